Background: an optimization exercise with open tools, aiming at small area. Do not read the settings as production practice. Where RTL was checked, it was by simulation tests only, not by an equivalence proof against the original. Order is by start time. A run may have started before the one above it ended, and the first run may already hold edits. The series may have gaps, and a smaller design here may also do less where the tests do not look. No functional check of the RTL was part of runs 2, 3, 9 to 12, 14 to 16, 21, 23 to 27, 30, 32, 35 and 36.

==> design/flow/constraint.sdc <==
create_clock -name core_clock -period 10.0 [get_ports {aclk}]
set_input_delay 2.0000 -clock core_clock [delete_from_list [all_inputs] [get_ports {aclk}]]
set_output_delay 2.0000 -clock core_clock [all_outputs]
set_load 0.01 [all_outputs]
==> design/flow/config.mk <==
export PLATFORM = sky130hd
export DESIGN_NAME = magnitude_wrapper
export DESIGN_NICKNAME = magnitude_wrapper
export VERILOG_FILES = /design/flow/design.v
export SDC_FILE = /design/flow/constraint.sdc
export NUM_CORES = 4
export LEC_CHECK = 0
export CAP_MARGIN = 20
export CORE_MARGIN = 2
export CORE_UTILIZATION = 40
export SLEW_MARGIN = 20
==> design/flow/run.sh <==
#!/bin/bash
# synth_recipe.tcl (not shown) runs the flow's synth.tcl, then flattens the netlist and writes it again
# the make line also repeats each setting of config.mk as NAME=value (left out here)
make -C /OpenROAD-flow-scripts/flow DESIGN_CONFIG=/design/flow/config.mk WORK_HOME=/design/flow/orfs CLKGATE_MAP_FILE= SYNTH_SCRIPT=/design/flow/synth_recipe.tcl finish
==> design/flow/design.v <==
`timescale 1ns / 1ps
module magnitude_wrapper(
	input aclk,
	input aresetn,
	input s_i_data_valid,
	output reg s_o_data_ready,
	input [31:0] s_i_data,
	output reg m_o_data_valid,
	input m_i_data_ready,
	output reg [31:0] m_o_data
    );
	reg [31:0] o_data_temp;
	reg [15:0] data_real;
	reg [15:0] data_imag;
	reg start_calc;
	reg ack_calc;
	wire [15:0] in_real = s_i_data[15:0];
	wire [15:0] in_imag = s_i_data[31:16];
	always @ (posedge aclk)
		begin
			if (aresetn == 0) begin
				s_o_data_ready <= 1'b0;
				start_calc <= 1'b0;
			end
			if (ack_calc == 1'b1) begin
				start_calc <= 0;
			end
			if ( (s_i_data_valid == 1'b1) && (ack_calc == 0)) begin
				if (in_real[15] == 1'b1)
					data_real <= ~in_real + 16'd1;
				else
					data_real <= in_real;
				if (in_imag[15] == 1'b1)
					data_imag <= ~in_imag + 16'd1;
				else
					data_imag <= in_imag;
				s_o_data_ready <= 1;
				start_calc <= 1'b1;
			end
		end
	always @ (posedge aclk)
		begin
			if (aresetn == 0) begin
				ack_calc <= 0;
			end
			if (start_calc == 1'b1) begin
				ack_calc <= 1;
				o_data_temp <= data_real*data_real + data_imag*data_imag;
			end
			else begin
				ack_calc <= 0;
			end
		end
	always @ (posedge aclk)
		begin
			if (aresetn == 0) begin
				m_o_data_valid <= 1'b0;
			end
			if (m_i_data_ready == 1'b1) begin
				if (ack_calc == 0) begin
					m_o_data_valid <= 1'b0;
				end
				else begin
					m_o_data_valid <= 1'b1;
					m_o_data <= o_data_temp;
				end
			end
		end
endmodule
==> results.json, run 1 <==
{
  "async_reset_ff_share_pct": 0,
  "grt_use_total_pct": 17.47,
  "ios": 70,
  "cts_tree": "built",
  "crit_chain": "inv_1 > nor2_1 > fa_1 > inv_1 > fa_1 > fa_1 > fa_1 > inv_1 > fa_1 > fa_1 > fa_1 > inv_1 > fa_1 > inv_1 > ha_1 > a211oi_1 > o21ai_0 > a221oi_1 > a2bb2oi_1 > a31oi_1 > o21ai_0 > a211oi_1",
  "grt_pass1_wl_um": 65210,
  "synth.distinct_cells": 59,
  "grt_overflow": 0,
  "critPathLaunchType": "flip-flop",
  "dieArea_sq_um": 48090,
  "worstSetupEndpointType": "flip-flop",
  "slew_headroom_pct": 26.68,
  "fin_nets": 2442,
  "hold_viol_final": 0,
  "cts.reportedPaths.clkPinSlew_ps": 70,
  "wl_per_cell_um": 15.73,
  "status": "timing/DRC/antenna clean",
  "drt_iter0_drc": 492,
  "numCtsBuffers": 9,
  "antennaDiodeCount": 0,
  "synth_top_cell_area_share_pct": 41.46,
  "drc": 0,
  "grt_pass1_vias": 13260,
  "synth_area_sq_um": 18540,
  "rsz0062_at_grt": "no",
  "ys_ff_latch": 100,
  "crit_arrival_ps": 8160,
  "crit_required_ps": 10120,
  "max_stage_delay_ps": 760,
  "ctsResizeCount": 0,
  "slew_violations": 0,
  "drive_gt1_share_pct": 1.965,
  "clk_latency_ps": 380,
  "portBuffers": 69,
  "wirelength_um": 38260,
  "fin_tns_setup_ps": 0,
  "core_area_sq_um": 45580,
  "netlist_instances": 1791,
  "cts_root_buf": "clkbuf_16",
  "cts_sinks": 100,
  "max_freq_ghz": 0.1245,
  "path_class": "reg2reg",
  "fin_crit_ps": 8034,
  "synth_ff_type": "edfxtp_1",
  "synth.area.top_cells": "fa_1, edfxtp_1, ha_1",
  "cts-htree-levels": 3,
  "synth.yosys.seq_area_share_pct": 16.03,
  "cts_setup_buffers": 0,
  "initial_core_util_pct": 40.68,
  "max_cap_violations": 0,
  "min_period_over_period_pct": 80.34,
  "setup_viol": 0,
  "r2r_slack_ps": 1970,
  "synth_edf_count": 97,
  "vias_per_cell": 4.813,
  "crit_family": "adder cells",
  "r2r_start": "data_real[11]",
  "avgSynthCellArea_sq_um": 10.35,
  "grt_antenna_before_repair": 0,
  "clock_path_buffers": 2,
  "worstHoldPathType": "reg2reg",
  "fp.dieH_um": 219.3,
  "yosysWarnings": 1,
  "drt_first_pass_iters": 5,
  "syn2layout_area_growth_pct": 8.509,
  "gp_congestion": 0.8606,
  "crit_slowest_cell": "edfxtp_1",
  "path_buf_inv": 5,
  "cp_common_cell": "fa_1",
  "grt_max_degree": 34,
  "path_max_fanout": 15,
  "die_x_um": 219.3,
  "tightest_slew_ps": 1086,
  "post-dp-hpwl_um": 33300,
  "via_count": 11705,
  "yosysTopAreaCell": "fa_1",
  "holdBufCountCts": 0,
  "worstSetupStartpoint": "data_real[11]",
  "num_rows": 78,
  "ant_nets": 0,
  "fin_skew_ps": 10.96,
  "holdCritStartpoint": "o_data_temp[3]"
}
-- through the flow --
| step | hold WS (ps) | instance area, sq um | instances | util (%) | setup slack, ps |
|---|---|---|---|---|---|
| floorplan | 400.3 | 18540 | 1791 | - | 2962 |
| global placement | 401.0 | 19810 | 2416 | 43.46 | 2125 |
| detailed placement | 405.2 | 19810 | 2416 | 43.46 | 2075 |
| CTS | 422.4 | 20120 | 2432 | 44.14 | 2035 |
| global route | 430.5 | 20120 | 2432 | 44.14 | 1513 |
| finish | 421.0 | 20120 | 2432 | 44.14 | 1966 |
-- registers in the layout, summed over array words and instances, names as in the netlist --
name and flops:
m_o_data_valid 1, data_imag 16, s_o_data_ready 1, ack_calc 1, m_o_data 32, data_real 16
o_data_temp 32, start_calc 1
-- per-layer routing --
| layer | routed length, um | GRT usage [%] |
|---|---|---|
| met1 | 14890 | 20.56 |
| met2 | 21440 | 33.17 |
| met3 | 1049 | 2.245 |
| met4 | 883 | 4.707 |
| met5 | 0 | 0 |
-- placed cells by master (no fill, tap or decap), types with 6 or more instances in the layout --
| master | n |
|---|---|
| inv_1 | 515 |
| fa_1 | 384 |
| ha_1 | 195 |
| nand2_1 | 133 |
| and2_1 | 127 |
| edfxtp_1 | 97 |
| clkdlybuf4s50_1 | 69 |
| xnor2_1 | 47 |
| nor2_1 | 36 |
| o21ai_0 | 25 |
| a21oi_1 | 20 |
| xor2_1 | 18 |
| a21o_1 | 18 |
| nor3_1 | 10 |
| nor2b_1 | 9 |
| clkbuf_16 | 9 |
| o31ai_1 | 8 |
| nand2b_1 | 7 |
| nand3_1 | 7 |
| a211oi_1 | 7 |
| or3_1 | 6 |
-- worst register-to-register path, stage by stage, from the launching register on --
cell       delay [ps]
edfxtp_1          760
inv_1             300
nor2_1            320
fa_1              470
inv_1              90
fa_1              430
fa_1              520
fa_1              520
inv_1              60
fa_1              550
fa_1              430
fa_1              490
inv_1              50
fa_1              530
inv_1              60
ha_1              400
a211oi_1          260
o21ai_0           150
a221oi_1          480
a2bb2oi_1         340
a31oi_1           170
o21ai_0           290
a211oi_1          110
-- cell usage after synthesis (all sizes together), types with 18 or more instances --
| cell type | instances |
|---|---|
| xnor2 | 47 |
| edfxtp | 97 |
| o21ai | 26 |
| a21o | 19 |
| inv | 515 |
| clkbuf | 45 |
| xor2 | 18 |
| nor2 | 36 |
| and2 | 128 |
| ha | 195 |
| fa | 384 |
| a21oi | 21 |
| nand2 | 133 |
-- kinds of logic after synthesis --
group / synth area share (%)
buffers and inverters: 11.54
AO/OA/AOI/OAI: 4.596
AND/OR/NAND/NOR: 9.967
flip-flops: 16.03
multiplexers: 0.1754
adder cells (fa/ha/maj): 54.62
XOR/XNOR: 3.070
-- worst paths after layout --
check	to	cells past startpoint
hold reg to reg	m_o_data[3]	0
setup reg to reg	o_data_temp[31]	22
hold / removal	m_o_data[3]	0
setup / recovery	o_data_temp[31]	22
-- final cells by class --
class / count / area, sq um
Clock buffer: 9 / 225.2
Clock inverter: 7 / 87.58
Fill cell: 4331 / 25460
Inverter: 515 / 1933
Multi-Input combinational cell: 1129 / 13440
Sequential cell: 100 / 2973
Tap cell: 600 / 750.7
Timing Repair Buffer: 72 / 713.2
Power of run 1 is not shown: default switching activity piles up to over one toggle a cycle in this logic, so the estimate is an artifact.
==> inputs of run 2 (changes only) <==
==> design/flow/design.v (replaced) <==
module magnitude_wrapper(
	input aclk,
	input aresetn,
	input s_i_data_valid,
	output reg s_o_data_ready,
	input [31:0] s_i_data,
	output reg m_o_data_valid,
	input m_i_data_ready,
	output reg [31:0] m_o_data
    );
	reg start, ack, f1, f2, f3;
	reg [15:0] a_re, a_im;
	reg [31:0] p;
	wire acc = s_i_data_valid & ~ack;
	wire [15:0] x = f2 ? a_re : (f1 | f3) ? a_im : ack ? 16'd0 : s_i_data[15:0];
	wire pm = f1 | (ack & ~f2);
	wire signed [31:0] xs = $signed(x);
	wire [31:0] t = (pm ? p : 32'd0) + xs * xs;
	always @(posedge aclk) begin
		start <= acc | (start & ~ack & aresetn);
		s_o_data_ready <= acc | (s_o_data_ready & aresetn);
		ack <= start;
		f1 <= acc & ~start;
		f2 <= acc & start;
		f3 <= f2;
		a_re <= s_i_data[15:0];
		if (acc) a_im <= s_i_data[31:16];
		p <= t;
		if (m_i_data_ready) m_o_data_valid <= ack;
		else if (!aresetn) m_o_data_valid <= 1'b0;
		if (m_i_data_ready & ack) m_o_data <= f3 ? t : p;
	end
endmodule
==> results.json, run 2 <==
{
  "async_reset_ff_share_pct": 0,
  "netlist_instances": 1356,
  "gp_congestion": 0.8814,
  "wl_met2_um": 15500,
  "synth.top_cells.by_count": "inv_1, fa_1, ha_1, nand2_1, nor2_1",
  "worstHoldPathType": "reg2reg",
  "cp_common_cell": "fa_1",
  "grt_max_degree": 41,
  "syn2layout_area_growth_pct": 11.87,
  "initial_core_util_pct": 40.56,
  "cts_root_buf": "clkbuf_16",
  "cts_setup_buffers": 0,
  "fin_tns_setup_ps": 0,
  "ant_nets": 0,
  "synth_area_sq_um": 13600,
  "path_max_fanout": 6,
  "grt_antenna_before_repair": 0,
  "drt_first_pass_iters": 5,
  "synth.area.top_cells": "fa_1, edfxtp_1, ha_1",
  "synth.distinct_cells": 57,
  "crit_required_ps": 10140,
  "mostFrequentLayoutCells": "inv_1, fa_1, nand2_1, ha_1, nor2_1",
  "crit_slowest_cell": "o21ai_0",
  "via_count": 9117,
  "synth_top_cell_area_share_pct": 38.57,
  "path_class": "in2reg",
  "hold_viol_final": 0,
  "hold_depth": 0,
  "wl_met3_um": 1483,
  "cts_tree": "built",
  "ys_ff_latch": 103,
  "fp.dieH_um": 188.4,
  "crit_family": "adder cells",
  "post-dp-hpwl_um": 26830,
  "grt_pass1_vias": 10008,
  "clk_latency_ps": 380,
  "core_area_sq_um": 33530,
  "slew_violations": 0,
  "slew_headroom_pct": 34.29,
  "synth.yosys.seq_area_share_pct": 18.77,
  "hold_end": "ack",
  "numCtsBuffers": 9,
  "fin_crit_ps": 9390,
  "max_cap_violations": 0,
  "grt_overflow": 0,
  "dieArea_sq_um": 35490,
  "r2r_start": "f1",
  "path_buf_inv": 6,
  "portBuffers": 69,
  "ctsResizeCount": 0,
  "max_stage_delay_ps": 580,
  "r2r_slack_ps": 1700,
  "yosysWarnings": 1,
  "setup_viol": 0,
  "final_common_cell": "inv_1",
  "synth_edf_count": 49,
  "crit_arrival_ps": 9530,
  "cts-htree-levels": 3,
  "die_x_um": 188.4,
  "wl_per_cell_um": 17.18,
  "top_layer": "met4",
  "fin_nets": 1830,
  "grt_pass1_wl_um": 53070,
  "antennaDiodeCount": 0,
  "vias_per_cell": 4.860,
  "fin_skew_ps": 15.04,
  "top_regs": "m_o_data (32), p (32)",
  "rsz0062_at_grt": "no",
  "reg2reg_to": "m_o_data[25]",
  "holdCritStartpoint": "start",
  "min_period_over_period_pct": 93.90,
  "synth_ff_type": "dfxtp_1",
  "reg2reg_depth": 25,
  "max_freq_ghz": 0.1065,
  "num_rows": 67,
  "drc": 0,
  "critPathLaunchType": "input port",
  "avgSynthCellArea_sq_um": 10.03,
  "tightest_slew_ps": 985.6,
  "cts.reportedPaths.clkPinSlew_ps": 90,
  "yosysMostFrequentCell": "inv_1",
  "holdBufCountCts": 0,
  "grt_use_total_pct": 19.55,
  "drt_iter0_drc": 387,
  "yosysTopAreaCell": "fa_1",
  "wirelength_um": 32220,
  "cts_sinks": 103,
  "drive_gt1_share_pct": 5.742,
  "clock_path_buffers": 2,
  "ios": 70,
  "worstSetupEndpointType": "flip-flop",
  "wirelength_met1_um": 14260,
  "status": "timing/DRC/antenna clean"
}
run 2: cell types whose count changed after synthesis, sizes merged, moves of 25 or more:
cell,before,now
nor2,36,87
inv,515,350
mux2,2,27
edfxtp,97,49
fa,384,262
nor2b,10,37
dfxtp,3,54
ha,195,109
and2,128,5
run 2: layout make-up:
cell class / count / area, sq um
timing repair buffer: 90 / 848.3
inverter: 357 / 1340
clock inverter: 7 / 96.34
sequential: 103 / 2554
clock buffer: 9 / 225.2
tap: 448 / 560.5
fill: 3221 / 18320
multi-input combinational: 862 / 9589
run 2: cell families (layout without fill, tap and decap cells):
family | Yosys count | in the layout | share of synthesized area [%]
fa+ha+maj | 371 | 371 | 48.60
xor+xnor | 44 | 44 | 2.935
buf+inv | 391 | 463 | 10.81
flops | 103 | 103 | 18.77
mux | 27 | 27 | 2.263
compound gates | 127 | 127 | 6.486
simple gates | 293 | 293 | 10.14
run 2: how the worst max path moves through the flow:
| stage | from | endpoint | slack, ps | cells past startpoint |
|---|---|---|---|---|
| global route | s_i_data[4] | m_o_data[25] | 290 | 25 |
| detailed placement | s_i_data[4] | m_o_data[25] | 310 | 25 |
| floorplan | s_i_data[15] | m_o_data[29] | 1390 | 25 |
| finish | s_i_data[4] | m_o_data[25] | 610 | 25 |
| CTS | s_i_data[4] | m_o_data[25] | 720 | 25 |
| global placement | s_i_data[4] | m_o_data[25] | 430 | 25 |
run 2: metal layers:
layer	track usage, %	vias up
met2	33.04	235
met1	26.07	4586
li1	-	4256
met5	0	-
met3	3.055	40
met4	5.709	0
run 2: through the flow:
step / setup slack [ps] / area (sq um) / std cells / hold slack, ps / utilization, %
2_1_floorplan: 1389 / 13600 / 1356 / 360.0 / -
3_3_place_gp: 435.0 / 14890 / 1860 / 369.7 / 44.41
3_5_place_dp: 314.3 / 14890 / 1860 / 373.8 / 44.41
4_1_cts: 724.9 / 15210 / 1876 / 386.8 / 45.37
5_1_grt: 291.3 / 15210 / 1876 / 395.3 / 45.37
6_report: 609.6 / 15210 / 1876 / 387.2 / 45.37
Power of run 2 is left out for the same reason.
==> inputs of run 3 (changes only) <==
==> design/flow/design.v (replaced) <==
module p_fa(input a, input b, input c, output s, output co);
  assign s = a ^ b ^ c;
  assign co = (a & b) | (c & (a ^ b));
endmodule
module p_fac(input a, input b, output s, output co);
  assign s = ~(a ^ b);
  assign co = a | b;
endmodule
module p_ha(input a, input b, output s, output co);
  assign s = a ^ b;
  assign co = a & b;
endmodule
module p_nor2(input a, input b, output y);
  assign y = ~(a | b);
endmodule
module p_or2(input a, input b, output y);
  assign y = a | b;
endmodule
module p_and2(input a, input b, output y);
  assign y = a & b;
endmodule
module p_inv(input a, output y);
  assign y = ~a;
endmodule
module p_xor2(input a, input b, output y);
  assign y = a ^ b;
endmodule
module p_xnor2(input a, input b, output y);
  assign y = ~(a ^ b);
endmodule
module p_xor3(input a, input b, input c, output y);
  assign y = a ^ b ^ c;
endmodule
module p_a222oi(input a1, input a2, input b1, input b2, input c1, input c2, output y);
  assign y = ~((a1 & a2) | (b1 & b2) | (c1 & c2));
endmodule
module magnitude_wrapper(
	input aclk,
	input aresetn,
	input s_i_data_valid,
	output reg s_o_data_ready,
	input [31:0] s_i_data,
	output reg m_o_data_valid,
	input m_i_data_ready,
	output [31:0] m_o_data
    );
	reg start, ack;
	reg f1, f2, f3;
	reg [15:0] a_re, a_im;
	reg [31:0] p;         
	reg [31:0] cn;        
	reg pc_9, cnc_9;
	wire tc_9, cvc_9, cdc_9;
	reg pc_16, cnc_16;
	wire tc_16, cvc_16, cdc_16;
	reg pc_22, cnc_22;
	wire tc_22, cvc_22, cdc_22;
	reg pc_27, cnc_27;
	wire tc_27, cvc_27, cdc_27;
	wire acc = s_i_data_valid & ~ack;
	wire [15:0] xn;       
	wire [31:0] t;        
	wire [31:0] cv;       
	wire [31:0] mo;
	wire [31:0] cd;
	wire sel_re = f2;
	wire sel_im = f1 | f3;
	wire sel_pin = ~ack & ~f1;
	wire pm = f1 | (ack & ~f2);
	wire ld_t = m_i_data_ready & f3;
	wire ld_p = m_i_data_ready & ~f3;
	wire hold = ~m_i_data_ready;
	p_a222oi um0 (.a1(sel_re), .a2(a_re[0]), .b1(sel_im), .b2(a_im[0]), .c1(sel_pin), .c2(s_i_data[0]), .y(xn[0]));
	p_a222oi um1 (.a1(sel_re), .a2(a_re[1]), .b1(sel_im), .b2(a_im[1]), .c1(sel_pin), .c2(s_i_data[1]), .y(xn[1]));
	p_a222oi um2 (.a1(sel_re), .a2(a_re[2]), .b1(sel_im), .b2(a_im[2]), .c1(sel_pin), .c2(s_i_data[2]), .y(xn[2]));
	p_a222oi um3 (.a1(sel_re), .a2(a_re[3]), .b1(sel_im), .b2(a_im[3]), .c1(sel_pin), .c2(s_i_data[3]), .y(xn[3]));
	p_a222oi um4 (.a1(sel_re), .a2(a_re[4]), .b1(sel_im), .b2(a_im[4]), .c1(sel_pin), .c2(s_i_data[4]), .y(xn[4]));
	p_a222oi um5 (.a1(sel_re), .a2(a_re[5]), .b1(sel_im), .b2(a_im[5]), .c1(sel_pin), .c2(s_i_data[5]), .y(xn[5]));
	p_a222oi um6 (.a1(sel_re), .a2(a_re[6]), .b1(sel_im), .b2(a_im[6]), .c1(sel_pin), .c2(s_i_data[6]), .y(xn[6]));
	p_a222oi um7 (.a1(sel_re), .a2(a_re[7]), .b1(sel_im), .b2(a_im[7]), .c1(sel_pin), .c2(s_i_data[7]), .y(xn[7]));
	p_a222oi um8 (.a1(sel_re), .a2(a_re[8]), .b1(sel_im), .b2(a_im[8]), .c1(sel_pin), .c2(s_i_data[8]), .y(xn[8]));
	p_a222oi um9 (.a1(sel_re), .a2(a_re[9]), .b1(sel_im), .b2(a_im[9]), .c1(sel_pin), .c2(s_i_data[9]), .y(xn[9]));
	p_a222oi um10 (.a1(sel_re), .a2(a_re[10]), .b1(sel_im), .b2(a_im[10]), .c1(sel_pin), .c2(s_i_data[10]), .y(xn[10]));
	p_a222oi um11 (.a1(sel_re), .a2(a_re[11]), .b1(sel_im), .b2(a_im[11]), .c1(sel_pin), .c2(s_i_data[11]), .y(xn[11]));
	p_a222oi um12 (.a1(sel_re), .a2(a_re[12]), .b1(sel_im), .b2(a_im[12]), .c1(sel_pin), .c2(s_i_data[12]), .y(xn[12]));
	p_a222oi um13 (.a1(sel_re), .a2(a_re[13]), .b1(sel_im), .b2(a_im[13]), .c1(sel_pin), .c2(s_i_data[13]), .y(xn[13]));
	p_a222oi um14 (.a1(sel_re), .a2(a_re[14]), .b1(sel_im), .b2(a_im[14]), .c1(sel_pin), .c2(s_i_data[14]), .y(xn[14]));
	p_a222oi um15 (.a1(sel_re), .a2(a_re[15]), .b1(sel_im), .b2(a_im[15]), .c1(sel_pin), .c2(s_i_data[15]), .y(xn[15]));
	assign t[0] = s_755;
	assign t[1] = s_758;
	assign t[2] = s_761;
	assign t[3] = s_764;
	assign t[4] = s_767;
	assign t[5] = s_770;
	assign t[6] = s_773;
	assign t[7] = s_776;
	assign t[8] = s_779;
	assign t[9] = s_782;
	assign t[10] = s_785;
	assign t[11] = s_788;
	assign t[12] = s_791;
	assign t[13] = s_794;
	assign t[14] = s_797;
	assign t[15] = s_800;
	assign t[16] = s_803;
	assign t[17] = s_806;
	assign t[18] = s_809;
	assign t[19] = s_812;
	assign t[20] = s_815;
	assign t[21] = s_818;
	assign t[22] = s_821;
	assign t[23] = s_824;
	assign t[24] = s_827;
	assign t[25] = s_830;
	assign t[26] = s_833;
	assign t[27] = s_836;
	assign t[28] = s_839;
	assign t[29] = s_842;
	assign t[30] = s_845;
	assign t[31] = s_848;
	assign tc_9 = c_780;
	assign tc_16 = c_801;
	assign tc_22 = c_819;
	assign tc_27 = c_834;
	p_a222oi uc0 (.a1(ld_t), .a2(t[0]), .b1(ld_p), .b2(p[0]), .c1(hold), .c2(cv[0]), .y(cd[0]));
	p_inv ui0 (.a(cn[0]), .y(cv[0]));
	p_a222oi uc1 (.a1(ld_t), .a2(t[1]), .b1(ld_p), .b2(p[1]), .c1(hold), .c2(cv[1]), .y(cd[1]));
	p_inv ui1 (.a(cn[1]), .y(cv[1]));
	p_a222oi uc2 (.a1(ld_t), .a2(t[2]), .b1(ld_p), .b2(p[2]), .c1(hold), .c2(cv[2]), .y(cd[2]));
	p_inv ui2 (.a(cn[2]), .y(cv[2]));
	p_a222oi uc3 (.a1(ld_t), .a2(t[3]), .b1(ld_p), .b2(p[3]), .c1(hold), .c2(cv[3]), .y(cd[3]));
	p_inv ui3 (.a(cn[3]), .y(cv[3]));
	p_a222oi uc4 (.a1(ld_t), .a2(t[4]), .b1(ld_p), .b2(p[4]), .c1(hold), .c2(cv[4]), .y(cd[4]));
	p_inv ui4 (.a(cn[4]), .y(cv[4]));
	p_a222oi uc5 (.a1(ld_t), .a2(t[5]), .b1(ld_p), .b2(p[5]), .c1(hold), .c2(cv[5]), .y(cd[5]));
	p_inv ui5 (.a(cn[5]), .y(cv[5]));
	p_a222oi uc6 (.a1(ld_t), .a2(t[6]), .b1(ld_p), .b2(p[6]), .c1(hold), .c2(cv[6]), .y(cd[6]));
	p_inv ui6 (.a(cn[6]), .y(cv[6]));
	p_a222oi uc7 (.a1(ld_t), .a2(t[7]), .b1(ld_p), .b2(p[7]), .c1(hold), .c2(cv[7]), .y(cd[7]));
	p_inv ui7 (.a(cn[7]), .y(cv[7]));
	p_a222oi uc8 (.a1(ld_t), .a2(t[8]), .b1(ld_p), .b2(p[8]), .c1(hold), .c2(cv[8]), .y(cd[8]));
	p_inv ui8 (.a(cn[8]), .y(cv[8]));
	p_a222oi uc9 (.a1(ld_t), .a2(t[9]), .b1(ld_p), .b2(p[9]), .c1(hold), .c2(cv[9]), .y(cd[9]));
	p_inv ui9 (.a(cn[9]), .y(cv[9]));
	p_a222oi uc10 (.a1(ld_t), .a2(t[10]), .b1(ld_p), .b2(p[10]), .c1(hold), .c2(cv[10]), .y(cd[10]));
	p_inv ui10 (.a(cn[10]), .y(cv[10]));
	p_a222oi uc11 (.a1(ld_t), .a2(t[11]), .b1(ld_p), .b2(p[11]), .c1(hold), .c2(cv[11]), .y(cd[11]));
	p_inv ui11 (.a(cn[11]), .y(cv[11]));
	p_a222oi uc12 (.a1(ld_t), .a2(t[12]), .b1(ld_p), .b2(p[12]), .c1(hold), .c2(cv[12]), .y(cd[12]));
	p_inv ui12 (.a(cn[12]), .y(cv[12]));
	p_a222oi uc13 (.a1(ld_t), .a2(t[13]), .b1(ld_p), .b2(p[13]), .c1(hold), .c2(cv[13]), .y(cd[13]));
	p_inv ui13 (.a(cn[13]), .y(cv[13]));
	p_a222oi uc14 (.a1(ld_t), .a2(t[14]), .b1(ld_p), .b2(p[14]), .c1(hold), .c2(cv[14]), .y(cd[14]));
	p_inv ui14 (.a(cn[14]), .y(cv[14]));
	p_a222oi uc15 (.a1(ld_t), .a2(t[15]), .b1(ld_p), .b2(p[15]), .c1(hold), .c2(cv[15]), .y(cd[15]));
	p_inv ui15 (.a(cn[15]), .y(cv[15]));
	p_a222oi uc16 (.a1(ld_t), .a2(t[16]), .b1(ld_p), .b2(p[16]), .c1(hold), .c2(cv[16]), .y(cd[16]));
	p_inv ui16 (.a(cn[16]), .y(cv[16]));
	p_a222oi uc17 (.a1(ld_t), .a2(t[17]), .b1(ld_p), .b2(p[17]), .c1(hold), .c2(cv[17]), .y(cd[17]));
	p_inv ui17 (.a(cn[17]), .y(cv[17]));
	p_a222oi uc18 (.a1(ld_t), .a2(t[18]), .b1(ld_p), .b2(p[18]), .c1(hold), .c2(cv[18]), .y(cd[18]));
	p_inv ui18 (.a(cn[18]), .y(cv[18]));
	p_a222oi uc19 (.a1(ld_t), .a2(t[19]), .b1(ld_p), .b2(p[19]), .c1(hold), .c2(cv[19]), .y(cd[19]));
	p_inv ui19 (.a(cn[19]), .y(cv[19]));
	p_a222oi uc20 (.a1(ld_t), .a2(t[20]), .b1(ld_p), .b2(p[20]), .c1(hold), .c2(cv[20]), .y(cd[20]));
	p_inv ui20 (.a(cn[20]), .y(cv[20]));
	p_a222oi uc21 (.a1(ld_t), .a2(t[21]), .b1(ld_p), .b2(p[21]), .c1(hold), .c2(cv[21]), .y(cd[21]));
	p_inv ui21 (.a(cn[21]), .y(cv[21]));
	p_a222oi uc22 (.a1(ld_t), .a2(t[22]), .b1(ld_p), .b2(p[22]), .c1(hold), .c2(cv[22]), .y(cd[22]));
	p_inv ui22 (.a(cn[22]), .y(cv[22]));
	p_a222oi uc23 (.a1(ld_t), .a2(t[23]), .b1(ld_p), .b2(p[23]), .c1(hold), .c2(cv[23]), .y(cd[23]));
	p_inv ui23 (.a(cn[23]), .y(cv[23]));
	p_a222oi uc24 (.a1(ld_t), .a2(t[24]), .b1(ld_p), .b2(p[24]), .c1(hold), .c2(cv[24]), .y(cd[24]));
	p_inv ui24 (.a(cn[24]), .y(cv[24]));
	p_a222oi uc25 (.a1(ld_t), .a2(t[25]), .b1(ld_p), .b2(p[25]), .c1(hold), .c2(cv[25]), .y(cd[25]));
	p_inv ui25 (.a(cn[25]), .y(cv[25]));
	p_a222oi uc26 (.a1(ld_t), .a2(t[26]), .b1(ld_p), .b2(p[26]), .c1(hold), .c2(cv[26]), .y(cd[26]));
	p_inv ui26 (.a(cn[26]), .y(cv[26]));
	p_a222oi uc27 (.a1(ld_t), .a2(t[27]), .b1(ld_p), .b2(p[27]), .c1(hold), .c2(cv[27]), .y(cd[27]));
	p_inv ui27 (.a(cn[27]), .y(cv[27]));
	p_a222oi uc28 (.a1(ld_t), .a2(t[28]), .b1(ld_p), .b2(p[28]), .c1(hold), .c2(cv[28]), .y(cd[28]));
	p_inv ui28 (.a(cn[28]), .y(cv[28]));
	p_a222oi uc29 (.a1(ld_t), .a2(t[29]), .b1(ld_p), .b2(p[29]), .c1(hold), .c2(cv[29]), .y(cd[29]));
	p_inv ui29 (.a(cn[29]), .y(cv[29]));
	p_a222oi uc30 (.a1(ld_t), .a2(t[30]), .b1(ld_p), .b2(p[30]), .c1(hold), .c2(cv[30]), .y(cd[30]));
	p_inv ui30 (.a(cn[30]), .y(cv[30]));
	p_a222oi uc31 (.a1(ld_t), .a2(t[31]), .b1(ld_p), .b2(p[31]), .c1(hold), .c2(cv[31]), .y(cd[31]));
	p_inv ui31 (.a(cn[31]), .y(cv[31]));
	p_a222oi ucc9 (.a1(ld_t), .a2(tc_9), .b1(ld_p), .b2(pc_9), .c1(hold), .c2(cvc_9), .y(cdc_9));
	p_inv uic9 (.a(cnc_9), .y(cvc_9));
	p_a222oi ucc16 (.a1(ld_t), .a2(tc_16), .b1(ld_p), .b2(pc_16), .c1(hold), .c2(cvc_16), .y(cdc_16));
	p_inv uic16 (.a(cnc_16), .y(cvc_16));
	p_a222oi ucc22 (.a1(ld_t), .a2(tc_22), .b1(ld_p), .b2(pc_22), .c1(hold), .c2(cvc_22), .y(cdc_22));
	p_inv uic22 (.a(cnc_22), .y(cvc_22));
	p_a222oi ucc27 (.a1(ld_t), .a2(tc_27), .b1(ld_p), .b2(pc_27), .c1(hold), .c2(cvc_27), .y(cdc_27));
	p_inv uic27 (.a(cnc_27), .y(cvc_27));
	assign mo[0] = cv[0];
	assign mo[1] = cv[1];
	assign mo[2] = cv[2];
	assign mo[3] = cv[3];
	assign mo[4] = cv[4];
	assign mo[5] = cv[5];
	assign mo[6] = cv[6];
	assign mo[7] = cv[7];
	assign mo[8] = cv[8];
	assign m_o_data = mo;
	wire dg_1;
	wire pp_3;
	wire pp_5;
	wire pp_7;
	wire pp_9;
	wire pp_11;
	wire pp_13;
	wire pp_15;
	wire pp_17;
	wire pp_19;
	wire pp_21;
	wire pp_23;
	wire pp_25;
	wire pp_27;
	wire pp_29;
	wire pp_31;
	wire dg_33;
	wire pp_35;
	wire pp_37;
	wire pp_39;
	wire pp_41;
	wire pp_43;
	wire pp_45;
	wire pp_47;
	wire pp_49;
	wire pp_51;
	wire pp_53;
	wire pp_55;
	wire pp_57;
	wire pp_59;
	wire pp_61;
	wire dg_63;
	wire pp_65;
	wire pp_67;
	wire pp_69;
	wire pp_71;
	wire pp_73;
	wire pp_75;
	wire pp_77;
	wire pp_79;
	wire pp_81;
	wire pp_83;
	wire pp_85;
	wire pp_87;
	wire pp_89;
	wire dg_91;
	wire pp_93;
	wire pp_95;
	wire pp_97;
	wire pp_99;
	wire pp_101;
	wire pp_103;
	wire pp_105;
	wire pp_107;
	wire pp_109;
	wire pp_111;
	wire pp_113;
	wire pp_115;
	wire dg_117;
	wire pp_119;
	wire pp_121;
	wire pp_123;
	wire pp_125;
	wire pp_127;
	wire pp_129;
	wire pp_131;
	wire pp_133;
	wire pp_135;
	wire pp_137;
	wire pp_139;
	wire dg_141;
	wire pp_143;
	wire pp_145;
	wire pp_147;
	wire pp_149;
	wire pp_151;
	wire pp_153;
	wire pp_155;
	wire pp_157;
	wire pp_159;
	wire pp_161;
	wire dg_163;
	wire pp_165;
	wire pp_167;
	wire pp_169;
	wire pp_171;
	wire pp_173;
	wire pp_175;
	wire pp_177;
	wire pp_179;
	wire pp_181;
	wire dg_183;
	wire pp_185;
	wire pp_187;
	wire pp_189;
	wire pp_191;
	wire pp_193;
	wire pp_195;
	wire pp_197;
	wire pp_199;
	wire dg_201;
	wire pp_203;
	wire pp_205;
	wire pp_207;
	wire pp_209;
	wire pp_211;
	wire pp_213;
	wire pp_215;
	wire dg_217;
	wire pp_219;
	wire pp_221;
	wire pp_223;
	wire pp_225;
	wire pp_227;
	wire pp_229;
	wire dg_231;
	wire pp_233;
	wire pp_235;
	wire pp_237;
	wire pp_239;
	wire pp_241;
	wire dg_243;
	wire pp_245;
	wire pp_247;
	wire pp_249;
	wire pp_251;
	wire dg_253;
	wire pp_255;
	wire pp_257;
	wire pp_259;
	wire dg_261;
	wire pp_263;
	wire pp_265;
	wire dg_267;
	wire pp_269;
	wire dg_271;
	wire pm_273;
	wire pm_275;
	wire pm_277;
	wire pm_279;
	wire pm_281;
	wire pm_283;
	wire pm_285;
	wire pm_287;
	wire pm_289;
	wire pm_291;
	wire pm_293;
	wire pm_295;
	wire pm_297;
	wire pm_299;
	wire pm_301;
	wire pm_303;
	wire pm_305;
	wire pm_307;
	wire pm_309;
	wire pm_311;
	wire pm_313;
	wire pm_315;
	wire pm_317;
	wire pm_319;
	wire pm_321;
	wire pm_323;
	wire pm_325;
	wire pm_327;
	wire pm_329;
	wire pm_331;
	wire pm_333;
	wire pm_335;
	wire pmc_337;
	wire pmc_339;
	wire pmc_341;
	wire pmc_343;
	wire s_345;
	wire c_346;
	wire s_348;
	wire c_349;
	wire s_351;
	wire c_352;
	wire s_354;
	wire c_355;
	wire s_357;
	wire c_358;
	wire s_360;
	wire c_361;
	wire s_363;
	wire c_364;
	wire s_366;
	wire c_367;
	wire s_369;
	wire c_370;
	wire s_372;
	wire c_373;
	wire s_375;
	wire c_376;
	wire s_378;
	wire c_379;
	wire s_381;
	wire c_382;
	wire s_384;
	wire c_385;
	wire s_387;
	wire c_388;
	wire s_390;
	wire c_391;
	wire s_393;
	wire c_394;
	wire s_396;
	wire c_397;
	wire s_399;
	wire c_400;
	wire s_402;
	wire c_403;
	wire s_405;
	wire c_406;
	wire s_408;
	wire c_409;
	wire s_411;
	wire c_412;
	wire s_414;
	wire c_415;
	wire s_417;
	wire c_418;
	wire s_420;
	wire c_421;
	wire s_423;
	wire c_424;
	wire s_426;
	wire c_427;
	wire s_429;
	wire c_430;
	wire s_432;
	wire c_433;
	wire s_435;
	wire c_436;
	wire s_438;
	wire c_439;
	wire s_441;
	wire c_442;
	wire s_444;
	wire c_445;
	wire s_447;
	wire c_448;
	wire s_450;
	wire c_451;
	wire s_453;
	wire c_454;
	wire s_456;
	wire c_457;
	wire s_459;
	wire c_460;
	wire s_462;
	wire c_463;
	wire s_465;
	wire c_466;
	wire s_468;
	wire c_469;
	wire s_471;
	wire c_472;
	wire s_474;
	wire c_475;
	wire s_477;
	wire c_478;
	wire s_480;
	wire c_481;
	wire s_483;
	wire c_484;
	wire s_486;
	wire c_487;
	wire s_489;
	wire c_490;
	wire s_492;
	wire c_493;
	wire s_495;
	wire c_496;
	wire s_498;
	wire c_499;
	wire s_501;
	wire c_502;
	wire s_504;
	wire c_505;
	wire s_507;
	wire c_508;
	wire s_510;
	wire c_511;
	wire s_513;
	wire c_514;
	wire s_516;
	wire c_517;
	wire s_519;
	wire c_520;
	wire s_522;
	wire c_523;
	wire s_525;
	wire c_526;
	wire s_528;
	wire c_529;
	wire s_531;
	wire c_532;
	wire s_534;
	wire c_535;
	wire s_537;
	wire c_538;
	wire s_540;
	wire c_541;
	wire s_543;
	wire c_544;
	wire s_546;
	wire c_547;
	wire s_549;
	wire c_550;
	wire s_552;
	wire c_553;
	wire s_555;
	wire c_556;
	wire s_558;
	wire c_559;
	wire s_561;
	wire c_562;
	wire s_564;
	wire c_565;
	wire s_567;
	wire c_568;
	wire s_570;
	wire c_571;
	wire s_573;
	wire c_574;
	wire s_576;
	wire c_577;
	wire s_579;
	wire c_580;
	wire s_582;
	wire c_583;
	wire s_585;
	wire c_586;
	wire s_588;
	wire c_589;
	wire s_591;
	wire c_592;
	wire s_594;
	wire c_595;
	wire s_597;
	wire c_598;
	wire s_600;
	wire c_601;
	wire s_603;
	wire c_604;
	wire s_606;
	wire c_607;
	wire s_609;
	wire c_610;
	wire s_612;
	wire c_613;
	wire s_615;
	wire c_616;
	wire s_618;
	wire c_619;
	wire s_621;
	wire c_622;
	wire s_624;
	wire c_625;
	wire s_627;
	wire c_628;
	wire s_630;
	wire c_631;
	wire s_633;
	wire c_634;
	wire s_636;
	wire c_637;
	wire s_639;
	wire c_640;
	wire s_642;
	wire c_643;
	wire s_645;
	wire c_646;
	wire s_648;
	wire c_649;
	wire s_651;
	wire c_652;
	wire s_654;
	wire c_655;
	wire s_657;
	wire c_658;
	wire s_660;
	wire c_661;
	wire s_663;
	wire c_664;
	wire s_666;
	wire c_667;
	wire s_669;
	wire c_670;
	wire s_672;
	wire c_673;
	wire s_675;
	wire c_676;
	wire s_678;
	wire c_679;
	wire s_681;
	wire c_682;
	wire s_684;
	wire c_685;
	wire s_687;
	wire c_688;
	wire s_690;
	wire c_691;
	wire s_693;
	wire c_694;
	wire s_696;
	wire c_697;
	wire s_699;
	wire c_700;
	wire s_702;
	wire c_703;
	wire s_705;
	wire c_706;
	wire s_708;
	wire c_709;
	wire s_711;
	wire c_712;
	wire s_714;
	wire c_715;
	wire s_717;
	wire c_718;
	wire s_720;
	wire c_721;
	wire s_723;
	wire c_724;
	wire s_726;
	wire c_727;
	wire s_729;
	wire c_730;
	wire s_732;
	wire c_733;
	wire s_735;
	wire c_736;
	wire s_738;
	wire c_739;
	wire s_741;
	wire c_742;
	wire s_744;
	wire c_745;
	wire s_747;
	wire c_748;
	wire s_750;
	wire c_751;
	wire s_753;
	wire s_755;
	wire c_756;
	wire s_758;
	wire c_759;
	wire s_761;
	wire c_762;
	wire s_764;
	wire c_765;
	wire s_767;
	wire c_768;
	wire s_770;
	wire c_771;
	wire s_773;
	wire c_774;
	wire s_776;
	wire c_777;
	wire s_779;
	wire c_780;
	wire s_782;
	wire c_783;
	wire s_785;
	wire c_786;
	wire s_788;
	wire c_789;
	wire s_791;
	wire c_792;
	wire s_794;
	wire c_795;
	wire s_797;
	wire c_798;
	wire s_800;
	wire c_801;
	wire s_803;
	wire c_804;
	wire s_806;
	wire c_807;
	wire s_809;
	wire c_810;
	wire s_812;
	wire c_813;
	wire s_815;
	wire c_816;
	wire s_818;
	wire c_819;
	wire s_821;
	wire c_822;
	wire s_824;
	wire c_825;
	wire s_827;
	wire c_828;
	wire s_830;
	wire c_831;
	wire s_833;
	wire c_834;
	wire s_836;
	wire c_837;
	wire s_839;
	wire c_840;
	wire s_842;
	wire c_843;
	wire s_845;
	wire c_846;
	wire s_848;
	wire e_850;
	wire e_852;
	wire e_854;
	wire e_856;
	wire e_858;
	wire e_860;
	wire e_862;
	wire e_864;
	wire e_866;
	wire e_868;
	wire e_870;
	wire e_872;
	wire e_874;
	wire e_876;
	wire e_878;
	wire e_880;
	wire e_882;
	wire e_884;
	wire e_886;
	wire e_888;
	wire e_890;
	wire e_892;
  p_inv u2 (.a(xn[0]), .y(dg_1));
  p_nor2 u4 (.a(xn[0]), .b(xn[1]), .y(pp_3));
  p_nor2 u6 (.a(xn[0]), .b(xn[2]), .y(pp_5));
  p_nor2 u8 (.a(xn[0]), .b(xn[3]), .y(pp_7));
  p_nor2 u10 (.a(xn[0]), .b(xn[4]), .y(pp_9));
  p_nor2 u12 (.a(xn[0]), .b(xn[5]), .y(pp_11));
  p_nor2 u14 (.a(xn[0]), .b(xn[6]), .y(pp_13));
  p_nor2 u16 (.a(xn[0]), .b(xn[7]), .y(pp_15));
  p_nor2 u18 (.a(xn[0]), .b(xn[8]), .y(pp_17));
  p_nor2 u20 (.a(xn[0]), .b(xn[9]), .y(pp_19));
  p_nor2 u22 (.a(xn[0]), .b(xn[10]), .y(pp_21));
  p_nor2 u24 (.a(xn[0]), .b(xn[11]), .y(pp_23));
  p_nor2 u26 (.a(xn[0]), .b(xn[12]), .y(pp_25));
  p_nor2 u28 (.a(xn[0]), .b(xn[13]), .y(pp_27));
  p_nor2 u30 (.a(xn[0]), .b(xn[14]), .y(pp_29));
  p_or2 u32 (.a(xn[0]), .b(xn[15]), .y(pp_31));
  p_inv u34 (.a(xn[1]), .y(dg_33));
  p_nor2 u36 (.a(xn[1]), .b(xn[2]), .y(pp_35));
  p_nor2 u38 (.a(xn[1]), .b(xn[3]), .y(pp_37));
  p_nor2 u40 (.a(xn[1]), .b(xn[4]), .y(pp_39));
  p_nor2 u42 (.a(xn[1]), .b(xn[5]), .y(pp_41));
  p_nor2 u44 (.a(xn[1]), .b(xn[6]), .y(pp_43));
  p_nor2 u46 (.a(xn[1]), .b(xn[7]), .y(pp_45));
  p_nor2 u48 (.a(xn[1]), .b(xn[8]), .y(pp_47));
  p_nor2 u50 (.a(xn[1]), .b(xn[9]), .y(pp_49));
  p_nor2 u52 (.a(xn[1]), .b(xn[10]), .y(pp_51));
  p_nor2 u54 (.a(xn[1]), .b(xn[11]), .y(pp_53));
  p_nor2 u56 (.a(xn[1]), .b(xn[12]), .y(pp_55));
  p_nor2 u58 (.a(xn[1]), .b(xn[13]), .y(pp_57));
  p_nor2 u60 (.a(xn[1]), .b(xn[14]), .y(pp_59));
  p_or2 u62 (.a(xn[1]), .b(xn[15]), .y(pp_61));
  p_inv u64 (.a(xn[2]), .y(dg_63));
  p_nor2 u66 (.a(xn[2]), .b(xn[3]), .y(pp_65));
  p_nor2 u68 (.a(xn[2]), .b(xn[4]), .y(pp_67));
  p_nor2 u70 (.a(xn[2]), .b(xn[5]), .y(pp_69));
  p_nor2 u72 (.a(xn[2]), .b(xn[6]), .y(pp_71));
  p_nor2 u74 (.a(xn[2]), .b(xn[7]), .y(pp_73));
  p_nor2 u76 (.a(xn[2]), .b(xn[8]), .y(pp_75));
  p_nor2 u78 (.a(xn[2]), .b(xn[9]), .y(pp_77));
  p_nor2 u80 (.a(xn[2]), .b(xn[10]), .y(pp_79));
  p_nor2 u82 (.a(xn[2]), .b(xn[11]), .y(pp_81));
  p_nor2 u84 (.a(xn[2]), .b(xn[12]), .y(pp_83));
  p_nor2 u86 (.a(xn[2]), .b(xn[13]), .y(pp_85));
  p_nor2 u88 (.a(xn[2]), .b(xn[14]), .y(pp_87));
  p_or2 u90 (.a(xn[2]), .b(xn[15]), .y(pp_89));
  p_inv u92 (.a(xn[3]), .y(dg_91));
  p_nor2 u94 (.a(xn[3]), .b(xn[4]), .y(pp_93));
  p_nor2 u96 (.a(xn[3]), .b(xn[5]), .y(pp_95));
  p_nor2 u98 (.a(xn[3]), .b(xn[6]), .y(pp_97));
  p_nor2 u100 (.a(xn[3]), .b(xn[7]), .y(pp_99));
  p_nor2 u102 (.a(xn[3]), .b(xn[8]), .y(pp_101));
  p_nor2 u104 (.a(xn[3]), .b(xn[9]), .y(pp_103));
  p_nor2 u106 (.a(xn[3]), .b(xn[10]), .y(pp_105));
  p_nor2 u108 (.a(xn[3]), .b(xn[11]), .y(pp_107));
  p_nor2 u110 (.a(xn[3]), .b(xn[12]), .y(pp_109));
  p_nor2 u112 (.a(xn[3]), .b(xn[13]), .y(pp_111));
  p_nor2 u114 (.a(xn[3]), .b(xn[14]), .y(pp_113));
  p_or2 u116 (.a(xn[3]), .b(xn[15]), .y(pp_115));
  p_inv u118 (.a(xn[4]), .y(dg_117));
  p_nor2 u120 (.a(xn[4]), .b(xn[5]), .y(pp_119));
  p_nor2 u122 (.a(xn[4]), .b(xn[6]), .y(pp_121));
  p_nor2 u124 (.a(xn[4]), .b(xn[7]), .y(pp_123));
  p_nor2 u126 (.a(xn[4]), .b(xn[8]), .y(pp_125));
  p_nor2 u128 (.a(xn[4]), .b(xn[9]), .y(pp_127));
  p_nor2 u130 (.a(xn[4]), .b(xn[10]), .y(pp_129));
  p_nor2 u132 (.a(xn[4]), .b(xn[11]), .y(pp_131));
  p_nor2 u134 (.a(xn[4]), .b(xn[12]), .y(pp_133));
  p_nor2 u136 (.a(xn[4]), .b(xn[13]), .y(pp_135));
  p_nor2 u138 (.a(xn[4]), .b(xn[14]), .y(pp_137));
  p_or2 u140 (.a(xn[4]), .b(xn[15]), .y(pp_139));
  p_inv u142 (.a(xn[5]), .y(dg_141));
  p_nor2 u144 (.a(xn[5]), .b(xn[6]), .y(pp_143));
  p_nor2 u146 (.a(xn[5]), .b(xn[7]), .y(pp_145));
  p_nor2 u148 (.a(xn[5]), .b(xn[8]), .y(pp_147));
  p_nor2 u150 (.a(xn[5]), .b(xn[9]), .y(pp_149));
  p_nor2 u152 (.a(xn[5]), .b(xn[10]), .y(pp_151));
  p_nor2 u154 (.a(xn[5]), .b(xn[11]), .y(pp_153));
  p_nor2 u156 (.a(xn[5]), .b(xn[12]), .y(pp_155));
  p_nor2 u158 (.a(xn[5]), .b(xn[13]), .y(pp_157));
  p_nor2 u160 (.a(xn[5]), .b(xn[14]), .y(pp_159));
  p_or2 u162 (.a(xn[5]), .b(xn[15]), .y(pp_161));
  p_inv u164 (.a(xn[6]), .y(dg_163));
  p_nor2 u166 (.a(xn[6]), .b(xn[7]), .y(pp_165));
  p_nor2 u168 (.a(xn[6]), .b(xn[8]), .y(pp_167));
  p_nor2 u170 (.a(xn[6]), .b(xn[9]), .y(pp_169));
  p_nor2 u172 (.a(xn[6]), .b(xn[10]), .y(pp_171));
  p_nor2 u174 (.a(xn[6]), .b(xn[11]), .y(pp_173));
  p_nor2 u176 (.a(xn[6]), .b(xn[12]), .y(pp_175));
  p_nor2 u178 (.a(xn[6]), .b(xn[13]), .y(pp_177));
  p_nor2 u180 (.a(xn[6]), .b(xn[14]), .y(pp_179));
  p_or2 u182 (.a(xn[6]), .b(xn[15]), .y(pp_181));
  p_inv u184 (.a(xn[7]), .y(dg_183));
  p_nor2 u186 (.a(xn[7]), .b(xn[8]), .y(pp_185));
  p_nor2 u188 (.a(xn[7]), .b(xn[9]), .y(pp_187));
  p_nor2 u190 (.a(xn[7]), .b(xn[10]), .y(pp_189));
  p_nor2 u192 (.a(xn[7]), .b(xn[11]), .y(pp_191));
  p_nor2 u194 (.a(xn[7]), .b(xn[12]), .y(pp_193));
  p_nor2 u196 (.a(xn[7]), .b(xn[13]), .y(pp_195));
  p_nor2 u198 (.a(xn[7]), .b(xn[14]), .y(pp_197));
  p_or2 u200 (.a(xn[7]), .b(xn[15]), .y(pp_199));
  p_inv u202 (.a(xn[8]), .y(dg_201));
  p_nor2 u204 (.a(xn[8]), .b(xn[9]), .y(pp_203));
  p_nor2 u206 (.a(xn[8]), .b(xn[10]), .y(pp_205));
  p_nor2 u208 (.a(xn[8]), .b(xn[11]), .y(pp_207));
  p_nor2 u210 (.a(xn[8]), .b(xn[12]), .y(pp_209));
  p_nor2 u212 (.a(xn[8]), .b(xn[13]), .y(pp_211));
  p_nor2 u214 (.a(xn[8]), .b(xn[14]), .y(pp_213));
  p_or2 u216 (.a(xn[8]), .b(xn[15]), .y(pp_215));
  p_inv u218 (.a(xn[9]), .y(dg_217));
  p_nor2 u220 (.a(xn[9]), .b(xn[10]), .y(pp_219));
  p_nor2 u222 (.a(xn[9]), .b(xn[11]), .y(pp_221));
  p_nor2 u224 (.a(xn[9]), .b(xn[12]), .y(pp_223));
  p_nor2 u226 (.a(xn[9]), .b(xn[13]), .y(pp_225));
  p_nor2 u228 (.a(xn[9]), .b(xn[14]), .y(pp_227));
  p_or2 u230 (.a(xn[9]), .b(xn[15]), .y(pp_229));
  p_inv u232 (.a(xn[10]), .y(dg_231));
  p_nor2 u234 (.a(xn[10]), .b(xn[11]), .y(pp_233));
  p_nor2 u236 (.a(xn[10]), .b(xn[12]), .y(pp_235));
  p_nor2 u238 (.a(xn[10]), .b(xn[13]), .y(pp_237));
  p_nor2 u240 (.a(xn[10]), .b(xn[14]), .y(pp_239));
  p_or2 u242 (.a(xn[10]), .b(xn[15]), .y(pp_241));
  p_inv u244 (.a(xn[11]), .y(dg_243));
  p_nor2 u246 (.a(xn[11]), .b(xn[12]), .y(pp_245));
  p_nor2 u248 (.a(xn[11]), .b(xn[13]), .y(pp_247));
  p_nor2 u250 (.a(xn[11]), .b(xn[14]), .y(pp_249));
  p_or2 u252 (.a(xn[11]), .b(xn[15]), .y(pp_251));
  p_inv u254 (.a(xn[12]), .y(dg_253));
  p_nor2 u256 (.a(xn[12]), .b(xn[13]), .y(pp_255));
  p_nor2 u258 (.a(xn[12]), .b(xn[14]), .y(pp_257));
  p_or2 u260 (.a(xn[12]), .b(xn[15]), .y(pp_259));
  p_inv u262 (.a(xn[13]), .y(dg_261));
  p_nor2 u264 (.a(xn[13]), .b(xn[14]), .y(pp_263));
  p_or2 u266 (.a(xn[13]), .b(xn[15]), .y(pp_265));
  p_inv u268 (.a(xn[14]), .y(dg_267));
  p_or2 u270 (.a(xn[14]), .b(xn[15]), .y(pp_269));
  p_inv u272 (.a(xn[15]), .y(dg_271));
  p_and2 u274 (.a(p[0]), .b(pm), .y(pm_273));
  p_and2 u276 (.a(p[1]), .b(pm), .y(pm_275));
  p_and2 u278 (.a(p[2]), .b(pm), .y(pm_277));
  p_and2 u280 (.a(p[3]), .b(pm), .y(pm_279));
  p_and2 u282 (.a(p[4]), .b(pm), .y(pm_281));
  p_and2 u284 (.a(p[5]), .b(pm), .y(pm_283));
  p_and2 u286 (.a(p[6]), .b(pm), .y(pm_285));
  p_and2 u288 (.a(p[7]), .b(pm), .y(pm_287));
  p_and2 u290 (.a(p[8]), .b(pm), .y(pm_289));
  p_and2 u292 (.a(p[9]), .b(pm), .y(pm_291));
  p_and2 u294 (.a(p[10]), .b(pm), .y(pm_293));
  p_and2 u296 (.a(p[11]), .b(pm), .y(pm_295));
  p_and2 u298 (.a(p[12]), .b(pm), .y(pm_297));
  p_and2 u300 (.a(p[13]), .b(pm), .y(pm_299));
  p_and2 u302 (.a(p[14]), .b(pm), .y(pm_301));
  p_and2 u304 (.a(p[15]), .b(pm), .y(pm_303));
  p_and2 u306 (.a(p[16]), .b(pm), .y(pm_305));
  p_and2 u308 (.a(p[17]), .b(pm), .y(pm_307));
  p_and2 u310 (.a(p[18]), .b(pm), .y(pm_309));
  p_and2 u312 (.a(p[19]), .b(pm), .y(pm_311));
  p_and2 u314 (.a(p[20]), .b(pm), .y(pm_313));
  p_and2 u316 (.a(p[21]), .b(pm), .y(pm_315));
  p_and2 u318 (.a(p[22]), .b(pm), .y(pm_317));
  p_and2 u320 (.a(p[23]), .b(pm), .y(pm_319));
  p_and2 u322 (.a(p[24]), .b(pm), .y(pm_321));
  p_and2 u324 (.a(p[25]), .b(pm), .y(pm_323));
  p_and2 u326 (.a(p[26]), .b(pm), .y(pm_325));
  p_and2 u328 (.a(p[27]), .b(pm), .y(pm_327));
  p_and2 u330 (.a(p[28]), .b(pm), .y(pm_329));
  p_and2 u332 (.a(p[29]), .b(pm), .y(pm_331));
  p_and2 u334 (.a(p[30]), .b(pm), .y(pm_333));
  p_and2 u336 (.a(p[31]), .b(pm), .y(pm_335));
  p_and2 u338 (.a(pc_9), .b(pm), .y(pmc_337));
  p_and2 u340 (.a(pc_16), .b(pm), .y(pmc_339));
  p_and2 u342 (.a(pc_22), .b(pm), .y(pmc_341));
  p_and2 u344 (.a(pc_27), .b(pm), .y(pmc_343));
  p_fac u347 (.a(pm_305), .b(pmc_339), .s(s_345), .co(c_346));
  p_ha u350 (.a(s_345), .b(dg_201), .s(s_348), .co(c_349));
  p_ha u353 (.a(pm_307), .b(c_346), .s(s_351), .co(c_352));
  p_ha u356 (.a(pm_309), .b(dg_217), .s(s_354), .co(c_355));
  p_ha u359 (.a(pm_293), .b(dg_141), .s(s_357), .co(c_358));
  p_ha u362 (.a(pm_295), .b(pp_121), .s(s_360), .co(c_361));
  p_fa u365 (.a(pm_297), .b(dg_163), .c(pp_101), .s(s_363), .co(c_364));
  p_ha u368 (.a(pp_123), .b(pp_143), .s(s_366), .co(c_367));
  p_fa u371 (.a(pm_299), .b(pp_103), .c(pp_125), .s(s_369), .co(c_370));
  p_ha u374 (.a(pp_145), .b(pp_25), .s(s_372), .co(c_373));
  p_fa u377 (.a(pm_301), .b(dg_183), .c(pp_105), .s(s_375), .co(c_376));
  p_fa u380 (.a(pp_127), .b(pp_147), .c(pp_165), .s(s_378), .co(c_379));
  p_ha u383 (.a(pp_27), .b(pp_55), .s(s_381), .co(c_382));
  p_fa u386 (.a(pm_303), .b(pp_107), .c(pp_129), .s(s_384), .co(c_385));
  p_fa u389 (.a(pp_149), .b(pp_167), .c(pp_29), .s(s_387), .co(c_388));
  p_ha u392 (.a(pp_57), .b(pp_83), .s(s_390), .co(c_391));
  p_fa u395 (.a(pp_109), .b(pp_131), .c(pp_151), .s(s_393), .co(c_394));
  p_fa u398 (.a(pp_169), .b(pp_185), .c(pp_31), .s(s_396), .co(c_397));
  p_fa u401 (.a(pp_59), .b(pp_85), .c(s_348), .s(s_399), .co(c_400));
  p_fa u404 (.a(s_351), .b(pp_111), .c(pp_133), .s(s_402), .co(c_403));
  p_fa u407 (.a(pp_153), .b(pp_171), .c(pp_187), .s(s_405), .co(c_406));
  p_fa u410 (.a(pp_61), .b(pp_87), .c(c_349), .s(s_408), .co(c_409));
  p_fa u413 (.a(c_352), .b(pp_113), .c(pp_135), .s(s_411), .co(c_412));
  p_fa u416 (.a(pp_155), .b(pp_173), .c(pp_189), .s(s_414), .co(c_415));
  p_fa u419 (.a(pp_203), .b(pp_89), .c(s_354), .s(s_417), .co(c_418));
  p_fa u422 (.a(pm_311), .b(pp_115), .c(pp_137), .s(s_420), .co(c_421));
  p_fa u425 (.a(pp_157), .b(pp_175), .c(pp_191), .s(s_423), .co(c_424));
  p_ha u428 (.a(pp_205), .b(c_355), .s(s_426), .co(c_427));
  p_fa u431 (.a(pm_313), .b(dg_231), .c(pp_139), .s(s_429), .co(c_430));
  p_fa u434 (.a(pp_159), .b(pp_177), .c(pp_193), .s(s_432), .co(c_433));
  p_ha u437 (.a(pp_207), .b(pp_219), .s(s_435), .co(c_436));
  p_fa u440 (.a(pm_315), .b(pp_161), .c(pp_179), .s(s_438), .co(c_439));
  p_ha u443 (.a(pp_195), .b(pp_209), .s(s_441), .co(c_442));
  p_fa u446 (.a(pm_317), .b(pmc_341), .c(dg_243), .s(s_444), .co(c_445));
  p_fa u449 (.a(pp_181), .b(pp_197), .c(pp_211), .s(s_447), .co(c_448));
  p_ha u452 (.a(pm_319), .b(pp_199), .s(s_450), .co(c_451));
  p_ha u455 (.a(pm_321), .b(dg_253), .s(s_453), .co(c_454));
  p_ha u458 (.a(pm_285), .b(dg_91), .s(s_456), .co(c_457));
  p_ha u461 (.a(pm_287), .b(pp_13), .s(s_459), .co(c_460));
  p_fa u464 (.a(pm_289), .b(dg_117), .c(pp_15), .s(s_462), .co(c_463));
  p_ha u467 (.a(pp_43), .b(pp_69), .s(s_465), .co(c_466));
  p_fa u470 (.a(pm_291), .b(pmc_337), .c(pp_17), .s(s_468), .co(c_469));
  p_fa u473 (.a(pp_45), .b(pp_71), .c(pp_95), .s(s_471), .co(c_472));
  p_fa u476 (.a(pp_119), .b(pp_19), .c(pp_47), .s(s_474), .co(c_475));
  p_fa u479 (.a(pp_73), .b(pp_97), .c(s_357), .s(s_477), .co(c_478));
  p_fa u482 (.a(pp_21), .b(pp_49), .c(pp_75), .s(s_480), .co(c_481));
  p_fa u485 (.a(pp_99), .b(c_358), .c(s_360), .s(s_483), .co(c_484));
  p_fa u488 (.a(pp_23), .b(pp_51), .c(pp_77), .s(s_486), .co(c_487));
  p_fa u491 (.a(c_361), .b(s_366), .c(s_363), .s(s_489), .co(c_490));
  p_fa u494 (.a(pp_53), .b(pp_79), .c(c_367), .s(s_492), .co(c_493));
  p_fa u497 (.a(s_372), .b(c_364), .c(s_369), .s(s_495), .co(c_496));
  p_fa u500 (.a(pp_81), .b(c_373), .c(s_381), .s(s_498), .co(c_499));
  p_fa u503 (.a(c_370), .b(s_375), .c(s_378), .s(s_501), .co(c_502));
  p_fa u506 (.a(c_382), .b(s_390), .c(c_376), .s(s_504), .co(c_505));
  p_fa u509 (.a(c_379), .b(s_384), .c(s_387), .s(s_507), .co(c_508));
  p_fa u512 (.a(c_391), .b(c_385), .c(c_388), .s(s_510), .co(c_511));
  p_fa u515 (.a(s_393), .b(s_396), .c(s_399), .s(s_513), .co(c_514));
  p_fa u518 (.a(c_394), .b(c_397), .c(s_402), .s(s_516), .co(c_517));
  p_fa u521 (.a(s_405), .b(c_400), .c(s_408), .s(s_519), .co(c_520));
  p_fa u524 (.a(c_403), .b(c_406), .c(s_411), .s(s_522), .co(c_523));
  p_fa u527 (.a(s_414), .b(c_409), .c(s_417), .s(s_525), .co(c_526));
  p_fa u530 (.a(c_412), .b(c_415), .c(s_420), .s(s_528), .co(c_529));
  p_fa u533 (.a(s_423), .b(s_426), .c(c_418), .s(s_531), .co(c_532));
  p_fa u536 (.a(s_435), .b(c_421), .c(c_424), .s(s_534), .co(c_535));
  p_fa u539 (.a(c_427), .b(s_429), .c(s_432), .s(s_537), .co(c_538));
  p_fa u542 (.a(pp_221), .b(c_436), .c(s_441), .s(s_540), .co(c_541));
  p_fa u545 (.a(c_430), .b(c_433), .c(s_438), .s(s_543), .co(c_544));
  p_fa u548 (.a(pp_223), .b(pp_233), .c(c_442), .s(s_546), .co(c_547));
  p_fa u551 (.a(c_439), .b(s_444), .c(s_447), .s(s_549), .co(c_550));
  p_fa u554 (.a(pp_213), .b(pp_225), .c(pp_235), .s(s_552), .co(c_553));
  p_fa u557 (.a(s_450), .b(c_445), .c(c_448), .s(s_555), .co(c_556));
  p_fa u560 (.a(pp_215), .b(pp_227), .c(pp_237), .s(s_558), .co(c_559));
  p_fa u563 (.a(pp_245), .b(c_451), .c(s_453), .s(s_561), .co(c_562));
  p_fa u566 (.a(pm_323), .b(pp_229), .c(pp_239), .s(s_564), .co(c_565));
  p_ha u569 (.a(pp_247), .b(c_454), .s(s_567), .co(c_568));
  p_fa u572 (.a(pm_325), .b(dg_261), .c(pp_241), .s(s_570), .co(c_571));
  p_ha u575 (.a(pp_249), .b(pp_255), .s(s_573), .co(c_574));
  p_fa u578 (.a(pm_327), .b(pmc_343), .c(pp_251), .s(s_576), .co(c_577));
  p_ha u581 (.a(pm_329), .b(dg_267), .s(s_579), .co(c_580));
  p_ha u584 (.a(pm_281), .b(dg_63), .s(s_582), .co(c_583));
  p_ha u587 (.a(pm_283), .b(pp_37), .s(s_585), .co(c_586));
  p_fa u590 (.a(pp_11), .b(pp_39), .c(pp_65), .s(s_588), .co(c_589));
  p_fa u593 (.a(pp_41), .b(pp_67), .c(c_457), .s(s_591), .co(c_592));
  p_fa u596 (.a(pp_93), .b(c_460), .c(s_465), .s(s_594), .co(c_595));
  p_fa u599 (.a(c_466), .b(c_463), .c(s_468), .s(s_597), .co(c_598));
  p_fa u602 (.a(c_469), .b(c_472), .c(s_474), .s(s_600), .co(c_601));
  p_fa u605 (.a(c_475), .b(s_480), .c(c_478), .s(s_603), .co(c_604));
  p_fa u608 (.a(c_481), .b(s_486), .c(c_484), .s(s_606), .co(c_607));
  p_fa u611 (.a(c_487), .b(s_492), .c(c_490), .s(s_609), .co(c_610));
  p_fa u614 (.a(c_493), .b(s_498), .c(c_496), .s(s_612), .co(c_613));
  p_fa u617 (.a(c_499), .b(s_504), .c(c_502), .s(s_615), .co(c_616));
  p_fa u620 (.a(c_505), .b(s_510), .c(c_508), .s(s_618), .co(c_619));
  p_fa u623 (.a(c_511), .b(s_516), .c(c_514), .s(s_621), .co(c_622));
  p_fa u626 (.a(c_517), .b(s_522), .c(c_520), .s(s_624), .co(c_625));
  p_fa u629 (.a(c_523), .b(s_528), .c(c_526), .s(s_627), .co(c_628));
  p_fa u632 (.a(c_529), .b(s_534), .c(s_537), .s(s_630), .co(c_631));
  p_fa u635 (.a(s_540), .b(c_535), .c(c_538), .s(s_633), .co(c_634));
  p_fa u638 (.a(c_541), .b(s_546), .c(c_544), .s(s_636), .co(c_637));
  p_fa u641 (.a(s_552), .b(c_547), .c(c_550), .s(s_639), .co(c_640));
  p_fa u644 (.a(c_553), .b(s_558), .c(s_561), .s(s_642), .co(c_643));
  p_fa u647 (.a(c_559), .b(s_564), .c(s_567), .s(s_645), .co(c_646));
  p_fa u650 (.a(s_573), .b(c_565), .c(c_568), .s(s_648), .co(c_649));
  p_fa u653 (.a(pp_257), .b(c_574), .c(c_571), .s(s_651), .co(c_652));
  p_fa u656 (.a(pp_259), .b(pp_263), .c(s_579), .s(s_654), .co(c_655));
  p_ha u659 (.a(pm_331), .b(pp_265), .s(s_657), .co(c_658));
  p_ha u662 (.a(pm_333), .b(dg_271), .s(s_660), .co(c_661));
  p_ha u665 (.a(pm_277), .b(dg_33), .s(s_663), .co(c_664));
  p_ha u668 (.a(pm_279), .b(pp_5), .s(s_666), .co(c_667));
  p_fa u671 (.a(pp_35), .b(pp_7), .c(s_582), .s(s_669), .co(c_670));
  p_fa u674 (.a(pp_9), .b(c_583), .c(s_585), .s(s_672), .co(c_673));
  p_fa u677 (.a(c_586), .b(s_456), .c(s_588), .s(s_675), .co(c_676));
  p_fa u680 (.a(s_459), .b(c_589), .c(s_591), .s(s_678), .co(c_679));
  p_fa u683 (.a(s_462), .b(c_592), .c(s_594), .s(s_681), .co(c_682));
  p_fa u686 (.a(s_471), .b(c_595), .c(s_597), .s(s_684), .co(c_685));
  p_fa u689 (.a(s_477), .b(c_598), .c(s_600), .s(s_687), .co(c_688));
  p_fa u692 (.a(s_483), .b(c_601), .c(s_603), .s(s_690), .co(c_691));
  p_fa u695 (.a(s_489), .b(c_604), .c(s_606), .s(s_693), .co(c_694));
  p_fa u698 (.a(s_495), .b(c_607), .c(s_609), .s(s_696), .co(c_697));
  p_fa u701 (.a(s_501), .b(c_610), .c(s_612), .s(s_699), .co(c_700));
  p_fa u704 (.a(s_507), .b(c_613), .c(s_615), .s(s_702), .co(c_703));
  p_fa u707 (.a(s_513), .b(c_616), .c(s_618), .s(s_705), .co(c_706));
  p_fa u710 (.a(s_519), .b(c_619), .c(s_621), .s(s_708), .co(c_709));
  p_fa u713 (.a(s_525), .b(c_622), .c(s_624), .s(s_711), .co(c_712));
  p_fa u716 (.a(s_531), .b(c_625), .c(s_627), .s(s_714), .co(c_715));
  p_fa u719 (.a(c_532), .b(s_630), .c(c_628), .s(s_717), .co(c_718));
  p_fa u722 (.a(s_543), .b(c_631), .c(s_633), .s(s_720), .co(c_721));
  p_fa u725 (.a(s_549), .b(c_634), .c(s_636), .s(s_723), .co(c_724));
  p_fa u728 (.a(s_555), .b(c_637), .c(s_639), .s(s_726), .co(c_727));
  p_fa u731 (.a(c_556), .b(s_642), .c(c_640), .s(s_729), .co(c_730));
  p_fa u734 (.a(c_562), .b(s_645), .c(c_643), .s(s_732), .co(c_733));
  p_fa u737 (.a(s_570), .b(c_646), .c(s_648), .s(s_735), .co(c_736));
  p_fa u740 (.a(s_576), .b(c_649), .c(s_651), .s(s_738), .co(c_739));
  p_fa u743 (.a(c_577), .b(c_652), .c(s_654), .s(s_741), .co(c_742));
  p_fa u746 (.a(c_580), .b(s_657), .c(c_655), .s(s_744), .co(c_745));
  p_fa u749 (.a(pp_269), .b(c_658), .c(s_660), .s(s_747), .co(c_748));
  p_ha u752 (.a(pm_335), .b(c_661), .s(s_750), .co(c_751));
  p_xor2 u754 (.a(s_750), .b(c_748), .y(s_753));
  p_ha u757 (.a(pm_273), .b(dg_1), .s(s_755), .co(c_756));
  p_ha u760 (.a(pm_275), .b(c_756), .s(s_758), .co(c_759));
  p_fa u763 (.a(pp_3), .b(s_663), .c(c_759), .s(s_761), .co(c_762));
  p_fa u766 (.a(c_664), .b(s_666), .c(c_762), .s(s_764), .co(c_765));
  p_fa u769 (.a(c_667), .b(s_669), .c(c_765), .s(s_767), .co(c_768));
  p_fa u772 (.a(c_670), .b(s_672), .c(c_768), .s(s_770), .co(c_771));
  p_fa u775 (.a(c_673), .b(s_675), .c(c_771), .s(s_773), .co(c_774));
  p_fa u778 (.a(c_676), .b(s_678), .c(c_774), .s(s_776), .co(c_777));
  p_fa u781 (.a(c_679), .b(s_681), .c(c_777), .s(s_779), .co(c_780));
  p_ha u784 (.a(c_682), .b(s_684), .s(s_782), .co(c_783));
  p_fa u787 (.a(c_685), .b(s_687), .c(c_783), .s(s_785), .co(c_786));
  p_fa u790 (.a(c_688), .b(s_690), .c(c_786), .s(s_788), .co(c_789));
  p_fa u793 (.a(c_691), .b(s_693), .c(c_789), .s(s_791), .co(c_792));
  p_fa u796 (.a(c_694), .b(s_696), .c(c_792), .s(s_794), .co(c_795));
  p_fa u799 (.a(c_697), .b(s_699), .c(c_795), .s(s_797), .co(c_798));
  p_fa u802 (.a(c_700), .b(s_702), .c(c_798), .s(s_800), .co(c_801));
  p_ha u805 (.a(c_703), .b(s_705), .s(s_803), .co(c_804));
  p_fa u808 (.a(c_706), .b(s_708), .c(c_804), .s(s_806), .co(c_807));
  p_fa u811 (.a(c_709), .b(s_711), .c(c_807), .s(s_809), .co(c_810));
  p_fa u814 (.a(c_712), .b(s_714), .c(c_810), .s(s_812), .co(c_813));
  p_fa u817 (.a(c_715), .b(s_717), .c(c_813), .s(s_815), .co(c_816));
  p_fa u820 (.a(s_720), .b(c_718), .c(c_816), .s(s_818), .co(c_819));
  p_ha u823 (.a(c_721), .b(s_723), .s(s_821), .co(c_822));
  p_fa u826 (.a(c_724), .b(s_726), .c(c_822), .s(s_824), .co(c_825));
  p_fa u829 (.a(c_727), .b(s_729), .c(c_825), .s(s_827), .co(c_828));
  p_fa u832 (.a(s_732), .b(c_730), .c(c_828), .s(s_830), .co(c_831));
  p_fa u835 (.a(s_735), .b(c_733), .c(c_831), .s(s_833), .co(c_834));
  p_ha u838 (.a(c_736), .b(s_738), .s(s_836), .co(c_837));
  p_fa u841 (.a(c_739), .b(s_741), .c(c_837), .s(s_839), .co(c_840));
  p_fa u844 (.a(s_744), .b(c_742), .c(c_840), .s(s_842), .co(c_843));
  p_fa u847 (.a(s_747), .b(c_745), .c(c_843), .s(s_845), .co(c_846));
  p_xnor2 u849 (.a(s_753), .b(c_846), .y(s_848));
  p_ha u851 (.a(cv[9]), .b(cvc_9), .s(mo[9]), .co(e_850));
  p_ha u853 (.a(cv[10]), .b(e_850), .s(mo[10]), .co(e_852));
  p_ha u855 (.a(cv[11]), .b(e_852), .s(mo[11]), .co(e_854));
  p_ha u857 (.a(cv[12]), .b(e_854), .s(mo[12]), .co(e_856));
  p_ha u859 (.a(cv[13]), .b(e_856), .s(mo[13]), .co(e_858));
  p_ha u861 (.a(cv[14]), .b(e_858), .s(mo[14]), .co(e_860));
  p_ha u863 (.a(cv[15]), .b(e_860), .s(mo[15]), .co(e_862));
  p_fa u865 (.a(cv[16]), .b(cvc_16), .c(e_862), .s(mo[16]), .co(e_864));
  p_ha u867 (.a(cv[17]), .b(e_864), .s(mo[17]), .co(e_866));
  p_ha u869 (.a(cv[18]), .b(e_866), .s(mo[18]), .co(e_868));
  p_ha u871 (.a(cv[19]), .b(e_868), .s(mo[19]), .co(e_870));
  p_ha u873 (.a(cv[20]), .b(e_870), .s(mo[20]), .co(e_872));
  p_ha u875 (.a(cv[21]), .b(e_872), .s(mo[21]), .co(e_874));
  p_fa u877 (.a(cv[22]), .b(cvc_22), .c(e_874), .s(mo[22]), .co(e_876));
  p_ha u879 (.a(cv[23]), .b(e_876), .s(mo[23]), .co(e_878));
  p_ha u881 (.a(cv[24]), .b(e_878), .s(mo[24]), .co(e_880));
  p_ha u883 (.a(cv[25]), .b(e_880), .s(mo[25]), .co(e_882));
  p_ha u885 (.a(cv[26]), .b(e_882), .s(mo[26]), .co(e_884));
  p_fa u887 (.a(cv[27]), .b(cvc_27), .c(e_884), .s(mo[27]), .co(e_886));
  p_ha u889 (.a(cv[28]), .b(e_886), .s(mo[28]), .co(e_888));
  p_ha u891 (.a(cv[29]), .b(e_888), .s(mo[29]), .co(e_890));
  p_ha u893 (.a(cv[30]), .b(e_890), .s(mo[30]), .co(e_892));
  p_xor2 u894 (.a(cv[31]), .b(e_892), .y(mo[31]));
	always @(posedge aclk) begin
		start <= acc | (start & ~ack & aresetn);
		s_o_data_ready <= acc | (s_o_data_ready & aresetn);
		ack <= start;
		f1 <= acc & ~start;
		f2 <= acc & start;
		f3 <= f2;
		if (m_i_data_ready) m_o_data_valid <= ack;
		else if (!aresetn) m_o_data_valid <= 1'b0;
		a_re <= s_i_data[15:0];
		if (acc) a_im <= s_i_data[31:16];
		p <= t;
		cn <= cd;
		pc_9 <= tc_9;
		cnc_9 <= cdc_9;
		pc_16 <= tc_16;
		cnc_16 <= cdc_16;
		pc_22 <= tc_22;
		cnc_22 <= cdc_22;
		pc_27 <= tc_27;
		cnc_27 <= cdc_27;
	end
endmodule
--- a/design/flow/config.mk
+++ b/design/flow/config.mk
@@ -11 +11,3 @@
 export SLEW_MARGIN = 20
+export SYNTH_HIERARCHICAL = 1
+export SYNTH_MINIMUM_KEEP_SIZE = 0
==> results.json, run 3 <==
{
  "rsz0062_at_grt": "no",
  "grt_antenna_before_repair": 0,
  "die_x_um": 140.1,
  "clock_path_buffers": 2,
  "synth.yosys.seq_area_share_pct": 32.30,
  "fin_tns_setup_ps": 0,
  "crit_required_ps": 8000,
  "fin_skew_ps": 10.87,
  "synth.area.top_cells": "fa_1, dfxtp_1, ha_1",
  "max_cap_violations": 0,
  "drive_gt1_share_pct": 5.959,
  "drc": 0,
  "clk_latency_ps": 370,
  "worstHoldPathType": "reg2reg",
  "synthAdderAreaFrac_pct": 45.71,
  "setup_viol": 0,
  "status": "timing/DRC/antenna clean",
  "cts-htree-levels": 3,
  "tightest_slew_ps": 1113,
  "holdBufCountCts": 0,
  "num_rows": 49,
  "synth_edf_count": 17,
  "synthXorXnorAreaFrac_pct": 0.3547,
  "ys_ff_latch": 111,
  "slew_headroom_pct": 25.55,
  "via_count": 4854,
  "vias_per_cell": 5.293,
  "synth_top_family_by_area": "adder cells",
  "worstSetupEndpointType": "output pin",
  "synth_compound_area_share_pct": 7.213,
  "async_reset_ff_share_pct": 0,
  "fin_crit_ps": 8216,
  "top_regs": "cn (32), p (32)",
  "ctsResizeCount": 0,
  "max_freq_ghz": 0.1217,
  "wirelength_um": 16790,
  "initial_core_util_pct": 40.95,
  "avgSynthCellArea_sq_um": 12.49,
  "ant_nets": 0,
  "final_common_cell": "fa_1",
  "cts_root_buf": "clkbuf_16",
  "synth.top_cells.by_count": "fa_1, nor2_1, dfxtp_1",
  "mostFrequentLayoutCells": "fa_1, nor2_1, dfxtp_1",
  "cts.reportedPaths.clkPinSlew_ps": 80,
  "synth_top_cell_area_share_pct": 36.76,
  "yosysWarnings": 7,
  "gp_congestion": 0.8155,
  "wl_per_cell_um": 18.31,
  "grt_use_total_pct": 18.35,
  "slew_violations": 0,
  "antennaDiodeCount": 0,
  "fin_nets": 908,
  "min_period_over_period_pct": 82.16,
  "grt_pass1_wl_um": 28350,
  "yosysTopAreaCell": "fa_1",
  "cts_setup_buffers": 0,
  "drt_iter0_drc": 434,
  "fp.dieH_um": 140.1,
  "grt_max_degree": 38,
  "netlist_instances": 593,
  "syn2layout_area_growth_pct": 18.78,
  "synth_ff_type": "dfxtp_1",
  "core_area_sq_um": 18090,
  "yosysMostFrequentCell": "fa_1",
  "cts_sinks": 111,
  "portBuffers": 69,
  "synth_area_sq_um": 7407,
  "critPathLaunchType": "flip-flop",
  "ios": 70,
  "muxShareOfSynthArea_pct": 0,
  "hold_viol_final": 0,
  "path_class": "reg2out",
  "cts_tree": "built",
  "grt_overflow": 0,
  "synth-simple-area-share_pct": 10.52,
  "numCtsBuffers": 9,
  "crit_slowest_cell": "clkdlybuf4s50_1",
  "max_stage_delay_ps": 550,
  "post-dp-hpwl_um": 11870,
  "grt_pass1_vias": 5652,
  "synth.distinct_cells": 19,
  "path_max_fanout": 2,
  "drt_first_pass_iters": 19,
  "dieArea_sq_um": 19620,
  "crit_arrival_ps": 6220,
  "cp_common_cell": "ha_1"
}
==> run 3: cell types whose count changed after synthesis, moves of 36 or more <==
cell,previous run,this run
a21oi_1,45,1
a222oi_1,0,52
dfxtp_1,54,94
fa_1,262,136
ha_1,109,53
inv_1,350,58
nand2_1,109,3
nor2b_1,36,0
==> run 3: cell type report <==
class                   count  area [sq um]
clock buffers               9         225.2
multi-input cells         414          4728
fillers                  1617          9288
clock inverters             7         111.4
inverters                  59         221.5
repair buffers             88         833.3
flip-flops and latches    111          2392
well taps                 229         286.5
==> run 3: cells by family after synthesis <==
logic type      Yosys count
simple gates            168
buf+inv                  68
compound gates           54
fa+ha+maj               189
flops                   111
xor+xnor                  3
==> run 3: per-stage QoR <==
stage | worst slack (ps) | utilization (%) | cell area, sq um | instances | hold WS [ps]
after floorplan | 2387 | - | 7407 | 593 | 360.0
after global placement | 2160 | 46.79 | 8462 | 901 | 368.6
after detailed placement | 2143 | 46.79 | 8462 | 901 | 375.0
after CTS | 1714 | 48.65 | 8798 | 917 | 390.2
after global routing | 1462 | 48.65 | 8798 | 917 | 407.6
final | 1784 | 48.65 | 8798 | 917 | 386.4
==> run 3: modules after synthesis (local to each module, per instance) <==
module	area [sq um]	flops+latches	times used	cells inside
p_nor2	3.754	0	105	1
magnitude_wrapper	2551	111	1	137
p_fa	20.02	0	136	1
p_ha	12.51	0	52	1
p_inv	3.754	0	52	1
p_xor2	8.758	0	2	1
p_a222oi	10.01	0	52	1
p_or2	6.256	0	15	1
p_fac	27.53	0	1	5
p_xnor2	8.758	0	1	1
p_and2	6.256	0	36	1
==> run 3: worst paths after layout <==
kind / from / endpoint / slack [ps] / cells after the start
worst max-delay path: cn[9] / m_o_data[31] / 1780 / 25
worst min-delay path: start / ack / 390 / 0
worst max register to register: f2 / cn[21] / 3480 / 17
worst min register to register: start / ack / 390 / 0
==> run 3: layer usage <==
metal | vias to the layer above | global-route usage, % | wire length (um)
li1 | 2183 | - | -
met1 | 2523 | 23.21 | 7095
met2 | 128 | 32.80 | 8725
met3 | 20 | 3.385 | 740
met4 | 0 | 4.413 | 231
met5 | - | 0 | 0
==> run 3: critical path: cells and delay by family (launching register included) <==
family | cells | cell delay [ps]
fa+ha+maj | 22 | 4810
xor+xnor | 1 | 140
buf+inv | 2 | 600
flops | 1 | 310
Power of run 3 is not shown: the default activity estimate is doubtful for this run.
## Run 4: large edit since run 3, in outline
design/flow/design.v: 1123 -> 1056 lines; modules unchanged: 11
  magnitude_wrapper: edited, 1087 -> 1020 lines, shown in part
==> module magnitude_wrapper, changes in run 4, first 71 of 1135 lines <==
@@ -15,10 +15,6 @@
 	reg [31:0] cn;        
-	reg pc_9, cnc_9;
-	wire tc_9, cvc_9, cdc_9;
-	reg pc_16, cnc_16;
-	wire tc_16, cvc_16, cdc_16;
-	reg pc_22, cnc_22;
-	wire tc_22, cvc_22, cdc_22;
-	reg pc_27, cnc_27;
-	wire tc_27, cvc_27, cdc_27;
+	reg pc_12, cnc_12;
+	wire tc_12, cvc_12, cdc_12;
+	reg pc_20, cnc_20;
+	wire tc_20, cvc_20, cdc_20;
 	wire acc = s_i_data_valid & ~ack;
@@ -52,38 +48,36 @@
 	p_a222oi um15 (.a1(sel_re), .a2(a_re[15]), .b1(sel_im), .b2(a_im[15]), .c1(sel_pin), .c2(s_i_data[15]), .y(xn[15]));
-	assign t[0] = s_755;
-	assign t[1] = s_758;
-	assign t[2] = s_761;
-	assign t[3] = s_764;
-	assign t[4] = s_767;
-	assign t[5] = s_770;
-	assign t[6] = s_773;
-	assign t[7] = s_776;
-	assign t[8] = s_779;
-	assign t[9] = s_782;
-	assign t[10] = s_785;
-	assign t[11] = s_788;
-	assign t[12] = s_791;
-	assign t[13] = s_794;
-	assign t[14] = s_797;
-	assign t[15] = s_800;
-	assign t[16] = s_803;
-	assign t[17] = s_806;
-	assign t[18] = s_809;
-	assign t[19] = s_812;
-	assign t[20] = s_815;
-	assign t[21] = s_818;
-	assign t[22] = s_821;
-	assign t[23] = s_824;
-	assign t[24] = s_827;
-	assign t[25] = s_830;
-	assign t[26] = s_833;
-	assign t[27] = s_836;
-	assign t[28] = s_839;
-	assign t[29] = s_842;
-	assign t[30] = s_845;
-	assign t[31] = s_848;
-	assign tc_9 = c_780;
-	assign tc_16 = c_801;
-	assign tc_22 = c_819;
-	assign tc_27 = c_834;
+	assign t[0] = s_734;
+	assign t[1] = s_737;
+	assign t[2] = s_740;
+	assign t[3] = s_743;
+	assign t[4] = s_746;
+	assign t[5] = s_749;
+	assign t[6] = s_752;
+	assign t[7] = s_755;
+	assign t[8] = s_758;
+	assign t[9] = s_761;
+	assign t[10] = s_764;
+	assign t[11] = s_767;
+	assign t[12] = s_770;
+	assign t[13] = s_773;
+	assign t[14] = s_776;
+	assign t[15] = s_779;
+	assign t[16] = s_782;
+	assign t[17] = s_785;
==> results.json, run 4 <==
{
  "fin_nets": 878,
  "max_freq_ghz": 0.1036,
  "nFillCells": 1558,
  "final_common_cell": "fa_1",
  "async_reset_ff_share_pct": 0,
  "worstSetupStartpoint": "s_i_data[15]",
  "multi_input_area_sq_um": 4451,
  "drc": 0,
  "fin_crit_ps": 9649,
  "setup_viol": 0,
  "cts_setup_buffers": 0,
  "avgSynthCellArea_sq_um": 12.44,
  "critPathLaunchType": "input port",
  "r2r_slack_ps": 1500,
  "yosysMostFrequentCell": "fa_1",
  "reg2reg_depth": 24,
  "num_rows": 48,
  "cts-htree-levels": 3,
  "top_regs": "cn (32), p (32)",
  "cts_sinks": 107,
  "synth_edf_count": 17,
  "fin_tns_setup_ps": 0,
  "synth.area.top_cells": "fa_1, dfxtp_1, edfxtp_1",
  "worstHoldPathType": "reg2reg",
  "grt_pass1_wl_um": 26960,
  "path_max_fanout": 4,
  "antennaDiodeCount": 0,
  "slew_violations": 0,
  "worst_hold_slack_ps": 389.7,
  "synth_top_cell_area_share_pct": 38.24,
  "cp_common_cell": "fa_1",
  "dieArea_sq_um": 18750,
  "drive_gt1_share_pct": 8.567,
  "cts_tree": "built",
  "die_x_um": 136.9,
  "numCtsBuffers": 9,
  "gp_congestion": 0.8482,
  "hold_end": "ack",
  "status": "timing/DRC/antenna clean",
  "mostFrequentLayoutCells": "fa_1, nor2_1, dfxtp_1",
  "cts_root_buf": "clkbuf_16",
  "min_period_over_period_pct": 96.49,
  "crit_required_ps": 10270,
  "fp.dieH_um": 136.9,
  "seqCellArea_sq_um": 2312,
  "synth_area_sq_um": 7068,
  "r2r_start": "f2",
  "grt_overflow": 0,
  "rsz0062_at_grt": "no",
  "reg2reg_to": "cn[31]",
  "yosysTopAreaCell": "fa_1",
  "holdBufCountCts": 0,
  "ant_nets": 0,
  "worstSetupEndpointType": "flip-flop",
  "grt_max_degree": 37,
  "holdCritStartpoint": "start",
  "ctsResizeCount": 0,
  "slew_headroom_pct": 47.22,
  "netlist_instances": 568,
  "synth.top_cells.by_count": "fa_1, nor2_1, dfxtp_1",
  "post-dp-hpwl_um": 12040,
  "yosysWarnings": 7,
  "fin_skew_ps": 15.15,
  "wl_per_cell_um": 17.88,
  "max_cap_violations": 0,
  "crit_arrival_ps": 9920,
  "synth.distinct_cells": 18,
  "crit_chain": "clkdlybuf4s50_1 > a222oi_1 > or2_1 > fa_1 > fa_1 > fa_1 > fa_1 > fa_1 > fa_1 > fa_1 > fa_1 > fa_1 > fa_1 > fa_1 > fa_1 > fa_1 > fa_1 > fa_1 > xor2_1 > inv_1 > a222oi_1",
  "crit_slowest_cell": "a222oi_1",
  "via_count": 4729,
  "clk_latency_ps": 370,
  "synth.yosys.seq_area_share_pct": 32.71,
  "grt_pass1_vias": 5339,
  "drt_iter0_drc": 475,
  "ys_ff_latch": 107,
  "hold_viol_final": 0,
  "vias_per_cell": 5.243,
  "final_core_util_pct": 49.41,
  "wirelength_um": 16130,
  "synth_ff_type": "dfxtp_1",
  "core_area_sq_um": 17300,
  "grt_use_total_pct": 18.79,
  "hold_depth": 0,
  "clock_path_buffers": 2,
  "tightest_slew_ps": 791.6,
  "max_stage_delay_ps": 680,
  "grt_antenna_before_repair": 0,
  "drt_first_pass_iters": 5,
  "cts.reportedPaths.clkPinSlew_ps": 90,
  "ios": 70,
  "initial_core_util_pct": 40.86,
  "portBuffers": 69,
  "path_class": "in2reg",
  "syn2layout_area_growth_pct": 20.92
}
run 4: cell count changes in the layout (fill, tap and decap cells not counted), moves of 2 or more:
cell,change
ha_1,-18
buf_4,+17
dfxtp_1,-4
a222oi_1,-2
and2_1,-2
run 4: per-stage QoR:
stage | area [sq um] | cells | worst slack (ps)
after global placement | 8223 | 886 | 111.1
after CTS | 8547 | 902 | 361.6
after global routing | 8547 | 902 | 84.31
after detailed placement | 8223 | 886 | -19.21
final | 8547 | 902 | 351.2
after floorplan | 7068 | 568 | 228.2
run 4: worst max-delay path, delay by kind of cell:
kind / cells / cell delay (ps)
buf+inv: 2 / 500
simple gates: 1 / 210
xor+xnor: 1 / 160
fa+ha+maj: 15 / 6060
compound gates: 2 / 970
run 4: per-module statistics from Yosys (local to each module, per instance), a selection:
module | cell area [sq um] | flops+latches | times used
p_fac | 27.53 | 0 | 1
p_ha | 12.51 | 0 | 34
p_and2 | 6.256 | 0 | 34
p_xor2 | 8.758 | 0 | 3
magnitude_wrapper | 2494 | 107 | 1
p_nor2 | 3.754 | 0 | 105
run 4: layer usage:
metal	global-route usage (%)	part of all wire, %	vias up
li1	-	-	2112
met3	4.074	6.9	23
met4	5.899	1.8	0
met2	31.23	49	190
met1	24.61	42	2404
met5	0	0	-
run 4: worst max-delay path by stage:
stage,endpoint,cells past startpoint
6_report,cn[31],21
5_1_grt,cn[31],25
4_1_cts,cn[31],21
3_5_place_dp,cn[31],21
3_3_place_gp,cn[31],21
2_1_floorplan,cn[31],20
run 4: area by class of cell:
cell class / count / area share, %
repair buffers: 105 / 11.24
flip-flops and latches: 107 / 27.05
inverters: 58 / 2.547
clock buffers: 9 / 2.635
well taps: 225 / 3.294
clock inverters: 7 / 1.156
multi-input cells: 391 / 52.07
run 4: logic make-up (layout without fill, tap and decap cells):
group / Yosys count / count (layout) / share of synthesized area [%]
and+or+nand+nor: 166 / 166 / 10.85
buffers and inverters: 70 / 179 / 4.355
adders and majority gates: 170 / 170 / 44.43
DFF: 107 / 107 / 32.71
xor gates and xnor gates: 3 / 3 / 0.3718
AOI/OAI and AO/OA: 52 / 52 / 7.276
Power of run 4 is not shown: the default activity estimate is doubtful for this run.
## Run 5: large edit since run 4, in outline
design/flow/design.v: 1056 -> 1082 lines; modules unchanged: 11
  magnitude_wrapper: edited, 1020 -> 1046 lines, shown in part
==> module magnitude_wrapper, changes in run 5, first 71 of 608 lines <==
@@ -15,6 +15,6 @@
 	reg [31:0] cn;        
-	reg pc_12, cnc_12;
-	wire tc_12, cvc_12, cdc_12;
-	reg pc_20, cnc_20;
-	wire tc_20, cvc_20, cdc_20;
+	reg pc_14, cnc_14;
+	wire tc_14, cvc_14, cdc_14;
+	reg pc_22, cnc_22;
+	wire tc_22, cvc_22, cdc_22;
 	wire acc = s_i_data_valid & ~ack;
@@ -48,36 +48,36 @@
 	p_a222oi um15 (.a1(sel_re), .a2(a_re[15]), .b1(sel_im), .b2(a_im[15]), .c1(sel_pin), .c2(s_i_data[15]), .y(xn[15]));
-	assign t[0] = s_734;
-	assign t[1] = s_737;
-	assign t[2] = s_740;
-	assign t[3] = s_743;
-	assign t[4] = s_746;
-	assign t[5] = s_749;
-	assign t[6] = s_752;
-	assign t[7] = s_755;
-	assign t[8] = s_758;
-	assign t[9] = s_761;
-	assign t[10] = s_764;
-	assign t[11] = s_767;
-	assign t[12] = s_770;
-	assign t[13] = s_773;
-	assign t[14] = s_776;
-	assign t[15] = s_779;
-	assign t[16] = s_782;
-	assign t[17] = s_785;
-	assign t[18] = s_788;
-	assign t[19] = s_791;
-	assign t[20] = s_611;
-	assign t[21] = s_629;
-	assign t[22] = s_647;
-	assign t[23] = s_662;
-	assign t[24] = s_677;
-	assign t[25] = s_689;
-	assign t[26] = s_701;
-	assign t[27] = s_710;
-	assign t[28] = s_719;
-	assign t[29] = s_725;
-	assign t[30] = s_731;
-	assign t[31] = s_798;
-	assign tc_12 = c_768;
-	assign tc_20 = c_792;
+	assign t[0] = s_733;
+	assign t[1] = s_736;
+	assign t[2] = s_739;
+	assign t[3] = s_742;
+	assign t[4] = s_745;
+	assign t[5] = s_748;
+	assign t[6] = s_751;
+	assign t[7] = s_754;
+	assign t[8] = s_757;
+	assign t[9] = s_760;
+	assign t[10] = s_763;
+	assign t[11] = s_766;
+	assign t[12] = s_769;
+	assign t[13] = s_772;
+	assign t[14] = s_775;
+	assign t[15] = s_778;
+	assign t[16] = s_781;
+	assign t[17] = s_784;
+	assign t[18] = s_787;
+	assign t[19] = s_790;
+	assign t[20] = s_793;
+	assign t[21] = s_796;
+	assign t[22] = s_799;
+	assign t[23] = s_802;
==> results.json, run 5 <==
{
  "antennaDiodeCount": 0,
  "die_x_um": 137.9,
  "synth_edf_count": 17,
  "max_freq_ghz": 0.1170,
  "via_count": 4767,
  "syn2layout_area_growth_pct": 18.32,
  "portBuffers": 69,
  "wl_per_cell_um": 18.21,
  "crit_required_ps": 10260,
  "ant_nets": 0,
  "core_area_sq_um": 17420,
  "drive_gt1_share_pct": 6.165,
  "yosysWarnings": 7,
  "fin_skew_ps": 6.127,
  "gp_congestion": 0.8156,
  "slew_violations": 0,
  "fin_tns_setup_ps": 0,
  "holdCritStartpoint": "start",
  "setup_viol": 0,
  "critPathLaunchType": "input port",
  "vias_per_cell": 5.356,
  "drt_iter0_drc": 342,
  "synth_area_sq_um": 7172,
  "dieArea_sq_um": 19020,
  "ios": 70,
  "drc": 0,
  "netlist_instances": 577,
  "mostFrequentLayoutCells": "fa_1, nor2_1, dfxtp_1",
  "top_regs": "cn (32), p (32)",
  "fin_crit_ps": 8546,
  "rsz0062_at_grt": "no",
  "synth_ff_type": "dfxtp_1",
  "synth.distinct_cells": 19,
  "worstSetupEndpointType": "flip-flop",
  "fin_nets": 874,
  "cts_root_buf": "clkbuf_16",
  "path_max_fanout": 5,
  "muxShareOfSynthArea_pct": 0,
  "grt_pass1_vias": 5357,
  "min_period_over_period_pct": 85.46,
  "grt_overflow": 0,
  "slew_headroom_pct": 31.06,
  "num_rows": 48,
  "clock_path_buffers": 2,
  "synth.top_cells.by_count": "fa_1, nor2_1, dfxtp_1",
  "path_class": "in2reg",
  "yosysMostFrequentCell": "fa_1",
  "cts.reportedPaths.clkPinSlew_ps": 80,
  "synthAdderAreaFrac_pct": 45.08,
  "r2r_start": "ack",
  "final_common_cell": "fa_1",
  "post-dp-hpwl_um": 11720,
  "async_reset_ff_share_pct": 0,
  "grt_antenna_before_repair": 0,
  "synth-simple-area-share_pct": 10.69,
  "cts_sinks": 107,
  "cts_tree": "built",
  "ys_ff_latch": 107,
  "synth_compound_area_share_pct": 7.170,
  "initial_core_util_pct": 41.18,
  "cts-htree-levels": 3,
  "avgSynthCellArea_sq_um": 12.43,
  "numCtsBuffers": 9,
  "hold_viol_final": 0,
  "yosysTopAreaCell": "fa_1",
  "clk_latency_ps": 360,
  "max_cap_violations": 0,
  "wirelength_um": 16210,
  "crit_arrival_ps": 8800,
  "worstSetupStartpoint": "s_i_data[5]",
  "synth_top_family_by_area": "adder cells",
  "fp.dieH_um": 137.9,
  "cts_setup_buffers": 0,
  "ctsResizeCount": 0,
  "synth.area.top_cells": "fa_1, dfxtp_1, ha_1",
  "grt_use_total_pct": 18.75,
  "worstHoldPathType": "reg2reg",
  "status": "timing/DRC/antenna clean",
  "tightest_slew_ps": 1032,
  "synthXorXnorAreaFrac_pct": 0.3664,
  "grt_pass1_wl_um": 27040,
  "drt_first_pass_iters": 8,
  "holdBufCountCts": 0,
  "synth_top_cell_area_share_pct": 37.40,
  "synth.yosys.seq_area_share_pct": 32.24,
  "grt_max_degree": 36
}
-- run 5: cell types whose count changed after synthesis --
cell / before / now
buf_4: 12 / 14
xor2_1: 3 / 2
xnor2_1: 0 / 1
inv_1: 57 / 56
fa_1: 135 / 134
ha_1: 35 / 44
-- run 5: layout make-up --
class | count | area, sq um
repair buffers | 86 | 818.3
well taps | 225 | 281.5
multi-input cells | 399 | 4552
clock buffers | 9 | 225.2
flip-flops and latches | 107 | 2312
inverters | 57 | 214.0
clock inverters | 7 | 82.58
fillers | 1551 | 8931
-- run 5: cells by family after synthesis --
| group | after synthesis |
|---|---|
| AOI/OAI and AO/OA | 52 |
| adders and majority gates | 178 |
| and+or+nand+nor | 166 |
| buffers and inverters | 71 |
| xor gates and xnor gates | 3 |
| DFF | 107 |
-- run 5: per-layer routing --
metal / GRT usage [%] / share of wire [%] / vias up
met5: 0 / 0 / -
met4: 5.726 / 1.5 / 0
met3: 3.984 / 6.5 / 20
met2: 32.67 / 51 / 189
met1: 23.42 / 41 / 2459
li1: - / - / 2099
-- run 5: modules after synthesis (local to each module, per instance) --
module / cells inside / flip-flops and latches
p_xnor2: 1 / 0
p_ha: 1 / 0
p_inv: 1 / 0
p_fac: 5 / 0
p_and2: 1 / 0
p_a222oi: 1 / 0
p_xor2: 1 / 0
p_or2: 1 / 0
p_fa: 1 / 0
p_nor2: 1 / 0
magnitude_wrapper: 138 / 107
-- run 5: worst paths after layout --
path	slack, ps	end	cells past startpoint
max reg2reg	2720	cn[31]	19
max	1450	cn[31]	18
min reg2reg	390	ack	0
min	390	ack	0
-- run 5: per-stage QoR --
step	util (%)	instances	worst slack [ps]	hold slack (ps)	instance area, sq um
6_report	48.72	890	1454	387.5	8486
3_5_place_dp	46.94	874	1066	372.6	8175
2_1_floorplan	-	577	1255	360.0	7172
3_3_place_gp	46.94	874	1191	363.9	8175
5_1_grt	48.72	890	1192	414.2	8486
4_1_cts	48.71	890	1436	383.6	8483
-- run 5: critical path, cell delays in order --
cell             delay [ps]
clkdlybuf4s50_1         440
a222oi_1                600
or2_1                   210
fa_1                    450
fa_1                    400
fa_1                    520
fa_1                    420
ha_1                    200
fa_1                    380
fa_1                    380
fa_1                    390
fa_1                    390
fa_1                    400
fa_1                    390
fa_1                    390
fa_1                    380
xnor2_1                 160
a222oi_1                300
Power of run 5 is not shown: the default activity estimate is doubtful for this run.
==> inputs of run 6 (changes only) <==
==> design/flow/flow/run.sh (new file) <==
#!/bin/bash
# Standard layout, but the port buffers are the smallest plain buffer.
set -euo pipefail
export BUFFER_PORTS_ARGS="-buffer_cell sky130_fd_sc_hd__buf_1"
bash standard.sh finish > standard_flow.log 2>&1
==> design/flow/standard.sh (new file) <==
#!/bin/bash
# synth_recipe.tcl (not shown) runs the flow's synth.tcl, then flattens the netlist and writes it again
# the make line also repeats each setting of config.mk as NAME=value (left out here)
make -C /OpenROAD-flow-scripts/flow DESIGN_CONFIG=/design/flow/config.mk WORK_HOME=/design/flow/orfs CLKGATE_MAP_FILE= SYNTH_SCRIPT=/design/flow/synth_recipe.tcl "${@:-finish}"
--- a/design/flow/config.mk
+++ b/design/flow/config.mk
@@ -7,6 +7,6 @@
 export LEC_CHECK = 0
-export CAP_MARGIN = 20
+export CAP_MARGIN = 0
 export CORE_MARGIN = 2
 export CORE_UTILIZATION = 40
-export SLEW_MARGIN = 20
+export SLEW_MARGIN = 0
 export SYNTH_HIERARCHICAL = 1
removed: design/flow/run.sh
==> results.json, run 6 <==
{
  "status": "timing/DRC/antenna clean",
  "wl_per_cell_um": 18.10,
  "syn2layout_area_growth_pct": 12.54,
  "cp_common_cell": "fa_1",
  "worstHoldPathType": "reg2reg",
  "die_x_um": 137.9,
  "gp_congestion": 0.8142,
  "async_reset_ff_share_pct": 0,
  "fin_nets": 875,
  "path_max_fanout": 5,
  "cts-htree-levels": 3,
  "cts_sinks": 107,
  "fin_crit_ps": 8195,
  "vias_per_cell": 5.303,
  "ctsResizeCount": 0,
  "clk_latency_ps": 370,
  "min_period_over_period_pct": 81.95,
  "yosysTopAreaCell": "fa_1",
  "core_area_sq_um": 17420,
  "mostFrequentLayoutCells": "fa_1, nor2_1, dfxtp_1",
  "setup_ws_ps": 1805,
  "synth_top_cell_area_share_pct": 37.40,
  "final_common_cell": "fa_1",
  "synth.distinct_cells": 19,
  "critPathCapture": "cn[31]",
  "ys_ff_latch": 107,
  "worstSetupEndpointType": "flip-flop",
  "fin_tns_setup_ps": 0,
  "slew_headroom_pct": 24.61,
  "synth.yosys.seq_area_share_pct": 32.24,
  "cts_tree": "built",
  "r2r_slack_ps": 2380,
  "grt_pass1_wl_um": 27390,
  "top_regs": "cn (32), p (32)",
  "drt_iter0_drc": 483,
  "synth_area_sq_um": 7172,
  "slew_violations": 0,
  "instances_no_fill": 891,
  "max_freq_ghz": 0.1220,
  "via_count": 4725,
  "drc": 0,
  "netlist_instances": 577,
  "grt_overflow": 0,
  "synth.area.top_cells": "fa_1, dfxtp_1, ha_1",
  "hold_viol_final": 0,
  "max_cap_violations": 0,
  "yosysMostFrequentCell": "fa_1",
  "yosysWarnings": 7,
  "crit_required_ps": 10270,
  "drive_gt1_share_pct": 6.156,
  "holdBufCountCts": 0,
  "cts_root_buf": "clkbuf_16",
  "critPathLaunchType": "input port",
  "dieArea_sq_um": 19020,
  "grt_max_degree": 35,
  "crit_arrival_ps": 8460,
  "place_ws_ps": 1377,
  "drt_first_pass_iters": 5,
  "setup_viol": 0,
  "r2r_start": "ack",
  "crit_chain": "buf_1 > a222oi_1 > nor2_1 > fa_1 > fa_1 > fa_1 > fa_1 > ha_1 > fa_1 > fa_1 > fa_1 > fa_1 > fa_1 > fa_1 > fa_1 > fa_1 > xnor2_1 > a222oi_1",
  "num_rows": 48,
  "ant_nets": 0,
  "final_core_util_pct": 46.34,
  "grt_antenna_before_repair": 0,
  "worstSetupStartpoint": "s_i_data[5]",
  "wirelength_um": 16130,
  "fin_skew_ps": 8.781,
  "reg2reg_to": "cn[31]",
  "max_stage_delay_ps": 660,
  "grt_use_total_pct": 18.98,
  "numCtsBuffers": 9,
  "initial_core_util_pct": 41.18,
  "synth.top_cells.by_count": "fa_1, nor2_1, dfxtp_1",
  "synth_ff_type": "dfxtp_1",
  "rsz0062_at_grt": "no",
  "fp.dieH_um": 137.9,
  "portBuffers": 69,
  "antennaDiodeCount": 0,
  "reg2reg_depth": 19,
  "avgSynthCellArea_sq_um": 12.43,
  "grt_pass1_vias": 5373,
  "crit_slowest_cell": "a222oi_1",
  "post-dp-hpwl_um": 11990,
  "clock_path_buffers": 2,
  "synth_edf_count": 17,
  "path_class": "in2reg",
  "ios": 70,
  "tightest_slew_ps": 1127,
  "cts.reportedPaths.clkPinSlew_ps": 80,
  "place_inst": 875,
  "cts_setup_buffers": 0
}
run 6: cell count changes in the layout (fill, tap and decap cells not counted), sizes merged:
cell and change:
clkdlybuf4s50 -69, inv -2, buf +70, clkinv +3
clkinvlp -1
run 6: routing by layer:
metal	track usage, %	wire [um]
met5	0	0
met4	5.612	325
met3	4.386	949
met2	32.62	8137
met1	23.96	6716
run 6: cell type report:
type	count	area [sq um]
clock buffer	9	225.2
timing repair buffer	87	394.1
tap	225	281.5
sequential	107	2312
fill	1625	9345
clock inverter	7	100.1
inverter	57	214.0
multi-input combinational	399	4544
run 6: how the worst min path moves through the flow:
stage | startpoint | to | slack [ps] | depth (start not counted)
after floorplan | start | ack | 360 | 0
after CTS | start | ack | 390 | 0
final | start | ack | 380 | 0
after global placement | start | ack | 360 | 0
after global routing | start | ack | 400 | 0
after detailed placement | start | ack | 380 | 0
run 6: worst max-delay path: cells and delay by family:
| family | cells | cell delay [ps] |
|---|---|---|
| AO/OA/AOI/OAI | 2 | 950 |
| XOR/XNOR | 1 | 150 |
| adder cells (fa/ha/maj) | 13 | 5120 |
| buffers and inverters | 1 | 90 |
| AND/OR/NAND/NOR | 1 | 150 |
run 6: cell families (layout without fill, tap and decap cells):
family | after synthesis | count (layout) | synth area share [%]
buffers and inverters | 71 | 160 | 4.449
AOI/OAI and AO/OA | 52 | 52 | 7.170
xor gates and xnor gates | 3 | 3 | 0.3664
and+or+nand+nor | 166 | 166 | 10.69
adders and majority gates | 178 | 178 | 45.08
DFF | 107 | 107 | 32.24
run 6: Yosys stat by module (local to each module, per instance), excerpt:
module	area [sq um]	cells
p_xor2	8.758	1
p_fa	20.02	1
p_or2	6.256	1
p_nor2	3.754	1
magnitude_wrapper	2509	138
p_inv	3.754	1
p_a222oi	10.01	1
p_xnor2	8.758	1
p_fac	27.53	5
run 6: metrics by stage:
step / area, sq um / hold slack [ps]
3_3_place_gp: 7746 / 362.4
4_1_cts: 8071 / 387.3
5_1_grt: 8071 / 399.6
2_1_floorplan: 7172 / 360.0
3_5_place_dp: 7746 / 376.4
6_report: 8071 / 382.6
Power of run 6 is not shown: the default activity estimate is doubtful for this run.
==> inputs of run 7 (changes only) <==
--- a/design/flow/config.mk
+++ b/design/flow/config.mk
@@ -7,6 +7,6 @@
 export LEC_CHECK = 0
-export CAP_MARGIN = 0
+export CAP_MARGIN = 20
 export CORE_MARGIN = 2
 export CORE_UTILIZATION = 40
-export SLEW_MARGIN = 0
+export SLEW_MARGIN = 20
 export SYNTH_HIERARCHICAL = 1
==> results.json, run 7 <==
{
  "yosysTopAreaCell": "fa_1",
  "crit_required_ps": 10270,
  "tightest_slew_ps": 850.4,
  "gp_congestion": 0.8142,
  "crit_slowest_cell": "a222oi_1",
  "async_reset_ff_share_pct": 0,
  "ios": 70,
  "cts_setup_buffers": 0,
  "cts_tree": "built",
  "max_freq_ghz": 0.1220,
  "cts_sinks": 107,
  "synth.top_cells.by_count": "fa_1, nor2_1, dfxtp_1",
  "max_cap_violations": 0,
  "r2r_start": "ack",
  "syn2layout_area_growth_pct": 12.58,
  "ys_ff_latch": 107,
  "grt_max_degree": 35,
  "path_class": "in2reg",
  "worstSetupStartpoint": "s_i_data[5]",
  "slew_headroom_pct": 43.31,
  "grt_overflow": 0,
  "core_area_sq_um": 17420,
  "synth_area_sq_um": 7172,
  "dieArea_sq_um": 19020,
  "top_regs": "cn (32), p (32)",
  "grt_pass1_wl_um": 27390,
  "yosysMostFrequentCell": "fa_1",
  "yosysWarnings": 7,
  "mostFrequentLayoutCells": "fa_1, nor2_1, dfxtp_1",
  "ant_nets": 0,
  "rsz0062_at_grt": "no",
  "synth_ff_type": "dfxtp_1",
  "via_count": 4695,
  "wirelength_um": 16120,
  "synth.distinct_cells": 19,
  "crit_chain": "buf_1 > a222oi_1 > nor2_1 > fa_1 > fa_1 > fa_1 > fa_1 > ha_1 > fa_1 > fa_1 > fa_1 > fa_1 > fa_1 > fa_1 > fa_1 > fa_1 > xnor2_1 > a222oi_1",
  "synth_edf_count": 17,
  "fin_crit_ps": 8197,
  "status": "timing/DRC/antenna clean",
  "worstSetupEndpointType": "flip-flop",
  "grt_pass1_vias": 5373,
  "grt_antenna_before_repair": 0,
  "drc": 0,
  "hold_viol_final": 0,
  "clock_path_buffers": 2,
  "cts_root_buf": "clkbuf_16",
  "drive_gt1_share_pct": 6.306,
  "cts.reportedPaths.clkPinSlew_ps": 80,
  "critPathLaunchType": "input port",
  "clk_latency_ps": 370,
  "wl_per_cell_um": 18.09,
  "synth.yosys.seq_area_share_pct": 32.24,
  "holdCritStartpoint": "start",
  "min_period_over_period_pct": 81.97,
  "fp.dieH_um": 137.9,
  "final_common_cell": "fa_1",
  "path_max_fanout": 5,
  "fin_skew_ps": 8.500,
  "fin_tns_setup_ps": 0,
  "avgSynthCellArea_sq_um": 12.43,
  "portBuffers": 69,
  "slew_violations": 0,
  "netlist_instances": 577,
  "fin_nets": 875,
  "holdBufCountCts": 0,
  "post-dp-hpwl_um": 11990,
  "num_rows": 48,
  "ctsResizeCount": 0,
  "setup_viol": 0,
  "crit_arrival_ps": 8460,
  "cp_common_cell": "fa_1",
  "grt_use_total_pct": 18.98,
  "cts-htree-levels": 3,
  "synth_top_cell_area_share_pct": 37.40,
  "max_stage_delay_ps": 660,
  "vias_per_cell": 5.269,
  "drt_iter0_drc": 488,
  "antennaDiodeCount": 0,
  "synth.area.top_cells": "fa_1, dfxtp_1, ha_1",
  "numCtsBuffers": 9,
  "nFillCells": 1624,
  "drt_first_pass_iters": 5,
  "die_x_um": 137.9,
  "initial_core_util_pct": 41.18,
  "worstHoldPathType": "reg2reg"
}
## run 7: final cells by class
class	count	area (sq um)	share of cell area, %
Inverter	57	214.0	2.650
Timing Repair Buffer	87	394.1	4.881
Clock inverter	7	100.1	1.240
Sequential cell	107	2312	28.64
Clock buffer	9	225.2	2.789
Multi-Input combinational cell	399	4547	56.31
Tap cell	225	281.5	3.487
## run 7: per-module statistics from Yosys, one instance, submodules excluded
module | flip-flops and latches | times used | cell area [sq um] | cells
magnitude_wrapper | 107 | 1 | 2509 | 138
p_fac | 0 | 1 | 27.53 | 5
p_fa | 0 | 134 | 20.02 | 1
p_ha | 0 | 43 | 12.51 | 1
p_a222oi | 0 | 50 | 10.01 | 1
p_xnor2 | 0 | 1 | 8.758 | 1
p_xor2 | 0 | 2 | 8.758 | 1
p_and2 | 0 | 34 | 6.256 | 1
p_or2 | 0 | 15 | 6.256 | 1
p_inv | 0 | 50 | 3.754 | 1
p_nor2 | 0 | 105 | 3.754 | 1
## run 7: metrics by stage
step / utilization (%) / setup slack [ps] / std cells / hold slack (ps) / cell area (sq um)
6_report: 46.36 / 1803 / 891 / 382.7 / 8074
4_1_cts: 46.34 / 1785 / 891 / 387.3 / 8071
3_3_place_gp: 44.48 / 1522 / 875 / 362.4 / 7746
3_5_place_dp: 44.48 / 1377 / 875 / 376.4 / 7746
2_1_floorplan: - / 1255 / 577 / 360.0 / 7172
5_1_grt: 46.36 / 1577 / 891 / 399.6 / 8074
## run 7: cell families after synthesis
kind of cell	after synthesis	synth area share (%)
compound gates	52	7.170
xor+xnor	3	0.3664
fa+ha+maj	178	45.08
buf+inv	71	4.449
flops	107	32.24
simple gates	166	10.69
## run 7: path summary, 6_finish.rpt
kind / slack [ps] / endpoint / cells after the start
min: 380 / ack / 0
max reg2reg: 2710 / cn[31] / 19
max: 1800 / cn[31] / 18
min reg2reg: 380 / ack / 0
## run 7: worst max-delay path: cells and delay by family
kind                     cells  cell delay (ps)
AND/OR/NAND/NOR              1              150
AO/OA/AOI/OAI                2              950
buffers and inverters        1               90
XOR/XNOR                     1              150
adder cells (fa/ha/maj)     13             5120
## run 7: routing by layer
layer  GRT usage [%]  wire length [um]  share of wire, %
met5               0                 0                 0
met4           5.612               325               2.0
met3           4.386               941               5.8
met2           32.62              8137                50
met1           23.96              6712                42
Power of run 7 is not shown: the default activity estimate is doubtful for this run.
==> inputs of run 8 (changes only) <==
==> design/flow/flow/run.sh (replaced) <==
#!/bin/bash
# Standard layout, but the port buffers are the smallest plain buffer and
# the clock tree uses smaller buffers without dummy loads.
set -euo pipefail
export BUFFER_PORTS_ARGS="-buffer_cell sky130_fd_sc_hd__buf_1"
export CTS_ARGS="-sink_clustering_enable -repair_clock_nets -dont_use_dummy_load -buf_list sky130_fd_sc_hd__clkbuf_8"
bash standard.sh finish > standard_flow.log 2>&1
==> results.json, run 8 <==
{
  "antennaDiodeCount": 0,
  "setup_viol": 0,
  "hold_end": "ack",
  "setup_ws_ps": 1801,
  "place_ws_ps": 1377,
  "avgSynthCellArea_sq_um": 12.43,
  "path_class": "in2reg",
  "synth_edf_count": 17,
  "async_reset_ff_share_pct": 0,
  "synth.yosys.seq_area_share_pct": 32.24,
  "ios": 70,
  "status": "timing/DRC/antenna clean",
  "fin_skew_ps": 30.85,
  "mostFrequentLayoutCells": "fa_1, nor2_1, dfxtp_1",
  "final_area_sq_um": 7873,
  "instances_no_fill": 884,
  "worstHoldPathType": "reg2reg",
  "crit_chain": "buf_1 > a222oi_1 > nor2_1 > fa_1 > ha_1 > fa_1 > fa_1 > fa_1 > fa_1 > fa_1 > fa_1 > fa_1 > fa_1 > fa_1 > fa_1 > fa_1 > a222oi_1",
  "path_max_fanout": 3,
  "worstSetupEndpointType": "flip-flop",
  "rsz0062_at_grt": "no",
  "cts_setup_buffers": 0,
  "crit_arrival_ps": 8460,
  "clock_path_buffers": 2,
  "fin_tns_setup_ps": 0,
  "ant_nets": 0,
  "max_cap_violations": 0,
  "holdCritStartpoint": "start",
  "dieArea_sq_um": 19020,
  "cts-htree-levels": 3,
  "cts.reportedPaths.clkPinSlew_ps": 110,
  "critPathLaunchType": "input port",
  "fin_nets": 875,
  "drt_iter0_drc": 458,
  "grt_max_degree": 35,
  "min_period_over_period_pct": 81.99,
  "netlist_instances": 577,
  "grt_overflow": 0,
  "hold_depth": 0,
  "crit_slowest_cell": "a222oi_1",
  "clk_latency_ps": 390,
  "via_count": 4672,
  "yosysMostFrequentCell": "fa_1",
  "synth.area.top_cells": "fa_1, dfxtp_1, ha_1",
  "cts_root_buf": "clkbuf_8",
  "crit_family": "adder cells",
  "grt_antenna_before_repair": 0,
  "post-dp-hpwl_um": 11990,
  "drc": 0,
  "reg2reg_to": "cn[31]",
  "reg2reg_depth": 19,
  "synth_ff_type": "dfxtp_1",
  "holdBufCountCts": 0,
  "cts_tree": "built",
  "core_area_sq_um": 17420,
  "max_freq_ghz": 0.1220,
  "grt_use_total_pct": 18.73,
  "grt_pass1_vias": 5331,
  "synth.top_cells.by_count": "fa_1, nor2_1, dfxtp_1",
  "place_inst": 875,
  "die_x_um": 137.9,
  "synth_top_cell_area_share_pct": 37.40,
  "wl_per_cell_um": 18.17,
  "grt_pass1_wl_um": 27140,
  "max_stage_delay_ps": 740,
  "ctsResizeCount": 0,
  "drive_gt1_share_pct": 5.311,
  "ys_ff_latch": 107,
  "numCtsBuffers": 9,
  "cp_common_cell": "fa_1",
  "syn2layout_area_growth_pct": 9.770,
  "gp_congestion": 0.8142,
  "synth_area_sq_um": 7172,
  "slew_headroom_pct": 41.55,
  "hold_viol_final": 0,
  "path_buf_inv": 1,
  "fin_crit_ps": 8199,
  "synth.distinct_cells": 19,
  "crit_required_ps": 10260,
  "tightest_slew_ps": 876.7,
  "postPlaceCellArea_sq_um": 7746,
  "vias_per_cell": 5.285,
  "cts_sinks": 107,
  "fp.dieH_um": 137.9,
  "r2r_slack_ps": 2690,
  "portBuffers": 69,
  "drt_first_pass_iters": 8,
  "num_rows": 48,
  "wirelength_um": 16070,
  "top_regs": "cn (32), p (32)",
  "yosysWarnings": 7,
  "slew_violations": 0,
  "yosysTopAreaCell": "fa_1",
  "initial_core_util_pct": 41.18,
  "r2r_start": "ack",
  "final_common_cell": "fa_1"
}
[run 8: cell count changes in the layout (fill, tap and decap cells not counted)]
cell	before	now
clkbuf_8	0	9
clkbuf_16	9	0
bufinv_16	1	0
inv_8	1	0
clkinv_4	3	0
clkinv_8	2	0
[run 8: worst max-delay path by stage]
stage,cells after the start,from,end,slack [ps]
floorplan,17,s_i_data[14],cn[31],1250
CTS,18,s_i_data[5],cn[31],1830
global placement,18,s_i_data[5],cn[31],1520
finish,17,s_i_data[0],cn[13],1800
detailed placement,18,s_i_data[5],cn[31],1380
global route,17,s_i_data[0],cn[13],1590
[run 8: final cells by class]
type / count / area [sq um]
Clock buffer: 9 / 123.9
Fill cell: 1650 / 9544
Inverter: 57 / 214.0
Multi-Input combinational cell: 399 / 4547
Sequential cell: 107 / 2312
Tap cell: 225 / 281.5
Timing Repair Buffer: 87 / 394.1
[run 8: kinds of logic (layout without fill, tap and decap cells)]
group,count (synthesis),in the layout,share of synthesized area (%)
buffers and inverters,71,153,4.449
AND/OR/NAND/NOR,166,166,10.69
adder cells (fa/ha/maj),178,178,45.08
XOR/XNOR,3,3,0.3664
AO/OA/AOI/OAI,52,52,7.170
flip-flops,107,107,32.24
[run 8: routing by layer]
| layer | global-route usage (%) | vias to the layer above | wire (um) |
|---|---|---|---|
| met1 | 23.71 | 2415 | 6852 |
| met5 | 0 | - | 0 |
| met2 | 32.76 | 151 | 8121 |
| met3 | 3.801 | 15 | 872 |
| li1 | - | 2091 | - |
| met4 | 5.045 | 0 | 219 |
[run 8: per-stage QoR]
| step | util (%) | hold slack, ps |
|---|---|---|
| 3_3_place_gp | 44.48 | 362.4 |
| 2_1_floorplan | - | 360.0 |
| 6_report | 45.20 | 387.7 |
| 4_1_cts | 45.19 | 392.5 |
| 3_5_place_dp | 44.48 | 376.4 |
| 5_1_grt | 45.20 | 405.2 |
[run 8: modules after synthesis, one instance, submodules excluded]
module | flip-flops and latches | area (sq um) | copies in the design
magnitude_wrapper | 107 | 2509 | 1
p_fac | 0 | 27.53 | 1
p_fa | 0 | 20.02 | 134
p_ha | 0 | 12.51 | 43
p_a222oi | 0 | 10.01 | 50
p_xnor2 | 0 | 8.758 | 1
p_xor2 | 0 | 8.758 | 2
p_and2 | 0 | 6.256 | 34
p_or2 | 0 | 6.256 | 15
p_inv | 0 | 3.754 | 50
p_nor2 | 0 | 3.754 | 105
Power of run 8 is not shown: the default activity estimate is doubtful for this run.
## Run 9: large edit since run 8, in outline
design/flow/design.v: 1082 -> 1083 lines; modules unchanged: 11
  magnitude_wrapper: edited, 1046 -> 1047 lines, shown in part
==> module magnitude_wrapper, changes in run 9, first 71 of 1064 lines <==
@@ -15,6 +15,8 @@
 	reg [31:0] cn;        
-	reg pc_14, cnc_14;
-	wire tc_14, cvc_14, cdc_14;
-	reg pc_22, cnc_22;
-	wire tc_22, cvc_22, cdc_22;
+	reg pc_11, cnc_11;
+	wire tc_11, cvc_11, cdc_11;
+	reg pc_19, cnc_19;
+	wire tc_19, cvc_19, cdc_19;
+	reg pc_26, cnc_26;
+	wire tc_26, cvc_26, cdc_26;
 	wire acc = s_i_data_valid & ~ack;
@@ -48,36 +50,37 @@
 	p_a222oi um15 (.a1(sel_re), .a2(a_re[15]), .b1(sel_im), .b2(a_im[15]), .c1(sel_pin), .c2(s_i_data[15]), .y(xn[15]));
-	assign t[0] = s_733;
-	assign t[1] = s_736;
-	assign t[2] = s_739;
-	assign t[3] = s_742;
-	assign t[4] = s_745;
-	assign t[5] = s_748;
-	assign t[6] = s_751;
-	assign t[7] = s_754;
-	assign t[8] = s_757;
-	assign t[9] = s_760;
-	assign t[10] = s_763;
-	assign t[11] = s_766;
-	assign t[12] = s_769;
-	assign t[13] = s_772;
-	assign t[14] = s_775;
-	assign t[15] = s_778;
-	assign t[16] = s_781;
-	assign t[17] = s_784;
-	assign t[18] = s_787;
-	assign t[19] = s_790;
-	assign t[20] = s_793;
-	assign t[21] = s_796;
-	assign t[22] = s_799;
-	assign t[23] = s_802;
-	assign t[24] = s_805;
-	assign t[25] = s_808;
-	assign t[26] = s_811;
-	assign t[27] = s_814;
-	assign t[28] = s_817;
-	assign t[29] = s_820;
-	assign t[30] = s_823;
-	assign t[31] = s_826;
-	assign tc_14 = c_773;
-	assign tc_22 = c_797;
+	assign t[0] = s_739;
+	assign t[1] = s_742;
+	assign t[2] = s_745;
+	assign t[3] = s_748;
+	assign t[4] = s_751;
+	assign t[5] = s_754;
+	assign t[6] = s_757;
+	assign t[7] = s_760;
+	assign t[8] = s_763;
+	assign t[9] = s_766;
+	assign t[10] = s_769;
+	assign t[11] = s_772;
+	assign t[12] = s_775;
+	assign t[13] = s_778;
+	assign t[14] = s_781;
+	assign t[15] = s_784;
+	assign t[16] = s_787;
+	assign t[17] = s_790;
+	assign t[18] = s_793;
+	assign t[19] = s_595;
+	assign t[20] = s_616;
+	assign t[21] = s_634;
==> results.json, run 9 <==
{
  "status": "timing/DRC/antenna clean",
  "top_regs": "cn (32), p (32)",
  "gp_congestion": 0.8604,
  "drive_gt1_share_pct": 5.255,
  "worstSetupEndpointType": "flip-flop",
  "drt_first_pass_iters": 8,
  "cts_root_buf": "clkbuf_8",
  "max_cap_violations": 0,
  "synth.yosys.seq_area_share_pct": 32.41,
  "cts_sinks": 108,
  "numCtsBuffers": 9,
  "clock_path_buffers": 2,
  "via_count": 4738,
  "antennaDiodeCount": 0,
  "syn2layout_area_growth_pct": 10.22,
  "rsz0062_at_grt": "no",
  "cts_setup_buffers": 0,
  "holdBufCountCts": 0,
  "reg2reg_depth": 22,
  "path_max_fanout": 6,
  "min_period_over_period_pct": 88.83,
  "yosysTopAreaCell": "fa_1",
  "crit_slowest_cell": "a222oi_1",
  "ctsResizeCount": 0,
  "core_area_sq_um": 17780,
  "yosysWarnings": 7,
  "fin_skew_ps": 42.86,
  "setup_viol": 0,
  "drt_iter0_drc": 421,
  "wl_per_cell_um": 18.22,
  "synth_edf_count": 17,
  "final_common_cell": "fa_1",
  "grt_use_total_pct": 18.25,
  "crit_arrival_ps": 9150,
  "max_stage_delay_ps": 830,
  "grt_pass1_vias": 5499,
  "cts-htree-levels": 3,
  "drc": 0,
  "synth_area_sq_um": 7196,
  "ys_ff_latch": 108,
  "post-dp-hpwl_um": 11770,
  "nFillCells": 1649,
  "hold_depth": 0,
  "wirelength_um": 16310,
  "ios": 70,
  "r2r_slack_ps": 1980,
  "crit_chain": "buf_1 > a222oi_1 > nor2_1 > fa_1 > fa_1 > fa_1 > fa_1 > fa_1 > fa_1 > fa_1 > fa_1 > fa_1 > fa_1 > fa_1 > ha_1 > ha_1 > ha_1 > ha_1 > ha_1 > xor2_1 > inv_1 > a222oi_1",
  "r2r_start": "f1",
  "synth_ff_type": "dfxtp_1",
  "critPathLaunchType": "input port",
  "yosysMostFrequentCell": "fa_1",
  "tightest_slew_ps": 1013,
  "initial_core_util_pct": 40.47,
  "cp_common_cell": "fa_1",
  "hold_viol_final": 0,
  "portBuffers": 69,
  "fin_tns_setup_ps": 0,
  "fin_crit_ps": 8883,
  "fp.dieH_um": 138.1,
  "hold_end": "ack",
  "cts.reportedPaths.clkPinSlew_ps": 120,
  "die_x_um": 138.1,
  "ant_nets": 0,
  "slew_headroom_pct": 32.44,
  "cts_tree": "built",
  "async_reset_ff_share_pct": 0,
  "synth.area.top_cells": "fa_1, dfxtp_1, a222oi_1",
  "num_rows": 49,
  "clk_latency_ps": 400,
  "max_freq_ghz": 0.1126,
  "grt_antenna_before_repair": 0,
  "fin_nets": 880,
  "synth_top_cell_area_share_pct": 37.84,
  "grt_pass1_wl_um": 27970,
  "dieArea_sq_um": 19080,
  "crit_required_ps": 10260,
  "reg2reg_to": "cn[31]",
  "synth.distinct_cells": 19,
  "netlist_instances": 579,
  "mostFrequentLayoutCells": "fa_1, nor2_1, dfxtp_1",
  "grt_max_degree": 37,
  "slew_violations": 0,
  "synth.top_cells.by_count": "fa_1, nor2_1, dfxtp_1",
  "avgSynthCellArea_sq_um": 12.43,
  "holdCritStartpoint": "start",
  "path_class": "in2reg",
  "vias_per_cell": 5.294,
  "grt_overflow": 0,
  "worstHoldPathType": "reg2reg"
}
run 9: cell count changes after synthesis, sizes merged:
cell | previous run | this run
a222oi | 50 | 51
and2 | 37 | 38
buf | 14 | 11
conb | 0 | 1
dfxtp | 90 | 91
fa | 134 | 136
ha | 44 | 40
inv | 57 | 59
xnor2 | 1 | 0
xor2 | 2 | 4
run 9: Yosys stat by module (local to each module, per instance):
module	cell area, sq um	flip-flops and latches
p_fa	20.02	0
p_nor2	3.754	0
p_or2	6.256	0
magnitude_wrapper	2510	108
p_inv	3.754	0
p_xor2	8.758	0
p_a222oi	10.01	0
p_and2	6.256	0
p_fac	27.53	0
p_ha	12.51	0
run 9: worst max-delay path by stage:
stage,depth (start not counted),slack (ps),start,to
6_report,22,1120,s_i_data[3],cn[31]
3_5_place_dp,22,740,s_i_data[3],cn[31]
5_1_grt,22,870,s_i_data[3],cn[31]
4_1_cts,22,1110,s_i_data[3],cn[31]
3_3_place_gp,22,940,s_i_data[14],cn[31]
2_1_floorplan,21,820,s_i_data[11],cn[31]
run 9: cell families after synthesis:
group,Yosys count,share of synthesized area (%)
adders and majority gates,176,44.79
and+or+nand+nor,167,10.75
DFF,108,32.41
buffers and inverters,70,4.225
AOI/OAI and AO/OA,53,7.286
xor gates and xnor gates,4,0.4868
other,1,0.05211
run 9: final cells by class:
type	instances	area, sq um	area share (%)
tap	229	286.5	3.613
clock buffer	9	123.9	1.562
sequential	108	2332	29.41
multi-input combinational	403	4573	57.66
timing repair buffer	87	394.1	4.969
inverter	59	221.5	2.792
run 9: metrics by stage:
step | cell area [sq um] | std cells | hold WS (ps) | setup WS [ps] | util, %
6_report | 7931 | 895 | 388.8 | 1117 | 44.61
5_1_grt | 7931 | 895 | 400.5 | 866.9 | 44.61
3_5_place_dp | 7805 | 886 | 373.5 | 735.6 | 43.90
4_1_cts | 7929 | 895 | 391.3 | 1110 | 44.60
2_1_floorplan | 7203 | 581 | 360.0 | 819.5 | -
3_3_place_gp | 7805 | 886 | 367.4 | 940.2 | 43.90
run 9: routing by layer:
layer  vias to the layer above  routed length, um  track usage (%)
li1                       2112                  -                -
met1                      2465               6901            23.81
met2                       152               8379            31.61
met3                         9                894            3.776
met4                         0                132            4.028
met5                         -                  0                0
run 9: worst max-delay path: cells and delay by family:
family,cells,cell delay (ps)
AND/OR/NAND/NOR,1,140
adder cells (fa/ha/maj),16,5560
XOR/XNOR,1,150
buffers and inverters,2,150
AO/OA/AOI/OAI,2,1130
Power of run 9 is not shown: the default activity estimate is doubtful for this run.
## Run 10: large edit since run 9, in outline
design/flow/design.v: 1083 -> 1054 lines; modules unchanged: 9
  p_nand2: new, 3 lines
  magnitude_wrapper: edited, 1047 -> 1022 lines, shown in part
  removed: p_fac, p_and2
==> module p_nand2 as of run 10 <==
module p_nand2(input a, input b, output y);
  assign y = ~(a & b);
endmodule
==> module magnitude_wrapper, changes in run 10, first 69 of 1811 lines <==
@@ -13,16 +13,15 @@
 	reg [15:0] a_re, a_im;
-	reg [31:0] p;         
-	reg [31:0] cn;        
-	reg pc_11, cnc_11;
-	wire tc_11, cvc_11, cdc_11;
-	reg pc_19, cnc_19;
-	wire tc_19, cvc_19, cdc_19;
-	reg pc_26, cnc_26;
-	wire tc_26, cvc_26, cdc_26;
+	reg [31:0] pn;        
+	reg [31:0] cq;        
+	reg pcn_12, cc_12;     
+	wire tn_12, ccd_12, ccn_12;
+	reg pcn_20, cc_20;     
+	wire tn_20, ccd_20, ccn_20;
 	wire acc = s_i_data_valid & ~ack;
 	wire [15:0] xn;       
-	wire [31:0] t;        
-	wire [31:0] cv;       
+	wire [15:0] x;
+	wire [31:0] tn;       
+	wire [31:0] cd;       
+	wire [31:0] cn;       
 	wire [31:0] mo;
-	wire [31:0] cd;
 	wire sel_re = f2;
@@ -30,3 +29,3 @@
 	wire sel_pin = ~ack & ~f1;
-	wire pm = f1 | (ack & ~f2);
+	wire pmn = ~(f1 | (ack & ~f2));
 	wire ld_t = m_i_data_ready & f3;
@@ -50,136 +49,133 @@
 	p_a222oi um15 (.a1(sel_re), .a2(a_re[15]), .b1(sel_im), .b2(a_im[15]), .c1(sel_pin), .c2(s_i_data[15]), .y(xn[15]));
-	assign t[0] = s_739;
-	assign t[1] = s_742;
-	assign t[2] = s_745;
-	assign t[3] = s_748;
-	assign t[4] = s_751;
-	assign t[5] = s_754;
-	assign t[6] = s_757;
-	assign t[7] = s_760;
-	assign t[8] = s_763;
-	assign t[9] = s_766;
-	assign t[10] = s_769;
-	assign t[11] = s_772;
-	assign t[12] = s_775;
-	assign t[13] = s_778;
-	assign t[14] = s_781;
-	assign t[15] = s_784;
-	assign t[16] = s_787;
-	assign t[17] = s_790;
-	assign t[18] = s_793;
-	assign t[19] = s_595;
-	assign t[20] = s_616;
-	assign t[21] = s_634;
-	assign t[22] = s_652;
-	assign t[23] = s_667;
-	assign t[24] = s_682;
-	assign t[25] = s_694;
-	assign t[26] = s_796;
-	assign t[27] = s_799;
-	assign t[28] = s_802;
-	assign t[29] = s_805;
-	assign t[30] = s_808;
-	assign t[31] = s_817;
-	assign tc_11 = c_770;
-	assign tc_19 = c_794;
-	assign tc_26 = 1'b0;
==> results.json, run 10 <==
{
  "status": "timing/DRC/antenna clean",
  "worstSetupEndpointType": "flip-flop",
  "nFillCells": 1611,
  "multi_input_area_sq_um": 4453,
  "clk_latency_ps": 400,
  "ios": 70,
  "final_common_cell": "fa_1",
  "tightest_slew_ps": 915.8,
  "fin_tns_setup_ps": 0,
  "gp_congestion": 0.8824,
  "synth_top_cell_area_share_pct": 38.35,
  "yosysWarnings": 7,
  "max_cap_violations": 0,
  "clock_path_buffers": 2,
  "hold_viol_final": 0,
  "wirelength_um": 15670,
  "cts-htree-levels": 3,
  "grt_overflow": 0,
  "max_freq_ghz": 0.1055,
  "mostFrequentLayoutCells": "fa_1, nand2_1, dfxtp_1",
  "wl_per_cell_um": 17.29,
  "grt_pass1_vias": 5197,
  "die_x_um": 136.7,
  "post-dp-hpwl_um": 12480,
  "postPlaceCellArea_sq_um": 7767,
  "netlist_instances": 579,
  "ys_ff_latch": 107,
  "synth.area.top_cells": "fa_1, dfxtp_1, edfxtp_1",
  "ant_nets": 0,
  "cts.reportedPaths.clkPinSlew_ps": 120,
  "initial_core_util_pct": 40.89,
  "fin_skew_ps": 48.49,
  "drive_gt1_share_pct": 7.353,
  "seqCellArea_sq_um": 2312,
  "avgSynthCellArea_sq_um": 12.17,
  "setup_viol": 0,
  "drt_iter0_drc": 357,
  "path_max_fanout": 3,
  "cts_root_buf": "clkbuf_8",
  "cts_tree": "built",
  "cts_setup_buffers": 0,
  "vias_per_cell": 5.205,
  "fin_crit_ps": 9481,
  "num_rows": 48,
  "syn2layout_area_growth_pct": 12.00,
  "crit_arrival_ps": 9760,
  "numCtsBuffers": 9,
  "drc": 0,
  "holdBufCountCts": 0,
  "crit_required_ps": 10280,
  "slew_headroom_pct": 38.94,
  "grt_use_total_pct": 18.81,
  "path_class": "in2reg",
  "synth_ff_type": "dfxtp_1",
  "grt_pass1_wl_um": 26610,
  "async_reset_ff_share_pct": 0,
  "fin_nets": 872,
  "portBuffers": 69,
  "dieArea_sq_um": 18700,
  "via_count": 4716,
  "slew_violations": 0,
  "yosysMostFrequentCell": "fa_1",
  "fp.dieH_um": 136.7,
  "final_area_sq_um": 7894,
  "ctsResizeCount": 0,
  "min_period_over_period_pct": 94.81,
  "synth.top_cells.by_count": "fa_1, nand2_1, dfxtp_1",
  "synth.distinct_cells": 18,
  "core_area_sq_um": 17240,
  "top_regs": "cq (32), pn (32)",
  "cts_sinks": 107,
  "synth_area_sq_um": 7048,
  "synth_edf_count": 17,
  "worstHoldPathType": "reg2reg",
  "rsz0062_at_grt": "no",
  "grt_antenna_before_repair": 0,
  "grt_max_degree": 37,
  "yosysTopAreaCell": "fa_1",
  "synth.yosys.seq_area_share_pct": 32.81,
  "drt_first_pass_iters": 9,
  "critPathLaunchType": "input port"
}
run 10: Yosys stat by module, one instance, submodules excluded:
module             cell area, sq um  times used  flip-flops and latches
magnitude_wrapper              2490           1                     107
p_fa                          20.02         135                       0
p_ha                          12.51          19                       0
p_a222oi                      10.01          50                       0
p_xnor2                       8.758          16                       0
p_xor2                        8.758           3                       0
p_or2                         6.256          50                       0
p_inv                         3.754          50                       0
p_nand2                       3.754         105                       0
p_nor2                        3.754          15                       0
run 10: area by class of cell:
type	count	area share, %
clock buffer	9	1.569
sequential	107	29.29
multi-input combinational	407	56.41
tap	225	3.566
inverter	53	2.520
antenna	1	0.03170
timing repair buffer	104	6.610
run 10: through the flow:
stage / cells / setup slack [ps] / util (%) / hold WS [ps]
2_1_floorplan: 579 / 181.4 / - / 360.0
3_3_place_gp: 896 / 224.7 / 45.06 / 368.8
3_5_place_dp: 896 / 137.1 / 45.06 / 383.9
4_1_cts: 905 / 570.6 / 45.78 / 401.5
5_1_grt: 905 / 212.2 / 45.78 / 413.1
6_report: 906 / 519.4 / 45.80 / 397.0
run 10: cells by family after synthesis:
group                      after synthesis  synth area share [%]
and+or+nand+nor                        182                 11.77
adders and majority gates              154                 41.72
DFF                                    107                 32.81
buffers and inverters                   65                 4.101
AOI/OAI and AO/OA                       52                 7.243
xor gates and xnor gates                19                 2.361
run 10: path summary, 6_finish.rpt:
kind / startpoint / end / slack [ps] / cells past startpoint
max: s_i_data[1] / cq[19] / 520 / 22
min: start / ack / 400 / 0
max reg2reg: f2 / cq[31] / 1340 / 22
min reg2reg: start / ack / 400 / 0
run 10: critical path: stages:
cell      delay [ps]
buf_1             90
a222oi_1         740
inv_1            130
nand2_1          130
fa_1             440
fa_1             430
fa_1             410
fa_1             400
fa_1             400
fa_1             400
fa_1             400
fa_1             410
fa_1             410
or2_1            280
or2_1            260
or2_1            260
or2_1            250
fa_1             380
fa_1             390
fa_1             390
fa_1             460
a222oi_1         310
run 10: routing by layer:
layer  GRT usage (%)  routed length (um)  vias to the layer above
met5               0                   0                        -
met4           5.787                 299                        0
met3           3.556                 826                       17
met2           30.89                7572                      156
met1           25.35                6971                     2419
li1                -                   -                     2124
Power of run 10 is not shown: the default activity estimate is doubtful for this run.
==> inputs of run 11 (changes only) <==
--- a/design/flow/config.mk
+++ b/design/flow/config.mk
@@ -9,3 +9,3 @@
 export CORE_MARGIN = 2
-export CORE_UTILIZATION = 40
+export CORE_UTILIZATION = 65
 export SLEW_MARGIN = 20
==> results.json, run 11 <==
{
  "grt_use_total_pct": 29.30,
  "r2r_slack_ps": 1010,
  "hold_depth": 0,
  "hold_viol_final": 0,
  "portBuffers": 69,
  "netlist_instances": 579,
  "ys_ff_latch": 107,
  "worstSetupEndpointType": "flip-flop",
  "grt_pass1_vias": 5237,
  "place_ws_ps": 5.619,
  "reg2reg_depth": 22,
  "dieArea_sq_um": 11690,
  "setup_viol": 0,
  "fin_nets": 868,
  "hold_end": "ack",
  "drt_iter0_drc": 569,
  "synth.area.top_cells": "fa_1, dfxtp_1, edfxtp_1",
  "drt_first_pass_iters": 7,
  "min_period_over_period_pct": 96.85,
  "numCtsBuffers": 9,
  "final_common_cell": "fa_1",
  "wl_per_cell_um": 18.94,
  "cts_sinks": 107,
  "holdCritStartpoint": "start",
  "place_inst": 807,
  "setup_ws_ps": 315.2,
  "fin_crit_ps": 9685,
  "critPathLaunchType": "input port",
  "fin_tns_setup_ps": 0,
  "yosysTopAreaCell": "fa_1",
  "ctsResizeCount": 0,
  "synth_edf_count": 17,
  "max_cap_violations": 0,
  "post-dp-hpwl_um": 11910,
  "wirelength_um": 15460,
  "yosysMostFrequentCell": "fa_1",
  "synth_top_cell_area_share_pct": 38.35,
  "grt_antenna_before_repair": 0,
  "drc": 0,
  "synth.distinct_cells": 18,
  "cts.reportedPaths.clkPinSlew_ps": 120,
  "path_class": "in2reg",
  "antennaDiodeCount": 0,
  "ant_nets": 0,
  "tightest_slew_ps": 1043,
  "core_area_sq_um": 10700,
  "cts_setup_buffers": 0,
  "synth_ff_type": "dfxtp_1",
  "holdBufCountCts": 0,
  "status": "timing/DRC/antenna clean",
  "synth.top_cells.by_count": "fa_1, nand2_1, dfxtp_1",
  "synth.yosys.seq_area_share_pct": 32.81,
  "crit_required_ps": 10280,
  "top_regs": "cq (32), pn (32)",
  "grt_max_degree": 36,
  "syn2layout_area_growth_pct": 10.14,
  "max_freq_ghz": 0.1033,
  "cts_tree": "built",
  "grt_pass1_wl_um": 25630,
  "vias_per_cell": 5.848,
  "die_x_um": 108.1,
  "synth_area_sq_um": 7048,
  "async_reset_ff_share_pct": 0,
  "cts_root_buf": "clkbuf_8",
  "worstHoldPathType": "reg2reg",
  "num_rows": 38,
  "instances_no_fill": 816,
  "worstSetupStartpoint": "s_i_data[1]",
  "path_max_fanout": 3,
  "worst_hold_slack_ps": 398.2,
  "yosysWarnings": 7,
  "gp_congestion": 0.9554,
  "ios": 70,
  "slew_violations": 0,
  "r2r_start": "f2",
  "fin_skew_ps": 35.72,
  "grt_overflow": 0,
  "avgSynthCellArea_sq_um": 12.17,
  "rsz0062_at_grt": "no",
  "clk_latency_ps": 400,
  "initial_core_util_pct": 65.88,
  "cts-htree-levels": 3,
  "via_count": 4772,
  "crit_arrival_ps": 9960,
  "drive_gt1_share_pct": 6.953,
  "fp.dieH_um": 108.1,
  "clock_path_buffers": 2,
  "reg2reg_to": "cq[19]",
  "slew_headroom_pct": 30.50,
  "mostFrequentLayoutCells": "fa_1, nand2_1, dfxtp_1"
}
-- run 11: cell types whose count changed in the layout (fill, tap and decap cells not counted), sizes merged --
| cell | previous run | this run |
|---|---|---|
| buf | 104 | 100 |
| diode | 1 | 0 |
-- run 11: area by class of cell --
type	instances	area [sq um]
repair buffers	100	491.7
well taps	140	175.2
clock buffers	9	123.9
fillers	799	2935
flip-flops and latches	107	2312
multi-input cells	407	4461
inverters	53	198.9
-- run 11: critical path: stages --
cell and delay [ps]:
buf_1 80, a222oi_1 850, inv_1 130, nand2_1 130, fa_1 440, fa_1 430, fa_1 410, fa_1 390
fa_1 390, fa_1 410, fa_1 400, fa_1 410, fa_1 410, or2_1 270, or2_1 250, or2_1 270
or2_1 260, fa_1 390, fa_1 440, fa_1 410, fa_1 480, a222oi_1 310
-- run 11: stage by stage --
step	cell area [sq um]	utilization [%]
2_1_floorplan	7048	-
3_3_place_gp	7636	71.38
3_5_place_dp	7636	71.38
4_1_cts	7760	72.54
5_1_grt	7762	72.56
6_report	7762	72.56
-- run 11: layer usage --
layer | share of wire (%) | track usage [%] | up-vias | wire length, um
met3 | 6.8 | 6.992 | 28 | 1049
met5 | 0 | 0 | - | 0
met4 | 2.5 | 9.799 | 0 | 380
met2 | 50 | 47.93 | 176 | 7739
met1 | 41 | 39.00 | 2455 | 6286
li1 | - | - | 2113 | -
-- run 11: logic make-up (layout without fill, tap and decap cells) --
group | count (synthesis) | count (layout) | share of synthesized area, %
and+or+nand+nor | 182 | 182 | 11.77
adders and majority gates | 154 | 154 | 41.72
DFF | 107 | 107 | 32.81
buffers and inverters | 65 | 162 | 4.101
AOI/OAI and AO/OA | 52 | 52 | 7.243
xor gates and xnor gates | 19 | 19 | 2.361
-- run 11: worst max-delay path by stage --
stage,end,slack (ps),cells past startpoint
2_1_floorplan,cq[31],180,20
3_3_place_gp,cq[19],210,22
3_5_place_dp,cq[19],6,22
4_1_cts,cq[19],390,22
5_1_grt,cq[19],80,22
6_report,cq[19],320,22
-- run 11: per-module statistics from Yosys (local to each module, per instance) --
module / cells inside / copies in the design
p_fa: 1 / 135
p_xnor2: 1 / 16
magnitude_wrapper: 136 / 1
p_inv: 1 / 50
p_nor2: 1 / 15
p_ha: 1 / 19
p_a222oi: 1 / 50
p_nand2: 1 / 105
p_or2: 1 / 50
p_xor2: 1 / 3
Power of run 11 is not shown: the default activity estimate is doubtful for this run.
==> inputs of run 12 (changes only) <==
--- a/design/flow/config.mk
+++ b/design/flow/config.mk
@@ -9,3 +9,4 @@
 export CORE_MARGIN = 2
-export CORE_UTILIZATION = 65
+export CORE_UTILIZATION = 40
+export GPL_TIMING_DRIVEN = 0
 export SLEW_MARGIN = 20
==> results.json, run 12 <==
{
  "grt_pass1_wl_um": 26500,
  "synth_edf_count": 17,
  "worstSetupEndpointType": "flip-flop",
  "max_freq_ghz": 0.1024,
  "ios": 70,
  "postPlaceCellArea_sq_um": 7679,
  "wl_per_cell_um": 16.82,
  "path_class": "in2reg",
  "antennaDiodeCount": 0,
  "cts_sinks": 107,
  "reg2reg_depth": 23,
  "wl_met2_um": 7284,
  "portBuffers": 69,
  "drt_first_pass_iters": 7,
  "drc": 0,
  "fp.dieH_um": 136.7,
  "tightest_slew_ps": 1047,
  "grt_use_total_pct": 18.48,
  "cts_tree": "built",
  "final_area_sq_um": 7930,
  "grt_max_degree": 37,
  "synth.top_cells.by_count": "fa_1, nand2_1, dfxtp_1",
  "wirelength_um": 15210,
  "fin_tns_setup_ps": 0,
  "hold_depth": 0,
  "top_layer": "met4",
  "gp_congestion": 0.7983,
  "grt_antenna_before_repair": 0,
  "cts-htree-levels": 3,
  "async_reset_ff_share_pct": 0,
  "cts.reportedPaths.clkPinSlew_ps": 100,
  "slew_headroom_pct": 29.92,
  "wirelength_met1_um": 6788,
  "synth.distinct_cells": 18,
  "avgSynthCellArea_sq_um": 12.17,
  "final_common_cell": "fa_1",
  "critPathLaunchType": "input port",
  "fin_nets": 871,
  "grt_pass1_vias": 5150,
  "path_max_fanout": 14,
  "wl_met3_um": 846,
  "crit_arrival_ps": 10060,
  "ys_ff_latch": 107,
  "worstHoldPathType": "reg2reg",
  "holdBufCountCts": 0,
  "clk_latency_ps": 400,
  "netlist_instances": 579,
  "dieArea_sq_um": 18700,
  "num_rows": 48,
  "max_cap_violations": 0,
  "post-dp-hpwl_um": 11360,
  "hold_viol_final": 0,
  "status": "timing/DRC/antenna clean",
  "synth_area_sq_um": 7048,
  "core_area_sq_um": 17240,
  "setup_viol": 0,
  "grt_overflow": 0,
  "synth.area.top_cells": "fa_1, dfxtp_1, edfxtp_1",
  "min_period_over_period_pct": 97.65,
  "drt_iter0_drc": 387,
  "synth.yosys.seq_area_share_pct": 32.81,
  "mostFrequentLayoutCells": "fa_1, nand2_1, dfxtp_1",
  "fin_crit_ps": 9765,
  "nFillCells": 1588,
  "synth_top_cell_area_share_pct": 38.35,
  "numCtsBuffers": 9,
  "cts_root_buf": "clkbuf_8",
  "crit_required_ps": 10300,
  "final_core_util_pct": 46.01,
  "yosysTopAreaCell": "fa_1",
  "synth_ff_type": "dfxtp_1",
  "vias_per_cell": 5.236,
  "initial_core_util_pct": 40.89,
  "fin_skew_ps": 30.62,
  "drive_gt1_share_pct": 8.542,
  "yosysWarnings": 7,
  "yosysMostFrequentCell": "fa_1",
  "clock_path_buffers": 2,
  "die_x_um": 136.7,
  "rsz0062_at_grt": "yes",
  "worst_hold_slack_ps": 395.2,
  "via_count": 4733,
  "top_regs": "cq (32), pn (32)",
  "syn2layout_area_growth_pct": 12.52,
  "ant_nets": 0,
  "slew_violations": 0
}
==> run 12: cell types whose count changed in the layout (fill, tap and decap cells not counted) <==
cell	delta
buf_4	-1
clkdlybuf4s18_2	+1
a21oi_4	+1
buf_12	+1
buf_16	+1
nor2_2	-1
inv_2	+8
a21oi_2	-1
buf_2	+1
inv_1	-8
nor2_1	+1
and2_2	+1
and2_1	-1
==> run 12: through the flow <==
stage	cells	setup WS, ps
2_1_floorplan	579	181.4
3_3_place_gp	873	-907.1
3_5_place_dp	878	-675.5
4_1_cts	894	3.391
5_1_grt	904	-7.117
6_report	904	235.0
==> run 12: kinds of logic after synthesis <==
family | Yosys count | share of synthesized area, %
XOR/XNOR | 19 | 2.361
buffers and inverters | 65 | 4.101
flip-flops | 107 | 32.81
AO/OA/AOI/OAI | 52 | 7.243
AND/OR/NAND/NOR | 182 | 11.77
adder cells (fa/ha/maj) | 154 | 41.72
==> run 12: timing repair <==
| action | 4_1_cts | 5_1_grt |
|---|---|---|
| endpoints found under the setup margin | 3 | 5 |
| buffers inserted | 7 | 10 |
| gates cloned | 0 | 0 |
| pin swaps | 4 | 6 |
| endpoints found under the hold margin | 0 | 0 |
| resized for setup | 0 | 7 |
==> run 12: per-module statistics from Yosys, one instance, submodules excluded <==
module	copies in the design	area, sq um	flops+latches
p_inv	50	3.754	0
p_a222oi	50	10.01	0
p_xnor2	16	8.758	0
p_nand2	105	3.754	0
magnitude_wrapper	1	2490	107
p_or2	50	6.256	0
p_ha	19	12.51	0
p_xor2	3	8.758	0
p_nor2	15	3.754	0
p_fa	135	20.02	0
==> run 12: worst max-delay path, stage by stage <==
cell	delay [ps]
buf_1	90
a222oi_1	800
inv_2	350
nand2_1	190
fa_1	460
fa_1	400
fa_1	470
fa_1	400
fa_1	430
fa_1	430
fa_1	410
fa_1	390
fa_1	390
fa_1	380
fa_1	390
fa_1	390
fa_1	390
fa_1	390
fa_1	390
xor2_1	160
inv_1	70
a222oi_1	300
==> run 12: path summary, 6_finish.rpt <==
kind         slack (ps)  endpoint         from
max reg2reg         800    cq[19]          ack
min reg2reg         400       ack        start
min                 400       ack        start
max                 230    cq[31]  s_i_data[8]
==> run 12: final cells by class <==
class,instances,area [sq um],area share (%)
Buffer,12,90.09,1.136
Clock buffer,9,123.9,1.562
Sequential cell,107,2312,29.16
Inverter,53,198.9,2.509
Timing Repair Buffer,91,456.7,5.759
Multi-Input combinational cell,407,4467,56.33
Tap cell,225,281.5,3.550
==> run 12: per-layer routing <==
layer  vias to the layer above  GRT usage, %
li1                       2118             -
met1                      2424         25.15
met2                       168         29.64
met3                        23         3.889
met4                         0         6.019
met5                         -             0
Power of run 12 is not shown: the default activity estimate is doubtful for this run.
==> inputs of run 13 (changes only) <==
==> design/flow/design.v: back to that of run 4 <==
==> results.json, run 13 <==
{
  "status": "timing/DRC/antenna clean",
  "ant_nets": 0,
  "via_count": 4845,
  "ctsResizeCount": 0,
  "cts_root_buf": "clkbuf_8",
  "async_reset_ff_share_pct": 0,
  "cts.reportedPaths.clkPinSlew_ps": 110,
  "syn2layout_area_growth_pct": 15.77,
  "ios": 70,
  "clock_path_buffers": 2,
  "fin_nets": 918,
  "crit_slowest_cell": "fa_1",
  "top_regs": "cn (32), p (32)",
  "postPlaceCellArea_sq_um": 7966,
  "synth.top_cells.by_count": "fa_1, nor2_1, dfxtp_1",
  "worstHoldPathType": "reg2reg",
  "path_max_fanout": 6,
  "antennaDiodeCount": 0,
  "dieArea_sq_um": 18750,
  "post-dp-hpwl_um": 12420,
  "synth_area_sq_um": 7068,
  "yosysTopAreaCell": "fa_1",
  "r2r_start": "ack",
  "path_class": "in2reg",
  "core_area_sq_um": 17300,
  "wl_per_cell_um": 16.96,
  "final_area_sq_um": 8183,
  "fin_crit_ps": 9685,
  "synth.yosys.seq_area_share_pct": 32.71,
  "drt_first_pass_iters": 5,
  "avgSynthCellArea_sq_um": 12.44,
  "grt_pass1_vias": 5301,
  "netlist_instances": 568,
  "wirelength_um": 15860,
  "max_cap_violations": 0,
  "synth_edf_count": 17,
  "cp_common_cell": "fa_1",
  "min_period_over_period_pct": 96.85,
  "grt_pass1_wl_um": 26870,
  "slew_violations": 0,
  "grt_max_degree": 37,
  "initial_core_util_pct": 40.86,
  "cts_tree": "built",
  "yosysWarnings": 7,
  "setup_viol": 0,
  "fp.dieH_um": 136.9,
  "grt_antenna_before_repair": 0,
  "reg2reg_to": "cn[31]",
  "drt_iter0_drc": 361,
  "max_stage_delay_ps": 460,
  "holdCritStartpoint": "start",
  "yosysMostFrequentCell": "fa_1",
  "r2r_slack_ps": 1030,
  "ys_ff_latch": 107,
  "numCtsBuffers": 9,
  "hold_viol_final": 0,
  "num_rows": 48,
  "critPathLaunchType": "input port",
  "synth.area.top_cells": "fa_1, dfxtp_1, edfxtp_1",
  "hold_depth": 0,
  "slew_headroom_pct": 46.91,
  "path_buf_inv": 5,
  "drc": 0,
  "reg2reg_depth": 24,
  "crit_required_ps": 10300,
  "crit_chain": "buf_1 > a222oi_1 > clkdlybuf4s18_2 > buf_2 > buf_2 > or2_1 > fa_1 > fa_1 > fa_1 > fa_1 > fa_1 > fa_1 > fa_1 > fa_1 > fa_1 > fa_1 > fa_1 > fa_1 > fa_1 > fa_1 > fa_1 > xor2_1 > inv_1 > a222oi_1",
  "grt_use_total_pct": 18.65,
  "mostFrequentLayoutCells": "fa_1, nor2_1, dfxtp_1",
  "portBuffers": 69,
  "tightest_slew_ps": 795.1,
  "hold_end": "ack",
  "cts-htree-levels": 3,
  "die_x_um": 136.9,
  "cts_setup_buffers": 0,
  "worstSetupEndpointType": "flip-flop",
  "synth.distinct_cells": 18,
  "gp_congestion": 0.8026,
  "vias_per_cell": 5.182,
  "crit_arrival_ps": 9990,
  "synth_top_cell_area_share_pct": 38.24,
  "crit_family": "adder cells",
  "synth_ff_type": "dfxtp_1",
  "holdBufCountCts": 0,
  "cts_sinks": 107,
  "drive_gt1_share_pct": 13.24,
  "grt_overflow": 0,
  "final_common_cell": "fa_1",
  "fin_skew_ps": 34.35,
  "max_freq_ghz": 0.1033,
  "clk_latency_ps": 400
}
## run 13: changes by cell type after synthesis, sizes merged
cell,previous run,this run
a21o,0,1
and2,3,37
nor2,19,109
ha,19,35
or2,51,16
xnor2,16,0
nand2,108,3
inv,53,58
a21oi,2,1
## run 13: metal layers
metal  routed length, um  track usage (%)  share of wire (%)
met1                7132            25.48                 45
met2                7566            29.74                 48
met4                 404            7.961                2.5
met3                 751            2.741                4.7
met5                   0                0                  0
## run 13: cell families (layout without fill, tap and decap cells)
kind of cell    after synthesis  after routing  synth area share [%]
flops                       107            107                 32.71
compound gates               52             52                 7.276
fa+ha+maj                   170            170                 44.43
simple gates                166            166                 10.85
xor+xnor                      3              3                0.3718
buf+inv                      70            212                 4.355
## run 13: worst register-to-register path, delay by kind of cell, from the launching register on
kind,cells,cell delay (ps)
simple gates,2,770
compound gates,2,540
buf+inv,4,830
flops,1,370
fa+ha+maj,15,6160
xor+xnor,1,190
## run 13: per-stage QoR
step	setup TNS (ps)	hold WS (ps)	utilization [%]	instances	setup slack [ps]
2_1_floorplan	0	360.0	-	568	228.2
3_3_place_gp	-9947	367.4	43.99	862	-1373
3_5_place_dp	-282.4	382.0	46.06	914	-221.0
4_1_cts	0	399.0	46.77	923	183.0
5_1_grt	-15.45	415.6	47.31	935	-15.45
6_report	0	394.9	47.31	935	315.0
## run 13: area by class of cell
cell class                 count  area (sq um)
buffer                        12         90.09
timing repair buffer         133         698.2
tap                          225         281.5
sequential                   107          2312
clock buffer                   9         123.9
inverter                      58         217.7
fill                        1616          9114
multi-input combinational    391          4459
## run 13: worst max path at each step
| stage | from | endpoint | slack, ps | depth (start not counted) |
|---|---|---|---|---|
| 2_1_floorplan | s_i_data[13] | cn[31] | 230 | 20 |
| 3_3_place_gp | s_i_data[5] | cn[31] | -1370 | 21 |
| 3_5_place_dp | s_i_data[10] | cn[31] | -220 | 23 |
| 4_1_cts | s_i_data[10] | cn[31] | 180 | 23 |
| 5_1_grt | s_i_data[8] | cn[31] | -20 | 27 |
| 6_report | s_i_data[2] | cn[31] | 310 | 24 |
## run 13: per-module statistics from Yosys (local to each module, per instance), excerpt
module / cells / copies in the design / cell area [sq um]
magnitude_wrapper: 136 / 1 / 2494
p_inv: 1 / 51 / 3.754
p_nor2: 1 / 105 / 3.754
p_and2: 1 / 34 / 6.256
p_ha: 1 / 34 / 12.51
p_xor2: 1 / 3 / 8.758
Power of run 13 is not shown: the default activity estimate is doubtful for this run.
## Run 14: large edit since run 13, in outline
design/flow/design.v: 1056 -> 1090 lines; modules unchanged: 10
  p_nand2: new, 3 lines
  p_andn: new, 3 lines
  magnitude_wrapper: edited, 1020 -> 1052 lines, shown in part
  removed: p_fac
==> module p_nand2 as of run 14 <==
module p_nand2(input a, input b, output y);
  assign y = ~(a & b);
endmodule
==> module p_andn as of run 14 <==
module p_andn(input a, input b, output y);
  assign y = a & ~b;
endmodule
==> module magnitude_wrapper, changes in run 14, first 52 of 1708 lines <==
@@ -13,14 +13,17 @@
 	reg [15:0] a_re, a_im;
-	reg [31:0] p;         
-	reg [31:0] cn;        
-	reg pc_12, cnc_12;
-	wire tc_12, cvc_12, cdc_12;
-	reg pc_20, cnc_20;
-	wire tc_20, cvc_20, cdc_20;
+	reg [31:0] pn;        
+	reg [31:0] cq;        
+	reg pcn_12, cc_12;     
+	wire tn_12, ccd_12, ccn_12;
+	reg pcn_20, cc_20;     
+	wire tn_20, ccd_20, ccn_20;
+	localparam NCP = 3;
 	wire acc = s_i_data_valid & ~ack;
 	wire [15:0] xn;       
-	wire [31:0] t;        
-	wire [31:0] cv;       
+	wire [15:0] xa, xb;
+	wire xn15a, xn15b;    
+	wire [31:0] tn;       
+	wire [31:0] cd;       
+	wire [31:0] cn;       
 	wire [31:0] mo;
-	wire [31:0] cd;
 	wire sel_re = f2;
@@ -29,5 +32,15 @@
 	wire pm = f1 | (ack & ~f2);
-	wire ld_t = m_i_data_ready & f3;
-	wire ld_p = m_i_data_ready & ~f3;
-	wire hold = ~m_i_data_ready;
+	wire [NCP-1:0] pmn, ld_t, ld_p, hold;
+	p_inv upm0 (.a(pm), .y(pmn[0]));
+	p_and2 ult0 (.a(m_i_data_ready), .b(f3), .y(ld_t[0]));
+	p_andn ulp0 (.a(m_i_data_ready), .b(f3), .y(ld_p[0]));
+	p_inv uho0 (.a(m_i_data_ready), .y(hold[0]));
+	p_inv upm1 (.a(pm), .y(pmn[1]));
+	p_and2 ult1 (.a(m_i_data_ready), .b(f3), .y(ld_t[1]));
+	p_andn ulp1 (.a(m_i_data_ready), .b(f3), .y(ld_p[1]));
+	p_inv uho1 (.a(m_i_data_ready), .y(hold[1]));
+	p_inv upm2 (.a(pm), .y(pmn[2]));
+	p_and2 ult2 (.a(m_i_data_ready), .b(f3), .y(ld_t[2]));
+	p_andn ulp2 (.a(m_i_data_ready), .b(f3), .y(ld_p[2]));
+	p_inv uho2 (.a(m_i_data_ready), .y(hold[2]));
 	p_a222oi um0 (.a1(sel_re), .a2(a_re[0]), .b1(sel_im), .b2(a_im[0]), .c1(sel_pin), .c2(s_i_data[0]), .y(xn[0]));
@@ -48,118 +61,119 @@
 	p_a222oi um15 (.a1(sel_re), .a2(a_re[15]), .b1(sel_im), .b2(a_im[15]), .c1(sel_pin), .c2(s_i_data[15]), .y(xn[15]));
-	assign t[0] = s_734;
-	assign t[1] = s_737;
-	assign t[2] = s_740;
-	assign t[3] = s_743;
--- a/design/flow/config.mk
+++ b/design/flow/config.mk
@@ -10,3 +10,2 @@
 export CORE_UTILIZATION = 40
-export GPL_TIMING_DRIVEN = 0
 export SLEW_MARGIN = 20
==> results.json, run 14 <==
{
  "status": "timing/DRC/antenna clean",
  "initial_core_util_pct": 40.35,
  "crit_required_ps": 10280,
  "fin_skew_ps": 25.77,
  "final_core_util_pct": 45.62,
  "portBuffers": 69,
  "rsz0062_at_grt": "no",
  "crit_slowest_cell": "a222oi_1",
  "path_class": "in2reg",
  "fin_tns_setup_ps": 0,
  "synth.top_cells.by_count": "fa_1, nand2_1, dfxtp_1",
  "final_common_cell": "fa_1",
  "fin_nets": 911,
  "max_stage_delay_ps": 680,
  "slew_violations": 0,
  "post-dp-hpwl_um": 15570,
  "reg2reg_depth": 24,
  "cts-htree-levels": 3,
  "grt_max_degree": 21,
  "drive_gt1_share_pct": 9.040,
  "critPathLaunchType": "input port",
  "clk_latency_ps": 390,
  "setup_viol": 0,
  "wirelength_um": 20080,
  "synth_edf_count": 17,
  "fp.dieH_um": 138.2,
  "cts_root_buf": "clkbuf_8",
  "mostFrequentLayoutCells": "fa_1, nand2_1, dfxtp_1",
  "syn2layout_area_growth_pct": 13.05,
  "yosysWarnings": 7,
  "hold_end": "ack",
  "synth_ff_type": "dfxtp_1",
  "instances_no_fill": 948,
  "place_inst": 939,
  "path_max_fanout": 3,
  "holdBufCountCts": 0,
  "cts_tree": "built",
  "slew_headroom_pct": 44.86,
  "clock_path_buffers": 2,
  "hold_viol_final": 0,
  "dieArea_sq_um": 19090,
  "wl_per_cell_um": 21.18,
  "nFillCells": 1677,
  "via_count": 5031,
  "grt_use_total_pct": 21.86,
  "reg2reg_to": "cq[19]",
  "yosysMostFrequentCell": "fa_1",
  "top_regs": "cq (32), pn (32)",
  "fin_crit_ps": 9344,
  "crit_arrival_ps": 9620,
  "synth.area.top_cells": "fa_1, dfxtp_1, a222oi_1",
  "grt_overflow": 0,
  "core_area_sq_um": 17840,
  "die_x_um": 138.2,
  "worstSetupEndpointType": "flip-flop",
  "gp_congestion": 0.9182,
  "cts_sinks": 107,
  "holdCritStartpoint": "start",
  "path_buf_inv": 2,
  "hold_depth": 0,
  "ios": 70,
  "max_freq_ghz": 0.1070,
  "ant_nets": 0,
  "async_reset_ff_share_pct": 0,
  "avgSynthCellArea_sq_um": 11.90,
  "grt_antenna_before_repair": 0,
  "cp_common_cell": "fa_1",
  "grt_pass1_vias": 5479,
  "worst_hold_slack_ps": 388.3,
  "ctsResizeCount": 0,
  "r2r_start": "f3",
  "grt_pass1_wl_um": 31130,
  "worstHoldPathType": "reg2reg",
  "crit_chain": "buf_1 > a222oi_1 > inv_1 > nand2_1 > fa_1 > fa_1 > fa_1 > fa_1 > fa_1 > fa_1 > fa_1 > fa_1 > fa_1 > or2_1 > or2_1 > or2_1 > or2_1 > fa_1 > fa_1 > fa_1 > fa_1 > a222oi_1",
  "drt_iter0_drc": 528,
  "cts.reportedPaths.clkPinSlew_ps": 100,
  "synth_top_cell_area_share_pct": 37.54,
  "tightest_slew_ps": 827.0,
  "drc": 0,
  "netlist_instances": 605,
  "min_period_over_period_pct": 93.44,
  "synth.distinct_cells": 21,
  "synth_area_sq_um": 7199,
  "vias_per_cell": 5.307,
  "antennaDiodeCount": 0,
  "numCtsBuffers": 9,
  "yosysTopAreaCell": "fa_1",
  "ys_ff_latch": 107,
  "num_rows": 49,
  "r2r_slack_ps": 1410,
  "max_cap_violations": 0,
  "crit_family": "adder cells",
  "synth.yosys.seq_area_share_pct": 32.12,
  "drt_first_pass_iters": 6,
  "cts_setup_buffers": 0
}
## run 14: cell families after synthesis
family                     synth area share, %
adders and majority gates                40.84
xor gates and xnor gates                 2.311
AOI/OAI and AO/OA                        7.421
buffers and inverters                    5.057
DFF                                      32.12
and+or+nand+nor                          12.25
## run 14: per-layer routing
metal	part of all wire [%]	wire, um	GRT usage (%)	vias to the layer above
li1	-	-	-	2214
met1	41	8266	29.90	2605
met2	49	9807	35.59	184
met3	7.8	1575	3.776	28
met4	2.1	425	7.358	0
met5	0	0	0	-
## run 14: final cells by class
cell class                 count  area [sq um]  share of cell area [%]
timing repair buffer         117         619.3                   7.610
clock buffer                   9         123.9                   1.522
multi-input combinational    413          4523                   55.57
tap                          229         286.5                   3.520
inverter                      73         274.0                   3.367
sequential                   107          2312                   28.41
## run 14: modules after synthesis (local to each module, per instance)
module             copies in the design  area [sq um]  flip-flops and latches
magnitude_wrapper                     1          2482                     107
p_fa                                135         20.02                       0
p_andn                                3         13.76                       0
p_ha                                 19         12.51                       0
p_a222oi                             52         10.01                       0
p_xnor2                              16         8.758                       0
p_xor2                                3         8.758                       0
p_and2                                3         6.256                       0
p_or2                                50         6.256                       0
p_inv                                71         3.754                       0
p_nand2                             105         3.754                       0
p_nor2                               15         3.754                       0
## run 14: worst max-delay path by stage
| stage | to | start | cells after the start | slack [ps] |
|---|---|---|---|---|
| CTS | cq[19] | s_i_data[1] | 22 | 660 |
| floorplan | cq[31] | s_i_data[3] | 21 | 710 |
| finish | cq[19] | s_i_data[1] | 22 | 660 |
| detailed placement | cq[19] | s_i_data[1] | 22 | 240 |
| global placement | cq[19] | s_i_data[1] | 22 | 340 |
| global route | cq[31] | s_i_data[1] | 21 | 300 |
## run 14: per-stage QoR
stage	cell area (sq um)	worst slack [ps]
floorplan	7199	714.5
global placement	8015	343.8
detailed placement	8015	239.5
CTS	8139	656.0
global route	8139	296.9
finish	8139	655.5
## run 14: worst register-to-register path: stages (launching register included)
cell and delay [ps]:
dfxtp_1 540, or2_2 400, a222oi_1 250, inv_1 150, buf_4 160, nand2_1 80
fa_1 400, fa_1 390, fa_1 390, fa_1 400, fa_1 400, fa_1 390
fa_1 390, fa_1 390, fa_1 380, fa_1 400, or2_1 270, or2_1 260
or2_1 270, or2_1 250, fa_1 380, fa_1 380, fa_1 390, fa_1 460
a222oi_1 320
Power of run 14 is not shown: the default activity estimate is doubtful for this run.
==> inputs of run 15 (changes only) <==
--- a/design/flow/config.mk
+++ b/design/flow/config.mk
@@ -9,3 +9,3 @@
 export CORE_MARGIN = 2
-export CORE_UTILIZATION = 40
+export CORE_UTILIZATION = 65
 export SLEW_MARGIN = 20
==> results.json, run 15 <==
{
  "crit_arrival_ps": 9760,
  "max_cap_violations": 0,
  "netlist_instances": 605,
  "cts_tree": "built",
  "grt_pass1_vias": 5374,
  "synth.top_cells.by_count": "fa_1, nand2_1, dfxtp_1",
  "initial_core_util_pct": 66.41,
  "clock_path_buffers": 2,
  "die_x_um": 109.2,
  "holdBufCountCts": 0,
  "grt_overflow": 0,
  "min_period_over_period_pct": 94.61,
  "drc": 0,
  "fin_crit_ps": 9461,
  "synth.distinct_cells": 21,
  "synth_edf_count": 17,
  "avgSynthCellArea_sq_um": 11.90,
  "synth_ff_type": "dfxtp_1",
  "dieArea_sq_um": 11930,
  "fin_nets": 891,
  "grt_use_total_pct": 34.59,
  "cts_root_buf": "clkbuf_8",
  "path_class": "in2reg",
  "yosysWarnings": 7,
  "post-dp-hpwl_um": 14680,
  "fp.dieH_um": 109.2,
  "postPlaceCellArea_sq_um": 7754,
  "status": "timing/DRC/antenna clean",
  "core_area_sq_um": 10840,
  "async_reset_ff_share_pct": 0,
  "vias_per_cell": 6.098,
  "cts-htree-levels": 3,
  "ios": 70,
  "cts.reportedPaths.clkPinSlew_ps": 90,
  "num_rows": 38,
  "fin_tns_setup_ps": 0,
  "cts_setup_buffers": 0,
  "rsz0062_at_grt": "no",
  "synth_top_cell_area_share_pct": 37.54,
  "ctsResizeCount": 0,
  "top_regs": "cq (32), pn (32)",
  "nFillCells": 794,
  "place_ws_ps": 184.0,
  "drt_first_pass_iters": 8,
  "fin_skew_ps": 40.49,
  "ant_nets": 0,
  "path_max_fanout": 4,
  "grt_max_degree": 21,
  "synth.area.top_cells": "fa_1, dfxtp_1, a222oi_1",
  "drive_gt1_share_pct": 6.438,
  "slew_violations": 0,
  "worstSetupEndpointType": "flip-flop",
  "cts_sinks": 107,
  "synth_area_sq_um": 7199,
  "final_common_cell": "fa_1",
  "portBuffers": 69,
  "antennaDiodeCount": 0,
  "gp_congestion": 0.9919,
  "wirelength_um": 18460,
  "drt_iter0_drc": 772,
  "ys_ff_latch": 107,
  "final_core_util_pct": 72.67,
  "worstHoldPathType": "reg2reg",
  "grt_antenna_before_repair": 0,
  "numCtsBuffers": 9,
  "hold_viol_final": 0,
  "wl_per_cell_um": 22.01,
  "synth.yosys.seq_area_share_pct": 32.12,
  "yosysTopAreaCell": "fa_1",
  "yosysMostFrequentCell": "fa_1",
  "clk_latency_ps": 410,
  "via_count": 5116,
  "critPathLaunchType": "input port",
  "setup_viol": 0,
  "max_freq_ghz": 0.1057,
  "final_area_sq_um": 7878,
  "setup_ws_ps": 539.4,
  "slew_headroom_pct": 33.58,
  "tightest_slew_ps": 996.3,
  "mostFrequentLayoutCells": "fa_1, nand2_1, dfxtp_1",
  "grt_pass1_wl_um": 29260,
  "syn2layout_area_growth_pct": 9.420,
  "crit_required_ps": 10300
}
## run 15: final cells by class
class	instances	area, sq um	area share, %
multi-input combinational	413	4523	57.42
inverter	73	274.0	3.478
clock buffer	9	123.9	1.572
timing repair buffer	97	469.2	5.956
sequential	107	2312	29.35
tap	140	175.2	2.224
## run 15: path summary, 6_finish.rpt
| path | start | endpoint | slack (ps) | cells past startpoint |
|---|---|---|---|---|
| max | s_i_data[1] | cq[19] | 540 | 22 |
| min | start | ack | 400 | 0 |
| max reg2reg | f3 | cq[19] | 1190 | 23 |
| min reg2reg | start | ack | 400 | 0 |
## run 15: critical path, cell delays in order
cell and delay, ps:
buf_1 80, a222oi_1 770, inv_1 140, nand2_1 130, fa_1 450, fa_1 430
fa_1 390, fa_1 400, fa_1 390, fa_1 390, fa_1 390, fa_1 390
fa_1 420, or2_1 270, or2_1 260, or2_1 250, or2_1 250, fa_1 380
fa_1 410, fa_1 400, fa_1 460, a222oi_1 310
## run 15: modules after synthesis, one instance, submodules excluded
module	flip-flops and latches	cells inside	times used	cell area, sq um
p_xor2	0	1	3	8.758
p_and2	0	1	3	6.256
magnitude_wrapper	107	133	1	2482
p_or2	0	1	50	6.256
p_fa	0	1	135	20.02
p_andn	0	1	3	13.76
p_a222oi	0	1	52	10.01
p_nor2	0	1	15	3.754
p_ha	0	1	19	12.51
p_nand2	0	1	105	3.754
p_xnor2	0	1	16	8.758
p_inv	0	1	71	3.754
## run 15: metrics by stage
stage               hold WS, ps  cells
floorplan                 360.0    605
global placement          369.2    830
detailed placement        385.2    830
CTS                       398.2    839
global route              408.7    839
finish                    396.9    839
## run 15: cells by family after synthesis
| kind of cell | Yosys count | synth area share, % |
|---|---|---|
| buf+inv | 85 | 5.057 |
| xor+xnor | 19 | 2.311 |
| flops | 107 | 32.12 |
| fa+ha+maj | 154 | 40.84 |
| compound gates | 54 | 7.421 |
| simple gates | 186 | 12.25 |
## run 15: layer usage
layer	global-route usage, %	vias up	share of wire, %
met5	0	-	0
met4	11.12	0	2.7
met3	11.95	45	10
met2	53.19	300	47
met1	46.77	2594	40
li1	-	2177	-
Power of run 15 is not shown: the default activity estimate is doubtful for this run.
==> inputs of run 16 (changes only) <==
==> design/flow/design.v: back to that of run 9 <==
--- a/design/flow/config.mk
+++ b/design/flow/config.mk
@@ -9,3 +9,4 @@
 export CORE_MARGIN = 2
-export CORE_UTILIZATION = 65
+export CORE_UTILIZATION = 40
+export GPL_TIMING_DRIVEN = 0
 export SLEW_MARGIN = 20
==> results.json, run 16 <==
{
  "wirelength_um": 16180,
  "fin_skew_ps": 31.70,
  "fp.dieH_um": 138.1,
  "synth_edf_count": 17,
  "path_max_fanout": 6,
  "multi_input_area_sq_um": 4578,
  "hold_depth": 0,
  "reg2reg_depth": 23,
  "setup_viol": 0,
  "cts_setup_buffers": 0,
  "numCtsBuffers": 9,
  "critPathLaunchType": "input port",
  "crit_arrival_ps": 9770,
  "rsz0062_at_grt": "no",
  "drt_first_pass_iters": 6,
  "seqCellArea_sq_um": 2332,
  "drc": 0,
  "max_freq_ghz": 0.1052,
  "cts_tree": "built",
  "critPathCapture": "cnc_19",
  "grt_overflow": 0,
  "path_class": "in2reg",
  "worstSetupStartpoint": "s_i_data[0]",
  "tightest_slew_ps": 979.6,
  "worstSetupEndpointType": "flip-flop",
  "async_reset_ff_share_pct": 0,
  "final_common_cell": "fa_1",
  "synth.yosys.seq_area_share_pct": 32.41,
  "crit_chain": "buf_1 > a222oi_1 > buf_2 > clkdlybuf4s18_2 > nor2_1 > fa_1 > fa_1 > fa_1 > fa_1 > fa_1 > fa_1 > fa_1 > fa_1 > fa_1 > ha_1 > ha_1 > ha_1 > ha_1 > ha_1 > fa_1 > fa_1 > fa_1 > a222oi_1",
  "max_stage_delay_ps": 820,
  "cts.reportedPaths.clkPinSlew_ps": 100,
  "via_count": 4864,
  "cts-htree-levels": 3,
  "mostFrequentLayoutCells": "fa_1, nor2_1, dfxtp_1",
  "place_ws_ps": 207.6,
  "yosysTopAreaCell": "fa_1",
  "netlist_instances": 579,
  "min_period_over_period_pct": 95.05,
  "yosysMostFrequentCell": "fa_1",
  "grt_pass1_vias": 5581,
  "wl_per_cell_um": 17.25,
  "crit_required_ps": 10260,
  "portBuffers": 69,
  "syn2layout_area_growth_pct": 14.40,
  "drt_iter0_drc": 401,
  "ios": 70,
  "synth_area_sq_um": 7196,
  "reg2reg_to": "cnc_19",
  "fin_nets": 923,
  "antennaDiodeCount": 0,
  "path_buf_inv": 3,
  "holdBufCountCts": 0,
  "cts_sinks": 108,
  "cts_root_buf": "clkbuf_8",
  "ctsResizeCount": 0,
  "synth.top_cells.by_count": "fa_1, nor2_1, dfxtp_1",
  "crit_family": "adder cells",
  "r2r_slack_ps": 1400,
  "gp_congestion": 0.8509,
  "die_x_um": 138.1,
  "clock_path_buffers": 2,
  "slew_violations": 0,
  "ys_ff_latch": 108,
  "postPlaceCellArea_sq_um": 8105,
  "status": "timing/DRC/antenna clean",
  "slew_headroom_pct": 34.69,
  "grt_max_degree": 38,
  "setup_ws_ps": 495.0,
  "synth_ff_type": "dfxtp_1",
  "r2r_start": "f3",
  "final_area_sq_um": 8232,
  "clk_latency_ps": 390,
  "grt_pass1_wl_um": 27830,
  "avgSynthCellArea_sq_um": 12.43,
  "worst_hold_slack_ps": 396.2,
  "critical_path_cell_count": 23,
  "synth_top_cell_area_share_pct": 37.84,
  "vias_per_cell": 5.186,
  "nFillCells": 1658,
  "crit_slowest_cell": "a222oi_1",
  "fin_tns_setup_ps": 0,
  "cp_common_cell": "fa_1",
  "initial_core_util_pct": 40.47,
  "post-dp-hpwl_um": 12910,
  "top_regs": "cn (32), p (32)",
  "fin_crit_ps": 9505,
  "synth.area.top_cells": "fa_1, dfxtp_1, a222oi_1",
  "max_cap_violations": 0,
  "dieArea_sq_um": 19080,
  "synth.distinct_cells": 19,
  "core_area_sq_um": 17780,
  "worstHoldPathType": "reg2reg",
  "yosysWarnings": 7,
  "hold_viol_final": 0,
  "grt_use_total_pct": 18.23,
  "num_rows": 49,
  "drive_gt1_share_pct": 11.14,
  "grt_antenna_before_repair": 0,
  "ant_nets": 0
}
[run 16: cells by family (layout without fill, tap and decap cells)]
logic type,Yosys count,count (layout),synth area share (%)
other,1,3,0.05211
DFF,108,108,32.41
buffers and inverters,70,198,4.225
xor gates and xnor gates,4,4,0.4868
AOI/OAI and AO/OA,53,53,7.286
adders and majority gates,176,176,44.79
and+or+nand+nor,167,167,10.75
[run 16: worst reg2reg max path, stage by stage (launching register included)]
cell             delay (ps)
dfxtp_1                 360
or2_2                   430
a222oi_1                830
buf_2                   320
clkdlybuf4s18_2         300
nor2_1                   80
fa_1                    400
fa_1                    410
fa_1                    390
fa_1                    400
fa_1                    400
fa_1                    400
fa_1                    400
fa_1                    400
fa_1                    390
ha_1                    200
ha_1                    180
ha_1                    190
ha_1                    190
ha_1                    190
fa_1                    410
fa_1                    420
fa_1                    440
a222oi_1                340
[run 16: worst min path at each step]
stage,start,end
finish,start,ack
global route,start,ack
CTS,start,ack
detailed placement,start,ack
global placement,start,ack
floorplan,start,ack
[run 16: area by class of cell]
class | instances | share of cell area (%)
flip-flops and latches | 108 | 28.33
inverters | 59 | 2.690
repair buffers | 119 | 7.372
plain buffers | 11 | 1.003
multi-input cells | 403 | 55.62
clock buffers | 9 | 1.505
well taps | 229 | 3.481
[run 16: per-layer routing]
metal | global-route usage (%) | vias up | share of wire (%)
li1 | - | 2191 | -
met1 | 22.75 | 2507 | 41
met2 | 32.18 | 144 | 53
met3 | 3.845 | 22 | 4.8
met4 | 5.102 | 0 | 1.7
met5 | 0 | - | 0
[run 16: Yosys stat by module (local to each module, per instance)]
module	cells	cell area, sq um	times used	flip-flops and latches
p_inv	1	3.754	52	0
p_a222oi	1	10.01	51	0
p_nor2	1	3.754	105	0
p_ha	1	12.51	39	0
p_and2	1	6.256	35	0
magnitude_wrapper	137	2510	1	108
p_fac	5	27.53	1	0
p_fa	1	20.02	136	0
p_xor2	1	8.758	4	0
p_or2	1	6.256	15	0
[run 16: through the flow]
| step | cells | utilization [%] |
|---|---|---|
| 4_1_cts | 938 | 46.28 |
| 2_1_floorplan | 581 | - |
| 3_3_place_gp | 879 | 43.58 |
| 6_report | 938 | 46.30 |
| 5_1_grt | 938 | 46.30 |
| 3_5_place_dp | 929 | 45.59 |
Power of run 16 is not shown: the default activity estimate is doubtful for this run.
==> inputs of run 17 (changes only) <==
==> design/flow/design.v: back to that of run 5 <==
==> results.json, run 17 <==
{
  "status": "timing/DRC/antenna clean",
  "fin_skew_ps": 40.34,
  "core_area_sq_um": 17420,
  "grt_use_total_pct": 18.93,
  "cts.reportedPaths.clkPinSlew_ps": 120,
  "path_max_fanout": 6,
  "tightest_slew_ps": 1104,
  "place_ws_ps": 804.3,
  "cts_root_buf": "clkbuf_8",
  "cts_sinks": 107,
  "gr-max-usage-layer": "met2",
  "ios": 70,
  "setup_ws_ps": 1202,
  "holdBufCountCts": 0,
  "vias_per_cell": 5.185,
  "hold_viol_final": 0,
  "fin_crit_ps": 8798,
  "synth_top_cell_area_share_pct": 37.40,
  "avgSynthCellArea_sq_um": 12.43,
  "critPathLaunchType": "input port",
  "ctsResizeCount": 0,
  "yosysWarnings": 7,
  "crit_arrival_ps": 9080,
  "drive_gt1_share_pct": 11.49,
  "fp.dieH_um": 137.9,
  "syn2layout_area_growth_pct": 14.06,
  "grt_pass1_wl_um": 27590,
  "max_cap_violations": 0,
  "worstSetupEndpointType": "flip-flop",
  "drt_iter0_drc": 394,
  "synth_ff_type": "dfxtp_1",
  "yosysMostFrequentCell": "fa_1",
  "via_count": 4822,
  "dieArea_sq_um": 19020,
  "wirelength_um": 16080,
  "top_regs": "cn (32), p (32)",
  "die_x_um": 137.9,
  "grt_overflow": 0,
  "setup_viol": 0,
  "cts-htree-levels": 3,
  "numCtsBuffers": 9,
  "mostFrequentLayoutCells": "fa_1, nor2_1, dfxtp_1",
  "postPlaceCellArea_sq_um": 8056,
  "grt_antenna_before_repair": 0,
  "path_class": "in2reg",
  "hold_depth": 0,
  "synth.top_cells.by_count": "fa_1, nor2_1, dfxtp_1",
  "final_common_cell": "fa_1",
  "final_area_sq_um": 8180,
  "gp_congestion": 0.8004,
  "post-dp-hpwl_um": 12780,
  "worstHoldPathType": "reg2reg",
  "drt_first_pass_iters": 7,
  "synth.yosys.seq_area_share_pct": 32.24,
  "reg2reg_depth": 21,
  "synth.distinct_cells": 19,
  "rsz0062_at_grt": "no",
  "r2r_slack_ps": 1900,
  "initial_core_util_pct": 41.18,
  "ys_ff_latch": 107,
  "antennaDiodeCount": 0,
  "use_met3_pct": 3.582,
  "slew_headroom_pct": 26.12,
  "portBuffers": 69,
  "ant_nets": 0,
  "min_period_over_period_pct": 87.98,
  "synth_edf_count": 17,
  "cts_tree": "built",
  "max_freq_ghz": 0.1137,
  "synth_area_sq_um": 7172,
  "cts_setup_buffers": 0,
  "slew_violations": 0,
  "clk_latency_ps": 400,
  "grt_pass1_vias": 5447,
  "final_core_util_pct": 46.97,
  "num_rows": 48,
  "crit_required_ps": 10290,
  "wl_per_cell_um": 17.29,
  "nFillCells": 1645,
  "fin_nets": 921,
  "async_reset_ff_share_pct": 0,
  "grtUsageMet2_pct": 32.92,
  "clock_path_buffers": 2,
  "grt_max_degree": 37,
  "grt_use_met1_pct": 24.46,
  "netlist_instances": 577,
  "yosysTopAreaCell": "fa_1",
  "drc": 0,
  "synth.area.top_cells": "fa_1, dfxtp_1, ha_1"
}
run 17: cell types whose count changed in the layout (fill, tap and decap cells not counted), sizes merged, moves of 2 or more:
cell,change
inv,-2
buf,+5
clkdlybuf4s18,-2
ha,+4
conb,-3
fa,-2
xor2,-2
run 17: path summary, 6_finish.rpt:
check	end	from
setup / recovery	cn[31]	s_i_data[10]
hold / removal	ack	start
setup reg to reg	cn[31]	ack
hold reg to reg	ack	start
run 17: critical path, cell delays in order:
cell             delay, ps
buf_1                  100
a222oi_1               780
clkdlybuf4s18_2        390
buf_2                  160
inv_1                   60
fa_1                   500
fa_1                   420
fa_1                   400
fa_1                   480
ha_1                   210
fa_1                   380
fa_1                   390
fa_1                   380
fa_1                   390
fa_1                   390
fa_1                   400
fa_1                   410
fa_1                   390
xnor2_1                160
a222oi_1               300
run 17: routing by layer:
metal / part of all wire, % / wire, um
met4: 1.4 / 218
met5: 0 / 0
met1: 42 / 6758
met2: 51 / 8242
met3: 5.3 / 858
run 17: cell type report:
class | instances | area, sq um | share of cell area, %
plain buffers | 14 | 105.1 | 1.285
multi-input cells | 399 | 4549 | 55.61
repair buffers | 119 | 594.3 | 7.265
flip-flops and latches | 107 | 2312 | 28.27
well taps | 225 | 281.5 | 3.441
inverters | 57 | 214.0 | 2.615
clock buffers | 9 | 123.9 | 1.514
run 17: kinds of logic after synthesis:
group	count (synthesis)	share of synthesized area, %
and+or+nand+nor	166	10.69
adders and majority gates	178	45.08
AOI/OAI and AO/OA	52	7.170
xor gates and xnor gates	3	0.3664
buffers and inverters	71	4.449
DFF	107	32.24
run 17: through the flow:
| step | hold slack [ps] | cells | TNS (ps) |
|---|---|---|---|
| after detailed placement | 374.4 | 921 | 0 |
| after global routing | 402.3 | 930 | 0 |
| after global placement | 363.5 | 871 | -139.2 |
| after CTS | 391.1 | 930 | 0 |
| final | 390.0 | 930 | 0 |
| after floorplan | 360.0 | 577 | 0 |
run 17: modules after synthesis, one instance, submodules excluded, a selection:
| module | flip-flops and latches | cells inside |
|---|---|---|
| p_xor2 | 0 | 1 |
| p_and2 | 0 | 1 |
| p_ha | 0 | 1 |
| p_nor2 | 0 | 1 |
| p_or2 | 0 | 1 |
| p_xnor2 | 0 | 1 |
| p_fac | 0 | 5 |
| p_fa | 0 | 1 |
| p_inv | 0 | 1 |
| p_a222oi | 0 | 1 |
Power of run 17 is not shown: the default activity estimate is doubtful for this run.
==> inputs of run 18 (changes only) <==
==> design/flow/design.v: back to that of run 4 <==
--- a/design/flow/config.mk
+++ b/design/flow/config.mk
@@ -10,3 +10,2 @@
 export CORE_UTILIZATION = 40
-export GPL_TIMING_DRIVEN = 0
 export SLEW_MARGIN = 20
==> results.json, run 18 <==
{
  "path_class": "in2reg",
  "holdCritStartpoint": "start",
  "via_count": 4621,
  "place_ws_ps": 293.2,
  "r2r_start": "f2",
  "cts_setup_buffers": 0,
  "post-dp-hpwl_um": 11550,
  "ios": 70,
  "nFillCells": 1628,
  "reg2reg_depth": 24,
  "max_freq_ghz": 0.1074,
  "min_period_over_period_pct": 93.12,
  "clk_latency_ps": 390,
  "initial_core_util_pct": 40.86,
  "hold_end": "ack",
  "hold_depth": 0,
  "gp_congestion": 0.8412,
  "slew_violations": 0,
  "holdBufCountCts": 0,
  "seqCellArea_sq_um": 2312,
  "yosysMostFrequentCell": "fa_1",
  "synthAdderAreaFrac_pct": 44.43,
  "synth_area_sq_um": 7068,
  "mostFrequentLayoutCells": "fa_1, nor2_1, dfxtp_1",
  "vias_per_cell": 5.251,
  "synth.yosys.seq_area_share_pct": 32.71,
  "wirelength_um": 15750,
  "grt_use_total_pct": 19.08,
  "tightest_slew_ps": 765.4,
  "hold_viol_final": 0,
  "synthXorXnorAreaFrac_pct": 0.3717,
  "cts_tree": "built",
  "cts_sinks": 107,
  "core_area_sq_um": 17300,
  "synth-simple-area-share_pct": 10.85,
  "antennaDiodeCount": 0,
  "status": "timing/DRC/antenna clean",
  "setup_viol": 0,
  "synth.area.top_cells": "fa_1, dfxtp_1, edfxtp_1",
  "synth_edf_count": 17,
  "reg2reg_to": "cn[31]",
  "slew_headroom_pct": 48.97,
  "grt_pass1_vias": 5378,
  "fin_nets": 863,
  "dieArea_sq_um": 18750,
  "num_rows": 48,
  "ctsResizeCount": 0,
  "drc": 0,
  "grt_max_degree": 37,
  "max_cap_violations": 0,
  "crit_required_ps": 10290,
  "ys_ff_latch": 107,
  "fin_tns_setup_ps": 0,
  "fin_skew_ps": 38.26,
  "muxShareOfSynthArea_pct": 0,
  "syn2layout_area_growth_pct": 11.13,
  "multi_input_area_sq_um": 4453,
  "cts-htree-levels": 3,
  "grt_pass1_wl_um": 27530,
  "drt_first_pass_iters": 5,
  "netlist_instances": 568,
  "yosysWarnings": 7,
  "worst_hold_slack_ps": 396.9,
  "final_common_cell": "fa_1",
  "synth_ff_type": "dfxtp_1",
  "synth_compound_area_share_pct": 7.276,
  "die_x_um": 136.9,
  "yosysTopAreaCell": "fa_1",
  "r2r_slack_ps": 1480,
  "clock_path_buffers": 2,
  "grt_overflow": 0,
  "synth_top_cell_area_share_pct": 38.24,
  "grt_antenna_before_repair": 0,
  "portBuffers": 69,
  "critPathLaunchType": "input port",
  "ant_nets": 0,
  "path_max_fanout": 13,
  "avgSynthCellArea_sq_um": 12.44,
  "synth.distinct_cells": 18,
  "worstSetupEndpointType": "flip-flop",
  "top_regs": "cn (32), p (32)",
  "setup_ws_ps": 687.8,
  "fin_crit_ps": 9312,
  "cts_root_buf": "clkbuf_8",
  "wl_per_cell_um": 17.90,
  "crit_arrival_ps": 9600,
  "synth.top_cells.by_count": "fa_1, nor2_1, dfxtp_1",
  "drt_iter0_drc": 320,
  "drive_gt1_share_pct": 5.649,
  "async_reset_ff_share_pct": 0,
  "synth_top_family_by_area": "adder cells",
  "fp.dieH_um": 136.9,
  "numCtsBuffers": 9,
  "worstHoldPathType": "reg2reg",
  "cts.reportedPaths.clkPinSlew_ps": 110,
  "rsz0062_at_grt": "no"
}
## run 18: cell count changes in the layout (fill, tap and decap cells not counted), sizes merged
cell / change
inv: +1
buf: -36
xor2: +1
fa: +1
clkdlybuf4s15: -2
xnor2: -1
ha: -9
clkdlybuf4s18: -5
## run 18: worst max path at each step
stage / start / to / slack, ps
after floorplan: s_i_data[13] / cn[31] / 230
after global placement: s_i_data[8] / cn[31] / 470
after detailed placement: s_i_data[8] / cn[31] / 290
after CTS: s_i_data[8] / cn[31] / 750
after global routing: s_i_data[8] / cn[31] / 390
final: s_i_data[15] / cn[31] / 690
## run 18: layer usage
metal,vias to the layer above,wire (um),GRT usage [%],share of wire [%]
met5,-,0,0,0
met4,0,245,4.868,1.6
met3,16,840,4.259,5.3
met2,131,7798,32.03,50
met1,2401,6863,25.10,44
li1,2073,-,-,-
## run 18: final cells by class
class / count / share of cell area [%]
multi-input cells: 391 / 56.69
inverters: 58 / 2.772
flip-flops and latches: 107 / 29.44
repair buffers: 90 / 5.941
well taps: 225 / 3.584
clock buffers: 9 / 1.577
## run 18: modules after synthesis (local to each module, per instance)
module / cells inside / copies in the design / area [sq um] / flip-flops and latches
p_ha: 1 / 34 / 12.51 / 0
p_fa: 1 / 135 / 20.02 / 0
p_nor2: 1 / 105 / 3.754 / 0
magnitude_wrapper: 136 / 1 / 2494 / 107
p_a222oi: 1 / 50 / 10.01 / 0
p_inv: 1 / 51 / 3.754 / 0
p_xor2: 1 / 3 / 8.758 / 0
p_fac: 5 / 1 / 27.53 / 0
p_or2: 1 / 15 / 6.256 / 0
p_and2: 1 / 34 / 6.256 / 0
## run 18: worst max-delay path, cell delays in order
cell and delay [ps]:
buf_1 90, a222oi_1 650, buf_4 330, or2_1 160
fa_1 430, fa_1 570, fa_1 440, fa_1 420
fa_1 400, fa_1 390, fa_1 390, fa_1 400
fa_1 410, fa_1 420, fa_1 400, fa_1 390
fa_1 390, fa_1 380, xor2_1 160, inv_1 70
a222oi_1 310
## run 18: through the flow
step	instance area [sq um]	instances	util [%]
floorplan	7068	568	-
global placement	7729	871	44.68
detailed placement	7729	871	44.68
CTS	7853	880	45.40
global route	7855	880	45.41
finish	7855	880	45.41
## run 18: kinds of logic (layout without fill, tap and decap cells)
logic type                 Yosys count  in the layout
adders and majority gates          170            170
and+or+nand+nor                    166            166
DFF                                107            107
buffers and inverters               70            157
AOI/OAI and AO/OA                   52             52
xor gates and xnor gates             3              3
Power of run 18 is not shown: the default activity estimate is doubtful for this run.
==> inputs of run 19 (changes only) <==
--- a/design/flow/config.mk
+++ b/design/flow/config.mk
@@ -9,3 +9,3 @@
 export CORE_MARGIN = 2
-export CORE_UTILIZATION = 40
+export CORE_UTILIZATION = 65
 export SLEW_MARGIN = 20
==> results.json, run 19 <==
{
  "initial_core_util_pct": 65.78,
  "slew_violations": 0,
  "yosysWarnings": 7,
  "grt_pass1_wl_um": 25010,
  "ant_nets": 0,
  "synth_edf_count": 17,
  "fp.dieH_um": 108.3,
  "num_rows": 38,
  "worstSetupEndpointType": "flip-flop",
  "critPathLaunchType": "input port",
  "vias_per_cell": 5.865,
  "clk_latency_ps": 390,
  "top_regs": "cn (32), p (32)",
  "max_freq_ghz": 0.1074,
  "post-dp-hpwl_um": 10870,
  "grt_overflow": 0,
  "wl_per_cell_um": 19.09,
  "drc": 0,
  "fin_tns_setup_ps": 0,
  "max_cap_violations": 0,
  "path_max_fanout": 16,
  "grt_use_total_pct": 28.84,
  "synth.area.top_cells": "fa_1, dfxtp_1, edfxtp_1",
  "cts_tree": "built",
  "fin_crit_ps": 9310,
  "syn2layout_area_growth_pct": 10.16,
  "yosysTopAreaCell": "fa_1",
  "setup_viol": 0,
  "final_common_cell": "fa_1",
  "status": "timing/DRC/antenna clean",
  "cts_setup_buffers": 0,
  "final_core_util_pct": 72.46,
  "die_x_um": 108.3,
  "path_class": "in2reg",
  "drive_gt1_share_pct": 5.927,
  "fin_skew_ps": 31.55,
  "drt_first_pass_iters": 6,
  "crit_required_ps": 10290,
  "seqCellArea_sq_um": 2312,
  "gp_congestion": 0.8782,
  "synth_top_cell_area_share_pct": 38.24,
  "ys_ff_latch": 107,
  "avgSynthCellArea_sq_um": 12.44,
  "multi_input_area_sq_um": 4456,
  "portBuffers": 69,
  "async_reset_ff_share_pct": 0,
  "ios": 70,
  "grt_max_degree": 36,
  "holdBufCountCts": 0,
  "wirelength_um": 15230,
  "synth.yosys.seq_area_share_pct": 32.71,
  "yosysMostFrequentCell": "fa_1",
  "mostFrequentLayoutCells": "fa_1, nor2_1, dfxtp_1",
  "dieArea_sq_um": 11720,
  "netlist_instances": 568,
  "worstHoldPathType": "reg2reg",
  "cts.reportedPaths.clkPinSlew_ps": 110,
  "cts_root_buf": "clkbuf_8",
  "synth_area_sq_um": 7068,
  "tightest_slew_ps": 780.6,
  "place_inst": 789,
  "nFillCells": 799,
  "crit_arrival_ps": 9600,
  "antennaDiodeCount": 0,
  "numCtsBuffers": 9,
  "cts-htree-levels": 3,
  "slew_headroom_pct": 47.96,
  "synth.top_cells.by_count": "fa_1, nor2_1, dfxtp_1",
  "core_area_sq_um": 10750,
  "synth.distinct_cells": 18,
  "grt_pass1_vias": 5201,
  "instances_no_fill": 798,
  "fin_nets": 866,
  "grt_antenna_before_repair": 0,
  "ctsResizeCount": 0,
  "cts_sinks": 107,
  "drt_iter0_drc": 439,
  "rsz0062_at_grt": "no",
  "hold_viol_final": 0,
  "worst_hold_slack_ps": 393.1,
  "via_count": 4680,
  "synth_ff_type": "dfxtp_1",
  "min_period_over_period_pct": 93.10,
  "clock_path_buffers": 2
}
[run 19: layout make-up]
class                           count  area share, %
Multi-Input combinational cell    391          57.22
Sequential cell                   107          29.70
Timing Repair Buffer               93          6.444
Inverter                           58          2.796
Tap cell                          140          2.250
Clock buffer                        9          1.591
[run 19: final timing paths]
path,startpoint,to,slack [ps],cells after the start
setup reg to reg,f2,cn[31],1550,24
setup / recovery,s_i_data[8],cn[31],690,25
hold reg to reg,start,ack,390,0
hold / removal,start,ack,390,0
[run 19: stage by stage]
stage	setup WS, ps	instance area [sq um]
2_1_floorplan	228.2	7068
3_3_place_gp	353.9	7657
3_5_place_dp	190.3	7657
4_1_cts	653.8	7781
5_1_grt	381.5	7786
6_report	689.7	7786
[run 19: layer usage]
| layer | GRT usage (%) | up-vias | wire length (um) |
|---|---|---|---|
| met4 | 10.62 | 0 | 312 |
| met2 | 48.11 | 183 | 7554 |
| li1 | - | 2076 | - |
| met1 | 36.74 | 2397 | 6180 |
| met5 | 0 | - | 0 |
| met3 | 7.354 | 24 | 1187 |
[run 19: logic make-up (layout without fill, tap and decap cells)]
| kind of cell | count (synthesis) | after routing | synth area share, % |
|---|---|---|---|
| flops | 107 | 107 | 32.71 |
| compound gates | 52 | 52 | 7.276 |
| fa+ha+maj | 170 | 170 | 44.43 |
| buf+inv | 70 | 160 | 4.355 |
| xor+xnor | 3 | 3 | 0.3718 |
| simple gates | 166 | 166 | 10.85 |
[run 19: per-module statistics from Yosys, one instance, submodules excluded, excerpt]
module / flops+latches / cells inside
magnitude_wrapper: 107 / 136
p_a222oi: 0 / 1
p_and2: 0 / 1
p_fac: 0 / 5
p_ha: 0 / 1
p_inv: 0 / 1
p_nor2: 0 / 1
p_or2: 0 / 1
p_xor2: 0 / 1
[run 19: worst max-delay path, stage by stage]
cell	delay (ps)
buf_1	90
a222oi_1	440
buf_12	220
inv_1	50
inv_1	50
ha_1	130
inv_1	50
fa_1	450
fa_1	410
fa_1	420
fa_1	470
fa_1	400
fa_1	390
fa_1	390
fa_1	390
fa_1	390
fa_1	380
fa_1	410
fa_1	400
fa_1	390
fa_1	400
fa_1	390
xor2_1	170
inv_1	70
a222oi_1	280
Power of run 19 is not shown: the default activity estimate is doubtful for this run.
==> inputs of run 20 (changes only) <==
==> design/flow/flow/run.sh (replaced) <==
#!/bin/bash
# Standard layout, but the port buffers are the smallest plain buffer and
# the clock tree uses smaller buffers without dummy loads.
set -euo pipefail
export BUFFER_PORTS_ARGS="-buffer_cell sky130_fd_sc_hd__buf_1"
export CTS_ARGS="-sink_clustering_enable -repair_clock_nets -dont_use_dummy_load -root_buf sky130_fd_sc_hd__clkbuf_8 -buf_list sky130_fd_sc_hd__clkbuf_4"
bash standard.sh finish > standard_flow.log 2>&1
--- a/design/flow/config.mk
+++ b/design/flow/config.mk
@@ -9,3 +9,3 @@
 export CORE_MARGIN = 2
-export CORE_UTILIZATION = 65
+export CORE_UTILIZATION = 40
 export SLEW_MARGIN = 20
==> results.json, run 20 <==
{
  "cts_tree": "built",
  "drt_first_pass_iters": 5,
  "clock_path_buffers": 2,
  "gp_congestion": 0.8412,
  "wirelength_um": 15750,
  "rsz0062_at_grt": "no",
  "synthAdderAreaFrac_pct": 44.43,
  "cp_common_cell": "fa_1",
  "fin_tns_setup_ps": 0,
  "status": "timing/DRC/antenna clean",
  "fin_crit_ps": 9312,
  "crit_chain": "buf_1 > a222oi_1 > buf_4 > or2_1 > fa_1 > fa_1 > fa_1 > fa_1 > fa_1 > fa_1 > fa_1 > fa_1 > fa_1 > fa_1 > fa_1 > fa_1 > fa_1 > fa_1 > xor2_1 > inv_1 > a222oi_1",
  "synth_compound_area_share_pct": 7.276,
  "ios": 70,
  "final_common_cell": "fa_1",
  "slew_violations": 0,
  "path_class": "in2reg",
  "max_stage_delay_ps": 650,
  "slew_headroom_pct": 48.97,
  "crit_slowest_cell": "a222oi_1",
  "netlist_instances": 568,
  "crit_required_ps": 10290,
  "post-dp-hpwl_um": 11550,
  "vias_per_cell": 5.251,
  "antennaDiodeCount": 0,
  "clk_latency_ps": 390,
  "synth_top_family_by_area": "adder cells",
  "numCtsBuffers": 9,
  "synth.yosys.seq_area_share_pct": 32.71,
  "critPathCapture": "cn[31]",
  "grt_max_degree": 37,
  "grt_use_total_pct": 19.08,
  "grt_pass1_vias": 5378,
  "drive_gt1_share_pct": 5.649,
  "wl_per_cell_um": 17.90,
  "synthXorXnorAreaFrac_pct": 0.3717,
  "ant_nets": 0,
  "avgSynthCellArea_sq_um": 12.44,
  "synth-simple-area-share_pct": 10.85,
  "via_count": 4621,
  "max_freq_ghz": 0.1074,
  "muxShareOfSynthArea_pct": 0,
  "setup_viol": 0,
  "yosysWarnings": 7,
  "synth_top_cell_area_share_pct": 38.24,
  "drc": 0,
  "portBuffers": 69,
  "critical_path_cell_count": 21,
  "r2r_start": "f2",
  "min_period_over_period_pct": 93.12,
  "cts_sinks": 107,
  "dieArea_sq_um": 18750,
  "ctsResizeCount": 0,
  "drt_iter0_drc": 320,
  "grt_pass1_wl_um": 27530,
  "fin_skew_ps": 38.26,
  "ys_ff_latch": 107,
  "reg2reg_to": "cn[31]",
  "synth.top_cells.by_count": "fa_1, nor2_1, dfxtp_1",
  "max_cap_violations": 0,
  "synth.area.top_cells": "fa_1, dfxtp_1, edfxtp_1",
  "fin_nets": 863,
  "yosysTopAreaCell": "fa_1",
  "top_regs": "cn (32), p (32)",
  "worstHoldPathType": "reg2reg",
  "fp.dieH_um": 136.9,
  "worstSetupStartpoint": "s_i_data[15]",
  "async_reset_ff_share_pct": 0,
  "crit_arrival_ps": 9600,
  "synth_area_sq_um": 7068,
  "cts_setup_buffers": 0,
  "num_rows": 48,
  "holdBufCountCts": 0,
  "worstSetupEndpointType": "flip-flop",
  "grt_overflow": 0,
  "mostFrequentLayoutCells": "fa_1, nor2_1, dfxtp_1",
  "core_area_sq_um": 17300,
  "r2r_slack_ps": 1480,
  "yosysMostFrequentCell": "fa_1",
  "path_max_fanout": 13,
  "cts-htree-levels": 3,
  "synth_ff_type": "dfxtp_1",
  "cts.reportedPaths.clkPinSlew_ps": 110,
  "syn2layout_area_growth_pct": 11.13,
  "reg2reg_depth": 24,
  "die_x_um": 136.9,
  "tightest_slew_ps": 765.4,
  "hold_viol_final": 0,
  "path_buf_inv": 3,
  "synth.distinct_cells": 18,
  "synth_edf_count": 17,
  "initial_core_util_pct": 40.86,
  "cts_root_buf": "clkbuf_8",
  "crit_family": "adder cells",
  "grt_antenna_before_repair": 0,
  "critPathLaunchType": "input port"
}
==> run 20: cell counts after synthesis <==
No cell type changed its count.
==> run 20: kinds of logic (layout without fill, tap and decap cells) <==
group / Yosys count / in the layout
compound gates: 52 / 52
fa+ha+maj: 170 / 170
xor+xnor: 3 / 3
buf+inv: 70 / 157
flops: 107 / 107
simple gates: 166 / 166
==> run 20: area by class of cell <==
class,count,area [sq um]
Tap cell,225,281.5
Sequential cell,107,2312
Fill cell,1628,9442
Inverter,58,217.7
Timing Repair Buffer,90,466.7
Clock buffer,9,123.9
Multi-Input combinational cell,391,4453
==> run 20: worst min path at each step <==
stage	from	endpoint	slack [ps]	cells after the start
after global routing	start	ack	420	0
after CTS	start	ack	400	0
after floorplan	start	ack	360	0
after global placement	start	ack	370	0
final	start	ack	400	0
after detailed placement	start	ack	370	0
==> run 20: metal layers <==
metal | global-route usage (%) | routed length [um] | vias up
met5 | 0 | 0 | -
met4 | 4.868 | 245 | 0
met3 | 4.259 | 840 | 16
met2 | 32.03 | 7798 | 131
met1 | 25.10 | 6863 | 2401
li1 | - | - | 2073
==> run 20: through the flow <==
stage	setup WS (ps)	std cells	area (sq um)	util, %	hold slack, ps
floorplan	228.2	568	7068	-	360.0
global placement	472.9	871	7729	44.68	368.8
finish	687.8	880	7855	45.41	396.9
CTS	750.2	880	7853	45.40	397.2
global route	391.4	880	7855	45.41	420.1
detailed placement	293.2	871	7729	44.68	374.1
==> run 20: per-module statistics from Yosys, one instance, submodules excluded <==
| module | cells inside | copies in the design | cell area [sq um] | flops+latches |
|---|---|---|---|---|
| magnitude_wrapper | 136 | 1 | 2494 | 107 |
| p_a222oi | 1 | 50 | 10.01 | 0 |
| p_and2 | 1 | 34 | 6.256 | 0 |
| p_fa | 1 | 135 | 20.02 | 0 |
| p_fac | 5 | 1 | 27.53 | 0 |
| p_ha | 1 | 34 | 12.51 | 0 |
| p_inv | 1 | 51 | 3.754 | 0 |
| p_nor2 | 1 | 105 | 3.754 | 0 |
| p_or2 | 1 | 15 | 6.256 | 0 |
| p_xor2 | 1 | 3 | 8.758 | 0 |
==> run 20: worst reg2reg max path: stages (launching register included) <==
cell      delay [ps]
dfxtp_1          740
inv_1             90
a21o_2           440
and2_1           260
inv_1             80
ha_1             160
inv_1             50
fa_1             460
fa_1             420
fa_1             400
fa_1             420
fa_1             390
fa_1             400
fa_1             390
fa_1             390
fa_1             400
fa_1             410
fa_1             420
fa_1             400
fa_1             390
fa_1             390
fa_1             380
xor2_1           160
inv_1             70
a222oi_1         310
Power of run 20 is not shown: the default activity estimate is doubtful for this run.
==> inputs of run 21 (changes only) <==
--- a/design/flow/design.v
+++ b/design/flow/design.v
@@ -47,3 +47,3 @@
 	reg start, ack;
-	reg f1, f2, f3;
+	reg f2, f3;
 	reg [15:0] a_re, a_im;
@@ -62,4 +62,5 @@
 	wire sel_re = f2;
+	wire f1 = start & ~ack;
 	wire sel_im = f1 | f3;
-	wire sel_pin = ~ack & ~f1;
+	wire sel_pin = ~ack & ~start;
 	wire pm = f1 | (ack & ~f2);
@@ -1041,3 +1042,2 @@
 		ack <= start;
-		f1 <= acc & ~start;
 		f2 <= acc & start;
==> design/flow/flow/run.sh (replaced) <==
#!/bin/bash
# Standard layout, but the port buffers are the smallest plain buffer and
# the clock tree uses smaller buffers without dummy loads.
set -euo pipefail
export BUFFER_PORTS_ARGS="-buffer_cell sky130_fd_sc_hd__buf_1"
export CTS_ARGS="-sink_clustering_enable -repair_clock_nets -dont_use_dummy_load -buf_list sky130_fd_sc_hd__clkbuf_8"
bash standard.sh finish > standard_flow.log 2>&1
==> results.json, run 21 <==
{
  "fin_nets": 863,
  "wl_met3_um": 849,
  "synthXorXnorAreaFrac_pct": 0.3738,
  "ctsResizeCount": 0,
  "top_regs": "cn (32), p (32)",
  "yosysWarnings": 7,
  "crit_required_ps": 10290,
  "cts_setup_buffers": 0,
  "post-dp-hpwl_um": 11430,
  "fp.dieH_um": 136.6,
  "r2r_start": "ack",
  "synthAdderAreaFrac_pct": 44.68,
  "synth_top_cell_area_share_pct": 38.45,
  "cts.reportedPaths.clkPinSlew_ps": 120,
  "nFillCells": 1604,
  "slew_violations": 0,
  "worst_hold_slack_ps": 412.9,
  "holdBufCountCts": 0,
  "cts-htree-levels": 3,
  "fin_crit_ps": 9338,
  "drt_first_pass_iters": 6,
  "grt_overflow": 0,
  "wl_per_cell_um": 17.67,
  "initial_core_util_pct": 40.78,
  "cts_root_buf": "clkbuf_8",
  "final_area_sq_um": 7856,
  "async_reset_ff_share_pct": 0,
  "hold_depth": 0,
  "antennaDiodeCount": 0,
  "grt_pass1_vias": 5240,
  "hold_end": "ack",
  "synth_area_sq_um": 7029,
  "critPathLaunchType": "input port",
  "synth_ff_type": "dfxtp_1",
  "die_x_um": 136.6,
  "top_layer": "met4",
  "synth_top_family_by_area": "adder cells",
  "slew_headroom_pct": 46.84,
  "portBuffers": 69,
  "gp_congestion": 0.8656,
  "crit_arrival_ps": 9630,
  "fin_tns_setup_ps": 0,
  "drt_iter0_drc": 389,
  "status": "timing/DRC/antenna clean",
  "cts_tree": "built",
  "grt_antenna_before_repair": 0,
  "synth_compound_area_share_pct": 7.476,
  "synth.area.top_cells": "fa_1, dfxtp_1, edfxtp_1",
  "muxShareOfSynthArea_pct": 0,
  "wirelength_um": 15550,
  "yosysTopAreaCell": "fa_1",
  "numCtsBuffers": 9,
  "rsz0062_at_grt": "no",
  "min_period_over_period_pct": 93.38,
  "seqCellArea_sq_um": 2292,
  "hold_viol_final": 0,
  "synth.yosys.seq_area_share_pct": 32.61,
  "core_area_sq_um": 17240,
  "reg2reg_depth": 26,
  "num_rows": 48,
  "multi_input_area_sq_um": 4436,
  "clock_path_buffers": 2,
  "holdCritStartpoint": "start",
  "postPlaceCellArea_sq_um": 7732,
  "grt_max_degree": 38,
  "setup_viol": 0,
  "r2r_slack_ps": 1450,
  "synth.distinct_cells": 15,
  "wirelength_met1_um": 6620,
  "avgSynthCellArea_sq_um": 12.46,
  "ys_ff_latch": 106,
  "drc": 0,
  "final_common_cell": "fa_1",
  "path_max_fanout": 16,
  "worstHoldPathType": "reg2reg",
  "path_class": "in2reg",
  "wl_met2_um": 7831,
  "ant_nets": 0,
  "netlist_instances": 564,
  "cts_sinks": 106,
  "yosysMostFrequentCell": "fa_1",
  "syn2layout_area_growth_pct": 11.77,
  "ios": 70,
  "fin_skew_ps": 41.63,
  "vias_per_cell": 5.223,
  "grt_pass1_wl_um": 26540,
  "synth_edf_count": 17,
  "max_freq_ghz": 0.1071,
  "synth-simple-area-share_pct": 10.54,
  "synth.top_cells.by_count": "fa_1, nor2_1, dfxtp_1",
  "via_count": 4596,
  "mostFrequentLayoutCells": "fa_1, nor2_1, dfxtp_1",
  "drive_gt1_share_pct": 5.496,
  "clk_latency_ps": 410,
  "tightest_slew_ps": 793.8,
  "dieArea_sq_um": 18650,
  "worstSetupEndpointType": "flip-flop",
  "max_cap_violations": 0,
  "grt_use_total_pct": 18.73,
  "reg2reg_to": "cn[31]"
}
## run 21: modules after synthesis (local to each module, per instance)
module             flip-flops and latches  area (sq um)  copies in the design  cells
p_and2                                  0         6.256                    34      1
p_or2                                   0         6.256                    15      1
p_ha                                    0         12.51                    34      1
p_xor2                                  0         8.758                     3      1
magnitude_wrapper                     106          2455                     1    132
p_fa                                    0         20.02                   135      1
p_fac                                   0         27.53                     1      5
p_nor2                                  0         3.754                   105      1
p_inv                                   0         3.754                    51      1
p_a222oi                                0         10.01                    50      1
## run 21: cell type report
type | count | area share, %
Sequential cell | 106 | 29.18
Multi-Input combinational cell | 389 | 56.46
Inverter | 57 | 2.723
Timing Repair Buffer | 94 | 6.482
Clock buffer | 9 | 1.577
Tap cell | 225 | 3.583
## run 21: worst max path at each step
stage / from / endpoint / slack [ps] / depth (start not counted)
2_1_floorplan: s_i_data[13] / cn[31] / 230 / 20
3_3_place_gp: s_i_data[8] / cn[31] / 400 / 25
3_5_place_dp: s_i_data[8] / cn[31] / 280 / 25
4_1_cts: s_i_data[8] / cn[31] / 690 / 25
5_1_grt: s_i_data[8] / cn[31] / 310 / 25
6_report: s_i_data[8] / cn[31] / 660 / 25
## run 21: logic make-up after synthesis
logic type | Yosys count
flops | 106
fa+ha+maj | 170
compound gates | 54
buf+inv | 69
simple gates | 162
xor+xnor | 3
## run 21: critical path, stage by stage
cell and delay (ps):
buf_1 90, a222oi_1 450, buf_12 210, inv_1 40, inv_1 50, ha_1 130
inv_1 50, fa_1 450, fa_1 400, fa_1 400, fa_1 420, fa_1 380
fa_1 390, fa_1 390, fa_1 380, fa_1 400, fa_1 420, fa_1 410
fa_1 410, fa_1 410, fa_1 400, fa_1 390, xor2_1 160, inv_1 80
a222oi_1 320
## run 21: per-layer routing
| metal | global-route usage (%) | vias up |
|---|---|---|
| met3 | 3.852 | 19 |
| met5 | 0 | - |
| li1 | - | 2071 |
| met4 | 6.250 | 0 |
| met1 | 23.99 | 2374 |
| met2 | 31.78 | 132 |
## run 21: metrics by stage
step | setup WS, ps | instances | utilization (%)
3_3_place_gp | 402.6 | 871 | 44.86
5_1_grt | 309.8 | 880 | 45.58
4_1_cts | 694.4 | 880 | 45.58
6_report | 662.2 | 880 | 45.58
2_1_floorplan | 228.0 | 564 | -
3_5_place_dp | 276.0 | 871 | 44.86
Power of run 21 is not shown: the default activity estimate is doubtful for this run.
==> inputs of run 22 (changes only) <==
--- a/design/flow/design.v
+++ b/design/flow/design.v
@@ -47,3 +47,3 @@
 	reg start, ack;
-	reg f2, f3;
+	reg f1, f2, f3;
 	reg [15:0] a_re, a_im;
@@ -62,5 +62,4 @@
 	wire sel_re = f2;
-	wire f1 = start & ~ack;
 	wire sel_im = f1 | f3;
-	wire sel_pin = ~ack & ~start;
+	wire sel_pin = ~ack & ~f1;
 	wire pm = f1 | (ack & ~f2);
@@ -1042,2 +1041,3 @@
 		ack <= start;
+		f1 <= acc & ~start;
 		f2 <= acc & start;
==> design/flow/flow/run.sh (replaced) <==
#!/bin/bash
# Standard layout, but the port buffers are the smallest plain buffer and
# the clock tree uses smaller buffers without dummy loads.
set -euo pipefail
export BUFFER_PORTS_ARGS="-buffer_cell sky130_fd_sc_hd__buf_1"
export CTS_ARGS="-sink_clustering_enable -repair_clock_nets -dont_use_dummy_load -root_buf sky130_fd_sc_hd__clkbuf_8 -tree_buf sky130_fd_sc_hd__clkbuf_4 -sink_clustering_buffer sky130_fd_sc_hd__clkbuf_4 -buf_list sky130_fd_sc_hd__clkbuf_4 -sink_clustering_size 12"
bash standard.sh finish > standard_flow.log 2>&1
==> results.json, run 22 <==
{
  "grt_overflow": 0,
  "grt_pass1_vias": 5378,
  "seqCellArea_sq_um": 2312,
  "synth_edf_count": 17,
  "ys_ff_latch": 107,
  "dieArea_sq_um": 18750,
  "tightest_slew_ps": 765.4,
  "die_x_um": 136.9,
  "synth_ff_type": "dfxtp_1",
  "max_cap_violations": 0,
  "hold_end": "ack",
  "drt_iter0_drc": 320,
  "cts_tree": "built",
  "r2r_start": "f2",
  "multi_input_area_sq_um": 4453,
  "post-dp-hpwl_um": 11550,
  "portBuffers": 69,
  "yosysTopAreaCell": "fa_1",
  "holdBufCountCts": 0,
  "drt_first_pass_iters": 5,
  "crit_family": "adder cells",
  "vias_per_cell": 5.251,
  "cp_common_cell": "fa_1",
  "clock_path_buffers": 2,
  "fp.dieH_um": 136.9,
  "fin_skew_ps": 38.26,
  "ctsResizeCount": 0,
  "yosysWarnings": 7,
  "num_rows": 48,
  "via_count": 4621,
  "grt_use_total_pct": 19.08,
  "cts_root_buf": "clkbuf_8",
  "max_freq_ghz": 0.1074,
  "cts_setup_buffers": 0,
  "hold_depth": 0,
  "holdCritStartpoint": "start",
  "path_max_fanout": 13,
  "wl_per_cell_um": 17.90,
  "slew_headroom_pct": 48.97,
  "synth.top_cells.by_count": "fa_1, nor2_1, dfxtp_1",
  "synth.distinct_cells": 18,
  "mostFrequentLayoutCells": "fa_1, nor2_1, dfxtp_1",
  "avgSynthCellArea_sq_um": 12.44,
  "antennaDiodeCount": 0,
  "grt_pass1_wl_um": 27530,
  "fin_crit_ps": 9312,
  "crit_required_ps": 10290,
  "setup_viol": 0,
  "path_buf_inv": 3,
  "grt_max_degree": 37,
  "r2r_slack_ps": 1480,
  "synth.area.top_cells": "fa_1, dfxtp_1, edfxtp_1",
  "final_common_cell": "fa_1",
  "path_class": "in2reg",
  "synth_top_cell_area_share_pct": 38.24,
  "status": "timing/DRC/antenna clean",
  "fin_nets": 863,
  "crit_arrival_ps": 9600,
  "slew_violations": 0,
  "numCtsBuffers": 9,
  "hold_viol_final": 0,
  "drc": 0,
  "reg2reg_to": "cn[31]",
  "crit_slowest_cell": "a222oi_1",
  "worstHoldPathType": "reg2reg",
  "ios": 70,
  "yosysMostFrequentCell": "fa_1",
  "reg2reg_depth": 24,
  "nFillCells": 1628,
  "syn2layout_area_growth_pct": 11.13,
  "synth.yosys.seq_area_share_pct": 32.71,
  "cts-htree-levels": 3,
  "clk_latency_ps": 390,
  "initial_core_util_pct": 40.86,
  "critPathLaunchType": "input port",
  "rsz0062_at_grt": "no",
  "wirelength_um": 15750,
  "netlist_instances": 568,
  "top_regs": "cn (32), p (32)",
  "fin_tns_setup_ps": 0,
  "synth_area_sq_um": 7068,
  "drive_gt1_share_pct": 5.649,
  "crit_chain": "buf_1 > a222oi_1 > buf_4 > or2_1 > fa_1 > fa_1 > fa_1 > fa_1 > fa_1 > fa_1 > fa_1 > fa_1 > fa_1 > fa_1 > fa_1 > fa_1 > fa_1 > fa_1 > xor2_1 > inv_1 > a222oi_1",
  "gp_congestion": 0.8412,
  "cts.reportedPaths.clkPinSlew_ps": 110,
  "worstSetupEndpointType": "flip-flop",
  "cts_sinks": 107,
  "core_area_sq_um": 17300,
  "async_reset_ff_share_pct": 0,
  "min_period_over_period_pct": 93.12,
  "max_stage_delay_ps": 650,
  "ant_nets": 0,
  "grt_antenna_before_repair": 0
}
-- run 22: cell type report --
class                      instances  share of cell area, %
tap                              225                  3.584
sequential                       107                  29.44
clock buffer                       9                  1.577
inverter                          58                  2.772
timing repair buffer              90                  5.941
multi-input combinational        391                  56.69
-- run 22: worst max-delay path by stage --
stage,cells after the start,end,from
floorplan,20,cn[31],s_i_data[13]
global placement,25,cn[31],s_i_data[8]
detailed placement,25,cn[31],s_i_data[8]
CTS,25,cn[31],s_i_data[8]
global route,25,cn[31],s_i_data[8]
finish,21,cn[31],s_i_data[15]
-- run 22: cells by family (layout without fill, tap and decap cells) --
family                   after synthesis  after routing  synth area share, %
adder cells (fa/ha/maj)              170            170                44.43
AND/OR/NAND/NOR                      166            166                10.85
flip-flops                           107            107                32.71
buffers and inverters                 70            157                4.355
AO/OA/AOI/OAI                         52             52                7.276
XOR/XNOR                               3              3               0.3718
-- run 22: Yosys stat by module, one instance, submodules excluded --
| module | flip-flops and latches | cell area [sq um] | cells |
|---|---|---|---|
| magnitude_wrapper | 107 | 2494 | 136 |
| p_a222oi | 0 | 10.01 | 1 |
| p_and2 | 0 | 6.256 | 1 |
| p_fa | 0 | 20.02 | 1 |
| p_fac | 0 | 27.53 | 5 |
| p_ha | 0 | 12.51 | 1 |
| p_inv | 0 | 3.754 | 1 |
| p_nor2 | 0 | 3.754 | 1 |
| p_or2 | 0 | 6.256 | 1 |
| p_xor2 | 0 | 8.758 | 1 |
-- run 22: through the flow --
stage,hold slack [ps],instances,util [%],instance area [sq um],worst slack [ps]
3_5_place_dp,374.1,871,44.68,7729,293.2
4_1_cts,397.2,880,45.40,7853,750.2
5_1_grt,420.1,880,45.41,7855,391.4
6_report,396.9,880,45.41,7855,687.8
2_1_floorplan,360.0,568,-,7068,228.2
3_3_place_gp,368.8,871,44.68,7729,472.9
-- run 22: layer usage --
| layer | track usage (%) | part of all wire, % | routed length [um] | vias up |
|---|---|---|---|---|
| met5 | 0 | 0 | 0 | - |
| met4 | 4.868 | 1.6 | 245 | 0 |
| met3 | 4.259 | 5.3 | 840 | 16 |
| met2 | 32.03 | 50 | 7798 | 131 |
| met1 | 25.10 | 44 | 6863 | 2401 |
| li1 | - | - | - | 2073 |
Power of run 22 is not shown: the default activity estimate is doubtful for this run.
==> inputs of run 23 (changes only) <==
--- a/design/flow/design.v
+++ b/design/flow/design.v
@@ -47,3 +47,3 @@
 	reg start, ack;
-	reg f1, f2, f3;
+	reg f2, f3;
 	reg [15:0] a_re, a_im;
@@ -51,4 +51,4 @@
 	reg [31:0] cn;        
-	reg pc_12, cnc_12;
-	wire tc_12, cvc_12, cdc_12;
+	reg pc_11, cnc_11;
+	wire tc_11, cvc_11, cdc_11;
 	reg pc_20, cnc_20;
@@ -62,4 +62,5 @@
 	wire sel_re = f2;
+	wire f1 = start & ~ack;
 	wire sel_im = f1 | f3;
-	wire sel_pin = ~ack & ~f1;
+	wire sel_pin = ~ack & ~start;
 	wire pm = f1 | (ack & ~f2);
@@ -116,3 +117,3 @@
 	assign t[31] = s_798;
-	assign tc_12 = c_768;
+	assign tc_11 = c_765;
 	assign tc_20 = c_792;
@@ -182,4 +183,4 @@
 	p_inv ui31 (.a(cn[31]), .y(cv[31]));
-	p_a222oi ucc12 (.a1(ld_t), .a2(tc_12), .b1(ld_p), .b2(pc_12), .c1(hold), .c2(cvc_12), .y(cdc_12));
-	p_inv uic12 (.a(cnc_12), .y(cvc_12));
+	p_a222oi ucc11 (.a1(ld_t), .a2(tc_11), .b1(ld_p), .b2(pc_11), .c1(hold), .c2(cvc_11), .y(cdc_11));
+	p_inv uic11 (.a(cnc_11), .y(cvc_11));
 	p_a222oi ucc20 (.a1(ld_t), .a2(tc_20), .b1(ld_p), .b2(pc_20), .c1(hold), .c2(cvc_20), .y(cdc_20));
@@ -197,3 +198,2 @@
 	assign mo[10] = cv[10];
-	assign mo[11] = cv[11];
 	assign m_o_data = mo;
@@ -693,2 +693,3 @@
 	wire e_836;
+	wire e_838;
   p_inv u2 (.a(xn[0]), .y(dg_1));
@@ -861,3 +862,3 @@
   p_and2 u336 (.a(p[31]), .b(pm), .y(pm_335));
-  p_and2 u338 (.a(pc_12), .b(pm), .y(pmc_337));
+  p_and2 u338 (.a(pc_11), .b(pm), .y(pmc_337));
   p_and2 u340 (.a(pc_20), .b(pm), .y(pmc_339));
@@ -889,13 +890,13 @@
   p_fa u418 (.a(c_399), .b(s_413), .c(c_402), .s(s_416), .co(c_417));
-  p_fa u421 (.a(pm_295), .b(pp_121), .c(pp_21), .s(s_419), .co(c_420));
-  p_fa u424 (.a(pp_49), .b(pp_75), .c(pp_99), .s(s_422), .co(c_423));
-  p_fa u427 (.a(c_405), .b(c_408), .c(s_419), .s(s_425), .co(c_426));
-  p_fa u430 (.a(s_422), .b(c_411), .c(s_425), .s(s_428), .co(c_429));
-  p_fa u433 (.a(c_414), .b(s_428), .c(c_417), .s(s_431), .co(c_432));
-  p_fa u436 (.a(pm_297), .b(pmc_337), .c(dg_163), .s(s_434), .co(c_435));
-  p_fa u439 (.a(pp_101), .b(pp_123), .c(pp_143), .s(s_437), .co(c_438));
-  p_fa u442 (.a(pp_23), .b(pp_51), .c(pp_77), .s(s_440), .co(c_441));
-  p_fa u445 (.a(c_420), .b(s_434), .c(c_423), .s(s_443), .co(c_444));
-  p_fa u448 (.a(s_437), .b(s_440), .c(c_426), .s(s_446), .co(c_447));
-  p_fa u451 (.a(s_443), .b(c_429), .c(s_446), .s(s_449), .co(c_450));
+  p_fa u421 (.a(pm_295), .b(pmc_337), .c(pp_121), .s(s_419), .co(c_420));
+  p_fa u424 (.a(pp_21), .b(pp_49), .c(pp_75), .s(s_422), .co(c_423));
+  p_fa u427 (.a(pp_99), .b(c_405), .c(c_408), .s(s_425), .co(c_426));
+  p_fa u430 (.a(s_419), .b(s_422), .c(c_411), .s(s_428), .co(c_429));
+  p_fa u433 (.a(s_425), .b(c_414), .c(s_428), .s(s_431), .co(c_432));
+  p_fa u436 (.a(pm_297), .b(dg_163), .c(pp_101), .s(s_434), .co(c_435));
+  p_fa u439 (.a(pp_123), .b(pp_143), .c(pp_23), .s(s_437), .co(c_438));
+  p_fa u442 (.a(pp_51), .b(pp_77), .c(c_420), .s(s_440), .co(c_441));
+  p_fa u445 (.a(c_423), .b(s_434), .c(s_437), .s(s_443), .co(c_444));
+  p_fa u448 (.a(c_426), .b(s_440), .c(s_443), .s(s_446), .co(c_447));
+  p_fa u451 (.a(c_429), .b(s_446), .c(c_432), .s(s_449), .co(c_450));
   p_fa u454 (.a(pm_299), .b(pp_103), .c(pp_125), .s(s_452), .co(c_453));
@@ -903,3 +904,3 @@
   p_fa u460 (.a(pp_79), .b(c_435), .c(c_438), .s(s_458), .co(c_459));
-  p_fa u463 (.a(c_441), .b(s_452), .c(s_455), .s(s_461), .co(c_462));
+  p_fa u463 (.a(s_452), .b(s_455), .c(c_441), .s(s_461), .co(c_462));
   p_fa u466 (.a(c_444), .b(s_458), .c(s_461), .s(s_464), .co(c_465));
@@ -911,3 +912,3 @@
   p_fa u484 (.a(s_473), .b(s_476), .c(c_459), .s(s_482), .co(c_483));
-  p_fa u487 (.a(c_462), .b(s_479), .c(s_482), .s(s_485), .co(c_486));
+  p_fa u487 (.a(s_479), .b(c_462), .c(s_482), .s(s_485), .co(c_486));
   p_fa u490 (.a(c_465), .b(s_485), .c(c_468), .s(s_488), .co(c_489));
@@ -1005,4 +1006,4 @@
   p_ha u766 (.a(c_762), .b(s_416), .s(s_764), .co(c_765));
-  p_ha u769 (.a(c_765), .b(s_431), .s(s_767), .co(c_768));
-  p_ha u772 (.a(s_449), .b(c_432), .s(s_770), .co(c_771));
+  p_ha u769 (.a(s_431), .b(c_417), .s(s_767), .co(c_768));
+  p_ha u772 (.a(s_449), .b(c_768), .s(s_770), .co(c_771));
   p_ha u775 (.a(s_467), .b(c_771), .s(s_773), .co(c_774));
@@ -1017,22 +1018,23 @@
   p_inv u799 (.a(s_796), .y(s_798));
-  p_ha u801 (.a(cv[12]), .b(cvc_12), .s(mo[12]), .co(e_800));
-  p_ha u803 (.a(cv[13]), .b(e_800), .s(mo[13]), .co(e_802));
-  p_ha u805 (.a(cv[14]), .b(e_802), .s(mo[14]), .co(e_804));
-  p_ha u807 (.a(cv[15]), .b(e_804), .s(mo[15]), .co(e_806));
-  p_ha u809 (.a(cv[16]), .b(e_806), .s(mo[16]), .co(e_808));
-  p_ha u811 (.a(cv[17]), .b(e_808), .s(mo[17]), .co(e_810));
-  p_ha u813 (.a(cv[18]), .b(e_810), .s(mo[18]), .co(e_812));
-  p_ha u815 (.a(cv[19]), .b(e_812), .s(mo[19]), .co(e_814));
-  p_fa u817 (.a(cv[20]), .b(cvc_20), .c(e_814), .s(mo[20]), .co(e_816));
-  p_ha u819 (.a(cv[21]), .b(e_816), .s(mo[21]), .co(e_818));
-  p_ha u821 (.a(cv[22]), .b(e_818), .s(mo[22]), .co(e_820));
-  p_ha u823 (.a(cv[23]), .b(e_820), .s(mo[23]), .co(e_822));
-  p_ha u825 (.a(cv[24]), .b(e_822), .s(mo[24]), .co(e_824));
-  p_ha u827 (.a(cv[25]), .b(e_824), .s(mo[25]), .co(e_826));
-  p_ha u829 (.a(cv[26]), .b(e_826), .s(mo[26]), .co(e_828));
-  p_ha u831 (.a(cv[27]), .b(e_828), .s(mo[27]), .co(e_830));
-  p_ha u833 (.a(cv[28]), .b(e_830), .s(mo[28]), .co(e_832));
-  p_ha u835 (.a(cv[29]), .b(e_832), .s(mo[29]), .co(e_834));
-  p_ha u837 (.a(cv[30]), .b(e_834), .s(mo[30]), .co(e_836));
-  p_xor2 u838 (.a(cv[31]), .b(e_836), .y(mo[31]));
+  p_ha u801 (.a(cv[11]), .b(cvc_11), .s(mo[11]), .co(e_800));
+  p_ha u803 (.a(cv[12]), .b(e_800), .s(mo[12]), .co(e_802));
+  p_ha u805 (.a(cv[13]), .b(e_802), .s(mo[13]), .co(e_804));
+  p_ha u807 (.a(cv[14]), .b(e_804), .s(mo[14]), .co(e_806));
+  p_ha u809 (.a(cv[15]), .b(e_806), .s(mo[15]), .co(e_808));
+  p_ha u811 (.a(cv[16]), .b(e_808), .s(mo[16]), .co(e_810));
+  p_ha u813 (.a(cv[17]), .b(e_810), .s(mo[17]), .co(e_812));
+  p_ha u815 (.a(cv[18]), .b(e_812), .s(mo[18]), .co(e_814));
+  p_ha u817 (.a(cv[19]), .b(e_814), .s(mo[19]), .co(e_816));
+  p_fa u819 (.a(cv[20]), .b(cvc_20), .c(e_816), .s(mo[20]), .co(e_818));
+  p_ha u821 (.a(cv[21]), .b(e_818), .s(mo[21]), .co(e_820));
+  p_ha u823 (.a(cv[22]), .b(e_820), .s(mo[22]), .co(e_822));
+  p_ha u825 (.a(cv[23]), .b(e_822), .s(mo[23]), .co(e_824));
+  p_ha u827 (.a(cv[24]), .b(e_824), .s(mo[24]), .co(e_826));
+  p_ha u829 (.a(cv[25]), .b(e_826), .s(mo[25]), .co(e_828));
+  p_ha u831 (.a(cv[26]), .b(e_828), .s(mo[26]), .co(e_830));
+  p_ha u833 (.a(cv[27]), .b(e_830), .s(mo[27]), .co(e_832));
+  p_ha u835 (.a(cv[28]), .b(e_832), .s(mo[28]), .co(e_834));
+  p_ha u837 (.a(cv[29]), .b(e_834), .s(mo[29]), .co(e_836));
+  p_ha u839 (.a(cv[30]), .b(e_836), .s(mo[30]), .co(e_838));
+  p_xor2 u840 (.a(cv[31]), .b(e_838), .y(mo[31]));
 	always @(posedge aclk) begin
@@ -1041,3 +1043,2 @@
 		ack <= start;
-		f1 <= acc & ~start;
 		f2 <= acc & start;
@@ -1050,4 +1051,4 @@
 		cn <= cd;
-		pc_12 <= tc_12;
-		cnc_12 <= cdc_12;
+		pc_11 <= tc_11;
+		cnc_11 <= cdc_11;
 		pc_20 <= tc_20;
==> design/flow/flow/run.sh (replaced) <==
#!/bin/bash
# Standard layout, but the port buffers are the smallest plain buffer and
# the clock tree uses smaller buffers without dummy loads.
set -euo pipefail
export BUFFER_PORTS_ARGS="-buffer_cell sky130_fd_sc_hd__buf_1"
export CTS_ARGS="-sink_clustering_enable -repair_clock_nets -dont_use_dummy_load -buf_list sky130_fd_sc_hd__clkbuf_8"
bash standard.sh finish > standard_flow.log 2>&1
==> results.json, run 23 <==
{
  "cts_setup_buffers": 0,
  "synth.top_cells.by_count": "fa_1, nor2_1, dfxtp_1",
  "fin_crit_ps": 9300,
  "yosysMostFrequentCell": "fa_1",
  "holdBufCountCts": 0,
  "slew_headroom_pct": 43.84,
  "holdCritStartpoint": "start",
  "portBuffers": 69,
  "ios": 70,
  "hold_viol_final": 0,
  "min_period_over_period_pct": 93.00,
  "r2r_start": "ack",
  "wirelength_um": 15600,
  "avgSynthCellArea_sq_um": 12.47,
  "fp.dieH_um": 136.6,
  "crit_family": "adder cells",
  "drt_iter0_drc": 393,
  "async_reset_ff_share_pct": 0,
  "num_rows": 48,
  "syn2layout_area_growth_pct": 11.99,
  "drt_first_pass_iters": 5,
  "clk_latency_ps": 400,
  "wl_per_cell_um": 17.73,
  "cts_tree": "built",
  "crit_required_ps": 10310,
  "place_inst": 871,
  "max_stage_delay_ps": 460,
  "synth_area_sq_um": 7034,
  "synth_edf_count": 17,
  "final_common_cell": "fa_1",
  "drc": 0,
  "synth.yosys.seq_area_share_pct": 32.59,
  "final_core_util_pct": 45.70,
  "reg2reg_depth": 26,
  "vias_per_cell": 5.206,
  "fin_tns_setup_ps": 0,
  "synth_top_cell_area_share_pct": 38.42,
  "worstSetupEndpointType": "flip-flop",
  "grt_overflow": 0,
  "cts.reportedPaths.clkPinSlew_ps": 110,
  "cts_sinks": 106,
  "path_class": "in2reg",
  "grt_pass1_wl_um": 26850,
  "hold_end": "ack",
  "instances_no_fill": 880,
  "grt_use_total_pct": 18.84,
  "gp_congestion": 0.8734,
  "synth_ff_type": "dfxtp_1",
  "cts_root_buf": "clkbuf_8",
  "fin_skew_ps": 32.64,
  "path_buf_inv": 6,
  "synth.distinct_cells": 15,
  "crit_arrival_ps": 9610,
  "reg2reg_to": "cn[31]",
  "grt_max_degree": 38,
  "antennaDiodeCount": 0,
  "synth.area.top_cells": "fa_1, dfxtp_1, edfxtp_1",
  "die_x_um": 136.6,
  "initial_core_util_pct": 40.81,
  "mostFrequentLayoutCells": "fa_1, nor2_1, dfxtp_1",
  "yosysWarnings": 7,
  "cp_common_cell": "fa_1",
  "hold_depth": 0,
  "setup_viol": 0,
  "drive_gt1_share_pct": 5.496,
  "max_cap_violations": 0,
  "rsz0062_at_grt": "no",
  "crit_slowest_cell": "fa_1",
  "tightest_slew_ps": 838.6,
  "r2r_slack_ps": 1470,
  "clock_path_buffers": 2,
  "fin_nets": 864,
  "ctsResizeCount": 0,
  "numCtsBuffers": 9,
  "grt_antenna_before_repair": 0,
  "top_regs": "cn (32), p (32)",
  "worstHoldPathType": "reg2reg",
  "yosysTopAreaCell": "fa_1",
  "post-dp-hpwl_um": 11520,
  "core_area_sq_um": 17240,
  "cts-htree-levels": 3,
  "netlist_instances": 564,
  "via_count": 4581,
  "status": "timing/DRC/antenna clean",
  "max_freq_ghz": 0.1075,
  "critPathLaunchType": "input port",
  "path_max_fanout": 16,
  "dieArea_sq_um": 18660,
  "slew_violations": 0,
  "grt_pass1_vias": 5227,
  "ys_ff_latch": 106,
  "ant_nets": 0
}
[run 23: worst max path at each step]
| stage | endpoint | start | cells past startpoint | slack, ps |
|---|---|---|---|---|
| global route | cn[31] | s_i_data[8] | 25 | 390 |
| detailed placement | cn[31] | s_i_data[8] | 25 | 280 |
| global placement | cn[31] | s_i_data[8] | 25 | 410 |
| finish | cn[31] | s_i_data[8] | 25 | 700 |
| CTS | cn[31] | s_i_data[8] | 25 | 720 |
| floorplan | cn[31] | s_i_data[13] | 20 | 230 |
[run 23: metrics by stage]
stage | setup slack, ps | instance area, sq um | hold slack (ps)
after detailed placement | 281.6 | 7754 | 387.6
after global routing | 385.7 | 7878 | 426.2
after CTS | 718.4 | 7878 | 402.5
after global placement | 414.5 | 7754 | 388.7
after floorplan | 228.0 | 7034 | 372.0
final | 700.3 | 7878 | 407.3
[run 23: per-module statistics from Yosys, one instance, submodules excluded]
| module | flip-flops and latches | area (sq um) | copies in the design | cells inside |
|---|---|---|---|---|
| p_or2 | 0 | 6.256 | 15 | 1 |
| p_fac | 0 | 27.53 | 1 | 5 |
| p_nor2 | 0 | 3.754 | 105 | 1 |
| magnitude_wrapper | 106 | 2447 | 1 | 131 |
| p_xor2 | 0 | 8.758 | 3 | 1 |
| p_ha | 0 | 12.51 | 35 | 1 |
| p_and2 | 0 | 6.256 | 34 | 1 |
| p_a222oi | 0 | 10.01 | 50 | 1 |
| p_fa | 0 | 20.02 | 135 | 1 |
| p_inv | 0 | 3.754 | 51 | 1 |
[run 23: final cells by class]
cell class	count	area [sq um]
Clock buffer	9	123.9
Fill cell	1596	9359
Inverter	57	214.0
Multi-Input combinational cell	390	4452
Sequential cell	106	2292
Tap cell	225	281.5
Timing Repair Buffer	93	514.2
[run 23: layer usage]
| layer | wire length (um) | up-vias | share of wire, % | global-route usage, % |
|---|---|---|---|---|
| li1 | - | 2067 | - | - |
| met3 | 863 | 22 | 5.5 | 4.370 |
| met2 | 7598 | 143 | 49 | 31.58 |
| met1 | 6809 | 2349 | 44 | 24.55 |
| met5 | 0 | - | 0 | 0 |
| met4 | 327 | 0 | 2.1 | 5.266 |
[run 23: logic make-up after synthesis]
group / Yosys count / synth area share, %
AO/OA/AOI/OAI: 54 / 7.471
adder cells (fa/ha/maj): 171 / 44.82
XOR/XNOR: 3 / 0.3736
flip-flops: 106 / 32.59
buffers and inverters: 68 / 4.216
AND/OR/NAND/NOR: 162 / 10.53
[run 23: worst reg2reg max path, stage by stage (launching register included)]
cell      delay, ps
dfxtp_1         450
inv_1            90
a21o_1          340
a222oi_1        480
buf_12          210
inv_1            60
inv_1            60
ha_1            140
inv_1            50
fa_1            460
fa_1            400
fa_1            400
fa_1            410
fa_1            390
fa_1            400
fa_1            400
fa_1            390
fa_1            400
fa_1            400
fa_1            400
fa_1            420
fa_1            400
fa_1            400
fa_1            380
xor2_1          160
inv_1            70
a222oi_1        280
Power of run 23 is not shown: the default activity estimate is doubtful for this run.
==> inputs of run 24 (changes only) <==
--- a/design/flow/design.v
+++ b/design/flow/design.v
@@ -51,4 +51,4 @@
 	reg [31:0] cn;        
-	reg pc_11, cnc_11;
-	wire tc_11, cvc_11, cdc_11;
+	reg pc_13, cnc_13;
+	wire tc_13, cvc_13, cdc_13;
 	reg pc_20, cnc_20;
@@ -117,3 +117,3 @@
 	assign t[31] = s_798;
-	assign tc_11 = c_765;
+	assign tc_13 = c_771;
 	assign tc_20 = c_792;
@@ -183,4 +183,4 @@
 	p_inv ui31 (.a(cn[31]), .y(cv[31]));
-	p_a222oi ucc11 (.a1(ld_t), .a2(tc_11), .b1(ld_p), .b2(pc_11), .c1(hold), .c2(cvc_11), .y(cdc_11));
-	p_inv uic11 (.a(cnc_11), .y(cvc_11));
+	p_a222oi ucc13 (.a1(ld_t), .a2(tc_13), .b1(ld_p), .b2(pc_13), .c1(hold), .c2(cvc_13), .y(cdc_13));
+	p_inv uic13 (.a(cnc_13), .y(cvc_13));
 	p_a222oi ucc20 (.a1(ld_t), .a2(tc_20), .b1(ld_p), .b2(pc_20), .c1(hold), .c2(cvc_20), .y(cdc_20));
@@ -198,2 +198,4 @@
 	assign mo[10] = cv[10];
+	assign mo[11] = cv[11];
+	assign mo[12] = cv[12];
 	assign m_o_data = mo;
@@ -692,4 +694,2 @@
 	wire e_834;
-	wire e_836;
-	wire e_838;
   p_inv u2 (.a(xn[0]), .y(dg_1));
@@ -862,3 +862,3 @@
   p_and2 u336 (.a(p[31]), .b(pm), .y(pm_335));
-  p_and2 u338 (.a(pc_11), .b(pm), .y(pmc_337));
+  p_and2 u338 (.a(pc_13), .b(pm), .y(pmc_337));
   p_and2 u340 (.a(pc_20), .b(pm), .y(pmc_339));
@@ -890,7 +890,7 @@
   p_fa u418 (.a(c_399), .b(s_413), .c(c_402), .s(s_416), .co(c_417));
-  p_fa u421 (.a(pm_295), .b(pmc_337), .c(pp_121), .s(s_419), .co(c_420));
-  p_fa u424 (.a(pp_21), .b(pp_49), .c(pp_75), .s(s_422), .co(c_423));
-  p_fa u427 (.a(pp_99), .b(c_405), .c(c_408), .s(s_425), .co(c_426));
-  p_fa u430 (.a(s_419), .b(s_422), .c(c_411), .s(s_428), .co(c_429));
-  p_fa u433 (.a(s_425), .b(c_414), .c(s_428), .s(s_431), .co(c_432));
+  p_fa u421 (.a(pm_295), .b(pp_121), .c(pp_21), .s(s_419), .co(c_420));
+  p_fa u424 (.a(pp_49), .b(pp_75), .c(pp_99), .s(s_422), .co(c_423));
+  p_fa u427 (.a(c_405), .b(c_408), .c(s_419), .s(s_425), .co(c_426));
+  p_fa u430 (.a(s_422), .b(c_411), .c(s_425), .s(s_428), .co(c_429));
+  p_fa u433 (.a(c_414), .b(s_428), .c(c_417), .s(s_431), .co(c_432));
   p_fa u436 (.a(pm_297), .b(dg_163), .c(pp_101), .s(s_434), .co(c_435));
@@ -901,8 +901,8 @@
   p_fa u451 (.a(c_429), .b(s_446), .c(c_432), .s(s_449), .co(c_450));
-  p_fa u454 (.a(pm_299), .b(pp_103), .c(pp_125), .s(s_452), .co(c_453));
-  p_fa u457 (.a(pp_145), .b(pp_25), .c(pp_53), .s(s_455), .co(c_456));
-  p_fa u460 (.a(pp_79), .b(c_435), .c(c_438), .s(s_458), .co(c_459));
-  p_fa u463 (.a(s_452), .b(s_455), .c(c_441), .s(s_461), .co(c_462));
-  p_fa u466 (.a(c_444), .b(s_458), .c(s_461), .s(s_464), .co(c_465));
-  p_fa u469 (.a(c_447), .b(s_464), .c(c_450), .s(s_467), .co(c_468));
+  p_fa u454 (.a(pm_299), .b(pmc_337), .c(pp_103), .s(s_452), .co(c_453));
+  p_fa u457 (.a(pp_125), .b(pp_145), .c(pp_25), .s(s_455), .co(c_456));
+  p_fa u460 (.a(pp_53), .b(pp_79), .c(c_435), .s(s_458), .co(c_459));
+  p_fa u463 (.a(c_438), .b(s_452), .c(s_455), .s(s_461), .co(c_462));
+  p_fa u466 (.a(c_441), .b(s_458), .c(c_444), .s(s_464), .co(c_465));
+  p_fa u469 (.a(s_461), .b(c_447), .c(s_464), .s(s_467), .co(c_468));
   p_fa u472 (.a(pm_301), .b(dg_183), .c(pp_105), .s(s_470), .co(c_471));
@@ -912,3 +912,3 @@
   p_fa u484 (.a(s_473), .b(s_476), .c(c_459), .s(s_482), .co(c_483));
-  p_fa u487 (.a(s_479), .b(c_462), .c(s_482), .s(s_485), .co(c_486));
+  p_fa u487 (.a(c_462), .b(s_479), .c(s_482), .s(s_485), .co(c_486));
   p_fa u490 (.a(c_465), .b(s_485), .c(c_468), .s(s_488), .co(c_489));
@@ -1006,5 +1006,5 @@
   p_ha u766 (.a(c_762), .b(s_416), .s(s_764), .co(c_765));
-  p_ha u769 (.a(s_431), .b(c_417), .s(s_767), .co(c_768));
-  p_ha u772 (.a(s_449), .b(c_768), .s(s_770), .co(c_771));
-  p_ha u775 (.a(s_467), .b(c_771), .s(s_773), .co(c_774));
+  p_ha u769 (.a(c_765), .b(s_431), .s(s_767), .co(c_768));
+  p_ha u772 (.a(c_768), .b(s_449), .s(s_770), .co(c_771));
+  p_ha u775 (.a(s_467), .b(c_450), .s(s_773), .co(c_774));
   p_ha u778 (.a(s_488), .b(c_774), .s(s_776), .co(c_777));
@@ -1018,23 +1018,21 @@
   p_inv u799 (.a(s_796), .y(s_798));
-  p_ha u801 (.a(cv[11]), .b(cvc_11), .s(mo[11]), .co(e_800));
-  p_ha u803 (.a(cv[12]), .b(e_800), .s(mo[12]), .co(e_802));
-  p_ha u805 (.a(cv[13]), .b(e_802), .s(mo[13]), .co(e_804));
-  p_ha u807 (.a(cv[14]), .b(e_804), .s(mo[14]), .co(e_806));
-  p_ha u809 (.a(cv[15]), .b(e_806), .s(mo[15]), .co(e_808));
-  p_ha u811 (.a(cv[16]), .b(e_808), .s(mo[16]), .co(e_810));
-  p_ha u813 (.a(cv[17]), .b(e_810), .s(mo[17]), .co(e_812));
-  p_ha u815 (.a(cv[18]), .b(e_812), .s(mo[18]), .co(e_814));
-  p_ha u817 (.a(cv[19]), .b(e_814), .s(mo[19]), .co(e_816));
-  p_fa u819 (.a(cv[20]), .b(cvc_20), .c(e_816), .s(mo[20]), .co(e_818));
-  p_ha u821 (.a(cv[21]), .b(e_818), .s(mo[21]), .co(e_820));
-  p_ha u823 (.a(cv[22]), .b(e_820), .s(mo[22]), .co(e_822));
-  p_ha u825 (.a(cv[23]), .b(e_822), .s(mo[23]), .co(e_824));
-  p_ha u827 (.a(cv[24]), .b(e_824), .s(mo[24]), .co(e_826));
-  p_ha u829 (.a(cv[25]), .b(e_826), .s(mo[25]), .co(e_828));
-  p_ha u831 (.a(cv[26]), .b(e_828), .s(mo[26]), .co(e_830));
-  p_ha u833 (.a(cv[27]), .b(e_830), .s(mo[27]), .co(e_832));
-  p_ha u835 (.a(cv[28]), .b(e_832), .s(mo[28]), .co(e_834));
-  p_ha u837 (.a(cv[29]), .b(e_834), .s(mo[29]), .co(e_836));
-  p_ha u839 (.a(cv[30]), .b(e_836), .s(mo[30]), .co(e_838));
-  p_xor2 u840 (.a(cv[31]), .b(e_838), .y(mo[31]));
+  p_ha u801 (.a(cv[13]), .b(cvc_13), .s(mo[13]), .co(e_800));
+  p_ha u803 (.a(cv[14]), .b(e_800), .s(mo[14]), .co(e_802));
+  p_ha u805 (.a(cv[15]), .b(e_802), .s(mo[15]), .co(e_804));
+  p_ha u807 (.a(cv[16]), .b(e_804), .s(mo[16]), .co(e_806));
+  p_ha u809 (.a(cv[17]), .b(e_806), .s(mo[17]), .co(e_808));
+  p_ha u811 (.a(cv[18]), .b(e_808), .s(mo[18]), .co(e_810));
+  p_ha u813 (.a(cv[19]), .b(e_810), .s(mo[19]), .co(e_812));
+  p_fa u815 (.a(cv[20]), .b(cvc_20), .c(e_812), .s(mo[20]), .co(e_814));
+  p_ha u817 (.a(cv[21]), .b(e_814), .s(mo[21]), .co(e_816));
+  p_ha u819 (.a(cv[22]), .b(e_816), .s(mo[22]), .co(e_818));
+  p_ha u821 (.a(cv[23]), .b(e_818), .s(mo[23]), .co(e_820));
+  p_ha u823 (.a(cv[24]), .b(e_820), .s(mo[24]), .co(e_822));
+  p_ha u825 (.a(cv[25]), .b(e_822), .s(mo[25]), .co(e_824));
+  p_ha u827 (.a(cv[26]), .b(e_824), .s(mo[26]), .co(e_826));
+  p_ha u829 (.a(cv[27]), .b(e_826), .s(mo[27]), .co(e_828));
+  p_ha u831 (.a(cv[28]), .b(e_828), .s(mo[28]), .co(e_830));
+  p_ha u833 (.a(cv[29]), .b(e_830), .s(mo[29]), .co(e_832));
+  p_ha u835 (.a(cv[30]), .b(e_832), .s(mo[30]), .co(e_834));
+  p_xor2 u836 (.a(cv[31]), .b(e_834), .y(mo[31]));
 	always @(posedge aclk) begin
@@ -1051,4 +1049,4 @@
 		cn <= cd;
-		pc_11 <= tc_11;
-		cnc_11 <= cdc_11;
+		pc_13 <= tc_13;
+		cnc_13 <= cdc_13;
 		pc_20 <= tc_20;
==> results.json, run 24 <==
{
  "clk_latency_ps": 390,
  "die_x_um": 136.5,
  "yosysWarnings": 7,
  "max_cap_violations": 0,
  "cts_root_buf": "clkbuf_8",
  "async_reset_ff_share_pct": 0,
  "drt_first_pass_iters": 8,
  "crit_chain": "buf_1 > a222oi_1 > inv_1 > fa_1 > fa_1 > fa_1 > fa_1 > fa_1 > fa_1 > fa_1 > fa_1 > fa_1 > fa_1 > fa_1 > ha_1 > ha_1 > ha_1 > fa_1 > fa_1 > fa_1 > fa_1 > a222oi_1",
  "grt_antenna_before_repair": 0,
  "cts_tree": "built",
  "fin_tns_setup_ps": 0,
  "drc": 0,
  "crit_slowest_cell": "fa_1",
  "fin_skew_ps": 29.22,
  "slew_headroom_pct": 42.12,
  "top_regs": "cn (32), p (32)",
  "drt_iter0_drc": 394,
  "ant_nets": 0,
  "path_class": "in2reg",
  "slew_violations": 0,
  "crit_arrival_ps": 9650,
  "post-dp-hpwl_um": 11580,
  "fp.dieH_um": 136.5,
  "synth_ff_type": "dfxtp_1",
  "cts_sinks": 106,
  "crit_required_ps": 10260,
  "worstSetupEndpointType": "flip-flop",
  "synth.yosys.seq_area_share_pct": 32.63,
  "wirelength_um": 15730,
  "antennaDiodeCount": 0,
  "portBuffers": 69,
  "dieArea_sq_um": 18640,
  "numCtsBuffers": 9,
  "clock_path_buffers": 2,
  "synth.distinct_cells": 15,
  "synth.top_cells.by_count": "fa_1, nor2_1, dfxtp_1",
  "synth_edf_count": 17,
  "synth.area.top_cells": "fa_1, dfxtp_1, edfxtp_1",
  "cts-htree-levels": 3,
  "rsz0062_at_grt": "no",
  "grt_pass1_vias": 5194,
  "cts_setup_buffers": 0,
  "drive_gt1_share_pct": 5.657,
  "tightest_slew_ps": 864.3,
  "fin_nets": 861,
  "mostFrequentLayoutCells": "fa_1, nor2_1, dfxtp_1",
  "vias_per_cell": 5.283,
  "grt_pass1_wl_um": 26480,
  "via_count": 4644,
  "netlist_instances": 564,
  "max_freq_ghz": 0.1065,
  "synth_area_sq_um": 7024,
  "cts.reportedPaths.clkPinSlew_ps": 90,
  "avgSynthCellArea_sq_um": 12.45,
  "grt_overflow": 0,
  "yosysTopAreaCell": "fa_1",
  "setup_viol": 0,
  "wl_per_cell_um": 17.90,
  "hold_viol_final": 0,
  "synth_top_cell_area_share_pct": 38.48,
  "cp_common_cell": "fa_1",
  "path_max_fanout": 3,
  "initial_core_util_pct": 40.75,
  "worstHoldPathType": "reg2reg",
  "ios": 70,
  "final_common_cell": "fa_1",
  "yosysMostFrequentCell": "fa_1",
  "syn2layout_area_growth_pct": 11.01,
  "grt_use_total_pct": 18.59,
  "core_area_sq_um": 17240,
  "critPathLaunchType": "input port",
  "status": "timing/DRC/antenna clean",
  "min_period_over_period_pct": 93.88,
  "fin_crit_ps": 9388,
  "ys_ff_latch": 106,
  "max_stage_delay_ps": 460,
  "gp_congestion": 0.8379,
  "num_rows": 48,
  "grt_max_degree": 38,
  "ctsResizeCount": 0,
  "holdBufCountCts": 0
}
## run 24: cell types whose count changed after synthesis, sizes merged
| cell | change |
|---|---|
| buf | +2 |
| ha | -2 |
## run 24: metal layers
layer  vias up  global-route usage (%)  part of all wire [%]
li1       2065                       -                     -
met1      2409                   24.76                    43
met2       162                   31.56                    50
met3         8                   3.778                   6.4
met4         0                   3.993                  0.79
met5         -                       0                     0
## run 24: stage by stage
step	utilization, %	instances	hold slack (ps)	worst slack [ps]	instance area, sq um
2_1_floorplan	-	564	372.0	82.58	7024
3_3_place_gp	44.52	870	383.7	379.1	7674
3_5_place_dp	44.52	870	399.9	276.5	7674
4_1_cts	45.24	879	411.4	630.1	7797
5_1_grt	45.24	879	418.3	244.6	7797
6_report	45.24	879	408.6	611.8	7797
## run 24: final timing paths
path                    start      to  slack (ps)  depth (start not counted)
setup / recovery  s_i_data[1]  cn[19]         610                         22
setup reg to reg          ack  cn[19]        1410                         23
hold reg to reg         start     ack         410                          0
hold / removal          start     ack         410                          0
## run 24: logic make-up (layout without fill, tap and decap cells)
group | Yosys count | in the layout | share of synthesized area [%]
XOR/XNOR | 3 | 3 | 0.3741
AND/OR/NAND/NOR | 162 | 162 | 10.55
flip-flops | 106 | 106 | 32.63
adder cells (fa/ha/maj) | 169 | 169 | 44.53
AO/OA/AOI/OAI | 54 | 54 | 7.481
buffers and inverters | 70 | 160 | 4.435
## run 24: critical path: cells and delay by family
kind,cells,cell delay (ps)
fa+ha+maj,18,6670
buf+inv,2,220
compound gates,2,740
## run 24: final cells by class
class | count | area [sq um]
tap | 225 | 281.5
fill | 1607 | 9439
sequential | 106 | 2292
multi-input combinational | 388 | 4427
inverter | 57 | 214.0
timing repair buffer | 94 | 459.2
clock buffer | 9 | 123.9
## run 24: per-module statistics from Yosys, one instance, submodules excluded, a selection
module / cell area, sq um / copies in the design
p_and2: 6.256 / 34
p_fa: 20.02 / 135
magnitude_wrapper: 2462 / 1
p_or2: 6.256 / 15
p_inv: 3.754 / 51
p_a222oi: 10.01 / 50
Power of run 24 is not shown: the default activity estimate is doubtful for this run.
==> inputs of run 25 (changes only) <==
--- a/design/flow/design.v
+++ b/design/flow/design.v
@@ -51,4 +51,4 @@
 	reg [31:0] cn;        
-	reg pc_13, cnc_13;
-	wire tc_13, cvc_13, cdc_13;
+	reg pc_14, cnc_14;
+	wire tc_14, cvc_14, cdc_14;
 	reg pc_20, cnc_20;
@@ -117,3 +117,3 @@
 	assign t[31] = s_798;
-	assign tc_13 = c_771;
+	assign tc_14 = c_774;
 	assign tc_20 = c_792;
@@ -183,4 +183,4 @@
 	p_inv ui31 (.a(cn[31]), .y(cv[31]));
-	p_a222oi ucc13 (.a1(ld_t), .a2(tc_13), .b1(ld_p), .b2(pc_13), .c1(hold), .c2(cvc_13), .y(cdc_13));
-	p_inv uic13 (.a(cnc_13), .y(cvc_13));
+	p_a222oi ucc14 (.a1(ld_t), .a2(tc_14), .b1(ld_p), .b2(pc_14), .c1(hold), .c2(cvc_14), .y(cdc_14));
+	p_inv uic14 (.a(cnc_14), .y(cvc_14));
 	p_a222oi ucc20 (.a1(ld_t), .a2(tc_20), .b1(ld_p), .b2(pc_20), .c1(hold), .c2(cvc_20), .y(cdc_20));
@@ -200,2 +200,3 @@
 	assign mo[12] = cv[12];
+	assign mo[13] = cv[13];
 	assign m_o_data = mo;
@@ -693,3 +694,2 @@
 	wire e_832;
-	wire e_834;
   p_inv u2 (.a(xn[0]), .y(dg_1));
@@ -862,3 +862,3 @@
   p_and2 u336 (.a(p[31]), .b(pm), .y(pm_335));
-  p_and2 u338 (.a(pc_13), .b(pm), .y(pmc_337));
+  p_and2 u338 (.a(pc_14), .b(pm), .y(pmc_337));
   p_and2 u340 (.a(pc_20), .b(pm), .y(pmc_339));
@@ -901,15 +901,15 @@
   p_fa u451 (.a(c_429), .b(s_446), .c(c_432), .s(s_449), .co(c_450));
-  p_fa u454 (.a(pm_299), .b(pmc_337), .c(pp_103), .s(s_452), .co(c_453));
-  p_fa u457 (.a(pp_125), .b(pp_145), .c(pp_25), .s(s_455), .co(c_456));
-  p_fa u460 (.a(pp_53), .b(pp_79), .c(c_435), .s(s_458), .co(c_459));
-  p_fa u463 (.a(c_438), .b(s_452), .c(s_455), .s(s_461), .co(c_462));
-  p_fa u466 (.a(c_441), .b(s_458), .c(c_444), .s(s_464), .co(c_465));
-  p_fa u469 (.a(s_461), .b(c_447), .c(s_464), .s(s_467), .co(c_468));
-  p_fa u472 (.a(pm_301), .b(dg_183), .c(pp_105), .s(s_470), .co(c_471));
-  p_fa u475 (.a(pp_127), .b(pp_147), .c(pp_165), .s(s_473), .co(c_474));
-  p_fa u478 (.a(pp_27), .b(pp_55), .c(pp_81), .s(s_476), .co(c_477));
-  p_fa u481 (.a(c_453), .b(c_456), .c(s_470), .s(s_479), .co(c_480));
-  p_fa u484 (.a(s_473), .b(s_476), .c(c_459), .s(s_482), .co(c_483));
-  p_fa u487 (.a(c_462), .b(s_479), .c(s_482), .s(s_485), .co(c_486));
-  p_fa u490 (.a(c_465), .b(s_485), .c(c_468), .s(s_488), .co(c_489));
+  p_fa u454 (.a(pm_299), .b(pp_103), .c(pp_125), .s(s_452), .co(c_453));
+  p_fa u457 (.a(pp_145), .b(pp_25), .c(pp_53), .s(s_455), .co(c_456));
+  p_fa u460 (.a(pp_79), .b(c_435), .c(c_438), .s(s_458), .co(c_459));
+  p_fa u463 (.a(s_452), .b(s_455), .c(c_441), .s(s_461), .co(c_462));
+  p_fa u466 (.a(c_444), .b(s_458), .c(s_461), .s(s_464), .co(c_465));
+  p_fa u469 (.a(c_447), .b(s_464), .c(c_450), .s(s_467), .co(c_468));
+  p_fa u472 (.a(pm_301), .b(pmc_337), .c(dg_183), .s(s_470), .co(c_471));
+  p_fa u475 (.a(pp_105), .b(pp_127), .c(pp_147), .s(s_473), .co(c_474));
+  p_fa u478 (.a(pp_165), .b(pp_27), .c(pp_55), .s(s_476), .co(c_477));
+  p_fa u481 (.a(pp_81), .b(c_453), .c(s_470), .s(s_479), .co(c_480));
+  p_fa u484 (.a(c_456), .b(s_473), .c(s_476), .s(s_482), .co(c_483));
+  p_fa u487 (.a(c_459), .b(s_479), .c(s_482), .s(s_485), .co(c_486));
+  p_fa u490 (.a(c_462), .b(s_485), .c(c_465), .s(s_488), .co(c_489));
   p_fa u493 (.a(pm_303), .b(pp_107), .c(pp_129), .s(s_491), .co(c_492));
@@ -918,4 +918,4 @@
   p_fa u502 (.a(c_474), .b(c_477), .c(s_491), .s(s_500), .co(c_501));
-  p_fa u505 (.a(s_494), .b(c_480), .c(s_497), .s(s_503), .co(c_504));
-  p_fa u508 (.a(s_500), .b(c_483), .c(s_503), .s(s_506), .co(c_507));
+  p_fa u505 (.a(s_494), .b(s_497), .c(c_480), .s(s_503), .co(c_504));
+  p_fa u508 (.a(c_483), .b(s_500), .c(s_503), .s(s_506), .co(c_507));
   p_fa u511 (.a(c_486), .b(s_506), .c(c_489), .s(s_509), .co(c_510));
@@ -925,5 +925,5 @@
   p_fa u523 (.a(c_492), .b(c_495), .c(s_512), .s(s_521), .co(c_522));
-  p_fa u526 (.a(s_515), .b(s_518), .c(c_498), .s(s_524), .co(c_525));
-  p_fa u529 (.a(c_501), .b(s_521), .c(s_524), .s(s_527), .co(c_528));
-  p_fa u532 (.a(c_504), .b(s_527), .c(c_507), .s(s_530), .co(c_531));
+  p_fa u526 (.a(s_515), .b(c_498), .c(s_518), .s(s_524), .co(c_525));
+  p_fa u529 (.a(c_501), .b(s_521), .c(c_504), .s(s_527), .co(c_528));
+  p_fa u532 (.a(s_524), .b(c_507), .c(s_527), .s(s_530), .co(c_531));
   p_fa u535 (.a(pm_307), .b(pp_111), .c(pp_133), .s(s_533), .co(c_534));
@@ -933,4 +933,4 @@
   p_fa u547 (.a(s_536), .b(c_519), .c(s_539), .s(s_545), .co(c_546));
-  p_fa u550 (.a(c_522), .b(s_542), .c(s_545), .s(s_548), .co(c_549));
-  p_fa u553 (.a(c_525), .b(s_548), .c(c_528), .s(s_551), .co(c_552));
+  p_fa u550 (.a(c_522), .b(s_542), .c(c_525), .s(s_548), .co(c_549));
+  p_fa u553 (.a(s_545), .b(c_528), .c(s_548), .s(s_551), .co(c_552));
   p_fa u556 (.a(pm_309), .b(dg_217), .c(pp_113), .s(s_554), .co(c_555));
@@ -1008,4 +1008,4 @@
   p_ha u772 (.a(c_768), .b(s_449), .s(s_770), .co(c_771));
-  p_ha u775 (.a(s_467), .b(c_450), .s(s_773), .co(c_774));
-  p_ha u778 (.a(s_488), .b(c_774), .s(s_776), .co(c_777));
+  p_ha u775 (.a(c_771), .b(s_467), .s(s_773), .co(c_774));
+  p_ha u778 (.a(s_488), .b(c_468), .s(s_776), .co(c_777));
   p_ha u781 (.a(s_509), .b(c_777), .s(s_779), .co(c_780));
@@ -1014,3 +1014,3 @@
   p_fa u790 (.a(s_572), .b(c_552), .c(c_786), .s(s_788), .co(c_789));
-  p_fa u793 (.a(s_590), .b(c_573), .c(c_789), .s(s_791), .co(c_792));
+  p_fa u793 (.a(c_573), .b(s_590), .c(c_789), .s(s_791), .co(c_792));
   p_xor2 u795 (.a(pm_335), .b(c_729), .y(s_794));
@@ -1018,21 +1018,20 @@
   p_inv u799 (.a(s_796), .y(s_798));
-  p_ha u801 (.a(cv[13]), .b(cvc_13), .s(mo[13]), .co(e_800));
-  p_ha u803 (.a(cv[14]), .b(e_800), .s(mo[14]), .co(e_802));
-  p_ha u805 (.a(cv[15]), .b(e_802), .s(mo[15]), .co(e_804));
-  p_ha u807 (.a(cv[16]), .b(e_804), .s(mo[16]), .co(e_806));
-  p_ha u809 (.a(cv[17]), .b(e_806), .s(mo[17]), .co(e_808));
-  p_ha u811 (.a(cv[18]), .b(e_808), .s(mo[18]), .co(e_810));
-  p_ha u813 (.a(cv[19]), .b(e_810), .s(mo[19]), .co(e_812));
-  p_fa u815 (.a(cv[20]), .b(cvc_20), .c(e_812), .s(mo[20]), .co(e_814));
-  p_ha u817 (.a(cv[21]), .b(e_814), .s(mo[21]), .co(e_816));
-  p_ha u819 (.a(cv[22]), .b(e_816), .s(mo[22]), .co(e_818));
-  p_ha u821 (.a(cv[23]), .b(e_818), .s(mo[23]), .co(e_820));
-  p_ha u823 (.a(cv[24]), .b(e_820), .s(mo[24]), .co(e_822));
-  p_ha u825 (.a(cv[25]), .b(e_822), .s(mo[25]), .co(e_824));
-  p_ha u827 (.a(cv[26]), .b(e_824), .s(mo[26]), .co(e_826));
-  p_ha u829 (.a(cv[27]), .b(e_826), .s(mo[27]), .co(e_828));
-  p_ha u831 (.a(cv[28]), .b(e_828), .s(mo[28]), .co(e_830));
-  p_ha u833 (.a(cv[29]), .b(e_830), .s(mo[29]), .co(e_832));
-  p_ha u835 (.a(cv[30]), .b(e_832), .s(mo[30]), .co(e_834));
-  p_xor2 u836 (.a(cv[31]), .b(e_834), .y(mo[31]));
+  p_ha u801 (.a(cv[14]), .b(cvc_14), .s(mo[14]), .co(e_800));
+  p_ha u803 (.a(cv[15]), .b(e_800), .s(mo[15]), .co(e_802));
+  p_ha u805 (.a(cv[16]), .b(e_802), .s(mo[16]), .co(e_804));
+  p_ha u807 (.a(cv[17]), .b(e_804), .s(mo[17]), .co(e_806));
+  p_ha u809 (.a(cv[18]), .b(e_806), .s(mo[18]), .co(e_808));
+  p_ha u811 (.a(cv[19]), .b(e_808), .s(mo[19]), .co(e_810));
+  p_fa u813 (.a(cv[20]), .b(cvc_20), .c(e_810), .s(mo[20]), .co(e_812));
+  p_ha u815 (.a(cv[21]), .b(e_812), .s(mo[21]), .co(e_814));
+  p_ha u817 (.a(cv[22]), .b(e_814), .s(mo[22]), .co(e_816));
+  p_ha u819 (.a(cv[23]), .b(e_816), .s(mo[23]), .co(e_818));
+  p_ha u821 (.a(cv[24]), .b(e_818), .s(mo[24]), .co(e_820));
+  p_ha u823 (.a(cv[25]), .b(e_820), .s(mo[25]), .co(e_822));
+  p_ha u825 (.a(cv[26]), .b(e_822), .s(mo[26]), .co(e_824));
+  p_ha u827 (.a(cv[27]), .b(e_824), .s(mo[27]), .co(e_826));
+  p_ha u829 (.a(cv[28]), .b(e_826), .s(mo[28]), .co(e_828));
+  p_ha u831 (.a(cv[29]), .b(e_828), .s(mo[29]), .co(e_830));
+  p_ha u833 (.a(cv[30]), .b(e_830), .s(mo[30]), .co(e_832));
+  p_xor2 u834 (.a(cv[31]), .b(e_832), .y(mo[31]));
 	always @(posedge aclk) begin
@@ -1049,4 +1048,4 @@
 		cn <= cd;
-		pc_13 <= tc_13;
-		cnc_13 <= cdc_13;
+		pc_14 <= tc_14;
+		cnc_14 <= cdc_14;
 		pc_20 <= tc_20;
==> results.json, run 25 <==
{
  "netlist_instances": 564,
  "wirelength_um": 15800,
  "wl_per_cell_um": 17.99,
  "ant_nets": 0,
  "ctsResizeCount": 0,
  "cts_root_buf": "clkbuf_8",
  "synth_ff_type": "dfxtp_1",
  "numCtsBuffers": 9,
  "synth_top_cell_area_share_pct": 38.50,
  "fin_tns_setup_ps": 0,
  "async_reset_ff_share_pct": 0,
  "yosysMostFrequentCell": "fa_1",
  "mostFrequentLayoutCells": "fa_1, nor2_1, dfxtp_1",
  "die_x_um": 136.5,
  "ys_ff_latch": 106,
  "crit_arrival_ps": 9600,
  "worstSetupEndpointType": "flip-flop",
  "reg2reg_depth": 23,
  "core_area_sq_um": 17240,
  "final_common_cell": "fa_1",
  "grt_pass1_wl_um": 26920,
  "drive_gt1_share_pct": 6.585,
  "gp_congestion": 0.8540,
  "slew_violations": 0,
  "reg2reg_to": "cn[19]",
  "fin_nets": 859,
  "synth_area_sq_um": 7019,
  "cts_sinks": 106,
  "holdBufCountCts": 0,
  "cts_tree": "built",
  "yosysTopAreaCell": "fa_1",
  "vias_per_cell": 5.229,
  "grt_max_degree": 37,
  "ios": 70,
  "path_class": "in2reg",
  "nFillCells": 1602,
  "synth.yosys.seq_area_share_pct": 32.66,
  "portBuffers": 69,
  "avgSynthCellArea_sq_um": 12.45,
  "grt_antenna_before_repair": 0,
  "hold_end": "ack",
  "tightest_slew_ps": 944.2,
  "r2r_start": "ack",
  "min_period_over_period_pct": 93.27,
  "fin_skew_ps": 42.00,
  "worstHoldPathType": "reg2reg",
  "cts-htree-levels": 3,
  "setup_viol": 0,
  "worstSetupStartpoint": "s_i_data[1]",
  "synth.top_cells.by_count": "fa_1, nor2_1, dfxtp_1",
  "max_cap_violations": 0,
  "via_count": 4591,
  "synth.area.top_cells": "fa_1, dfxtp_1, edfxtp_1",
  "num_rows": 48,
  "critPathLaunchType": "input port",
  "top_regs": "cn (32), p (32)",
  "yosysWarnings": 7,
  "holdCritStartpoint": "start",
  "dieArea_sq_um": 18620,
  "initial_core_util_pct": 40.72,
  "status": "timing/DRC/antenna clean",
  "hold_viol_final": 0,
  "grt_pass1_vias": 5221,
  "cts.reportedPaths.clkPinSlew_ps": 100,
  "syn2layout_area_growth_pct": 11.73,
  "clk_latency_ps": 410,
  "final_core_util_pct": 45.50,
  "max_freq_ghz": 0.1072,
  "synth_edf_count": 17,
  "slew_headroom_pct": 36.90,
  "fp.dieH_um": 136.5,
  "drc": 0,
  "grt_overflow": 0,
  "hold_depth": 0,
  "cts_setup_buffers": 0,
  "drt_iter0_drc": 361,
  "drt_first_pass_iters": 8,
  "r2r_slack_ps": 1420,
  "clock_path_buffers": 2,
  "antennaDiodeCount": 0,
  "fin_crit_ps": 9327,
  "synth.distinct_cells": 15,
  "post-dp-hpwl_um": 11840,
  "path_max_fanout": 3,
  "crit_required_ps": 10280,
  "grt_use_total_pct": 19.05,
  "rsz0062_at_grt": "no"
}
## run 25: metal layers
layer | global-route usage (%) | vias up | wire (um)
met5 | 0 | - | 0
met2 | 32.89 | 129 | 8151
met3 | 4.101 | 14 | 896
li1 | - | 2059 | -
met4 | 5.613 | 0 | 216
met1 | 24.01 | 2389 | 6535
## run 25: worst max path at each step
stage / slack [ps] / endpoint / cells after the start
2_1_floorplan: 30 / cn[19] / 21
3_3_place_gp: 400 / cn[19] / 22
3_5_place_dp: 290 / cn[31] / 25
4_1_cts: 720 / cn[19] / 22
5_1_grt: 490 / cn[19] / 22
6_report: 670 / cn[19] / 22
## run 25: cell families (layout without fill, tap and decap cells)
logic type / count (synthesis) / in the layout / synth area share, %
adder cells (fa/ha/maj): 168 / 168 / 44.39
buffers and inverters: 71 / 160 / 4.546
XOR/XNOR: 3 / 3 / 0.3744
AO/OA/AOI/OAI: 54 / 54 / 7.487
flip-flops: 106 / 106 / 32.66
AND/OR/NAND/NOR: 162 / 162 / 10.55
## run 25: Yosys stat by module, one instance, submodules excluded, a selection
module	area, sq um	flops+latches
p_ha	12.51	0
p_a222oi	10.01	0
p_or2	6.256	0
p_nor2	3.754	0
magnitude_wrapper	2470	106
p_inv	3.754	0
p_xor2	8.758	0
## run 25: area by class of cell
class | instances | area, sq um | share of cell area, %
Clock buffer | 9 | 123.9 | 1.579
Inverter | 57 | 214.0 | 2.728
Multi-Input combinational cell | 387 | 4434 | 56.54
Sequential cell | 106 | 2292 | 29.23
Tap cell | 225 | 281.5 | 3.590
Timing Repair Buffer | 94 | 496.7 | 6.334
## run 25: worst max-delay path, stage by stage
cell      delay [ps]
buf_1             80
a222oi_1         460
inv_1            140
fa_2             410
fa_1             400
fa_2             360
fa_1             410
fa_1             400
fa_1             420
fa_1             400
fa_2             350
fa_2             350
fa_2             350
fa_2             350
fa_1             390
ha_1             200
ha_1             200
fa_1             380
fa_1             390
fa_1             390
fa_1             470
a222oi_1         300
## run 25: metrics by stage
stage                     setup WS (ps)  std cells  hold slack [ps]  cell area (sq um)
after floorplan                   33.45        564            372.0               7034
after global placement            399.6        869            382.2               7715
after detailed placement          286.9        869            387.4               7715
after CTS                         720.1        878            402.2               7839
after global routing              485.8        878            418.9               7843
final                             672.7        878            399.9               7843
Power of run 25 is not shown: the default activity estimate is doubtful for this run.
--- run 26: outline of the changes from run 25 ---
design/flow/design.v: 1054 -> 1055 lines; modules unchanged: 11
  magnitude_wrapper: edited, 1018 -> 1019 lines, shown in part
==> module magnitude_wrapper, changes in run 26, first 71 of 349 lines <==
@@ -15,6 +15,6 @@
 	reg [31:0] cn;        
-	reg pc_14, cnc_14;
-	wire tc_14, cvc_14, cdc_14;
-	reg pc_20, cnc_20;
-	wire tc_20, cvc_20, cdc_20;
+	reg pc_13, cnc_13;
+	wire tc_13, cvc_13, cdc_13;
+	reg pc_21, cnc_21;
+	wire tc_21, cvc_21, cdc_21;
 	wire acc = s_i_data_valid & ~ack;
@@ -49,36 +49,36 @@
 	p_a222oi um15 (.a1(sel_re), .a2(a_re[15]), .b1(sel_im), .b2(a_im[15]), .c1(sel_pin), .c2(s_i_data[15]), .y(xn[15]));
-	assign t[0] = s_734;
-	assign t[1] = s_737;
-	assign t[2] = s_740;
-	assign t[3] = s_743;
-	assign t[4] = s_746;
-	assign t[5] = s_749;
-	assign t[6] = s_752;
-	assign t[7] = s_755;
-	assign t[8] = s_758;
-	assign t[9] = s_761;
-	assign t[10] = s_764;
-	assign t[11] = s_767;
-	assign t[12] = s_770;
-	assign t[13] = s_773;
-	assign t[14] = s_776;
-	assign t[15] = s_779;
-	assign t[16] = s_782;
-	assign t[17] = s_785;
-	assign t[18] = s_788;
-	assign t[19] = s_791;
-	assign t[20] = s_611;
-	assign t[21] = s_629;
-	assign t[22] = s_647;
-	assign t[23] = s_662;
-	assign t[24] = s_677;
-	assign t[25] = s_689;
-	assign t[26] = s_701;
-	assign t[27] = s_710;
-	assign t[28] = s_719;
-	assign t[29] = s_725;
-	assign t[30] = s_731;
+	assign t[0] = s_731;
+	assign t[1] = s_734;
+	assign t[2] = s_737;
+	assign t[3] = s_740;
+	assign t[4] = s_743;
+	assign t[5] = s_746;
+	assign t[6] = s_749;
+	assign t[7] = s_752;
+	assign t[8] = s_755;
+	assign t[9] = s_758;
+	assign t[10] = s_761;
+	assign t[11] = s_764;
+	assign t[12] = s_767;
+	assign t[13] = s_770;
+	assign t[14] = s_773;
+	assign t[15] = s_776;
+	assign t[16] = s_779;
+	assign t[17] = s_782;
+	assign t[18] = s_785;
+	assign t[19] = s_788;
+	assign t[20] = s_791;
+	assign t[21] = s_626;
+	assign t[22] = s_644;
+	assign t[23] = s_659;
+	assign t[24] = s_674;
+	assign t[25] = s_686;
+	assign t[26] = s_698;
==> results.json, run 26 <==
{
  "synth.top_cells.by_count": "fa_1, nor2_1, dfxtp_1",
  "antennaDiodeCount": 0,
  "ys_ff_latch": 106,
  "wirelength_um": 15670,
  "status": "timing/DRC/antenna clean",
  "hold_end": "ack",
  "synth_area_sq_um": 7024,
  "grt_pass1_wl_um": 26450,
  "via_count": 4593,
  "fin_skew_ps": 32.33,
  "slew_violations": 0,
  "initial_core_util_pct": 40.75,
  "async_reset_ff_share_pct": 0,
  "top_regs": "cn (32), p (32)",
  "yosysWarnings": 7,
  "synth-simple-area-share_pct": 10.55,
  "clk_latency_ps": 400,
  "cts.reportedPaths.clkPinSlew_ps": 100,
  "crit_chain": "buf_1 > a222oi_1 > inv_1 > fa_2 > fa_1 > fa_2 > fa_1 > fa_2 > fa_2 > fa_2 > fa_2 > fa_2 > fa_2 > fa_1 > ha_1 > ha_1 > ha_1 > fa_1 > fa_1 > fa_2 > fa_2 > fa_1 > a222oi_1",
  "max_freq_ghz": 0.1074,
  "synth_compound_area_share_pct": 7.481,
  "rsz0062_at_grt": "no",
  "setup_ws_ps": 686.1,
  "synth_edf_count": 17,
  "holdCritStartpoint": "start",
  "synth.area.top_cells": "fa_1, dfxtp_1, edfxtp_1",
  "crit_required_ps": 10270,
  "cp_common_cell": "fa_2",
  "r2r_slack_ps": 1490,
  "num_rows": 48,
  "max_cap_violations": 0,
  "ctsResizeCount": 0,
  "cts_sinks": 106,
  "min_period_over_period_pct": 93.14,
  "fin_tns_setup_ps": 0,
  "vias_per_cell": 5.243,
  "reg2reg_to": "cn[20]",
  "synth.distinct_cells": 15,
  "wl_per_cell_um": 17.89,
  "yosysTopAreaCell": "fa_1",
  "grt_antenna_before_repair": 0,
  "avgSynthCellArea_sq_um": 12.45,
  "place_ws_ps": 279.6,
  "tightest_slew_ps": 877.8,
  "grt_max_degree": 37,
  "synth_top_family_by_area": "adder cells",
  "synthXorXnorAreaFrac_pct": 0.3741,
  "setup_viol": 0,
  "path_class": "in2reg",
  "yosysMostFrequentCell": "fa_1",
  "crit_arrival_ps": 9580,
  "critPathLaunchType": "input port",
  "r2r_start": "ack",
  "gp_congestion": 0.8074,
  "core_area_sq_um": 17240,
  "path_max_fanout": 3,
  "hold_depth": 0,
  "grt_overflow": 0,
  "cts_tree": "built",
  "slew_headroom_pct": 41.22,
  "drt_first_pass_iters": 5,
  "worstHoldPathType": "reg2reg",
  "numCtsBuffers": 9,
  "post-dp-hpwl_um": 11660,
  "clock_path_buffers": 2,
  "muxShareOfSynthArea_pct": 0,
  "die_x_um": 136.5,
  "cts_root_buf": "clkbuf_8",
  "mostFrequentLayoutCells": "fa_1, nor2_1, dfxtp_1",
  "drc": 0,
  "synth.yosys.seq_area_share_pct": 32.63,
  "worstSetupEndpointType": "flip-flop",
  "drt_iter0_drc": 441,
  "max_stage_delay_ps": 450,
  "synthAdderAreaFrac_pct": 44.53,
  "syn2layout_area_growth_pct": 10.87,
  "netlist_instances": 564,
  "synth_top_cell_area_share_pct": 38.48,
  "drive_gt1_share_pct": 6.759,
  "reg2reg_depth": 24,
  "fin_crit_ps": 9314,
  "ant_nets": 0,
  "synth_ff_type": "dfxtp_1",
  "final_common_cell": "fa_1",
  "crit_slowest_cell": "fa_1",
  "portBuffers": 69,
  "cts-htree-levels": 3,
  "grt_pass1_vias": 5228,
  "hold_viol_final": 0,
  "dieArea_sq_um": 18640,
  "holdBufCountCts": 0,
  "fp.dieH_um": 136.5,
  "grt_use_total_pct": 18.70,
  "ios": 70,
  "fin_nets": 858,
  "cts_setup_buffers": 0
}
==> run 26: logic make-up after synthesis <==
kind of cell / count (synthesis)
xor gates and xnor gates: 3
AOI/OAI and AO/OA: 54
DFF: 106
buffers and inverters: 70
adders and majority gates: 169
and+or+nand+nor: 162
==> run 26: modules after synthesis, one instance, submodules excluded <==
module / cells / flip-flops and latches / times used / area, sq um
p_xor2: 1 / 0 / 3 / 8.758
p_a222oi: 1 / 0 / 50 / 10.01
p_inv: 1 / 0 / 51 / 3.754
p_ha: 1 / 0 / 33 / 12.51
p_or2: 1 / 0 / 15 / 6.256
p_and2: 1 / 0 / 34 / 6.256
p_fa: 1 / 0 / 135 / 20.02
p_fac: 5 / 0 / 1 / 27.53
p_nor2: 1 / 0 / 105 / 3.754
magnitude_wrapper: 133 / 106 / 1 / 2462
==> run 26: critical path, delay by kind of cell <==
kind / cells / cell delay [ps]
AO/OA/AOI/OAI: 2 / 750
adder cells (fa/ha/maj): 19 / 6600
buffers and inverters: 2 / 220
==> run 26: metal layers <==
layer	vias up	part of all wire, %	GRT usage, %
li1	2057	-	-
met3	19	4.7	3.926
met5	-	0	0
met4	0	1.6	5.093
met2	113	52	32.78
met1	2404	42	23.44
==> run 26: final cells by class <==
type                       count  area, sq um
clock buffer                   9        123.9
fill                        1604         9449
inverter                      57        214.0
multi-input combinational    388         4452
sequential                   106         2292
tap                          225        281.5
timing repair buffer          91        424.2
==> run 26: worst max-delay path by stage <==
stage | cells past startpoint | slack [ps] | to | startpoint
floorplan | 22 | 20 | cn[20] | s_i_data[1]
finish | 23 | 690 | cn[20] | s_i_data[1]
global route | 23 | 470 | cn[20] | s_i_data[1]
global placement | 23 | 420 | cn[20] | s_i_data[1]
detailed placement | 23 | 280 | cn[20] | s_i_data[1]
CTS | 23 | 690 | cn[20] | s_i_data[1]
==> run 26: per-stage QoR <==
stage               hold slack (ps)  utilization (%)  instance area (sq um)  std cells
floorplan                     372.0                -                   7049        564
global placement              386.4            44.46                   7664        867
detailed placement            395.2            44.46                   7664        867
CTS                           413.8            45.18                   7787        876
global route                  434.1            45.18                   7787        876
finish                        407.4            45.18                   7787        876
Power of run 26 is not shown: the default activity estimate is doubtful for this run.
==> inputs of run 27 (changes only) <==
--- a/design/flow/design.v
+++ b/design/flow/design.v
@@ -53,4 +53,4 @@
 	wire tc_13, cvc_13, cdc_13;
-	reg pc_21, cnc_21;
-	wire tc_21, cvc_21, cdc_21;
+	reg pc_22, cnc_22;
+	wire tc_22, cvc_22, cdc_22;
 	wire acc = s_i_data_valid & ~ack;
@@ -85,36 +85,36 @@
 	p_a222oi um15 (.a1(sel_re), .a2(a_re[15]), .b1(sel_im), .b2(a_im[15]), .c1(sel_pin), .c2(s_i_data[15]), .y(xn[15]));
-	assign t[0] = s_731;
-	assign t[1] = s_734;
-	assign t[2] = s_737;
-	assign t[3] = s_740;
-	assign t[4] = s_743;
-	assign t[5] = s_746;
-	assign t[6] = s_749;
-	assign t[7] = s_752;
-	assign t[8] = s_755;
-	assign t[9] = s_758;
-	assign t[10] = s_761;
-	assign t[11] = s_764;
-	assign t[12] = s_767;
-	assign t[13] = s_770;
-	assign t[14] = s_773;
-	assign t[15] = s_776;
-	assign t[16] = s_779;
-	assign t[17] = s_782;
-	assign t[18] = s_785;
-	assign t[19] = s_788;
-	assign t[20] = s_791;
-	assign t[21] = s_626;
-	assign t[22] = s_644;
-	assign t[23] = s_659;
-	assign t[24] = s_674;
-	assign t[25] = s_686;
-	assign t[26] = s_698;
-	assign t[27] = s_707;
-	assign t[28] = s_716;
-	assign t[29] = s_722;
-	assign t[30] = s_728;
+	assign t[0] = s_728;
+	assign t[1] = s_731;
+	assign t[2] = s_734;
+	assign t[3] = s_737;
+	assign t[4] = s_740;
+	assign t[5] = s_743;
+	assign t[6] = s_746;
+	assign t[7] = s_749;
+	assign t[8] = s_752;
+	assign t[9] = s_755;
+	assign t[10] = s_758;
+	assign t[11] = s_761;
+	assign t[12] = s_764;
+	assign t[13] = s_767;
+	assign t[14] = s_770;
+	assign t[15] = s_773;
+	assign t[16] = s_776;
+	assign t[17] = s_779;
+	assign t[18] = s_782;
+	assign t[19] = s_785;
+	assign t[20] = s_788;
+	assign t[21] = s_791;
+	assign t[22] = s_641;
+	assign t[23] = s_656;
+	assign t[24] = s_671;
+	assign t[25] = s_683;
+	assign t[26] = s_695;
+	assign t[27] = s_704;
+	assign t[28] = s_713;
+	assign t[29] = s_719;
+	assign t[30] = s_725;
 	assign t[31] = s_798;
-	assign tc_13 = c_768;
-	assign tc_21 = c_792;
+	assign tc_13 = c_765;
+	assign tc_22 = c_792;
 	p_a222oi uc0 (.a1(ld_t), .a2(t[0]), .b1(ld_p), .b2(p[0]), .c1(hold), .c2(cv[0]), .y(cd[0]));
@@ -185,4 +185,4 @@
 	p_inv uic13 (.a(cnc_13), .y(cvc_13));
-	p_a222oi ucc21 (.a1(ld_t), .a2(tc_21), .b1(ld_p), .b2(pc_21), .c1(hold), .c2(cvc_21), .y(cdc_21));
-	p_inv uic21 (.a(cnc_21), .y(cvc_21));
+	p_a222oi ucc22 (.a1(ld_t), .a2(tc_22), .b1(ld_p), .b2(pc_22), .c1(hold), .c2(cvc_22), .y(cdc_22));
+	p_inv uic22 (.a(cnc_22), .y(cvc_22));
 	assign mo[0] = cv[0];
@@ -863,3 +863,3 @@
   p_and2 u338 (.a(pc_13), .b(pm), .y(pmc_337));
-  p_and2 u340 (.a(pc_21), .b(pm), .y(pmc_339));
+  p_and2 u340 (.a(pc_22), .b(pm), .y(pmc_339));
   p_fac u343 (.a(pm_305), .b(dg_201), .s(s_341), .co(c_342));
@@ -954,65 +954,65 @@
   p_fa u610 (.a(s_602), .b(c_588), .c(s_605), .s(s_608), .co(c_609));
-  p_fa u613 (.a(pm_315), .b(pmc_339), .c(pp_161), .s(s_611), .co(c_612));
-  p_fa u616 (.a(pp_179), .b(pp_195), .c(pp_209), .s(s_614), .co(c_615));
-  p_fa u619 (.a(pp_221), .b(c_594), .c(c_597), .s(s_617), .co(c_618));
-  p_fa u622 (.a(s_611), .b(s_614), .c(c_600), .s(s_620), .co(c_621));
-  p_fa u625 (.a(c_603), .b(s_617), .c(s_620), .s(s_623), .co(c_624));
-  p_fa u628 (.a(c_606), .b(s_623), .c(c_609), .s(s_626), .co(c_627));
-  p_fa u631 (.a(pm_317), .b(dg_243), .c(pp_181), .s(s_629), .co(c_630));
-  p_fa u634 (.a(pp_197), .b(pp_211), .c(pp_223), .s(s_632), .co(c_633));
-  p_fa u637 (.a(pp_233), .b(c_612), .c(c_615), .s(s_635), .co(c_636));
-  p_fa u640 (.a(s_629), .b(s_632), .c(c_618), .s(s_638), .co(c_639));
-  p_fa u643 (.a(s_635), .b(c_621), .c(s_638), .s(s_641), .co(c_642));
-  p_fa u646 (.a(c_624), .b(s_641), .c(c_627), .s(s_644), .co(c_645));
-  p_fa u649 (.a(pm_319), .b(pp_199), .c(pp_213), .s(s_647), .co(c_648));
-  p_fa u652 (.a(pp_225), .b(pp_235), .c(c_630), .s(s_650), .co(c_651));
-  p_fa u655 (.a(c_633), .b(s_647), .c(c_636), .s(s_653), .co(c_654));
-  p_fa u658 (.a(s_650), .b(c_639), .c(s_653), .s(s_656), .co(c_657));
-  p_fa u661 (.a(c_642), .b(s_656), .c(c_645), .s(s_659), .co(c_660));
-  p_fa u664 (.a(pm_321), .b(dg_253), .c(pp_215), .s(s_662), .co(c_663));
-  p_fa u667 (.a(pp_227), .b(pp_237), .c(pp_245), .s(s_665), .co(c_666));
-  p_fa u670 (.a(c_648), .b(s_662), .c(s_665), .s(s_668), .co(c_669));
-  p_fa u673 (.a(c_651), .b(s_668), .c(c_654), .s(s_671), .co(c_672));
-  p_fa u676 (.a(c_657), .b(s_671), .c(c_660), .s(s_674), .co(c_675));
-  p_fa u679 (.a(pm_323), .b(pp_229), .c(pp_239), .s(s_677), .co(c_678));
-  p_fa u682 (.a(pp_247), .b(c_663), .c(c_666), .s(s_680), .co(c_681));
-  p_fa u685 (.a(s_677), .b(c_669), .c(s_680), .s(s_683), .co(c_684));
-  p_fa u688 (.a(s_683), .b(c_672), .c(c_675), .s(s_686), .co(c_687));
-  p_fa u691 (.a(pm_325), .b(dg_261), .c(pp_241), .s(s_689), .co(c_690));
-  p_fa u694 (.a(pp_249), .b(pp_255), .c(c_678), .s(s_692), .co(c_693));
-  p_fa u697 (.a(s_689), .b(c_681), .c(s_692), .s(s_695), .co(c_696));
-  p_fa u700 (.a(c_684), .b(s_695), .c(c_687), .s(s_698), .co(c_699));
-  p_fa u703 (.a(pm_327), .b(pp_251), .c(pp_257), .s(s_701), .co(c_702));
-  p_fa u706 (.a(c_690), .b(s_701), .c(c_693), .s(s_704), .co(c_705));
-  p_fa u709 (.a(c_696), .b(s_704), .c(c_699), .s(s_707), .co(c_708));
-  p_fa u712 (.a(pm_329), .b(dg_267), .c(pp_259), .s(s_710), .co(c_711));
-  p_fa u715 (.a(pp_263), .b(c_702), .c(s_710), .s(s_713), .co(c_714));
-  p_fa u718 (.a(s_713), .b(c_705), .c(c_708), .s(s_716), .co(c_717));
-  p_fa u721 (.a(pm_331), .b(pp_265), .c(c_711), .s(s_719), .co(c_720));
-  p_fa u724 (.a(c_714), .b(s_719), .c(c_717), .s(s_722), .co(c_723));
-  p_fa u727 (.a(pm_333), .b(dg_271), .c(pp_269), .s(s_725), .co(c_726));
-  p_fa u730 (.a(s_725), .b(c_720), .c(c_723), .s(s_728), .co(c_729));
-  p_ha u733 (.a(pm_273), .b(dg_1), .s(s_731), .co(c_732));
-  p_ha u736 (.a(pm_275), .b(c_732), .s(s_734), .co(c_735));
-  p_ha u739 (.a(c_735), .b(s_344), .s(s_737), .co(c_738));
-  p_ha u742 (.a(c_738), .b(s_347), .s(s_740), .co(c_741));
-  p_ha u745 (.a(c_741), .b(s_353), .s(s_743), .co(c_744));
-  p_ha u748 (.a(c_744), .b(s_359), .s(s_746), .co(c_747));
-  p_ha u751 (.a(c_747), .b(s_368), .s(s_749), .co(c_750));
-  p_ha u754 (.a(c_750), .b(s_377), .s(s_752), .co(c_753));
-  p_ha u757 (.a(c_753), .b(s_389), .s(s_755), .co(c_756));
-  p_ha u760 (.a(c_756), .b(s_401), .s(s_758), .co(c_759));
-  p_ha u763 (.a(c_759), .b(s_416), .s(s_761), .co(c_762));
-  p_ha u766 (.a(c_762), .b(s_431), .s(s_764), .co(c_765));
-  p_ha u769 (.a(c_765), .b(s_449), .s(s_767), .co(c_768));
-  p_ha u772 (.a(s_467), .b(c_450), .s(s_770), .co(c_771));
-  p_ha u775 (.a(s_488), .b(c_771), .s(s_773), .co(c_774));
-  p_ha u778 (.a(s_509), .b(c_774), .s(s_776), .co(c_777));
-  p_fa u781 (.a(s_530), .b(c_510), .c(c_777), .s(s_779), .co(c_780));
-  p_fa u784 (.a(s_551), .b(c_531), .c(c_780), .s(s_782), .co(c_783));
-  p_fa u787 (.a(s_572), .b(c_552), .c(c_783), .s(s_785), .co(c_786));
-  p_fa u790 (.a(s_590), .b(c_573), .c(c_786), .s(s_788), .co(c_789));
-  p_fa u793 (.a(s_608), .b(c_591), .c(c_789), .s(s_791), .co(c_792));
-  p_xor2 u795 (.a(pm_335), .b(c_726), .y(s_794));
-  p_xor2 u797 (.a(s_794), .b(c_729), .y(s_796));
+  p_fa u613 (.a(pm_315), .b(pp_161), .c(pp_179), .s(s_611), .co(c_612));
+  p_fa u616 (.a(pp_195), .b(pp_209), .c(pp_221), .s(s_614), .co(c_615));
+  p_fa u619 (.a(c_594), .b(c_597), .c(s_611), .s(s_617), .co(c_618));
+  p_fa u622 (.a(s_614), .b(c_600), .c(c_603), .s(s_620), .co(c_621));
+  p_fa u625 (.a(s_617), .b(c_606), .c(s_620), .s(s_623), .co(c_624));
+  p_fa u628 (.a(pm_317), .b(pmc_339), .c(dg_243), .s(s_626), .co(c_627));
+  p_fa u631 (.a(pp_181), .b(pp_197), .c(pp_211), .s(s_629), .co(c_630));
+  p_fa u634 (.a(pp_223), .b(pp_233), .c(c_612), .s(s_632), .co(c_633));
+  p_fa u637 (.a(s_626), .b(c_615), .c(s_629), .s(s_635), .co(c_636));
+  p_fa u640 (.a(c_618), .b(s_632), .c(s_635), .s(s_638), .co(c_639));
+  p_fa u643 (.a(c_621), .b(s_638), .c(c_624), .s(s_641), .co(c_642));
+  p_fa u646 (.a(pm_319), .b(pp_199), .c(pp_213), .s(s_644), .co(c_645));
+  p_fa u649 (.a(pp_225), .b(pp_235), .c(c_627), .s(s_647), .co(c_648));
+  p_fa u652 (.a(c_630), .b(s_644), .c(c_633), .s(s_650), .co(c_651));
+  p_fa u655 (.a(s_647), .b(c_636), .c(s_650), .s(s_653), .co(c_654));
+  p_fa u658 (.a(c_639), .b(s_653), .c(c_642), .s(s_656), .co(c_657));
+  p_fa u661 (.a(pm_321), .b(dg_253), .c(pp_215), .s(s_659), .co(c_660));
+  p_fa u664 (.a(pp_227), .b(pp_237), .c(pp_245), .s(s_662), .co(c_663));
+  p_fa u667 (.a(c_645), .b(s_659), .c(s_662), .s(s_665), .co(c_666));
+  p_fa u670 (.a(c_648), .b(s_665), .c(c_651), .s(s_668), .co(c_669));
+  p_fa u673 (.a(c_654), .b(s_668), .c(c_657), .s(s_671), .co(c_672));
+  p_fa u676 (.a(pm_323), .b(pp_229), .c(pp_239), .s(s_674), .co(c_675));
+  p_fa u679 (.a(pp_247), .b(c_660), .c(c_663), .s(s_677), .co(c_678));
+  p_fa u682 (.a(s_674), .b(c_666), .c(s_677), .s(s_680), .co(c_681));
+  p_fa u685 (.a(s_680), .b(c_669), .c(c_672), .s(s_683), .co(c_684));
+  p_fa u688 (.a(pm_325), .b(dg_261), .c(pp_241), .s(s_686), .co(c_687));
+  p_fa u691 (.a(pp_249), .b(pp_255), .c(c_675), .s(s_689), .co(c_690));
+  p_fa u694 (.a(s_686), .b(c_678), .c(s_689), .s(s_692), .co(c_693));
+  p_fa u697 (.a(c_681), .b(s_692), .c(c_684), .s(s_695), .co(c_696));
+  p_fa u700 (.a(pm_327), .b(pp_251), .c(pp_257), .s(s_698), .co(c_699));
+  p_fa u703 (.a(c_687), .b(s_698), .c(c_690), .s(s_701), .co(c_702));
+  p_fa u706 (.a(c_693), .b(s_701), .c(c_696), .s(s_704), .co(c_705));
+  p_fa u709 (.a(pm_329), .b(dg_267), .c(pp_259), .s(s_707), .co(c_708));
+  p_fa u712 (.a(pp_263), .b(c_699), .c(s_707), .s(s_710), .co(c_711));
+  p_fa u715 (.a(s_710), .b(c_702), .c(c_705), .s(s_713), .co(c_714));
+  p_fa u718 (.a(pm_331), .b(pp_265), .c(c_708), .s(s_716), .co(c_717));
+  p_fa u721 (.a(c_711), .b(s_716), .c(c_714), .s(s_719), .co(c_720));
+  p_fa u724 (.a(pm_333), .b(dg_271), .c(pp_269), .s(s_722), .co(c_723));
+  p_fa u727 (.a(s_722), .b(c_717), .c(c_720), .s(s_725), .co(c_726));
+  p_ha u730 (.a(pm_273), .b(dg_1), .s(s_728), .co(c_729));
+  p_ha u733 (.a(pm_275), .b(c_729), .s(s_731), .co(c_732));
+  p_ha u736 (.a(c_732), .b(s_344), .s(s_734), .co(c_735));
+  p_ha u739 (.a(c_735), .b(s_347), .s(s_737), .co(c_738));
+  p_ha u742 (.a(c_738), .b(s_353), .s(s_740), .co(c_741));
+  p_ha u745 (.a(c_741), .b(s_359), .s(s_743), .co(c_744));
+  p_ha u748 (.a(c_744), .b(s_368), .s(s_746), .co(c_747));
+  p_ha u751 (.a(c_747), .b(s_377), .s(s_749), .co(c_750));
+  p_ha u754 (.a(c_750), .b(s_389), .s(s_752), .co(c_753));
+  p_ha u757 (.a(c_753), .b(s_401), .s(s_755), .co(c_756));
+  p_ha u760 (.a(c_756), .b(s_416), .s(s_758), .co(c_759));
+  p_ha u763 (.a(c_759), .b(s_431), .s(s_761), .co(c_762));
+  p_ha u766 (.a(c_762), .b(s_449), .s(s_764), .co(c_765));
+  p_ha u769 (.a(s_467), .b(c_450), .s(s_767), .co(c_768));
+  p_ha u772 (.a(s_488), .b(c_768), .s(s_770), .co(c_771));
+  p_ha u775 (.a(s_509), .b(c_771), .s(s_773), .co(c_774));
+  p_fa u778 (.a(s_530), .b(c_510), .c(c_774), .s(s_776), .co(c_777));
+  p_fa u781 (.a(s_551), .b(c_531), .c(c_777), .s(s_779), .co(c_780));
+  p_fa u784 (.a(s_572), .b(c_552), .c(c_780), .s(s_782), .co(c_783));
+  p_fa u787 (.a(s_590), .b(c_573), .c(c_783), .s(s_785), .co(c_786));
+  p_fa u790 (.a(s_608), .b(c_591), .c(c_786), .s(s_788), .co(c_789));
+  p_fa u793 (.a(c_609), .b(s_623), .c(c_789), .s(s_791), .co(c_792));
+  p_xor2 u795 (.a(pm_335), .b(c_723), .y(s_794));
+  p_xor2 u797 (.a(s_794), .b(c_726), .y(s_796));
   p_inv u799 (.a(s_796), .y(s_798));
@@ -1026,4 +1026,4 @@
   p_ha u815 (.a(cv[20]), .b(e_812), .s(mo[20]), .co(e_814));
-  p_fa u817 (.a(cv[21]), .b(cvc_21), .c(e_814), .s(mo[21]), .co(e_816));
-  p_ha u819 (.a(cv[22]), .b(e_816), .s(mo[22]), .co(e_818));
+  p_ha u817 (.a(cv[21]), .b(e_814), .s(mo[21]), .co(e_816));
+  p_fa u819 (.a(cv[22]), .b(cvc_22), .c(e_816), .s(mo[22]), .co(e_818));
   p_ha u821 (.a(cv[23]), .b(e_818), .s(mo[23]), .co(e_820));
@@ -1051,4 +1051,4 @@
 		cnc_13 <= cdc_13;
-		pc_21 <= tc_21;
-		cnc_21 <= cdc_21;
+		pc_22 <= tc_22;
+		cnc_22 <= cdc_22;
 	end
==> results.json, run 27 <==
{
  "min_period_over_period_pct": 93.75,
  "path_class": "in2reg",
  "worstHoldPathType": "reg2reg",
  "path_max_fanout": 3,
  "ios": 70,
  "nFillCells": 1608,
  "instances_no_fill": 875,
  "fin_crit_ps": 9375,
  "clock_path_buffers": 2,
  "portBuffers": 69,
  "worst_hold_slack_ps": 396.8,
  "numCtsBuffers": 9,
  "synth.area.top_cells": "fa_1, dfxtp_1, edfxtp_1",
  "die_x_um": 136.5,
  "netlist_instances": 564,
  "avgSynthCellArea_sq_um": 12.45,
  "crit_family": "adder cells",
  "postPlaceCellArea_sq_um": 7675,
  "async_reset_ff_share_pct": 0,
  "final_common_cell": "fa_1",
  "drive_gt1_share_pct": 7.846,
  "holdBufCountCts": 0,
  "synth_edf_count": 17,
  "cp_common_cell": "fa_2",
  "yosysTopAreaCell": "fa_1",
  "antennaDiodeCount": 0,
  "clk_latency_ps": 400,
  "drc": 0,
  "crit_slowest_cell": "a222oi_1",
  "final_core_util_pct": 45.25,
  "yosysWarnings": 7,
  "synth.distinct_cells": 15,
  "cts.reportedPaths.clkPinSlew_ps": 120,
  "via_count": 4615,
  "wl_per_cell_um": 17.75,
  "fp.dieH_um": 136.5,
  "hold_viol_final": 0,
  "ys_ff_latch": 106,
  "crit_required_ps": 10280,
  "cts_tree": "built",
  "ctsResizeCount": 0,
  "rsz0062_at_grt": "no",
  "final_area_sq_um": 7799,
  "place_inst": 866,
  "max_stage_delay_ps": 460,
  "gp_congestion": 0.8592,
  "cts_root_buf": "clkbuf_8",
  "crit_arrival_ps": 9650,
  "setup_viol": 0,
  "mostFrequentLayoutCells": "fa_1, nor2_1, dfxtp_1",
  "max_cap_violations": 0,
  "grt_antenna_before_repair": 0,
  "wirelength_um": 15530,
  "grt_overflow": 0,
  "critPathLaunchType": "input port",
  "num_rows": 48,
  "post-dp-hpwl_um": 11410,
  "synth_area_sq_um": 7024,
  "crit_chain": "buf_1 > a222oi_1 > inv_1 > fa_2 > fa_2 > fa_2 > fa_2 > fa_2 > fa_2 > fa_2 > fa_2 > fa_2 > fa_2 > fa_2 > ha_2 > ha_1 > ha_2 > fa_2 > fa_2 > fa_2 > fa_2 > fa_2 > fa_2 > a222oi_1",
  "grt_use_total_pct": 18.54,
  "synth_ff_type": "dfxtp_1",
  "synth.yosys.seq_area_share_pct": 32.63,
  "fin_skew_ps": 44.49,
  "cts_sinks": 106,
  "fin_nets": 857,
  "synth.top_cells.by_count": "fa_1, nor2_1, dfxtp_1",
  "cts_setup_buffers": 0,
  "cts-htree-levels": 3,
  "initial_core_util_pct": 40.75,
  "grt_pass1_wl_um": 26270,
  "syn2layout_area_growth_pct": 11.03,
  "grt_max_degree": 35,
  "top_regs": "cn (32), p (32)",
  "path_buf_inv": 2,
  "status": "timing/DRC/antenna clean",
  "ant_nets": 0,
  "grt_pass1_vias": 5289,
  "vias_per_cell": 5.274,
  "tightest_slew_ps": 951.9,
  "dieArea_sq_um": 18640,
  "drt_first_pass_iters": 8,
  "drt_iter0_drc": 501,
  "core_area_sq_um": 17240,
  "worstSetupEndpointType": "flip-flop",
  "yosysMostFrequentCell": "fa_1",
  "slew_violations": 0,
  "synth_top_cell_area_share_pct": 38.48,
  "slew_headroom_pct": 36.25,
  "max_freq_ghz": 0.1067
}
-- run 27: changes by cell type in the layout (fill, tap and decap cells not counted) --
cell,before,now
buf_4,22,21
ha_2,0,2
fa_2,10,17
fa_1,125,118
a21oi_2,1,0
ha_1,34,32
a21oi_1,1,2
-- run 27: area by class of cell --
type	count	area, sq um	share of cell area, %
tap	225	281.5	3.610
multi-input combinational	388	4471	57.32
inverter	57	214.0	2.743
timing repair buffer	90	416.7	5.343
sequential	106	2292	29.39
clock buffer	9	123.9	1.588
-- run 27: Yosys stat by module (local to each module, per instance), excerpt --
| module | cell area (sq um) | cells inside | times used | flip-flops and latches |
|---|---|---|---|---|
| magnitude_wrapper | 2462 | 133 | 1 | 106 |
| p_ha | 12.51 | 1 | 33 | 0 |
| p_or2 | 6.256 | 1 | 15 | 0 |
| p_and2 | 6.256 | 1 | 34 | 0 |
| p_inv | 3.754 | 1 | 51 | 0 |
| p_nor2 | 3.754 | 1 | 105 | 0 |
-- run 27: path summary, 6_finish.rpt --
path / startpoint / to / slack, ps / cells past startpoint
worst max-delay path: s_i_data[1] / cn[21] / 620 / 24
worst min-delay path: p[27] / cn[27] / 400 / 1
worst max register to register: ack / cn[21] / 1450 / 25
worst min register to register: p[27] / cn[27] / 400 / 1
-- run 27: kinds of logic (layout without fill, tap and decap cells) --
| family | count (synthesis) | count (layout) | synth area share, % |
|---|---|---|---|
| flops | 106 | 106 | 32.63 |
| xor+xnor | 3 | 3 | 0.3741 |
| buf+inv | 70 | 156 | 4.435 |
| compound gates | 54 | 54 | 7.481 |
| simple gates | 162 | 162 | 10.55 |
| fa+ha+maj | 169 | 169 | 44.53 |
-- run 27: per-layer routing --
metal	wire [um]	vias to the layer above	part of all wire [%]	track usage (%)
li1	-	2059	-	-
met1	6552	2384	42	23.88
met2	7735	150	50	30.92
met3	916	22	5.9	3.556
met4	329	0	2.1	7.350
met5	0	-	0	0
-- run 27: metrics by stage --
step | setup WS, ps | setup TNS (ps)
global placement | 304.2 | 0
floorplan | -79.65 | -79.65
detailed placement | 230.9 | 0
CTS | 608.5 | 0
global route | 453.8 | 0
finish | 624.8 | 0
-- run 27: worst reg2reg max path: stages, from the launching register on --
cell and delay (ps):
dfxtp_1 420, inv_1 80, a21o_1 370, a222oi_1 480, inv_1 140, fa_2 410
fa_2 370, fa_2 350, fa_2 370, fa_2 360, fa_2 350, fa_2 350
fa_2 350, fa_2 350, fa_2 350, fa_2 340, ha_2 180, ha_1 180
ha_2 180, fa_2 340, fa_2 350, fa_2 340, fa_2 340, fa_2 350
fa_2 430, a222oi_1 320
Power of run 27 is not shown: the default activity estimate is doubtful for this run.
==> inputs of run 28 (changes only) <==
--- a/design/flow/design.v
+++ b/design/flow/design.v
@@ -51,6 +51,6 @@
 	reg [31:0] cn;        
-	reg pc_13, cnc_13;
-	wire tc_13, cvc_13, cdc_13;
-	reg pc_22, cnc_22;
-	wire tc_22, cvc_22, cdc_22;
+	reg pc_12, cnc_12;
+	wire tc_12, cvc_12, cdc_12;
+	reg pc_21, cnc_21;
+	wire tc_21, cvc_21, cdc_21;
 	wire acc = s_i_data_valid & ~ack;
@@ -85,36 +85,36 @@
 	p_a222oi um15 (.a1(sel_re), .a2(a_re[15]), .b1(sel_im), .b2(a_im[15]), .c1(sel_pin), .c2(s_i_data[15]), .y(xn[15]));
-	assign t[0] = s_728;
-	assign t[1] = s_731;
-	assign t[2] = s_734;
-	assign t[3] = s_737;
-	assign t[4] = s_740;
-	assign t[5] = s_743;
-	assign t[6] = s_746;
-	assign t[7] = s_749;
-	assign t[8] = s_752;
-	assign t[9] = s_755;
-	assign t[10] = s_758;
-	assign t[11] = s_761;
-	assign t[12] = s_764;
-	assign t[13] = s_767;
-	assign t[14] = s_770;
-	assign t[15] = s_773;
-	assign t[16] = s_776;
-	assign t[17] = s_779;
-	assign t[18] = s_782;
-	assign t[19] = s_785;
-	assign t[20] = s_788;
-	assign t[21] = s_791;
-	assign t[22] = s_641;
-	assign t[23] = s_656;
-	assign t[24] = s_671;
-	assign t[25] = s_683;
-	assign t[26] = s_695;
-	assign t[27] = s_704;
-	assign t[28] = s_713;
-	assign t[29] = s_719;
-	assign t[30] = s_725;
+	assign t[0] = s_731;
+	assign t[1] = s_734;
+	assign t[2] = s_737;
+	assign t[3] = s_740;
+	assign t[4] = s_743;
+	assign t[5] = s_746;
+	assign t[6] = s_749;
+	assign t[7] = s_752;
+	assign t[8] = s_755;
+	assign t[9] = s_758;
+	assign t[10] = s_761;
+	assign t[11] = s_764;
+	assign t[12] = s_767;
+	assign t[13] = s_770;
+	assign t[14] = s_773;
+	assign t[15] = s_776;
+	assign t[16] = s_779;
+	assign t[17] = s_782;
+	assign t[18] = s_785;
+	assign t[19] = s_788;
+	assign t[20] = s_791;
+	assign t[21] = s_626;
+	assign t[22] = s_644;
+	assign t[23] = s_659;
+	assign t[24] = s_674;
+	assign t[25] = s_686;
+	assign t[26] = s_698;
+	assign t[27] = s_707;
+	assign t[28] = s_716;
+	assign t[29] = s_722;
+	assign t[30] = s_728;
 	assign t[31] = s_798;
-	assign tc_13 = c_765;
-	assign tc_22 = c_792;
+	assign tc_12 = c_765;
+	assign tc_21 = c_792;
 	p_a222oi uc0 (.a1(ld_t), .a2(t[0]), .b1(ld_p), .b2(p[0]), .c1(hold), .c2(cv[0]), .y(cd[0]));
@@ -183,6 +183,6 @@
 	p_inv ui31 (.a(cn[31]), .y(cv[31]));
-	p_a222oi ucc13 (.a1(ld_t), .a2(tc_13), .b1(ld_p), .b2(pc_13), .c1(hold), .c2(cvc_13), .y(cdc_13));
-	p_inv uic13 (.a(cnc_13), .y(cvc_13));
-	p_a222oi ucc22 (.a1(ld_t), .a2(tc_22), .b1(ld_p), .b2(pc_22), .c1(hold), .c2(cvc_22), .y(cdc_22));
-	p_inv uic22 (.a(cnc_22), .y(cvc_22));
+	p_a222oi ucc12 (.a1(ld_t), .a2(tc_12), .b1(ld_p), .b2(pc_12), .c1(hold), .c2(cvc_12), .y(cdc_12));
+	p_inv uic12 (.a(cnc_12), .y(cvc_12));
+	p_a222oi ucc21 (.a1(ld_t), .a2(tc_21), .b1(ld_p), .b2(pc_21), .c1(hold), .c2(cvc_21), .y(cdc_21));
+	p_inv uic21 (.a(cnc_21), .y(cvc_21));
 	assign mo[0] = cv[0];
@@ -199,3 +199,2 @@
 	assign mo[11] = cv[11];
-	assign mo[12] = cv[12];
 	assign m_o_data = mo;
@@ -694,2 +693,3 @@
 	wire e_834;
+	wire e_836;
   p_inv u2 (.a(xn[0]), .y(dg_1));
@@ -862,4 +862,4 @@
   p_and2 u336 (.a(p[31]), .b(pm), .y(pm_335));
-  p_and2 u338 (.a(pc_13), .b(pm), .y(pmc_337));
-  p_and2 u340 (.a(pc_22), .b(pm), .y(pmc_339));
+  p_and2 u338 (.a(pc_12), .b(pm), .y(pmc_337));
+  p_and2 u340 (.a(pc_21), .b(pm), .y(pmc_339));
   p_fac u343 (.a(pm_305), .b(dg_201), .s(s_341), .co(c_342));
@@ -895,14 +895,14 @@
   p_fa u433 (.a(c_414), .b(s_428), .c(c_417), .s(s_431), .co(c_432));
-  p_fa u436 (.a(pm_297), .b(dg_163), .c(pp_101), .s(s_434), .co(c_435));
-  p_fa u439 (.a(pp_123), .b(pp_143), .c(pp_23), .s(s_437), .co(c_438));
-  p_fa u442 (.a(pp_51), .b(pp_77), .c(c_420), .s(s_440), .co(c_441));
-  p_fa u445 (.a(c_423), .b(s_434), .c(s_437), .s(s_443), .co(c_444));
-  p_fa u448 (.a(c_426), .b(s_440), .c(s_443), .s(s_446), .co(c_447));
-  p_fa u451 (.a(c_429), .b(s_446), .c(c_432), .s(s_449), .co(c_450));
-  p_fa u454 (.a(pm_299), .b(pmc_337), .c(pp_103), .s(s_452), .co(c_453));
-  p_fa u457 (.a(pp_125), .b(pp_145), .c(pp_25), .s(s_455), .co(c_456));
-  p_fa u460 (.a(pp_53), .b(pp_79), .c(c_435), .s(s_458), .co(c_459));
-  p_fa u463 (.a(c_438), .b(s_452), .c(s_455), .s(s_461), .co(c_462));
-  p_fa u466 (.a(c_441), .b(s_458), .c(c_444), .s(s_464), .co(c_465));
-  p_fa u469 (.a(s_461), .b(c_447), .c(s_464), .s(s_467), .co(c_468));
+  p_fa u436 (.a(pm_297), .b(pmc_337), .c(dg_163), .s(s_434), .co(c_435));
+  p_fa u439 (.a(pp_101), .b(pp_123), .c(pp_143), .s(s_437), .co(c_438));
+  p_fa u442 (.a(pp_23), .b(pp_51), .c(pp_77), .s(s_440), .co(c_441));
+  p_fa u445 (.a(c_420), .b(s_434), .c(c_423), .s(s_443), .co(c_444));
+  p_fa u448 (.a(s_437), .b(s_440), .c(c_426), .s(s_446), .co(c_447));
+  p_fa u451 (.a(s_443), .b(c_429), .c(s_446), .s(s_449), .co(c_450));
+  p_fa u454 (.a(pm_299), .b(pp_103), .c(pp_125), .s(s_452), .co(c_453));
+  p_fa u457 (.a(pp_145), .b(pp_25), .c(pp_53), .s(s_455), .co(c_456));
+  p_fa u460 (.a(pp_79), .b(c_435), .c(c_438), .s(s_458), .co(c_459));
+  p_fa u463 (.a(c_441), .b(s_452), .c(s_455), .s(s_461), .co(c_462));
+  p_fa u466 (.a(c_444), .b(s_458), .c(s_461), .s(s_464), .co(c_465));
+  p_fa u469 (.a(c_447), .b(s_464), .c(c_450), .s(s_467), .co(c_468));
   p_fa u472 (.a(pm_301), .b(dg_183), .c(pp_105), .s(s_470), .co(c_471));
@@ -954,85 +954,86 @@
   p_fa u610 (.a(s_602), .b(c_588), .c(s_605), .s(s_608), .co(c_609));
-  p_fa u613 (.a(pm_315), .b(pp_161), .c(pp_179), .s(s_611), .co(c_612));
-  p_fa u616 (.a(pp_195), .b(pp_209), .c(pp_221), .s(s_614), .co(c_615));
-  p_fa u619 (.a(c_594), .b(c_597), .c(s_611), .s(s_617), .co(c_618));
-  p_fa u622 (.a(s_614), .b(c_600), .c(c_603), .s(s_620), .co(c_621));
-  p_fa u625 (.a(s_617), .b(c_606), .c(s_620), .s(s_623), .co(c_624));
-  p_fa u628 (.a(pm_317), .b(pmc_339), .c(dg_243), .s(s_626), .co(c_627));
-  p_fa u631 (.a(pp_181), .b(pp_197), .c(pp_211), .s(s_629), .co(c_630));
-  p_fa u634 (.a(pp_223), .b(pp_233), .c(c_612), .s(s_632), .co(c_633));
-  p_fa u637 (.a(s_626), .b(c_615), .c(s_629), .s(s_635), .co(c_636));
-  p_fa u640 (.a(c_618), .b(s_632), .c(s_635), .s(s_638), .co(c_639));
-  p_fa u643 (.a(c_621), .b(s_638), .c(c_624), .s(s_641), .co(c_642));
-  p_fa u646 (.a(pm_319), .b(pp_199), .c(pp_213), .s(s_644), .co(c_645));
-  p_fa u649 (.a(pp_225), .b(pp_235), .c(c_627), .s(s_647), .co(c_648));
-  p_fa u652 (.a(c_630), .b(s_644), .c(c_633), .s(s_650), .co(c_651));
-  p_fa u655 (.a(s_647), .b(c_636), .c(s_650), .s(s_653), .co(c_654));
-  p_fa u658 (.a(c_639), .b(s_653), .c(c_642), .s(s_656), .co(c_657));
-  p_fa u661 (.a(pm_321), .b(dg_253), .c(pp_215), .s(s_659), .co(c_660));
-  p_fa u664 (.a(pp_227), .b(pp_237), .c(pp_245), .s(s_662), .co(c_663));
-  p_fa u667 (.a(c_645), .b(s_659), .c(s_662), .s(s_665), .co(c_666));
-  p_fa u670 (.a(c_648), .b(s_665), .c(c_651), .s(s_668), .co(c_669));
-  p_fa u673 (.a(c_654), .b(s_668), .c(c_657), .s(s_671), .co(c_672));
-  p_fa u676 (.a(pm_323), .b(pp_229), .c(pp_239), .s(s_674), .co(c_675));
-  p_fa u679 (.a(pp_247), .b(c_660), .c(c_663), .s(s_677), .co(c_678));
-  p_fa u682 (.a(s_674), .b(c_666), .c(s_677), .s(s_680), .co(c_681));
-  p_fa u685 (.a(s_680), .b(c_669), .c(c_672), .s(s_683), .co(c_684));
-  p_fa u688 (.a(pm_325), .b(dg_261), .c(pp_241), .s(s_686), .co(c_687));
-  p_fa u691 (.a(pp_249), .b(pp_255), .c(c_675), .s(s_689), .co(c_690));
-  p_fa u694 (.a(s_686), .b(c_678), .c(s_689), .s(s_692), .co(c_693));
-  p_fa u697 (.a(c_681), .b(s_692), .c(c_684), .s(s_695), .co(c_696));
-  p_fa u700 (.a(pm_327), .b(pp_251), .c(pp_257), .s(s_698), .co(c_699));
-  p_fa u703 (.a(c_687), .b(s_698), .c(c_690), .s(s_701), .co(c_702));
-  p_fa u706 (.a(c_693), .b(s_701), .c(c_696), .s(s_704), .co(c_705));
-  p_fa u709 (.a(pm_329), .b(dg_267), .c(pp_259), .s(s_707), .co(c_708));
-  p_fa u712 (.a(pp_263), .b(c_699), .c(s_707), .s(s_710), .co(c_711));
-  p_fa u715 (.a(s_710), .b(c_702), .c(c_705), .s(s_713), .co(c_714));
-  p_fa u718 (.a(pm_331), .b(pp_265), .c(c_708), .s(s_716), .co(c_717));
-  p_fa u721 (.a(c_711), .b(s_716), .c(c_714), .s(s_719), .co(c_720));
-  p_fa u724 (.a(pm_333), .b(dg_271), .c(pp_269), .s(s_722), .co(c_723));
-  p_fa u727 (.a(s_722), .b(c_717), .c(c_720), .s(s_725), .co(c_726));
-  p_ha u730 (.a(pm_273), .b(dg_1), .s(s_728), .co(c_729));
-  p_ha u733 (.a(pm_275), .b(c_729), .s(s_731), .co(c_732));
-  p_ha u736 (.a(c_732), .b(s_344), .s(s_734), .co(c_735));
-  p_ha u739 (.a(c_735), .b(s_347), .s(s_737), .co(c_738));
-  p_ha u742 (.a(c_738), .b(s_353), .s(s_740), .co(c_741));
-  p_ha u745 (.a(c_741), .b(s_359), .s(s_743), .co(c_744));
-  p_ha u748 (.a(c_744), .b(s_368), .s(s_746), .co(c_747));
-  p_ha u751 (.a(c_747), .b(s_377), .s(s_749), .co(c_750));
-  p_ha u754 (.a(c_750), .b(s_389), .s(s_752), .co(c_753));
-  p_ha u757 (.a(c_753), .b(s_401), .s(s_755), .co(c_756));
-  p_ha u760 (.a(c_756), .b(s_416), .s(s_758), .co(c_759));
-  p_ha u763 (.a(c_759), .b(s_431), .s(s_761), .co(c_762));
-  p_ha u766 (.a(c_762), .b(s_449), .s(s_764), .co(c_765));
-  p_ha u769 (.a(s_467), .b(c_450), .s(s_767), .co(c_768));
-  p_ha u772 (.a(s_488), .b(c_768), .s(s_770), .co(c_771));
-  p_ha u775 (.a(s_509), .b(c_771), .s(s_773), .co(c_774));
-  p_fa u778 (.a(s_530), .b(c_510), .c(c_774), .s(s_776), .co(c_777));
-  p_fa u781 (.a(s_551), .b(c_531), .c(c_777), .s(s_779), .co(c_780));
-  p_fa u784 (.a(s_572), .b(c_552), .c(c_780), .s(s_782), .co(c_783));
-  p_fa u787 (.a(s_590), .b(c_573), .c(c_783), .s(s_785), .co(c_786));
-  p_fa u790 (.a(s_608), .b(c_591), .c(c_786), .s(s_788), .co(c_789));
-  p_fa u793 (.a(c_609), .b(s_623), .c(c_789), .s(s_791), .co(c_792));
-  p_xor2 u795 (.a(pm_335), .b(c_723), .y(s_794));
-  p_xor2 u797 (.a(s_794), .b(c_726), .y(s_796));
+  p_fa u613 (.a(pm_315), .b(pmc_339), .c(pp_161), .s(s_611), .co(c_612));
+  p_fa u616 (.a(pp_179), .b(pp_195), .c(pp_209), .s(s_614), .co(c_615));
+  p_fa u619 (.a(pp_221), .b(c_594), .c(c_597), .s(s_617), .co(c_618));
+  p_fa u622 (.a(s_611), .b(s_614), .c(c_600), .s(s_620), .co(c_621));
+  p_fa u625 (.a(c_603), .b(s_617), .c(s_620), .s(s_623), .co(c_624));
+  p_fa u628 (.a(c_606), .b(s_623), .c(c_609), .s(s_626), .co(c_627));
+  p_fa u631 (.a(pm_317), .b(dg_243), .c(pp_181), .s(s_629), .co(c_630));
+  p_fa u634 (.a(pp_197), .b(pp_211), .c(pp_223), .s(s_632), .co(c_633));
+  p_fa u637 (.a(pp_233), .b(c_612), .c(c_615), .s(s_635), .co(c_636));
+  p_fa u640 (.a(s_629), .b(s_632), .c(c_618), .s(s_638), .co(c_639));
+  p_fa u643 (.a(s_635), .b(c_621), .c(s_638), .s(s_641), .co(c_642));
+  p_fa u646 (.a(c_624), .b(s_641), .c(c_627), .s(s_644), .co(c_645));
+  p_fa u649 (.a(pm_319), .b(pp_199), .c(pp_213), .s(s_647), .co(c_648));
+  p_fa u652 (.a(pp_225), .b(pp_235), .c(c_630), .s(s_650), .co(c_651));
+  p_fa u655 (.a(c_633), .b(s_647), .c(c_636), .s(s_653), .co(c_654));
+  p_fa u658 (.a(s_650), .b(c_639), .c(s_653), .s(s_656), .co(c_657));
+  p_fa u661 (.a(c_642), .b(s_656), .c(c_645), .s(s_659), .co(c_660));
+  p_fa u664 (.a(pm_321), .b(dg_253), .c(pp_215), .s(s_662), .co(c_663));
+  p_fa u667 (.a(pp_227), .b(pp_237), .c(pp_245), .s(s_665), .co(c_666));
+  p_fa u670 (.a(c_648), .b(s_662), .c(s_665), .s(s_668), .co(c_669));
+  p_fa u673 (.a(c_651), .b(s_668), .c(c_654), .s(s_671), .co(c_672));
+  p_fa u676 (.a(c_657), .b(s_671), .c(c_660), .s(s_674), .co(c_675));
+  p_fa u679 (.a(pm_323), .b(pp_229), .c(pp_239), .s(s_677), .co(c_678));
+  p_fa u682 (.a(pp_247), .b(c_663), .c(c_666), .s(s_680), .co(c_681));
+  p_fa u685 (.a(s_677), .b(c_669), .c(s_680), .s(s_683), .co(c_684));
+  p_fa u688 (.a(s_683), .b(c_672), .c(c_675), .s(s_686), .co(c_687));
+  p_fa u691 (.a(pm_325), .b(dg_261), .c(pp_241), .s(s_689), .co(c_690));
+  p_fa u694 (.a(pp_249), .b(pp_255), .c(c_678), .s(s_692), .co(c_693));
+  p_fa u697 (.a(s_689), .b(c_681), .c(s_692), .s(s_695), .co(c_696));
+  p_fa u700 (.a(c_684), .b(s_695), .c(c_687), .s(s_698), .co(c_699));
+  p_fa u703 (.a(pm_327), .b(pp_251), .c(pp_257), .s(s_701), .co(c_702));
+  p_fa u706 (.a(c_690), .b(s_701), .c(c_693), .s(s_704), .co(c_705));
+  p_fa u709 (.a(c_696), .b(s_704), .c(c_699), .s(s_707), .co(c_708));
+  p_fa u712 (.a(pm_329), .b(dg_267), .c(pp_259), .s(s_710), .co(c_711));
+  p_fa u715 (.a(pp_263), .b(c_702), .c(s_710), .s(s_713), .co(c_714));
+  p_fa u718 (.a(s_713), .b(c_705), .c(c_708), .s(s_716), .co(c_717));
+  p_fa u721 (.a(pm_331), .b(pp_265), .c(c_711), .s(s_719), .co(c_720));
+  p_fa u724 (.a(c_714), .b(s_719), .c(c_717), .s(s_722), .co(c_723));
+  p_fa u727 (.a(pm_333), .b(dg_271), .c(pp_269), .s(s_725), .co(c_726));
+  p_fa u730 (.a(s_725), .b(c_720), .c(c_723), .s(s_728), .co(c_729));
+  p_ha u733 (.a(pm_273), .b(dg_1), .s(s_731), .co(c_732));
+  p_ha u736 (.a(pm_275), .b(c_732), .s(s_734), .co(c_735));
+  p_ha u739 (.a(c_735), .b(s_344), .s(s_737), .co(c_738));
+  p_ha u742 (.a(c_738), .b(s_347), .s(s_740), .co(c_741));
+  p_ha u745 (.a(c_741), .b(s_353), .s(s_743), .co(c_744));
+  p_ha u748 (.a(c_744), .b(s_359), .s(s_746), .co(c_747));
+  p_ha u751 (.a(c_747), .b(s_368), .s(s_749), .co(c_750));
+  p_ha u754 (.a(c_750), .b(s_377), .s(s_752), .co(c_753));
+  p_ha u757 (.a(c_753), .b(s_389), .s(s_755), .co(c_756));
+  p_ha u760 (.a(c_756), .b(s_401), .s(s_758), .co(c_759));
+  p_ha u763 (.a(c_759), .b(s_416), .s(s_761), .co(c_762));
+  p_ha u766 (.a(c_762), .b(s_431), .s(s_764), .co(c_765));
+  p_ha u769 (.a(s_449), .b(c_432), .s(s_767), .co(c_768));
+  p_ha u772 (.a(s_467), .b(c_768), .s(s_770), .co(c_771));
+  p_ha u775 (.a(s_488), .b(c_771), .s(s_773), .co(c_774));
+  p_ha u778 (.a(s_509), .b(c_774), .s(s_776), .co(c_777));
+  p_fa u781 (.a(s_530), .b(c_510), .c(c_777), .s(s_779), .co(c_780));
+  p_fa u784 (.a(s_551), .b(c_531), .c(c_780), .s(s_782), .co(c_783));
+  p_fa u787 (.a(s_572), .b(c_552), .c(c_783), .s(s_785), .co(c_786));
+  p_fa u790 (.a(s_590), .b(c_573), .c(c_786), .s(s_788), .co(c_789));
+  p_fa u793 (.a(s_608), .b(c_591), .c(c_789), .s(s_791), .co(c_792));
+  p_xor2 u795 (.a(pm_335), .b(c_726), .y(s_794));
+  p_xor2 u797 (.a(s_794), .b(c_729), .y(s_796));
   p_inv u799 (.a(s_796), .y(s_798));
-  p_ha u801 (.a(cv[13]), .b(cvc_13), .s(mo[13]), .co(e_800));
-  p_ha u803 (.a(cv[14]), .b(e_800), .s(mo[14]), .co(e_802));
-  p_ha u805 (.a(cv[15]), .b(e_802), .s(mo[15]), .co(e_804));
-  p_ha u807 (.a(cv[16]), .b(e_804), .s(mo[16]), .co(e_806));
-  p_ha u809 (.a(cv[17]), .b(e_806), .s(mo[17]), .co(e_808));
-  p_ha u811 (.a(cv[18]), .b(e_808), .s(mo[18]), .co(e_810));
-  p_ha u813 (.a(cv[19]), .b(e_810), .s(mo[19]), .co(e_812));
-  p_ha u815 (.a(cv[20]), .b(e_812), .s(mo[20]), .co(e_814));
-  p_ha u817 (.a(cv[21]), .b(e_814), .s(mo[21]), .co(e_816));
-  p_fa u819 (.a(cv[22]), .b(cvc_22), .c(e_816), .s(mo[22]), .co(e_818));
-  p_ha u821 (.a(cv[23]), .b(e_818), .s(mo[23]), .co(e_820));
-  p_ha u823 (.a(cv[24]), .b(e_820), .s(mo[24]), .co(e_822));
-  p_ha u825 (.a(cv[25]), .b(e_822), .s(mo[25]), .co(e_824));
-  p_ha u827 (.a(cv[26]), .b(e_824), .s(mo[26]), .co(e_826));
-  p_ha u829 (.a(cv[27]), .b(e_826), .s(mo[27]), .co(e_828));
-  p_ha u831 (.a(cv[28]), .b(e_828), .s(mo[28]), .co(e_830));
-  p_ha u833 (.a(cv[29]), .b(e_830), .s(mo[29]), .co(e_832));
-  p_ha u835 (.a(cv[30]), .b(e_832), .s(mo[30]), .co(e_834));
-  p_xor2 u836 (.a(cv[31]), .b(e_834), .y(mo[31]));
+  p_ha u801 (.a(cv[12]), .b(cvc_12), .s(mo[12]), .co(e_800));
+  p_ha u803 (.a(cv[13]), .b(e_800), .s(mo[13]), .co(e_802));
+  p_ha u805 (.a(cv[14]), .b(e_802), .s(mo[14]), .co(e_804));
+  p_ha u807 (.a(cv[15]), .b(e_804), .s(mo[15]), .co(e_806));
+  p_ha u809 (.a(cv[16]), .b(e_806), .s(mo[16]), .co(e_808));
+  p_ha u811 (.a(cv[17]), .b(e_808), .s(mo[17]), .co(e_810));
+  p_ha u813 (.a(cv[18]), .b(e_810), .s(mo[18]), .co(e_812));
+  p_ha u815 (.a(cv[19]), .b(e_812), .s(mo[19]), .co(e_814));
+  p_ha u817 (.a(cv[20]), .b(e_814), .s(mo[20]), .co(e_816));
+  p_fa u819 (.a(cv[21]), .b(cvc_21), .c(e_816), .s(mo[21]), .co(e_818));
+  p_ha u821 (.a(cv[22]), .b(e_818), .s(mo[22]), .co(e_820));
+  p_ha u823 (.a(cv[23]), .b(e_820), .s(mo[23]), .co(e_822));
+  p_ha u825 (.a(cv[24]), .b(e_822), .s(mo[24]), .co(e_824));
+  p_ha u827 (.a(cv[25]), .b(e_824), .s(mo[25]), .co(e_826));
+  p_ha u829 (.a(cv[26]), .b(e_826), .s(mo[26]), .co(e_828));
+  p_ha u831 (.a(cv[27]), .b(e_828), .s(mo[27]), .co(e_830));
+  p_ha u833 (.a(cv[28]), .b(e_830), .s(mo[28]), .co(e_832));
+  p_ha u835 (.a(cv[29]), .b(e_832), .s(mo[29]), .co(e_834));
+  p_ha u837 (.a(cv[30]), .b(e_834), .s(mo[30]), .co(e_836));
+  p_xor2 u838 (.a(cv[31]), .b(e_836), .y(mo[31]));
 	always @(posedge aclk) begin
@@ -1049,6 +1050,6 @@
 		cn <= cd;
-		pc_13 <= tc_13;
-		cnc_13 <= cdc_13;
-		pc_22 <= tc_22;
-		cnc_22 <= cdc_22;
+		pc_12 <= tc_12;
+		cnc_12 <= cdc_12;
+		pc_21 <= tc_21;
+		cnc_21 <= cdc_21;
 	end
==> results.json, run 28 <==
{
  "cts_tree": "built",
  "hold_end": "ack",
  "grt_use_total_pct": 19.09,
  "hold_depth": 0,
  "netlist_instances": 564,
  "min_period_over_period_pct": 93.29,
  "synth_area_sq_um": 7029,
  "clock_path_buffers": 2,
  "cts_root_buf": "clkbuf_8",
  "holdCritStartpoint": "start",
  "ant_nets": 0,
  "path_class": "in2reg",
  "crit_required_ps": 10290,
  "max_cap_violations": 0,
  "hold_viol_final": 0,
  "post-dp-hpwl_um": 11520,
  "fin_crit_ps": 9329,
  "synth_ff_type": "dfxtp_1",
  "wl_per_cell_um": 18.29,
  "fp.dieH_um": 136.6,
  "instances_no_fill": 875,
  "drive_gt1_share_pct": 5.538,
  "r2r_slack_ps": 1480,
  "rsz0062_at_grt": "no",
  "slew_headroom_pct": 34.48,
  "fin_nets": 858,
  "grt_antenna_before_repair": 0,
  "vias_per_cell": 5.341,
  "synth.yosys.seq_area_share_pct": 32.61,
  "syn2layout_area_growth_pct": 10.59,
  "yosysMostFrequentCell": "fa_1",
  "yosysWarnings": 7,
  "final_common_cell": "fa_1",
  "synth.top_cells.by_count": "fa_1, nor2_1, dfxtp_1",
  "synth_top_cell_area_share_pct": 38.45,
  "max_freq_ghz": 0.1072,
  "initial_core_util_pct": 40.78,
  "ios": 70,
  "path_max_fanout": 3,
  "ctsResizeCount": 0,
  "critPathLaunchType": "input port",
  "setup_viol": 0,
  "top_regs": "cn (32), p (32)",
  "cts_setup_buffers": 0,
  "slew_violations": 0,
  "cts_sinks": 106,
  "antennaDiodeCount": 0,
  "crit_arrival_ps": 9620,
  "fin_skew_ps": 43.45,
  "place_inst": 866,
  "async_reset_ff_share_pct": 0,
  "clk_latency_ps": 410,
  "cts-htree-levels": 3,
  "drt_iter0_drc": 431,
  "grt_overflow": 0,
  "numCtsBuffers": 9,
  "status": "timing/DRC/antenna clean",
  "drc": 0,
  "die_x_um": 136.6,
  "ys_ff_latch": 106,
  "synth.distinct_cells": 15,
  "fin_tns_setup_ps": 0,
  "mostFrequentLayoutCells": "fa_1, nor2_1, dfxtp_1",
  "core_area_sq_um": 17240,
  "worstHoldPathType": "reg2reg",
  "cts.reportedPaths.clkPinSlew_ps": 90,
  "grt_pass1_vias": 5351,
  "holdBufCountCts": 0,
  "grt_max_degree": 38,
  "r2r_start": "ack",
  "num_rows": 48,
  "worstSetupEndpointType": "flip-flop",
  "synth_edf_count": 17,
  "via_count": 4673,
  "synth.area.top_cells": "fa_1, dfxtp_1, edfxtp_1",
  "drt_first_pass_iters": 8,
  "reg2reg_to": "cn[20]",
  "reg2reg_depth": 24,
  "gp_congestion": 0.8257,
  "yosysTopAreaCell": "fa_1",
  "avgSynthCellArea_sq_um": 12.46,
  "wirelength_um": 16000,
  "portBuffers": 69,
  "tightest_slew_ps": 978.4,
  "dieArea_sq_um": 18650,
  "grt_pass1_wl_um": 26970
}
## run 28: cell types whose count changed in the layout (fill, tap and decap cells not counted), sizes merged
cell / before / now
buf: 90 / 89
ha: 34 / 35
## run 28: worst max-delay path by stage
stage,start,depth (start not counted),endpoint
2_1_floorplan,s_i_data[1],22,cn[20]
3_3_place_gp,s_i_data[1],23,cn[20]
3_5_place_dp,s_i_data[1],23,cn[20]
4_1_cts,s_i_data[1],23,cn[20]
5_1_grt,s_i_data[1],23,cn[20]
6_report,s_i_data[1],23,cn[20]
## run 28: stage by stage
| stage | utilization [%] | hold WS (ps) | area [sq um] | setup slack, ps |
|---|---|---|---|---|
| 2_1_floorplan | - | 372.0 | 7042 | 29.98 |
| 4_1_cts | 45.10 | 400.4 | 7774 | 663.1 |
| 3_3_place_gp | 44.38 | 386.8 | 7650 | 319.1 |
| 3_5_place_dp | 44.38 | 385.1 | 7650 | 267.2 |
| 5_1_grt | 45.10 | 414.4 | 7774 | 320.9 |
| 6_report | 45.10 | 402.3 | 7774 | 670.8 |
## run 28: per-layer routing
layer / up-vias / GRT usage, % / wire length [um]
li1: 2060 / - / -
met1: 2436 / 24.21 / 6883
met2: 151 / 32.11 / 7904
met3: 26 / 4.037 / 865
met4: 0 / 7.292 / 348
met5: - / 0 / 0
## run 28: layout make-up
| cell class | instances | area, sq um |
|---|---|---|
| Clock buffer | 9 | 123.9 |
| Fill cell | 1591 | 9463 |
| Inverter | 57 | 214.0 |
| Multi-Input combinational cell | 389 | 4453 |
| Sequential cell | 106 | 2292 |
| Tap cell | 225 | 281.5 |
| Timing Repair Buffer | 89 | 409.1 |
## run 28: modules after synthesis, one instance, submodules excluded
module	flip-flops and latches	cell area (sq um)
p_fa	0	20.02
p_a222oi	0	10.01
p_xor2	0	8.758
p_inv	0	3.754
p_or2	0	6.256
p_nor2	0	3.754
p_fac	0	27.53
magnitude_wrapper	106	2455
p_ha	0	12.51
p_and2	0	6.256
## run 28: logic make-up (layout without fill, tap and decap cells)
logic type / count (synthesis) / in the layout / share of synthesized area, %
AO/OA/AOI/OAI: 54 / 54 / 7.476
XOR/XNOR: 3 / 3 / 0.3739
adder cells (fa/ha/maj): 170 / 170 / 44.68
buffers and inverters: 69 / 155 / 4.326
flip-flops: 106 / 106 / 32.61
AND/OR/NAND/NOR: 162 / 162 / 10.54
## run 28: worst max-delay path: stages
cell	delay (ps)
buf_1	110
a222oi_1	430
inv_1	130
fa_2	400
fa_1	410
fa_2	380
fa_1	390
fa_1	420
fa_1	410
fa_2	360
fa_2	350
fa_2	350
fa_1	390
ha_1	200
ha_1	180
ha_1	180
ha_1	200
fa_1	380
fa_1	380
fa_1	390
fa_1	390
fa_1	470
a222oi_1	320
Power of run 28 is not shown: the default activity estimate is doubtful for this run.
==> inputs of run 29 (changes only) <==
==> design/flow/flow/run.sh (replaced) <==
#!/bin/bash
# Standard layout, but the port buffers are the smallest plain buffer and
# the clock tree uses smaller buffers without dummy loads.
set -euo pipefail
export BUFFER_PORTS_ARGS="-buffer_cell sky130_fd_sc_hd__buf_1"
export CTS_ARGS="-sink_clustering_enable -repair_clock_nets -dont_use_dummy_load -buf_list sky130_fd_sc_hd__clkbuf_8 -sink_clustering_size 30 -sink_clustering_max_diameter 150"
bash standard.sh finish > standard_flow.log 2>&1
==> results.json, run 29 <==
{
  "status": "timing/DRC/antenna clean",
  "ios": 70,
  "place_ws_ps": 267.2,
  "path_class": "in2reg",
  "synthAdderAreaFrac_pct": 44.68,
  "r2r_start": "ack",
  "crit_slowest_cell": "fa_1",
  "max_freq_ghz": 0.1072,
  "synth.distinct_cells": 15,
  "drc": 0,
  "cts_setup_buffers": 0,
  "numCtsBuffers": 9,
  "grt_overflow": 0,
  "synth_compound_area_share_pct": 7.476,
  "post-dp-hpwl_um": 11520,
  "max_stage_delay_ps": 470,
  "ant_nets": 0,
  "synth.area.top_cells": "fa_1, dfxtp_1, edfxtp_1",
  "crit_family": "adder cells",
  "cts_sinks": 106,
  "drt_first_pass_iters": 8,
  "die_x_um": 136.6,
  "initial_core_util_pct": 40.78,
  "setup_ws_ps": 670.8,
  "gp_congestion": 0.8257,
  "wl_per_cell_um": 18.29,
  "drive_gt1_share_pct": 5.538,
  "worstSetupEndpointType": "flip-flop",
  "synth_edf_count": 17,
  "top_regs": "cn (32), p (32)",
  "critPathLaunchType": "input port",
  "portBuffers": 69,
  "core_area_sq_um": 17240,
  "reg2reg_to": "cn[20]",
  "grt_max_degree": 38,
  "cts-htree-levels": 3,
  "syn2layout_area_growth_pct": 10.59,
  "nFillCells": 1591,
  "tightest_slew_ps": 978.4,
  "ctsResizeCount": 0,
  "crit_arrival_ps": 9620,
  "num_rows": 48,
  "fp.dieH_um": 136.6,
  "hold_depth": 0,
  "reg2reg_depth": 24,
  "synth-simple-area-share_pct": 10.54,
  "yosysMostFrequentCell": "fa_1",
  "via_count": 4673,
  "ys_ff_latch": 106,
  "synth_area_sq_um": 7029,
  "fin_crit_ps": 9329,
  "cts_root_buf": "clkbuf_8",
  "crit_required_ps": 10290,
  "r2r_slack_ps": 1480,
  "synth_top_family_by_area": "adder cells",
  "avgSynthCellArea_sq_um": 12.46,
  "holdBufCountCts": 0,
  "fin_tns_setup_ps": 0,
  "hold_end": "ack",
  "synth.top_cells.by_count": "fa_1, nor2_1, dfxtp_1",
  "yosysWarnings": 7,
  "grt_pass1_wl_um": 26970,
  "grt_pass1_vias": 5351,
  "slew_violations": 0,
  "grt_use_total_pct": 19.09,
  "cp_common_cell": "fa_1",
  "async_reset_ff_share_pct": 0,
  "synth_top_cell_area_share_pct": 38.45,
  "setup_viol": 0,
  "antennaDiodeCount": 0,
  "fin_nets": 858,
  "wirelength_um": 16000,
  "min_period_over_period_pct": 93.29,
  "hold_viol_final": 0,
  "synth.yosys.seq_area_share_pct": 32.61,
  "dieArea_sq_um": 18650,
  "synthXorXnorAreaFrac_pct": 0.3738,
  "drt_iter0_drc": 431,
  "cts_tree": "built",
  "path_max_fanout": 3,
  "slew_headroom_pct": 34.48,
  "clock_path_buffers": 2,
  "rsz0062_at_grt": "no",
  "worstHoldPathType": "reg2reg",
  "synth_ff_type": "dfxtp_1",
  "clk_latency_ps": 410,
  "yosysTopAreaCell": "fa_1",
  "max_cap_violations": 0,
  "cts.reportedPaths.clkPinSlew_ps": 90,
  "vias_per_cell": 5.341,
  "crit_chain": "buf_1 > a222oi_1 > inv_1 > fa_2 > fa_1 > fa_2 > fa_1 > fa_1 > fa_1 > fa_2 > fa_2 > fa_2 > fa_1 > ha_1 > ha_1 > ha_1 > ha_1 > fa_1 > fa_1 > fa_1 > fa_1 > fa_1 > a222oi_1",
  "netlist_instances": 564,
  "path_buf_inv": 2,
  "holdCritStartpoint": "start",
  "fin_skew_ps": 43.45,
  "muxShareOfSynthArea_pct": 0,
  "mostFrequentLayoutCells": "fa_1, nor2_1, dfxtp_1",
  "grt_antenna_before_repair": 0,
  "final_common_cell": "fa_1"
}
run 29: cell counts after synthesis:
No cell type changed its count.
run 29: worst max-delay path by stage:
stage	end	start	cells after the start	slack, ps
6_report	cn[20]	s_i_data[1]	23	670
5_1_grt	cn[20]	s_i_data[1]	23	320
4_1_cts	cn[20]	s_i_data[1]	23	660
3_5_place_dp	cn[20]	s_i_data[1]	23	270
3_3_place_gp	cn[20]	s_i_data[1]	23	320
2_1_floorplan	cn[20]	s_i_data[1]	22	30
run 29: worst register-to-register path, delay by kind of cell, from the launching register on:
kind,cells,cell delay [ps]
flip-flops,1,430
AO/OA/AOI/OAI,3,1160
adder cells (fa/ha/maj),19,6630
buffers and inverters,2,210
run 29: Yosys stat by module (local to each module, per instance):
module             cells inside  flip-flops and latches
p_or2                         1                       0
p_and2                        1                       0
p_ha                          1                       0
magnitude_wrapper           132                     106
p_xor2                        1                       0
p_fa                          1                       0
p_inv                         1                       0
p_nor2                        1                       0
p_fac                         5                       0
p_a222oi                      1                       0
run 29: cell type report:
cell class	count	area [sq um]	share of cell area (%)
clock buffers	9	123.9	1.593
inverters	57	214.0	2.752
multi-input cells	389	4453	57.28
flip-flops and latches	106	2292	29.49
well taps	225	281.5	3.621
repair buffers	89	409.1	5.263
run 29: cell families after synthesis:
kind of cell             after synthesis
buffers and inverters                 69
AO/OA/AOI/OAI                         54
flip-flops                           106
XOR/XNOR                               3
adder cells (fa/ha/maj)              170
AND/OR/NAND/NOR                      162
run 29: routing by layer:
metal / vias to the layer above / GRT usage, % / part of all wire [%]
li1: 2060 / - / -
met1: 2436 / 24.21 / 43
met2: 151 / 32.11 / 49
met3: 26 / 4.037 / 5.4
met4: 0 / 7.292 / 2.2
met5: - / 0 / 0
run 29: metrics by stage:
stage          hold WS, ps  cells  utilization [%]  cell area, sq um
2_1_floorplan        372.0    564                -              7042
3_3_place_gp         386.8    866            44.38              7650
3_5_place_dp         385.1    866            44.38              7650
4_1_cts              400.4    875            45.10              7774
5_1_grt              414.4    875            45.10              7774
6_report             402.3    875            45.10              7774
Power of run 29 is not shown: the default activity estimate is doubtful for this run.
--- run 30: outline of the changes from run 29 ---
design/flow/design.v: 1056 -> 1055 lines; modules unchanged: 11
  magnitude_wrapper: edited, 1020 -> 1019 lines, shown in part
==> module magnitude_wrapper, changes in run 30, first 89 of 726 lines <==
@@ -15,4 +15,4 @@
 	reg [31:0] cn;        
-	reg pc_12, cnc_12;
-	wire tc_12, cvc_12, cdc_12;
+	reg pc_13, cnc_13;
+	wire tc_13, cvc_13, cdc_13;
 	reg pc_21, cnc_21;
@@ -81,3 +81,3 @@
 	assign t[31] = s_798;
-	assign tc_12 = c_765;
+	assign tc_13 = c_768;
 	assign tc_21 = c_792;
@@ -147,4 +147,4 @@
 	p_inv ui31 (.a(cn[31]), .y(cv[31]));
-	p_a222oi ucc12 (.a1(ld_t), .a2(tc_12), .b1(ld_p), .b2(pc_12), .c1(hold), .c2(cvc_12), .y(cdc_12));
-	p_inv uic12 (.a(cnc_12), .y(cvc_12));
+	p_a222oi ucc13 (.a1(ld_t), .a2(tc_13), .b1(ld_p), .b2(pc_13), .c1(hold), .c2(cvc_13), .y(cdc_13));
+	p_inv uic13 (.a(cnc_13), .y(cvc_13));
 	p_a222oi ucc21 (.a1(ld_t), .a2(tc_21), .b1(ld_p), .b2(pc_21), .c1(hold), .c2(cvc_21), .y(cdc_21));
@@ -163,20 +163,21 @@
 	assign mo[11] = cv[11];
+	assign mo[12] = cv[12];
 	assign m_o_data = mo;
 	wire dg_1;
-	wire pp_3;
-	wire pp_5;
-	wire pp_7;
-	wire pp_9;
-	wire pp_11;
-	wire pp_13;
-	wire pp_15;
-	wire pp_17;
-	wire pp_19;
-	wire pp_21;
-	wire pp_23;
-	wire pp_25;
-	wire pp_27;
-	wire pp_29;
-	wire pp_31;
-	wire dg_33;
+	wire dg_3;
+	wire dg_5;
+	wire dg_7;
+	wire dg_9;
+	wire dg_11;
+	wire dg_13;
+	wire dg_15;
+	wire dg_17;
+	wire dg_19;
+	wire dg_21;
+	wire dg_23;
+	wire dg_25;
+	wire dg_27;
+	wire dg_29;
+	wire dg_31;
+	wire pp_33;
 	wire pp_35;
@@ -195,3 +196,3 @@
 	wire pp_61;
-	wire dg_63;
+	wire pp_63;
 	wire pp_65;
@@ -209,3 +210,3 @@
 	wire pp_89;
-	wire dg_91;
+	wire pp_91;
 	wire pp_93;
@@ -222,3 +223,3 @@
 	wire pp_115;
-	wire dg_117;
+	wire pp_117;
 	wire pp_119;
@@ -234,3 +235,3 @@
 	wire pp_139;
-	wire dg_141;
+	wire pp_141;
 	wire pp_143;
@@ -245,3 +246,3 @@
 	wire pp_161;
-	wire dg_163;
+	wire pp_163;
 	wire pp_165;
@@ -255,3 +256,3 @@
 	wire pp_181;
-	wire dg_183;
+	wire pp_183;
 	wire pp_185;
@@ -264,3 +265,3 @@
 	wire pp_199;
==> design/flow/flow/run.sh (replaced) <==
#!/bin/bash
# Standard layout, but the port buffers are the smallest plain buffer and
# the clock tree uses smaller buffers without dummy loads.
set -euo pipefail
export BUFFER_PORTS_ARGS="-buffer_cell sky130_fd_sc_hd__buf_1"
export CTS_ARGS="-sink_clustering_enable -repair_clock_nets -dont_use_dummy_load -buf_list sky130_fd_sc_hd__clkbuf_8"
bash standard.sh finish > standard_flow.log 2>&1
==> results.json, run 30 <==
{
  "fin_crit_ps": 9357,
  "gp_congestion": 0.8634,
  "drc": 0,
  "min_period_over_period_pct": 93.57,
  "synth.top_cells.by_count": "fa_1, nor2_1, dfxtp_1",
  "status": "timing/DRC/antenna clean",
  "clock_path_buffers": 2,
  "via_count": 4664,
  "synth_ff_type": "dfxtp_1",
  "cts_sinks": 106,
  "mostFrequentLayoutCells": "fa_1, nor2_1, dfxtp_1",
  "crit_required_ps": 10280,
  "post-dp-hpwl_um": 12190,
  "cts.reportedPaths.clkPinSlew_ps": 110,
  "critPathLaunchType": "input port",
  "yosysTopAreaCell": "fa_1",
  "setup_viol": 0,
  "grt_overflow": 0,
  "drt_iter0_drc": 432,
  "path_max_fanout": 3,
  "top_regs": "cn (32), p (32)",
  "fin_nets": 853,
  "drive_gt1_share_pct": 6.502,
  "path_class": "in2reg",
  "async_reset_ff_share_pct": 0,
  "syn2layout_area_growth_pct": 10.84,
  "ios": 70,
  "holdBufCountCts": 0,
  "max_freq_ghz": 0.1069,
  "cts_tree": "built",
  "seqCellArea_sq_um": 2292,
  "worstHoldPathType": "reg2reg",
  "fp.dieH_um": 136.1,
  "crit_family": "adder cells",
  "synth_edf_count": 17,
  "grt_pass1_vias": 5343,
  "drt_first_pass_iters": 8,
  "fin_tns_setup_ps": 0,
  "initial_core_util_pct": 40.66,
  "antennaDiodeCount": 0,
  "synth.distinct_cells": 14,
  "netlist_instances": 560,
  "synth.area.top_cells": "fa_1, dfxtp_1, edfxtp_1",
  "wl_per_cell_um": 18.65,
  "avgSynthCellArea_sq_um": 12.47,
  "nFillCells": 1654,
  "num_rows": 48,
  "ant_nets": 0,
  "final_common_cell": "fa_1",
  "portBuffers": 69,
  "cts_setup_buffers": 0,
  "synth.yosys.seq_area_share_pct": 32.82,
  "hold_viol_final": 0,
  "worstSetupEndpointType": "flip-flop",
  "grt_pass1_wl_um": 27570,
  "place_inst": 862,
  "cts-htree-levels": 3,
  "core_area_sq_um": 17180,
  "die_x_um": 136.1,
  "max_cap_violations": 0,
  "slew_violations": 0,
  "grt_use_total_pct": 19.60,
  "ctsResizeCount": 0,
  "grt_max_degree": 38,
  "yosysWarnings": 7,
  "max_stage_delay_ps": 470,
  "tightest_slew_ps": 942.4,
  "instances_no_fill": 871,
  "grt_antenna_before_repair": 0,
  "dieArea_sq_um": 18530,
  "crit_chain": "buf_1 > a222oi_1 > inv_1 > fa_2 > fa_1 > fa_2 > fa_1 > fa_1 > fa_2 > fa_2 > fa_2 > fa_2 > fa_2 > fa_1 > ha_1 > ha_1 > ha_1 > fa_1 > fa_2 > fa_2 > fa_2 > fa_1 > a222oi_1",
  "fin_skew_ps": 35.01,
  "yosysMostFrequentCell": "fa_1",
  "multi_input_area_sq_um": 4432,
  "clk_latency_ps": 400,
  "ys_ff_latch": 106,
  "crit_arrival_ps": 9640,
  "numCtsBuffers": 9,
  "vias_per_cell": 5.355,
  "rsz0062_at_grt": "no",
  "path_buf_inv": 2,
  "slew_headroom_pct": 37.17,
  "wirelength_um": 16240,
  "synth_area_sq_um": 6984,
  "synth_top_cell_area_share_pct": 38.98,
  "crit_slowest_cell": "a222oi_1",
  "cts_root_buf": "clkbuf_8",
  "cp_common_cell": "fa_2"
}
run 30: cell count changes after synthesis, sizes merged:
cell,previous run,this run
buf,12,13
fa,135,136
ha,35,33
inv,57,52
nor2,109,124
or2,15,0
xor2,3,4
run 30: through the flow:
stage	instance area, sq um	setup WS, ps	hold WS [ps]	util, %
after detailed placement	7617	280.6	391.3	44.35
final	7741	643.1	401.3	45.07
after CTS	7741	655.1	407.0	45.07
after global routing	7741	387.8	409.1	45.07
after global placement	7617	408.2	383.0	44.35
after floorplan	7009	12.65	372.0	-
run 30: kinds of logic after synthesis:
family / synth area share (%)
adder cells (fa/ha/maj): 44.89
buffers and inverters: 4.192
AND/OR/NAND/NOR: 10.07
flip-flops: 32.82
AO/OA/AOI/OAI: 7.524
XOR/XNOR: 0.5016
run 30: Yosys stat by module (local to each module, per instance):
module             flops+latches  area (sq um)  cells inside  times used
p_inv                          0         3.754             1          50
p_and2                         0         6.256             1          34
p_xor2                         0         8.758             1           4
magnitude_wrapper            106          2462           133           1
p_ha                           0         12.51             1          33
p_fa                           0         20.02             1         136
p_nor2                         0         3.754             1         120
p_a222oi                       0         10.01             1          50
run 30: area by class of cell:
| class | instances | share of cell area [%] |
|---|---|---|
| Multi-Input combinational cell | 389 | 57.25 |
| Sequential cell | 106 | 29.61 |
| Timing Repair Buffer | 90 | 5.382 |
| Tap cell | 225 | 3.637 |
| Inverter | 52 | 2.521 |
| Clock buffer | 9 | 1.600 |
run 30: metal layers:
| metal | global-route usage, % | vias up | part of all wire (%) |
|---|---|---|---|
| li1 | - | 2050 | - |
| met1 | 23.93 | 2453 | 42 |
| met2 | 33.98 | 140 | 51 |
| met3 | 5.034 | 21 | 5.2 |
| met4 | 6.192 | 0 | 1.9 |
| met5 | 0 | - | 0 |
run 30: path summary, 6_finish.rpt:
kind | from | end | slack [ps] | cells past startpoint
setup / recovery | s_i_data[1] | cn[20] | 640 | 23
hold / removal | p[2] | cn[2] | 400 | 1
setup reg to reg | ack | cn[20] | 1460 | 24
hold reg to reg | p[2] | cn[2] | 400 | 1
Power of run 30 is not shown: the default activity estimate is doubtful for this run.
==> inputs of run 31 (changes only) <==
--- a/design/flow/design.v
+++ b/design/flow/design.v
@@ -51,4 +51,4 @@
 	reg [31:0] cn;        
-	reg pc_13, cnc_13;
-	wire tc_13, cvc_13, cdc_13;
+	reg pc_12, cnc_12;
+	wire tc_12, cvc_12, cdc_12;
 	reg pc_21, cnc_21;
@@ -117,3 +117,3 @@
 	assign t[31] = s_798;
-	assign tc_13 = c_768;
+	assign tc_12 = c_765;
 	assign tc_21 = c_792;
@@ -183,4 +183,4 @@
 	p_inv ui31 (.a(cn[31]), .y(cv[31]));
-	p_a222oi ucc13 (.a1(ld_t), .a2(tc_13), .b1(ld_p), .b2(pc_13), .c1(hold), .c2(cvc_13), .y(cdc_13));
-	p_inv uic13 (.a(cnc_13), .y(cvc_13));
+	p_a222oi ucc12 (.a1(ld_t), .a2(tc_12), .b1(ld_p), .b2(pc_12), .c1(hold), .c2(cvc_12), .y(cdc_12));
+	p_inv uic12 (.a(cnc_12), .y(cvc_12));
 	p_a222oi ucc21 (.a1(ld_t), .a2(tc_21), .b1(ld_p), .b2(pc_21), .c1(hold), .c2(cvc_21), .y(cdc_21));
@@ -199,3 +199,2 @@
 	assign mo[11] = cv[11];
-	assign mo[12] = cv[12];
 	assign m_o_data = mo;
@@ -694,2 +693,3 @@
 	wire e_834;
+	wire e_836;
   p_inv u2 (.a(xn[0]), .y(dg_1));
@@ -862,3 +862,3 @@
   p_and2 u336 (.a(p[31]), .b(pm), .y(pm_335));
-  p_and2 u338 (.a(pc_13), .b(pm), .y(pmc_337));
+  p_and2 u338 (.a(pc_12), .b(pm), .y(pmc_337));
   p_and2 u340 (.a(pc_21), .b(pm), .y(pmc_339));
@@ -894,14 +894,14 @@
   p_fa u430 (.a(c_411), .b(s_425), .c(c_414), .s(s_428), .co(c_429));
-  p_fa u433 (.a(pm_297), .b(dg_13), .c(pp_103), .s(s_431), .co(c_432));
-  p_fa u436 (.a(pp_125), .b(pp_145), .c(pp_163), .s(s_434), .co(c_435));
-  p_fa u439 (.a(pp_53), .b(pp_79), .c(c_417), .s(s_437), .co(c_438));
-  p_fa u442 (.a(c_420), .b(s_431), .c(s_434), .s(s_440), .co(c_441));
-  p_fa u445 (.a(c_423), .b(s_437), .c(s_440), .s(s_443), .co(c_444));
-  p_fa u448 (.a(c_426), .b(s_443), .c(c_429), .s(s_446), .co(c_447));
-  p_fa u451 (.a(pm_299), .b(pmc_337), .c(pp_105), .s(s_449), .co(c_450));
-  p_fa u454 (.a(pp_127), .b(pp_147), .c(pp_165), .s(s_452), .co(c_453));
-  p_fa u457 (.a(pp_55), .b(pp_81), .c(c_432), .s(s_455), .co(c_456));
-  p_fa u460 (.a(c_435), .b(s_449), .c(s_452), .s(s_458), .co(c_459));
-  p_fa u463 (.a(c_438), .b(s_455), .c(c_441), .s(s_461), .co(c_462));
-  p_fa u466 (.a(s_458), .b(c_444), .c(s_461), .s(s_464), .co(c_465));
+  p_fa u433 (.a(pm_297), .b(pmc_337), .c(dg_13), .s(s_431), .co(c_432));
+  p_fa u436 (.a(pp_103), .b(pp_125), .c(pp_145), .s(s_434), .co(c_435));
+  p_fa u439 (.a(pp_163), .b(pp_53), .c(pp_79), .s(s_437), .co(c_438));
+  p_fa u442 (.a(c_417), .b(s_431), .c(c_420), .s(s_440), .co(c_441));
+  p_fa u445 (.a(s_434), .b(s_437), .c(c_423), .s(s_443), .co(c_444));
+  p_fa u448 (.a(s_440), .b(c_426), .c(s_443), .s(s_446), .co(c_447));
+  p_fa u451 (.a(pm_299), .b(pp_105), .c(pp_127), .s(s_449), .co(c_450));
+  p_fa u454 (.a(pp_147), .b(pp_165), .c(pp_55), .s(s_452), .co(c_453));
+  p_fa u457 (.a(pp_81), .b(c_432), .c(c_435), .s(s_455), .co(c_456));
+  p_fa u460 (.a(c_438), .b(s_449), .c(s_452), .s(s_458), .co(c_459));
+  p_fa u463 (.a(c_441), .b(s_455), .c(s_458), .s(s_461), .co(c_462));
+  p_fa u466 (.a(c_444), .b(s_461), .c(c_447), .s(s_464), .co(c_465));
   p_fa u469 (.a(pm_301), .b(dg_15), .c(pp_107), .s(s_467), .co(c_468));
@@ -1006,4 +1006,4 @@
   p_ha u766 (.a(c_762), .b(s_428), .s(s_764), .co(c_765));
-  p_ha u769 (.a(c_765), .b(s_446), .s(s_767), .co(c_768));
-  p_ha u772 (.a(s_464), .b(c_447), .s(s_770), .co(c_771));
+  p_ha u769 (.a(s_446), .b(c_429), .s(s_767), .co(c_768));
+  p_ha u772 (.a(s_464), .b(c_768), .s(s_770), .co(c_771));
   p_ha u775 (.a(s_485), .b(c_771), .s(s_773), .co(c_774));
@@ -1018,21 +1018,22 @@
   p_xor2 u799 (.a(s_796), .b(c_729), .y(s_798));
-  p_ha u801 (.a(cv[13]), .b(cvc_13), .s(mo[13]), .co(e_800));
-  p_ha u803 (.a(cv[14]), .b(e_800), .s(mo[14]), .co(e_802));
-  p_ha u805 (.a(cv[15]), .b(e_802), .s(mo[15]), .co(e_804));
-  p_ha u807 (.a(cv[16]), .b(e_804), .s(mo[16]), .co(e_806));
-  p_ha u809 (.a(cv[17]), .b(e_806), .s(mo[17]), .co(e_808));
-  p_ha u811 (.a(cv[18]), .b(e_808), .s(mo[18]), .co(e_810));
-  p_ha u813 (.a(cv[19]), .b(e_810), .s(mo[19]), .co(e_812));
-  p_ha u815 (.a(cv[20]), .b(e_812), .s(mo[20]), .co(e_814));
-  p_fa u817 (.a(cv[21]), .b(cvc_21), .c(e_814), .s(mo[21]), .co(e_816));
-  p_ha u819 (.a(cv[22]), .b(e_816), .s(mo[22]), .co(e_818));
-  p_ha u821 (.a(cv[23]), .b(e_818), .s(mo[23]), .co(e_820));
-  p_ha u823 (.a(cv[24]), .b(e_820), .s(mo[24]), .co(e_822));
-  p_ha u825 (.a(cv[25]), .b(e_822), .s(mo[25]), .co(e_824));
-  p_ha u827 (.a(cv[26]), .b(e_824), .s(mo[26]), .co(e_826));
-  p_ha u829 (.a(cv[27]), .b(e_826), .s(mo[27]), .co(e_828));
-  p_ha u831 (.a(cv[28]), .b(e_828), .s(mo[28]), .co(e_830));
-  p_ha u833 (.a(cv[29]), .b(e_830), .s(mo[29]), .co(e_832));
-  p_ha u835 (.a(cv[30]), .b(e_832), .s(mo[30]), .co(e_834));
-  p_xor2 u836 (.a(cv[31]), .b(e_834), .y(mo[31]));
+  p_ha u801 (.a(cv[12]), .b(cvc_12), .s(mo[12]), .co(e_800));
+  p_ha u803 (.a(cv[13]), .b(e_800), .s(mo[13]), .co(e_802));
+  p_ha u805 (.a(cv[14]), .b(e_802), .s(mo[14]), .co(e_804));
+  p_ha u807 (.a(cv[15]), .b(e_804), .s(mo[15]), .co(e_806));
+  p_ha u809 (.a(cv[16]), .b(e_806), .s(mo[16]), .co(e_808));
+  p_ha u811 (.a(cv[17]), .b(e_808), .s(mo[17]), .co(e_810));
+  p_ha u813 (.a(cv[18]), .b(e_810), .s(mo[18]), .co(e_812));
+  p_ha u815 (.a(cv[19]), .b(e_812), .s(mo[19]), .co(e_814));
+  p_ha u817 (.a(cv[20]), .b(e_814), .s(mo[20]), .co(e_816));
+  p_fa u819 (.a(cv[21]), .b(cvc_21), .c(e_816), .s(mo[21]), .co(e_818));
+  p_ha u821 (.a(cv[22]), .b(e_818), .s(mo[22]), .co(e_820));
+  p_ha u823 (.a(cv[23]), .b(e_820), .s(mo[23]), .co(e_822));
+  p_ha u825 (.a(cv[24]), .b(e_822), .s(mo[24]), .co(e_824));
+  p_ha u827 (.a(cv[25]), .b(e_824), .s(mo[25]), .co(e_826));
+  p_ha u829 (.a(cv[26]), .b(e_826), .s(mo[26]), .co(e_828));
+  p_ha u831 (.a(cv[27]), .b(e_828), .s(mo[27]), .co(e_830));
+  p_ha u833 (.a(cv[28]), .b(e_830), .s(mo[28]), .co(e_832));
+  p_ha u835 (.a(cv[29]), .b(e_832), .s(mo[29]), .co(e_834));
+  p_ha u837 (.a(cv[30]), .b(e_834), .s(mo[30]), .co(e_836));
+  p_xor2 u838 (.a(cv[31]), .b(e_836), .y(mo[31]));
 	always @(posedge aclk) begin
@@ -1049,4 +1050,4 @@
 		cn <= cd;
-		pc_13 <= tc_13;
-		cnc_13 <= cdc_13;
+		pc_12 <= tc_12;
+		cnc_12 <= cdc_12;
 		pc_21 <= tc_21;
==> results.json, run 31 <==
{
  "path_class": "in2reg",
  "cts_root_buf": "clkbuf_8",
  "ant_nets": 0,
  "vias_per_cell": 5.321,
  "rsz0062_at_grt": "no",
  "avgSynthCellArea_sq_um": 12.48,
  "cts_sinks": 106,
  "cts.reportedPaths.clkPinSlew_ps": 110,
  "initial_core_util_pct": 40.69,
  "drive_gt1_share_pct": 5.573,
  "gp_congestion": 0.8420,
  "synth_top_cell_area_share_pct": 38.95,
  "post-dp-hpwl_um": 12010,
  "hold_viol_final": 0,
  "clk_latency_ps": 400,
  "cts-htree-levels": 3,
  "slew_violations": 0,
  "crit_family": "adder cells",
  "crit_slowest_cell": "a222oi_1",
  "setup_viol": 0,
  "max_cap_violations": 0,
  "yosysMostFrequentCell": "fa_1",
  "grt_pass1_wl_um": 27050,
  "clock_path_buffers": 2,
  "min_period_over_period_pct": 94.25,
  "worstSetupEndpointType": "flip-flop",
  "path_buf_inv": 2,
  "ios": 70,
  "holdBufCountCts": 0,
  "mostFrequentLayoutCells": "fa_1, nor2_1, dfxtp_1",
  "synth_edf_count": 17,
  "tightest_slew_ps": 948.4,
  "cts_setup_buffers": 0,
  "grt_pass1_vias": 5351,
  "crit_required_ps": 10270,
  "yosysTopAreaCell": "fa_1",
  "yosysWarnings": 7,
  "status": "timing/DRC/antenna clean",
  "synth_ff_type": "dfxtp_1",
  "grt_use_total_pct": 19.06,
  "grt_max_degree": 38,
  "cp_common_cell": "fa_1",
  "synth.distinct_cells": 14,
  "fin_skew_ps": 36.76,
  "drt_first_pass_iters": 6,
  "synth.top_cells.by_count": "fa_1, nor2_1, dfxtp_1",
  "async_reset_ff_share_pct": 0,
  "drc": 0,
  "numCtsBuffers": 9,
  "fp.dieH_um": 136.2,
  "cts_tree": "built",
  "portBuffers": 69,
  "synth_area_sq_um": 6989,
  "fin_nets": 854,
  "wl_per_cell_um": 18.37,
  "core_area_sq_um": 17180,
  "fin_tns_setup_ps": 0,
  "crit_arrival_ps": 9700,
  "slew_headroom_pct": 36.77,
  "max_freq_ghz": 0.1061,
  "worstHoldPathType": "reg2reg",
  "max_stage_delay_ps": 490,
  "netlist_instances": 560,
  "top_regs": "cn (32), p (32)",
  "drt_iter0_drc": 464,
  "path_max_fanout": 3,
  "grt_antenna_before_repair": 0,
  "die_x_um": 136.2,
  "via_count": 4635,
  "fin_crit_ps": 9425,
  "syn2layout_area_growth_pct": 10.65,
  "grt_overflow": 0,
  "crit_chain": "buf_1 > a222oi_1 > inv_1 > fa_2 > fa_1 > fa_2 > fa_1 > fa_1 > fa_1 > fa_1 > fa_1 > fa_1 > fa_1 > ha_1 > ha_1 > ha_1 > ha_1 > fa_1 > fa_2 > fa_2 > fa_2 > fa_1 > a222oi_1",
  "synth.area.top_cells": "fa_1, dfxtp_1, edfxtp_1",
  "wirelength_um": 16000,
  "critPathLaunchType": "input port",
  "final_common_cell": "fa_1",
  "ctsResizeCount": 0,
  "dieArea_sq_um": 18550,
  "antennaDiodeCount": 0,
  "synth.yosys.seq_area_share_pct": 32.80,
  "num_rows": 48,
  "ys_ff_latch": 106
}
[run 31: routing by layer]
layer	global-route usage [%]	share of wire, %	up-vias
met1	23.72	42	2421
li1	-	-	2052
met2	33.00	51	138
met3	3.840	5.0	24
met5	0	0	-
met4	6.713	2.0	0
[run 31: layout make-up]
class | count | area (sq um)
timing repair buffer | 89 | 409.1
tap | 225 | 281.5
multi-input combinational | 390 | 4432
inverter | 52 | 195.2
clock buffer | 9 | 123.9
sequential | 106 | 2292
fill | 1638 | 9443
[run 31: stage by stage]
| step | hold slack (ps) | std cells | utilization (%) | instance area [sq um] | setup slack, ps |
|---|---|---|---|---|---|
| finish | 397.8 | 871 | 45.02 | 7734 | 574.7 |
| global route | 429.5 | 871 | 45.02 | 7734 | 231.5 |
| CTS | 397.5 | 871 | 45.02 | 7734 | 561.7 |
| detailed placement | 390.0 | 862 | 44.30 | 7610 | 198.1 |
| global placement | 384.5 | 862 | 44.30 | 7610 | 383.0 |
| floorplan | 372.0 | 560 | - | 7002 | 21.84 |
[run 31: final timing paths]
path / from / cells past startpoint / to / slack (ps)
setup / recovery: s_i_data[1] / 23 / cn[20] / 570
hold reg to reg: start / 0 / ack / 400
setup reg to reg: ack / 24 / cn[20] / 1370
hold / removal: start / 0 / ack / 400
[run 31: kinds of logic (layout without fill, tap and decap cells)]
group | after synthesis | after routing | share of synthesized area [%]
buffers and inverters | 64 | 150 | 4.082
AO/OA/AOI/OAI | 54 | 54 | 7.519
XOR/XNOR | 4 | 4 | 0.5012
flip-flops | 106 | 106 | 32.80
adder cells (fa/ha/maj) | 170 | 170 | 45.04
AND/OR/NAND/NOR | 162 | 162 | 10.06
[run 31: per-module statistics from Yosys, one instance, submodules excluded]
module,cell area (sq um),flip-flops and latches,cells,times used
magnitude_wrapper,2455,106,132,1
p_fa,20.02,0,1,136
p_ha,12.51,0,1,34
p_a222oi,10.01,0,1,50
p_xor2,8.758,0,1,4
p_and2,6.256,0,1,34
p_inv,3.754,0,1,50
p_nor2,3.754,0,1,120
Power of run 31 is not shown: the default activity estimate is doubtful for this run.
==> inputs of run 32 (changes only) <==
--- a/design/flow/design.v
+++ b/design/flow/design.v
@@ -33,2 +33,8 @@
 endmodule
+module p_a22o(input a1, input a2, input b1, input b2, output y);
+  assign y = (a1 & a2) | (b1 & b2);
+endmodule
+module p_a21oi(input a1, input a2, input b1, output y);
+  assign y = ~((a1 & a2) | b1);
+endmodule
 module p_a222oi(input a1, input a2, input b1, input b2, input c1, input c2, output y);
@@ -57,2 +63,3 @@
 	wire [15:0] xn;       
+	wire [15:0] xr;       
 	wire [31:0] t;        
@@ -69,18 +76,34 @@
 	wire hold = ~m_i_data_ready;
-	p_a222oi um0 (.a1(sel_re), .a2(a_re[0]), .b1(sel_im), .b2(a_im[0]), .c1(sel_pin), .c2(s_i_data[0]), .y(xn[0]));
-	p_a222oi um1 (.a1(sel_re), .a2(a_re[1]), .b1(sel_im), .b2(a_im[1]), .c1(sel_pin), .c2(s_i_data[1]), .y(xn[1]));
-	p_a222oi um2 (.a1(sel_re), .a2(a_re[2]), .b1(sel_im), .b2(a_im[2]), .c1(sel_pin), .c2(s_i_data[2]), .y(xn[2]));
-	p_a222oi um3 (.a1(sel_re), .a2(a_re[3]), .b1(sel_im), .b2(a_im[3]), .c1(sel_pin), .c2(s_i_data[3]), .y(xn[3]));
-	p_a222oi um4 (.a1(sel_re), .a2(a_re[4]), .b1(sel_im), .b2(a_im[4]), .c1(sel_pin), .c2(s_i_data[4]), .y(xn[4]));
-	p_a222oi um5 (.a1(sel_re), .a2(a_re[5]), .b1(sel_im), .b2(a_im[5]), .c1(sel_pin), .c2(s_i_data[5]), .y(xn[5]));
-	p_a222oi um6 (.a1(sel_re), .a2(a_re[6]), .b1(sel_im), .b2(a_im[6]), .c1(sel_pin), .c2(s_i_data[6]), .y(xn[6]));
-	p_a222oi um7 (.a1(sel_re), .a2(a_re[7]), .b1(sel_im), .b2(a_im[7]), .c1(sel_pin), .c2(s_i_data[7]), .y(xn[7]));
-	p_a222oi um8 (.a1(sel_re), .a2(a_re[8]), .b1(sel_im), .b2(a_im[8]), .c1(sel_pin), .c2(s_i_data[8]), .y(xn[8]));
-	p_a222oi um9 (.a1(sel_re), .a2(a_re[9]), .b1(sel_im), .b2(a_im[9]), .c1(sel_pin), .c2(s_i_data[9]), .y(xn[9]));
-	p_a222oi um10 (.a1(sel_re), .a2(a_re[10]), .b1(sel_im), .b2(a_im[10]), .c1(sel_pin), .c2(s_i_data[10]), .y(xn[10]));
-	p_a222oi um11 (.a1(sel_re), .a2(a_re[11]), .b1(sel_im), .b2(a_im[11]), .c1(sel_pin), .c2(s_i_data[11]), .y(xn[11]));
-	p_a222oi um12 (.a1(sel_re), .a2(a_re[12]), .b1(sel_im), .b2(a_im[12]), .c1(sel_pin), .c2(s_i_data[12]), .y(xn[12]));
-	p_a222oi um13 (.a1(sel_re), .a2(a_re[13]), .b1(sel_im), .b2(a_im[13]), .c1(sel_pin), .c2(s_i_data[13]), .y(xn[13]));
-	p_a222oi um14 (.a1(sel_re), .a2(a_re[14]), .b1(sel_im), .b2(a_im[14]), .c1(sel_pin), .c2(s_i_data[14]), .y(xn[14]));
-	p_a222oi um15 (.a1(sel_re), .a2(a_re[15]), .b1(sel_im), .b2(a_im[15]), .c1(sel_pin), .c2(s_i_data[15]), .y(xn[15]));
+	p_a22o umr0 (.a1(sel_re), .a2(a_re[0]), .b1(sel_im), .b2(a_im[0]), .y(xr[0]));
+	p_a21oi um0 (.a1(sel_pin), .a2(s_i_data[0]), .b1(xr[0]), .y(xn[0]));
+	p_a22o umr1 (.a1(sel_re), .a2(a_re[1]), .b1(sel_im), .b2(a_im[1]), .y(xr[1]));
+	p_a21oi um1 (.a1(sel_pin), .a2(s_i_data[1]), .b1(xr[1]), .y(xn[1]));
+	p_a22o umr2 (.a1(sel_re), .a2(a_re[2]), .b1(sel_im), .b2(a_im[2]), .y(xr[2]));
+	p_a21oi um2 (.a1(sel_pin), .a2(s_i_data[2]), .b1(xr[2]), .y(xn[2]));
+	p_a22o umr3 (.a1(sel_re), .a2(a_re[3]), .b1(sel_im), .b2(a_im[3]), .y(xr[3]));
+	p_a21oi um3 (.a1(sel_pin), .a2(s_i_data[3]), .b1(xr[3]), .y(xn[3]));
+	p_a22o umr4 (.a1(sel_re), .a2(a_re[4]), .b1(sel_im), .b2(a_im[4]), .y(xr[4]));
+	p_a21oi um4 (.a1(sel_pin), .a2(s_i_data[4]), .b1(xr[4]), .y(xn[4]));
+	p_a22o umr5 (.a1(sel_re), .a2(a_re[5]), .b1(sel_im), .b2(a_im[5]), .y(xr[5]));
+	p_a21oi um5 (.a1(sel_pin), .a2(s_i_data[5]), .b1(xr[5]), .y(xn[5]));
+	p_a22o umr6 (.a1(sel_re), .a2(a_re[6]), .b1(sel_im), .b2(a_im[6]), .y(xr[6]));
+	p_a21oi um6 (.a1(sel_pin), .a2(s_i_data[6]), .b1(xr[6]), .y(xn[6]));
+	p_a22o umr7 (.a1(sel_re), .a2(a_re[7]), .b1(sel_im), .b2(a_im[7]), .y(xr[7]));
+	p_a21oi um7 (.a1(sel_pin), .a2(s_i_data[7]), .b1(xr[7]), .y(xn[7]));
+	p_a22o umr8 (.a1(sel_re), .a2(a_re[8]), .b1(sel_im), .b2(a_im[8]), .y(xr[8]));
+	p_a21oi um8 (.a1(sel_pin), .a2(s_i_data[8]), .b1(xr[8]), .y(xn[8]));
+	p_a22o umr9 (.a1(sel_re), .a2(a_re[9]), .b1(sel_im), .b2(a_im[9]), .y(xr[9]));
+	p_a21oi um9 (.a1(sel_pin), .a2(s_i_data[9]), .b1(xr[9]), .y(xn[9]));
+	p_a22o umr10 (.a1(sel_re), .a2(a_re[10]), .b1(sel_im), .b2(a_im[10]), .y(xr[10]));
+	p_a21oi um10 (.a1(sel_pin), .a2(s_i_data[10]), .b1(xr[10]), .y(xn[10]));
+	p_a22o umr11 (.a1(sel_re), .a2(a_re[11]), .b1(sel_im), .b2(a_im[11]), .y(xr[11]));
+	p_a21oi um11 (.a1(sel_pin), .a2(s_i_data[11]), .b1(xr[11]), .y(xn[11]));
+	p_a22o umr12 (.a1(sel_re), .a2(a_re[12]), .b1(sel_im), .b2(a_im[12]), .y(xr[12]));
+	p_a21oi um12 (.a1(sel_pin), .a2(s_i_data[12]), .b1(xr[12]), .y(xn[12]));
+	p_a22o umr13 (.a1(sel_re), .a2(a_re[13]), .b1(sel_im), .b2(a_im[13]), .y(xr[13]));
+	p_a21oi um13 (.a1(sel_pin), .a2(s_i_data[13]), .b1(xr[13]), .y(xn[13]));
+	p_a22o umr14 (.a1(sel_re), .a2(a_re[14]), .b1(sel_im), .b2(a_im[14]), .y(xr[14]));
+	p_a21oi um14 (.a1(sel_pin), .a2(s_i_data[14]), .b1(xr[14]), .y(xn[14]));
+	p_a22o umr15 (.a1(sel_re), .a2(a_re[15]), .b1(sel_im), .b2(a_im[15]), .y(xr[15]));
+	p_a21oi um15 (.a1(sel_pin), .a2(s_i_data[15]), .b1(xr[15]), .y(xn[15]));
 	assign t[0] = s_731;
==> results.json, run 32 <==
{
  "status": "timing/DRC/antenna clean",
  "fp.dieH_um": 137.3,
  "gp_congestion": 0.8880,
  "slew_headroom_pct": 41.12,
  "num_rows": 48,
  "critical_path_cell_count": 23,
  "cts_root_buf": "clkbuf_8",
  "avgSynthCellArea_sq_um": 12.34,
  "cts_setup_buffers": 0,
  "nFillCells": 1611,
  "slew_violations": 0,
  "clk_latency_ps": 400,
  "fin_tns_setup_ps": 0,
  "initial_core_util_pct": 40.96,
  "vias_per_cell": 5.255,
  "final_common_cell": "fa_1",
  "synth.top_cells.by_count": "fa_1, nor2_1, dfxtp_1",
  "via_count": 4666,
  "netlist_instances": 576,
  "cts.reportedPaths.clkPinSlew_ps": 110,
  "synth_top_family_by_area": "adder cells",
  "dieArea_sq_um": 18860,
  "drc": 0,
  "numCtsBuffers": 9,
  "fin_crit_ps": 9117,
  "synth.area.top_cells": "fa_1, dfxtp_1, edfxtp_1",
  "holdBufCountCts": 0,
  "crit_required_ps": 10280,
  "fin_skew_ps": 28.56,
  "grt_use_total_pct": 19.29,
  "wirelength_um": 16570,
  "worstSetupStartpoint": "s_i_data[1]",
  "yosysTopAreaCell": "fa_1",
  "clock_path_buffers": 2,
  "cts_tree": "built",
  "synth_compound_area_share_pct": 9.081,
  "max_cap_violations": 0,
  "critPathLaunchType": "input port",
  "tightest_slew_ps": 879.3,
  "max_freq_ghz": 0.1097,
  "min_period_over_period_pct": 91.17,
  "r2r_slack_ps": 1330,
  "place_ws_ps": 435.6,
  "antennaDiodeCount": 0,
  "synth.distinct_cells": 16,
  "drt_iter0_drc": 328,
  "synth-simple-area-share_pct": 9.891,
  "grt_max_degree": 37,
  "setup_viol": 0,
  "ys_ff_latch": 106,
  "grt_antenna_before_repair": 0,
  "crit_family": "adder cells",
  "crit_chain": "buf_1 > a21oi_2 > inv_1 > fa_1 > fa_1 > fa_1 > fa_1 > fa_1 > fa_1 > fa_1 > fa_1 > fa_1 > fa_1 > ha_1 > ha_1 > ha_1 > ha_1 > fa_1 > fa_1 > fa_1 > fa_1 > fa_1 > a222oi_1",
  "synthAdderAreaFrac_pct": 44.28,
  "hold_viol_final": 0,
  "drt_first_pass_iters": 5,
  "reg2reg_to": "cn[20]",
  "wl_per_cell_um": 18.66,
  "path_max_fanout": 3,
  "yosysWarnings": 7,
  "crit_arrival_ps": 9400,
  "synth_ff_type": "dfxtp_1",
  "synthXorXnorAreaFrac_pct": 0.4928,
  "muxShareOfSynthArea_pct": 0,
  "die_x_um": 137.3,
  "cp_common_cell": "fa_1",
  "synth_top_cell_area_share_pct": 38.30,
  "place_inst": 879,
  "r2r_start": "ack",
  "instances_no_fill": 888,
  "path_buf_inv": 2,
  "rsz0062_at_grt": "no",
  "grt_pass1_vias": 5209,
  "max_stage_delay_ps": 450,
  "yosysMostFrequentCell": "fa_1",
  "grt_overflow": 0,
  "crit_slowest_cell": "fa_1",
  "fin_nets": 871,
  "ctsResizeCount": 0,
  "core_area_sq_um": 17360,
  "syn2layout_area_growth_pct": 10.42,
  "ant_nets": 0,
  "cts_sinks": 106,
  "grt_pass1_wl_um": 27210,
  "portBuffers": 69,
  "path_class": "in2reg",
  "reg2reg_depth": 25,
  "top_regs": "cn (32), p (32)",
  "post-dp-hpwl_um": 13090,
  "synth.yosys.seq_area_share_pct": 32.24,
  "drive_gt1_share_pct": 7.541,
  "setup_ws_ps": 882.7,
  "worstHoldPathType": "reg2reg",
  "critPathCapture": "cn[20]",
  "ios": 70,
  "synth_edf_count": 17,
  "mostFrequentLayoutCells": "fa_1, nor2_1, dfxtp_1",
  "worstSetupEndpointType": "flip-flop",
  "synth_area_sq_um": 7109,
  "async_reset_ff_share_pct": 0,
  "cts-htree-levels": 3
}
-- run 32: cell count changes in the layout (fill, tap and decap cells not counted) --
| cell | change |
|---|---|
| a21oi_2 | +17 |
| a21oi_1 | -1 |
| fa_1 | +5 |
| a222oi_1 | -16 |
| nor2_1 | -1 |
| nor2_4 | -1 |
| fa_2 | -5 |
| a22o_1 | +16 |
| buf_4 | +1 |
| nor2_2 | +2 |
-- run 32: worst min path at each step --
stage	to	slack [ps]	depth (start not counted)	start
floorplan	ack	370	0	start
global placement	ack	400	0	start
detailed placement	ack	410	0	start
CTS	ack	430	0	start
global route	ack	440	0	start
finish	ack	420	0	start
-- run 32: cell type report --
class | instances | area, sq um | share of cell area, %
clock buffers | 9 | 123.9 | 1.578
inverters | 52 | 195.2 | 2.486
multi-input cells | 406 | 4541 | 57.84
flip-flops and latches | 106 | 2292 | 29.20
well taps | 225 | 281.5 | 3.586
repair buffers | 90 | 416.7 | 5.308
-- run 32: logic make-up (layout without fill, tap and decap cells) --
group / after synthesis / after routing
buffers and inverters: 64 / 151
DFF: 106 / 106
xor gates and xnor gates: 4 / 4
and+or+nand+nor: 162 / 162
AOI/OAI and AO/OA: 70 / 70
adders and majority gates: 170 / 170
-- run 32: stage by stage --
| stage | area (sq um) | hold slack (ps) | utilization (%) |
|---|---|---|---|
| floorplan | 7109 | 372.0 | - |
| global placement | 7726 | 397.8 | 44.51 |
| detailed placement | 7726 | 410.3 | 44.51 |
| CTS | 7850 | 426.2 | 45.23 |
| global route | 7850 | 442.5 | 45.23 |
| finish | 7850 | 420.2 | 45.23 |
-- run 32: Yosys stat by module, one instance, submodules excluded --
module / cell area (sq um) / flops+latches / copies in the design / cells inside
magnitude_wrapper: 2455 / 106 / 1 / 132
p_fa: 20.02 / 0 / 136 / 1
p_ha: 12.51 / 0 / 34 / 1
p_a222oi: 10.01 / 0 / 34 / 1
p_a21oi: 8.758 / 0 / 16 / 1
p_a22o: 8.758 / 0 / 16 / 1
p_xor2: 8.758 / 0 / 4 / 1
p_and2: 6.256 / 0 / 34 / 1
p_inv: 3.754 / 0 / 50 / 1
p_nor2: 3.754 / 0 / 120 / 1
-- run 32: worst reg2reg max path: cells and delay by family (launching register included) --
kind	cells	cell delay (ps)
adder cells (fa/ha/maj)	19	6730
AO/OA/AOI/OAI	4	1100
flip-flops	1	490
buffers and inverters	2	210
-- run 32: routing by layer --
metal  vias to the layer above  track usage (%)  wire (um)
li1                       2086                -          -
met1                      2387            24.95       6940
met2                       165            32.17       8247
met3                        28            4.047        966
met4                         0            6.873        419
met5                         -                0          0
Power of run 32 is not shown: the default activity estimate is doubtful for this run.
==> inputs of run 33 (changes only) <==
==> design/flow/design.v: back to that of run 31 <==
==> design/flow/run.sh (new file) <==
#!/bin/bash
# synth_recipe.tcl (not shown) runs the flow's synth.tcl, then flattens the netlist and writes it again
# the make line also repeats each setting of config.mk as NAME=value (left out here)
make -C /OpenROAD-flow-scripts/flow DESIGN_CONFIG=/design/flow/config.mk WORK_HOME=/design/flow/orfs CLKGATE_MAP_FILE= SYNTH_SCRIPT=/design/flow/synth_recipe.tcl finish
removed: design/flow/flow/run.sh
removed: design/flow/standard.sh
==> results.json, run 33 <==
{
  "die_x_um": 136.2,
  "num_rows": 48,
  "status": "timing/DRC/antenna clean",
  "ys_ff_latch": 106,
  "crit_arrival_ps": 9910,
  "cts_tree": "built",
  "tightest_slew_ps": 1005,
  "synth.yosys.seq_area_share_pct": 32.80,
  "r2r_slack_ps": 1500,
  "cts_sinks": 106,
  "grt_use_met1_pct": 24.71,
  "yosysMostFrequentCell": "fa_1",
  "ios": 70,
  "grt_pass1_wl_um": 27570,
  "max_freq_ghz": 0.1036,
  "synth_ff_type": "dfxtp_1",
  "critPathLaunchType": "input port",
  "wl_per_cell_um": 18.55,
  "antennaDiodeCount": 0,
  "min_period_over_period_pct": 96.57,
  "use_met3_pct": 2.983,
  "drt_iter0_drc": 430,
  "portBuffers": 69,
  "final_common_cell": "fa_1",
  "synth_area_sq_um": 6989,
  "vias_per_cell": 5.377,
  "initial_core_util_pct": 40.69,
  "synth_edf_count": 17,
  "holdBufCountCts": 0,
  "yosysWarnings": 7,
  "gp_congestion": 0.8648,
  "synth.distinct_cells": 14,
  "path_class": "in2reg",
  "nFillCells": 1540,
  "reg2reg_to": "cn[20]",
  "instances_no_fill": 880,
  "gr-max-usage-layer": "met2",
  "grtUsageMet2_pct": 34.28,
  "drive_gt1_share_pct": 6.870,
  "yosysTopAreaCell": "fa_1",
  "worstSetupEndpointType": "flip-flop",
  "syn2layout_area_growth_pct": 20.18,
  "reg2reg_depth": 25,
  "rsz0062_at_grt": "no",
  "mostFrequentLayoutCells": "fa_1, nor2_1, dfxtp_1",
  "post-dp-hpwl_um": 11880,
  "slew_violations": 0,
  "crit_required_ps": 10250,
  "clock_path_buffers": 2,
  "final_area_sq_um": 8399,
  "numCtsBuffers": 9,
  "top_regs": "cn (32), p (32)",
  "wirelength_um": 16330,
  "grt_overflow": 0,
  "place_inst": 863,
  "cts-htree-levels": 3,
  "drt_first_pass_iters": 5,
  "fin_nets": 856,
  "grt_pass1_vias": 5308,
  "hold_viol_final": 0,
  "r2r_start": "ack",
  "fin_skew_ps": 14.50,
  "postPlaceCellArea_sq_um": 8087,
  "slew_headroom_pct": 32.81,
  "core_area_sq_um": 17180,
  "synth_top_cell_area_share_pct": 38.95,
  "cts_root_buf": "clkbuf_16",
  "holdCritStartpoint": "start",
  "worstHoldPathType": "reg2reg",
  "cts.reportedPaths.clkPinSlew_ps": 80,
  "hold_depth": 0,
  "fin_tns_setup_ps": 0,
  "clk_latency_ps": 360,
  "netlist_instances": 560,
  "path_max_fanout": 3,
  "avgSynthCellArea_sq_um": 12.48,
  "dieArea_sq_um": 18550,
  "setup_viol": 0,
  "fp.dieH_um": 136.2,
  "grt_use_total_pct": 19.50,
  "fin_crit_ps": 9657,
  "synth.top_cells.by_count": "fa_1, nor2_1, dfxtp_1",
  "async_reset_ff_share_pct": 0,
  "drc": 0,
  "grt_antenna_before_repair": 0,
  "hold_end": "ack",
  "ant_nets": 0,
  "max_cap_violations": 0,
  "grt_max_degree": 38,
  "synth.area.top_cells": "fa_1, dfxtp_1, edfxtp_1",
  "via_count": 4732
}
==> run 33: cell types whose count changed after synthesis, sizes merged <==
cell,delta
a21oi,-16
a222oi,+16
a22o,-16
==> run 33: cell type report <==
class / instances / area (sq um) / share of cell area, %
clock buffers: 9 / 225.2 / 2.681
well taps: 225 / 281.5 / 3.352
repair buffers: 91 / 893.4 / 10.64
flip-flops and latches: 106 / 2292 / 27.29
inverters: 52 / 195.2 / 2.324
clock inverters: 7 / 80.08 / 0.9534
multi-input cells: 390 / 4432 / 52.76
==> run 33: Yosys stat by module, one instance, submodules excluded, excerpt <==
| module | cell area, sq um | times used | cells inside | flops+latches |
|---|---|---|---|---|
| p_and2 | 6.256 | 34 | 1 | 0 |
| p_xor2 | 8.758 | 4 | 1 | 0 |
| p_ha | 12.51 | 34 | 1 | 0 |
| magnitude_wrapper | 2455 | 1 | 132 | 106 |
| p_a222oi | 10.01 | 50 | 1 | 0 |
| p_fa | 20.02 | 136 | 1 | 0 |
| p_nor2 | 3.754 | 120 | 1 | 0 |
==> run 33: routing by layer <==
metal	vias to the layer above	part of all wire, %
met5	-	0
met1	2482	41
met3	22	5.0
li1	2068	-
met4	0	2.0
met2	160	52
==> run 33: worst max path at each step <==
stage | from | cells past startpoint | to
CTS | s_i_data[1] | 23 | cn[20]
global placement | s_i_data[1] | 23 | cn[20]
global route | s_i_data[1] | 24 | cn[20]
finish | s_i_data[1] | 24 | cn[20]
detailed placement | s_i_data[1] | 23 | cn[20]
floorplan | s_i_data[1] | 22 | cn[20]
==> run 33: per-stage QoR <==
step	hold slack [ps]	setup slack, ps	util, %
after CTS	405.7	173.8	48.86
after global placement	386.1	32.55	47.08
after global routing	425.0	4.047	48.90
final	405.3	343.1	48.90
after floorplan	372.0	21.84	-
after detailed placement	395.1	-145.5	47.08
==> run 33: cell families (layout without fill, tap and decap cells) <==
logic type / after synthesis / after routing / synth area share [%]
xor+xnor: 4 / 4 / 0.5012
fa+ha+maj: 170 / 170 / 45.04
compound gates: 54 / 54 / 7.519
simple gates: 162 / 162 / 10.06
flops: 106 / 106 / 32.80
buf+inv: 64 / 159 / 4.082
==> run 33: critical path, stage by stage <==
cell and delay, ps:
clkdlybuf4s50_1 420, a222oi_1 300, buf_4 190, inv_1 60, fa_2 390, fa_1 390, fa_2 380, fa_1 400
fa_1 400, fa_1 400, fa_1 400, fa_1 400, fa_1 400, fa_1 400, ha_1 200, ha_1 180
ha_1 190, ha_1 190, fa_1 380, fa_2 350, fa_2 350, fa_2 350, fa_1 460, a222oi_1 320
==> run 33: repair_timing <==
item,4_1_cts,5_1_grt
endpoints found under the setup margin,0,2
resized for setup,0,0
buffers inserted,0,1
Power of run 33 is not shown: the default activity estimate is doubtful for this run.
==> inputs of run 34 (changes only) <==
==> design/flow/flow/run.sh (new file) <==
#!/bin/bash
# Standard layout, but the port buffers are the smallest plain buffer and
# the clock tree uses smaller buffers without dummy loads.
set -euo pipefail
export BUFFER_PORTS_ARGS="-buffer_cell sky130_fd_sc_hd__buf_1"
export CTS_ARGS="-sink_clustering_enable -repair_clock_nets -dont_use_dummy_load -buf_list sky130_fd_sc_hd__clkbuf_8"
export GPL_KEEP_OVERFLOW=0
bash standard.sh finish > standard_flow.log 2>&1
==> design/flow/standard.sh (new file) <==
#!/bin/bash
# synth_recipe.tcl (not shown) runs the flow's synth.tcl, then flattens the netlist and writes it again
# the make line also repeats each setting of config.mk as NAME=value (left out here)
make -C /OpenROAD-flow-scripts/flow DESIGN_CONFIG=/design/flow/config.mk WORK_HOME=/design/flow/orfs CLKGATE_MAP_FILE= SYNTH_SCRIPT=/design/flow/synth_recipe.tcl "${@:-finish}"
removed: design/flow/run.sh
==> results.json, run 34 <==
{
  "synth.distinct_cells": 14,
  "synth_top_family_by_area": "adder cells",
  "synthAdderAreaFrac_pct": 45.04,
  "synth_edf_count": 17,
  "critPathLaunchType": "input port",
  "drive_gt1_share_pct": 9.403,
  "yosysWarnings": 7,
  "rsz0062_at_grt": "no",
  "dieArea_sq_um": 18550,
  "ios": 70,
  "min_period_over_period_pct": 96.71,
  "setup_viol": 0,
  "r2r_slack_ps": 1000,
  "top_regs": "cn (32), p (32)",
  "fin_nets": 878,
  "ys_ff_latch": 106,
  "fp.dieH_um": 136.2,
  "portBuffers": 69,
  "yosysMostFrequentCell": "fa_1",
  "worst_hold_slack_ps": 416.3,
  "clock_path_buffers": 2,
  "initial_core_util_pct": 40.69,
  "cts-htree-levels": 3,
  "reg2reg_depth": 25,
  "final_common_cell": "fa_1",
  "seqCellArea_sq_um": 2292,
  "drt_iter0_drc": 461,
  "synth_compound_area_share_pct": 7.519,
  "fin_skew_ps": 46.24,
  "slew_violations": 0,
  "vias_per_cell": 5.372,
  "avgSynthCellArea_sq_um": 12.48,
  "status": "timing/DRC/antenna clean",
  "numCtsBuffers": 9,
  "drc": 0,
  "synth_top_cell_area_share_pct": 38.95,
  "wirelength_um": 16110,
  "max_freq_ghz": 0.1034,
  "grt_use_total_pct": 18.99,
  "die_x_um": 136.2,
  "worstHoldPathType": "reg2reg",
  "yosysTopAreaCell": "fa_1",
  "path_max_fanout": 5,
  "synth_ff_type": "dfxtp_1",
  "mostFrequentLayoutCells": "fa_1, nor2_1, dfxtp_1",
  "synth-simple-area-share_pct": 10.06,
  "path_class": "in2reg",
  "grt_pass1_wl_um": 27040,
  "async_reset_ff_share_pct": 0,
  "synth.yosys.seq_area_share_pct": 32.80,
  "grt_max_degree": 38,
  "holdBufCountCts": 0,
  "num_rows": 48,
  "fin_crit_ps": 9671,
  "ant_nets": 0,
  "post-dp-hpwl_um": 12950,
  "cts.reportedPaths.clkPinSlew_ps": 120,
  "muxShareOfSynthArea_pct": 0,
  "max_cap_violations": 0,
  "crit_required_ps": 10270,
  "cts_tree": "built",
  "grt_overflow": 0,
  "via_count": 4808,
  "drt_first_pass_iters": 5,
  "multi_input_area_sq_um": 4447,
  "synthXorXnorAreaFrac_pct": 0.5013,
  "worstSetupEndpointType": "flip-flop",
  "hold_depth": 0,
  "synth.area.top_cells": "fa_1, dfxtp_1, edfxtp_1",
  "cts_sinks": 106,
  "gp_congestion": 0.8927,
  "synth_area_sq_um": 6989,
  "hold_viol_final": 0,
  "wl_per_cell_um": 18.00,
  "syn2layout_area_growth_pct": 13.16,
  "clk_latency_ps": 410,
  "grt_antenna_before_repair": 0,
  "synth.top_cells.by_count": "fa_1, nor2_1, dfxtp_1",
  "nFillCells": 1624,
  "slew_headroom_pct": 37.20,
  "antennaDiodeCount": 0,
  "netlist_instances": 560,
  "tightest_slew_ps": 942.0,
  "crit_arrival_ps": 9940,
  "core_area_sq_um": 17180,
  "cts_root_buf": "clkbuf_8",
  "grt_pass1_vias": 5439
}
[run 34: critical path, cell delays in order]
cell	delay (ps)
buf_1	80
a222oi_1	600
buf_2	280
inv_1	100
fa_2	390
fa_1	400
fa_2	380
fa_1	400
fa_1	390
fa_1	390
fa_1	400
fa_1	400
fa_1	390
fa_1	400
ha_1	200
ha_1	180
ha_1	180
ha_1	190
fa_1	380
fa_2	350
fa_2	350
fa_2	340
fa_1	460
a222oi_1	300
[run 34: worst paths after layout]
kind / start / end
worst min register to register: start / ack
worst max register to register: ack / cn[20]
worst max-delay path: s_i_data[1] / cn[20]
worst min-delay path: start / ack
[run 34: timing repair]
action	CTS	global route
setup endpoints to repair	0	1
buffers inserted	0	3
gates resized for setup	0	0
[run 34: per-module statistics from Yosys, one instance, submodules excluded]
module,cell area [sq um],flip-flops and latches
p_a222oi,10.01,0
p_xor2,8.758,0
p_inv,3.754,0
p_fa,20.02,0
p_and2,6.256,0
p_ha,12.51,0
p_nor2,3.754,0
magnitude_wrapper,2455,106
[run 34: layer usage]
metal | GRT usage, % | vias to the layer above | part of all wire, %
met5 | 0 | - | 0
met4 | 4.919 | 0 | 1.7
met3 | 4.586 | 28 | 6.6
met2 | 33.98 | 200 | 52
met1 | 22.90 | 2475 | 40
li1 | - | 2105 | -
[run 34: cell type report]
| class | count | area share (%) |
|---|---|---|
| Multi-Input combinational cell | 390 | 56.23 |
| Sequential cell | 106 | 28.98 |
| Timing Repair Buffer | 113 | 7.198 |
| Tap cell | 225 | 3.560 |
| Inverter | 52 | 2.468 |
| Clock buffer | 9 | 1.566 |
[run 34: per-stage QoR]
step	setup slack, ps	cell area, sq um	util, %	cells	TNS, ps
2_1_floorplan	21.84	7002	-	560	0
3_3_place_gp	-724.7	7452	43.39	842	-4097
3_5_place_dp	-40.90	7762	45.19	883	-40.90
4_1_cts	327.1	7886	45.91	892	0
5_1_grt	12.81	7909	46.04	895	0
6_report	328.6	7909	46.04	895	0
[run 34: kinds of logic (layout without fill, tap and decap cells)]
| group | after synthesis | after routing |
|---|---|---|
| DFF | 106 | 106 |
| adders and majority gates | 170 | 170 |
| buffers and inverters | 64 | 174 |
| AOI/OAI and AO/OA | 54 | 54 |
| and+or+nand+nor | 162 | 162 |
| xor gates and xnor gates | 4 | 4 |
Power of run 34 is not shown: the default activity estimate is doubtful for this run.
==> inputs of run 35 (changes only) <==
--- a/design/flow/design.v
+++ b/design/flow/design.v
@@ -53,4 +53,4 @@
 	wire tc_12, cvc_12, cdc_12;
-	reg pc_21, cnc_21;
-	wire tc_21, cvc_21, cdc_21;
+	reg pc_22, cnc_22;
+	wire tc_22, cvc_22, cdc_22;
 	wire acc = s_i_data_valid & ~ack;
@@ -85,36 +85,36 @@
 	p_a222oi um15 (.a1(sel_re), .a2(a_re[15]), .b1(sel_im), .b2(a_im[15]), .c1(sel_pin), .c2(s_i_data[15]), .y(xn[15]));
-	assign t[0] = s_731;
-	assign t[1] = s_734;
-	assign t[2] = s_737;
-	assign t[3] = s_740;
-	assign t[4] = s_743;
-	assign t[5] = s_746;
-	assign t[6] = s_749;
-	assign t[7] = s_752;
-	assign t[8] = s_755;
-	assign t[9] = s_758;
-	assign t[10] = s_761;
-	assign t[11] = s_764;
-	assign t[12] = s_767;
-	assign t[13] = s_770;
-	assign t[14] = s_773;
-	assign t[15] = s_776;
-	assign t[16] = s_779;
-	assign t[17] = s_782;
-	assign t[18] = s_785;
-	assign t[19] = s_788;
-	assign t[20] = s_791;
-	assign t[21] = s_626;
-	assign t[22] = s_644;
-	assign t[23] = s_659;
-	assign t[24] = s_674;
-	assign t[25] = s_686;
-	assign t[26] = s_698;
-	assign t[27] = s_707;
-	assign t[28] = s_716;
-	assign t[29] = s_722;
-	assign t[30] = s_728;
+	assign t[0] = s_728;
+	assign t[1] = s_731;
+	assign t[2] = s_734;
+	assign t[3] = s_737;
+	assign t[4] = s_740;
+	assign t[5] = s_743;
+	assign t[6] = s_746;
+	assign t[7] = s_749;
+	assign t[8] = s_752;
+	assign t[9] = s_755;
+	assign t[10] = s_758;
+	assign t[11] = s_761;
+	assign t[12] = s_764;
+	assign t[13] = s_767;
+	assign t[14] = s_770;
+	assign t[15] = s_773;
+	assign t[16] = s_776;
+	assign t[17] = s_779;
+	assign t[18] = s_782;
+	assign t[19] = s_785;
+	assign t[20] = s_788;
+	assign t[21] = s_791;
+	assign t[22] = s_641;
+	assign t[23] = s_656;
+	assign t[24] = s_671;
+	assign t[25] = s_683;
+	assign t[26] = s_695;
+	assign t[27] = s_704;
+	assign t[28] = s_713;
+	assign t[29] = s_719;
+	assign t[30] = s_725;
 	assign t[31] = s_798;
-	assign tc_12 = c_765;
-	assign tc_21 = c_792;
+	assign tc_12 = c_762;
+	assign tc_22 = c_792;
 	p_a222oi uc0 (.a1(ld_t), .a2(t[0]), .b1(ld_p), .b2(p[0]), .c1(hold), .c2(cv[0]), .y(cd[0]));
@@ -185,4 +185,4 @@
 	p_inv uic12 (.a(cnc_12), .y(cvc_12));
-	p_a222oi ucc21 (.a1(ld_t), .a2(tc_21), .b1(ld_p), .b2(pc_21), .c1(hold), .c2(cvc_21), .y(cdc_21));
-	p_inv uic21 (.a(cnc_21), .y(cvc_21));
+	p_a222oi ucc22 (.a1(ld_t), .a2(tc_22), .b1(ld_p), .b2(pc_22), .c1(hold), .c2(cvc_22), .y(cdc_22));
+	p_inv uic22 (.a(cnc_22), .y(cvc_22));
 	assign mo[0] = cv[0];
@@ -863,3 +863,3 @@
   p_and2 u338 (.a(pc_12), .b(pm), .y(pmc_337));
-  p_and2 u340 (.a(pc_21), .b(pm), .y(pmc_339));
+  p_and2 u340 (.a(pc_22), .b(pm), .y(pmc_339));
   p_fa u343 (.a(pm_277), .b(dg_3), .c(pp_33), .s(s_341), .co(c_342));
@@ -954,66 +954,66 @@
   p_fa u610 (.a(s_602), .b(c_588), .c(s_605), .s(s_608), .co(c_609));
-  p_fa u613 (.a(pm_315), .b(pmc_339), .c(pp_197), .s(s_611), .co(c_612));
-  p_fa u616 (.a(pp_211), .b(pp_223), .c(pp_233), .s(s_614), .co(c_615));
-  p_fa u619 (.a(pp_181), .b(c_594), .c(c_597), .s(s_617), .co(c_618));
-  p_fa u622 (.a(s_611), .b(s_614), .c(c_600), .s(s_620), .co(c_621));
-  p_fa u625 (.a(c_603), .b(s_617), .c(s_620), .s(s_623), .co(c_624));
-  p_fa u628 (.a(c_606), .b(s_623), .c(c_609), .s(s_626), .co(c_627));
-  p_fa u631 (.a(pm_317), .b(dg_23), .c(pp_213), .s(s_629), .co(c_630));
-  p_fa u634 (.a(pp_225), .b(pp_235), .c(pp_243), .s(s_632), .co(c_633));
-  p_fa u637 (.a(pp_199), .b(c_612), .c(c_615), .s(s_635), .co(c_636));
-  p_fa u640 (.a(s_629), .b(s_632), .c(c_618), .s(s_638), .co(c_639));
-  p_fa u643 (.a(s_635), .b(c_621), .c(s_638), .s(s_641), .co(c_642));
-  p_fa u646 (.a(c_624), .b(s_641), .c(c_627), .s(s_644), .co(c_645));
-  p_fa u649 (.a(pm_319), .b(pp_227), .c(pp_237), .s(s_647), .co(c_648));
-  p_fa u652 (.a(pp_245), .b(pp_215), .c(c_630), .s(s_650), .co(c_651));
-  p_fa u655 (.a(c_633), .b(s_647), .c(c_636), .s(s_653), .co(c_654));
-  p_fa u658 (.a(s_650), .b(c_639), .c(s_653), .s(s_656), .co(c_657));
-  p_fa u661 (.a(c_642), .b(s_656), .c(c_645), .s(s_659), .co(c_660));
-  p_fa u664 (.a(pm_321), .b(dg_25), .c(pp_239), .s(s_662), .co(c_663));
-  p_fa u667 (.a(pp_247), .b(pp_253), .c(pp_229), .s(s_665), .co(c_666));
-  p_fa u670 (.a(c_648), .b(s_662), .c(s_665), .s(s_668), .co(c_669));
-  p_fa u673 (.a(c_651), .b(s_668), .c(c_654), .s(s_671), .co(c_672));
-  p_fa u676 (.a(c_657), .b(s_671), .c(c_660), .s(s_674), .co(c_675));
-  p_fa u679 (.a(pm_323), .b(pp_249), .c(pp_255), .s(s_677), .co(c_678));
-  p_fa u682 (.a(pp_241), .b(c_663), .c(c_666), .s(s_680), .co(c_681));
-  p_fa u685 (.a(s_677), .b(c_669), .c(s_680), .s(s_683), .co(c_684));
-  p_fa u688 (.a(s_683), .b(c_672), .c(c_675), .s(s_686), .co(c_687));
-  p_fa u691 (.a(pm_325), .b(dg_27), .c(pp_257), .s(s_689), .co(c_690));
-  p_fa u694 (.a(pp_261), .b(pp_251), .c(c_678), .s(s_692), .co(c_693));
-  p_fa u697 (.a(s_689), .b(c_681), .c(s_692), .s(s_695), .co(c_696));
-  p_fa u700 (.a(c_684), .b(s_695), .c(c_687), .s(s_698), .co(c_699));
-  p_fa u703 (.a(pm_327), .b(pp_263), .c(pp_259), .s(s_701), .co(c_702));
-  p_fa u706 (.a(c_690), .b(s_701), .c(c_693), .s(s_704), .co(c_705));
-  p_fa u709 (.a(s_704), .b(c_696), .c(c_699), .s(s_707), .co(c_708));
-  p_fa u712 (.a(pm_329), .b(dg_29), .c(pp_267), .s(s_710), .co(c_711));
-  p_fa u715 (.a(pp_265), .b(s_710), .c(c_702), .s(s_713), .co(c_714));
-  p_fa u718 (.a(s_713), .b(c_705), .c(c_708), .s(s_716), .co(c_717));
-  p_fa u721 (.a(pm_331), .b(pp_269), .c(c_711), .s(s_719), .co(c_720));
-  p_fa u724 (.a(s_719), .b(c_714), .c(c_717), .s(s_722), .co(c_723));
-  p_fa u727 (.a(pm_333), .b(dg_31), .c(pp_271), .s(s_725), .co(c_726));
-  p_fa u730 (.a(s_725), .b(c_720), .c(c_723), .s(s_728), .co(c_729));
-  p_ha u733 (.a(pm_273), .b(dg_1), .s(s_731), .co(c_732));
-  p_ha u736 (.a(pm_275), .b(c_732), .s(s_734), .co(c_735));
-  p_ha u739 (.a(c_735), .b(s_341), .s(s_737), .co(c_738));
-  p_ha u742 (.a(c_738), .b(s_344), .s(s_740), .co(c_741));
-  p_ha u745 (.a(c_741), .b(s_350), .s(s_743), .co(c_744));
-  p_ha u748 (.a(c_744), .b(s_356), .s(s_746), .co(c_747));
-  p_ha u751 (.a(c_747), .b(s_365), .s(s_749), .co(c_750));
-  p_ha u754 (.a(c_750), .b(s_374), .s(s_752), .co(c_753));
-  p_ha u757 (.a(c_753), .b(s_386), .s(s_755), .co(c_756));
-  p_ha u760 (.a(c_756), .b(s_398), .s(s_758), .co(c_759));
-  p_ha u763 (.a(c_759), .b(s_413), .s(s_761), .co(c_762));
-  p_ha u766 (.a(c_762), .b(s_428), .s(s_764), .co(c_765));
-  p_ha u769 (.a(s_446), .b(c_429), .s(s_767), .co(c_768));
-  p_ha u772 (.a(s_464), .b(c_768), .s(s_770), .co(c_771));
-  p_ha u775 (.a(s_485), .b(c_771), .s(s_773), .co(c_774));
-  p_ha u778 (.a(s_506), .b(c_774), .s(s_776), .co(c_777));
-  p_fa u781 (.a(s_530), .b(c_507), .c(c_777), .s(s_779), .co(c_780));
-  p_fa u784 (.a(c_531), .b(s_551), .c(c_780), .s(s_782), .co(c_783));
-  p_fa u787 (.a(c_552), .b(s_572), .c(c_783), .s(s_785), .co(c_786));
-  p_fa u790 (.a(c_573), .b(s_590), .c(c_786), .s(s_788), .co(c_789));
-  p_fa u793 (.a(s_608), .b(c_591), .c(c_789), .s(s_791), .co(c_792));
+  p_fa u613 (.a(pm_315), .b(pp_197), .c(pp_211), .s(s_611), .co(c_612));
+  p_fa u616 (.a(pp_223), .b(pp_233), .c(pp_181), .s(s_614), .co(c_615));
+  p_fa u619 (.a(c_594), .b(c_597), .c(s_611), .s(s_617), .co(c_618));
+  p_fa u622 (.a(s_614), .b(c_600), .c(c_603), .s(s_620), .co(c_621));
+  p_fa u625 (.a(s_617), .b(c_606), .c(s_620), .s(s_623), .co(c_624));
+  p_fa u628 (.a(pm_317), .b(pmc_339), .c(dg_23), .s(s_626), .co(c_627));
+  p_fa u631 (.a(pp_213), .b(pp_225), .c(pp_235), .s(s_629), .co(c_630));
+  p_fa u634 (.a(pp_243), .b(pp_199), .c(c_612), .s(s_632), .co(c_633));
+  p_fa u637 (.a(s_626), .b(c_615), .c(s_629), .s(s_635), .co(c_636));
+  p_fa u640 (.a(c_618), .b(s_632), .c(s_635), .s(s_638), .co(c_639));
+  p_fa u643 (.a(c_621), .b(s_638), .c(c_624), .s(s_641), .co(c_642));
+  p_fa u646 (.a(pm_319), .b(pp_227), .c(pp_237), .s(s_644), .co(c_645));
+  p_fa u649 (.a(pp_245), .b(pp_215), .c(c_627), .s(s_647), .co(c_648));
+  p_fa u652 (.a(c_630), .b(s_644), .c(c_633), .s(s_650), .co(c_651));
+  p_fa u655 (.a(s_647), .b(c_636), .c(s_650), .s(s_653), .co(c_654));
+  p_fa u658 (.a(c_639), .b(s_653), .c(c_642), .s(s_656), .co(c_657));
+  p_fa u661 (.a(pm_321), .b(dg_25), .c(pp_239), .s(s_659), .co(c_660));
+  p_fa u664 (.a(pp_247), .b(pp_253), .c(pp_229), .s(s_662), .co(c_663));
+  p_fa u667 (.a(c_645), .b(s_659), .c(s_662), .s(s_665), .co(c_666));
+  p_fa u670 (.a(c_648), .b(s_665), .c(c_651), .s(s_668), .co(c_669));
+  p_fa u673 (.a(c_654), .b(s_668), .c(c_657), .s(s_671), .co(c_672));
+  p_fa u676 (.a(pm_323), .b(pp_249), .c(pp_255), .s(s_674), .co(c_675));
+  p_fa u679 (.a(pp_241), .b(c_660), .c(c_663), .s(s_677), .co(c_678));
+  p_fa u682 (.a(s_674), .b(c_666), .c(s_677), .s(s_680), .co(c_681));
+  p_fa u685 (.a(s_680), .b(c_669), .c(c_672), .s(s_683), .co(c_684));
+  p_fa u688 (.a(pm_325), .b(dg_27), .c(pp_257), .s(s_686), .co(c_687));
+  p_fa u691 (.a(pp_261), .b(pp_251), .c(c_675), .s(s_689), .co(c_690));
+  p_fa u694 (.a(s_686), .b(c_678), .c(s_689), .s(s_692), .co(c_693));
+  p_fa u697 (.a(c_681), .b(s_692), .c(c_684), .s(s_695), .co(c_696));
+  p_fa u700 (.a(pm_327), .b(pp_263), .c(pp_259), .s(s_698), .co(c_699));
+  p_fa u703 (.a(c_687), .b(s_698), .c(c_690), .s(s_701), .co(c_702));
+  p_fa u706 (.a(s_701), .b(c_693), .c(c_696), .s(s_704), .co(c_705));
+  p_fa u709 (.a(pm_329), .b(dg_29), .c(pp_267), .s(s_707), .co(c_708));
+  p_fa u712 (.a(pp_265), .b(s_707), .c(c_699), .s(s_710), .co(c_711));
+  p_fa u715 (.a(s_710), .b(c_702), .c(c_705), .s(s_713), .co(c_714));
+  p_fa u718 (.a(pm_331), .b(pp_269), .c(c_708), .s(s_716), .co(c_717));
+  p_fa u721 (.a(s_716), .b(c_711), .c(c_714), .s(s_719), .co(c_720));
+  p_fa u724 (.a(pm_333), .b(dg_31), .c(pp_271), .s(s_722), .co(c_723));
+  p_fa u727 (.a(s_722), .b(c_717), .c(c_720), .s(s_725), .co(c_726));
+  p_ha u730 (.a(pm_273), .b(dg_1), .s(s_728), .co(c_729));
+  p_ha u733 (.a(pm_275), .b(c_729), .s(s_731), .co(c_732));
+  p_ha u736 (.a(c_732), .b(s_341), .s(s_734), .co(c_735));
+  p_ha u739 (.a(c_735), .b(s_344), .s(s_737), .co(c_738));
+  p_ha u742 (.a(c_738), .b(s_350), .s(s_740), .co(c_741));
+  p_ha u745 (.a(c_741), .b(s_356), .s(s_743), .co(c_744));
+  p_ha u748 (.a(c_744), .b(s_365), .s(s_746), .co(c_747));
+  p_ha u751 (.a(c_747), .b(s_374), .s(s_749), .co(c_750));
+  p_ha u754 (.a(c_750), .b(s_386), .s(s_752), .co(c_753));
+  p_ha u757 (.a(c_753), .b(s_398), .s(s_755), .co(c_756));
+  p_ha u760 (.a(c_756), .b(s_413), .s(s_758), .co(c_759));
+  p_ha u763 (.a(c_759), .b(s_428), .s(s_761), .co(c_762));
+  p_ha u766 (.a(s_446), .b(c_429), .s(s_764), .co(c_765));
+  p_ha u769 (.a(s_464), .b(c_765), .s(s_767), .co(c_768));
+  p_ha u772 (.a(s_485), .b(c_768), .s(s_770), .co(c_771));
+  p_ha u775 (.a(s_506), .b(c_771), .s(s_773), .co(c_774));
+  p_fa u778 (.a(s_530), .b(c_507), .c(c_774), .s(s_776), .co(c_777));
+  p_fa u781 (.a(c_531), .b(s_551), .c(c_777), .s(s_779), .co(c_780));
+  p_fa u784 (.a(c_552), .b(s_572), .c(c_780), .s(s_782), .co(c_783));
+  p_fa u787 (.a(c_573), .b(s_590), .c(c_783), .s(s_785), .co(c_786));
+  p_fa u790 (.a(s_608), .b(c_591), .c(c_786), .s(s_788), .co(c_789));
+  p_fa u793 (.a(c_609), .b(s_623), .c(c_789), .s(s_791), .co(c_792));
   p_xor2 u795 (.a(pm_335), .b(dg_31), .y(s_794));
-  p_xor2 u797 (.a(s_794), .b(c_726), .y(s_796));
-  p_xor2 u799 (.a(s_796), .b(c_729), .y(s_798));
+  p_xor2 u797 (.a(s_794), .b(c_723), .y(s_796));
+  p_xor2 u799 (.a(s_796), .b(c_726), .y(s_798));
   p_ha u801 (.a(cv[12]), .b(cvc_12), .s(mo[12]), .co(e_800));
@@ -1027,4 +1027,4 @@
   p_ha u817 (.a(cv[20]), .b(e_814), .s(mo[20]), .co(e_816));
-  p_fa u819 (.a(cv[21]), .b(cvc_21), .c(e_816), .s(mo[21]), .co(e_818));
-  p_ha u821 (.a(cv[22]), .b(e_818), .s(mo[22]), .co(e_820));
+  p_ha u819 (.a(cv[21]), .b(e_816), .s(mo[21]), .co(e_818));
+  p_fa u821 (.a(cv[22]), .b(cvc_22), .c(e_818), .s(mo[22]), .co(e_820));
   p_ha u823 (.a(cv[23]), .b(e_820), .s(mo[23]), .co(e_822));
@@ -1052,4 +1052,4 @@
 		cnc_12 <= cdc_12;
-		pc_21 <= tc_21;
-		cnc_21 <= cdc_21;
+		pc_22 <= tc_22;
+		cnc_22 <= cdc_22;
 	end
--- a/design/flow/flow/run.sh
+++ b/design/flow/flow/run.sh
@@ -6,3 +6,2 @@
 export CTS_ARGS="-sink_clustering_enable -repair_clock_nets -dont_use_dummy_load -buf_list sky130_fd_sc_hd__clkbuf_8"
-export GPL_KEEP_OVERFLOW=0
 bash standard.sh finish > standard_flow.log 2>&1
==> results.json, run 35 <==
{
  "status": "timing/DRC/antenna clean",
  "min_period_over_period_pct": 93.24,
  "drive_gt1_share_pct": 6.966,
  "rsz0062_at_grt": "no",
  "setup_viol": 0,
  "synth.yosys.seq_area_share_pct": 32.80,
  "cts-htree-levels": 3,
  "path_max_fanout": 15,
  "crit_arrival_ps": 9610,
  "core_area_sq_um": 17180,
  "die_x_um": 136.2,
  "grt_pass1_vias": 5437,
  "ant_nets": 0,
  "nFillCells": 1648,
  "portBuffers": 69,
  "holdBufCountCts": 0,
  "yosysMostFrequentCell": "fa_1",
  "fin_tns_setup_ps": 0,
  "max_freq_ghz": 0.1072,
  "ios": 70,
  "num_rows": 48,
  "wl_per_cell_um": 18.04,
  "final_area_sq_um": 7756,
  "reg2reg_depth": 26,
  "vias_per_cell": 5.312,
  "grt_overflow": 0,
  "ctsResizeCount": 0,
  "cts_sinks": 106,
  "drc": 0,
  "synth_edf_count": 17,
  "setup_ws_ps": 675.8,
  "worstHoldPathType": "reg2reg",
  "wirelength_um": 15720,
  "hold_viol_final": 0,
  "place_ws_ps": 303.6,
  "drt_first_pass_iters": 6,
  "r2r_slack_ps": 1440,
  "postPlaceCellArea_sq_um": 7632,
  "slew_violations": 0,
  "mostFrequentLayoutCells": "nor2_1, fa_1, dfxtp_1",
  "ys_ff_latch": 106,
  "synth.distinct_cells": 14,
  "slew_headroom_pct": 36.20,
  "synth.top_cells.by_count": "fa_1, nor2_1, dfxtp_1",
  "gp_congestion": 0.8468,
  "yosysWarnings": 7,
  "instances_no_fill": 871,
  "fin_nets": 854,
  "critPathLaunchType": "input port",
  "path_class": "in2reg",
  "clock_path_buffers": 2,
  "place_inst": 862,
  "hold_depth": 0,
  "via_count": 4627,
  "initial_core_util_pct": 40.69,
  "synth_top_cell_area_share_pct": 38.95,
  "cts.reportedPaths.clkPinSlew_ps": 110,
  "cts_root_buf": "clkbuf_8",
  "numCtsBuffers": 9,
  "avgSynthCellArea_sq_um": 12.48,
  "clk_latency_ps": 400,
  "fin_skew_ps": 38.25,
  "grt_max_degree": 37,
  "worstSetupEndpointType": "flip-flop",
  "final_common_cell": "nor2_1",
  "cts_tree": "built",
  "antennaDiodeCount": 0,
  "post-dp-hpwl_um": 11850,
  "synth.area.top_cells": "fa_1, dfxtp_1, edfxtp_1",
  "async_reset_ff_share_pct": 0,
  "yosysTopAreaCell": "fa_1",
  "syn2layout_area_growth_pct": 10.97,
  "max_cap_violations": 0,
  "drt_iter0_drc": 399,
  "grt_pass1_wl_um": 27250,
  "crit_required_ps": 10280,
  "tightest_slew_ps": 954.8,
  "grt_antenna_before_repair": 0,
  "dieArea_sq_um": 18550,
  "fin_crit_ps": 9324,
  "grt_use_total_pct": 19.34,
  "netlist_instances": 560,
  "fp.dieH_um": 136.2,
  "synth_ff_type": "dfxtp_1",
  "synth_area_sq_um": 6989,
  "cts_setup_buffers": 0,
  "top_regs": "cn (32), p (32)"
}
-- run 35: cell counts after synthesis --
Identical to the previous run, type by type.
-- run 35: cells by family (layout without fill, tap and decap cells) --
kind of cell | count (synthesis) | count (layout) | synth area share (%)
and+or+nand+nor | 162 | 162 | 10.06
buffers and inverters | 64 | 150 | 4.082
adders and majority gates | 170 | 170 | 45.04
DFF | 106 | 106 | 32.80
AOI/OAI and AO/OA | 54 | 54 | 7.519
xor gates and xnor gates | 4 | 4 | 0.5012
-- run 35: path summary, 6_finish.rpt --
path,start,end
hold / removal,start,ack
setup reg to reg,ack,cn[21]
hold reg to reg,start,ack
setup / recovery,s_i_data[0],cn[21]
-- run 35: critical path, cell delays in order --
cell,delay (ps)
buf_1,80
a222oi_1,310
buf_4,270
nor2_1,80
fa_2,370
fa_2,350
fa_2,360
fa_2,350
fa_2,350
fa_2,350
fa_2,350
fa_2,350
fa_2,350
fa_1,410
ha_1,210
ha_1,180
ha_1,190
ha_1,190
fa_2,340
fa_2,350
fa_2,340
fa_2,340
fa_2,340
fa_1,460
a222oi_1,320
-- run 35: cell type report --
type	count	area (sq um)	share of cell area [%]
repair buffers	89	409.1	5.275
flip-flops and latches	106	2292	29.55
well taps	225	281.5	3.630
inverters	52	195.2	2.517
multi-input cells	390	4454	57.43
clock buffers	9	123.9	1.597
-- run 35: metal layers --
metal / global-route usage, % / up-vias / wire [um]
met2: 33.47 / 156 / 8107
met3: 4.176 / 30 / 860
met4: 7.350 / 0 / 429
li1: - / 2052 / -
met5: 0 / - / 0
met1: 23.68 / 2389 / 6319
-- run 35: through the flow --
stage / hold WS (ps) / utilization [%]
2_1_floorplan: 372.0 / -
5_1_grt: 426.8 / 45.16
3_3_place_gp: 387.2 / 44.43
4_1_cts: 414.4 / 45.16
3_5_place_dp: 402.4 / 44.43
6_report: 415.9 / 45.16
-- run 35: Yosys stat by module, one instance, submodules excluded --
module / copies in the design / area (sq um) / flip-flops and latches
magnitude_wrapper: 1 / 2455 / 106
p_fa: 136 / 20.02 / 0
p_ha: 34 / 12.51 / 0
p_a222oi: 50 / 10.01 / 0
p_xor2: 4 / 8.758 / 0
p_and2: 34 / 6.256 / 0
p_inv: 50 / 3.754 / 0
p_nor2: 120 / 3.754 / 0
Power of run 35 is not shown: the default activity estimate is doubtful for this run.
--- run 36: outline of the changes from run 35 ---
design/flow/design.v: 1056 -> 1057 lines; modules unchanged: 11
  magnitude_wrapper: edited, 1020 -> 1021 lines, shown in part
==> module magnitude_wrapper, changes in run 36, first 71 of 324 lines <==
@@ -15,6 +15,6 @@
 	reg [31:0] cn;        
-	reg pc_12, cnc_12;
-	wire tc_12, cvc_12, cdc_12;
-	reg pc_22, cnc_22;
-	wire tc_22, cvc_22, cdc_22;
+	reg pc_11, cnc_11;
+	wire tc_11, cvc_11, cdc_11;
+	reg pc_21, cnc_21;
+	wire tc_21, cvc_21, cdc_21;
 	wire acc = s_i_data_valid & ~ack;
@@ -49,36 +49,36 @@
 	p_a222oi um15 (.a1(sel_re), .a2(a_re[15]), .b1(sel_im), .b2(a_im[15]), .c1(sel_pin), .c2(s_i_data[15]), .y(xn[15]));
-	assign t[0] = s_728;
-	assign t[1] = s_731;
-	assign t[2] = s_734;
-	assign t[3] = s_737;
-	assign t[4] = s_740;
-	assign t[5] = s_743;
-	assign t[6] = s_746;
-	assign t[7] = s_749;
-	assign t[8] = s_752;
-	assign t[9] = s_755;
-	assign t[10] = s_758;
-	assign t[11] = s_761;
-	assign t[12] = s_764;
-	assign t[13] = s_767;
-	assign t[14] = s_770;
-	assign t[15] = s_773;
-	assign t[16] = s_776;
-	assign t[17] = s_779;
-	assign t[18] = s_782;
-	assign t[19] = s_785;
-	assign t[20] = s_788;
-	assign t[21] = s_791;
-	assign t[22] = s_641;
-	assign t[23] = s_656;
-	assign t[24] = s_671;
-	assign t[25] = s_683;
-	assign t[26] = s_695;
-	assign t[27] = s_704;
-	assign t[28] = s_713;
-	assign t[29] = s_719;
-	assign t[30] = s_725;
+	assign t[0] = s_731;
+	assign t[1] = s_734;
+	assign t[2] = s_737;
+	assign t[3] = s_740;
+	assign t[4] = s_743;
+	assign t[5] = s_746;
+	assign t[6] = s_749;
+	assign t[7] = s_752;
+	assign t[8] = s_755;
+	assign t[9] = s_758;
+	assign t[10] = s_761;
+	assign t[11] = s_764;
+	assign t[12] = s_767;
+	assign t[13] = s_770;
+	assign t[14] = s_773;
+	assign t[15] = s_776;
+	assign t[16] = s_779;
+	assign t[17] = s_782;
+	assign t[18] = s_785;
+	assign t[19] = s_788;
+	assign t[20] = s_791;
+	assign t[21] = s_626;
+	assign t[22] = s_644;
+	assign t[23] = s_659;
+	assign t[24] = s_674;
+	assign t[25] = s_686;
+	assign t[26] = s_698;
==> results.json, run 36 <==
{
  "status": "timing/DRC/antenna clean",
  "critPathCapture": "cn[20]",
  "cts_setup_buffers": 0,
  "grt_antenna_before_repair": 0,
  "drc": 0,
  "synth.top_cells.by_count": "fa_1, nor2_1, dfxtp_1",
  "worstSetupStartpoint": "s_i_data[1]",
  "initial_core_util_pct": 40.72,
  "path_max_fanout": 3,
  "critical_path_cell_count": 23,
  "cts_sinks": 106,
  "yosysMostFrequentCell": "fa_1",
  "top_layer": "met4",
  "cts.reportedPaths.clkPinSlew_ps": 100,
  "reg2reg_depth": 24,
  "cts-htree-levels": 3,
  "yosysWarnings": 7,
  "dieArea_sq_um": 18560,
  "worstSetupEndpointType": "flip-flop",
  "gp_congestion": 0.8523,
  "hold_viol_final": 0,
  "die_x_um": 136.2,
  "rsz0062_at_grt": "no",
  "syn2layout_area_growth_pct": 10.57,
  "wl_met2_um": 7930,
  "mostFrequentLayoutCells": "fa_1, nor2_1, dfxtp_1",
  "final_common_cell": "fa_1",
  "clock_path_buffers": 2,
  "wirelength_um": 16160,
  "crit_required_ps": 10250,
  "setup_viol": 0,
  "wl_per_cell_um": 18.53,
  "nFillCells": 1658,
  "ant_nets": 0,
  "wl_met3_um": 884,
  "max_freq_ghz": 0.1054,
  "netlist_instances": 560,
  "core_area_sq_um": 17180,
  "synth.distinct_cells": 14,
  "fin_nets": 856,
  "r2r_slack_ps": 1320,
  "reg2reg_to": "cn[20]",
  "synth.yosys.seq_area_share_pct": 32.77,
  "top_regs": "cn (32), p (32)",
  "num_rows": 48,
  "synth.area.top_cells": "fa_1, dfxtp_1, edfxtp_1",
  "async_reset_ff_share_pct": 0,
  "fin_crit_ps": 9492,
  "post-dp-hpwl_um": 12150,
  "cts_tree": "built",
  "crit_arrival_ps": 9740,
  "worstHoldPathType": "reg2reg",
  "grt_pass1_wl_um": 27050,
  "critPathLaunchType": "input port",
  "antennaDiodeCount": 0,
  "wirelength_met1_um": 6849,
  "slew_violations": 0,
  "max_cap_violations": 0,
  "cts_root_buf": "clkbuf_8",
  "crit_family": "adder cells",
  "grt_overflow": 0,
  "clk_latency_ps": 390,
  "drt_first_pass_iters": 6,
  "path_buf_inv": 2,
  "synth_area_sq_um": 6994,
  "via_count": 4655,
  "grt_max_degree": 38,
  "ys_ff_latch": 106,
  "crit_slowest_cell": "a222oi_1",
  "ctsResizeCount": 0,
  "min_period_over_period_pct": 94.92,
  "portBuffers": 69,
  "grt_pass1_vias": 5316,
  "avgSynthCellArea_sq_um": 12.49,
  "worst_hold_slack_ps": 403.4,
  "cp_common_cell": "fa_1",
  "fin_skew_ps": 36.05,
  "tightest_slew_ps": 925.5,
  "path_class": "in2reg",
  "fin_tns_setup_ps": 0,
  "slew_headroom_pct": 38.30,
  "crit_chain": "buf_1 > a222oi_1 > inv_1 > fa_1 > fa_1 > fa_1 > fa_1 > fa_1 > fa_1 > fa_1 > fa_1 > fa_1 > ha_1 > ha_1 > ha_1 > ha_1 > ha_1 > fa_1 > fa_1 > fa_1 > fa_1 > fa_1 > a222oi_1",
  "r2r_start": "ack",
  "numCtsBuffers": 9,
  "yosysTopAreaCell": "fa_1",
  "vias_per_cell": 5.338,
  "fp.dieH_um": 136.2,
  "ios": 70,
  "max_stage_delay_ps": 490,
  "synth_ff_type": "dfxtp_1",
  "holdBufCountCts": 0,
  "synth_edf_count": 17,
  "drt_iter0_drc": 416,
  "drive_gt1_share_pct": 4.791,
  "grt_use_total_pct": 19.29,
  "synth_top_cell_area_share_pct": 38.93
}
run 36: cells by family (layout without fill, tap and decap cells):
kind of cell             after synthesis  count (layout)  share of synthesized area (%)
flip-flops                           106             106                          32.77
AO/OA/AOI/OAI                         54              54                          7.513
adder cells (fa/ha/maj)              171             171                          45.19
buffers and inverters                 63             150                          3.971
XOR/XNOR                               4               4                         0.5008
AND/OR/NAND/NOR                      162             162                          10.05
run 36: modules after synthesis, one instance, submodules excluded:
module,times used,flops+latches,cells
p_xor2,4,0,1
p_fa,136,0,1
magnitude_wrapper,1,106,131
p_and2,34,0,1
p_inv,50,0,1
p_ha,35,0,1
p_a222oi,50,0,1
p_nor2,120,0,1
run 36: stage by stage:
stage / setup WS, ps / utilization (%) / std cells / area [sq um]
2_1_floorplan: 110.5 / - / 560 / 6994
3_3_place_gp: 439.3 / 44.30 / 863 / 7610
3_5_place_dp: 213.2 / 44.30 / 863 / 7610
4_1_cts: 556.8 / 45.02 / 872 / 7734
5_1_grt: 250.7 / 45.02 / 872 / 7734
6_report: 508.3 / 45.02 / 872 / 7734
run 36: metal layers:
layer,track usage [%],up-vias
li1,-,2059
met5,0,-
met3,4.101,37
met4,7.523,0
met1,24.36,2384
met2,32.47,175
run 36: worst reg2reg max path, delay by kind of cell (launching register included):
kind	cells	cell delay (ps)
compound gates	3	1230
fa+ha+maj	19	6630
buf+inv	2	250
flops	1	410
run 36: how the worst min path moves through the flow:
stage                     slack (ps)  cells after the start   from  endpoint
after detailed placement         390                      0  start       ack
final                            400                      0  start       ack
after CTS                        400                      0  start       ack
after global routing             430                      0  start       ack
after global placement           390                      0  start       ack
after floorplan                  370                      0  start       ack
run 36: final cells by class:
type	count	area, sq um	share of cell area [%]
multi-input cells	391	4432	57.30
flip-flops and latches	106	2292	29.64
repair buffers	89	409.1	5.290
well taps	225	281.5	3.640
inverters	52	195.2	2.524
clock buffers	9	123.9	1.602
Power of run 36 is not shown: the default activity estimate is doubtful for this run.

-- port drivers added, routing unchanged --
Ports are ideal in the flow. The routed layouts listed here were re-timed in OpenROAD.
Step 1, drivers: a clkbuf_16 drives aclk and a buf_2 each remaining input, both assumed.
Step 2 also shifts input and output timing later by t, the mid clock arrival at the registers, as if the neighbouring blocks saw the same clock.
a / b / c = no drivers / after step 1 / after step 2; a / b = the first two.
| run | t, ns | setup slack, ns | hold WS [ns] | latest minus earliest clock arrival (ns) | slew at the worst register clock pin (ns) |
|---|---|---|---|---|---|
| run 1 | 0.428 | 1.966 / 1.966 / 1.966 | 0.421 / 0.421 / 0.421 | 0.011 / 0.011 | 0.08 / 0.08 |
| run 2 | 0.418 | 0.610 / 0.629 / 0.211 | 0.387 / 0.387 / 0.387 | 0.015 / 0.016 | 0.09 / 0.09 |
| run 3 | 0.398 | 1.784 / 1.747 / 2.145 | 0.386 / 0.386 / 0.386 | 0.011 / 0.011 | 0.08 / 0.08 |
| run 4 | 0.402 | 0.351 / 0.370 / -0.032 | 0.390 / 0.390 / 0.390 | 0.015 / 0.015 | 0.09 / 0.09 |
| run 5 | 0.392 | 1.454 / 1.467 / 1.075 | 0.387 / 0.387 / 0.387 | 0.006 / 0.006 | 0.08 / 0.08 |
| run 6 | 0.405 | 1.805 / 1.819 / 1.414 | 0.383 / 0.383 / 0.383 | 0.008 / 0.008 | 0.08 / 0.08 |
| run 7 | 0.404 | 1.803 / 1.816 / 1.412 | 0.383 / 0.383 / 0.383 | 0.008 / 0.008 | 0.08 / 0.08 |
| run 8 | 0.413 | 1.801 / 1.818 / 1.405 | 0.388 / 0.388 / 0.388 | 0.031 / 0.032 | 0.11 / 0.11 |
| run 9 | 0.413 | 1.117 / 1.132 / 0.718 | 0.389 / 0.389 / 0.389 | 0.043 / 0.043 | 0.12 / 0.12 |
| run 10 | 0.413 | 0.519 / 0.539 / 0.126 | 0.397 / 0.397 / 0.397 | 0.048 / 0.048 | 0.12 / 0.12 |
| run 11 | 0.415 | 0.315 / 0.329 / -0.087 | 0.398 / 0.398 / 0.398 | 0.035 / 0.035 | 0.12 / 0.12 |
| run 12 | 0.419 | 0.235 / 0.251 / -0.168 | 0.395 / 0.395 / 0.395 | 0.031 / 0.030 | 0.10 / 0.10 |
| run 13 | 0.416 | 0.315 / 0.331 / -0.085 | 0.395 / 0.395 / 0.395 | 0.034 / 0.034 | 0.11 / 0.11 |
| run 14 | 0.411 | 0.656 / 0.673 / 0.262 | 0.388 / 0.388 / 0.388 | 0.026 / 0.025 | 0.10 / 0.10 |
| run 15 | 0.428 | 0.539 / 0.554 / 0.125 | 0.397 / 0.397 / 0.397 | 0.041 / 0.041 | 0.11 / 0.11 |
| run 16 | 0.415 | 0.495 / 0.507 / 0.092 | 0.396 / 0.396 / 0.396 | 0.032 / 0.032 | 0.11 / 0.11 |
| run 17 | 0.417 | 1.202 / 1.211 / 0.793 | 0.390 / 0.390 / 0.390 | 0.040 / 0.041 | 0.12 / 0.12 |
| run 18 | 0.408 | 0.688 / 0.700 / 0.292 | 0.397 / 0.397 / 0.397 | 0.038 / 0.038 | 0.11 / 0.11 |
| run 19 | 0.414 | 0.690 / 0.703 / 0.288 | 0.393 / 0.393 / 0.393 | 0.032 / 0.031 | 0.11 / 0.11 |
| run 20 | 0.408 | 0.688 / 0.700 / 0.292 | 0.397 / 0.397 / 0.397 | 0.038 / 0.038 | 0.11 / 0.11 |
| run 21 | 0.427 | 0.662 / 0.683 / 0.255 | 0.413 / 0.413 / 0.413 | 0.042 / 0.041 | 0.12 / 0.12 |
| run 22 | 0.408 | 0.688 / 0.700 / 0.292 | 0.397 / 0.397 / 0.397 | 0.038 / 0.038 | 0.11 / 0.11 |
| run 23 | 0.416 | 0.700 / 0.716 / 0.299 | 0.407 / 0.407 / 0.407 | 0.033 / 0.033 | 0.11 / 0.11 |
| run 24 | 0.410 | 0.612 / 0.624 / 0.213 | 0.409 / 0.409 / 0.409 | 0.029 / 0.029 | 0.11 / 0.11 |
| run 25 | 0.427 | 0.673 / 0.683 / 0.256 | 0.400 / 0.400 / 0.400 | 0.042 / 0.042 | 0.12 / 0.12 |
| run 26 | 0.417 | 0.686 / 0.697 / 0.280 | 0.407 / 0.407 / 0.407 | 0.032 / 0.032 | 0.11 / 0.11 |
| run 27 | 0.419 | 0.625 / 0.642 / 0.222 | 0.397 / 0.397 / 0.397 | 0.044 / 0.045 | 0.12 / 0.12 |
| run 28 | 0.425 | 0.671 / 0.685 / 0.260 | 0.402 / 0.402 / 0.402 | 0.043 / 0.044 | 0.12 / 0.12 |
| run 29 | 0.425 | 0.671 / 0.685 / 0.260 | 0.402 / 0.402 / 0.402 | 0.043 / 0.044 | 0.12 / 0.12 |
| run 30 | 0.420 | 0.643 / 0.658 / 0.238 | 0.401 / 0.401 / 0.401 | 0.035 / 0.035 | 0.11 / 0.11 |
| run 31 | 0.420 | 0.575 / 0.588 / 0.168 | 0.398 / 0.398 / 0.398 | 0.037 / 0.037 | 0.11 / 0.11 |
| run 32 | 0.417 | 0.883 / 0.891 / 0.474 | 0.420 / 0.420 / 0.420 | 0.028 / 0.028 | 0.11 / 0.11 |
| run 33 | 0.400 | 0.343 / 0.363 / -0.037 | 0.405 / 0.405 / 0.405 | 0.014 / 0.014 | 0.08 / 0.08 |
| run 34 | 0.421 | 0.329 / 0.340 / -0.081 | 0.416 / 0.416 / 0.416 | 0.047 / 0.046 | 0.12 / 0.12 |
| run 35 | 0.422 | 0.676 / 0.687 / 0.265 | 0.416 / 0.416 / 0.416 | 0.039 / 0.038 | 0.12 / 0.12 |
| run 36 | 0.409 | 0.508 / 0.523 / 0.114 | 0.403 / 0.403 / 0.403 | 0.036 / 0.036 | 0.11 / 0.11 |
With both steps, setup timing fails in 6 of these runs, where it was met with ideal ports. The setup slack of run 25, which loses most, moves by +0.010 ns with the drivers and by -0.417 ns with both steps.
